This is an optimization exercise on Yosys and OpenROAD, whose aim is small area and a short achievable clock period, not a production implementation.
At most, simulation tests tie the RTL to the original design; equivalence was not proved.
The runs stand in the order in which they began. Some may have run side by side, so a run need not build on the results above it, and the first need not be the original design.
Not every run is shown, and edits may drop behaviour that the tests do not exercise.
For runs 1 to 3, 5, 6, 8 to 10, 16 to 19, 22 to 26, 28, 30, 31 and 34, only the layout was checked, not whether the RTL still works.
The clock port is modelled as an ideal driver; clocking choices that lean on that would not hold on a real chip.
No activity file was given, so power comes from the tool's default toggle rates.

[flow/design.v]
module montgomery_reduce (
    input               clk ,
    input       [23:0]  p   ,
    output reg  [11:0]  r
);
localparam [11:0] Q = 12'd3329;
wire [26:0] prod = p[23:11] * 14'd10079;
reg [12:0] qh;
reg [13:0] pl;
always @(posedge clk) begin
    qh <= prod[26:14];
    pl <= p[13:0];
end
wire [13:0] rr  = pl - qh * Q;
wire [13:0] rs  = rr - {2'b0, Q};
always @(posedge clk)
    r <= rs[13] ? rr[11:0] : rs[11:0];
endmodule
module montgomery_multiply (
    input               clk ,
    input       [11:0]  a   ,
    input       [11:0]  b   ,
    output reg  [23:0]  p
);
always @(posedge clk)
    p <= a * b;
endmodule
module montgomery_top (
    input           clk     ,
    input           rst_n   ,
    input           en      ,
    input   [11:0]  a       ,
    input   [11:0]  b       ,
    output          busy    ,
    output          done    ,
    output  [11:0]  r
);
reg [3:0] vld;
always @(posedge clk) begin
    if (!rst_n) vld <= 4'd0;
    else        vld <= {vld[2:0], en};
end
reg [11:0] a0, b0;
always @(posedge clk) begin
    a0 <= a;
    b0 <= b;
end
wire [23:0] p;
montgomery_multiply u_mul (.clk(clk), .a(a0), .b(b0), .p(p));
montgomery_reduce u_red (.clk(clk), .p(p), .r(r));
assign done = vld[3];
assign busy = en | done;
endmodule
[flow/run.sh]
#!/bin/bash
# synth_recipe.tcl (not shown) runs the flow's synth.tcl, then flattens the netlist and writes it again
# the make line also repeats each setting of config.mk as NAME=value (left out here)
make -C /OpenROAD-flow-scripts/flow DESIGN_CONFIG=/design/flow/config.mk WORK_HOME=/design/flow/orfs CLKGATE_MAP_FILE= SYNTH_SCRIPT=/design/flow/synth_recipe.tcl finish
[flow/config.mk]
export PLATFORM = sky130hd
export DESIGN_NAME = montgomery_top
export DESIGN_NICKNAME = montgomery_top
export VERILOG_FILES = /design/flow/design.v
export SDC_FILE = /design/flow/constraint.sdc
export NUM_CORES = 4
export LEC_CHECK = 0
export CAP_MARGIN = 20
export CORE_MARGIN = 2
export CORE_UTILIZATION = 40
export SLEW_MARGIN = 20
[flow/constraint.sdc]
create_clock -name core_clock -period 8.0 [get_ports {clk}]
set_input_delay 1.6000 -clock core_clock [delete_from_list [all_inputs] [get_ports {clk}]]
set_output_delay 1.6000 -clock core_clock [all_outputs]
set_load 0.01 [all_outputs]
==> reports/qor.csv, run 1 <==
stage,metric,value,unit
status,status,"complete, no violations",
timing,Worst Skew,0.0113,ns
clock_tree,setup repair bufs after CTS,0,
grt,vias in the first global route,8274,
drt,final WL,22800,um
timing,total negative slack,0,ns
cells_and_area,max reg flops,24,
grt,All-Layer GR Usage,0.161,
cells_and_area,area delta synth->final,8.85,%
drt,DRC Markers,0,
cells_and_area,fill count,2892,
placed_design,DP Cell Count,1657,
cells_and_area,Register Area,1820,um^2
setup_path,"CP delay by family, top",adder cells,
timing,Final Critical Period,5.60,ns
timing,Max Freq,0.179,GHz
yosys,post-synthesis register bit count,91,
timing,Final period util,0.700,
floorplan,die width,177,um
setup_path,Critical Path AT,5.90,ns
drt,WL/cell,13.6,um
yosys,Synth Area in Compound Gates,0.0627,
yosys,post-synthesis simple-gate area fraction,0.122,
setup_path,R2R cell count,17,
placed_design,detailed placement HPWL,19600,um
setup_path,Critical Path RT,8.30,ns
job,max-cap viol count,0,
clock_tree,hold_buf cts,0,
setup_path,Setup crit start,a0[2]$_DFF_P_,
grt,largest net degree at the start of global routing,20,
yosys,"Cell Area, Synth",12000,um^2
clock_tree,Clock Sinks,91,
timing,Pins Over Slew Limit,0,
grt,first-pass GRT wire length,40000,um
cells_and_area,Multi-input gate area,8980,um^2
yosys,Syn Inst Count,1258,
drt,Detail Route Antenna Nets,0,
setup_path,critical path class,reg -> reg,
setup_path,Reg-to-Reg Start,a0[2]$_DFF_P_,
cells_and_area,# diodes,0,
grt,gr ovfl total,0,
setup_path,"Cell Chain, Critical Path",nand2_1 > fa_1 > fa_1 > inv_1 > fa_1 > fa_1 > inv_1 > fa_1 > inv_1 > ha_1 > a21o_1 > a21oi_1 > o22ai_1 > o41ai_1 > a31oi_1 > or4_1 > nand3_1,
cells_and_area,biggest regs,"u_mul.p x24, u_red.pl x14, u_red.qh x13",
yosys,Adder-Cell Fraction of Synth Area,0.507,
clock_tree,CTS H-tree lvls,3,
setup_path,Most common cell on crit path,fa_1,
setup_path,Crit. path cell count,17,
yosys,Synth cell types,59,
clock_tree,clk slew on worst S/H paths,0.08,ns
timing,Max transition margin,0.439,
setup_path,CP Buf/Inv Count,3,
hold_path,Hold WC Path Type,reg -> reg,
timing,Hold Fails Final Rpt,0,
yosys,number of synthesized flops with an enable pin,0,
timing,RSZ-0062 raised after global routing,false,
drt,Via density,4.68,
setup_path,Crit Path Max Fanout,12,
floorplan,Initial Util,0.406,
floorplan,Die H,177,um
setup_path,CP endpoint kind,flop,
timing,Worst Tran Pin Value,0.839,ns
yosys,post-synthesis mux area share,0.0117,
cells_and_area,layout cell share with drive strength beyond 1,0.0265,
yosys,main combinational cell family by area after synthesis,adder cells,
yosys,ys async rst share,0,
hold_path,hold path startpoint,u_mul.p[6]$_DFF_P_,
setup_path,critical path's largest stage delay,0.58,ns
clock_tree,clk buf depth,2,
floorplan,Ports,41,
hold_path,hold path cells,0,
clock_tree,Skew-Pair Late Insertion Delay,0.36,ns
timing,Final setup viols,0,
floorplan,row cnt,63,
floorplan,Core ar.,29600,um^2
drt,number of iterations in the first detailed-routing pass,4,
clock_tree,post-CTS resize count,0,
drt,total number of vias,7828,
grt,initial antenna violation count,0,
cells_and_area,fin nets,1685,
drt,initial DRC count,343,
setup_path,slowest cell on the critical path,dfxtp_1,
clock_tree,CTS tree,built,
placed_design,Placer Congestion,0.872,
cells_and_area,Largest Register,u_mul.p,
cells_and_area,final non-filler cell total,1673,
yosys,synthesis warning total,3,
setup_path,crit path launch type,flop,
yosys,xor-xnor portion of the synthesized cell area,0.0446,
yosys,"Top FF cell, synth",dfxtp_1,
floorplan,die area,31400,um^2
yosys,"Avg Cell Area, Syn",9.53,um^2
placed_design,Port Buffer Count,40,
yosys,"Seq/Total Area, Yosys",0.152,
clock_tree,Root Buffer,clkbuf_16,
clock_tree,total CTS buffers,9,
final timing paths:
kind / end / slack, ns
max: u_mul.p[23]$_DFF_P_ / 2.40
min: u_red.pl[6]$_DFF_P_ / 0.32
max reg2reg: u_mul.p[23]$_DFF_P_ / 2.40
min reg2reg: u_red.pl[6]$_DFF_P_ / 0.32
logic make-up (layout without fill, tap and decap cells):
| group | Yosys count | in the layout |
|---|---|---|
| adder cells (fa/ha/maj) | 380 | 380 |
| XOR/XNOR | 59 | 59 |
| AO/OA/AOI/OAI | 107 | 107 |
| multiplexers | 14 | 14 |
| flip-flops | 91 | 91 |
| AND/OR/NAND/NOR | 293 | 293 |
| buffers and inverters | 314 | 339 |
cells in the final DEF (no fill, tap or decap), drive strengths merged, types with 12 or more instances in the layout:
master	instances
inv	288
ha	203
fa	177
nand2	110
dfxtp	91
and2	69
xnor2	41
nor2	40
clkdlybuf4s50	40
a21oi	27
xor2	18
o21ai	16
mux2i	14
nor3	13
o21a	12
synth_stat cells, types with 3 or more instances:
cell type  instances  area share
clkbuf_1          24      0.0075
nor3b_1            3      0.0019
buf_2              4      0.0017
mux2i_1           14       0.012
inv_1            283       0.089
and2_1            69       0.036
nand2b_1           4      0.0021
dfxtp_1           91        0.15
o21bai_1           7      0.0044
a31oi_1            6      0.0031
nand4_1            7      0.0037
a211o_1            3      0.0022
nor2b_1            6      0.0031
o21a_1            12      0.0075
nor4_1             3      0.0016
a21oi_2            3      0.0022
nand3b_1           3      0.0019
fa_1             177        0.30
nor3_1            13      0.0054
or4_1              3      0.0019
and3_1             5      0.0026
or2_2              6      0.0031
a211oi_1           5      0.0031
ha_1             203        0.21
nand3_1           11      0.0046
xnor2_1           40       0.029
o21ai_0           15      0.0063
a21o_1             9      0.0056
a21oi_1           24       0.010
nor2_1            40       0.013
nand2_1          110       0.034
xor2_1            18       0.013
o31ai_1            3      0.0019
metrics by stage:
step,instance area [um^2],setup slack (ns),utilization,hold slack (ns)
after floorplan,12000,2.78,-,0.310
after global placement,12700,2.53,0.431,0.313
after detailed placement,12700,2.42,0.431,0.313
after CTS,13000,2.40,0.441,0.327
after global routing,13100,1.95,0.442,0.338
final,13100,2.40,0.442,0.325
area by class of cell:
class	count	area share
multi-input combinational	853	0.688
sequential	91	0.140
inverter	283	0.0814
tap	390	0.0374
timing repair buffer	40	0.0307
clock buffer	9	0.0173
clock inverter	7	0.00585
routing by layer:
layer | global-route usage | up-vias | wire length [um]
li1 | - | 3959 | -
met1 | 0.216 | 3769 | 11000
met2 | 0.274 | 85 | 11100
met3 | 0.0217 | 15 | 496
met4 | 0.0379 | 0 | 258
met5 | 0 | - | 0
worst reg2reg max path: cells and delay by family, from the launching register on:
family | cells | cell delay (ns)
compound gates | 5 | 1.13
fa+ha+maj | 6 | 2.99
buf+inv | 3 | 0.15
flops | 1 | 0.58
simple gates | 3 | 0.66
Power of run 1 is not shown: default switching activity piles up to over one toggle a cycle in this logic, so the estimate is an artifact.
==> inputs of run 2 (changes only) <==
--- a/flow/config.mk
+++ b/flow/config.mk
@@ -6,6 +6,8 @@
 export NUM_CORES = 4
 export LEC_CHECK = 0
+export ABC_CLOCK_PERIOD_IN_PS = 3000
 export CAP_MARGIN = 20
 export CORE_MARGIN = 2
 export CORE_UTILIZATION = 40
+export SETUP_SLACK_MARGIN = 4.6
 export SLEW_MARGIN = 20
==> reports/qor.csv, run 2 <==
stage,metric,value,unit
yosys,number of synthesized flops with an enable pin,0,
timing,Max transition margin,0.640,
setup_path,critical path class,reg -> reg,
clock_tree,Skew-Pair Late Insertion Delay,0.36,ns
yosys,"Avg Cell Area, Syn",9.53,um^2
floorplan,die width,177,um
yosys,Synth top cells by count,"inv_1 (283), ha_1 (203), fa_1 (177)",
timing,Final Critical Period,4.89,ns
grt,All-Layer GR Usage,0.161,
setup_path,"CP delay by family, top",adder cells,
yosys,ys async rst share,0,
setup_path,Most common cell on crit path,fa_1,
cells_and_area,most frequent cells in the layout,"inv_1 (265), ha_1 (180), fa_1 (166), nand2_1 (97), and2_1 (65)",
setup_path,Critical Path RT,8.30,ns
yosys,"count leader, synth",inv_1,
clock_tree,CTS tree,built,
grt,gr ovfl total,0,
drt,total number of vias,8221,
clock_tree,Clock Sinks,91,
timing,Final period util,0.611,
drt,Via density,4.70,
yosys,Synth area leaders,"fa_1 (30%), ha_1 (21%), dfxtp_1 (15%)",
cells_and_area,area delta synth->final,22.2,%
yosys,post-synth top area cell,fa_1,
timing,Worst Tran Pin Value,0.527,ns
drt,Detail Route Antenna Nets,0,
floorplan,die area,31400,um^2
clock_tree,clk slew on worst S/H paths,0.08,ns
timing,Final setup viols,0,
yosys,synthesis warning total,3,
setup_path,critical path's largest stage delay,0.53,ns
timing,Pins Over Slew Limit,0,
timing,Worst Skew,0.0121,ns
cells_and_area,"most common cell after layout, fill and taps aside",inv_1,
floorplan,Ports,41,
job,max-cap viol count,0,
setup_path,"Cell Chain, Critical Path",and2_4 > fa_1 > inv_1 > fa_1 > inv_2 > fa_1 > fa_1 > inv_1 > fa_1 > inv_2 > ha_4 > a21o_1 > a21oi_2 > o22ai_2 > o41ai_2 > a31oi_1 > or4_1 > nand3_1,
drt,initial DRC count,283,
setup_path,CP Buf/Inv Count,4,
timing,Hold Fails Final Rpt,0,
yosys,Synth top area share,0.295,
cells_and_area,biggest regs,"u_mul.p x24, u_red.pl x14, u_red.qh x13",
cells_and_area,Largest Register,u_mul.p,
floorplan,Core ar.,29600,um^2
drt,WL/cell,13.8,um
hold_path,Hold WC Path Type,reg -> reg,
yosys,Synth cell types,59,
placed_design,Placer Congestion,0.845,
grt,largest net degree at the start of global routing,20,
yosys,"Cell Area, Synth",12000,um^2
cells_and_area,fin nets,1763,
floorplan,Initial Util,0.406,
drt,DRC Markers,0,
yosys,post-synthesis register bit count,91,
setup_path,slowest cell on the critical path,fa_1,
floorplan,Die H,177,um
clock_tree,clk buf depth,2,
placed_design,detailed placement HPWL,19400,um
clock_tree,Root Buffer,clkbuf_16,
timing,total negative slack,0,ns
setup_path,CP endpoint kind,flop,
cells_and_area,max reg flops,24,
cells_and_area,# diodes,0,
clock_tree,total CTS buffers,9,
drt,number of iterations in the first detailed-routing pass,4,
cells_and_area,layout cell share with drive strength beyond 1,0.209,
setup_path,Critical Path AT,5.18,ns
timing,RSZ-0062 raised after global routing,true,
placed_design,Port Buffer Count,40,
grt,first-pass GRT wire length,40700,um
yosys,"Seq/Total Area, Yosys",0.152,
setup_path,crit path launch type,flop,
drt,final WL,24100,um
yosys,"Top FF cell, synth",dfxtp_1,
grt,vias in the first global route,8580,
clock_tree,CTS H-tree lvls,3,
grt,initial antenna violation count,0,
status,status,"complete, no violations",
floorplan,row cnt,63,
yosys,Syn Inst Count,1258,
clock_tree,hold_buf cts,0,
timing,Max Freq,0.205,GHz
setup_path,Crit Path Max Fanout,5,
run 2: cell type report:
type | instances | area (um^2)
clock inverter | 7 | 81.3
tap | 390 | 488
clock buffer | 9 | 225
sequential | 91 | 1950
fill | 2746 | 14900
timing repair buffer | 118 | 1100
inverter | 283 | 1070
multi-input combinational | 853 | 9740
run 2: final timing paths:
kind | cells after the start | from | end | slack, ns
setup / recovery | 18 | a0[3]$_DFF_P_ | u_mul.p[23]$_DFF_P_ | 3.11
hold / removal | 0 | u_mul.p[5]$_DFF_P_ | u_red.pl[5]$_DFF_P_ | 0.33
setup reg to reg | 18 | a0[3]$_DFF_P_ | u_mul.p[23]$_DFF_P_ | 3.11
hold reg to reg | 0 | u_mul.p[5]$_DFF_P_ | u_red.pl[5]$_DFF_P_ | 0.33
run 2: repair_timing:
action | in CTS | in global routing
endpoints found under the hold margin | 0 | 0
pin swaps | 71 | 45
buffers inserted | 58 | 19
setup endpoints to repair | 45 | 45
gates cloned | 1 | 0
gates resized for setup | 120 | 54
run 2: cell families (layout without fill, tap and decap cells):
family	count (synthesis)	in the layout	synth area share
AND/OR/NAND/NOR	293	293	0.122
AO/OA/AOI/OAI	107	107	0.0627
multiplexers	14	14	0.0117
XOR/XNOR	59	59	0.0446
flip-flops	91	91	0.152
adder cells (fa/ha/maj)	380	380	0.507
buffers and inverters	314	417	0.0999
run 2: routing by layer:
| metal | wire [um] | vias to the layer above | global-route usage |
|---|---|---|---|
| li1 | - | 4104 | - |
| met1 | 11700 | 3982 | 0.221 |
| met2 | 11500 | 107 | 0.274 |
| met3 | 620 | 28 | 0.0191 |
| met4 | 310 | 0 | 0.0348 |
| met5 | 0 | - | 0 |
run 2: metrics by stage:
stage / util / std cells / setup WS, ns / area (um^2) / hold WS, ns
5_1_grt: 0.496 / 1751 / 2.91 / 14700 / 0.335
3_3_place_gp: 0.444 / 1657 / 2.77 / 13100 / 0.312
2_1_floorplan: - / 1258 / 3.11 / 12600 / 0.310
3_5_place_dp: 0.444 / 1657 / 2.67 / 13100 / 0.312
6_report: 0.496 / 1751 / 3.11 / 14700 / 0.329
4_1_cts: 0.482 / 1732 / 3.16 / 14300 / 0.330
run 2: worst register-to-register path: cells and delay by family, from the launching register on:
family                   cells  cell delay [ns]
flip-flops                   1             0.37
adder cells (fa/ha/maj)      6             2.68
AND/OR/NAND/NOR              3             0.68
buffers and inverters        4             0.19
AO/OA/AOI/OAI                5             0.92
Power of run 2 is left out for the same reason.
==> inputs of run 3 (changes only) <==
==> flow/design.v (replaced) <==
module montgomery_reduce #(
    parameter [11:0]    N = 3329        ,
    parameter [12:0]    R = 12          ,
    parameter [12:0]    N_prime = 3327  
)
(
    input                   clk     ,
    input                   rst_n   ,
    input                   en      ,
    input    [25:0]         X       , 
    output   [14:0]         y       ,
    output                  valid
);
reg     [25:0]      X_delay_1       ;
reg     [25:0]      X_delay_2       ;
always@(posedge clk)begin
    if(!rst_n)begin
        X_delay_1 <= 26'b0;
        X_delay_2 <= 26'b0;
    end
    else begin
        X_delay_1 <= X;
        X_delay_2 <= X_delay_1;
    end
end
reg  [3:0]   valid_delay_reg;  
always @(posedge clk)begin	
    if(!rst_n)
        valid_delay_reg <= 4'd0;
    else if(en == 1'b1)
        valid_delay_reg <= {valid_delay_reg[2:0],en};
    else
        valid_delay_reg <= {valid_delay_reg[2:0],1'b0};
end
assign valid = valid_delay_reg[3];  
reg     [11:0]      m               ;
reg     [23:0]      m_mul_N         ;
reg     [26:0]      X_plus_mul      ;
reg     [14:0]      result_reduce   ;
always@(posedge clk)begin
    if(!rst_n)begin
        m <= 12'b0;
        m_mul_N <= 24'b0;
        X_plus_mul <= 27'b0;
        result_reduce <= 15'b0;
    end
    else begin
        m <= X * N_prime;
        m_mul_N <= m * N;
        X_plus_mul <= X_delay_2 + m_mul_N;
        result_reduce <= X_plus_mul >> R;
    end
end
assign y = (result_reduce < N) ? result_reduce : result_reduce - N;
endmodule
module montgomery_multiply #(
    parameter [11:0]    N = 3329        ,
    parameter [12:0]    R = 12          ,
    parameter [12:0]    N_prime = 3327  ,
    parameter [12:0]    R_sq_modN = 2385
)
(
    input                   clk     ,
    input                   rst_n   ,
    input                   en      ,
    input    [11:0]         a       ,
    input    [11:0]         b       ,
    output   [11:0]         result  ,
    output                  valid
);
reg     [23:0]              A1;
reg     [23:0]              B1;
wire    [14:0]              a_mont;
wire    [14:0]              b_mont;
wire                        a_mont_valid;
wire                        b_mont_valid;
reg  [3:0]   en_delay_reg ;
wire         en_delay_1;
always @(posedge clk)begin	
    if(!rst_n)
        en_delay_reg <= 4'd0;
    else if(en == 1'b1)
        en_delay_reg <= {en_delay_reg[2:0],en};
    else
        en_delay_reg <= {en_delay_reg[2:0],1'b0};
end
assign en_delay_1 = en_delay_reg[0] ;
always@(posedge clk)begin
    if(!rst_n)begin
        A1 <= 24'b0;
        B1 <= 24'b0;
    end
    else if(en)begin
        A1 <= a * R_sq_modN;
        B1 <= b * R_sq_modN;
    end
end
montgomery_reduce #(
    .N          (N),
    .R          (R),
    .N_prime    (N_prime)
)
montgomery_reduce_A1
(
    .clk     (clk           ),
    .rst_n   (rst_n         ),
    .en      (en_delay_1    ),
    .X       ({2'b0, A1}    ), 
    .y       (a_mont        ),
    .valid   (a_mont_valid  )
);
montgomery_reduce #(
    .N          (N),
    .R          (R),
    .N_prime    (N_prime)
)
montgomery_reduce_B1
(
    .clk     (clk           ),
    .rst_n   (rst_n         ),
    .en      (en_delay_1    ),
    .X       ({2'b0, B1}    ), 
    .y       (b_mont        ),
    .valid   (b_mont_valid  )
);
reg         [25:0]      X_mul_ab;
reg                     X_mul_ab_valid;
always@(posedge clk)begin
    if(!rst_n)begin 
        X_mul_ab <= 26'b0;
        X_mul_ab_valid <= 1'b0;
    end
    else if(a_mont_valid & b_mont_valid)begin
        X_mul_ab <= a_mont * b_mont;
        X_mul_ab_valid <= a_mont_valid && b_mont_valid;
    end
    else begin 
        X_mul_ab_valid <= a_mont_valid && b_mont_valid;
    end
end
wire     [14:0]     X_out;
wire                X_out_valid;
montgomery_reduce #(
    .N          (N),
    .R          (R),
    .N_prime    (N_prime)
)
montgomery_reduce_X
(
    .clk     (clk           ),
    .rst_n   (rst_n         ),
    .en      (X_mul_ab_valid),
    .X       (X_mul_ab      ), 
    .y       (X_out         ),
    .valid   (X_out_valid   )
);
wire     [14:0]     X1_out;
wire                X1_out_valid;
montgomery_reduce #(
    .N          (N),
    .R          (R),
    .N_prime    (N_prime)
)
montgomery_reduce_X1
(
    .clk     (clk           ),
    .rst_n   (rst_n         ),
    .en      (X_out_valid   ),
    .X       ({11'b0, X_out}), 
    .y       (X1_out        ),
    .valid   (X1_out_valid  )
);
assign result = X1_out;
assign valid = X1_out_valid;
endmodule
module montgomery_top#(
    parameter [11:0]    N = 3329        ,
    parameter [12:0]    R = 12          ,
    parameter [12:0]    N_prime = 3327  ,
    parameter [12:0]    R_sq_modN = 2385
)
(
    input           clk     ,
    input           rst_n   ,
    input           en      ,
    input   [11:0]  a       ,
    input   [11:0]  b       ,
    output          busy    ,
    output          done    ,
    output  [11:0]  r       
);
montgomery_multiply #(
    .N          (N          ),
    .R          (R          ),
    .N_prime    (N_prime    ),
    .R_sq_modN  (R_sq_modN  )
)
u_montgomery_multiply
(
    .clk     (clk       ),
    .rst_n   (rst_n     ),
    .en      (en        ),
    .a       (a         ),
    .b       (b         ),
    .result  (r         ),
    .valid   (done      )
);
assign busy = en || done;
endmodule
--- a/flow/config.mk
+++ b/flow/config.mk
@@ -6,8 +6,6 @@
 export NUM_CORES = 4
 export LEC_CHECK = 0
-export ABC_CLOCK_PERIOD_IN_PS = 3000
 export CAP_MARGIN = 20
 export CORE_MARGIN = 2
 export CORE_UTILIZATION = 40
-export SETUP_SLACK_MARGIN = 4.6
 export SLEW_MARGIN = 20
==> reports/qor.csv, run 3 <==
stage,metric,value,unit
timing,Worst Tran Pin Value,1.18,ns
power,Pwr Density,223,nW/um^2
yosys,"count leader, synth",ha_1,
drt,WL/cell,13.4,um
power,Psw,3480,uW
drt,initial DRC count,967,
power,VDD IR-drop max,0.169,mV
setup_path,Crit Path Max Fanout,9,
cells_and_area,area delta synth->final,10.4,%
timing,total negative slack,0,ns
cells_and_area,# diodes,0,
power,logic gate share of total power,0.416,
timing,Pins Over Slew Limit,0,
power,Seq pwr share,0.311,
yosys,Synth cell types,80,
clock_tree,Clock Sinks,510,
yosys,Syn Inst Count,4059,
power,Net Sw Frac,0.359,
setup_path,reg2reg setup slack,0.42,ns
yosys,"Seq/Total Area, Yosys",0.258,
setup_path,CP endpoint kind,flop,
setup_path,critical path class,reg -> reg,
timing,Final setup viols,0,
setup_path,slowest cell on the critical path,fa_1,
grt,vias in the first global route,26200,
clock_tree,hold_buf cts,0,
yosys,Synth top area share,0.258,
setup_path,critical path's largest stage delay,0.54,ns
setup_path,Most common cell on crit path,fa_1,
clock_tree,Root Buffer,clkbuf_16,
yosys,post-synthesis register bit count,510,
timing,Max Freq,0.132,GHz
setup_path,R2R cell count,29,
drt,number of iterations in the first detailed-routing pass,5,
clock_tree,clk buf depth,3,
hold_path,Hold WC Path Type,reg -> reg,
power,internal power,6230,uW
power,total power,9720,uW
grt,gr ovfl total,0,
yosys,"Avg Cell Area, Syn",9.73,um^2
cells_and_area,fin nets,5209,
floorplan,Core ar.,98100,um^2
floorplan,row cnt,115,
drt,total number of vias,25700,
setup_path,"CP delay by family, top",adder cells,
yosys,Synth top cells by count,"ha_1 (689), inv_1 (644), dfxtp_1 (510)",
grt,largest net degree at the start of global routing,129,
yosys,"Top FF cell, synth",dfxtp_1,
status,status,"complete, no violations",
grt,first-pass GRT wire length,127000,um
clock_tree,CTS tree,built,
clock_tree,clk slew on worst S/H paths,0.06,ns
setup_path,CP Buf/Inv Count,6,
drt,Via density,4.69,
cells_and_area,most frequent cells in the layout,"ha_1 (689), inv_1 (644), dfxtp_1 (510), nor2_1 (369), fa_1 (354)",
clock_tree,total CTS buffers,56,
drt,Detail Route Antenna Nets,0,
power,Clock power frac,0.273,
grt,initial antenna violation count,1,
setup_path,Critical Path AT,8.07,ns
placed_design,detailed placement HPWL,59100,um
floorplan,Ports,41,
yosys,post-synth top area cell,dfxtp_1,
grt,All-Layer GR Usage,0.149,
yosys,ys async rst share,0,
drt,final WL,73500,um
yosys,Synth area leaders,"dfxtp_1 (26%), ha_1 (22%), fa_1 (18%)",
cells_and_area,"most common cell after layout, fill and taps aside",ha_1,
clock_tree,CTS H-tree lvls,2,
floorplan,Die H,318,um
cells_and_area,layout cell share with drive strength beyond 1,0.0444,
timing,Final period util,0.948,
yosys,synthesis warning total,2,
clock_tree,Skew-Pair Late Insertion Delay,0.64,ns
floorplan,Initial Util,0.402,
timing,Final Critical Period,7.58,ns
clock_tree,setup repair bufs after CTS,0,
floorplan,die width,318,um
clock_tree,post-CTS resize count,0,
timing,Max transition margin,0.188,
yosys,number of synthesized flops with an enable pin,0,
floorplan,die area,101000,um^2
drt,DRC Markers,0,
setup_path,Critical Path RT,8.49,ns
timing,Hold Fails Final Rpt,0,
setup_path,CP Capture Point,u_montgomery_multiply.X_mul_ab[24]$_SDFFE_PN0P_,
job,max-cap viol count,0,
placed_design,Port Buffer Count,40,
yosys,"Cell Area, Synth",39500,um^2
setup_path,Crit. path cell count,29,
power,leak pwr,0.0223,uW
cells_and_area,fin util,0.445,
cells_and_area,biggest regs,"u_montgomery_multiply.X_mul_ab x26, u_montgomery_multiply.montgomery_reduce_X.X_delay_1 x26, u_montgomery_multiply.montgomery_reduce_X.X_delay_2 x26",
setup_path,crit path launch type,flop,
placed_design,Placer Congestion,0.898,
setup_path,Critical R2R Capture,u_montgomery_multiply.X_mul_ab[24]$_SDFFE_PN0P_,
timing,Worst Skew,0.0370,ns
[run 3: cell count changes after synthesis, moves of 48 or more]
| cell | previous run | this run |
|---|---|---|
| xnor2_1 | 40 | 168 |
| ha_1 | 203 | 689 |
| xor2_1 | 18 | 92 |
| nor2_1 | 40 | 369 |
| clkbuf_1 | 24 | 72 |
| o21ai_0 | 15 | 74 |
| dfxtp_1 | 91 | 510 |
| inv_1 | 283 | 644 |
| fa_1 | 177 | 354 |
| a21o_1 | 9 | 67 |
| nor3_1 | 13 | 65 |
| a21oi_1 | 24 | 121 |
| and2_1 | 69 | 290 |
[run 3: kinds of logic after synthesis]
kind of cell    count (synthesis)  synth area share
buf+inv                       729            0.0695
simple gates                 1037             0.131
flops                         510             0.258
compound gates                419            0.0699
fa+ha+maj                    1043             0.398
other cells                     2          0.000190
xor+xnor                      262            0.0586
mux                            57            0.0145
[run 3: power by group through the flow]
stage | registers, uW | clock network, uW | logic [uW]
2_1_floorplan | 2990 | 0 | 3290
3_3_place_gp | 3080 | 0 | 4030
3_5_place_dp | 3080 | 0 | 4080
4_1_cts | 3030 | 2740 | 4120
5_1_grt | 3050 | 2850 | 4750
6_report | 3020 | 2660 | 4040
[run 3: cell type report]
cell class	instances	area, um^2
Tap cell	1287	1610
Multi-Input combinational cell	2842	26700
Inverter	645	2430
Fill cell	9563	54500
Clock buffer	72	1570
Timing Repair Buffer	84	731
Sequential cell	510	10200
Clock inverter	34	385
[run 3: how the worst min path moves through the flow]
stage,endpoint,slack [ns],cells after the start
after global routing,flop,0.43,1
final,flop,0.41,1
after detailed placement,flop,0.42,1
after global placement,flop,0.41,1
after CTS,flop,0.42,1
after floorplan,flop,0.41,1
[run 3: routing by layer]
metal / track usage / vias to the layer above / share of wire
li1: - / 13200 / -
met5: 0 / - / 0
met1: 0.200 / 12100 / 0.48
met4: 0.0312 / 0 / 0.016
met3: 0.0204 / 84 / 0.033
met2: 0.256 / 327 / 0.47
[run 3: metrics by stage]
stage                     cells  worst slack (ns)  hold WS, ns  instance area, um^2
after floorplan            4081             0.523        0.412                39600
after global placement     5368             0.232        0.414                41600
after detailed placement   5368            0.0896        0.417                41600
after CTS                  5474            0.0547        0.419                43600
after global routing       5474          -0.00256        0.427                43600
final                      5474             0.416        0.410                43600
==> inputs of run 4 (changes only) <==
==> flow/design.v (replaced) <==
module montgomery_reduce (
    input   [23:0]  p1,
    output  [12:0]  qh,
    input   [12:0]  qh2,
    input   [12:0]  pl2,
    output  [12:0]  rp
);
wire q_1;
wire q_2;
wire q_3;
wire q_4;
wire q_5;
wire q_6;
wire q_7;
wire q_8;
wire q_9;
wire q_10;
wire q_11;
wire q_12;
wire q_13;
wire q_14;
wire q_15;
wire q_16;
wire q_17;
wire q_18;
wire q_19;
wire q_20;
wire q_21;
wire q_22;
wire q_23;
wire q_24;
wire q_25;
wire q_26;
wire q_27;
wire q_28;
wire q_29;
wire q_30;
wire q_31;
wire q_32;
wire q_33;
wire q_34;
wire q_35;
wire q_36;
wire q_37;
wire q_38;
wire q_39;
wire q_40;
wire q_41;
wire q_42;
wire q_43;
wire q_44;
wire q_45;
wire q_46;
wire q_47;
wire q_48;
wire q_49;
wire q_50;
wire q_51;
wire q_52;
wire q_53;
wire q_54;
wire q_55;
wire q_56;
wire q_57;
wire q_58;
wire q_59;
wire q_60;
wire q_61;
wire q_62;
wire q_63;
wire q_64;
wire q_65;
wire q_66;
wire q_67;
wire q_68;
wire q_69;
wire q_70;
wire q_71;
wire q_72;
wire q_73;
wire q_74;
wire q_75;
wire q_76;
wire q_77;
wire q_78;
wire q_79;
wire q_80;
wire q_81;
wire q_82;
wire r_1;
wire r_2;
wire r_3;
wire r_4;
wire r_5;
wire r_6;
wire r_7;
wire r_8;
wire r_9;
wire r_10;
wire r_11;
wire r_12;
wire r_13;
wire r_14;
wire r_15;
wire r_16;
wire r_17;
wire r_18;
wire r_19;
wire r_20;
wire r_21;
wire r_22;
wire r_23;
wire r_24;
wire r_25;
wire r_26;
wire r_27;
wire r_28;
wire r_29;
wire r_30;
wire r_31;
wire r_32;
wire r_33;
wire r_34;
wire r_35;
wire r_36;
wire r_37;
wire r_38;
wire r_39;
wire r_40;
wire r_41;
wire r_42;
wire r_43;
wire r_44;
wire r_45;
wire r_46;
assign q_1 = p1[10] ^ p1[12];
assign q_2 = p1[10] & p1[12];
assign q_3 = p1[11] ^ p1[13];
assign q_4 = p1[11] & p1[13];
assign q_5 = p1[12] ^ p1[14];
assign q_6 = p1[12] & p1[14];
assign q_7 = p1[13] ^ p1[15];
assign q_8 = p1[13] & p1[15];
assign q_9 = p1[14] ^ p1[16];
assign q_10 = p1[14] & p1[16];
assign q_11 = p1[15] ^ p1[17];
assign q_12 = p1[15] & p1[17];
assign q_13 = p1[16] ^ p1[18];
assign q_14 = p1[16] & p1[18];
assign q_15 = p1[17] ^ p1[19];
assign q_16 = p1[17] & p1[19];
assign q_17 = p1[11] ^ ~p1[15];
assign q_18 = p1[11] & ~p1[15];
assign q_19 = ~p1[16] ^ ~p1[18] ^ 1'b1;
assign q_20 = (~p1[16] & ~p1[18]) | (1'b1 & (~p1[16] ^ ~p1[18]));
assign q_21 = ~p1[17] ^ ~p1[19] ^ q_2;
assign q_22 = (~p1[17] & ~p1[19]) | (q_2 & (~p1[17] ^ ~p1[19]));
assign q_23 = ~p1[18] ^ ~p1[20] ^ q_4;
assign q_24 = (~p1[18] & ~p1[20]) | (q_4 & (~p1[18] ^ ~p1[20]));
assign q_25 = ~p1[19] ^ ~p1[21] ^ q_6;
assign q_26 = (~p1[19] & ~p1[21]) | (q_6 & (~p1[19] ^ ~p1[21]));
assign q_27 = ~p1[20] ^ ~p1[22] ^ q_8;
assign q_28 = (~p1[20] & ~p1[22]) | (q_8 & (~p1[20] ^ ~p1[22]));
assign q_29 = ~p1[21] ^ ~p1[23] ^ q_10;
assign q_30 = (~p1[21] & ~p1[23]) | (q_10 & (~p1[21] ^ ~p1[23]));
assign q_31 = ~p1[22] ^ 1'b1 ^ q_12;
assign q_32 = (~p1[22] & 1'b1) | (q_12 & (~p1[22] ^ 1'b1));
assign q_33 = ~p1[23] ^ 1'b1 ^ q_14;
assign q_34 = (~p1[23] & 1'b1) | (q_14 & (~p1[23] ^ 1'b1));
assign q_35 = p1[18] ^ p1[20];
assign q_36 = p1[18] & p1[20];
assign q_37 = p1[19] ^ p1[21];
assign q_38 = p1[19] & p1[21];
assign q_39 = p1[20] ^ p1[22];
assign q_40 = p1[20] & p1[22];
assign q_41 = p1[21] ^ p1[23];
assign q_42 = p1[21] & p1[23];
assign q_43 = ~p1[10] ^ ~p1[12];
assign q_44 = ~p1[10] & ~p1[12];
assign q_45 = ~p1[11] ^ ~p1[13];
assign q_46 = ~p1[11] & ~p1[13];
assign q_47 = ~p1[12] ^ ~p1[14];
assign q_48 = ~p1[12] & ~p1[14];
assign q_49 = ~p1[13] ^ ~p1[15];
assign q_50 = ~p1[13] & ~p1[15];
assign q_51 = p1[10] ^ ~p1[14] ^ ~p1[16];
assign q_52 = (p1[10] & ~p1[14]) | (~p1[16] & (p1[10] ^ ~p1[14]));
assign q_53 = ~p1[17] ^ 1'b1 ^ q_17;
assign q_54 = (~p1[17] & 1'b1) | (q_17 & (~p1[17] ^ 1'b1));
assign q_55 = q_1 ^ q_18 ^ q_19;
assign q_56 = (q_1 & q_18) | (q_19 & (q_1 ^ q_18));
assign q_57 = q_3 ^ q_20 ^ q_21;
assign q_58 = (q_3 & q_20) | (q_21 & (q_3 ^ q_20));
assign q_59 = q_5 ^ q_22 ^ q_23;
assign q_60 = (q_5 & q_22) | (q_23 & (q_5 ^ q_22));
assign q_61 = q_7 ^ q_24 ^ q_25;
assign q_62 = (q_7 & q_24) | (q_25 & (q_7 ^ q_24));
assign q_63 = q_9 ^ q_26 ^ q_27;
assign q_64 = (q_9 & q_26) | (q_27 & (q_9 ^ q_26));
assign q_65 = q_11 ^ q_28 ^ q_29;
assign q_66 = (q_11 & q_28) | (q_29 & (q_11 ^ q_28));
assign q_67 = q_13 ^ q_30 ^ q_31;
assign q_68 = (q_13 & q_30) | (q_31 & (q_13 ^ q_30));
assign q_69 = q_15 ^ q_32 ^ q_33;
assign q_70 = (q_15 & q_32) | (q_33 & (q_15 ^ q_32));
assign q_71 = q_16 ^ q_34 ^ q_35;
assign q_72 = (q_16 & q_34) | (q_35 & (q_16 ^ q_34));
assign q_73 = 1'b1 ^ q_36 ^ q_37;
assign q_74 = (1'b1 & q_36) | (q_37 & (1'b1 ^ q_36));
assign q_75 = 1'b1 ^ q_38 ^ q_39;
assign q_76 = (1'b1 & q_38) | (q_39 & (1'b1 ^ q_38));
assign q_77 = 1'b1 ^ q_40 ^ q_41;
assign q_78 = (1'b1 & q_40) | (q_41 & (1'b1 ^ q_40));
assign q_79 = p1[22] ^ 1'b1 ^ q_42;
assign q_80 = (p1[22] & 1'b1) | (q_42 & (p1[22] ^ 1'b1));
assign q_81 = p1[23] ^ 1'b1;
assign q_82 = p1[23] & 1'b1;
wire [23:0] qsum = {1'b1, 1'b1, q_80, q_78, q_76, q_74, q_72, q_70, q_68, q_66, q_64, q_62, q_60, q_58, q_56, q_54, q_52, q_50, q_48, q_46, q_44, 1'b1, ~p1[11], ~p1[10]} + {1'b0, q_82, q_81, q_79, q_77, q_75, q_73, q_71, q_69, q_67, q_65, q_63, q_61, q_59, q_57, q_55, q_53, q_51, q_49, q_47, q_45, q_43, 1'b0, 1'b1};
assign qh = qsum[22:10];
assign r_1 = pl2[10] ^ ~qh2[10];
assign r_2 = pl2[10] & ~qh2[10];
assign r_3 = pl2[11] ^ ~qh2[11] ^ ~qh2[3];
assign r_4 = (pl2[11] & ~qh2[11]) | (~qh2[3] & (pl2[11] ^ ~qh2[11]));
assign r_5 = ~qh2[1] ^ ~qh2[0];
assign r_6 = ~qh2[1] & ~qh2[0];
assign r_7 = pl2[12] ^ ~qh2[12] ^ ~qh2[4];
assign r_8 = (pl2[12] & ~qh2[12]) | (~qh2[4] & (pl2[12] ^ ~qh2[12]));
assign r_9 = ~qh2[2] ^ ~qh2[1];
assign r_10 = ~qh2[2] & ~qh2[1];
assign r_11 = pl2[8] ^ ~qh2[8];
assign r_12 = pl2[8] & ~qh2[8];
assign r_13 = pl2[9] ^ ~qh2[9];
assign r_14 = pl2[9] & ~qh2[9];
assign r_15 = ~qh2[2] ^ ~qh2[0] ^ 1'b1;
assign r_16 = (~qh2[2] & ~qh2[0]) | (1'b1 & (~qh2[2] ^ ~qh2[0]));
assign r_17 = 1'b1 ^ r_2 ^ r_3;
assign r_18 = (1'b1 & r_2) | (r_3 & (1'b1 ^ r_2));
assign r_19 = r_4 ^ r_6 ^ r_7;
assign r_20 = (r_4 & r_6) | (r_7 & (r_4 ^ r_6));
assign r_21 = pl2[0] ^ ~qh2[0];
assign r_22 = pl2[0] & ~qh2[0];
assign r_23 = pl2[1] ^ ~qh2[1];
assign r_24 = pl2[1] & ~qh2[1];
assign r_25 = pl2[2] ^ ~qh2[2];
assign r_26 = pl2[2] & ~qh2[2];
assign r_27 = pl2[3] ^ ~qh2[3];
assign r_28 = pl2[3] & ~qh2[3];
assign r_29 = pl2[4] ^ ~qh2[4];
assign r_30 = pl2[4] & ~qh2[4];
assign r_31 = pl2[5] ^ ~qh2[5];
assign r_32 = pl2[5] & ~qh2[5];
assign r_33 = pl2[6] ^ ~qh2[6];
assign r_34 = pl2[6] & ~qh2[6];
assign r_35 = pl2[7] ^ ~qh2[7];
assign r_36 = pl2[7] & ~qh2[7];
assign r_37 = ~qh2[0] ^ 1'b1 ^ r_11;
assign r_38 = (~qh2[0] & 1'b1) | (r_11 & (~qh2[0] ^ 1'b1));
assign r_39 = ~qh2[1] ^ r_12 ^ r_13;
assign r_40 = (~qh2[1] & r_12) | (r_13 & (~qh2[1] ^ r_12));
assign r_41 = r_1 ^ r_14 ^ r_15;
assign r_42 = (r_1 & r_14) | (r_15 & (r_1 ^ r_14));
assign r_43 = r_5 ^ r_16 ^ r_17;
assign r_44 = (r_5 & r_16) | (r_17 & (r_5 ^ r_16));
assign r_45 = r_9 ^ r_18 ^ r_19;
assign r_46 = (r_9 & r_18) | (r_19 & (r_9 ^ r_18));
assign rp = {r_44, r_42, r_40, r_38, r_36, r_34, r_32, r_30, r_28, r_26, r_24, r_22, 1'b1} + {r_45, r_43, r_41, r_39, r_37, r_35, r_33, r_31, r_29, r_27, r_25, r_23, r_21};
endmodule
module montgomery_multiply (
    input   [11:0]  a0,
    input   [11:0]  b0,
    output  [23:0]  p
);
wire m_1;
wire m_2;
wire m_3;
wire m_4;
wire m_5;
wire m_6;
wire m_7;
wire m_8;
wire m_9;
wire m_10;
wire m_11;
wire m_12;
wire m_13;
wire m_14;
wire m_15;
wire m_16;
wire m_17;
wire m_18;
wire m_19;
wire m_20;
wire m_21;
wire m_22;
wire m_23;
wire m_24;
wire m_25;
wire m_26;
wire m_27;
wire m_28;
wire m_29;
wire m_30;
wire m_31;
wire m_32;
wire m_33;
wire m_34;
wire m_35;
wire m_36;
wire m_37;
wire m_38;
wire m_39;
wire m_40;
wire m_41;
wire m_42;
wire m_43;
wire m_44;
wire m_45;
wire m_46;
wire m_47;
wire m_48;
wire m_49;
wire m_50;
wire m_51;
wire m_52;
wire m_53;
wire m_54;
wire m_55;
wire m_56;
wire m_57;
wire m_58;
wire m_59;
wire m_60;
wire m_61;
wire m_62;
wire m_63;
wire m_64;
wire m_65;
wire m_66;
wire m_67;
wire m_68;
wire m_69;
wire m_70;
wire m_71;
wire m_72;
wire m_73;
wire m_74;
wire m_75;
wire m_76;
wire m_77;
wire m_78;
wire m_79;
wire m_80;
wire m_81;
wire m_82;
wire m_83;
wire m_84;
wire m_85;
wire m_86;
wire m_87;
wire m_88;
wire m_89;
wire m_90;
wire m_91;
wire m_92;
wire m_93;
wire m_94;
wire m_95;
wire m_96;
wire m_97;
wire m_98;
wire m_99;
wire m_100;
wire m_101;
wire m_102;
wire m_103;
wire m_104;
wire m_105;
wire m_106;
wire m_107;
wire m_108;
wire m_109;
wire m_110;
wire m_111;
wire m_112;
wire m_113;
wire m_114;
wire m_115;
wire m_116;
wire m_117;
wire m_118;
wire m_119;
wire m_120;
wire m_121;
wire m_122;
wire m_123;
wire m_124;
wire m_125;
wire m_126;
wire m_127;
wire m_128;
wire m_129;
wire m_130;
wire m_131;
wire m_132;
wire m_133;
wire m_134;
wire m_135;
wire m_136;
wire m_137;
wire m_138;
wire m_139;
wire m_140;
wire m_141;
wire m_142;
wire m_143;
wire m_144;
wire m_145;
wire m_146;
wire m_147;
wire m_148;
wire m_149;
wire m_150;
wire m_151;
wire m_152;
wire m_153;
wire m_154;
wire m_155;
wire m_156;
wire m_157;
wire m_158;
wire m_159;
wire m_160;
wire m_161;
wire m_162;
wire m_163;
wire m_164;
wire m_165;
wire m_166;
wire m_167;
wire m_168;
wire m_169;
wire m_170;
wire m_171;
wire m_172;
wire m_173;
wire m_174;
wire m_175;
wire m_176;
wire m_177;
wire m_178;
wire m_179;
wire m_180;
wire m_181;
wire m_182;
wire m_183;
wire m_184;
wire m_185;
wire m_186;
wire m_187;
wire m_188;
wire m_189;
wire m_190;
wire m_191;
wire m_192;
wire m_193;
wire m_194;
wire m_195;
wire m_196;
wire m_197;
wire m_198;
wire m_199;
wire m_200;
wire m_201;
wire m_202;
wire m_203;
wire m_204;
wire m_205;
wire m_206;
wire m_207;
wire m_208;
wire m_209;
wire m_210;
wire m_211;
wire m_212;
wire m_213;
wire m_214;
wire m_215;
wire m_216;
wire m_217;
wire m_218;
wire m_219;
wire m_220;
wire m_221;
wire m_222;
wire m_223;
wire m_224;
wire m_225;
wire m_226;
wire m_227;
wire m_228;
wire m_229;
wire m_230;
wire m_231;
wire m_232;
wire m_233;
wire m_234;
wire m_235;
wire m_236;
wire m_237;
wire m_238;
wire m_239;
wire m_240;
wire m_241;
wire m_242;
wire m_243;
wire m_244;
wire m_245;
wire m_246;
wire m_247;
wire m_248;
wire m_249;
wire m_250;
wire m_251;
wire m_252;
wire m_253;
wire m_254;
wire m_255;
wire m_256;
wire m_257;
wire m_258;
wire m_259;
wire m_260;
wire m_261;
wire m_262;
wire m_263;
wire m_264;
wire m_265;
wire m_266;
wire m_267;
wire m_268;
wire m_269;
wire m_270;
wire m_271;
wire m_272;
wire m_273;
wire m_274;
wire m_275;
wire m_276;
wire m_277;
wire m_278;
wire m_279;
wire m_280;
wire m_281;
wire m_282;
wire m_283;
wire m_284;
wire m_285;
wire m_286;
wire m_287;
wire m_288;
wire m_289;
wire m_290;
wire m_291;
wire m_292;
wire m_293;
wire m_294;
wire m_295;
wire m_296;
wire m_297;
wire m_298;
wire m_299;
wire m_300;
wire m_301;
wire m_302;
wire m_303;
wire m_304;
wire m_305;
wire m_306;
wire m_307;
wire m_308;
wire m_309;
wire m_310;
wire m_311;
wire m_312;
wire m_313;
wire m_314;
wire m_315;
wire m_316;
wire m_317;
wire m_318;
wire m_319;
wire m_320;
wire m_321;
wire m_322;
wire m_323;
wire m_324;
wire m_325;
wire m_326;
wire m_327;
wire m_328;
wire m_329;
wire m_330;
wire m_331;
wire m_332;
wire m_333;
wire m_334;
wire m_335;
wire m_336;
wire m_337;
wire m_338;
wire m_339;
wire m_340;
wire m_341;
wire m_342;
wire m_343;
wire m_344;
wire m_345;
wire m_346;
wire m_347;
wire m_348;
wire m_349;
wire m_350;
wire m_351;
wire m_352;
wire m_353;
wire m_354;
wire m_355;
wire m_356;
wire m_357;
wire m_358;
wire m_359;
wire m_360;
wire m_361;
wire m_362;
wire m_363;
wire m_364;
assign m_1 = a0[0] & b0[0];
assign m_2 = a0[0] & b0[1];
assign m_3 = a0[0] & b0[2];
assign m_4 = a0[0] & b0[3];
assign m_5 = a0[0] & b0[4];
assign m_6 = a0[0] & b0[5];
assign m_7 = a0[0] & b0[6];
assign m_8 = a0[0] & b0[7];
assign m_9 = a0[0] & b0[8];
assign m_10 = a0[0] & b0[9];
assign m_11 = a0[0] & b0[10];
assign m_12 = a0[0] & b0[11];
assign m_13 = a0[1] & b0[0];
assign m_14 = a0[1] & b0[1];
assign m_15 = a0[1] & b0[2];
assign m_16 = a0[1] & b0[3];
assign m_17 = a0[1] & b0[4];
assign m_18 = a0[1] & b0[5];
assign m_19 = a0[1] & b0[6];
assign m_20 = a0[1] & b0[7];
assign m_21 = a0[1] & b0[8];
assign m_22 = a0[1] & b0[9];
assign m_23 = a0[1] & b0[10];
assign m_24 = a0[1] & b0[11];
assign m_25 = a0[2] & b0[0];
assign m_26 = a0[2] & b0[1];
assign m_27 = a0[2] & b0[2];
assign m_28 = a0[2] & b0[3];
assign m_29 = a0[2] & b0[4];
assign m_30 = a0[2] & b0[5];
assign m_31 = a0[2] & b0[6];
assign m_32 = a0[2] & b0[7];
assign m_33 = a0[2] & b0[8];
assign m_34 = a0[2] & b0[9];
assign m_35 = a0[2] & b0[10];
assign m_36 = a0[2] & b0[11];
assign m_37 = a0[3] & b0[0];
assign m_38 = a0[3] & b0[1];
assign m_39 = a0[3] & b0[2];
assign m_40 = a0[3] & b0[3];
assign m_41 = a0[3] & b0[4];
assign m_42 = a0[3] & b0[5];
assign m_43 = a0[3] & b0[6];
assign m_44 = a0[3] & b0[7];
assign m_45 = a0[3] & b0[8];
assign m_46 = a0[3] & b0[9];
assign m_47 = a0[3] & b0[10];
assign m_48 = a0[3] & b0[11];
assign m_49 = a0[4] & b0[0];
assign m_50 = a0[4] & b0[1];
assign m_51 = a0[4] & b0[2];
assign m_52 = a0[4] & b0[3];
assign m_53 = a0[4] & b0[4];
assign m_54 = a0[4] & b0[5];
assign m_55 = a0[4] & b0[6];
assign m_56 = a0[4] & b0[7];
assign m_57 = a0[4] & b0[8];
assign m_58 = a0[4] & b0[9];
assign m_59 = a0[4] & b0[10];
assign m_60 = a0[4] & b0[11];
assign m_61 = a0[5] & b0[0];
assign m_62 = a0[5] & b0[1];
assign m_63 = a0[5] & b0[2];
assign m_64 = a0[5] & b0[3];
assign m_65 = a0[5] & b0[4];
assign m_66 = a0[5] & b0[5];
assign m_67 = a0[5] & b0[6];
assign m_68 = a0[5] & b0[7];
assign m_69 = a0[5] & b0[8];
assign m_70 = a0[5] & b0[9];
assign m_71 = a0[5] & b0[10];
assign m_72 = a0[5] & b0[11];
assign m_73 = a0[6] & b0[0];
assign m_74 = a0[6] & b0[1];
assign m_75 = a0[6] & b0[2];
assign m_76 = a0[6] & b0[3];
assign m_77 = a0[6] & b0[4];
assign m_78 = a0[6] & b0[5];
assign m_79 = a0[6] & b0[6];
assign m_80 = a0[6] & b0[7];
assign m_81 = a0[6] & b0[8];
assign m_82 = a0[6] & b0[9];
assign m_83 = a0[6] & b0[10];
assign m_84 = a0[6] & b0[11];
assign m_85 = a0[7] & b0[0];
assign m_86 = a0[7] & b0[1];
assign m_87 = a0[7] & b0[2];
assign m_88 = a0[7] & b0[3];
assign m_89 = a0[7] & b0[4];
assign m_90 = a0[7] & b0[5];
assign m_91 = a0[7] & b0[6];
assign m_92 = a0[7] & b0[7];
assign m_93 = a0[7] & b0[8];
assign m_94 = a0[7] & b0[9];
assign m_95 = a0[7] & b0[10];
assign m_96 = a0[7] & b0[11];
assign m_97 = a0[8] & b0[0];
assign m_98 = a0[8] & b0[1];
assign m_99 = a0[8] & b0[2];
assign m_100 = a0[8] & b0[3];
assign m_101 = a0[8] & b0[4];
assign m_102 = a0[8] & b0[5];
assign m_103 = a0[8] & b0[6];
assign m_104 = a0[8] & b0[7];
assign m_105 = a0[8] & b0[8];
assign m_106 = a0[8] & b0[9];
assign m_107 = a0[8] & b0[10];
assign m_108 = a0[8] & b0[11];
assign m_109 = a0[9] & b0[0];
assign m_110 = a0[9] & b0[1];
assign m_111 = a0[9] & b0[2];
assign m_112 = a0[9] & b0[3];
assign m_113 = a0[9] & b0[4];
assign m_114 = a0[9] & b0[5];
assign m_115 = a0[9] & b0[6];
assign m_116 = a0[9] & b0[7];
assign m_117 = a0[9] & b0[8];
assign m_118 = a0[9] & b0[9];
assign m_119 = a0[9] & b0[10];
assign m_120 = a0[9] & b0[11];
assign m_121 = a0[10] & b0[0];
assign m_122 = a0[10] & b0[1];
assign m_123 = a0[10] & b0[2];
assign m_124 = a0[10] & b0[3];
assign m_125 = a0[10] & b0[4];
assign m_126 = a0[10] & b0[5];
assign m_127 = a0[10] & b0[6];
assign m_128 = a0[10] & b0[7];
assign m_129 = a0[10] & b0[8];
assign m_130 = a0[10] & b0[9];
assign m_131 = a0[10] & b0[10];
assign m_132 = a0[10] & b0[11];
assign m_133 = a0[11] & b0[0];
assign m_134 = a0[11] & b0[1];
assign m_135 = a0[11] & b0[2];
assign m_136 = a0[11] & b0[3];
assign m_137 = a0[11] & b0[4];
assign m_138 = a0[11] & b0[5];
assign m_139 = a0[11] & b0[6];
assign m_140 = a0[11] & b0[7];
assign m_141 = a0[11] & b0[8];
assign m_142 = a0[11] & b0[9];
assign m_143 = a0[11] & b0[10];
assign m_144 = a0[11] & b0[11];
assign m_145 = m_10 ^ m_21;
assign m_146 = m_10 & m_21;
assign m_147 = m_11 ^ m_22 ^ m_33;
assign m_148 = (m_11 & m_22) | (m_33 & (m_11 ^ m_22));
assign m_149 = m_44 ^ m_55;
assign m_150 = m_44 & m_55;
assign m_151 = m_12 ^ m_23 ^ m_34;
assign m_152 = (m_12 & m_23) | (m_34 & (m_12 ^ m_23));
assign m_153 = m_45 ^ m_56 ^ m_67;
assign m_154 = (m_45 & m_56) | (m_67 & (m_45 ^ m_56));
assign m_155 = m_78 ^ m_89;
assign m_156 = m_78 & m_89;
assign m_157 = m_24 ^ m_35 ^ m_46;
assign m_158 = (m_24 & m_35) | (m_46 & (m_24 ^ m_35));
assign m_159 = m_57 ^ m_68 ^ m_79;
assign m_160 = (m_57 & m_68) | (m_79 & (m_57 ^ m_68));
assign m_161 = m_90 ^ m_101;
assign m_162 = m_90 & m_101;
assign m_163 = m_36 ^ m_47 ^ m_58;
assign m_164 = (m_36 & m_47) | (m_58 & (m_36 ^ m_47));
assign m_165 = m_69 ^ m_80 ^ m_91;
assign m_166 = (m_69 & m_80) | (m_91 & (m_69 ^ m_80));
assign m_167 = m_48 ^ m_59 ^ m_70;
assign m_168 = (m_48 & m_59) | (m_70 & (m_48 ^ m_59));
assign m_169 = m_7 ^ m_18;
assign m_170 = m_7 & m_18;
assign m_171 = m_8 ^ m_19 ^ m_30;
assign m_172 = (m_8 & m_19) | (m_30 & (m_8 ^ m_19));
assign m_173 = m_41 ^ m_52;
assign m_174 = m_41 & m_52;
assign m_175 = m_9 ^ m_20 ^ m_31;
assign m_176 = (m_9 & m_20) | (m_31 & (m_9 ^ m_20));
assign m_177 = m_42 ^ m_53 ^ m_64;
assign m_178 = (m_42 & m_53) | (m_64 & (m_42 ^ m_53));
assign m_179 = m_75 ^ m_86;
assign m_180 = m_75 & m_86;
assign m_181 = m_32 ^ m_43 ^ m_54;
assign m_182 = (m_32 & m_43) | (m_54 & (m_32 ^ m_43));
assign m_183 = m_65 ^ m_76 ^ m_87;
assign m_184 = (m_65 & m_76) | (m_87 & (m_65 ^ m_76));
assign m_185 = m_98 ^ m_109 ^ m_145;
assign m_186 = (m_98 & m_109) | (m_145 & (m_98 ^ m_109));
assign m_187 = m_66 ^ m_77 ^ m_88;
assign m_188 = (m_66 & m_77) | (m_88 & (m_66 ^ m_77));
assign m_189 = m_99 ^ m_110 ^ m_121;
assign m_190 = (m_99 & m_110) | (m_121 & (m_99 ^ m_110));
assign m_191 = m_146 ^ m_147 ^ m_149;
assign m_192 = (m_146 & m_147) | (m_149 & (m_146 ^ m_147));
assign m_193 = m_100 ^ m_111 ^ m_122;
assign m_194 = (m_100 & m_111) | (m_122 & (m_100 ^ m_111));
assign m_195 = m_133 ^ m_148 ^ m_150;
assign m_196 = (m_133 & m_148) | (m_150 & (m_133 ^ m_148));
assign m_197 = m_151 ^ m_153 ^ m_155;
assign m_198 = (m_151 & m_153) | (m_155 & (m_151 ^ m_153));
assign m_199 = m_112 ^ m_123 ^ m_134;
assign m_200 = (m_112 & m_123) | (m_134 & (m_112 ^ m_123));
assign m_201 = m_152 ^ m_154 ^ m_156;
assign m_202 = (m_152 & m_154) | (m_156 & (m_152 ^ m_154));
assign m_203 = m_157 ^ m_159 ^ m_161;
assign m_204 = (m_157 & m_159) | (m_161 & (m_157 ^ m_159));
assign m_205 = m_102 ^ m_113 ^ m_124;
assign m_206 = (m_102 & m_113) | (m_124 & (m_102 ^ m_113));
assign m_207 = m_135 ^ m_158 ^ m_160;
assign m_208 = (m_135 & m_158) | (m_160 & (m_135 ^ m_158));
assign m_209 = m_162 ^ m_163 ^ m_165;
assign m_210 = (m_162 & m_163) | (m_165 & (m_162 ^ m_163));
assign m_211 = m_81 ^ m_92 ^ m_103;
assign m_212 = (m_81 & m_92) | (m_103 & (m_81 ^ m_92));
assign m_213 = m_114 ^ m_125 ^ m_136;
assign m_214 = (m_114 & m_125) | (m_136 & (m_114 ^ m_125));
assign m_215 = m_164 ^ m_166 ^ m_167;
assign m_216 = (m_164 & m_166) | (m_167 & (m_164 ^ m_166));
assign m_217 = m_60 ^ m_71 ^ m_82;
assign m_218 = (m_60 & m_71) | (m_82 & (m_60 ^ m_71));
assign m_219 = m_93 ^ m_104 ^ m_115;
assign m_220 = (m_93 & m_104) | (m_115 & (m_93 ^ m_104));
assign m_221 = m_126 ^ m_137 ^ m_168;
assign m_222 = (m_126 & m_137) | (m_168 & (m_126 ^ m_137));
assign m_223 = m_72 ^ m_83 ^ m_94;
assign m_224 = (m_72 & m_83) | (m_94 & (m_72 ^ m_83));
assign m_225 = m_105 ^ m_116 ^ m_127;
assign m_226 = (m_105 & m_116) | (m_127 & (m_105 ^ m_116));
assign m_227 = m_84 ^ m_95 ^ m_106;
assign m_228 = (m_84 & m_95) | (m_106 & (m_84 ^ m_95));
assign m_229 = m_5 ^ m_16;
assign m_230 = m_5 & m_16;
assign m_231 = m_6 ^ m_17 ^ m_28;
assign m_232 = (m_6 & m_17) | (m_28 & (m_6 ^ m_17));
assign m_233 = m_39 ^ m_50;
assign m_234 = m_39 & m_50;
assign m_235 = m_29 ^ m_40 ^ m_51;
assign m_236 = (m_29 & m_40) | (m_51 & (m_29 ^ m_40));
assign m_237 = m_62 ^ m_73 ^ m_169;
assign m_238 = (m_62 & m_73) | (m_169 & (m_62 ^ m_73));
assign m_239 = m_63 ^ m_74 ^ m_85;
assign m_240 = (m_63 & m_74) | (m_85 & (m_63 ^ m_74));
assign m_241 = m_170 ^ m_171 ^ m_173;
assign m_242 = (m_170 & m_171) | (m_173 & (m_170 ^ m_171));
assign m_243 = m_97 ^ m_172 ^ m_174;
assign m_244 = (m_97 & m_172) | (m_174 & (m_97 ^ m_172));
assign m_245 = m_175 ^ m_177 ^ m_179;
assign m_246 = (m_175 & m_177) | (m_179 & (m_175 ^ m_177));
assign m_247 = m_176 ^ m_178 ^ m_180;
assign m_248 = (m_176 & m_178) | (m_180 & (m_176 ^ m_178));
assign m_249 = m_181 ^ m_183 ^ m_185;
assign m_250 = (m_181 & m_183) | (m_185 & (m_181 ^ m_183));
assign m_251 = m_182 ^ m_184 ^ m_186;
assign m_252 = (m_182 & m_184) | (m_186 & (m_182 ^ m_184));
assign m_253 = m_187 ^ m_189 ^ m_191;
assign m_254 = (m_187 & m_189) | (m_191 & (m_187 ^ m_189));
assign m_255 = m_188 ^ m_190 ^ m_192;
assign m_256 = (m_188 & m_190) | (m_192 & (m_188 ^ m_190));
assign m_257 = m_193 ^ m_195 ^ m_197;
assign m_258 = (m_193 & m_195) | (m_197 & (m_193 ^ m_195));
assign m_259 = m_194 ^ m_196 ^ m_198;
assign m_260 = (m_194 & m_196) | (m_198 & (m_194 ^ m_196));
assign m_261 = m_199 ^ m_201 ^ m_203;
assign m_262 = (m_199 & m_201) | (m_203 & (m_199 ^ m_201));
assign m_263 = m_200 ^ m_202 ^ m_204;
assign m_264 = (m_200 & m_202) | (m_204 & (m_200 ^ m_202));
assign m_265 = m_205 ^ m_207 ^ m_209;
assign m_266 = (m_205 & m_207) | (m_209 & (m_205 ^ m_207));
assign m_267 = m_206 ^ m_208 ^ m_210;
assign m_268 = (m_206 & m_208) | (m_210 & (m_206 ^ m_208));
assign m_269 = m_211 ^ m_213 ^ m_215;
assign m_270 = (m_211 & m_213) | (m_215 & (m_211 ^ m_213));
assign m_271 = m_212 ^ m_214 ^ m_216;
assign m_272 = (m_212 & m_214) | (m_216 & (m_212 ^ m_214));
assign m_273 = m_217 ^ m_219 ^ m_221;
assign m_274 = (m_217 & m_219) | (m_221 & (m_217 ^ m_219));
assign m_275 = m_138 ^ m_218 ^ m_220;
assign m_276 = (m_138 & m_218) | (m_220 & (m_138 ^ m_218));
assign m_277 = m_222 ^ m_223 ^ m_225;
assign m_278 = (m_222 & m_223) | (m_225 & (m_222 ^ m_223));
assign m_279 = m_117 ^ m_128 ^ m_139;
assign m_280 = (m_117 & m_128) | (m_139 & (m_117 ^ m_128));
assign m_281 = m_224 ^ m_226 ^ m_227;
assign m_282 = (m_224 & m_226) | (m_227 & (m_224 ^ m_226));
assign m_283 = m_96 ^ m_107 ^ m_118;
assign m_284 = (m_96 & m_107) | (m_118 & (m_96 ^ m_107));
assign m_285 = m_129 ^ m_140 ^ m_228;
assign m_286 = (m_129 & m_140) | (m_228 & (m_129 ^ m_140));
assign m_287 = m_108 ^ m_119 ^ m_130;
assign m_288 = (m_108 & m_119) | (m_130 & (m_108 ^ m_119));
assign m_289 = m_4 ^ m_15;
assign m_290 = m_4 & m_15;
assign m_291 = m_27 ^ m_38 ^ m_49;
assign m_292 = (m_27 & m_38) | (m_49 & (m_27 ^ m_38));
assign m_293 = m_61 ^ m_230 ^ m_231;
assign m_294 = (m_61 & m_230) | (m_231 & (m_61 ^ m_230));
assign m_295 = m_232 ^ m_234 ^ m_235;
assign m_296 = (m_232 & m_234) | (m_235 & (m_232 ^ m_234));
assign m_297 = m_236 ^ m_238 ^ m_239;
assign m_298 = (m_236 & m_238) | (m_239 & (m_236 ^ m_238));
assign m_299 = m_240 ^ m_242 ^ m_243;
assign m_300 = (m_240 & m_242) | (m_243 & (m_240 ^ m_242));
assign m_301 = m_244 ^ m_246 ^ m_247;
assign m_302 = (m_244 & m_246) | (m_247 & (m_244 ^ m_246));
assign m_303 = m_248 ^ m_250 ^ m_251;
assign m_304 = (m_248 & m_250) | (m_251 & (m_248 ^ m_250));
assign m_305 = m_252 ^ m_254 ^ m_255;
assign m_306 = (m_252 & m_254) | (m_255 & (m_252 ^ m_254));
assign m_307 = m_256 ^ m_258 ^ m_259;
assign m_308 = (m_256 & m_258) | (m_259 & (m_256 ^ m_258));
assign m_309 = m_260 ^ m_262 ^ m_263;
assign m_310 = (m_260 & m_262) | (m_263 & (m_260 ^ m_262));
assign m_311 = m_264 ^ m_266 ^ m_267;
assign m_312 = (m_264 & m_266) | (m_267 & (m_264 ^ m_266));
assign m_313 = m_268 ^ m_270 ^ m_271;
assign m_314 = (m_268 & m_270) | (m_271 & (m_268 ^ m_270));
assign m_315 = m_272 ^ m_274 ^ m_275;
assign m_316 = (m_272 & m_274) | (m_275 & (m_272 ^ m_274));
assign m_317 = m_276 ^ m_278 ^ m_279;
assign m_318 = (m_276 & m_278) | (m_279 & (m_276 ^ m_278));
assign m_319 = m_280 ^ m_282 ^ m_283;
assign m_320 = (m_280 & m_282) | (m_283 & (m_280 ^ m_282));
assign m_321 = m_141 ^ m_284 ^ m_286;
assign m_322 = (m_141 & m_284) | (m_286 & (m_141 ^ m_284));
assign m_323 = m_120 ^ m_131 ^ m_142;
assign m_324 = (m_120 & m_131) | (m_142 & (m_120 ^ m_131));
assign m_325 = m_3 ^ m_14;
assign m_326 = m_3 & m_14;
assign m_327 = m_26 ^ m_37 ^ m_289;
assign m_328 = (m_26 & m_37) | (m_289 & (m_26 ^ m_37));
assign m_329 = m_229 ^ m_290 ^ m_291;
assign m_330 = (m_229 & m_290) | (m_291 & (m_229 ^ m_290));
assign m_331 = m_233 ^ m_292 ^ m_293;
assign m_332 = (m_233 & m_292) | (m_293 & (m_233 ^ m_292));
assign m_333 = m_237 ^ m_294 ^ m_295;
assign m_334 = (m_237 & m_294) | (m_295 & (m_237 ^ m_294));
assign m_335 = m_241 ^ m_296 ^ m_297;
assign m_336 = (m_241 & m_296) | (m_297 & (m_241 ^ m_296));
assign m_337 = m_245 ^ m_298 ^ m_299;
assign m_338 = (m_245 & m_298) | (m_299 & (m_245 ^ m_298));
assign m_339 = m_249 ^ m_300 ^ m_301;
assign m_340 = (m_249 & m_300) | (m_301 & (m_249 ^ m_300));
assign m_341 = m_253 ^ m_302 ^ m_303;
assign m_342 = (m_253 & m_302) | (m_303 & (m_253 ^ m_302));
assign m_343 = m_257 ^ m_304 ^ m_305;
assign m_344 = (m_257 & m_304) | (m_305 & (m_257 ^ m_304));
assign m_345 = m_261 ^ m_306 ^ m_307;
assign m_346 = (m_261 & m_306) | (m_307 & (m_261 ^ m_306));
assign m_347 = m_265 ^ m_308 ^ m_309;
assign m_348 = (m_265 & m_308) | (m_309 & (m_265 ^ m_308));
assign m_349 = m_269 ^ m_310 ^ m_311;
assign m_350 = (m_269 & m_310) | (m_311 & (m_269 ^ m_310));
assign m_351 = m_273 ^ m_312 ^ m_313;
assign m_352 = (m_273 & m_312) | (m_313 & (m_273 ^ m_312));
assign m_353 = m_277 ^ m_314 ^ m_315;
assign m_354 = (m_277 & m_314) | (m_315 & (m_277 ^ m_314));
assign m_355 = m_281 ^ m_316 ^ m_317;
assign m_356 = (m_281 & m_316) | (m_317 & (m_281 ^ m_316));
assign m_357 = m_285 ^ m_318 ^ m_319;
assign m_358 = (m_285 & m_318) | (m_319 & (m_285 ^ m_318));
assign m_359 = m_287 ^ m_320 ^ m_321;
assign m_360 = (m_287 & m_320) | (m_321 & (m_287 ^ m_320));
assign m_361 = m_288 ^ m_322 ^ m_323;
assign m_362 = (m_288 & m_322) | (m_323 & (m_288 ^ m_322));
assign m_363 = m_132 ^ m_143 ^ m_324;
assign m_364 = (m_132 & m_143) | (m_324 & (m_132 ^ m_143));
assign p = {1'b0, m_144, m_362, m_360, m_358, m_356, m_354, m_352, m_350, m_348, m_346, m_344, m_342, m_340, m_338, m_336, m_334, m_332, m_330, m_328, m_326, m_25, m_2, m_1} + {1'b0, m_364, m_363, m_361, m_359, m_357, m_355, m_353, m_351, m_349, m_347, m_345, m_343, m_341, m_339, m_337, m_335, m_333, m_331, m_329, m_327, m_325, m_13, 1'b0};
endmodule
module montgomery_top (
    input           clk     ,
    input           rst_n   ,
    input           en      ,
    input   [11:0]  a       ,
    input   [11:0]  b       ,
    output          busy    ,
    output          done    ,
    output  [11:0]  r
);
reg [3:0] vld;
always @(posedge clk) begin
    if (!rst_n) vld <= 4'd0;
    else        vld <= {vld[2:0], en};
end
assign done = vld[3];
assign busy = en | done;
reg [11:0] a0, b0;
always @(posedge clk) begin
    a0 <= a;
    b0 <= b;
end
wire [23:0] p;
montgomery_multiply u_mul (.a0(a0), .b0(b0), .p(p));
reg [23:0] p1;
always @(posedge clk) p1 <= p;
wire [12:0] qh;
wire [12:0] rp;
reg  [12:0] qh2, pl2, rp3;
montgomery_reduce u_red (.p1(p1), .qh(qh), .qh2(qh2), .pl2(pl2), .rp(rp));
always @(posedge clk) begin
    qh2 <= qh;
    pl2 <= p1[12:0];
    rp3 <= rp;
end
assign r = rp3[12] ? rp3[11:0] + 12'd3329 : rp3[11:0];
endmodule
==> reports/qor.csv, run 4 <==
stage,metric,value,unit
timing,Final Critical Period,4.97,ns
clock_tree,Root Buffer,clkbuf_16,
cells_and_area,fill count,2157,
yosys,synthesis warning total,1,
drt,initial DRC count,276,
setup_path,critical path class,reg -> reg,
cells_and_area,Final Instance Area,9850,um^2
clock_tree,total CTS buffers,9,
placed_design,"worst slack, placed",3.05,ns
grt,first-pass GRT wire length,31200,um
drt,number of iterations in the first detailed-routing pass,4,
setup_path,Critical R2R Capture,p1[21]$_DFF_P_,
yosys,Synth area leaders,"fa_1 (27%), dfxtp_1 (20%), ha_1 (15%)",
yosys,post-synthesis simple-gate area fraction,0.137,
timing,Pins Over Slew Limit,0,
floorplan,Initial Util,0.408,
grt,gr ovfl total,0,
floorplan,die width,153,um
yosys,Synth top area share,0.270,
cells_and_area,most frequent cells in the layout,"inv_1 (184), fa_1 (120), ha_1 (107), nand2_1 (94), dfxtp_1 (91)",
yosys,main combinational cell family by area after synthesis,adder cells,
setup_path,Reg-to-Reg Start,b0[8]$_DFF_P_,
setup_path,reg2reg setup slack,3.03,ns
placed_design,DP Area,9560,um^2
cells_and_area,layout cell share with drive strength beyond 1,0.0347,
setup_path,Critical Path AT,5.21,ns
grt,initial antenna violation count,0,
floorplan,Die H,153,um
setup_path,Setup crit start,b0[8]$_DFF_P_,
clock_tree,Clock Sinks,91,
floorplan,Core ar.,21800,um^2
cells_and_area,fin util,0.451,
setup_path,R2R cell count,14,
clock_tree,post-CTS resize count,0,
timing,Final setup viols,0,
timing,Hold Fails Final Rpt,0,
yosys,post-synth top area cell,fa_1,
cells_and_area,area delta synth->final,10.6,%
grt,All-Layer GR Usage,0.163,
floorplan,die area,23500,um^2
setup_path,Most common cell on crit path,fa_1,
setup_path,Crit Path Max Fanout,12,
cells_and_area,Multi-input gate area,6300,um^2
yosys,ys async rst share,0,
clock_tree,clk buf depth,2,
drt,Via density,4.78,
yosys,Synth cell types,53,
clock_tree,Skew-Pair Late Insertion Delay,0.35,ns
setup_path,Critical Path RT,8.24,ns
clock_tree,CTS tree,built,
placed_design,Placer Congestion,0.845,
yosys,Synth top cells by count,"inv_1 (184), fa_1 (120), ha_1 (107)",
yosys,"Top FF cell, synth",dfxtp_1,
setup_path,"Cell Chain, Critical Path",nand2_1 > fa_1 > fa_1 > fa_1 > inv_1 > fa_1 > fa_1 > ha_1 > a211oi_1 > o21ai_0 > a21oi_1 > o221ai_2 > o41a_1 > xor2_1,
yosys,post-synthesis register bit count,91,
floorplan,Ports,41,
cells_and_area,Register Area,1820,um^2
hold_path,Hold WC Path Type,reg -> reg,
clock_tree,clk slew on worst S/H paths,0.07,ns
setup_path,CP Capture Point,p1[21]$_DFF_P_,
grt,vias in the first global route,6374,
drt,final WL,17700,um
yosys,number of synthesized flops with an enable pin,0,
setup_path,critical path's largest stage delay,0.60,ns
job,max-cap viol count,0,
timing,worst setup margin,3.03,ns
cells_and_area,max reg flops,24,
yosys,xor-xnor portion of the synthesized cell area,0.0521,
cells_and_area,"most common cell after layout, fill and taps aside",inv_1,
drt,Detail Route Antenna Nets,0,
cells_and_area,Largest Register,p1,
yosys,"Seq/Total Area, Yosys",0.205,
drt,total number of vias,6030,
clock_tree,setup repair bufs after CTS,0,
setup_path,slowest cell on the critical path,dfxtp_1,
setup_path,crit path launch type,flop,
grt,largest net degree at the start of global routing,18,
timing,Max Freq,0.201,GHz
clock_tree,CTS H-tree lvls,3,
timing,total negative slack,0,ns
yosys,"count leader, synth",inv_1,
timing,Max transition margin,0.613,
timing,Worst Skew,0.00984,ns
setup_path,CP endpoint kind,flop,
clock_tree,hold_buf cts,0,
drt,WL/cell,14.1,um
drt,DRC Markers,0,
yosys,"Avg Cell Area, Syn",9.36,um^2
placed_design,detailed placement HPWL,14500,um
cells_and_area,fin nets,1230,
timing,Final period util,0.621,
yosys,"Cell Area, Synth",8910,um^2
yosys,post-synthesis mux area share,0.00126,
cells_and_area,# diodes,0,
placed_design,Port Buffer Count,40,
floorplan,row cnt,54,
yosys,Synth Area in Compound Gates,0.0962,
yosys,Adder-Cell Fraction of Synth Area,0.420,
timing,Worst Tran Pin Value,0.580,ns
timing,RSZ-0062 raised after global routing,false,
yosys,Syn Inst Count,951,
status,status,"complete, no violations",
-- run 4: cell count changes in the layout (fill, tap and decap cells not counted), sizes merged, moves of 59 or more --
cell	delta
fa	-234
ha	-582
and2	-215
clkbuf	-62
xnor2	-133
nor3	-59
nor2	-336
a21oi	-89
dfxtp	-419
inv	-463
xor2	-75
-- run 4: logic make-up (layout without fill, tap and decap cells) --
kind of cell	Yosys count	count (layout)
adders and majority gates	227	227
DFF	91	91
xor gates and xnor gates	53	53
AOI/OAI and AO/OA	121	121
and+or+nand+nor	248	248
muxes	1	1
buffers and inverters	210	240
-- run 4: area by class of cell --
type	instances	area share
clock buffers	10	0.0243
clock inverters	6	0.00546
inverters	184	0.0701
multi-input cells	650	0.639
flip-flops and latches	91	0.185
well taps	280	0.0356
repair buffers	40	0.0406
-- run 4: metal layers --
| metal | GRT usage | vias up | routed length (um) |
|---|---|---|---|
| met5 | 0 | - | 0 |
| met4 | 0.0432 | 0 | 233 |
| met3 | 0.0250 | 17 | 641 |
| met2 | 0.265 | 100 | 8140 |
| met1 | 0.227 | 2903 | 8720 |
| li1 | - | 3010 | - |
-- run 4: critical path: cells and delay by family (launching register included) --
family,cells,cell delay [ns]
compound gates,5,1.18
xor+xnor,1,0.14
fa+ha+maj,6,2.74
buf+inv,1,0.05
flops,1,0.60
simple gates,1,0.14
-- run 4: worst min-delay path by stage --
stage	start	endpoint	cells after the start
after CTS	p1[1]$_DFF_P_	pl2[1]$_DFF_P_	0
after global routing	p1[1]$_DFF_P_	pl2[1]$_DFF_P_	0
after detailed placement	p1[1]$_DFF_P_	pl2[1]$_DFF_P_	0
after global placement	p1[7]$_DFF_P_	pl2[7]$_DFF_P_	0
final	p1[1]$_DFF_P_	pl2[1]$_DFF_P_	0
after floorplan	p1[0]$_DFF_P_	pl2[0]$_DFF_P_	0
-- run 4: metrics by stage --
step                cells  hold WS [ns]
global placement     1245         0.312
finish               1261         0.328
floorplan             951         0.310
global route         1261         0.331
CTS                  1261         0.329
detailed placement   1245         0.312
Power of run 4 is left out: the tool's default activity adds up to more than one toggle a clock period on the data nets, which glitch-free logic cannot reach.
## Run 5: large edit since run 4, in outline
flow/design.v: 1039 -> 1159 lines; modules unchanged: 0
  montgomery_reduce: edited, 267 -> 2 lines
  montgomery_multiply: edited, 735 -> 1133 lines, shown in part
  montgomery_top: edited, 37 -> 24 lines
==> module montgomery_reduce as of run 5 <==
module montgomery_reduce;
endmodule
==> module montgomery_multiply as of run 5, first 151 of 1133 lines <==
module montgomery_multiply (
    input           clk,
    input   [11:0]  a0,
    input   [11:0]  b0,
    output  [11:0]  r
);
reg [22:0] px1;
reg [21:0] py1;
reg [20:0] qx2;
reg [20:0] qy2;
reg [12:0] pl2;
reg [11:0] rx3;
reg [12:0] ry3;
reg [11:0] r4;
wire w1;
wire w2;
wire w3;
wire w4;
wire w5;
wire w6;
wire w7;
wire w8;
wire w9;
wire w10;
wire w11;
wire w12;
wire w13;
wire w14;
wire w15;
wire w16;
wire w17;
wire w18;
wire w19;
wire w20;
wire w21;
wire w22;
wire w23;
wire w24;
wire w25;
wire w26;
wire w27;
wire w28;
wire w29;
wire w30;
wire w31;
wire w32;
wire w33;
wire w34;
wire w35;
wire w36;
wire w37;
wire w38;
wire w39;
wire w40;
wire w41;
wire w42;
wire w43;
wire w44;
wire w45;
wire w46;
wire w47;
wire w48;
wire w49;
wire w50;
wire w51;
wire w52;
wire w53;
wire w54;
wire w55;
wire w56;
wire w57;
wire w58;
wire w59;
wire w60;
wire w61;
wire w62;
wire w63;
wire w64;
wire w65;
wire w66;
wire w67;
wire w68;
wire w69;
wire w70;
wire w71;
wire w72;
wire w73;
wire w74;
wire w75;
wire w76;
wire w77;
wire w78;
wire w79;
wire w80;
wire w81;
wire w82;
wire w83;
wire w84;
wire w85;
wire w86;
wire w87;
wire w88;
wire w89;
wire w90;
wire w91;
wire w92;
wire w93;
wire w94;
wire w95;
wire w96;
wire w97;
wire w98;
wire w99;
wire w100;
wire w101;
wire w102;
wire w103;
wire w104;
wire w105;
wire w106;
wire w107;
wire w108;
wire w109;
wire w110;
wire w111;
wire w112;
wire w113;
wire w114;
wire w115;
wire w116;
wire w117;
wire w118;
wire w119;
wire w120;
wire w121;
wire w122;
wire w123;
wire w124;
wire w125;
wire w126;
wire w127;
wire w128;
wire w129;
wire w130;
wire w131;
wire w132;
wire w133;
wire w134;
wire w135;
wire w136;
wire w137;
==> module montgomery_top as of run 5 <==
module montgomery_top (
    input           clk     ,
    input           rst_n   ,
    input           en      ,
    input   [11:0]  a       ,
    input   [11:0]  b       ,
    output          busy    ,
    output          done    ,
    output  [11:0]  r
);
reg [4:0] vld;
always @(posedge clk) begin
    if (!rst_n) vld <= 5'd0;
    else        vld <= {vld[3:0], en};
end
assign done = vld[4];
assign busy = en | done;
reg [11:0] a0, b0;
always @(posedge clk) begin
    a0 <= a;
    b0 <= b;
end
montgomery_multiply u_mm (.clk(clk), .a0(a0), .b0(b0), .r(r));
endmodule
==> reports/qor.csv, run 5 <==
stage,metric,value,unit
floorplan,row cnt,59,
setup_path,Crit Path Max Fanout,2,
clock_tree,hold_buf cts,0,
timing,Hold Fails Final Rpt,0,
clock_tree,CTS H-tree lvls,4,
timing,Pins Over Slew Limit,0,
setup_path,Critical Path RT,6.40,ns
yosys,post-synth top area cell,dfxtp_1,
yosys,"Top FF cell, synth",dfxtp_1,
clock_tree,total CTS buffers,17,
setup_path,Most common cell on crit path,clkdlybuf4s50_1,
clock_tree,Clock Sinks,166,
setup_path,CP endpoint kind,output pin,
clock_tree,clk slew on worst S/H paths,0.07,ns
cells_and_area,biggest regs,"u_mm.px1 x23, u_mm.py1 x22",
yosys,ys async rst share,0,
yosys,number of synthesized flops with an enable pin,0,
floorplan,Initial Util,0.410,
yosys,Synth top cells by count,"inv_1 (170), dfxtp_1 (166), fa_1 (124)",
cells_and_area,fin nets,1334,
timing,Max transition margin,0.455,
cells_and_area,Register Area,3320,um^2
cells_and_area,area delta synth->final,12.2,%
drt,initial DRC count,200,
clock_tree,Skew-Pair Late Insertion Delay,0.42,ns
grt,gr ovfl total,0,
cells_and_area,"most common cell after layout, fill and taps aside",inv_1,
cells_and_area,Largest Register,u_mm.px1,
yosys,Synth cell types,52,
drt,total number of vias,6528,
timing,Final period util,0.545,
setup_path,critical path's largest stage delay,0.48,ns
grt,largest net degree at the start of global routing,20,
timing,Final setup viols,0,
cells_and_area,max reg flops,23,
floorplan,die area,28200,um^2
timing,total negative slack,0,ns
floorplan,Die H,168,um
yosys,synthesis warning total,2,
timing,Final Critical Period,4.36,ns
job,max-cap viol count,0,
setup_path,slowest cell on the critical path,clkdlybuf4s50_1,
setup_path,critical path class,in -> out,
hold_path,Hold WC Path Type,reg -> reg,
yosys,"Avg Cell Area, Syn",10.4,um^2
cells_and_area,fill count,2433,
status,status,"complete, no violations",
drt,Via density,4.61,
grt,vias in the first global route,6702,
drt,final WL,19500,um
floorplan,Ports,41,
drt,WL/cell,13.8,um
cells_and_area,most frequent cells in the layout,"inv_1 (170), dfxtp_1 (166), fa_1 (124), and2_1 (116), ha_1 (116)",
timing,Worst Skew,0.0139,ns
drt,number of iterations in the first detailed-routing pass,4,
floorplan,die width,168,um
yosys,Synth top area share,0.310,
yosys,Syn Inst Count,1034,
timing,Worst Tran Pin Value,0.809,ns
yosys,post-synthesis register bit count,166,
grt,initial antenna violation count,0,
setup_path,"Cell Chain, Critical Path",clkdlybuf4s50_1 > or2_2 > clkdlybuf4s50_1,
cells_and_area,# diodes,0,
setup_path,"CP delay by family, top",buffers and inverters,
cells_and_area,layout cell share with drive strength beyond 1,0.0426,
placed_design,"worst slack, placed",3.63,ns
grt,first-pass GRT wire length,33200,um
yosys,Synth area leaders,"dfxtp_1 (31%), fa_1 (23%), ha_1 (14%)",
placed_design,detailed placement HPWL,15500,um
yosys,"Seq/Total Area, Yosys",0.310,
yosys,"count leader, synth",inv_1,
placed_design,Placer Congestion,0.815,
setup_path,Critical Path AT,2.76,ns
placed_design,Port Buffer Count,40,
clock_tree,setup repair bufs after CTS,0,
grt,All-Layer GR Usage,0.148,
clock_tree,Root Buffer,clkbuf_16,
clock_tree,CTS tree,built,
timing,Max Freq,0.229,GHz
clock_tree,clk buf depth,2,
timing,RSZ-0062 raised after global routing,false,
setup_path,crit path launch type,input pin,
timing,worst setup margin,3.64,ns
cells_and_area,Multi-input gate area,6670,um^2
setup_path,CP Buf/Inv Count,2,
floorplan,Core ar.,26200,um^2
drt,Detail Route Antenna Nets,0,
drt,DRC Markers,0,
clock_tree,post-CTS resize count,0,
yosys,"Cell Area, Synth",10700,um^2
-- run 5: through the flow --
step / hold WS, ns / cells / instance area [um^2] / util
after floorplan: 0.310 / 1034 / 10700 / -
after global placement: 0.318 / 1383 / 11500 / 0.437
after detailed placement: 0.321 / 1383 / 11500 / 0.437
after CTS: 0.338 / 1415 / 12000 / 0.459
after global routing: 0.346 / 1415 / 12000 / 0.459
final: 0.335 / 1415 / 12000 / 0.459
-- run 5: kinds of logic after synthesis --
logic type / synth area share
flops: 0.310
simple gates: 0.120
buf+inv: 0.0691
fa+ha+maj: 0.367
xor+xnor: 0.0511
mux: 0.00385
compound gates: 0.0797
-- run 5: cell type report --
cell class                 instances  area share
clock buffer                      17      0.0353
clock inverter                    15      0.0128
inverter                         170      0.0530
multi-input combinational        671       0.554
sequential                       166       0.276
tap                              335      0.0348
timing repair buffer              41      0.0339
-- run 5: metal layers --
layer | vias to the layer above | global-route usage | routed length, um | share of wire
met5 | - | 0 | 0 | 0
met4 | 0 | 0.0529 | 372 | 0.019
met3 | 23 | 0.0219 | 534 | 0.027
met2 | 97 | 0.252 | 9370 | 0.48
met1 | 3103 | 0.193 | 9220 | 0.47
li1 | 3305 | - | - | -
-- run 5: final timing paths --
kind                  startpoint                    to  slack [ns]  cells past startpoint
min          u_mm.px1[0]$_DFF_P_   u_mm.pl2[0]$_DFF_P_        0.33                      0
max                           en                  busy        3.64                      3
min reg2reg  u_mm.px1[0]$_DFF_P_   u_mm.pl2[0]$_DFF_P_        0.33                      0
max reg2reg  u_mm.py1[0]$_DFF_P_  u_mm.qy2[10]$_DFF_P_        3.91                     14
Power of run 5 is left out for the same reason.
==> inputs of run 6 (changes only) <==
--- a/flow/config.mk
+++ b/flow/config.mk
@@ -6,6 +6,8 @@
 export NUM_CORES = 4
 export LEC_CHECK = 0
+export ABC_CLOCK_PERIOD_IN_PS = 3500
 export CAP_MARGIN = 20
 export CORE_MARGIN = 2
 export CORE_UTILIZATION = 40
+export SETUP_SLACK_MARGIN = 4.4
 export SLEW_MARGIN = 20
==> reports/qor.csv, run 6 <==
stage,metric,value,unit
clock_tree,clk slew on worst S/H paths,0.08,ns
grt,met3 global-route usage,0.0237,
grt,met1 usage,0.190,
yosys,ys async rst share,0,
yosys,Synth cell types,52,
setup_path,CP endpoint kind,flop,
drt,Detail Route Antenna Nets,0,
timing,Final period util,0.468,
cells_and_area,area delta synth->final,16.9,%
yosys,"Avg Cell Area, Syn",10.4,um^2
timing,worst setup margin,4.26,ns
drt,WL/cell,14.1,um
cells_and_area,"most common cell after layout, fill and taps aside",inv_1,
setup_path,R2R cell count,17,
yosys,"Top FF cell, synth",dfxtp_1,
placed_design,detailed placement HPWL,15500,um
floorplan,row cnt,59,
clock_tree,CTS tree,built,
cells_and_area,max reg flops,23,
clock_tree,hold_buf cts,0,
setup_path,critical path class,reg -> reg,
cells_and_area,# diodes,0,
grt,GRT Max-Usage Layer,met2,
grt,vias in the first global route,6929,
cells_and_area,fill count,2381,
drt,final WL,20100,um
floorplan,Initial Util,0.410,
floorplan,Core ar.,26200,um^2
setup_path,Critical Path RT,8.32,ns
floorplan,die area,28200,um^2
floorplan,die width,168,um
drt,number of iterations in the first detailed-routing pass,4,
timing,Final setup viols,0,
yosys,post-synthesis register bit count,166,
timing,Pins Over Slew Limit,0,
yosys,Synth top cells by count,"inv_1 (170), dfxtp_1 (166), fa_1 (124)",
setup_path,crit path launch type,flop,
yosys,"Cell Area, Synth",10700,um^2
setup_path,Crit Path Max Fanout,3,
cells_and_area,Largest Register,u_mm.px1,
setup_path,Critical R2R Capture,u_mm.ry3[12]$_DFF_P_,
floorplan,Ports,41,
timing,Max transition margin,0.400,
clock_tree,Clock Sinks,166,
drt,initial DRC count,243,
yosys,post-synth top area cell,dfxtp_1,
cells_and_area,biggest regs,"u_mm.px1 x23, u_mm.py1 x22",
grt,initial antenna violation count,0,
job,max-cap viol count,0,
cells_and_area,fin nets,1350,
timing,Max Freq,0.267,GHz
hold_path,hold path startpoint,u_mm.px1[0]$_DFF_P_,
timing,total negative slack,0,ns
hold_path,hold path cells,0,
clock_tree,total CTS buffers,17,
timing,RSZ-0062 raised after global routing,true,
hold_path,WHS Endpoint,u_mm.pl2[0]$_DFF_P_,
floorplan,Die H,168,um
timing,Final Critical Period,3.74,ns
grt,first-pass GRT wire length,33900,um
clock_tree,Root Buffer,clkbuf_16,
clock_tree,CTS H-tree lvls,4,
setup_path,Critical Path AT,4.06,ns
clock_tree,Skew-Pair Late Insertion Delay,0.43,ns
status,status,"complete, no violations",
grt,largest net degree at the start of global routing,21,
yosys,synthesis warning total,2,
yosys,number of synthesized flops with an enable pin,0,
grt,All-Layer GR Usage,0.152,
drt,Via density,4.68,
grt,met2 usage,0.266,
drt,DRC Markers,0,
yosys,"Seq/Total Area, Yosys",0.310,
hold_path,Hold WC Path Type,reg -> reg,
setup_path,reg2reg setup slack,4.26,ns
timing,Worst Skew,0.0118,ns
timing,Worst Tran Pin Value,0.890,ns
setup_path,Reg-to-Reg Start,u_mm.qx2[11]$_DFF_P_,
clock_tree,clk buf depth,2,
yosys,Synth area leaders,"dfxtp_1 (31%), fa_1 (23%), ha_1 (14%)",
cells_and_area,layout cell share with drive strength beyond 1,0.106,
yosys,Synth top area share,0.310,
timing,Hold Fails Final Rpt,0,
placed_design,"worst slack, placed",3.64,ns
placed_design,Port Buffer Count,40,
cells_and_area,most frequent cells in the layout,"inv_1 (168), dfxtp_1 (160), fa_1 (119), and2_1 (116), ha_1 (103)",
yosys,"count leader, synth",inv_1,
placed_design,Placer Congestion,0.812,
drt,total number of vias,6701,
grt,gr ovfl total,0,
yosys,Syn Inst Count,1034,
run 6: cells by family (layout without fill, tap and decap cells):
logic type | after synthesis | after routing | share of synthesized area
compound gates | 126 | 126 | 0.0797
xor+xnor | 61 | 61 | 0.0511
simple gates | 240 | 240 | 0.120
mux | 4 | 4 | 0.00385
fa+ha+maj | 240 | 240 | 0.367
buf+inv | 197 | 259 | 0.0691
flops | 166 | 166 | 0.310
run 6: repair_timing:
action                                 in CTS  in global routing
setup endpoints to repair                  14                 16
endpoints found under the hold margin       0                  0
gates resized for setup                    37                 36
setup buffers                              10                  6
pin swaps                                  32                 27
run 6: layer usage:
metal	vias up	part of all wire
li1	3337	-
met1	3200	0.46
met2	111	0.49
met3	53	0.028
met4	0	0.031
met5	-	0
run 6: area by class of cell:
class | count | area [um^2] | share of cell area
Sequential cell | 166 | 3330 | 0.265
Tap cell | 335 | 419 | 0.0334
Timing Repair Buffer | 57 | 534 | 0.0426
Clock buffer | 17 | 425 | 0.0339
Clock inverter | 15 | 195 | 0.0156
Multi-Input combinational cell | 671 | 7010 | 0.558
Inverter | 170 | 638 | 0.0508
run 6: how the worst max path moves through the flow:
| stage | start | to | slack, ns | cells past startpoint |
|---|---|---|---|---|
| detailed placement | en | busy | 3.64 | 3 |
| CTS | u_mm.qy2[1]$_DFF_P_ | u_mm.ry3[12]$_DFF_P_ | 4.25 | 17 |
| global placement | en | busy | 3.64 | 3 |
| global route | u_mm.qy2[9]$_DFF_P_ | u_mm.ry3[12]$_DFF_P_ | 4.05 | 17 |
| floorplan | u_mm.py1[0]$_DFF_P_ | u_mm.qy2[10]$_DFF_P_ | 4.41 | 14 |
| finish | u_mm.qx2[11]$_DFF_P_ | u_mm.ry3[12]$_DFF_P_ | 4.26 | 17 |
run 6: critical path: stages, from the launching register on:
cell      delay [ns]
dfxtp_2         0.33
ha_4            0.18
nor3_4          0.18
o211ai_1        0.14
a211oi_2        0.31
nor3_2          0.08
o211ai_1        0.27
a21boi_1        0.14
o21ai_2         0.18
a21oi_2         0.10
fa_1            0.53
ha_2            0.20
xor2_2          0.16
xnor2_1         0.15
xnor2_1         0.16
xnor2_1         0.16
xnor2_1         0.15
xnor3_1         0.23
run 6: through the flow:
step	instances	util	hold WS, ns	instance area (um^2)
2_1_floorplan	1034	-	0.310	10800
3_3_place_gp	1383	0.438	0.315	11500
3_5_place_dp	1383	0.438	0.320	11500
4_1_cts	1425	0.471	0.338	12300
5_1_grt	1431	0.479	0.350	12600
6_report	1431	0.479	0.333	12600
Power of run 6 is left out for the same reason.
==> inputs of run 7 (changes only) <==
==> flow/design.v: back to that of run 4 <==
==> reports/qor.csv, run 7 <==
stage,metric,value,unit
status,status,"complete, no violations",
setup_path,critical path class,reg -> reg,
hold_path,WHS Endpoint,pl2[2]$_DFF_P_,
yosys,Syn Inst Count,951,
setup_path,Critical Path AT,4.71,ns
cells_and_area,Register Area,1890,um^2
drt,number of iterations in the first detailed-routing pass,4,
drt,final WL,18500,um
hold_path,hold path cells,0,
cells_and_area,area delta synth->final,19.3,%
setup_path,R2R cell count,15,
timing,Final Critical Period,4.48,ns
placed_design,Port Buffer Count,40,
drt,WL/cell,14.2,um
timing,Hold Slack,0.327,ns
floorplan,Die H,153,um
grt,first-pass GRT wire length,31000,um
yosys,main combinational cell family by area after synthesis,adder cells,
floorplan,die area,23500,um^2
yosys,number of synthesized flops with an enable pin,0,
yosys,"Seq/Total Area, Yosys",0.205,
clock_tree,Root Buffer,clkbuf_16,
hold_path,Hold WC Path Type,reg -> reg,
placed_design,DP Cell Count,1245,
yosys,xor-xnor portion of the synthesized cell area,0.0521,
cells_and_area,layout cell share with drive strength beyond 1,0.166,
yosys,post-synthesis register bit count,91,
yosys,Synth Area in Compound Gates,0.0962,
setup_path,"Cell Chain, Critical Path",and2_4 > fa_1 > inv_1 > fa_2 > fa_1 > inv_1 > fa_1 > fa_1 > ha_4 > a211oi_4 > o21ai_2 > a21oi_2 > o221ai_2 > o41a_1 > xor2_1,
grt,vias in the first global route,6353,
floorplan,Ports,41,
cells_and_area,"most common cell after layout, fill and taps aside",inv_1,
clock_tree,CTS H-tree lvls,3,
setup_path,crit path launch type,flop,
cells_and_area,Multi-input gate area,6680,um^2
timing,RSZ-0062 raised after global routing,true,
setup_path,Critical R2R Capture,p1[21]$_DFF_P_,
grt,All-Layer GR Usage,0.162,
setup_path,Most common cell on crit path,fa_1,
yosys,"Cell Area, Synth",8910,um^2
timing,total negative slack,0,ns
setup_path,Critical Path RT,8.23,ns
job,max-cap viol count,0,
cells_and_area,fill count,2083,
yosys,ys async rst share,0,
timing,Worst Tran Pin Value,0.530,ns
grt,initial antenna violation count,0,
clock_tree,Skew-Pair Late Insertion Delay,0.35,ns
timing,Max transition margin,0.646,
clock_tree,Clock Sinks,91,
cells_and_area,final non-filler cell total,1301,
placed_design,Placer Congestion,0.802,
yosys,post-synthesis mux area share,0.00126,
clock_tree,clk slew on worst S/H paths,0.07,ns
yosys,"count leader, synth",inv_1,
yosys,Synth area leaders,"fa_1 (27%), dfxtp_1 (20%), ha_1 (15%)",
yosys,"Top FF cell, synth",dfxtp_1,
cells_and_area,Largest Register,p1,
yosys,synthesis warning total,1,
grt,largest net degree at the start of global routing,17,
clock_tree,CTS tree,built,
yosys,post-synthesis simple-gate area fraction,0.137,
placed_design,detailed placement HPWL,14500,um
cells_and_area,most frequent cells in the layout,"inv_1 (181), fa_1 (105), ha_1 (94), nand2_1 (89)",
timing,Pins Over Slew Limit,0,
setup_path,reg2reg setup slack,3.52,ns
setup_path,CP endpoint kind,flop,
yosys,post-synth top area cell,fa_1,
floorplan,row cnt,54,
cells_and_area,max reg flops,24,
setup_path,Crit Path Max Fanout,4,
timing,Final setup viols,0,
hold_path,hold path startpoint,p1[2]$_DFF_P_,
cells_and_area,fin nets,1271,
drt,total number of vias,6169,
timing,Hold Fails Final Rpt,0,
clock_tree,hold_buf cts,0,
cells_and_area,# diodes,0,
clock_tree,total CTS buffers,9,
timing,Final period util,0.560,
grt,gr ovfl total,0,
timing,Worst Skew,0.0161,ns
drt,Via density,4.74,
yosys,Synth top area share,0.270,
drt,initial DRC count,233,
floorplan,die width,153,um
floorplan,Initial Util,0.408,
yosys,"Avg Cell Area, Syn",9.36,um^2
yosys,Adder-Cell Fraction of Synth Area,0.420,
yosys,Synth top cells by count,"inv_1 (184), fa_1 (120), ha_1 (107)",
setup_path,Reg-to-Reg Start,a0[2]$_DFF_P_,
drt,Detail Route Antenna Nets,0,
setup_path,critical path's largest stage delay,0.56,ns
floorplan,Core ar.,21800,um^2
yosys,Synth cell types,53,
setup_path,slowest cell on the critical path,fa_1,
clock_tree,clk buf depth,2,
drt,DRC Markers,0,
timing,Max Freq,0.223,GHz
run 7: cell types whose count changed after synthesis, sizes merged, moves of 6 or more:
cell    delta
xor2       -6
nor2b      +8
dfxtp     -75
a21o       -7
and2      -41
o21bai    -14
nor2      +11
nand2     +32
a211oi     +6
ha         -9
inv       +14
run 7: logic make-up after synthesis:
| kind of cell | count (synthesis) |
|---|---|
| simple gates | 248 |
| xor+xnor | 53 |
| flops | 91 |
| mux | 1 |
| buf+inv | 210 |
| compound gates | 121 |
| fa+ha+maj | 227 |
run 7: critical path: cells and delay by family, from the launching register on:
family,cells,cell delay [ns]
simple gates,1,0.16
flops,1,0.37
buf+inv,2,0.10
fa+ha+maj,6,2.60
compound gates,5,0.99
xor+xnor,1,0.14
run 7: cell type report:
type	count	area share
Clock buffer	9	0.0212
Clock inverter	6	0.00683
Inverter	184	0.0650
Multi-Input combinational cell	650	0.629
Sequential cell	91	0.177
Tap cell	280	0.0330
Timing Repair Buffer	81	0.0677
run 7: timing repair:
| item | 4_1_cts | 5_1_grt |
|---|---|---|
| setup buffers | 21 | 20 |
| endpoints found under the setup margin | 24 | 25 |
| gates resized for setup | 54 | 66 |
| pin swaps | 15 | 49 |
run 7: routing by layer:
metal  part of all wire  GRT usage
met5                  0          0
met3              0.020     0.0255
met4              0.015     0.0366
met1               0.47      0.218
met2               0.49      0.277
run 7: through the flow:
step | utilization | cell area [um^2] | worst slack, ns
floorplan | - | 9140 | 3.54
global placement | 0.445 | 9710 | 3.28
detailed placement | 0.445 | 9710 | 3.20
CTS | 0.470 | 10300 | 3.53
global route | 0.487 | 10600 | 3.39
finish | 0.487 | 10600 | 3.52
run 7: how the worst max path moves through the flow:
| stage | start | to | slack (ns) | depth (start not counted) |
|---|---|---|---|---|
| floorplan | a0[1]$_DFF_P_ | p1[21]$_DFF_P_ | 3.54 | 16 |
| detailed placement | a0[3]$_DFF_P_ | p1[21]$_DFF_P_ | 3.20 | 14 |
| global placement | a0[1]$_DFF_P_ | p1[21]$_DFF_P_ | 3.28 | 16 |
| finish | a0[2]$_DFF_P_ | p1[21]$_DFF_P_ | 3.52 | 15 |
| CTS | a0[2]$_DFF_P_ | p1[21]$_DFF_P_ | 3.53 | 15 |
| global route | a0[2]$_DFF_P_ | p1[21]$_DFF_P_ | 3.39 | 15 |
Power of run 7 is left out for the same reason.
--- run 8: outline of the changes from run 7 ---
flow/design.v: 1039 -> 962 lines; modules unchanged: 0
  mm_fa: new, 4 lines
  mm_ha: new, 4 lines
  montgomery_multiply: edited, 735 -> 930 lines, shown in part
  montgomery_top: edited, 37 -> 24 lines
  removed: montgomery_reduce
==> module mm_fa as of run 8 <==
module mm_fa (input a, input b, input c, output s, output co);
assign s  = a ^ b ^ c;
assign co = (a & b) | (c & (a ^ b));
endmodule
==> module mm_ha as of run 8 <==
module mm_ha (input a, input b, output s, output co);
assign s  = a ^ b;
assign co = a & b;
endmodule
==> module montgomery_multiply as of run 8, first 119 of 930 lines <==
module montgomery_multiply (
    input           clk,
    input   [11:0]  a0,
    input   [11:0]  b0,
    output  [11:0]  r
);
reg [22:0] px1;
reg [21:0] py1;
reg [22:0] qx2;
reg [21:0] qy2;
reg [12:0] pl2;
reg [12:0] rx3;
reg [12:0] ry3;
reg [11:0] r4;
wire w1;
wire w2;
wire w3;
wire w4;
wire w5;
wire w6;
wire w7;
wire w8;
wire w9;
wire w10;
wire w11;
wire w12;
wire w13;
wire w14;
wire w15;
wire w16;
wire w17;
wire w18;
wire w19;
wire w20;
wire w21;
wire w22;
wire w23;
wire w24;
wire w25;
wire w26;
wire w27;
wire w28;
wire w29;
wire w30;
wire w31;
wire w32;
wire w33;
wire w34;
wire w35;
wire w36;
wire w37;
wire w38;
wire w39;
wire w40;
wire w41;
wire w42;
wire w43;
wire w44;
wire w45;
wire w46;
wire w47;
wire w48;
wire w49;
wire w50;
wire w51;
wire w52;
wire w53;
wire w54;
wire w55;
wire w56;
wire w57;
wire w58;
wire w59;
wire w60;
wire w61;
wire w62;
wire w63;
wire w64;
wire w65;
wire w66;
wire w67;
wire w68;
wire w69;
wire w70;
wire w71;
wire w72;
wire w73;
wire w74;
wire w75;
wire w76;
wire w77;
wire w78;
wire w79;
wire w80;
wire w81;
wire w82;
wire w83;
wire w84;
wire w85;
wire w86;
wire w87;
wire w88;
wire w89;
wire w90;
wire w91;
wire w92;
wire w93;
wire w94;
wire w95;
wire w96;
wire w97;
wire w98;
wire w99;
wire w100;
wire w101;
wire w102;
wire w103;
wire w104;
wire w105;
==> module montgomery_top as of run 8 <==
module montgomery_top (
    input           clk     ,
    input           rst_n   ,
    input           en      ,
    input   [11:0]  a       ,
    input   [11:0]  b       ,
    output          busy    ,
    output          done    ,
    output  [11:0]  r
);
reg [4:0] vld;
always @(posedge clk) begin
    if (!rst_n) vld <= 5'd0;
    else        vld <= {vld[3:0], en};
end
assign done = vld[4];
assign busy = en | done;
reg [11:0] a0, b0;
always @(posedge clk) begin
    a0 <= a;
    b0 <= b;
end
montgomery_multiply u_mm (.clk(clk), .a0(a0), .b0(b0), .r(r));
endmodule
--- a/flow/config.mk
+++ b/flow/config.mk
@@ -12,2 +12,3 @@
 export SETUP_SLACK_MARGIN = 4.4
 export SLEW_MARGIN = 20
+export SYNTH_HIERARCHICAL = 1
==> reports/qor.csv, run 8 <==
stage,metric,value,unit
status,status,"complete, no violations",
yosys,Syn Inst Count,939,
drt,Via density,4.87,
timing,total negative slack,0,ns
grt,first-pass GRT wire length,34400,um
cells_and_area,# diodes,0,
yosys,"Cell Area, Synth",10700,um^2
setup_path,CP endpoint kind,output pin,
grt,gr ovfl total,0,
drt,initial DRC count,216,
timing,Final Critical Period,3.63,ns
setup_path,Critical Path RT,6.40,ns
cells_and_area,Multi-input gate area,7220,um^2
cells_and_area,layout cell share with drive strength beyond 1,0.101,
placed_design,Port Buffer Count,40,
clock_tree,CTS tree,built,
placed_design,DP Cell Count,1281,
timing,Worst Tran Pin Value,0.677,ns
grt,largest net degree at the start of global routing,20,
cells_and_area,biggest regs,"u_mm.px1 x23, u_mm.py1 x22",
drt,WL/cell,15.3,um
yosys,"Seq/Total Area, Yosys",0.313,
setup_path,critical path class,in -> out,
cells_and_area,max reg flops,23,
floorplan,die area,28000,um^2
yosys,"count leader, synth",dfxtp_1,
drt,total number of vias,6456,
yosys,"Top FF cell, synth",dfxtp_1,
yosys,number of synthesized flops with an enable pin,0,
cells_and_area,area delta synth->final,14.8,%
clock_tree,CTS H-tree lvls,4,
floorplan,Die H,167,um
setup_path,Crit. path cell count,3,
floorplan,die width,167,um
timing,RSZ-0062 raised after global routing,true,
yosys,post-synth top area cell,dfxtp_1,
timing,Max transition margin,0.547,
timing,Max Freq,0.276,GHz
setup_path,R2R cell count,14,
timing,Final period util,0.454,
job,max-cap viol count,0,
clock_tree,Skew-Pair Late Insertion Delay,0.43,ns
clock_tree,Root Buffer,clkbuf_16,
cells_and_area,"most common cell after layout, fill and taps aside",dfxtp_1,
setup_path,slowest cell on the critical path,or2_1,
cells_and_area,fin nets,1242,
cells_and_area,Register Area,3350,um^2
timing,Hold Slack,0.334,ns
timing,Final setup viols,0,
cells_and_area,Largest Register,u_mm.px1,
setup_path,"CP delay by family, top",buffers and inverters,
setup_path,critical path's largest stage delay,0.20,ns
yosys,Synth area leaders,"dfxtp_1 (31%), fa_1 (26%), ha_1 (12%)",
floorplan,Core ar.,26100,um^2
yosys,ys async rst share,0,
setup_path,Critical Path AT,2.03,ns
setup_path,"Cell Chain, Critical Path",buf_6 > or2_1 > buf_2,
placed_design,Placer Congestion,0.808,
clock_tree,Clock Sinks,167,
cells_and_area,fill count,2406,
setup_path,crit path launch type,input pin,
drt,Detail Route Antenna Nets,0,
yosys,Synth top cells by count,"dfxtp_1 (167), and2_1 (152), fa_1 (138)",
setup_path,CP Buf/Inv Count,2,
yosys,"Avg Cell Area, Syn",11.4,um^2
timing,Worst Skew,0.0131,ns
yosys,Synth cell types,62,
clock_tree,total CTS buffers,17,
timing,Hold Fails Final Rpt,0,
floorplan,Ports,41,
drt,DRC Markers,0,
grt,initial antenna violation count,0,
floorplan,row cnt,59,
setup_path,Crit Path Max Fanout,2,
drt,final WL,20300,um
clock_tree,clk buf depth,2,
placed_design,detailed placement HPWL,15700,um
drt,number of iterations in the first detailed-routing pass,4,
timing,Pins Over Slew Limit,0,
floorplan,Initial Util,0.409,
cells_and_area,most frequent cells in the layout,"dfxtp_1 (163), and2_1 (152), fa_1 (134), ha_1 (95), inv_1 (45)",
yosys,post-synthesis register bit count,167,
cells_and_area,final non-filler cell total,1325,
hold_path,hold path cells,0,
grt,All-Layer GR Usage,0.154,
clock_tree,clk slew on worst S/H paths,0.07,ns
yosys,synthesis warning total,8,
yosys,Synth top area share,0.313,
hold_path,Hold WC Path Type,reg -> reg,
grt,vias in the first global route,6922,
[run 8: area by class of cell]
| class | instances | share of cell area |
|---|---|---|
| Multi-Input combinational cell | 693 | 0.589 |
| Sequential cell | 167 | 0.273 |
| Timing Repair Buffer | 52 | 0.0397 |
| Clock buffer | 17 | 0.0347 |
| Tap cell | 335 | 0.0342 |
| Clock inverter | 15 | 0.0148 |
| Inverter | 46 | 0.0141 |
[run 8: final timing paths]
kind / start / slack (ns) / endpoint
setup / recovery: en / 4.37 / busy
hold / removal: u_mm.px1[0]$_DFF_P_ / 0.33 / u_mm.pl2[0]$_DFF_P_
setup reg to reg: u_mm.px1[1]$_DFF_P_ / 4.43 / u_mm.qy2[9]$_DFF_P_
hold reg to reg: u_mm.px1[0]$_DFF_P_ / 0.33 / u_mm.pl2[0]$_DFF_P_
[run 8: layer usage]
metal	vias up	part of all wire	GRT usage
met5	-	0	0
met4	0	0.016	0.0503
met3	20	0.021	0.0251
met2	88	0.50	0.268
met1	3183	0.46	0.196
li1	3165	-	-
[run 8: kinds of logic (layout without fill, tap and decap cells)]
kind of cell / after synthesis / after routing / share of synthesized area
flops: 167 / 167 / 0.313
fa+ha+maj: 238 / 238 / 0.376
compound gates: 143 / 143 / 0.0935
xor+xnor: 57 / 57 / 0.0485
simple gates: 247 / 247 / 0.132
buf+inv: 79 / 130 / 0.0289
mux: 8 / 8 / 0.00750
[run 8: per-module statistics from Yosys, one instance, submodules excluded]
module,copies in the design,flip-flops and latches,cell area (um^2)
mm_fa,131,0,20.0
mm_ha,32,0,12.5
montgomery_multiply,1,138,7040
montgomery_top,1,29,618
[run 8: metrics by stage]
stage | cell area, um^2 | worst slack [ns] | utilization
floorplan | 10700 | 4.43 | -
global placement | 11400 | 3.71 | 0.435
detailed placement | 11400 | 3.70 | 0.435
CTS | 12000 | 4.23 | 0.461
global route | 12300 | 4.25 | 0.469
finish | 12300 | 4.37 | 0.469
[run 8: timing repair]
action                     4_1_cts  5_1_grt
resized for setup               15       33
pin swaps                        6       17
setup buffers                    4        8
hold buffers                     0        0
setup endpoints to repair       17       18
Power of run 8 is left out for the same reason.
==> inputs of run 9 (changes only) <==
--- a/flow/config.mk
+++ b/flow/config.mk
@@ -9,5 +9,6 @@
 export CAP_MARGIN = 20
 export CORE_MARGIN = 2
-export CORE_UTILIZATION = 40
+export CORE_UTILIZATION = 65
+export CTS_CLUSTER_SIZE = 40
 export SETUP_SLACK_MARGIN = 4.4
 export SLEW_MARGIN = 20
==> reports/qor.csv, run 9 <==
stage,metric,value,unit
yosys,Synth cell types,62,
placed_design,DP Area,11200,um^2
timing,Hold Fails Final Rpt,0,
setup_path,Most common cell on crit path,buf_2,
setup_path,Critical R2R Capture,u_mm.qy2[9]$_DFF_P_,
clock_tree,CTS tree,built,
cells_and_area,max reg flops,23,
clock_tree,total CTS buffers,17,
yosys,ys async rst share,0,
floorplan,Initial Util,0.670,
yosys,synthesis warning total,8,
setup_path,critical path's largest stage delay,0.19,ns
setup_path,"CP delay by family, top",buffers and inverters,
setup_path,crit path launch type,input pin,
yosys,"count leader, synth",dfxtp_1,
drt,metal3 WL,590,um
yosys,"Avg Cell Area, Syn",11.4,um^2
drt,total number of vias,6717,
yosys,Synth top area share,0.313,
setup_path,R2R cell count,14,
cells_and_area,Multi-input gate area,7210,um^2
yosys,Synth Area in Compound Gates,0.0935,
timing,Worst Skew,0.0116,ns
timing,Worst Tran Pin Value,0.673,ns
yosys,"Seq/Total Area, Yosys",0.313,
drt,WL/cell,17.1,um
setup_path,Critical Path RT,6.40,ns
yosys,Synth top cells by count,"dfxtp_1 (167), and2_1 (152), fa_1 (138)",
cells_and_area,Register Area,3350,um^2
timing,total negative slack,0,ns
drt,final WL,20500,um
timing,Final Critical Period,3.63,ns
cells_and_area,Largest Register,u_mm.px1,
placed_design,detailed placement HPWL,16100,um
cells_and_area,most frequent cells in the layout,"dfxtp_1 (166), and2_1 (152), fa_1 (135), ha_1 (97), inv_1 (45)",
setup_path,Reg-to-Reg Start,u_mm.px1[1]$_DFF_P_,
setup_path,critical path class,in -> out,
yosys,post-synthesis simple-gate area fraction,0.132,
timing,RSZ-0062 raised after global routing,true,
yosys,Synth area leaders,"dfxtp_1 (31%), fa_1 (26%), ha_1 (12%)",
hold_path,Hold WC Path Type,reg -> reg,
setup_path,slowest cell on the critical path,or2_1,
cells_and_area,# diodes,0,
yosys,"Top FF cell, synth",dfxtp_1,
setup_path,CP endpoint kind,output pin,
setup_path,CP Capture Point,busy,
yosys,post-synthesis mux area share,0.00750,
clock_tree,Root Buffer,clkbuf_16,
grt,first-pass GRT wire length,34100,um
placed_design,Port Buffer Count,40,
drt,Max Used Layer,met4,
floorplan,die area,17500,um^2
drt,Via density,5.57,
drt,WL met2,11100,um
yosys,Syn Inst Count,939,
grt,All-Layer GR Usage,0.248,
clock_tree,Skew-Pair Late Insertion Delay,0.42,ns
drt,Detail Route Antenna Nets,0,
drt,DRC Markers,0,
grt,largest net degree at the start of global routing,20,
yosys,post-synth top area cell,dfxtp_1,
drt,initial DRC count,232,
grt,initial antenna violation count,0,
yosys,"Cell Area, Synth",10700,um^2
cells_and_area,layout cell share with drive strength beyond 1,0.0961,
cells_and_area,Final Instance Area,12100,um^2
drt,Metal-1 WL,8450,um
grt,vias in the first global route,7306,
cells_and_area,fill count,1061,
floorplan,Core ar.,15900,um^2
drt,number of iterations in the first detailed-routing pass,4,
yosys,main combinational cell family by area after synthesis,adder cells,
clock_tree,clk slew on worst S/H paths,0.06,ns
clock_tree,Clock Sinks,167,
floorplan,die width,132,um
cells_and_area,fin nets,1242,
yosys,xor-xnor portion of the synthesized cell area,0.0485,
yosys,post-synthesis register bit count,167,
grt,gr ovfl total,0,
timing,Hold Slack,0.326,ns
clock_tree,clk buf depth,2,
clock_tree,hold_buf cts,0,
floorplan,row cnt,46,
yosys,Adder-Cell Fraction of Synth Area,0.376,
timing,Max Freq,0.276,GHz
cells_and_area,biggest regs,"u_mm.px1 x23, u_mm.py1 x22",
setup_path,Crit. path cell count,3,
setup_path,Critical Path AT,2.03,ns
setup_path,CP Buf/Inv Count,2,
setup_path,Setup crit start,en,
timing,Max transition margin,0.550,
setup_path,reg2reg setup slack,4.49,ns
cells_and_area,"most common cell after layout, fill and taps aside",dfxtp_1,
setup_path,"Cell Chain, Critical Path",buf_2 > or2_1 > buf_2,
setup_path,Crit Path Max Fanout,2,
placed_design,Placer Congestion,0.915,
cells_and_area,area delta synth->final,12.9,%
timing,Final period util,0.453,
floorplan,Ports,41,
timing,Pins Over Slew Limit,0,
floorplan,Die H,132,um
job,max-cap viol count,0,
status,status,"complete, no violations",
timing,Final setup viols,0,
clock_tree,CTS H-tree lvls,4,
yosys,number of synthesized flops with an enable pin,0,
[run 9: logic make-up after synthesis]
kind of cell | after synthesis
DFF | 167
and+or+nand+nor | 247
adders and majority gates | 238
buffers and inverters | 79
muxes | 8
AOI/OAI and AO/OA | 143
xor gates and xnor gates | 57
[run 9: how the worst min path moves through the flow]
stage                   startpoint                  end  slack (ns)  cells after the start
5_1_grt        u_mm.px1[0]$_DFF_P_  u_mm.pl2[0]$_DFF_P_        0.34                      0
3_3_place_gp   u_mm.px1[0]$_DFF_P_  u_mm.pl2[0]$_DFF_P_        0.31                      0
6_report       u_mm.px1[0]$_DFF_P_  u_mm.pl2[0]$_DFF_P_        0.33                      0
2_1_floorplan  u_mm.px1[0]$_DFF_P_  u_mm.pl2[0]$_DFF_P_        0.31                      0
4_1_cts        u_mm.px1[0]$_DFF_P_  u_mm.pl2[0]$_DFF_P_        0.33                      0
3_5_place_dp   u_mm.px1[0]$_DFF_P_  u_mm.pl2[0]$_DFF_P_        0.31                      0
[run 9: cell type report]
cell class / instances / area share
Multi-Input combinational cell: 693 / 0.598
Clock inverter: 11 / 0.00934
Clock buffer: 20 / 0.0387
Tap cell: 216 / 0.0224
Sequential cell: 167 / 0.278
Inverter: 46 / 0.0143
Timing Repair Buffer: 52 / 0.0399
[run 9: per-layer routing]
layer,track usage,vias to the layer above
li1,-,3168
met1,0.279,3383
met2,0.468,131
met3,0.0381,35
met4,0.0960,0
met5,0,-
[run 9: per-module statistics from Yosys, one instance, submodules excluded]
module / times used / flip-flops and latches / cells inside / cell area [um^2]
montgomery_top: 1 / 29 / 35 / 618
montgomery_multiply: 1 / 138 / 741 / 7040
mm_fa: 131 / 0 / 1 / 20.0
mm_ha: 32 / 0 / 1 / 12.5
[run 9: repair_timing]
action,CTS,global route
endpoints found under the setup margin,16,18
buffers inserted,5,7
pin swaps,6,6
resized for setup,18,24
[run 9: through the flow]
step / util / std cells / setup WS (ns)
after floorplan: - / 939 / 4.43
after global placement: 0.703 / 1162 / 3.71
after detailed placement: 0.703 / 1162 / 3.71
after CTS: 0.746 / 1198 / 4.37
after global routing: 0.756 / 1205 / 4.34
final: 0.756 / 1205 / 4.37
Power of run 9 is left out for the same reason.
==> inputs of run 10 (changes only) <==
--- a/flow/config.mk
+++ b/flow/config.mk
@@ -9,5 +9,6 @@
 export CAP_MARGIN = 20
 export CORE_MARGIN = 2
-export CORE_UTILIZATION = 65
+export CORE_UTILIZATION = 40
+export CTS_CLUSTER_DIAMETER = 100
 export CTS_CLUSTER_SIZE = 40
 export SETUP_SLACK_MARGIN = 4.4
==> reports/qor.csv, run 10 <==
stage,metric,value,unit
timing,Final period util,0.454,
cells_and_area,# diodes,0,
cells_and_area,"most common cell after layout, fill and taps aside",dfxtp_1,
timing,Final Critical Period,3.63,ns
floorplan,Core ar.,26100,um^2
placed_design,"worst slack, placed",3.70,ns
drt,WL/cell,15.3,um
placed_design,DP Cell Count,1281,
cells_and_area,layout cell share with drive strength beyond 1,0.101,
cells_and_area,area delta synth->final,14.8,%
grt,largest net degree at the start of global routing,20,
yosys,Adder-Cell Fraction of Synth Area,0.376,
yosys,ys async rst share,0,
yosys,post-synthesis register bit count,167,
setup_path,Critical Path RT,6.40,ns
cells_and_area,most frequent cells in the layout,"dfxtp_1 (163), and2_1 (152), fa_1 (134), ha_1 (95), inv_1 (45)",
timing,Hold Fails Final Rpt,0,
drt,final WL,20300,um
setup_path,CP endpoint kind,output pin,
drt,Metal-1 WL,9350,um
yosys,post-synth top area cell,dfxtp_1,
grt,All-Layer GR Usage,0.154,
clock_tree,total CTS buffers,17,
timing,total negative slack,0,ns
floorplan,die area,28000,um^2
setup_path,critical path class,in -> out,
timing,Max transition margin,0.547,
clock_tree,CTS tree,built,
drt,metal3 WL,436,um
cells_and_area,biggest regs,"u_mm.px1 x23, u_mm.py1 x22",
setup_path,crit path launch type,input pin,
placed_design,Placer Congestion,0.808,
yosys,Syn Inst Count,939,
clock_tree,CTS H-tree lvls,4,
drt,DRC Markers,0,
yosys,Synth top area share,0.313,
yosys,"Top FF cell, synth",dfxtp_1,
setup_path,R2R cell count,14,
cells_and_area,final non-filler cell total,1325,
yosys,Synth cell types,62,
floorplan,row cnt,59,
floorplan,Die H,167,um
timing,Pins Over Slew Limit,0,
grt,first-pass GRT wire length,34400,um
yosys,"Cell Area, Synth",10700,um^2
drt,Detail Route Antenna Nets,0,
timing,RSZ-0062 raised after global routing,true,
yosys,Synth Area in Compound Gates,0.0935,
clock_tree,Clock Sinks,167,
placed_design,Port Buffer Count,40,
drt,total number of vias,6456,
timing,worst setup margin,4.37,ns
cells_and_area,fin nets,1242,
drt,Via density,4.87,
setup_path,CP Capture Point,busy,
setup_path,reg2reg setup slack,4.43,ns
yosys,"Seq/Total Area, Yosys",0.313,
yosys,post-synthesis simple-gate area fraction,0.132,
yosys,xor-xnor portion of the synthesized cell area,0.0485,
placed_design,detailed placement HPWL,15700,um
yosys,"Avg Cell Area, Syn",11.4,um^2
status,status,"complete, no violations",
clock_tree,clk buf depth,2,
clock_tree,clk slew on worst S/H paths,0.07,ns
floorplan,Ports,41,
timing,Final setup viols,0,
grt,vias in the first global route,6922,
yosys,Synth top cells by count,"dfxtp_1 (167), and2_1 (152), fa_1 (138)",
timing,Worst Skew,0.0131,ns
clock_tree,Root Buffer,clkbuf_16,
clock_tree,Skew-Pair Late Insertion Delay,0.43,ns
grt,initial antenna violation count,0,
hold_path,Hold WC Path Type,reg -> reg,
drt,WL met2,10200,um
timing,Worst Tran Pin Value,0.677,ns
yosys,Synth area leaders,"dfxtp_1 (31%), fa_1 (26%), ha_1 (12%)",
setup_path,Setup crit start,en,
setup_path,Critical Path AT,2.03,ns
cells_and_area,Largest Register,u_mm.px1,
yosys,synthesis warning total,8,
setup_path,Crit Path Max Fanout,2,
yosys,main combinational cell family by area after synthesis,adder cells,
clock_tree,hold_buf cts,0,
job,max-cap viol count,0,
grt,gr ovfl total,0,
yosys,"count leader, synth",dfxtp_1,
floorplan,die width,167,um
cells_and_area,max reg flops,23,
floorplan,Initial Util,0.409,
drt,number of iterations in the first detailed-routing pass,4,
drt,Max Used Layer,met4,
setup_path,Critical R2R Capture,u_mm.qy2[9]$_DFF_P_,
yosys,number of synthesized flops with an enable pin,0,
timing,Max Freq,0.276,GHz
yosys,post-synthesis mux area share,0.00750,
drt,initial DRC count,216,
setup_path,Reg-to-Reg Start,u_mm.px1[1]$_DFF_P_,
==> run 10: cell counts after synthesis <==
Identical to the previous run, type by type.
==> run 10: per-stage QoR <==
stage          instance area [um^2]  utilization  hold WS (ns)
2_1_floorplan                 10700            -         0.310
3_3_place_gp                  11400        0.435         0.314
3_5_place_dp                  11400        0.435         0.325
4_1_cts                       12000        0.461         0.339
5_1_grt                       12300        0.469         0.346
6_report                      12300        0.469         0.334
==> run 10: how the worst min path moves through the flow <==
stage / slack (ns) / start / endpoint / cells after the start
after floorplan: 0.31 / u_mm.px1[0]$_DFF_P_ / u_mm.pl2[0]$_DFF_P_ / 0
after global placement: 0.31 / u_mm.px1[0]$_DFF_P_ / u_mm.pl2[0]$_DFF_P_ / 0
after detailed placement: 0.33 / u_mm.px1[0]$_DFF_P_ / u_mm.pl2[0]$_DFF_P_ / 0
after CTS: 0.34 / u_mm.px1[0]$_DFF_P_ / u_mm.pl2[0]$_DFF_P_ / 0
after global routing: 0.35 / u_mm.px1[0]$_DFF_P_ / u_mm.pl2[0]$_DFF_P_ / 0
final: 0.33 / u_mm.px1[0]$_DFF_P_ / u_mm.pl2[0]$_DFF_P_ / 0
==> run 10: logic make-up (layout without fill, tap and decap cells) <==
family	Yosys count	in the layout
xor+xnor	57	57
flops	167	167
compound gates	143	143
mux	8	8
fa+ha+maj	238	238
buf+inv	79	130
simple gates	247	247
==> run 10: critical path, stage by stage <==
cell	delay, ns
buf_6	0.09
or2_1	0.20
buf_2	0.14
==> run 10: per-module statistics from Yosys, one instance, submodules excluded <==
| module | cells | flip-flops and latches | cell area, um^2 |
|---|---|---|---|
| mm_ha | 1 | 0 | 12.5 |
| mm_fa | 1 | 0 | 20.0 |
| montgomery_top | 35 | 29 | 618 |
| montgomery_multiply | 741 | 138 | 7040 |
==> run 10: cell type report <==
type / instances / area (um^2)
clock buffers: 17 / 425
flip-flops and latches: 167 / 3350
repair buffers: 52 / 487
well taps: 335 / 419
inverters: 46 / 173
fillers: 2406 / 13900
clock inverters: 15 / 181
multi-input cells: 693 / 7220
==> run 10: routing by layer <==
| layer | vias up | track usage |
|---|---|---|
| li1 | 3165 | - |
| met1 | 3183 | 0.196 |
| met2 | 88 | 0.268 |
| met3 | 20 | 0.0251 |
| met4 | 0 | 0.0503 |
| met5 | - | 0 |
==> run 10: timing repair <==
item,CTS,global route
endpoints found under the setup margin,17,18
resized for setup,15,33
pin swaps,6,17
buffers inserted,4,8
Power of run 10 is left out for the same reason.
==> inputs of run 11 (changes only) <==
--- a/flow/design.v
+++ b/flow/design.v
@@ -15,10 +15,8 @@
 reg [22:0] px1;
 reg [21:0] py1;
-reg [22:0] qx2;
-reg [21:0] qy2;
-reg [12:0] pl2;
-reg [12:0] rx3;
-reg [12:0] ry3;
-reg [11:0] r4;
+reg [23:0] p2r;
+reg [12:0] qhn3;
+reg [12:0] pl3;
+reg [12:0] r4;
 wire w1;
 wire w2;
@@ -745,25 +743,25 @@
 mm_fa u_w361 (.a(w288), .b(w322), .c(w323), .s(w361), .co(w362));
 mm_fa u_w363 (.a(w132), .b(w143), .c(w324), .s(w363), .co(w364));
-mm_ha u_w365 (.a(p2[12]), .b(~p2[16]), .s(w365), .co(w366));
-mm_fa u_w367 (.a(p2[11]), .b(p2[13]), .c(~p2[17]), .s(w367), .co(w368));
-mm_ha u_w369 (.a(p2[12]), .b(p2[14]), .s(w369), .co(w370));
-mm_ha u_w371 (.a(p2[13]), .b(p2[15]), .s(w371), .co(w372));
-mm_ha u_w373 (.a(p2[14]), .b(p2[16]), .s(w373), .co(w374));
-mm_ha u_w375 (.a(p2[15]), .b(p2[17]), .s(w375), .co(w376));
-mm_ha u_w377 (.a(~p2[18]), .b(p2[11]), .s(w377), .co(w378));
-mm_fa u_w379 (.a(~p2[19]), .b(p2[10]), .c(w366), .s(w379), .co(w380));
-mm_fa u_w381 (.a(~p2[18]), .b(~p2[20]), .c(w368), .s(w381), .co(w382));
-mm_fa u_w383 (.a(~p2[19]), .b(~p2[21]), .c(w370), .s(w383), .co(w384));
-mm_fa u_w385 (.a(~p2[20]), .b(~p2[22]), .c(w372), .s(w385), .co(w386));
-mm_fa u_w387 (.a(~p2[21]), .b(~p2[23]), .c(w374), .s(w387), .co(w388));
-mm_fa u_w389 (.a(p2[18]), .b(~p2[22]), .c(~p2[16]), .s(w389), .co(w390));
-mm_fa u_w391 (.a(p2[19]), .b(~p2[23]), .c(p2[16]), .s(w391), .co(w392));
-mm_ha u_w393 (.a(p2[18]), .b(p2[20]), .s(w393), .co(w394));
-mm_ha u_w395 (.a(~p2[11]), .b(~p2[13]), .s(w395), .co(w396));
-mm_ha u_w397 (.a(~p2[12]), .b(~p2[14]), .s(w397), .co(w398));
-mm_ha u_w399 (.a(~p2[13]), .b(~p2[15]), .s(w399), .co(w400));
-mm_fa u_w401 (.a(p2[10]), .b(~p2[14]), .c(~p2[16]), .s(w401), .co(w402));
-mm_fa u_w403 (.a(~p2[15]), .b(~p2[17]), .c(~p2[11]), .s(w403), .co(w404));
-mm_fa u_w405 (.a(~p2[10]), .b(w365), .c(w377), .s(w405), .co(w406));
+mm_ha u_w365 (.a(p2r[12]), .b(~p2r[16]), .s(w365), .co(w366));
+mm_fa u_w367 (.a(p2r[11]), .b(p2r[13]), .c(~p2r[17]), .s(w367), .co(w368));
+mm_ha u_w369 (.a(p2r[12]), .b(p2r[14]), .s(w369), .co(w370));
+mm_ha u_w371 (.a(p2r[13]), .b(p2r[15]), .s(w371), .co(w372));
+mm_ha u_w373 (.a(p2r[14]), .b(p2r[16]), .s(w373), .co(w374));
+mm_ha u_w375 (.a(p2r[15]), .b(p2r[17]), .s(w375), .co(w376));
+mm_ha u_w377 (.a(~p2r[18]), .b(p2r[11]), .s(w377), .co(w378));
+mm_fa u_w379 (.a(~p2r[19]), .b(p2r[10]), .c(w366), .s(w379), .co(w380));
+mm_fa u_w381 (.a(~p2r[18]), .b(~p2r[20]), .c(w368), .s(w381), .co(w382));
+mm_fa u_w383 (.a(~p2r[19]), .b(~p2r[21]), .c(w370), .s(w383), .co(w384));
+mm_fa u_w385 (.a(~p2r[20]), .b(~p2r[22]), .c(w372), .s(w385), .co(w386));
+mm_fa u_w387 (.a(~p2r[21]), .b(~p2r[23]), .c(w374), .s(w387), .co(w388));
+mm_fa u_w389 (.a(p2r[18]), .b(~p2r[22]), .c(~p2r[16]), .s(w389), .co(w390));
+mm_fa u_w391 (.a(p2r[19]), .b(~p2r[23]), .c(p2r[16]), .s(w391), .co(w392));
+mm_ha u_w393 (.a(p2r[18]), .b(p2r[20]), .s(w393), .co(w394));
+mm_ha u_w395 (.a(~p2r[11]), .b(~p2r[13]), .s(w395), .co(w396));
+mm_ha u_w397 (.a(~p2r[12]), .b(~p2r[14]), .s(w397), .co(w398));
+mm_ha u_w399 (.a(~p2r[13]), .b(~p2r[15]), .s(w399), .co(w400));
+mm_fa u_w401 (.a(p2r[10]), .b(~p2r[14]), .c(~p2r[16]), .s(w401), .co(w402));
+mm_fa u_w403 (.a(~p2r[15]), .b(~p2r[17]), .c(~p2r[11]), .s(w403), .co(w404));
+mm_fa u_w405 (.a(~p2r[10]), .b(w365), .c(w377), .s(w405), .co(w406));
 mm_fa u_w407 (.a(w367), .b(w378), .c(w379), .s(w407), .co(w408));
 mm_fa u_w409 (.a(w369), .b(w380), .c(w381), .s(w409), .co(w410));
@@ -772,35 +770,33 @@
 mm_fa u_w415 (.a(w375), .b(w386), .c(w387), .s(w415), .co(w416));
 mm_fa u_w417 (.a(w376), .b(w388), .c(w389), .s(w417), .co(w418));
-mm_fa u_w419 (.a(~p2[17]), .b(w390), .c(w391), .s(w419), .co(w420));
-mm_fa u_w421 (.a(p2[17]), .b(w392), .c(w393), .s(w421), .co(w422));
-mm_fa u_w423 (.a(p2[21]), .b(~p2[19]), .c(w394), .s(w423), .co(w424));
-mm_fa u_w425 (.a(p2[22]), .b(p2[19]), .c(~p2[20]), .s(w425), .co(w426));
-mm_fa u_w427 (.a(p2[23]), .b(p2[20]), .c(~p2[21]), .s(w427), .co(w428));
-mm_ha u_w429 (.a(p2[21]), .b(~p2[22]), .s(w429), .co(w430));
-mm_ha u_w431 (.a(p2[22]), .b(~p2[23]), .s(w431), .co(w432));
-mm_fa u_w433 (.a(~qh3[11]), .b(~qh3[3]), .c(~qh3[1]), .s(w433), .co(w434));
-mm_fa u_w435 (.a(pl2[12]), .b(~qh3[12]), .c(~qh3[4]), .s(w435), .co(w436));
-mm_ha u_w437 (.a(~qh3[2]), .b(~qh3[1]), .s(w437), .co(w438));
-mm_ha u_w439 (.a(pl2[9]), .b(~qh3[9]), .s(w439), .co(w440));
-mm_fa u_w441 (.a(~qh3[10]), .b(~qh3[2]), .c(~qh3[0]), .s(w441), .co(w442));
-mm_fa u_w443 (.a(~qh3[0]), .b(pl2[10]), .c(~pl2[11]), .s(w443), .co(w444));
-mm_fa u_w445 (.a(pl2[11]), .b(w434), .c(w435), .s(w445), .co(w446));
-mm_ha u_w447 (.a(pl2[1]), .b(~qh3[1]), .s(w447), .co(w448));
-mm_ha u_w449 (.a(pl2[2]), .b(~qh3[2]), .s(w449), .co(w450));
-mm_ha u_w451 (.a(pl2[3]), .b(~qh3[3]), .s(w451), .co(w452));
-mm_ha u_w453 (.a(pl2[4]), .b(~qh3[4]), .s(w453), .co(w454));
-mm_ha u_w455 (.a(pl2[5]), .b(~qh3[5]), .s(w455), .co(w456));
-mm_ha u_w457 (.a(pl2[6]), .b(~qh3[6]), .s(w457), .co(w458));
-mm_ha u_w459 (.a(pl2[7]), .b(~qh3[7]), .s(w459), .co(w460));
-mm_fa u_w461 (.a(~qh3[8]), .b(~qh3[0]), .c(~pl2[8]), .s(w461), .co(w462));
-mm_fa u_w463 (.a(~qh3[1]), .b(pl2[8]), .c(w439), .s(w463), .co(w464));
-mm_fa u_w465 (.a(~pl2[10]), .b(w440), .c(w441), .s(w465), .co(w466));
+mm_fa u_w419 (.a(~p2r[17]), .b(w390), .c(w391), .s(w419), .co(w420));
+mm_fa u_w421 (.a(p2r[17]), .b(w392), .c(w393), .s(w421), .co(w422));
+mm_fa u_w423 (.a(p2r[21]), .b(~p2r[19]), .c(w394), .s(w423), .co(w424));
+mm_fa u_w425 (.a(p2r[22]), .b(p2r[19]), .c(~p2r[20]), .s(w425), .co(w426));
+mm_fa u_w427 (.a(p2r[23]), .b(p2r[20]), .c(~p2r[21]), .s(w427), .co(w428));
+mm_ha u_w429 (.a(p2r[21]), .b(~p2r[22]), .s(w429), .co(w430));
+mm_ha u_w431 (.a(p2r[22]), .b(~p2r[23]), .s(w431), .co(w432));
+mm_fa u_w433 (.a(qhn3[11]), .b(qhn3[3]), .c(qhn3[1]), .s(w433), .co(w434));
+mm_fa u_w435 (.a(pl3[12]), .b(qhn3[12]), .c(qhn3[4]), .s(w435), .co(w436));
+mm_ha u_w437 (.a(qhn3[2]), .b(qhn3[1]), .s(w437), .co(w438));
+mm_ha u_w439 (.a(pl3[9]), .b(qhn3[9]), .s(w439), .co(w440));
+mm_fa u_w441 (.a(qhn3[10]), .b(qhn3[2]), .c(qhn3[0]), .s(w441), .co(w442));
+mm_fa u_w443 (.a(qhn3[0]), .b(pl3[10]), .c(~pl3[11]), .s(w443), .co(w444));
+mm_fa u_w445 (.a(pl3[11]), .b(w434), .c(w435), .s(w445), .co(w446));
+mm_ha u_w447 (.a(pl3[1]), .b(qhn3[1]), .s(w447), .co(w448));
+mm_ha u_w449 (.a(pl3[2]), .b(qhn3[2]), .s(w449), .co(w450));
+mm_ha u_w451 (.a(pl3[3]), .b(qhn3[3]), .s(w451), .co(w452));
+mm_ha u_w453 (.a(pl3[4]), .b(qhn3[4]), .s(w453), .co(w454));
+mm_ha u_w455 (.a(pl3[5]), .b(qhn3[5]), .s(w455), .co(w456));
+mm_ha u_w457 (.a(pl3[6]), .b(qhn3[6]), .s(w457), .co(w458));
+mm_ha u_w459 (.a(pl3[7]), .b(qhn3[7]), .s(w459), .co(w460));
+mm_fa u_w461 (.a(qhn3[8]), .b(qhn3[0]), .c(~pl3[8]), .s(w461), .co(w462));
+mm_fa u_w463 (.a(qhn3[1]), .b(pl3[8]), .c(w439), .s(w463), .co(w464));
+mm_fa u_w465 (.a(~pl3[10]), .b(w440), .c(w441), .s(w465), .co(w466));
 mm_fa u_w467 (.a(w433), .b(w442), .c(w443), .s(w467), .co(w468));
 mm_fa u_w469 (.a(w437), .b(w444), .c(w445), .s(w469), .co(w470));
 wire [23:0] p2 = {1'b0, px1[22], px1[21], px1[20], px1[19], px1[18], px1[17], px1[16], px1[15], px1[14], px1[13], px1[12], px1[11], px1[10], px1[9], px1[8], px1[7], px1[6], px1[5], px1[4], px1[3], px1[2], px1[1], px1[0]} + {1'b0, py1[21], py1[20], py1[19], py1[18], py1[17], py1[16], py1[15], py1[14], py1[13], py1[12], py1[11], py1[10], py1[9], py1[8], py1[7], py1[6], py1[5], py1[4], py1[3], py1[2], py1[1], py1[0], 1'b0};
-wire [22:0] qs3 = {qx2[22], qx2[21], qx2[20], qx2[19], qx2[18], qx2[17], qx2[16], qx2[15], qx2[14], qx2[13], qx2[12], qx2[11], qx2[10], qx2[9], qx2[8], qx2[7], qx2[6], qx2[5], qx2[4], qx2[3], qx2[2], qx2[1], qx2[0]} + {qy2[21], qy2[20], qy2[19], qy2[18], qy2[17], qy2[16], qy2[15], qy2[14], qy2[13], qy2[12], qy2[11], qy2[10], qy2[9], qy2[8], qy2[7], qy2[6], qy2[5], qy2[4], qy2[3], qy2[2], qy2[1], qy2[0], 1'b0};
-wire [12:0] qh3 = qs3[22:10];
-wire [12:0] ra4 = {rx3[12], rx3[11], rx3[10], rx3[9], rx3[8], rx3[7], rx3[6], rx3[5], rx3[4], rx3[3], rx3[2], rx3[1], rx3[0]} + {ry3[12], ry3[11], ry3[10], ry3[9], ry3[8], ry3[7], ry3[6], ry3[5], ry3[4], ry3[3], ry3[2], ry3[1], ry3[0]};
-wire [11:0] rb4 = {rx3[11], rx3[10], rx3[9], rx3[8], rx3[7], rx3[6], rx3[5], rx3[4], rx3[3], rx3[2], rx3[1], rx3[0]} + {ry3[11], ry3[10], ry3[9], ry3[8], ry3[7], ry3[6], ry3[5], ry3[4], ry3[3], ry3[2], ry3[1], ry3[0]} + 12'd3329;
+wire [22:0] qs3 = {~p2r[23], w430, w428, w426, w424, w422, w420, w418, w416, w414, w412, w410, w408, w406, w404, w402, w400, w398, w396, ~p2r[10], ~p2r[12], ~p2r[11], p2r[10]} + {w432, w431, w429, w427, w425, w423, w421, w419, w417, w415, w413, w411, w409, w407, w405, w403, w401, w399, w397, w395, p2r[10], ~p2r[10], 1'b0};
+wire [12:0] ra4 = {w468, w466, w464, w462, w460, w458, w456, w454, w452, w450, w448, pl3[0], qhn3[0]} + {w469, w467, w465, w463, w461, w459, w457, w455, w453, w451, w449, w447, ~pl3[0]};
 always @(posedge clk) begin
     px1[0] <= w1;
@@ -849,91 +845,57 @@
     py1[20] <= w363;
     py1[21] <= w364;
-    qx2[0] <= p2[10];
-    qx2[1] <= ~p2[11];
-    qx2[2] <= ~p2[12];
-    qx2[3] <= ~p2[10];
-    qx2[4] <= w396;
-    qx2[5] <= w398;
-    qx2[6] <= w400;
-    qx2[7] <= w402;
-    qx2[8] <= w404;
-    qx2[9] <= w406;
-    qx2[10] <= w408;
-    qx2[11] <= w410;
-    qx2[12] <= w412;
-    qx2[13] <= w414;
-    qx2[14] <= w416;
-    qx2[15] <= w418;
-    qx2[16] <= w420;
-    qx2[17] <= w422;
-    qx2[18] <= w424;
-    qx2[19] <= w426;
-    qx2[20] <= w428;
-    qx2[21] <= w430;
-    qx2[22] <= ~p2[23];
-    qy2[0] <= ~p2[10];
-    qy2[1] <= p2[10];
-    qy2[2] <= w395;
-    qy2[3] <= w397;
-    qy2[4] <= w399;
-    qy2[5] <= w401;
-    qy2[6] <= w403;
-    qy2[7] <= w405;
-    qy2[8] <= w407;
-    qy2[9] <= w409;
-    qy2[10] <= w411;
-    qy2[11] <= w413;
-    qy2[12] <= w415;
-    qy2[13] <= w417;
-    qy2[14] <= w419;
-    qy2[15] <= w421;
-    qy2[16] <= w423;
-    qy2[17] <= w425;
-    qy2[18] <= w427;
-    qy2[19] <= w429;
-    qy2[20] <= w431;
-    qy2[21] <= w432;
-    pl2[0] <= p2[0];
-    pl2[1] <= p2[1];
-    pl2[2] <= p2[2];
-    pl2[3] <= p2[3];
-    pl2[4] <= p2[4];
-    pl2[5] <= p2[5];
-    pl2[6] <= p2[6];
-    pl2[7] <= p2[7];
-    pl2[8] <= p2[8];
-    pl2[9] <= p2[9];
-    pl2[10] <= p2[10];
-    pl2[11] <= p2[11];
-    pl2[12] <= p2[12];
-    rx3[0] <= ~qh3[0];
-    rx3[1] <= pl2[0];
-    rx3[2] <= w448;
-    rx3[3] <= w450;
-    rx3[4] <= w452;
-    rx3[5] <= w454;
-    rx3[6] <= w456;
-    rx3[7] <= w458;
-    rx3[8] <= w460;
-    rx3[9] <= w462;
-    rx3[10] <= w464;
-    rx3[11] <= w466;
-    rx3[12] <= w468;
-    ry3[0] <= ~pl2[0];
-    ry3[1] <= w447;
-    ry3[2] <= w449;
-    ry3[3] <= w451;
-    ry3[4] <= w453;
-    ry3[5] <= w455;
-    ry3[6] <= w457;
-    ry3[7] <= w459;
-    ry3[8] <= w461;
-    ry3[9] <= w463;
-    ry3[10] <= w465;
-    ry3[11] <= w467;
-    ry3[12] <= w469;
-    r4 <= ra4[12] ? rb4 : ra4[11:0];
+    p2r[0] <= p2[0];
+    p2r[1] <= p2[1];
+    p2r[2] <= p2[2];
+    p2r[3] <= p2[3];
+    p2r[4] <= p2[4];
+    p2r[5] <= p2[5];
+    p2r[6] <= p2[6];
+    p2r[7] <= p2[7];
+    p2r[8] <= p2[8];
+    p2r[9] <= p2[9];
+    p2r[10] <= p2[10];
+    p2r[11] <= p2[11];
+    p2r[12] <= p2[12];
+    p2r[13] <= p2[13];
+    p2r[14] <= p2[14];
+    p2r[15] <= p2[15];
+    p2r[16] <= p2[16];
+    p2r[17] <= p2[17];
+    p2r[18] <= p2[18];
+    p2r[19] <= p2[19];
+    p2r[20] <= p2[20];
+    p2r[21] <= p2[21];
+    p2r[22] <= p2[22];
+    p2r[23] <= p2[23];
+    qhn3[0] <= ~qs3[10];
+    qhn3[1] <= ~qs3[11];
+    qhn3[2] <= ~qs3[12];
+    qhn3[3] <= ~qs3[13];
+    qhn3[4] <= ~qs3[14];
+    qhn3[5] <= ~qs3[15];
+    qhn3[6] <= ~qs3[16];
+    qhn3[7] <= ~qs3[17];
+    qhn3[8] <= ~qs3[18];
+    qhn3[9] <= ~qs3[19];
+    qhn3[10] <= ~qs3[20];
+    qhn3[11] <= ~qs3[21];
+    qhn3[12] <= ~qs3[22];
+    pl3[0] <= p2r[0];
+    pl3[1] <= p2r[1];
+    pl3[2] <= p2r[2];
+    pl3[3] <= p2r[3];
+    pl3[4] <= p2r[4];
+    pl3[5] <= p2r[5];
+    pl3[6] <= p2r[6];
+    pl3[7] <= p2r[7];
+    pl3[8] <= p2r[8];
+    pl3[9] <= p2r[9];
+    pl3[10] <= p2r[10];
+    pl3[11] <= p2r[11];
+    pl3[12] <= p2r[12];
+    r4 <= ra4;
 end
-assign r = r4;
+assign r = r4[12] ? r4[11:0] + 12'd3329 : r4[11:0];
 endmodule
 module montgomery_top (
--- a/flow/config.mk
+++ b/flow/config.mk
@@ -10,6 +10,4 @@
 export CORE_MARGIN = 2
 export CORE_UTILIZATION = 40
-export CTS_CLUSTER_DIAMETER = 100
-export CTS_CLUSTER_SIZE = 40
 export SETUP_SLACK_MARGIN = 4.4
 export SLEW_MARGIN = 20
==> reports/qor.csv, run 11 <==
stage,metric,value,unit
drt,final WL,18100,um
floorplan,die area,24900,um^2
floorplan,Initial Util,0.405,
clock_tree,Clock Sinks,137,
grt,All-Layer GR Usage,0.160,
setup_path,CP Buf/Inv Count,2,
timing,RSZ-0062 raised after global routing,true,
yosys,post-synth top area cell,dfxtp_1,
drt,initial DRC count,182,
timing,Final setup viols,0,
yosys,"Avg Cell Area, Syn",11.2,um^2
cells_and_area,"most common cell after layout, fill and taps aside",and2_1,
yosys,"count leader, synth",and2_1,
timing,Worst Tran Pin Value,0.529,ns
timing,Max Freq,0.277,GHz
yosys,Synth top area share,0.290,
clock_tree,CTS H-tree lvls,4,
grt,initial antenna violation count,0,
floorplan,row cnt,56,
clock_tree,clk slew on worst S/H paths,0.06,ns
yosys,main combinational cell family by area after synthesis,adder cells,
yosys,post-synthesis simple-gate area fraction,0.153,
yosys,Synth Area in Compound Gates,0.0839,
drt,DRC Markers,0,
cells_and_area,layout cell share with drive strength beyond 1,0.0721,
yosys,xor-xnor portion of the synthesized cell area,0.0510,
status,status,"complete, no violations",
grt,gr ovfl total,0,
timing,Final Critical Period,3.61,ns
drt,Detail Route Antenna Nets,0,
cells_and_area,most frequent cells in the layout,"and2_1 (151), fa_1 (132), dfxtp_1 (130), ha_1 (85), xnor2_1 (43)",
grt,first-pass GRT wire length,31000,um
timing,Max transition margin,0.639,
yosys,ys async rst share,0,
yosys,post-synthesis mux area share,0.00119,
cells_and_area,area delta synth->final,14.6,%
timing,Final period util,0.452,
grt,largest net degree at the start of global routing,17,
job,max-cap viol count,0,
yosys,"Top FF cell, synth",dfxtp_1,
setup_path,Critical Path AT,2.01,ns
setup_path,"Cell Chain, Critical Path",clkbuf_2 > or2_1 > buf_2,
timing,Pins Over Slew Limit,0,
setup_path,critical path's largest stage delay,0.19,ns
setup_path,Crit Path Max Fanout,2,
timing,Hold Fails Final Rpt,0,
yosys,number of synthesized flops with an enable pin,0,
yosys,Synth top cells by count,"and2_1 (151), dfxtp_1 (137), fa_1 (133)",
placed_design,Placer Congestion,0.886,
yosys,Synth area leaders,"dfxtp_1 (29%), fa_1 (28%), ha_1 (12%)",
floorplan,die width,158,um
cells_and_area,max reg flops,24,
floorplan,Die H,158,um
cells_and_area,# diodes,0,
yosys,Adder-Cell Fraction of Synth Area,0.397,
timing,total negative slack,0,ns
drt,Via density,4.84,
hold_path,Hold WC Path Type,reg -> reg,
clock_tree,Root Buffer,clkbuf_16,
setup_path,slowest cell on the critical path,or2_1,
placed_design,detailed placement HPWL,14000,um
clock_tree,clk buf depth,2,
timing,Hold Slack,0.320,ns
yosys,Synth cell types,50,
setup_path,CP endpoint kind,output pin,
cells_and_area,fin nets,1122,
yosys,synthesis warning total,8,
drt,number of iterations in the first detailed-routing pass,4,
floorplan,Ports,41,
yosys,post-synthesis register bit count,137,
setup_path,"CP delay by family, top",buffers and inverters,
floorplan,Core ar.,23300,um^2
drt,total number of vias,5842,
clock_tree,total CTS buffers,17,
setup_path,crit path launch type,input pin,
cells_and_area,Largest Register,u_mm.p2r,
timing,Worst Skew,0.0115,ns
cells_and_area,fin util,0.464,
setup_path,Critical Path RT,6.40,ns
yosys,"Cell Area, Synth",9450,um^2
placed_design,Port Buffer Count,40,
clock_tree,Skew-Pair Late Insertion Delay,0.42,ns
clock_tree,hold_buf cts,0,
drt,WL/cell,15.0,um
yosys,Syn Inst Count,843,
grt,vias in the first global route,6267,
setup_path,critical path class,in -> out,
clock_tree,CTS tree,built,
yosys,"Seq/Total Area, Yosys",0.290,
cells_and_area,biggest regs,"u_mm.p2r x24, u_mm.px1 x23, u_mm.py1 x22",
-- run 11: changes by cell type after synthesis, sizes merged, moves of 8 or more --
cell and delta:
nor2 +8, o21ai -10, ha -13, xnor2 +9, inv -13, mux2i -8
dfxtp -30, xor2 -11
-- run 11: final timing paths --
| kind | cells past startpoint | end | start | slack, ns |
|---|---|---|---|---|
| worst min-delay path | 0 | u_mm.pl3[7]$_DFF_P_ | u_mm.p2r[7]$_DFF_P_ | 0.32 |
| worst max-delay path | 3 | busy | en | 4.39 |
| worst max register to register | 12 | u_mm.qhn3[10]$_DFF_P_ | u_mm.p2r[17]$_DFF_P_ | 4.57 |
| worst min register to register | 0 | u_mm.pl3[7]$_DFF_P_ | u_mm.p2r[7]$_DFF_P_ | 0.32 |
-- run 11: timing repair --
action,CTS,global route
resized for setup,14,19
setup buffers,0,1
endpoints found under the setup margin,7,14
pin swaps,0,2
-- run 11: cell type report --
| class | instances | area, um^2 |
|---|---|---|
| clock inverters | 15 | 221 |
| inverters | 33 | 124 |
| fillers | 2203 | 12500 |
| multi-input cells | 645 | 6520 |
| repair buffers | 41 | 393 |
| flip-flops and latches | 137 | 2750 |
| clock buffers | 17 | 425 |
| well taps | 319 | 399 |
-- run 11: per-layer routing --
layer / global-route usage / share of wire
met1: 0.212 / 0.48
met2: 0.266 / 0.48
met3: 0.0257 / 0.024
met4: 0.0545 / 0.017
met5: 0 / 0
-- run 11: worst reg2reg max path, stage by stage (launching register included) --
cell	delay, ns
dfxtp_2	0.36
inv_2	0.08
fa_1	0.38
fa_2	0.36
fa_1	0.53
ha_2	0.31
a21o_1	0.20
a21oi_1	0.14
nor2b_1	0.08
o41ai_2	0.35
a31oi_2	0.19
nor4b_2	0.25
a311oi_1	0.07
-- run 11: kinds of logic after synthesis --
logic type / after synthesis
flip-flops: 137
AO/OA/AOI/OAI: 114
XOR/XNOR: 55
adder cells (fa/ha/maj): 220
AND/OR/NAND/NOR: 255
buffers and inverters: 61
multiplexers: 1
-- run 11: Yosys stat by module (local to each module, per instance) --
module	cells	flops+latches	area, um^2
montgomery_multiply	645	108	5810
montgomery_top	35	29	618
mm_fa	1	0	20.0
mm_ha	1	0	12.5
-- run 11: metrics by stage --
stage                     std cells  instance area, um^2  setup slack, ns
final                          1207                10800             4.39
after CTS                      1206                10800             4.28
after detailed placement       1174                10100             3.69
after global placement         1174                10100             3.70
after global routing           1207                10800             4.36
after floorplan                 843                 9450             4.57
Power of run 11 is left out for the same reason.
==> inputs of run 12 (changes only) <==
--- a/flow/config.mk
+++ b/flow/config.mk
@@ -9,5 +9,6 @@
 export CAP_MARGIN = 20
 export CORE_MARGIN = 2
-export CORE_UTILIZATION = 40
+export CORE_UTILIZATION = 65
+export CTS_CLUSTER_SIZE = 40
 export SETUP_SLACK_MARGIN = 4.4
 export SLEW_MARGIN = 20
==> reports/qor.csv, run 12 <==
stage,metric,value,unit
status,status,"complete, no violations",
cells_and_area,most frequent cells in the layout,"and2_1 (151), dfxtp_1 (132), fa_1 (131), ha_1 (84), xnor2_1 (43)",
timing,Final period util,0.451,
timing,Max Freq,0.277,GHz
cells_and_area,"most common cell after layout, fill and taps aside",and2_1,
clock_tree,clk slew on worst S/H paths,0.05,ns
timing,Worst Skew,0.0131,ns
setup_path,Critical Path RT,6.40,ns
timing,Worst Tran Pin Value,0.489,ns
hold_path,Hold WC Path Type,reg -> reg,
clock_tree,clk buf depth,2,
clock_tree,CTS tree,built,
grt,first-pass GRT wire length,31100,um
yosys,number of synthesized flops with an enable pin,0,
floorplan,Die H,125,um
drt,Via density,5.67,
yosys,ys async rst share,0,
clock_tree,Root Buffer,clkbuf_16,
timing,Hold Slack,0.323,ns
yosys,"Cell Area, Synth",9450,um^2
timing,Hold Fails Final Rpt,0,
timing,worst setup margin,4.40,ns
yosys,Synth top cells by count,"and2_1 (151), dfxtp_1 (137), fa_1 (133)",
timing,Pins Over Slew Limit,0,
grt,largest net degree at the start of global routing,17,
placed_design,detailed placement HPWL,14200,um
cells_and_area,layout cell share with drive strength beyond 1,0.0643,
clock_tree,total CTS buffers,17,
setup_path,reg2reg setup slack,4.52,ns
setup_path,Critical Path AT,2.00,ns
grt,All-Layer GR Usage,0.252,
placed_design,"worst slack, placed",3.72,ns
yosys,post-synth top area cell,dfxtp_1,
floorplan,row cnt,44,
yosys,synthesis warning total,8,
clock_tree,CTS H-tree lvls,4,
placed_design,Placer Congestion,0.942,
yosys,Synth area leaders,"dfxtp_1 (29%), fa_1 (28%), ha_1 (12%)",
yosys,Syn Inst Count,843,
timing,Max transition margin,0.673,
clock_tree,Skew-Pair Late Insertion Delay,0.42,ns
drt,initial DRC count,357,
drt,total number of vias,6072,
grt,initial antenna violation count,0,
floorplan,Ports,41,
grt,vias in the first global route,6671,
cells_and_area,Largest Register,u_mm.p2r,
job,max-cap viol count,0,
floorplan,Initial Util,0.658,
yosys,"count leader, synth",and2_1,
cells_and_area,fin nets,1122,
cells_and_area,Final Instance Area,10600,um^2
cells_and_area,max reg flops,24,
floorplan,die area,15500,um^2
yosys,"Avg Cell Area, Syn",11.2,um^2
cells_and_area,biggest regs,"u_mm.p2r x24, u_mm.px1 x23, u_mm.py1 x22",
yosys,Synth cell types,50,
floorplan,die width,125,um
floorplan,Core ar.,14400,um^2
cells_and_area,# diodes,0,
setup_path,crit path launch type,input pin,
setup_path,Crit Path Max Fanout,2,
yosys,post-synthesis register bit count,137,
timing,total negative slack,0,ns
clock_tree,hold_buf cts,0,
drt,WL/cell,17.0,um
timing,RSZ-0062 raised after global routing,true,
grt,gr ovfl total,0,
setup_path,CP endpoint kind,output pin,
yosys,Synth top area share,0.290,
placed_design,Port Buffer Count,40,
timing,Final Critical Period,3.60,ns
placed_design,DP Area,9980,um^2
setup_path,critical path class,in -> out,
clock_tree,Clock Sinks,137,
cells_and_area,area delta synth->final,12.0,%
yosys,"Top FF cell, synth",dfxtp_1,
drt,Detail Route Antenna Nets,0,
yosys,"Seq/Total Area, Yosys",0.290,
drt,number of iterations in the first detailed-routing pass,5,
drt,final WL,18200,um
timing,Final setup viols,0,
drt,DRC Markers,0,
-- run 12: cell types whose count changed in the layout (fill, tap and decap cells not counted), moves of 2 or more --
cell / previous run / this run
inv_8: 5 / 0
clkinv_8: 2 / 0
clkinv_2: 0 / 4
inv_6: 4 / 0
clkinv_4: 0 / 2
dfxtp_1: 130 / 132
clkbuf_1: 0 / 5
dfxtp_2: 6 / 3
-- run 12: final timing paths --
path | from | cells past startpoint | end
worst min-delay path | u_mm.p2r[7]$_DFF_P_ | 0 | u_mm.pl3[7]$_DFF_P_
worst max-delay path | en | 3 | busy
worst max register to register | u_mm.p2r[17]$_DFF_P_ | 12 | u_mm.qhn3[12]$_DFF_P_
worst min register to register | u_mm.p2r[7]$_DFF_P_ | 0 | u_mm.pl3[7]$_DFF_P_
-- run 12: metrics by stage --
| step | utilization | instances |
|---|---|---|
| detailed placement | 0.694 | 1039 |
| finish | 0.736 | 1071 |
| global route | 0.736 | 1071 |
| global placement | 0.694 | 1039 |
| CTS | 0.734 | 1071 |
| floorplan | - | 843 |
-- run 12: cell families after synthesis --
logic type               Yosys count  synth area share
AO/OA/AOI/OAI                    114            0.0839
XOR/XNOR                          55            0.0510
adder cells (fa/ha/maj)          220             0.397
buffers and inverters             61            0.0242
flip-flops                       137             0.290
multiplexers                       1           0.00119
AND/OR/NAND/NOR                  255             0.153
-- run 12: final cells by class --
| cell class | count | area [um^2] |
|---|---|---|
| repair buffers | 41 | 392 |
| fillers | 1027 | 3790 |
| clock buffers | 23 | 458 |
| multi-input cells | 645 | 6530 |
| clock inverters | 8 | 97.6 |
| flip-flops and latches | 137 | 2750 |
| well taps | 184 | 230 |
| inverters | 33 | 124 |
-- run 12: layer usage --
layer | track usage | vias to the layer above | share of wire
met3 | 0.0477 | 49 | 0.043
met2 | 0.447 | 183 | 0.51
met1 | 0.302 | 2982 | 0.42
li1 | - | 2858 | -
met5 | 0 | - | 0
met4 | 0.101 | 0 | 0.030
-- run 12: what timing repair did --
item,CTS,global route
setup endpoints to repair,8,13
pin swaps,2,5
setup buffers,1,0
resized for setup,14,19
-- run 12: worst max-delay path, stage by stage --
cell and delay, ns:
clkbuf_2 0.08, or2_1 0.19, buf_2 0.13
-- run 12: modules after synthesis, one instance, submodules excluded --
module,copies in the design,cell area [um^2],cells inside,flops+latches
montgomery_multiply,1,5810,645,108
montgomery_top,1,618,35,29
mm_fa,131,20.0,1,0
mm_ha,32,12.5,1,0
Power of run 12 is left out for the same reason.
==> inputs of run 13 (changes only) <==
--- a/flow/config.mk
+++ b/flow/config.mk
@@ -10,4 +10,5 @@
 export CORE_MARGIN = 2
 export CORE_UTILIZATION = 65
+export CTS_BUF_LIST = sky130_fd_sc_hd__clkbuf_4
 export CTS_CLUSTER_SIZE = 40
 export SETUP_SLACK_MARGIN = 4.4
==> reports/qor.csv, run 13 <==
stage,metric,value,unit
floorplan,Initial Util,0.658,
hold_path,WHS Endpoint,u_mm.pl3[7]$_DFF_P_,
yosys,post-synth top area cell,dfxtp_1,
timing,Max Freq,0.277,GHz
yosys,"Top FF cell, synth",dfxtp_1,
setup_path,"Cell Chain, Critical Path",buf_6 > or2_1 > buf_2,
setup_path,CP endpoint kind,output pin,
yosys,Synth top cells by count,"and2_1 (151), dfxtp_1 (137), fa_1 (133)",
grt,All-Layer GR Usage,0.249,
floorplan,Die H,125,um
drt,WL/cell,16.8,um
grt,first-pass GRT wire length,30900,um
cells_and_area,biggest regs,"u_mm.p2r x24, u_mm.px1 x23, u_mm.py1 x22",
timing,Worst Skew,0.0210,ns
timing,Final Critical Period,3.61,ns
grt,largest net degree at the start of global routing,17,
cells_and_area,# diodes,0,
drt,Via density,5.65,
yosys,"Seq/Total Area, Yosys",0.290,
timing,Pins Over Slew Limit,0,
setup_path,critical path class,in -> out,
placed_design,detailed placement HPWL,14200,um
grt,initial antenna violation count,0,
setup_path,R2R cell count,12,
setup_path,Critical Path RT,6.40,ns
setup_path,critical path's largest stage delay,0.19,ns
floorplan,die width,125,um
yosys,synthesis warning total,8,
job,max-cap viol count,0,
clock_tree,CTS H-tree lvls,4,
floorplan,Ports,41,
floorplan,Core ar.,14400,um^2
cells_and_area,area delta synth->final,9.59,%
setup_path,crit path launch type,input pin,
cells_and_area,"most common cell after layout, fill and taps aside",and2_1,
setup_path,Crit Path Max Fanout,2,
timing,Final period util,0.451,
yosys,number of synthesized flops with an enable pin,0,
yosys,post-synthesis register bit count,137,
drt,initial DRC count,291,
yosys,Synth cell types,50,
clock_tree,Skew-Pair Late Insertion Delay,0.56,ns
grt,vias in the first global route,6640,
timing,RSZ-0062 raised after global routing,true,
clock_tree,total CTS buffers,17,
drt,number of iterations in the first detailed-routing pass,4,
yosys,Syn Inst Count,843,
timing,total negative slack,0,ns
timing,Worst Tran Pin Value,0.442,ns
drt,total number of vias,6083,
timing,Final setup viols,0,
timing,Max transition margin,0.698,
drt,final WL,18100,um
yosys,Synth top area share,0.290,
floorplan,row cnt,44,
clock_tree,clk buf depth,2,
status,status,"complete, no violations",
hold_path,Hold WC Path Type,reg -> reg,
setup_path,Reg-to-Reg Start,u_mm.p2r[17]$_DFF_P_,
clock_tree,CTS tree,built,
yosys,"Cell Area, Synth",9450,um^2
setup_path,reg2reg setup slack,4.50,ns
cells_and_area,fin nets,1128,
yosys,"Avg Cell Area, Syn",11.2,um^2
drt,DRC Markers,0,
placed_design,"worst slack, placed",3.72,ns
clock_tree,Clock Sinks,137,
setup_path,slowest cell on the critical path,or2_1,
timing,worst setup margin,4.39,ns
clock_tree,Root Buffer,clkbuf_4,
grt,gr ovfl total,0,
hold_path,hold path cells,0,
clock_tree,hold_buf cts,0,
setup_path,CP Buf/Inv Count,2,
clock_tree,clk slew on worst S/H paths,0.10,ns
placed_design,Placer Congestion,0.942,
setup_path,"CP delay by family, top",buffers and inverters,
drt,Detail Route Antenna Nets,0,
yosys,Synth area leaders,"dfxtp_1 (29%), fa_1 (28%), ha_1 (12%)",
yosys,"count leader, synth",and2_1,
timing,Hold Fails Final Rpt,0,
setup_path,Critical R2R Capture,u_mm.qhn3[10]$_DFF_P_,
setup_path,Critical Path AT,2.01,ns
placed_design,Port Buffer Count,40,
cells_and_area,most frequent cells in the layout,"and2_1 (151), fa_1 (131), dfxtp_1 (128), ha_1 (84), xnor2_1 (43)",
cells_and_area,Largest Register,u_mm.p2r,
cells_and_area,max reg flops,24,
hold_path,hold path startpoint,u_mm.p2r[7]$_DFF_P_,
yosys,ys async rst share,0,
floorplan,die area,15500,um^2
cells_and_area,layout cell share with drive strength beyond 1,0.0851,
[run 13: per-layer routing]
layer	vias up	GRT usage	part of all wire	routed length, um
met2	184	0.441	0.51	9160
met3	48	0.0503	0.047	858
met1	2982	0.299	0.41	7450
met4	0	0.0998	0.034	622
met5	-	0	0	0
li1	2869	-	-	-
[run 13: area by class of cell]
cell class                      instances  area, um^2
Multi-Input combinational cell        645        6540
Inverter                               33         124
Clock buffer                           22         165
Tap cell                              184         230
Sequential cell                       137        2760
Fill cell                            1070        4010
Clock inverter                          9         101
Timing Repair Buffer                   47         437
[run 13: kinds of logic (layout without fill, tap and decap cells)]
logic type	Yosys count	count (layout)	synth area share
simple gates	255	255	0.153
mux	1	1	0.00119
compound gates	114	114	0.0839
xor+xnor	55	55	0.0510
fa+ha+maj	220	220	0.397
flops	137	137	0.290
buf+inv	61	111	0.0242
[run 13: how the worst max path moves through the flow]
| stage | start | endpoint | slack (ns) | depth (start not counted) |
|---|---|---|---|---|
| after floorplan | en | busy | 4.57 | 1 |
| after global placement | en | busy | 3.72 | 3 |
| after detailed placement | en | busy | 3.72 | 3 |
| after CTS | en | busy | 4.22 | 3 |
| after global routing | u_mm.p2r[17]$_DFF_P_ | u_mm.qhn3[10]$_DFF_P_ | 4.35 | 12 |
| final | en | busy | 4.39 | 3 |
[run 13: modules after synthesis (local to each module, per instance)]
module | copies in the design | cells inside | flops+latches | cell area (um^2)
mm_ha | 32 | 1 | 0 | 12.5
montgomery_multiply | 1 | 645 | 108 | 5810
mm_fa | 131 | 1 | 0 | 20.0
montgomery_top | 1 | 35 | 29 | 618
[run 13: metrics by stage]
| step | hold slack, ns | instance area (um^2) | cells | util |
|---|---|---|---|---|
| after floorplan | 0.310 | 9450 | 843 | - |
| after global placement | 0.311 | 9980 | 1039 | 0.694 |
| after detailed placement | 0.312 | 9980 | 1039 | 0.694 |
| after CTS | 0.339 | 10300 | 1073 | 0.715 |
| after global routing | 0.337 | 10400 | 1077 | 0.721 |
| final | 0.335 | 10400 | 1077 | 0.721 |
[run 13: worst register-to-register path, cell delays in order, from the launching register on]
cell	delay [ns]
dfxtp_4	0.37
inv_2	0.07
fa_2	0.36
fa_2	0.57
fa_1	0.45
ha_4	0.19
a21o_1	0.16
a21oi_1	0.14
nor2b_1	0.09
o41ai_2	0.36
a31oi_2	0.20
buf_4	0.18
a311oi_1	0.28
[run 13: timing repair]
| action | 4_1_cts | 5_1_grt |
|---|---|---|
| endpoints found under the hold margin | 0 | 0 |
| gates cloned | 0 | 0 |
| setup buffers | 3 | 4 |
| resized for setup | 28 | 23 |
| pin swaps | 3 | 9 |
| endpoints found under the setup margin | 13 | 12 |
Power of run 13 is left out for the same reason.
==> inputs of run 14 (changes only) <==
--- a/flow/config.mk
+++ b/flow/config.mk
@@ -6,11 +6,10 @@
 export NUM_CORES = 4
 export LEC_CHECK = 0
-export ABC_CLOCK_PERIOD_IN_PS = 3500
+export ABC_CLOCK_PERIOD_IN_PS = 3300
 export CAP_MARGIN = 20
 export CORE_MARGIN = 2
 export CORE_UTILIZATION = 65
-export CTS_BUF_LIST = sky130_fd_sc_hd__clkbuf_4
 export CTS_CLUSTER_SIZE = 40
-export SETUP_SLACK_MARGIN = 4.4
+export SETUP_SLACK_MARGIN = 4.6
 export SLEW_MARGIN = 20
 export SYNTH_HIERARCHICAL = 1
==> reports/qor.csv, run 14 <==
stage,metric,value,unit
drt,Detail Route Antenna Nets,0,
yosys,"Cell Area, Synth",9450,um^2
floorplan,Die H,125,um
floorplan,Ports,41,
floorplan,Core ar.,14400,um^2
timing,total negative slack,0,ns
cells_and_area,"most common cell after layout, fill and taps aside",and2_1,
yosys,synthesis warning total,8,
placed_design,detailed placement HPWL,14200,um
clock_tree,clk buf depth,2,
drt,DRC Markers,0,
grt,met1 usage,0.302,
setup_path,crit path launch type,input pin,
clock_tree,Skew-Pair Late Insertion Delay,0.42,ns
grt,largest net degree at the start of global routing,17,
grt,met2 usage,0.451,
floorplan,die area,15500,um^2
cells_and_area,max reg flops,24,
setup_path,"Cell Chain, Critical Path",buf_6 > or2_4 > buf_6,
timing,Final Critical Period,3.62,ns
drt,number of iterations in the first detailed-routing pass,5,
yosys,"Avg Cell Area, Syn",11.2,um^2
grt,met3 global-route usage,0.0550,
placed_design,Port Buffer Count,40,
timing,Final setup viols,0,
setup_path,CP endpoint kind,output pin,
cells_and_area,area delta synth->final,14.3,%
setup_path,"CP delay by family, top",simple AND/OR/NAND/NOR gates,
timing,Max transition margin,0.693,
cells_and_area,layout cell share with drive strength beyond 1,0.0969,
setup_path,slowest cell on the critical path,or2_4,
cells_and_area,# diodes,0,
setup_path,Critical Path RT,6.40,ns
clock_tree,total CTS buffers,17,
clock_tree,CTS tree,built,
cells_and_area,Largest Register,u_mm.p2r,
hold_path,Hold WC Path Type,reg -> reg,
floorplan,die width,125,um
grt,first-pass GRT wire length,31700,um
clock_tree,CTS H-tree lvls,4,
grt,initial antenna violation count,0,
yosys,"Seq/Total Area, Yosys",0.290,
setup_path,CP Buf/Inv Count,2,
yosys,Syn Inst Count,843,
job,max-cap viol count,0,
timing,Pins Over Slew Limit,0,
yosys,"count leader, synth",and2_1,
setup_path,critical path class,in -> out,
yosys,ys async rst share,0,
drt,Via density,5.67,
grt,gr ovfl total,0,
status,status,"complete, no violations",
setup_path,critical path's largest stage delay,0.22,ns
timing,Worst Skew,0.0126,ns
timing,Worst Tran Pin Value,0.449,ns
yosys,Synth cell types,50,
yosys,number of synthesized flops with an enable pin,0,
clock_tree,clk slew on worst S/H paths,0.05,ns
floorplan,Initial Util,0.658,
yosys,post-synth top area cell,dfxtp_1,
drt,WL/cell,17.4,um
cells_and_area,most frequent cells in the layout,"and2_1 (151), fa_1 (130), dfxtp_1 (127), ha_1 (84), xnor2_1 (43)",
yosys,Synth top cells by count,"and2_1 (151), dfxtp_1 (137), fa_1 (133)",
clock_tree,Clock Sinks,137,
grt,vias in the first global route,6824,
timing,Max Freq,0.276,GHz
setup_path,Most common cell on crit path,buf_6,
timing,RSZ-0062 raised after global routing,true,
drt,initial DRC count,341,
placed_design,Placer Congestion,0.940,
yosys,post-synthesis register bit count,137,
grt,GRT Max-Usage Layer,met2,
yosys,Synth area leaders,"dfxtp_1 (29%), fa_1 (28%), ha_1 (12%)",
cells_and_area,fill count,947,
timing,Hold Fails Final Rpt,0,
setup_path,Crit Path Max Fanout,2,
floorplan,row cnt,44,
clock_tree,Root Buffer,clkbuf_16,
timing,Final period util,0.453,
grt,All-Layer GR Usage,0.255,
cells_and_area,biggest regs,"u_mm.p2r x24, u_mm.px1 x23, u_mm.py1 x22",
drt,total number of vias,6139,
drt,final WL,18900,um
setup_path,Critical Path AT,2.02,ns
yosys,Synth top area share,0.290,
yosys,"Top FF cell, synth",dfxtp_1,
cells_and_area,fin nets,1132,
[run 14: cell counts after synthesis]
No cell type changed its count.
[run 14: repair_timing]
action	4_1_cts	5_1_grt
pin swaps	9	10
setup endpoints to repair	17	14
gates resized for setup	49	19
buffers inserted	4	7
hold buffers	0	0
[run 14: per-stage QoR]
step	hold slack (ns)	std cells	cell area, um^2	worst slack, ns	utilization
after detailed placement	0.314	1039	9980	3.68	0.694
after global routing	0.330	1082	10800	4.37	0.752
after global placement	0.311	1039	9980	3.69	0.694
after CTS	0.328	1075	10700	4.35	0.743
final	0.324	1082	10800	4.38	0.752
after floorplan	0.310	843	9450	4.58	-
[run 14: kinds of logic (layout without fill, tap and decap cells)]
group | Yosys count | after routing | synth area share
AND/OR/NAND/NOR | 255 | 255 | 0.153
adder cells (fa/ha/maj) | 220 | 220 | 0.397
flip-flops | 137 | 137 | 0.290
AO/OA/AOI/OAI | 114 | 114 | 0.0839
buffers and inverters | 61 | 116 | 0.0242
XOR/XNOR | 55 | 55 | 0.0510
multiplexers | 1 | 1 | 0.00119
[run 14: layout make-up]
type                       instances  area, um^2  share of cell area
inverter                          33         124              0.0115
timing repair buffer              51         477              0.0441
tap                              184         230              0.0213
sequential                       137        2760               0.256
multi-input combinational        645        6610               0.612
clock buffer                      21         460              0.0426
clock inverter                    11         145              0.0134
[run 14: per-layer routing]
metal | vias to the layer above | share of wire | routed length [um]
met4 | 0 | 0.032 | 609
li1 | 2872 | - | -
met2 | 185 | 0.51 | 9580
met1 | 3032 | 0.42 | 7870
met3 | 50 | 0.043 | 804
met5 | - | 0 | 0
[run 14: path summary, 6_finish.rpt]
check	end	depth (start not counted)	slack, ns	start
worst max register to register	u_mm.qhn3[12]$_DFF_P_	11	4.73	u_mm.p2r[11]$_DFF_P_
worst min-delay path	u_mm.pl3[7]$_DFF_P_	0	0.32	u_mm.p2r[7]$_DFF_P_
worst max-delay path	busy	3	4.38	en
worst min register to register	u_mm.pl3[7]$_DFF_P_	0	0.32	u_mm.p2r[7]$_DFF_P_
[run 14: worst reg2reg max path: stages (launching register included)]
cell	delay [ns]
dfxtp_4	0.37
fa_2	0.40
fa_2	0.54
fa_2	0.45
ha_4	0.31
inv_1	0.05
nor3_1	0.17
o21ai_1	0.09
o211a_1	0.16
o211a_4	0.28
o31ai_2	0.23
xnor2_1	0.14
[run 14: Yosys stat by module (local to each module, per instance)]
module	cells	cell area [um^2]
mm_ha	1	12.5
montgomery_top	35	618
mm_fa	1	20.0
montgomery_multiply	645	5810
Power of run 14 is left out for the same reason.
==> run 15: too many edits to list; what changed since run 14 <==
flow/design.v: 924 -> 1637 lines; modules unchanged: 3
  montgomery_multiply: edited, 892 -> 1605 lines, shown in part
==> module montgomery_multiply, changes in run 15, first 144 of 921 lines <==
@@ -481,4 +481,353 @@
 wire w469;
 wire w470;
+wire w471;
+wire w472;
+wire w473;
+wire w474;
+wire w475;
+wire w476;
+wire w477;
+wire w478;
+wire w479;
+wire w480;
+wire w481;
+wire w482;
+wire w483;
+wire w484;
+wire w485;
+wire w486;
+wire w487;
+wire w488;
+wire w489;
+wire w490;
+wire w491;
+wire w492;
+wire w493;
+wire w494;
+wire w495;
+wire w496;
+wire w497;
+wire w498;
+wire w499;
+wire w500;
+wire w501;
+wire w502;
+wire w503;
+wire w504;
+wire w505;
+wire w506;
+wire w507;
+wire w508;
+wire w509;
+wire w510;
+wire w511;
+wire w512;
+wire w513;
+wire w514;
+wire w515;
+wire w516;
+wire w517;
+wire w518;
+wire w519;
+wire w520;
+wire w521;
+wire w522;
+wire w523;
+wire w524;
+wire w525;
+wire w526;
+wire w527;
+wire w528;
+wire w529;
+wire w530;
+wire w531;
+wire w532;
+wire w533;
+wire w534;
+wire w535;
+wire w536;
+wire w537;
+wire w538;
+wire w539;
+wire w540;
+wire w541;
+wire w542;
+wire w543;
+wire w544;
+wire w545;
+wire w546;
+wire w547;
+wire w548;
+wire w549;
+wire w550;
+wire w551;
+wire w552;
+wire w553;
+wire w554;
+wire w555;
+wire w556;
+wire w557;
+wire w558;
+wire w559;
+wire w560;
+wire w561;
+wire w562;
+wire w563;
+wire w564;
+wire w565;
+wire w566;
+wire w567;
+wire w568;
+wire w569;
+wire w570;
+wire w571;
+wire w572;
+wire w573;
+wire w574;
+wire w575;
+wire w576;
+wire w577;
+wire w578;
+wire w579;
+wire w580;
+wire w581;
+wire w582;
+wire w583;
+wire w584;
+wire w585;
+wire w586;
+wire w587;
+wire w588;
+wire w589;
+wire w590;
+wire w591;
+wire w592;
+wire w593;
+wire w594;
+wire w595;
+wire w596;
+wire w597;
+wire w598;
+wire w599;
+wire w600;
+wire w601;
+wire w602;
+wire w603;
+wire w604;
+wire w605;
+wire w606;
+wire w607;
+wire w608;
+wire w609;
+wire w610;
+wire w611;
--- a/flow/config.mk
+++ b/flow/config.mk
@@ -6,10 +6,11 @@
 export NUM_CORES = 4
 export LEC_CHECK = 0
-export ABC_CLOCK_PERIOD_IN_PS = 3300
+export ABC_CLOCK_PERIOD_IN_PS = 3500
 export CAP_MARGIN = 20
 export CORE_MARGIN = 2
 export CORE_UTILIZATION = 65
+export CTS_BUF_LIST = sky130_fd_sc_hd__clkbuf_8
 export CTS_CLUSTER_SIZE = 40
-export SETUP_SLACK_MARGIN = 4.6
+export SETUP_SLACK_MARGIN = 4.4
 export SLEW_MARGIN = 20
 export SYNTH_HIERARCHICAL = 1
==> reports/qor.csv, run 15 <==
stage,metric,value,unit
cells_and_area,fin nets,1011,
cells_and_area,fill count,958,
yosys,Synth top area share,0.314,
cells_and_area,fin util,0.734,
yosys,Synth cell types,43,
setup_path,R2R cell count,6,
drt,Detail Route Antenna Nets,0,
clock_tree,CTS H-tree lvls,4,
job,max-cap viol count,0,
yosys,"Top FF cell, synth",dfxtp_1,
setup_path,CP endpoint kind,output pin,
yosys,Synth area leaders,"fa_1 (31%), dfxtp_1 (31%), ha_1 (11%)",
setup_path,Crit. path cell count,3,
drt,WL/cell,17.4,um
timing,Final Critical Period,3.64,ns
drt,number of iterations in the first detailed-routing pass,4,
drt,final WL,16700,um
setup_path,"Cell Chain, Critical Path",buf_6 > or2_1 > buf_2,
grt,vias in the first global route,5861,
yosys,"Avg Cell Area, Syn",12.0,um^2
cells_and_area,most frequent cells in the layout,"and2_1 (150), fa_1 (138), dfxtp_1 (132), ha_1 (76), inv_1 (38)",
placed_design,Placer Congestion,0.850,
grt,largest net degree at the start of global routing,17,
drt,Via density,5.49,
setup_path,critical path's largest stage delay,0.21,ns
clock_tree,clk buf depth,2,
setup_path,critical path class,in -> out,
yosys,synthesis warning total,8,
cells_and_area,# diodes,0,
yosys,"count leader, synth",and2_1,
cells_and_area,layout cell share with drive strength beyond 1,0.0729,
floorplan,Core ar.,13200,um^2
timing,Max Freq,0.275,GHz
cells_and_area,Final Instance Area,9730,um^2
clock_tree,total CTS buffers,17,
cells_and_area,Largest Register,u_mm.p2r,
clock_tree,Clock Sinks,137,
clock_tree,Skew-Pair Late Insertion Delay,0.44,ns
yosys,ys async rst share,0,
cells_and_area,"most common cell after layout, fill and taps aside",and2_1,
timing,Pins Over Slew Limit,0,
hold_path,Hold WC Path Type,reg -> reg,
floorplan,Ports,41,
timing,RSZ-0062 raised after global routing,true,
floorplan,die width,120,um
clock_tree,Root Buffer,clkbuf_8,
timing,Worst Tran Pin Value,0.517,ns
clock_tree,clk slew on worst S/H paths,0.07,ns
hold_path,hold path cells,0,
clock_tree,CTS tree,built,
yosys,Synth top cells by count,"and2_1 (150), fa_1 (138), dfxtp_1 (137)",
placed_design,Port Buffer Count,40,
timing,worst setup margin,4.36,ns
setup_path,"CP delay by family, top",buffers and inverters,
grt,initial antenna violation count,0,
setup_path,Critical Path AT,2.04,ns
floorplan,Initial Util,0.664,
setup_path,slowest cell on the critical path,or2_1,
timing,Max transition margin,0.655,
placed_design,"worst slack, placed",3.69,ns
drt,initial DRC count,228,
drt,DRC Markers,0,
setup_path,Critical Path RT,6.40,ns
grt,All-Layer GR Usage,0.257,
yosys,number of synthesized flops with an enable pin,0,
cells_and_area,biggest regs,"u_mm.p2r x24, u_mm.px1 x23, u_mm.py1 x22",
grt,first-pass GRT wire length,28300,um
floorplan,Die H,120,um
cells_and_area,area delta synth->final,10.7,%
setup_path,CP Buf/Inv Count,2,
timing,Hold Fails Final Rpt,0,
status,status,"complete, no violations",
yosys,"Seq/Total Area, Yosys",0.312,
placed_design,detailed placement HPWL,12600,um
timing,Final period util,0.455,
timing,Final setup viols,0,
floorplan,row cnt,42,
floorplan,die area,14500,um^2
grt,gr ovfl total,0,
cells_and_area,max reg flops,24,
drt,total number of vias,5256,
setup_path,crit path launch type,input pin,
timing,total negative slack,0,ns
yosys,"Cell Area, Synth",8790,um^2
placed_design,DP Area,9320,um^2
yosys,post-synthesis register bit count,137,
timing,Worst Skew,0.0144,ns
yosys,post-synth top area cell,fa_1,
yosys,Syn Inst Count,734,
setup_path,Crit Path Max Fanout,2,
-- run 15: changes by cell type after synthesis, sizes merged, moves of 4 or more --
| cell | previous run | this run |
|---|---|---|
| a21oi | 40 | 20 |
| nor2 | 33 | 17 |
| xnor2 | 43 | 31 |
| ha | 87 | 77 |
| nand2 | 25 | 16 |
| o21ai | 17 | 9 |
| a21o | 13 | 7 |
| fa | 133 | 138 |
| nor2b | 6 | 2 |
| nor3 | 8 | 4 |
-- run 15: logic make-up (layout without fill, tap and decap cells) --
group	Yosys count	count (layout)	synth area share
adders and majority gates	215	215	0.424
buffers and inverters	61	109	0.0261
xor gates and xnor gates	46	46	0.0458
and+or+nand+nor	214	214	0.142
muxes	1	1	0.00128
DFF	137	137	0.312
AOI/OAI and AO/OA	60	60	0.0484
-- run 15: routing by layer --
layer,share of wire,GRT usage,vias up
li1,-,-,2423
met1,0.41,0.305,2624
met2,0.51,0.459,166
met3,0.044,0.0538,43
met4,0.026,0.0996,0
met5,0,0,-
-- run 15: per-module statistics from Yosys (local to each module, per instance) --
| module | cell area (um^2) | copies in the design |
|---|---|---|
| mm_ha | 12.5 | 29 |
| montgomery_top | 618 | 1 |
| mm_fa | 20.0 | 128 |
| montgomery_multiply | 5250 | 1 |
-- run 15: stage by stage --
step | std cells | hold WS [ns]
2_1_floorplan | 734 | 0.310
3_3_place_gp | 925 | 0.310
3_5_place_dp | 925 | 0.312
4_1_cts | 957 | 0.331
5_1_grt | 958 | 0.337
6_report | 958 | 0.329
-- run 15: final timing paths --
| path | slack (ns) | from | endpoint |
|---|---|---|---|
| worst max-delay path | 4.36 | en | busy |
| worst min-delay path | 0.33 | u_mm.p2r[9]$_DFF_P_ | u_mm.pl3[9]$_DFF_P_ |
| worst max register to register | 4.67 | a0[0]$_DFF_P_ | u_mm.py1[11]$_DFF_P_ |
| worst min register to register | 0.33 | u_mm.p2r[9]$_DFF_P_ | u_mm.pl3[9]$_DFF_P_ |
-- run 15: layout make-up --
class / instances / area, um^2 / area share
clock buffer: 20 / 275 / 0.0283
clock inverter: 12 / 125 / 0.0129
inverter: 36 / 135 / 0.0139
multi-input combinational: 536 / 5830 / 0.599
sequential: 137 / 2750 / 0.283
tap: 176 / 220 / 0.0226
timing repair buffer: 41 / 393 / 0.0404
-- run 15: repair_timing --
item,4_1_cts,5_1_grt
setup buffers,0,1
resized for setup,15,17
setup endpoints to repair,8,11
pin swaps,0,4
hold buffers,0,0
Power of run 15 is not shown: the default activity estimate is doubtful for this run.
--- run 16: outline of the changes from run 15 ---
flow/design.v: 1637 -> 1655 lines; modules unchanged: 3
  montgomery_multiply: edited, 1605 -> 1623 lines, shown in part
==> module montgomery_multiply as of run 16, first 165 of 1623 lines <==
module montgomery_multiply (
    input           clk,
    input   [11:0]  a0,
    input   [11:0]  b0,
    output  [11:0]  r
);
reg [22:0] px1;
reg [21:0] py1;
reg [23:0] p2r;
reg [12:0] qhn3;
reg [12:0] pl3;
reg [12:0] r4;
wire w1;
wire w2;
wire w3;
wire w4;
wire w5;
wire w6;
wire w7;
wire w8;
wire w9;
wire w10;
wire w11;
wire w12;
wire w13;
wire w14;
wire w15;
wire w16;
wire w17;
wire w18;
wire w19;
wire w20;
wire w21;
wire w22;
wire w23;
wire w24;
wire w25;
wire w26;
wire w27;
wire w28;
wire w29;
wire w30;
wire w31;
wire w32;
wire w33;
wire w34;
wire w35;
wire w36;
wire w37;
wire w38;
wire w39;
wire w40;
wire w41;
wire w42;
wire w43;
wire w44;
wire w45;
wire w46;
wire w47;
wire w48;
wire w49;
wire w50;
wire w51;
wire w52;
wire w53;
wire w54;
wire w55;
wire w56;
wire w57;
wire w58;
wire w59;
wire w60;
wire w61;
wire w62;
wire w63;
wire w64;
wire w65;
wire w66;
wire w67;
wire w68;
wire w69;
wire w70;
wire w71;
wire w72;
wire w73;
wire w74;
wire w75;
wire w76;
wire w77;
wire w78;
wire w79;
wire w80;
wire w81;
wire w82;
wire w83;
wire w84;
wire w85;
wire w86;
wire w87;
wire w88;
wire w89;
wire w90;
wire w91;
wire w92;
wire w93;
wire w94;
wire w95;
wire w96;
wire w97;
wire w98;
wire w99;
wire w100;
wire w101;
wire w102;
wire w103;
wire w104;
wire w105;
wire w106;
wire w107;
wire w108;
wire w109;
wire w110;
wire w111;
wire w112;
wire w113;
wire w114;
wire w115;
wire w116;
wire w117;
wire w118;
wire w119;
wire w120;
wire w121;
wire w122;
wire w123;
wire w124;
wire w125;
wire w126;
wire w127;
wire w128;
wire w129;
wire w130;
wire w131;
wire w132;
wire w133;
wire w134;
wire w135;
wire w136;
wire w137;
wire w138;
wire w139;
wire w140;
wire w141;
wire w142;
wire w143;
wire w144;
wire w145;
wire w146;
wire w147;
wire w148;
wire w149;
wire w150;
wire w151;
wire w152;
wire w153;
==> reports/qor.csv, run 16 <==
stage,metric,value,unit
drt,initial DRC count,266,
grt,largest net degree at the start of global routing,17,
placed_design,DP Area,9170,um^2
grt,initial antenna violation count,0,
yosys,xor-xnor portion of the synthesized cell area,0.0448,
timing,Worst Skew,0.00986,ns
grt,first-pass GRT wire length,27900,um
yosys,Synth Area in Compound Gates,0.0531,
timing,Pins Over Slew Limit,0,
timing,Final period util,0.451,
yosys,"count leader, synth",nand2_1,
timing,worst setup margin,4.39,ns
setup_path,CP endpoint kind,output pin,
placed_design,"worst slack, placed",3.72,ns
timing,RSZ-0062 raised after global routing,true,
cells_and_area,biggest regs,"u_mm.p2r x24, u_mm.px1 x23, u_mm.py1 x22",
placed_design,Port Buffer Count,40,
clock_tree,CTS tree,built,
grt,All-Layer GR Usage,0.255,
cells_and_area,fill count,868,
yosys,Syn Inst Count,752,
cells_and_area,fin nets,1039,
floorplan,row cnt,42,
hold_path,Hold WC Path Type,reg -> reg,
setup_path,Critical Path AT,2.01,ns
placed_design,detailed placement HPWL,12500,um
clock_tree,Root Buffer,clkbuf_8,
cells_and_area,# diodes,0,
setup_path,Crit Path Max Fanout,2,
cells_and_area,"most common cell after layout, fill and taps aside",nand2_1,
yosys,ys async rst share,0,
job,max-cap viol count,0,
cells_and_area,Final Instance Area,9600,um^2
yosys,Synth area leaders,"fa_1 (35%), dfxtp_1 (32%), ha_1 (9.6%)",
floorplan,Core ar.,13100,um^2
setup_path,critical path class,in -> out,
yosys,"Seq/Total Area, Yosys",0.319,
grt,vias in the first global route,6022,
cells_and_area,area delta synth->final,11.5,%
clock_tree,total CTS buffers,17,
clock_tree,Skew-Pair Late Insertion Delay,0.45,ns
timing,Max Freq,0.277,GHz
placed_design,Placer Congestion,0.902,
cells_and_area,max reg flops,24,
timing,Hold Fails Final Rpt,0,
floorplan,die area,14200,um^2
drt,Detail Route Antenna Nets,0,
yosys,synthesis warning total,8,
timing,Final Critical Period,3.61,ns
cells_and_area,layout cell share with drive strength beyond 1,0.0716,
clock_tree,Clock Sinks,137,
yosys,post-synthesis mux area share,0.00131,
cells_and_area,Largest Register,u_mm.p2r,
cells_and_area,Multi-input gate area,5670,um^2
cells_and_area,Register Area,2750,um^2
floorplan,Initial Util,0.658,
clock_tree,CTS H-tree lvls,4,
timing,total negative slack,0,ns
yosys,Synth top cells by count,"nand2_1 (162), fa_1 (149), dfxtp_1 (137)",
drt,total number of vias,5346,
timing,Final setup viols,0,
yosys,main combinational cell family by area after synthesis,adder cells,
yosys,post-synth top area cell,fa_1,
yosys,Adder-Cell Fraction of Synth Area,0.443,
timing,Worst Tran Pin Value,0.590,ns
status,status,"complete, no violations",
drt,final WL,16200,um
setup_path,crit path launch type,input pin,
drt,number of iterations in the first detailed-routing pass,4,
clock_tree,clk buf depth,2,
yosys,"Cell Area, Synth",8610,um^2
yosys,post-synthesis simple-gate area fraction,0.110,
yosys,post-synthesis register bit count,137,
clock_tree,clk slew on worst S/H paths,0.08,ns
yosys,Synth cell types,45,
floorplan,Die H,119,um
floorplan,die width,119,um
setup_path,Critical Path RT,6.40,ns
cells_and_area,most frequent cells in the layout,"nand2_1 (162), fa_1 (149), dfxtp_1 (132), ha_1 (65), inv_1 (41)",
yosys,"Top FF cell, synth",dfxtp_1,
yosys,number of synthesized flops with an enable pin,0,
grt,gr ovfl total,0,
yosys,Synth top area share,0.347,
floorplan,Ports,41,
timing,Max transition margin,0.606,
drt,Via density,5.42,
drt,WL/cell,16.5,um
yosys,"Avg Cell Area, Syn",11.4,um^2
drt,DRC Markers,0,
==> run 16: worst max-delay path, stage by stage <==
cell and delay [ns]:
clkbuf_2 0.08, or2_1 0.19, buf_2 0.13
==> run 16: final timing paths <==
kind | cells after the start | slack [ns] | from | endpoint
hold / removal | 0 | 0.33 | u_mm.p2r[6]$_DFF_P_ | u_mm.pl3[6]$_DFF_P_
hold reg to reg | 0 | 0.33 | u_mm.p2r[6]$_DFF_P_ | u_mm.pl3[6]$_DFF_P_
setup / recovery | 3 | 4.39 | en | busy
setup reg to reg | 11 | 4.54 | u_mm.p2r[19]$_DFF_P_ | u_mm.qhn3[12]$_DFF_P_
==> run 16: cell families after synthesis <==
logic type | Yosys count
xor gates and xnor gates | 44
buffers and inverters | 66
AOI/OAI and AO/OA | 64
other | 1
DFF | 137
and+or+nand+nor | 224
muxes | 1
adders and majority gates | 215
==> run 16: repair_timing <==
action / CTS / global route
buffers inserted: 0 / 1
pin swaps: 0 / 1
setup endpoints to repair: 9 / 8
hold buffers: 0 / 0
gates resized for setup: 17 / 12
==> run 16: final cells by class <==
type | count | area share
Clock buffer | 18 | 0.0258
Sequential cell | 137 | 0.287
Timing Repair Buffer | 41 | 0.0406
Inverter | 41 | 0.0160
Clock inverter | 14 | 0.0167
Multi-Input combinational cell | 559 | 0.591
Tap cell | 176 | 0.0229
==> run 16: routing by layer <==
| layer | global-route usage | share of wire |
|---|---|---|
| met2 | 0.437 | 0.51 |
| met4 | 0.101 | 0.015 |
| met1 | 0.310 | 0.40 |
| met5 | 0 | 0 |
| met3 | 0.0661 | 0.067 |
==> run 16: Yosys stat by module (local to each module, per instance) <==
| module | cells | cell area, um^2 |
|---|---|---|
| mm_fa | 1 | 20.0 |
| montgomery_multiply | 560 | 4980 |
| mm_ha | 1 | 12.5 |
| montgomery_top | 35 | 618 |
==> run 16: stage by stage <==
stage	hold slack, ns	instances	utilization
3_5_place_dp	0.312	953	0.701
4_1_cts	0.330	985	0.732
6_report	0.326	986	0.733
3_3_place_gp	0.310	953	0.701
5_1_grt	0.340	986	0.733
2_1_floorplan	0.310	762	-
Power of run 16 is not shown: the default activity estimate is doubtful for this run.
==> inputs of run 17 (changes only) <==
--- a/flow/config.mk
+++ b/flow/config.mk
@@ -6,4 +6,5 @@
 export NUM_CORES = 4
 export LEC_CHECK = 0
+export ABC_AREA = 1
 export ABC_CLOCK_PERIOD_IN_PS = 3500
 export CAP_MARGIN = 20
==> reports/qor.csv, run 17 <==
stage,metric,value,unit
drt,total number of vias,5982,
setup_path,CP Buf/Inv Count,3,
cells_and_area,fill count,998,
yosys,"Avg Cell Area, Syn",10.1,um^2
setup_path,Critical Path RT,6.40,ns
placed_design,Port Buffer Count,40,
cells_and_area,# diodes,0,
setup_path,slowest cell on the critical path,clkdlybuf4s15_1,
cells_and_area,Multi-input gate area,5820,um^2
timing,Hold Fails Final Rpt,0,
yosys,"count leader, synth",nand2_1,
timing,Worst Tran Pin Value,0.586,ns
yosys,Synth top cells by count,"nand2_1 (265), fa_1 (149), dfxtp_1 (137)",
grt,vias in the first global route,6461,
setup_path,Crit Path Max Fanout,2,
grt,first-pass GRT wire length,29200,um
drt,DRC Markers,0,
cells_and_area,"most common cell after layout, fill and taps aside",nand2_1,
cells_and_area,layout cell share with drive strength beyond 1,0.0681,
setup_path,reg2reg setup slack,4.56,ns
setup_path,crit path launch type,input pin,
floorplan,Ports,41,
setup_path,"CP delay by family, top",buffers and inverters,
timing,Pins Over Slew Limit,0,
job,max-cap viol count,0,
timing,Max Freq,0.276,GHz
setup_path,CP Capture Point,busy,
cells_and_area,most frequent cells in the layout,"nand2_1 (265), fa_1 (149), dfxtp_1 (131), inv_1 (87), ha_1 (66)",
setup_path,critical path class,in -> out,
timing,total negative slack,0,ns
yosys,Syn Inst Count,883,
clock_tree,clk buf depth,2,
clock_tree,Skew-Pair Late Insertion Delay,0.44,ns
clock_tree,Clock Sinks,137,
placed_design,detailed placement HPWL,13200,um
setup_path,critical path's largest stage delay,0.18,ns
grt,largest net degree at the start of global routing,17,
setup_path,Crit. path cell count,4,
timing,Final setup viols,0,
cells_and_area,area delta synth->final,11.1,%
clock_tree,Root Buffer,clkbuf_8,
yosys,synthesis warning total,8,
floorplan,Initial Util,0.670,
yosys,"Seq/Total Area, Yosys",0.307,
yosys,Synth area leaders,"fa_1 (33%), dfxtp_1 (31%), nand2_1 (11%)",
drt,Detail Route Antenna Nets,0,
yosys,post-synth top area cell,fa_1,
cells_and_area,Register Area,2750,um^2
floorplan,die area,14700,um^2
drt,Via density,5.36,
timing,RSZ-0062 raised after global routing,true,
grt,All-Layer GR Usage,0.259,
clock_tree,clk slew on worst S/H paths,0.07,ns
yosys,post-synthesis register bit count,137,
yosys,Synth top area share,0.334,
clock_tree,CTS H-tree lvls,4,
timing,Worst Skew,0.0117,ns
yosys,number of synthesized flops with an enable pin,0,
cells_and_area,Largest Register,u_mm.p2r,
setup_path,Critical R2R Capture,u_mm.py1[11]$_DFF_P_,
drt,initial DRC count,253,
grt,gr ovfl total,0,
status,status,"complete, no violations",
yosys,"Top FF cell, synth",dfxtp_1,
drt,WL/cell,15.2,um
timing,Max transition margin,0.609,
floorplan,row cnt,42,
clock_tree,hold_buf cts,0,
clock_tree,total CTS buffers,17,
setup_path,"Cell Chain, Critical Path",clkdlybuf4s15_1 > inv_1 > nand2_1 > buf_2,
floorplan,Die H,121,um
setup_path,R2R cell count,6,
grt,initial antenna violation count,0,
yosys,ys async rst share,0,
floorplan,Core ar.,13300,um^2
setup_path,Critical Path AT,2.02,ns
yosys,"Cell Area, Synth",8940,um^2
setup_path,Reg-to-Reg Start,b0[5]$_DFF_P_,
cells_and_area,max reg flops,24,
cells_and_area,biggest regs,"u_mm.p2r x24, u_mm.px1 x23, u_mm.py1 x22",
setup_path,Setup crit start,en,
drt,final WL,17000,um
clock_tree,CTS tree,built,
floorplan,die width,121,um
hold_path,Hold WC Path Type,reg -> reg,
drt,number of iterations in the first detailed-routing pass,5,
timing,Final Critical Period,3.62,ns
timing,Final period util,0.453,
placed_design,Placer Congestion,0.924,
cells_and_area,fin nets,1169,
yosys,Synth cell types,36,
setup_path,CP endpoint kind,output pin,
-- run 17: cell count changes after synthesis, sizes merged, moves of 7 or more --
cell / change
a21oi: +12
and2: -7
nand3: +21
xnor2: -9
inv: +47
a21o: -7
nand2: +116
nor2: +10
nor2b: -7
-- run 17: what timing repair did --
item | 4_1_cts | 5_1_grt
setup buffers | 0 | 0
pin swaps | 1 | 2
resized for setup | 19 | 6
endpoints found under the setup margin | 11 | 5
-- run 17: cell families (layout without fill, tap and decap cells) --
| kind of cell | count (synthesis) | in the layout | share of synthesized area |
|---|---|---|---|
| fa+ha+maj | 215 | 215 | 0.426 |
| flops | 137 | 137 | 0.307 |
| other cells | 1 | 11 | 0.000420 |
| buf+inv | 113 | 160 | 0.0476 |
| compound gates | 43 | 43 | 0.0294 |
| xor+xnor | 29 | 29 | 0.0284 |
| simple gates | 345 | 345 | 0.161 |
-- run 17: worst min-delay path by stage --
stage	startpoint	end	slack, ns	cells after the start
floorplan	u_mm.p2r[0]$_DFF_P_	u_mm.pl3[0]$_DFF_P_	0.31	0
global placement	u_mm.p2r[4]$_DFF_P_	u_mm.pl3[4]$_DFF_P_	0.31	0
detailed placement	u_mm.p2r[6]$_DFF_P_	u_mm.pl3[6]$_DFF_P_	0.31	0
CTS	u_mm.p2r[2]$_DFF_P_	u_mm.pl3[2]$_DFF_P_	0.33	0
global route	u_mm.p2r[2]$_DFF_P_	u_mm.pl3[2]$_DFF_P_	0.33	0
finish	u_mm.p2r[2]$_DFF_P_	u_mm.pl3[2]$_DFF_P_	0.33	0
-- run 17: cell type report --
type / instances / share of cell area
tap: 176 / 0.0222
clock inverter: 15 / 0.0178
clock buffer: 17 / 0.0236
multi-input combinational: 643 / 0.586
sequential: 137 / 0.277
inverter: 88 / 0.0333
timing repair buffer: 40 / 0.0401
-- run 17: Yosys stat by module (local to each module, per instance) --
module	copies in the design	cells inside	flip-flops and latches
mm_ha	18	1	0
montgomery_multiply	1	684	108
montgomery_top	1	42	29
mm_fa	139	1	0
-- run 17: routing by layer --
metal / routed length, um / GRT usage
met4: 417 / 0.111
met3: 1170 / 0.0620
met2: 8890 / 0.469
met5: 0 / 0
met1: 6530 / 0.290
-- run 17: per-stage QoR --
step           worst slack (ns)  hold WS (ns)  cell area (um^2)  utilization  instances
2_1_floorplan              4.69         0.310              8970            -        893
6_report                   4.38         0.330              9930        0.744       1116
3_5_place_dp               3.67         0.313              9500        0.712       1084
5_1_grt                    4.34         0.332              9930        0.744       1116
4_1_cts                    4.31         0.331              9910        0.743       1116
3_3_place_gp               3.71         0.310              9500        0.712       1084
Power of run 17 is not shown: default switching activity piles up to over one toggle a cycle in this logic, so the estimate is an artifact.
==> inputs of run 18 (changes only) <==
--- a/flow/config.mk
+++ b/flow/config.mk
@@ -6,9 +6,8 @@
 export NUM_CORES = 4
 export LEC_CHECK = 0
-export ABC_AREA = 1
 export ABC_CLOCK_PERIOD_IN_PS = 3500
 export CAP_MARGIN = 20
 export CORE_MARGIN = 2
-export CORE_UTILIZATION = 65
+export CORE_UTILIZATION = 80
 export CTS_BUF_LIST = sky130_fd_sc_hd__clkbuf_8
 export CTS_CLUSTER_SIZE = 40
==> reports/qor.csv, run 18 <==
stage,metric,value,unit
drt,initial DRC count,539,
timing,total negative slack,0,ns
cells_and_area,area delta synth->final,10.9,%
yosys,post-synth top area cell,fa_1,
job,max-cap viol count,0,
floorplan,die width,108,um
timing,Max transition margin,0.572,
timing,Worst Skew,0.0125,ns
cells_and_area,biggest regs,"u_mm.p2r x24, u_mm.px1 x23, u_mm.py1 x22",
clock_tree,CTS H-tree lvls,4,
clock_tree,Skew-Pair Late Insertion Delay,0.46,ns
floorplan,die area,11600,um^2
floorplan,Initial Util,0.830,
yosys,"Seq/Total Area, Yosys",0.319,
clock_tree,CTS tree,built,
clock_tree,total CTS buffers,17,
setup_path,slowest cell on the critical path,or2_1,
yosys,Syn Inst Count,752,
timing,Final setup viols,0,
floorplan,Die H,108,um
yosys,Synth top area share,0.347,
cells_and_area,# diodes,0,
timing,Final period util,0.454,
drt,number of iterations in the first detailed-routing pass,6,
yosys,Synth area leaders,"fa_1 (35%), dfxtp_1 (32%), ha_1 (9.6%)",
floorplan,row cnt,37,
timing,RSZ-0062 raised after global routing,true,
grt,gr ovfl total,0,
drt,final WL,22500,um
setup_path,Critical R2R Capture,u_mm.py1[14]$_DFF_P_,
cells_and_area,Largest Register,u_mm.p2r,
drt,Via density,6.55,
clock_tree,clk buf depth,2,
hold_path,WHS Endpoint,u_mm.pl3[2]$_DFF_P_,
setup_path,reg2reg setup slack,4.46,ns
cells_and_area,"most common cell after layout, fill and taps aside",nand2_1,
yosys,number of synthesized flops with an enable pin,0,
setup_path,crit path launch type,input pin,
hold_path,hold path cells,0,
setup_path,Critical Path AT,2.03,ns
drt,DRC Markers,0,
grt,first-pass GRT wire length,35400,um
yosys,Synth top cells by count,"nand2_1 (162), fa_1 (149), dfxtp_1 (137)",
drt,WL/cell,23.8,um
drt,total number of vias,6195,
cells_and_area,layout cell share with drive strength beyond 1,0.0765,
yosys,"Top FF cell, synth",dfxtp_1,
placed_design,Placer Congestion,0.870,
yosys,"Avg Cell Area, Syn",11.4,um^2
clock_tree,Clock Sinks,137,
floorplan,Core ar.,10400,um^2
timing,Final Critical Period,3.63,ns
cells_and_area,max reg flops,24,
placed_design,DP Area,9120,um^2
timing,Pins Over Slew Limit,0,
yosys,synthesis warning total,8,
yosys,"Cell Area, Synth",8610,um^2
status,status,"complete, no violations",
grt,largest net degree at the start of global routing,17,
cells_and_area,fin nets,1039,
yosys,ys async rst share,0,
yosys,"count leader, synth",nand2_1,
yosys,post-synthesis register bit count,137,
timing,Hold Fails Final Rpt,0,
timing,Max Freq,0.276,GHz
yosys,Synth cell types,45,
placed_design,Port Buffer Count,40,
grt,initial antenna violation count,0,
timing,Hold Slack,0.329,ns
setup_path,R2R cell count,6,
setup_path,critical path's largest stage delay,0.21,ns
cells_and_area,Final Instance Area,9550,um^2
timing,Worst Tran Pin Value,0.640,ns
setup_path,Reg-to-Reg Start,a0[4]$_DFF_P_,
grt,vias in the first global route,7001,
grt,All-Layer GR Usage,0.418,
setup_path,Critical Path RT,6.40,ns
clock_tree,clk slew on worst S/H paths,0.07,ns
setup_path,CP endpoint kind,output pin,
hold_path,hold path startpoint,u_mm.p2r[2]$_DFF_P_,
setup_path,"Cell Chain, Critical Path",clkbuf_2 > or2_1 > buf_2,
hold_path,Hold WC Path Type,reg -> reg,
setup_path,Crit Path Max Fanout,2,
placed_design,detailed placement HPWL,14600,um
setup_path,critical path class,in -> out,
cells_and_area,most frequent cells in the layout,"nand2_1 (161), fa_1 (149), dfxtp_1 (131), ha_1 (65), inv_1 (41)",
drt,Detail Route Antenna Nets,0,
cells_and_area,fill count,351,
floorplan,Ports,41,
clock_tree,Root Buffer,clkbuf_8,
-- run 18: logic make-up after synthesis --
logic type | count (synthesis) | synth area share
simple gates | 224 | 0.110
fa+ha+maj | 215 | 0.443
flops | 137 | 0.319
buf+inv | 66 | 0.0288
compound gates | 64 | 0.0531
xor+xnor | 44 | 0.0448
other cells | 1 | 0.000436
mux | 1 | 0.00131
-- run 18: per-module statistics from Yosys (local to each module, per instance) --
module               flops+latches  times used
montgomery_multiply            108           1
mm_fa                            0         139
montgomery_top                  29           1
mm_ha                            0          18
-- run 18: worst max-delay path by stage --
stage,from,to,slack [ns]
after floorplan,en,busy,4.57
after global placement,en,busy,3.71
after detailed placement,en,busy,3.71
after CTS,en,busy,4.23
after global routing,en,busy,4.35
final,en,busy,4.37
-- run 18: layout make-up --
class	instances	area [um^2]	area share
clock inverters	14	169	0.0177
clock buffers	18	248	0.0259
well taps	136	170	0.0178
multi-input cells	559	5670	0.594
repair buffers	41	387	0.0405
flip-flops and latches	137	2750	0.288
inverters	41	154	0.0161
-- run 18: what timing repair did --
action | CTS | global route
setup buffers | 0 | 1
hold endpoints to repair | 0 | 0
hold buffers | 0 | 0
setup endpoints to repair | 9 | 10
pin swaps | 0 | 4
gates resized for setup | 19 | 15
-- run 18: routing by layer --
metal | GRT usage | wire length (um) | vias up
li1 | - | - | 2472
met1 | 0.440 | 7160 | 2973
met2 | 0.735 | 11300 | 548
met3 | 0.116 | 2220 | 202
met4 | 0.266 | 1850 | 0
met5 | 0 | 0 | -
-- run 18: worst max-delay path: cells and delay by family --
kind / cells / cell delay (ns)
buffers and inverters: 2 / 0.22
and+or+nand+nor: 1 / 0.21
-- run 18: metrics by stage --
stage                util  worst slack, ns  instances
floorplan               -             4.57        762
global placement    0.880             3.71        913
detailed placement  0.880             3.71        913
CTS                 0.920             4.23        945
global route        0.921             4.35        946
finish              0.921             4.37        946
Power of run 18 is left out for the same reason.
==> inputs of run 19 (changes only) <==
==> flow/flow/run.sh (new file) <==
#!/bin/bash
# Standard layout, with the port buffers made from the smallest plain buffer.
set -euo pipefail
bash standard.sh "BUFFER_PORTS_ARGS=-buffer_cell sky130_fd_sc_hd__buf_1" finish > standard_flow.log 2>&1
==> flow/standard.sh (new file) <==
#!/bin/bash
# synth_recipe.tcl (not shown) runs the flow's synth.tcl, then flattens the netlist and writes it again
# the make line also repeats each setting of config.mk as NAME=value (left out here)
make -C /OpenROAD-flow-scripts/flow DESIGN_CONFIG=/design/flow/config.mk WORK_HOME=/design/flow/orfs CLKGATE_MAP_FILE= SYNTH_SCRIPT=/design/flow/synth_recipe.tcl "${@:-finish}"
--- a/flow/config.mk
+++ b/flow/config.mk
@@ -9,5 +9,5 @@
 export CAP_MARGIN = 20
 export CORE_MARGIN = 2
-export CORE_UTILIZATION = 80
+export CORE_UTILIZATION = 65
 export CTS_BUF_LIST = sky130_fd_sc_hd__clkbuf_8
 export CTS_CLUSTER_SIZE = 40
removed: flow/run.sh
==> reports/qor.csv, run 19 <==
stage,metric,value,unit
clock_tree,Skew-Pair Late Insertion Delay,0.45,ns
clock_tree,Clock Sinks,137,
grt,met3 global-route usage,0.0589,
yosys,Synth top cells by count,"nand2_1 (162), fa_1 (149), dfxtp_1 (137)",
clock_tree,clk slew on worst S/H paths,0.07,ns
grt,GRT Max-Usage Layer,met2,
drt,WL/cell,16.4,um
grt,first-pass GRT wire length,27400,um
yosys,"Top FF cell, synth",dfxtp_1,
cells_and_area,layout cell share with drive strength beyond 1,0.0605,
yosys,Synth cell types,45,
setup_path,critical path class,in -> out,
setup_path,crit path launch type,input pin,
timing,Hold Fails Final Rpt,0,
yosys,"count leader, synth",nand2_1,
cells_and_area,Final Instance Area,9310,um^2
drt,total number of vias,5298,
yosys,Synth top area share,0.347,
clock_tree,hold_buf cts,0,
grt,All-Layer GR Usage,0.251,
cells_and_area,fin util,0.712,
yosys,"Seq/Total Area, Yosys",0.319,
placed_design,DP Area,8920,um^2
status,status,"complete, no violations",
timing,Final setup viols,0,
clock_tree,clk buf depth,2,
drt,DRC Markers,0,
yosys,number of synthesized flops with an enable pin,0,
yosys,"Cell Area, Synth",8610,um^2
cells_and_area,# diodes,0,
drt,number of iterations in the first detailed-routing pass,4,
timing,Pins Over Slew Limit,0,
floorplan,Ports,41,
setup_path,CP endpoint kind,output pin,
timing,Max transition margin,0.619,
cells_and_area,fin nets,1039,
cells_and_area,Largest Register,u_mm.p2r,
timing,RSZ-0062 raised after global routing,true,
yosys,ys async rst share,0,
grt,vias in the first global route,5891,
yosys,Synth area leaders,"fa_1 (35%), dfxtp_1 (32%), ha_1 (9.6%)",
placed_design,detailed placement HPWL,12700,um
floorplan,Initial Util,0.658,
job,max-cap viol count,0,
cells_and_area,area delta synth->final,8.17,%
drt,Via density,5.37,
clock_tree,total CTS buffers,17,
yosys,synthesis warning total,8,
setup_path,Critical Path AT,2.01,ns
timing,Worst Tran Pin Value,0.571,ns
grt,initial antenna violation count,0,
floorplan,die area,14200,um^2
timing,total negative slack,0,ns
timing,Final period util,0.452,
yosys,post-synthesis register bit count,137,
grt,largest net degree at the start of global routing,17,
timing,Max Freq,0.277,GHz
cells_and_area,"most common cell after layout, fill and taps aside",nand2_1,
placed_design,Placer Congestion,0.893,
grt,met1 usage,0.294,
hold_path,Hold WC Path Type,reg -> reg,
clock_tree,CTS tree,built,
cells_and_area,biggest regs,"u_mm.p2r x24, u_mm.px1 x23, u_mm.py1 x22",
grt,met2 usage,0.443,
yosys,"Avg Cell Area, Syn",11.4,um^2
drt,final WL,16200,um
placed_design,Port Buffer Count,40,
setup_path,Critical Path RT,6.40,ns
timing,Final Critical Period,3.61,ns
floorplan,Die H,119,um
floorplan,Core ar.,13100,um^2
yosys,Syn Inst Count,752,
cells_and_area,fill count,962,
cells_and_area,most frequent cells in the layout,"nand2_1 (162), fa_1 (149), dfxtp_1 (137), ha_1 (66), inv_1 (43)",
setup_path,Crit Path Max Fanout,2,
cells_and_area,max reg flops,24,
floorplan,row cnt,42,
floorplan,die width,119,um
grt,gr ovfl total,0,
yosys,post-synth top area cell,fa_1,
timing,Worst Skew,0.0125,ns
clock_tree,CTS H-tree lvls,4,
clock_tree,Root Buffer,clkbuf_8,
drt,Detail Route Antenna Nets,0,
drt,initial DRC count,204,
## run 19: critical path: stages
cell and delay, ns:
buf_6 0.09, or2_1 0.19, buf_2 0.13
## run 19: Yosys stat by module, one instance, submodules excluded
module	area (um^2)	cells inside	flip-flops and latches	times used
mm_fa	20.0	1	0	139
mm_ha	12.5	1	0	18
montgomery_multiply	4980	560	108	1
montgomery_top	618	35	29	1
## run 19: logic make-up (layout without fill, tap and decap cells)
| kind of cell | after synthesis | in the layout | share of synthesized area |
|---|---|---|---|
| buf+inv | 66 | 114 | 0.0288 |
| mux | 1 | 1 | 0.00131 |
| simple gates | 224 | 224 | 0.110 |
| compound gates | 64 | 64 | 0.0531 |
| flops | 137 | 137 | 0.319 |
| xor+xnor | 44 | 44 | 0.0448 |
| other cells | 1 | 11 | 0.000436 |
| fa+ha+maj | 215 | 215 | 0.443 |
## run 19: layout make-up
| type | count | area (um^2) | area share |
|---|---|---|---|
| tap | 176 | 220 | 0.0237 |
| inverter | 41 | 154 | 0.0165 |
| multi-input combinational | 559 | 5660 | 0.608 |
| clock buffer | 17 | 234 | 0.0251 |
| clock inverter | 15 | 131 | 0.0141 |
| timing repair buffer | 41 | 168 | 0.0180 |
| sequential | 137 | 2740 | 0.295 |
## run 19: metal layers
metal,share of wire,up-vias
met5,0,-
met4,0.014,0
met3,0.066,25
met2,0.52,185
met1,0.40,2624
li1,-,2464
## run 19: path summary, 6_finish.rpt
check	slack [ns]	end	cells past startpoint	start
worst max register to register	4.63	u_mm.py1[11]$_DFF_P_	6	b0[5]$_DFF_P_
worst min-delay path	0.33	u_mm.pl3[3]$_DFF_P_	0	u_mm.p2r[3]$_DFF_P_
worst min register to register	0.33	u_mm.pl3[3]$_DFF_P_	0	u_mm.p2r[3]$_DFF_P_
worst max-delay path	4.39	busy	3	en
## run 19: repair_timing
item,4_1_cts,5_1_grt
setup endpoints to repair,0,4
resized for setup,0,8
setup buffers,0,1
## run 19: per-stage QoR
| stage | hold slack [ns] | setup WS [ns] | cells |
|---|---|---|---|
| floorplan | 0.310 | 4.57 | 762 |
| global placement | 0.310 | 4.41 | 953 |
| detailed placement | 0.312 | 4.40 | 953 |
| CTS | 0.331 | 4.40 | 985 |
| global route | 0.340 | 4.37 | 986 |
| finish | 0.329 | 4.39 | 986 |
Power of run 19 is not shown: the default activity estimate is doubtful for this run.
==> inputs of run 20 (changes only) <==
--- a/flow/design.v
+++ b/flow/design.v
@@ -14,5 +14,5 @@
 );
 reg [22:0] px1;
-reg [21:0] py1;
+reg [20:0] py1;
 reg [23:0] p2r;
 reg [12:0] qhn3;
@@ -991,34 +991,34 @@
 assign w143 = ~(a0[11] & b0[10]);
 assign w144 = ~(a0[11] & b0[11]);
-mm_fa u_w145 (.a(w10), .b(w21), .c(1'b1), .s(w145), .co(w146));
+mm_fa u_w145 (.a(w10), .b(w21), .c(w32), .s(w145), .co(w146));
 mm_fa u_w147 (.a(w11), .b(w22), .c(w33), .s(w147), .co(w148));
-mm_fa u_w149 (.a(w44), .b(w55), .c(1'b1), .s(w149), .co(w150));
+mm_fa u_w149 (.a(w44), .b(w55), .c(w66), .s(w149), .co(w150));
 mm_fa u_w151 (.a(w12), .b(w23), .c(w34), .s(w151), .co(w152));
 mm_fa u_w153 (.a(w45), .b(w56), .c(w67), .s(w153), .co(w154));
-mm_fa u_w155 (.a(w78), .b(w89), .c(1'b1), .s(w155), .co(w156));
+mm_fa u_w155 (.a(w78), .b(w89), .c(w100), .s(w155), .co(w156));
 mm_fa u_w157 (.a(w24), .b(w35), .c(w46), .s(w157), .co(w158));
 mm_fa u_w159 (.a(w57), .b(w68), .c(w79), .s(w159), .co(w160));
-mm_fa u_w161 (.a(w90), .b(w101), .c(1'b1), .s(w161), .co(w162));
+mm_fa u_w161 (.a(w90), .b(w101), .c(w112), .s(w161), .co(w162));
 mm_fa u_w163 (.a(w36), .b(w47), .c(w58), .s(w163), .co(w164));
 mm_fa u_w165 (.a(w69), .b(w80), .c(w91), .s(w165), .co(w166));
 mm_fa u_w167 (.a(w48), .b(w59), .c(w70), .s(w167), .co(w168));
-mm_fa u_w169 (.a(w7), .b(w18), .c(1'b1), .s(w169), .co(w170));
+mm_fa u_w169 (.a(w7), .b(w18), .c(w29), .s(w169), .co(w170));
 mm_fa u_w171 (.a(w8), .b(w19), .c(w30), .s(w171), .co(w172));
-mm_fa u_w173 (.a(w41), .b(w52), .c(1'b1), .s(w173), .co(w174));
+mm_fa u_w173 (.a(w41), .b(w52), .c(w63), .s(w173), .co(w174));
 mm_fa u_w175 (.a(w9), .b(w20), .c(w31), .s(w175), .co(w176));
 mm_fa u_w177 (.a(w42), .b(w53), .c(w64), .s(w177), .co(w178));
-mm_fa u_w179 (.a(w75), .b(w86), .c(1'b1), .s(w179), .co(w180));
-mm_fa u_w181 (.a(w32), .b(w43), .c(w54), .s(w181), .co(w182));
-mm_fa u_w183 (.a(w65), .b(w76), .c(w87), .s(w183), .co(w184));
-mm_fa u_w185 (.a(w98), .b(w109), .c(w145), .s(w185), .co(w186));
-mm_fa u_w187 (.a(w66), .b(w77), .c(w88), .s(w187), .co(w188));
-mm_fa u_w189 (.a(w99), .b(w110), .c(w121), .s(w189), .co(w190));
-mm_fa u_w191 (.a(w146), .b(w147), .c(w149), .s(w191), .co(w192));
-mm_fa u_w193 (.a(w100), .b(w111), .c(w122), .s(w193), .co(w194));
-mm_fa u_w195 (.a(w133), .b(w148), .c(w150), .s(w195), .co(w196));
-mm_fa u_w197 (.a(w151), .b(w153), .c(w155), .s(w197), .co(w198));
-mm_fa u_w199 (.a(w112), .b(w123), .c(w134), .s(w199), .co(w200));
-mm_fa u_w201 (.a(w152), .b(w154), .c(w156), .s(w201), .co(w202));
-mm_fa u_w203 (.a(w157), .b(w159), .c(w161), .s(w203), .co(w204));
+mm_fa u_w179 (.a(w75), .b(w86), .c(w97), .s(w179), .co(w180));
+mm_fa u_w181 (.a(w43), .b(w54), .c(w65), .s(w181), .co(w182));
+mm_fa u_w183 (.a(w76), .b(w87), .c(w98), .s(w183), .co(w184));
+mm_fa u_w185 (.a(w109), .b(w145), .c(1'b1), .s(w185), .co(w186));
+mm_fa u_w187 (.a(w77), .b(w88), .c(w99), .s(w187), .co(w188));
+mm_fa u_w189 (.a(w110), .b(w121), .c(w146), .s(w189), .co(w190));
+mm_fa u_w191 (.a(w147), .b(w149), .c(1'b1), .s(w191), .co(w192));
+mm_fa u_w193 (.a(w111), .b(w122), .c(w133), .s(w193), .co(w194));
+mm_fa u_w195 (.a(w148), .b(w150), .c(w151), .s(w195), .co(w196));
+mm_fa u_w197 (.a(w153), .b(w155), .c(1'b1), .s(w197), .co(w198));
+mm_fa u_w199 (.a(w123), .b(w134), .c(w152), .s(w199), .co(w200));
+mm_fa u_w201 (.a(w154), .b(w156), .c(w157), .s(w201), .co(w202));
+mm_fa u_w203 (.a(w159), .b(w161), .c(1'b1), .s(w203), .co(w204));
 mm_fa u_w205 (.a(w102), .b(w113), .c(w124), .s(w205), .co(w206));
 mm_fa u_w207 (.a(w135), .b(w158), .c(w160), .s(w207), .co(w208));
@@ -1033,13 +1033,13 @@
 mm_fa u_w225 (.a(w105), .b(w116), .c(w127), .s(w225), .co(w226));
 mm_fa u_w227 (.a(w84), .b(w95), .c(w106), .s(w227), .co(w228));
-mm_fa u_w229 (.a(w5), .b(w16), .c(1'b1), .s(w229), .co(w230));
+mm_fa u_w229 (.a(w5), .b(w16), .c(w27), .s(w229), .co(w230));
 mm_fa u_w231 (.a(w6), .b(w17), .c(w28), .s(w231), .co(w232));
-mm_fa u_w233 (.a(w39), .b(w50), .c(1'b1), .s(w233), .co(w234));
-mm_fa u_w235 (.a(w29), .b(w40), .c(w51), .s(w235), .co(w236));
-mm_fa u_w237 (.a(w62), .b(w73), .c(w169), .s(w237), .co(w238));
-mm_fa u_w239 (.a(w63), .b(w74), .c(w85), .s(w239), .co(w240));
-mm_fa u_w241 (.a(w170), .b(w171), .c(w173), .s(w241), .co(w242));
-mm_fa u_w243 (.a(w97), .b(w172), .c(w174), .s(w243), .co(w244));
-mm_fa u_w245 (.a(w175), .b(w177), .c(w179), .s(w245), .co(w246));
+mm_fa u_w233 (.a(w39), .b(w50), .c(w61), .s(w233), .co(w234));
+mm_fa u_w235 (.a(w40), .b(w51), .c(w62), .s(w235), .co(w236));
+mm_fa u_w237 (.a(w73), .b(w169), .c(1'b1), .s(w237), .co(w238));
+mm_fa u_w239 (.a(w74), .b(w85), .c(w170), .s(w239), .co(w240));
+mm_fa u_w241 (.a(w171), .b(w173), .c(1'b1), .s(w241), .co(w242));
+mm_fa u_w243 (.a(w172), .b(w174), .c(w175), .s(w243), .co(w244));
+mm_fa u_w245 (.a(w177), .b(w179), .c(1'b1), .s(w245), .co(w246));
 mm_fa u_w247 (.a(w176), .b(w178), .c(w180), .s(w247), .co(w248));
 mm_fa u_w249 (.a(w181), .b(w183), .c(w185), .s(w249), .co(w250));
@@ -1063,7 +1063,7 @@
 mm_fa u_w285 (.a(w129), .b(w140), .c(w228), .s(w285), .co(w286));
 mm_fa u_w287 (.a(w108), .b(w119), .c(w130), .s(w287), .co(w288));
-mm_fa u_w289 (.a(w4), .b(w15), .c(1'b1), .s(w289), .co(w290));
-mm_fa u_w291 (.a(w27), .b(w38), .c(w49), .s(w291), .co(w292));
-mm_fa u_w293 (.a(w61), .b(w230), .c(w231), .s(w293), .co(w294));
+mm_fa u_w289 (.a(w4), .b(w15), .c(w26), .s(w289), .co(w290));
+mm_fa u_w291 (.a(w38), .b(w49), .c(w229), .s(w291), .co(w292));
+mm_fa u_w293 (.a(w230), .b(w231), .c(w233), .s(w293), .co(w294));
 mm_fa u_w295 (.a(w232), .b(w234), .c(w235), .s(w295), .co(w296));
 mm_fa u_w297 (.a(w236), .b(w238), .c(w239), .s(w297), .co(w298));
@@ -1081,8 +1081,8 @@
 mm_fa u_w321 (.a(w141), .b(w284), .c(w286), .s(w321), .co(w322));
 mm_fa u_w323 (.a(w120), .b(w131), .c(w142), .s(w323), .co(w324));
-mm_fa u_w325 (.a(w3), .b(w14), .c(1'b1), .s(w325), .co(w326));
-mm_fa u_w327 (.a(w26), .b(w37), .c(w289), .s(w327), .co(w328));
-mm_fa u_w329 (.a(w229), .b(w290), .c(w291), .s(w329), .co(w330));
-mm_fa u_w331 (.a(w233), .b(w292), .c(w293), .s(w331), .co(w332));
+mm_fa u_w325 (.a(w3), .b(w14), .c(w25), .s(w325), .co(w326));
+mm_fa u_w327 (.a(w37), .b(w289), .c(1'b1), .s(w327), .co(w328));
+mm_fa u_w329 (.a(w290), .b(w291), .c(1'b1), .s(w329), .co(w330));
+mm_fa u_w331 (.a(w292), .b(w293), .c(1'b1), .s(w331), .co(w332));
 mm_fa u_w333 (.a(w237), .b(w294), .c(w295), .s(w333), .co(w334));
 mm_fa u_w335 (.a(w241), .b(w296), .c(w297), .s(w335), .co(w336));
@@ -1105,46 +1105,46 @@
 assign w367 = px1[1] & py1[0];
 assign w368 = px1[1] ^ py1[0];
-assign w369 = px1[2] & py1[1];
-assign w370 = px1[2] ^ py1[1];
-assign w371 = px1[3] & py1[2];
-assign w372 = px1[3] ^ py1[2];
-assign w373 = px1[4] & py1[3];
-assign w374 = px1[4] ^ py1[3];
-assign w375 = px1[5] & py1[4];
-assign w376 = px1[5] ^ py1[4];
-assign w377 = px1[6] & py1[5];
-assign w378 = px1[6] ^ py1[5];
-assign w379 = px1[7] & py1[6];
-assign w380 = px1[7] ^ py1[6];
-assign w381 = px1[8] & py1[7];
-assign w382 = px1[8] ^ py1[7];
-assign w383 = px1[9] & py1[8];
-assign w384 = px1[9] ^ py1[8];
-assign w385 = px1[10] & py1[9];
-assign w386 = px1[10] ^ py1[9];
-assign w387 = px1[11] & py1[10];
-assign w388 = px1[11] ^ py1[10];
-assign w389 = px1[12] & py1[11];
-assign w390 = px1[12] ^ py1[11];
-assign w391 = px1[13] & py1[12];
-assign w392 = px1[13] ^ py1[12];
-assign w393 = px1[14] & py1[13];
-assign w394 = px1[14] ^ py1[13];
-assign w395 = px1[15] & py1[14];
-assign w396 = px1[15] ^ py1[14];
-assign w397 = px1[16] & py1[15];
-assign w398 = px1[16] ^ py1[15];
-assign w399 = px1[17] & py1[16];
-assign w400 = px1[17] ^ py1[16];
-assign w401 = px1[18] & py1[17];
-assign w402 = px1[18] ^ py1[17];
-assign w403 = px1[19] & py1[18];
-assign w404 = px1[19] ^ py1[18];
-assign w405 = px1[20] & py1[19];
-assign w406 = px1[20] ^ py1[19];
-assign w407 = px1[21] & py1[20];
-assign w408 = px1[21] ^ py1[20];
-assign w409 = px1[22] & py1[21];
-assign w410 = px1[22] ^ py1[21];
+assign w369 = px1[2] & 1'b1;
+assign w370 = px1[2] ^ 1'b1;
+assign w371 = px1[3] & py1[1];
+assign w372 = px1[3] ^ py1[1];
+assign w373 = px1[4] & py1[2];
+assign w374 = px1[4] ^ py1[2];
+assign w375 = px1[5] & py1[3];
+assign w376 = px1[5] ^ py1[3];
+assign w377 = px1[6] & py1[4];
+assign w378 = px1[6] ^ py1[4];
+assign w379 = px1[7] & py1[5];
+assign w380 = px1[7] ^ py1[5];
+assign w381 = px1[8] & py1[6];
+assign w382 = px1[8] ^ py1[6];
+assign w383 = px1[9] & py1[7];
+assign w384 = px1[9] ^ py1[7];
+assign w385 = px1[10] & py1[8];
+assign w386 = px1[10] ^ py1[8];
+assign w387 = px1[11] & py1[9];
+assign w388 = px1[11] ^ py1[9];
+assign w389 = px1[12] & py1[10];
+assign w390 = px1[12] ^ py1[10];
+assign w391 = px1[13] & py1[11];
+assign w392 = px1[13] ^ py1[11];
+assign w393 = px1[14] & py1[12];
+assign w394 = px1[14] ^ py1[12];
+assign w395 = px1[15] & py1[13];
+assign w396 = px1[15] ^ py1[13];
+assign w397 = px1[16] & py1[14];
+assign w398 = px1[16] ^ py1[14];
+assign w399 = px1[17] & py1[15];
+assign w400 = px1[17] ^ py1[15];
+assign w401 = px1[18] & py1[16];
+assign w402 = px1[18] ^ py1[16];
+assign w403 = px1[19] & py1[17];
+assign w404 = px1[19] ^ py1[17];
+assign w405 = px1[20] & py1[18];
+assign w406 = px1[20] ^ py1[18];
+assign w407 = px1[21] & py1[19];
+assign w408 = px1[21] ^ py1[19];
+assign w409 = px1[22] & py1[20];
+assign w410 = px1[22] ^ py1[20];
 assign w411 = 1'b1 & 1'b1;
 assign w412 = 1'b1 ^ 1'b1;
@@ -1521,5 +1521,5 @@
     px1[0] <= w1;
     px1[1] <= w2;
-    px1[2] <= w25;
+    px1[2] <= w325;
     px1[3] <= w326;
     px1[4] <= w328;
@@ -1543,25 +1543,24 @@
     px1[22] <= w144;
     py1[0] <= w13;
-    py1[1] <= w325;
-    py1[2] <= w327;
-    py1[3] <= w329;
-    py1[4] <= w331;
-    py1[5] <= w333;
-    py1[6] <= w335;
-    py1[7] <= w337;
-    py1[8] <= w339;
-    py1[9] <= w341;
-    py1[10] <= w343;
-    py1[11] <= w345;
-    py1[12] <= w347;
-    py1[13] <= w349;
-    py1[14] <= w351;
-    py1[15] <= w353;
-    py1[16] <= w355;
-    py1[17] <= w357;
-    py1[18] <= w359;
-    py1[19] <= w361;
-    py1[20] <= w363;
-    py1[21] <= w364;
+    py1[1] <= w327;
+    py1[2] <= w329;
+    py1[3] <= w331;
+    py1[4] <= w333;
+    py1[5] <= w335;
+    py1[6] <= w337;
+    py1[7] <= w339;
+    py1[8] <= w341;
+    py1[9] <= w343;
+    py1[10] <= w345;
+    py1[11] <= w347;
+    py1[12] <= w349;
+    py1[13] <= w351;
+    py1[14] <= w353;
+    py1[15] <= w355;
+    py1[16] <= w357;
+    py1[17] <= w359;
+    py1[18] <= w361;
+    py1[19] <= w363;
+    py1[20] <= w364;
     p2r[0] <= ~w518;
     p2r[1] <= ~w519;
==> reports/qor.csv, run 20 <==
stage,metric,value,unit
timing,Hold Fails Final Rpt,0,
cells_and_area,final non-filler cell total,964,
job,max-cap viol count,0,
yosys,"count leader, synth",nand2_1,
cells_and_area,fill count,915,
cells_and_area,"most common cell after layout, fill and taps aside",nand2_1,
drt,Via density,5.40,
clock_tree,Skew-Pair Late Insertion Delay,0.45,ns
clock_tree,hold_buf cts,0,
grt,All-Layer GR Usage,0.250,
floorplan,Die H,119,um
yosys,post-synthesis register bit count,136,
yosys,"Seq/Total Area, Yosys",0.319,
timing,Final setup viols,0,
yosys,"Cell Area, Synth",8530,um^2
placed_design,detailed placement HPWL,12500,um
yosys,post-synth top area cell,fa_1,
cells_and_area,area delta synth->final,9.49,%
grt,first-pass GRT wire length,27100,um
cells_and_area,Largest Register,u_mm.p2r,
timing,Max transition margin,0.618,
setup_path,critical path class,in -> out,
drt,WL/cell,16.3,um
drt,final WL,15800,um
yosys,Synth area leaders,"fa_1 (35%), dfxtp_1 (32%), ha_1 (9.7%)",
status,status,"complete, no violations",
floorplan,Core ar.,12700,um^2
drt,total number of vias,5209,
hold_path,Hold WC Path Type,reg -> reg,
cells_and_area,# diodes,0,
setup_path,Critical Path RT,6.40,ns
clock_tree,total CTS buffers,17,
grt,largest net degree at the start of global routing,17,
drt,DRC Markers,0,
setup_path,CP endpoint kind,output pin,
yosys,Synth top area share,0.347,
drt,Detail Route Antenna Nets,0,
yosys,Synth top cells by count,"nand2_1 (160), fa_1 (148), dfxtp_1 (136)",
clock_tree,Clock Sinks,136,
cells_and_area,max reg flops,24,
floorplan,die width,119,um
cells_and_area,Multi-input gate area,5630,um^2
setup_path,Crit Path Max Fanout,2,
cells_and_area,layout cell share with drive strength beyond 1,0.0720,
placed_design,Port Buffer Count,40,
timing,Final Critical Period,3.60,ns
yosys,Syn Inst Count,735,
floorplan,die area,14100,um^2
floorplan,Initial Util,0.670,
cells_and_area,biggest regs,"u_mm.p2r x24, u_mm.px1 x23, u_mm.py1 x21",
grt,initial antenna violation count,0,
yosys,Synth cell types,49,
timing,Max Freq,0.278,GHz
clock_tree,CTS H-tree lvls,4,
timing,Worst Tran Pin Value,0.573,ns
yosys,number of synthesized flops with an enable pin,0,
cells_and_area,Register Area,2730,um^2
cells_and_area,fin nets,1020,
timing,total negative slack,0,ns
timing,RSZ-0062 raised after global routing,true,
clock_tree,clk slew on worst S/H paths,0.07,ns
timing,Pins Over Slew Limit,0,
placed_design,DP Cell Count,931,
yosys,synthesis warning total,8,
yosys,"Top FF cell, synth",dfxtp_1,
clock_tree,CTS tree,built,
drt,number of iterations in the first detailed-routing pass,4,
clock_tree,clk buf depth,2,
drt,initial DRC count,192,
placed_design,Placer Congestion,0.914,
floorplan,Ports,41,
clock_tree,Root Buffer,clkbuf_8,
timing,Final period util,0.450,
yosys,"Avg Cell Area, Syn",11.6,um^2
yosys,ys async rst share,0,
setup_path,crit path launch type,input pin,
timing,Worst Skew,0.0124,ns
grt,gr ovfl total,0,
floorplan,row cnt,41,
cells_and_area,most frequent cells in the layout,"nand2_1 (160), fa_1 (148), dfxtp_1 (132), ha_1 (65), inv_1 (40)",
setup_path,Critical Path AT,2.00,ns
grt,vias in the first global route,5881,
==> run 20: area by class of cell <==
cell class / instances / share of cell area
Clock inverter: 13 / 0.0217
Inverter: 38 / 0.0153
Multi-Input combinational cell: 545 / 0.603
Clock buffer: 19 / 0.0280
Sequential cell: 136 / 0.292
Timing Repair Buffer: 41 / 0.0170
Tap cell: 172 / 0.0231
==> run 20: what timing repair did <==
action / in CTS / in global routing
setup endpoints to repair: 1 / 8
resized for setup: 0 / 10
pin swaps: 0 / 3
gates cloned: 0 / 0
setup buffers: 0 / 1
==> run 20: cells by family after synthesis <==
group / after synthesis / synth area share
buffers and inverters: 63 / 0.0277
multiplexers: 1 / 0.00132
AND/OR/NAND/NOR: 212 / 0.105
other: 1 / 0.000440
flip-flops: 136 / 0.319
XOR/XNOR: 46 / 0.0472
AO/OA/AOI/OAI: 62 / 0.0549
adder cells (fa/ha/maj): 214 / 0.444
==> run 20: stage by stage <==
stage	setup slack, ns	hold slack [ns]	util	cell area [um^2]
after global routing	4.38	0.333	0.734	9340
after detailed placement	4.40	0.313	0.694	8830
after CTS	4.40	0.331	0.731	9300
after global placement	4.41	0.311	0.694	8830
after floorplan	4.57	0.310	-	8560
final	4.40	0.329	0.734	9340
==> run 20: modules after synthesis (local to each module, per instance) <==
| module | flip-flops and latches | area, um^2 | copies in the design | cells |
|---|---|---|---|---|
| mm_ha | 0 | 12.5 | 18 | 1 |
| montgomery_multiply | 107 | 4900 | 1 | 543 |
| montgomery_top | 29 | 618 | 1 | 35 |
| mm_fa | 0 | 20.0 | 139 | 1 |
==> run 20: final timing paths <==
path,to,start,slack (ns),cells after the start
max,busy,en,4.40,3
min,u_mm.pl3[4]$_DFF_P_,u_mm.p2r[4]$_DFF_P_,0.33,0
max reg2reg,u_mm.qhn3[12]$_DFF_P_,u_mm.p2r[19]$_DFF_P_,4.52,12
min reg2reg,u_mm.pl3[4]$_DFF_P_,u_mm.p2r[4]$_DFF_P_,0.33,0
==> run 20: critical path: stages <==
cell,delay [ns]
buf_1,0.08
or2_1,0.20
buf_1,0.12
==> run 20: per-layer routing <==
| layer | share of wire | vias up | global-route usage | routed length, um |
|---|---|---|---|---|
| met4 | 0.026 | 0 | 0.114 | 412 |
| li1 | - | 2412 | - | - |
| met1 | 0.40 | 2579 | 0.287 | 6250 |
| met3 | 0.061 | 39 | 0.0647 | 959 |
| met2 | 0.52 | 179 | 0.439 | 8130 |
| met5 | 0 | - | 0 | 0 |
Power of run 20 is not shown: the default activity estimate is doubtful for this run.
==> inputs of run 21 (changes only) <==
==> flow/flow/run.sh (replaced) <==
#!/bin/bash
# Standard layout, with the port buffers made from the smallest plain buffer and
# no dummy loads in the clock tree.
set -euo pipefail
bash standard.sh "BUFFER_PORTS_ARGS=-buffer_cell sky130_fd_sc_hd__buf_1" \
  "CTS_ARGS=-sink_clustering_enable -repair_clock_nets -dont_use_dummy_load -sink_clustering_size 40 -buf_list sky130_fd_sc_hd__clkbuf_8" \
  finish > standard_flow.log 2>&1
==> reports/qor.csv, run 21 <==
stage,metric,value,unit
cells_and_area,fin nets,1020,
grt,vias in the first global route,5841,
cells_and_area,fill count,954,
setup_path,crit path launch type,input pin,
setup_path,R2R cell count,11,
drt,number of iterations in the first detailed-routing pass,4,
clock_tree,total CTS buffers,17,
grt,All-Layer GR Usage,0.246,
drt,Via density,5.44,
setup_path,Most common cell on crit path,buf_1,
setup_path,"Cell Chain, Critical Path",buf_1 > or2_1 > buf_1,
cells_and_area,Register Area,2730,um^2
yosys,synthesis warning total,8,
placed_design,DP Area,8830,um^2
placed_design,detailed placement HPWL,12500,um
setup_path,reg2reg setup slack,4.52,ns
grt,gr ovfl total,0,
timing,Max transition margin,0.627,
timing,Final setup viols,0,
floorplan,row cnt,41,
drt,initial DRC count,218,
floorplan,Die H,119,um
status,status,"complete, no violations",
timing,Hold Slack,0.329,ns
timing,total negative slack,0,ns
cells_and_area,fin util,0.716,
placed_design,Placer Congestion,0.914,
yosys,Synth cell types,49,
yosys,Synth area leaders,"fa_1 (35%), dfxtp_1 (32%), ha_1 (9.7%)",
cells_and_area,biggest regs,"u_mm.p2r x24, u_mm.px1 x23, u_mm.py1 x21",
cells_and_area,"most common cell after layout, fill and taps aside",nand2_1,
setup_path,critical path class,in -> out,
setup_path,Critical Path RT,6.40,ns
floorplan,Initial Util,0.670,
floorplan,Ports,41,
yosys,"Cell Area, Synth",8530,um^2
yosys,"Seq/Total Area, Yosys",0.319,
drt,DRC Markers,0,
clock_tree,Root Buffer,clkbuf_8,
yosys,Synth top cells by count,"nand2_1 (160), fa_1 (148), dfxtp_1 (136)",
setup_path,slowest cell on the critical path,or2_1,
cells_and_area,area delta synth->final,6.76,%
timing,Max Freq,0.278,GHz
timing,Pins Over Slew Limit,0,
timing,Hold Fails Final Rpt,0,
job,max-cap viol count,0,
timing,Final Critical Period,3.60,ns
clock_tree,CTS tree,built,
drt,Detail Route Antenna Nets,0,
hold_path,Hold WC Path Type,reg -> reg,
timing,Worst Tran Pin Value,0.558,ns
placed_design,Port Buffer Count,40,
cells_and_area,most frequent cells in the layout,"nand2_1 (160), fa_1 (148), dfxtp_1 (133), ha_1 (65), buf_1 (40)",
setup_path,CP Capture Point,busy,
clock_tree,clk buf depth,2,
timing,RSZ-0062 raised after global routing,true,
setup_path,Crit Path Max Fanout,2,
cells_and_area,# diodes,0,
grt,initial antenna violation count,0,
cells_and_area,max reg flops,24,
cells_and_area,Largest Register,u_mm.p2r,
floorplan,die area,14100,um^2
yosys,post-synth top area cell,fa_1,
clock_tree,clk slew on worst S/H paths,0.07,ns
grt,first-pass GRT wire length,26800,um
yosys,Synth top area share,0.347,
drt,WL/cell,16.4,um
yosys,ys async rst share,0,
setup_path,Critical Path AT,2.00,ns
yosys,number of synthesized flops with an enable pin,0,
yosys,"count leader, synth",nand2_1,
setup_path,CP endpoint kind,output pin,
setup_path,Reg-to-Reg Start,u_mm.p2r[20]$_DFF_P_,
clock_tree,CTS H-tree lvls,4,
drt,total number of vias,5164,
yosys,post-synthesis register bit count,136,
yosys,"Top FF cell, synth",dfxtp_1,
drt,final WL,15600,um
setup_path,critical path's largest stage delay,0.20,ns
setup_path,Setup crit start,en,
floorplan,Core ar.,12700,um^2
cells_and_area,Final Instance Area,9100,um^2
yosys,Syn Inst Count,735,
cells_and_area,layout cell share with drive strength beyond 1,0.0553,
floorplan,die width,119,um
clock_tree,Skew-Pair Late Insertion Delay,0.44,ns
timing,Worst Skew,0.0188,ns
yosys,"Avg Cell Area, Syn",11.6,um^2
cells_and_area,Multi-input gate area,5630,um^2
setup_path,Critical R2R Capture,u_mm.qhn3[12]$_DFF_P_,
grt,largest net degree at the start of global routing,17,
timing,Final period util,0.450,
clock_tree,Clock Sinks,136,
run 21: cell counts after synthesis:
No cell type changed its count.
run 21: routing by layer:
layer | share of wire | global-route usage | up-vias
met5 | 0 | 0 | -
met4 | 0.011 | 0.0945 | 0
met3 | 0.059 | 0.0647 | 12
met2 | 0.53 | 0.439 | 156
met1 | 0.40 | 0.281 | 2596
li1 | - | - | 2400
run 21: how the worst min path moves through the flow:
stage / start / to / slack, ns / depth (start not counted)
floorplan: u_mm.p2r[0]$_DFF_P_ / u_mm.pl3[0]$_DFF_P_ / 0.31 / 0
global placement: u_mm.p2r[0]$_DFF_P_ / u_mm.pl3[0]$_DFF_P_ / 0.31 / 0
detailed placement: u_mm.p2r[3]$_DFF_P_ / u_mm.pl3[3]$_DFF_P_ / 0.31 / 0
CTS: u_mm.p2r[3]$_DFF_P_ / u_mm.pl3[3]$_DFF_P_ / 0.33 / 0
global route: u_mm.p2r[0]$_DFF_P_ / u_mm.pl3[0]$_DFF_P_ / 0.33 / 0
finish: u_mm.p2r[4]$_DFF_P_ / u_mm.pl3[4]$_DFF_P_ / 0.33 / 0
run 21: area by class of cell:
class	count	share of cell area
Inverter	38	0.0157
Timing Repair Buffer	41	0.0173
Multi-Input combinational cell	545	0.618
Tap cell	172	0.0236
Clock buffer	17	0.0257
Sequential cell	136	0.300
run 21: logic make-up (layout without fill, tap and decap cells):
group,Yosys count,after routing,share of synthesized area
flip-flops,136,136,0.319
multiplexers,1,1,0.00132
XOR/XNOR,46,46,0.0472
other,1,10,0.000440
adder cells (fa/ha/maj),214,214,0.444
AND/OR/NAND/NOR,212,212,0.105
buffers and inverters,63,96,0.0277
AO/OA/AOI/OAI,62,62,0.0549
run 21: metrics by stage:
stage                     setup slack, ns  cells
after CTS                            4.40    948
after floorplan                      4.57    744
after detailed placement             4.40    931
after global placement               4.41    931
final                                4.40    949
after global routing                 4.39    949
run 21: critical path: cells and delay by family:
family	cells	cell delay, ns
buffers and inverters	2	0.20
AND/OR/NAND/NOR	1	0.20
run 21: what timing repair did:
item / CTS / global route
setup endpoints to repair: 1 / 8
hold buffers: 0 / 0
pin swaps: 0 / 3
resized for setup: 0 / 9
buffers inserted: 0 / 1
run 21: per-module statistics from Yosys, one instance, submodules excluded:
module,area [um^2],flops+latches,cells
montgomery_multiply,4900,107,543
montgomery_top,618,29,35
mm_fa,20.0,0,1
mm_ha,12.5,0,1
Power of run 21 is not shown: the default activity estimate is doubtful for this run.
==> inputs of run 22 (changes only) <==
--- a/flow/design.v
+++ b/flow/design.v
@@ -1627,5 +1627,5 @@
     r4[12] <= w828;
 end
-assign r = r4[12] ? r4[11:0] + 12'd3329 : r4[11:0];
+assign r = r4[11:0] + ({12{r4[12]}} & 12'd3329);
 endmodule
 module montgomery_top (
==> reports/qor.csv, run 22 <==
stage,metric,value,unit
grt,initial antenna violation count,0,
setup_path,Critical R2R Capture,u_mm.qhn3[12]$_DFF_P_,
setup_path,reg2reg setup slack,4.55,ns
timing,RSZ-0062 raised after global routing,true,
yosys,Syn Inst Count,731,
drt,Detail Route Antenna Nets,0,
floorplan,Die H,118,um
timing,Worst Skew,0.0276,ns
cells_and_area,max reg flops,24,
setup_path,CP Buf/Inv Count,2,
yosys,number of synthesized flops with an enable pin,0,
yosys,"Seq/Total Area, Yosys",0.321,
status,status,"complete, no violations",
timing,Final Critical Period,3.60,ns
setup_path,Critical Path RT,6.40,ns
drt,WL/cell,16.7,um
setup_path,slowest cell on the critical path,or2_1,
timing,total negative slack,0,ns
yosys,Synth top area share,0.349,
yosys,post-synth top area cell,fa_1,
timing,Final setup viols,0,
drt,final WL,15800,um
grt,largest net degree at the start of global routing,17,
floorplan,die area,14000,um^2
setup_path,Critical Path AT,2.00,ns
clock_tree,clk slew on worst S/H paths,0.07,ns
grt,first-pass GRT wire length,26800,um
yosys,"Avg Cell Area, Syn",11.6,um^2
yosys,"Top FF cell, synth",dfxtp_1,
grt,All-Layer GR Usage,0.249,
grt,vias in the first global route,5758,
yosys,ys async rst share,0,
drt,total number of vias,5205,
floorplan,Core ar.,12700,um^2
timing,Hold Fails Final Rpt,0,
clock_tree,Root Buffer,clkbuf_8,
clock_tree,CTS tree,built,
floorplan,Ports,41,
setup_path,Reg-to-Reg Start,u_mm.p2r[19]$_DFF_P_,
drt,number of iterations in the first detailed-routing pass,5,
floorplan,Initial Util,0.669,
clock_tree,total CTS buffers,17,
yosys,"Cell Area, Synth",8480,um^2
floorplan,row cnt,41,
hold_path,hold path startpoint,u_mm.p2r[2]$_DFF_P_,
cells_and_area,# diodes,0,
cells_and_area,biggest regs,"u_mm.p2r x24, u_mm.px1 x23, u_mm.py1 x21",
timing,Max transition margin,0.615,
hold_path,hold path cells,0,
drt,DRC Markers,0,
placed_design,detailed placement HPWL,12400,um
setup_path,crit path launch type,input pin,
setup_path,Crit Path Max Fanout,2,
job,max-cap viol count,0,
setup_path,Setup crit start,en,
timing,Worst Tran Pin Value,0.576,ns
clock_tree,CTS H-tree lvls,4,
cells_and_area,fin nets,1021,
timing,Max Freq,0.278,GHz
cells_and_area,layout cell share with drive strength beyond 1,0.0697,
setup_path,critical path's largest stage delay,0.19,ns
drt,Via density,5.50,
cells_and_area,most frequent cells in the layout,"nand2_1 (160), fa_1 (148), dfxtp_1 (130), ha_1 (65), buf_1 (37)",
setup_path,R2R cell count,11,
clock_tree,clk buf depth,2,
floorplan,die width,118,um
clock_tree,Clock Sinks,136,
clock_tree,hold_buf cts,0,
yosys,Synth top cells by count,"nand2_1 (160), fa_1 (148), dfxtp_1 (136)",
timing,Final period util,0.450,
setup_path,"CP delay by family, top",buffers and inverters,
placed_design,Placer Congestion,0.879,
setup_path,critical path class,in -> out,
cells_and_area,"most common cell after layout, fill and taps aside",nand2_1,
cells_and_area,area delta synth->final,8.14,%
yosys,Synth area leaders,"fa_1 (35%), dfxtp_1 (32%), ha_1 (10%)",
setup_path,CP endpoint kind,output pin,
placed_design,Port Buffer Count,40,
yosys,"count leader, synth",nand2_1,
timing,Pins Over Slew Limit,0,
hold_path,Hold WC Path Type,reg -> reg,
clock_tree,Skew-Pair Late Insertion Delay,0.44,ns
cells_and_area,Largest Register,u_mm.p2r,
hold_path,WHS Endpoint,u_mm.pl3[2]$_DFF_P_,
yosys,synthesis warning total,8,
drt,initial DRC count,244,
setup_path,"Cell Chain, Critical Path",buf_1 > or2_1 > clkbuf_2,
grt,gr ovfl total,0,
yosys,Synth cell types,45,
yosys,post-synthesis register bit count,136,
-- run 22: layer usage --
| layer | part of all wire | up-vias | GRT usage |
|---|---|---|---|
| li1 | - | 2389 | - |
| met1 | 0.39 | 2595 | 0.289 |
| met2 | 0.53 | 182 | 0.440 |
| met3 | 0.054 | 39 | 0.0569 |
| met4 | 0.024 | 0 | 0.107 |
| met5 | 0 | - | 0 |
-- run 22: how the worst max path moves through the flow --
| stage | slack, ns | to | cells after the start |
|---|---|---|---|
| 3_5_place_dp | 4.40 | busy | 3 |
| 2_1_floorplan | 4.57 | busy | 1 |
| 6_report | 4.40 | busy | 3 |
| 5_1_grt | 4.36 | r[11] | 7 |
| 3_3_place_gp | 4.41 | busy | 3 |
| 4_1_cts | 4.39 | r[10] | 8 |
-- run 22: final cells by class --
class                      instances  area (um^2)
multi-input combinational        542         5680
inverter                          38          143
fill                             953         3500
tap                              172          215
sequential                       136         2730
timing repair buffer              42          169
clock buffer                      17          234
-- run 22: kinds of logic (layout without fill, tap and decap cells) --
kind of cell / after synthesis / after routing / synth area share
adders and majority gates: 217 / 217 / 0.451
and+or+nand+nor: 214 / 214 / 0.105
DFF: 136 / 136 / 0.321
buffers and inverters: 62 / 97 / 0.0274
AOI/OAI and AO/OA: 55 / 55 / 0.0469
xor gates and xnor gates: 46 / 46 / 0.0475
other: 1 / 10 / 0.000442
-- run 22: Yosys stat by module (local to each module, per instance) --
| module | copies in the design | flops+latches |
|---|---|---|
| mm_fa | 139 | 0 |
| mm_ha | 18 | 0 |
| montgomery_top | 1 | 29 |
| montgomery_multiply | 1 | 107 |
-- run 22: per-stage QoR --
stage	cells	hold WS [ns]	utilization	setup slack (ns)	cell area, um^2
finish	947	0.315	0.724	4.40	9170
global route	947	0.324	0.724	4.36	9170
CTS	945	0.316	0.717	4.39	9080
detailed placement	928	0.313	0.694	4.40	8790
global placement	928	0.311	0.694	4.41	8790
floorplan	740	0.310	-	4.57	8510
-- run 22: what timing repair did --
item,4_1_cts,5_1_grt
gates resized for setup,12,21
pin swaps,1,6
setup buffers,0,2
setup endpoints to repair,5,6
Power of run 22 is left out: the tool's default activity adds up to more than one toggle a clock period on the data nets, which glitch-free logic cannot reach.
==> inputs of run 23 (changes only) <==
==> flow/flow/run.sh (replaced) <==
#!/bin/bash
# Standard layout, with the port buffers made from the smallest plain buffer and
# a clock tree of larger sink clusters without dummy loads.
set -euo pipefail
bash standard.sh "BUFFER_PORTS_ARGS=-buffer_cell sky130_fd_sc_hd__buf_1" \
  "CTS_ARGS=-sink_clustering_enable -repair_clock_nets -dont_use_dummy_load -sink_clustering_size 40 -sink_clustering_max_diameter 200 -buf_list sky130_fd_sc_hd__clkbuf_8" \
  finish > standard_flow.log 2>&1
==> reports/qor.csv, run 23 <==
stage,metric,value,unit
yosys,"Cell Area, Synth",8480,um^2
job,max-cap viol count,0,
setup_path,"Cell Chain, Critical Path",buf_1 > or2_1 > clkbuf_2,
yosys,Synth Area in Compound Gates,0.0469,
timing,total negative slack,0,ns
timing,Hold Fails Final Rpt,0,
yosys,Synth area leaders,"fa_1 (35%), dfxtp_1 (32%), ha_1 (10%)",
cells_and_area,# diodes,0,
cells_and_area,fin nets,1021,
floorplan,die area,14000,um^2
yosys,"Avg Cell Area, Syn",11.6,um^2
clock_tree,Root Buffer,clkbuf_8,
floorplan,Core ar.,12700,um^2
timing,Max Freq,0.278,GHz
setup_path,reg2reg setup slack,4.55,ns
yosys,number of synthesized flops with an enable pin,0,
yosys,"Top FF cell, synth",dfxtp_1,
cells_and_area,area delta synth->final,8.14,%
hold_path,hold path startpoint,u_mm.p2r[2]$_DFF_P_,
setup_path,Critical Path AT,2.00,ns
floorplan,Die H,118,um
drt,DRC Markers,0,
yosys,post-synth top area cell,fa_1,
hold_path,Hold WC Path Type,reg -> reg,
yosys,post-synthesis register bit count,136,
setup_path,critical path's largest stage delay,0.19,ns
setup_path,"CP delay by family, top",buffers and inverters,
floorplan,Initial Util,0.669,
setup_path,Critical R2R Capture,u_mm.qhn3[12]$_DFF_P_,
setup_path,R2R cell count,11,
timing,Final setup viols,0,
yosys,synthesis warning total,8,
clock_tree,CTS tree,built,
yosys,xor-xnor portion of the synthesized cell area,0.0475,
timing,RSZ-0062 raised after global routing,true,
timing,Worst Tran Pin Value,0.576,ns
yosys,Synth top cells by count,"nand2_1 (160), fa_1 (148), dfxtp_1 (136)",
clock_tree,CTS H-tree lvls,4,
timing,Worst Skew,0.0276,ns
setup_path,critical path class,in -> out,
yosys,"Seq/Total Area, Yosys",0.321,
grt,first-pass GRT wire length,26800,um
cells_and_area,layout cell share with drive strength beyond 1,0.0697,
grt,initial antenna violation count,0,
yosys,ys async rst share,0,
cells_and_area,"most common cell after layout, fill and taps aside",nand2_1,
setup_path,CP Buf/Inv Count,2,
clock_tree,clk slew on worst S/H paths,0.07,ns
drt,initial DRC count,244,
yosys,Syn Inst Count,731,
grt,All-Layer GR Usage,0.249,
timing,worst setup margin,4.40,ns
cells_and_area,Largest Register,u_mm.p2r,
timing,Final Critical Period,3.60,ns
clock_tree,Skew-Pair Late Insertion Delay,0.44,ns
timing,Pins Over Slew Limit,0,
clock_tree,Clock Sinks,136,
clock_tree,clk buf depth,2,
timing,Hold Slack,0.315,ns
timing,Max transition margin,0.615,
yosys,post-synthesis simple-gate area fraction,0.105,
yosys,main combinational cell family by area after synthesis,adder cells,
yosys,post-synthesis mux area share,0,
drt,total number of vias,5205,
yosys,Adder-Cell Fraction of Synth Area,0.451,
floorplan,die width,118,um
clock_tree,total CTS buffers,17,
grt,vias in the first global route,5758,
cells_and_area,most frequent cells in the layout,"nand2_1 (160), fa_1 (148), dfxtp_1 (130), ha_1 (65), buf_1 (37)",
hold_path,WHS Endpoint,u_mm.pl3[2]$_DFF_P_,
hold_path,hold path cells,0,
cells_and_area,biggest regs,"u_mm.p2r x24, u_mm.px1 x23, u_mm.py1 x21",
setup_path,Reg-to-Reg Start,u_mm.p2r[19]$_DFF_P_,
setup_path,slowest cell on the critical path,or2_1,
setup_path,crit path launch type,input pin,
floorplan,Ports,41,
placed_design,Placer Congestion,0.879,
setup_path,Critical Path RT,6.40,ns
drt,WL/cell,16.7,um
placed_design,detailed placement HPWL,12400,um
drt,Via density,5.50,
setup_path,Crit Path Max Fanout,2,
grt,largest net degree at the start of global routing,17,
drt,number of iterations in the first detailed-routing pass,5,
floorplan,row cnt,41,
status,status,"complete, no violations",
grt,gr ovfl total,0,
cells_and_area,fin util,0.724,
drt,final WL,15800,um
yosys,Synth top area share,0.349,
yosys,Synth cell types,45,
setup_path,CP endpoint kind,output pin,
placed_design,"worst slack, placed",4.40,ns
drt,Detail Route Antenna Nets,0,
cells_and_area,max reg flops,24,
timing,Final period util,0.450,
yosys,"count leader, synth",nand2_1,
placed_design,Port Buffer Count,40,
-- run 23: cell counts after synthesis --
No cell type changed its count.
-- run 23: cell type report --
cell class | count | area (um^2)
inverters | 38 | 143
fillers | 953 | 3500
clock buffers | 17 | 234
well taps | 172 | 215
repair buffers | 42 | 169
flip-flops and latches | 136 | 2730
multi-input cells | 542 | 5680
-- run 23: repair_timing --
| action | in CTS | in global routing |
|---|---|---|
| hold buffers | 0 | 0 |
| pin swaps | 1 | 6 |
| setup endpoints to repair | 5 | 6 |
| setup buffers | 0 | 2 |
| resized for setup | 12 | 21 |
-- run 23: per-layer routing --
metal / track usage / part of all wire
met5: 0 / 0
met4: 0.107 / 0.024
met3: 0.0569 / 0.054
met2: 0.440 / 0.53
met1: 0.289 / 0.39
-- run 23: worst max-delay path by stage --
stage / to / start / depth (start not counted) / slack (ns)
floorplan: busy / en / 1 / 4.57
global placement: busy / en / 3 / 4.41
detailed placement: busy / en / 3 / 4.40
CTS: r[10] / u_mm.r4[0]$_DFF_P_ / 8 / 4.39
global route: r[11] / u_mm.r4[12]$_DFF_P_ / 7 / 4.36
finish: busy / en / 3 / 4.40
-- run 23: per-stage QoR --
stage	cell area, um^2	cells
after floorplan	8510	740
after global placement	8790	928
after detailed placement	8790	928
after CTS	9080	945
after global routing	9170	947
final	9170	947
-- run 23: logic make-up (layout without fill, tap and decap cells) --
group	after synthesis	after routing
fa+ha+maj	217	217
simple gates	214	214
flops	136	136
buf+inv	62	97
compound gates	55	55
xor+xnor	46	46
other cells	1	10
-- run 23: per-module statistics from Yosys (local to each module, per instance) --
module | cell area, um^2 | cells inside
montgomery_multiply | 4850 | 539
mm_fa | 20.0 | 1
montgomery_top | 618 | 35
mm_ha | 12.5 | 1
Power of run 23 is left out for the same reason.
==> inputs of run 24 (changes only) <==
==> flow/flow/run.sh (replaced) <==
#!/bin/bash
# Standard layout, with the port buffers made from the smallest plain buffer and
# a clock tree of larger sink clusters without dummy loads.
set -euo pipefail
bash standard.sh "BUFFER_PORTS_ARGS=-buffer_cell sky130_fd_sc_hd__buf_1" \
  "CTS_ARGS=-sink_clustering_enable -repair_clock_nets -dont_use_dummy_load -sink_clustering_size 80 -sink_clustering_max_diameter 300 -sink_clustering_levels 1 -buf_list sky130_fd_sc_hd__clkbuf_8" \
  finish > standard_flow.log 2>&1
==> reports/qor.csv, run 24 <==
stage,metric,value,unit
placed_design,detailed placement HPWL,12400,um
setup_path,R2R cell count,11,
drt,total number of vias,5205,
setup_path,crit path launch type,input pin,
yosys,Synth area leaders,"fa_1 (35%), dfxtp_1 (32%), ha_1 (10%)",
drt,DRC Markers,0,
drt,WL/cell,16.7,um
drt,Detail Route Antenna Nets,0,
clock_tree,clk buf depth,2,
yosys,ys async rst share,0,
yosys,Synth top area share,0.349,
setup_path,reg2reg setup slack,4.55,ns
setup_path,slowest cell on the critical path,or2_1,
cells_and_area,layout cell share with drive strength beyond 1,0.0697,
yosys,"Avg Cell Area, Syn",11.6,um^2
timing,Max transition margin,0.615,
timing,Final setup viols,0,
floorplan,die width,118,um
placed_design,Port Buffer Count,40,
setup_path,Critical Path RT,6.40,ns
setup_path,Critical Path AT,2.00,ns
setup_path,Reg-to-Reg Start,u_mm.p2r[19]$_DFF_P_,
placed_design,Placer Congestion,0.879,
yosys,Syn Inst Count,731,
timing,Pins Over Slew Limit,0,
yosys,synthesis warning total,8,
grt,initial antenna violation count,0,
yosys,number of synthesized flops with an enable pin,0,
floorplan,Initial Util,0.669,
status,status,"complete, no violations",
drt,Via density,5.50,
timing,Max Freq,0.278,GHz
timing,Hold Fails Final Rpt,0,
cells_and_area,# diodes,0,
grt,vias in the first global route,5758,
clock_tree,CTS H-tree lvls,4,
cells_and_area,fill count,953,
hold_path,hold path startpoint,u_mm.p2r[2]$_DFF_P_,
floorplan,row cnt,41,
drt,initial DRC count,244,
yosys,Synth cell types,45,
cells_and_area,most frequent cells in the layout,"nand2_1 (160), fa_1 (148), dfxtp_1 (130), ha_1 (65), buf_1 (37)",
grt,gr ovfl total,0,
timing,total negative slack,0,ns
cells_and_area,fin nets,1021,
timing,Final Critical Period,3.60,ns
yosys,"count leader, synth",nand2_1,
drt,number of iterations in the first detailed-routing pass,5,
grt,largest net degree at the start of global routing,17,
yosys,Synth top cells by count,"nand2_1 (160), fa_1 (148), dfxtp_1 (136)",
floorplan,Die H,118,um
timing,Worst Tran Pin Value,0.576,ns
setup_path,Critical R2R Capture,u_mm.qhn3[12]$_DFF_P_,
clock_tree,Skew-Pair Late Insertion Delay,0.44,ns
yosys,"Cell Area, Synth",8480,um^2
floorplan,Core ar.,12700,um^2
timing,Worst Skew,0.0276,ns
cells_and_area,max reg flops,24,
clock_tree,Root Buffer,clkbuf_8,
hold_path,Hold WC Path Type,reg -> reg,
yosys,post-synth top area cell,fa_1,
clock_tree,CTS tree,built,
setup_path,critical path's largest stage delay,0.19,ns
hold_path,hold path cells,0,
clock_tree,total CTS buffers,17,
cells_and_area,Largest Register,u_mm.p2r,
drt,final WL,15800,um
hold_path,WHS Endpoint,u_mm.pl3[2]$_DFF_P_,
job,max-cap viol count,0,
cells_and_area,area delta synth->final,8.14,%
cells_and_area,biggest regs,"u_mm.p2r x24, u_mm.px1 x23, u_mm.py1 x21",
cells_and_area,"most common cell after layout, fill and taps aside",nand2_1,
clock_tree,Clock Sinks,136,
grt,first-pass GRT wire length,26800,um
setup_path,CP Buf/Inv Count,2,
yosys,"Seq/Total Area, Yosys",0.321,
yosys,post-synthesis register bit count,136,
timing,Final period util,0.450,
clock_tree,clk slew on worst S/H paths,0.07,ns
setup_path,CP endpoint kind,output pin,
setup_path,"Cell Chain, Critical Path",buf_1 > or2_1 > clkbuf_2,
timing,RSZ-0062 raised after global routing,true,
setup_path,critical path class,in -> out,
setup_path,Setup crit start,en,
yosys,"Top FF cell, synth",dfxtp_1,
grt,All-Layer GR Usage,0.249,
setup_path,Crit Path Max Fanout,2,
floorplan,die area,14000,um^2
floorplan,Ports,41,
setup_path,"CP delay by family, top",buffers and inverters,
run 24: cell counts after synthesis:
No cell type changed its count.
run 24: cells by family after synthesis:
family | count (synthesis) | share of synthesized area
adder cells (fa/ha/maj) | 217 | 0.451
other | 1 | 0.000442
XOR/XNOR | 46 | 0.0475
flip-flops | 136 | 0.321
buffers and inverters | 62 | 0.0274
AO/OA/AOI/OAI | 55 | 0.0469
AND/OR/NAND/NOR | 214 | 0.105
run 24: how the worst max path moves through the flow:
stage,end,slack [ns],depth (start not counted)
after floorplan,busy,4.57,1
after global placement,busy,4.41,3
after detailed placement,busy,4.40,3
after CTS,r[10],4.39,8
after global routing,r[11],4.36,7
final,busy,4.40,3
run 24: what timing repair did:
action                     CTS  global route
pin swaps                    1             6
gates resized for setup     12            21
setup endpoints to repair    5             6
hold buffers                 0             0
setup buffers                0             2
cloned                       0             0
run 24: per-layer routing:
layer  vias to the layer above  wire, um  global-route usage
met5                         -         0                   0
met2                       182      8330               0.440
met3                        39       859              0.0569
met4                         0       384               0.107
li1                       2389         -                   -
met1                      2595      6240               0.289
run 24: through the flow:
step | hold slack [ns] | cell area [um^2] | utilization | std cells | worst slack, ns
after floorplan | 0.310 | 8510 | - | 740 | 4.57
after global placement | 0.311 | 8790 | 0.694 | 928 | 4.41
after global routing | 0.324 | 9170 | 0.724 | 947 | 4.36
after CTS | 0.316 | 9080 | 0.717 | 945 | 4.39
final | 0.315 | 9170 | 0.724 | 947 | 4.40
after detailed placement | 0.313 | 8790 | 0.694 | 928 | 4.40
run 24: final cells by class:
class | count | area, um^2 | share of cell area
tap | 172 | 215 | 0.0235
sequential | 136 | 2730 | 0.298
clock buffer | 17 | 234 | 0.0255
multi-input combinational | 542 | 5680 | 0.619
inverter | 38 | 143 | 0.0156
timing repair buffer | 42 | 169 | 0.0184
run 24: Yosys stat by module (local to each module, per instance):
module	flops+latches	copies in the design	cells inside	cell area [um^2]
montgomery_multiply	107	1	539	4850
mm_ha	0	18	1	12.5
mm_fa	0	139	1	20.0
montgomery_top	29	1	35	618
Power of run 24 is left out for the same reason.
==> run 25: too many edits to list; what changed since run 24 <==
flow/design.v: 1654 -> 1611 lines; modules unchanged: 3
  montgomery_multiply: edited, 1622 -> 1579 lines, shown in part
==> module montgomery_multiply, changes in run 25, first 72 of 1042 lines <==
@@ -5,6 +5,8 @@
     output  [11:0]  r
 );
-reg [22:0] px1;
-reg [20:0] py1;
+reg [9:0] plo1;
+reg [0:0] cy1;
+reg [12:0] px1;
+reg [12:0] py1;
 reg [23:0] p2r;
 reg [12:0] qhn3;
@@ -820,23 +822,4 @@
 wire w808;
 wire w809;
-wire w810;
-wire w811;
-wire w812;
-wire w813;
-wire w814;
-wire w815;
-wire w816;
-wire w817;
-wire w818;
-wire w819;
-wire w820;
-wire w821;
-wire w822;
-wire w823;
-wire w824;
-wire w825;
-wire w826;
-wire w827;
-wire w828;
 assign w1 = ~(a0[0] & b0[0]);
 assign w2 = ~(a0[0] & b0[1]);
@@ -1093,503 +1076,477 @@
 mm_fa u_w361 (.a(w288), .b(w322), .c(w323), .s(w361), .co(w362));
 mm_fa u_w363 (.a(w132), .b(w143), .c(w324), .s(w363), .co(w364));
-assign w365 = px1[0] & 1'b1;
-assign w366 = px1[0] ^ 1'b1;
-assign w367 = px1[1] & py1[0];
-assign w368 = px1[1] ^ py1[0];
-assign w369 = px1[2] & 1'b1;
-assign w370 = px1[2] ^ 1'b1;
-assign w371 = px1[3] & py1[1];
-assign w372 = px1[3] ^ py1[1];
-assign w373 = px1[4] & py1[2];
-assign w374 = px1[4] ^ py1[2];
-assign w375 = px1[5] & py1[3];
-assign w376 = px1[5] ^ py1[3];
-assign w377 = px1[6] & py1[4];
-assign w378 = px1[6] ^ py1[4];
-assign w379 = px1[7] & py1[5];
-assign w380 = px1[7] ^ py1[5];
-assign w381 = px1[8] & py1[6];
-assign w382 = px1[8] ^ py1[6];
-assign w383 = px1[9] & py1[7];
-assign w384 = px1[9] ^ py1[7];
-assign w385 = px1[10] & py1[8];
-assign w386 = px1[10] ^ py1[8];
-assign w387 = px1[11] & py1[9];
-assign w388 = px1[11] ^ py1[9];
-assign w389 = px1[12] & py1[10];
-assign w390 = px1[12] ^ py1[10];
-assign w391 = px1[13] & py1[11];
-assign w392 = px1[13] ^ py1[11];
-assign w393 = px1[14] & py1[12];
-assign w394 = px1[14] ^ py1[12];
-assign w395 = px1[15] & py1[13];
-assign w396 = px1[15] ^ py1[13];
-assign w397 = px1[16] & py1[14];
-assign w398 = px1[16] ^ py1[14];
==> flow/flow/run.sh (replaced) <==
#!/bin/bash
# Standard layout, with the port buffers made from the smallest plain buffer and
# no dummy loads in the clock tree.
set -euo pipefail
bash standard.sh "BUFFER_PORTS_ARGS=-buffer_cell sky130_fd_sc_hd__buf_1" \
  "CTS_ARGS=-sink_clustering_enable -repair_clock_nets -dont_use_dummy_load -sink_clustering_size 40 -buf_list sky130_fd_sc_hd__clkbuf_8" \
  finish > standard_flow.log 2>&1
==> reports/qor.csv, run 25 <==
stage,metric,value,unit
setup_path,CP endpoint kind,output pin,
placed_design,detailed placement HPWL,12100,um
clock_tree,Clock Sinks,129,
timing,Hold Fails Final Rpt,0,
cells_and_area,most frequent cells in the layout,"nand2_1 (154), fa_1 (150), dfxtp_1 (113), ha_1 (63), inv_1 (43)",
floorplan,Core ar.,12600,um^2
yosys,Synth top cells by count,"nand2_1 (156), fa_1 (152), dfxtp_1 (129)",
yosys,Synth cell types,42,
floorplan,Initial Util,0.664,
yosys,ys async rst share,0,
timing,Pins Over Slew Limit,0,
drt,WL/cell,16.3,um
yosys,post-synthesis register bit count,129,
setup_path,"CP delay by family, top",buffers and inverters,
setup_path,Critical Path AT,1.99,ns
clock_tree,Root Buffer,clkbuf_8,
clock_tree,clk slew on worst S/H paths,0.07,ns
timing,total negative slack,0,ns
yosys,Syn Inst Count,727,
grt,gr ovfl total,0,
timing,Final setup viols,0,
yosys,number of synthesized flops with an enable pin,0,
setup_path,CP Buf/Inv Count,2,
setup_path,Most common cell on crit path,buf_1,
yosys,"Top FF cell, synth",dfxtp_1,
timing,Worst Skew,0.0253,ns
drt,DRC Markers,0,
yosys,"count leader, synth",nand2_1,
placed_design,DP Cell Count,924,
setup_path,"Cell Chain, Critical Path",buf_1 > or2_1 > buf_1,
cells_and_area,fill count,912,
yosys,Synth area leaders,"fa_1 (36%), dfxtp_1 (31%), ha_1 (10%)",
setup_path,Critical Path RT,6.40,ns
yosys,"Cell Area, Synth",8380,um^2
cells_and_area,"most common cell after layout, fill and taps aside",nand2_1,
drt,Via density,5.42,
clock_tree,total CTS buffers,17,
floorplan,die area,13800,um^2
drt,number of iterations in the first detailed-routing pass,4,
drt,final WL,15500,um
setup_path,slowest cell on the critical path,or2_1,
placed_design,Placer Congestion,0.852,
timing,Worst Tran Pin Value,0.525,ns
grt,first-pass GRT wire length,26300,um
cells_and_area,area delta synth->final,8.99,%
yosys,post-synth top area cell,fa_1,
cells_and_area,fin nets,1027,
clock_tree,clk buf depth,2,
drt,initial DRC count,234,
floorplan,Ports,41,
yosys,"Avg Cell Area, Syn",11.5,um^2
grt,largest net degree at the start of global routing,17,
timing,Final period util,0.449,
floorplan,Die H,118,um
setup_path,critical path's largest stage delay,0.19,ns
setup_path,crit path launch type,input pin,
cells_and_area,max reg flops,24,
timing,Max Freq,0.278,GHz
floorplan,die width,118,um
timing,Final Critical Period,3.59,ns
cells_and_area,layout cell share with drive strength beyond 1,0.0873,
floorplan,row cnt,41,
timing,RSZ-0062 raised after global routing,true,
drt,Detail Route Antenna Nets,0,
drt,total number of vias,5153,
grt,vias in the first global route,5667,
cells_and_area,# diodes,0,
clock_tree,CTS H-tree lvls,4,
yosys,"Seq/Total Area, Yosys",0.308,
timing,Max transition margin,0.650,
yosys,Synth top area share,0.363,
hold_path,Hold WC Path Type,reg -> reg,
setup_path,critical path class,in -> out,
grt,initial antenna violation count,0,
cells_and_area,final non-filler cell total,951,
status,status,"complete, no violations",
placed_design,Port Buffer Count,40,
clock_tree,CTS tree,built,
grt,All-Layer GR Usage,0.246,
clock_tree,hold_buf cts,0,
job,max-cap viol count,0,
yosys,synthesis warning total,8,
setup_path,Crit Path Max Fanout,2,
clock_tree,Skew-Pair Late Insertion Delay,0.45,ns
cells_and_area,Largest Register,u_mm.p2r,
[run 25: cell type report]
class                      count  area (um^2)  area share
sequential                   129         2620       0.287
multi-input combinational    540         5670       0.621
clock buffer                  17          234      0.0256
inverter                      43          161      0.0177
tap                          172          215      0.0236
timing repair buffer          50          233      0.0255
[run 25: worst reg2reg max path, stage by stage (launching register included)]
cell and delay (ns):
dfxtp_4 0.37, nand2_4 0.05, fa_2 0.38, fa_1 0.53, fa_1 0.43, fa_1 0.54, ha_4 0.23, nand3_2 0.06
nand2_1 0.06, a41oi_2 0.20, nand2b_1 0.10, fa_1 0.39, xnor2_1 0.13
[run 25: final timing paths]
check / startpoint / slack (ns) / to / cells past startpoint
hold / removal: u_mm.plo1[7]$_DFF_P_ / 0.30 / u_mm.p2r[7]$_DFF_P_ / 0
setup / recovery: en / 4.41 / busy / 3
setup reg to reg: a0[0]$_DFF_P_ / 4.41 / u_mm.plo1[9]$_DFF_P_ / 12
hold reg to reg: u_mm.plo1[7]$_DFF_P_ / 0.30 / u_mm.p2r[7]$_DFF_P_ / 0
[run 25: cells by family (layout without fill, tap and decap cells)]
group                    count (synthesis)  after routing  share of synthesized area
buffers and inverters                   67            110                     0.0300
XOR/XNOR                                43             43                     0.0449
adder cells (fa/ha/maj)                219            219                      0.463
AND/OR/NAND/NOR                        207            207                      0.103
AO/OA/AOI/OAI                           61             61                     0.0503
other                                    1             10                   0.000447
flip-flops                             129            129                      0.308
[run 25: per-module statistics from Yosys (local to each module, per instance)]
module / copies in the design / flops+latches / cells
montgomery_multiply: 1 / 100 / 535
montgomery_top: 1 / 29 / 35
mm_fa: 139 / 0 / 1
mm_ha: 18 / 0 / 1
[run 25: metrics by stage]
| step | cell area, um^2 | util | setup slack (ns) | hold slack [ns] |
|---|---|---|---|---|
| after CTS | 9080 | 0.719 | 4.41 | 0.300 |
| after floorplan | 8490 | - | 4.39 | 0.310 |
| after global routing | 9140 | 0.724 | 4.30 | 0.301 |
| final | 9140 | 0.724 | 4.41 | 0.297 |
| after global placement | 8730 | 0.692 | 4.13 | 0.312 |
| after detailed placement | 8730 | 0.692 | 4.02 | 0.312 |
[run 25: repair_timing]
item | 4_1_cts | 5_1_grt
buffers inserted | 9 | 1
pin swaps | 3 | 2
resized for setup | 25 | 13
endpoints found under the setup margin | 7 | 6
[run 25: per-layer routing]
layer	vias up	routed length, um	GRT usage
met5	-	0	0
met4	0	308	0.0919
met3	27	795	0.0552
met2	144	7930	0.424
met1	2606	6440	0.304
li1	2376	-	-
Power of run 25 is left out for the same reason.
==> inputs of run 26 (changes only) <==
--- a/flow/design.v
+++ b/flow/design.v
@@ -806,28 +806,4 @@
 wire w784;
 wire w785;
-wire w786;
-wire w787;
-wire w788;
-wire w789;
-wire w790;
-wire w791;
-wire w792;
-wire w793;
-wire w794;
-wire w795;
-wire w796;
-wire w797;
-wire w798;
-wire w799;
-wire w800;
-wire w801;
-wire w802;
-wire w803;
-wire w804;
-wire w805;
-wire w806;
-wire w807;
-wire w808;
-wire w809;
 assign w1 = ~(a0[0] & b0[0]);
 assign w2 = ~(a0[0] & b0[1]);
@@ -1180,306 +1156,282 @@
 assign w459 = w432 | (w433 & w458);
 assign w460 = w433 & w431;
-assign w461 = w436 | (w437 & w434);
-assign w462 = w437 & w435;
-assign w463 = w440 | (w441 & w438);
-assign w464 = w441 & w439;
-assign w465 = w444 | (w445 & w442);
-assign w466 = w445 & w443;
-assign w467 = w448 | (w449 & w446);
-assign w468 = w449 & w447;
-assign w469 = w452 | (w453 & w450);
-assign w470 = w453 & w451;
-assign w471 = w456 | (w457 & w454);
-assign w472 = w457 & w455;
-assign w473 = w434 | (w435 & w459);
-assign w474 = w435 & w460;
-assign w475 = w461 | (w462 & w459);
-assign w476 = w462 & w460;
-assign w477 = w442 | (w443 & w463);
-assign w478 = w443 & w464;
-assign w479 = w465 | (w466 & w463);
-assign w480 = w466 & w464;
-assign w481 = w450 | (w451 & w467);
-assign w482 = w451 & w468;
-assign w483 = w469 | (w470 & w467);
-assign w484 = w470 & w468;
-assign w485 = w438 | (w439 & w475);
-assign w486 = w439 & w476;
-assign w487 = w463 | (w464 & w475);
-assign w488 = w464 & w476;
-assign w489 = w477 | (w478 & w475);
-assign w490 = w478 & w476;
-assign w491 = w479 | (w480 & w475);
-assign w492 = w480 & w476;
-assign w493 = w454 | (w455 & w483);
-assign w494 = w455 & w484;
-assign w495 = w471 | (w472 & w483);
-assign w496 = w472 & w484;
-assign w497 = w446 | (w447 & w491);
-assign w498 = w447 & w492;
-assign w499 = w467 | (w468 & w491);
-assign w500 = w468 & w492;
-assign w501 = w481 | (w482 & w491);
-assign w502 = w482 & w492;
-assign w503 = w483 | (w484 & w491);
-assign w504 = w484 & w492;
-assign w505 = w493 | (w494 & w491);
-assign w506 = w494 & w492;
-assign w507 = w495 | (w496 & w491);
-assign w508 = w496 & w492;
-assign w509 = w431 ^ cy1[0];
-assign w510 = w433 ^ w458;
-assign w511 = w435 ^ w459;
-assign w512 = w437 ^ w473;
-assign w513 = w439 ^ w475;
-assign w514 = w441 ^ w485;
-assign w515 = w443 ^ w487;
-assign w516 = w445 ^ w489;
-assign w517 = w447 ^ w491;
-assign w518 = w449 ^ w497;
-assign w519 = w451 ^ w499;
-assign w520 = w453 ^ w501;
-assign w521 = w455 ^ w503;
-assign w522 = w457 ^ w505;
-mm_ha u_w523 (.a(p2r[12]), .b(p2r[14]), .s(w523), .co(w524));
-mm_ha u_w525 (.a(p2r[13]), .b(p2r[15]), .s(w525), .co(w526));
-mm_ha u_w527 (.a(p2r[14]), .b(p2r[16]), .s(w527), .co(w528));
-mm_ha u_w529 (.a(p2r[15]), .b(p2r[17]), .s(w529), .co(w530));
-mm_ha u_w531 (.a(p2r[10]), .b(p2r[12]), .s(w531), .co(w532));
-mm_fa u_w533 (.a(p2r[13]), .b(~p2r[17]), .c(~p2r[19]), .s(w533), .co(w534));
-mm_fa u_w535 (.a(~p2r[18]), .b(~p2r[20]), .c(p2r[11]), .s(w535), .co(w536));
-mm_fa u_w537 (.a(~p2r[19]), .b(~p2r[21]), .c(w524), .s(w537), .co(w538));
-mm_fa u_w539 (.a(~p2r[20]), .b(~p2r[22]), .c(w526), .s(w539), .co(w540));
-mm_fa u_w541 (.a(~p2r[21]), .b(~p2r[23]), .c(w528), .s(w541), .co(w542));
-mm_fa u_w543 (.a(p2r[18]), .b(~p2r[22]), .c(~p2r[16]), .s(w543), .co(w544));
-mm_fa u_w545 (.a(p2r[19]), .b(~p2r[23]), .c(p2r[16]), .s(w545), .co(w546));
-mm_ha u_w547 (.a(p2r[18]), .b(p2r[20]), .s(w547), .co(w548));
-mm_ha u_w549 (.a(p2r[11]), .b(~p2r[15]), .s(w549), .co(w550));
-mm_fa u_w551 (.a(~p2r[16]), .b(~p2r[18]), .c(w531), .s(w551), .co(w552));
-mm_fa u_w553 (.a(~p2r[11]), .b(w532), .c(w533), .s(w553), .co(w554));
-mm_fa u_w555 (.a(w523), .b(w534), .c(w535), .s(w555), .co(w556));
-mm_fa u_w557 (.a(w525), .b(w536), .c(w537), .s(w557), .co(w558));
-mm_fa u_w559 (.a(w527), .b(w538), .c(w539), .s(w559), .co(w560));
-mm_fa u_w561 (.a(w529), .b(w540), .c(w541), .s(w561), .co(w562));
-mm_fa u_w563 (.a(w530), .b(w542), .c(w543), .s(w563), .co(w564));
-mm_fa u_w565 (.a(~p2r[17]), .b(w544), .c(w545), .s(w565), .co(w566));
-mm_fa u_w567 (.a(p2r[17]), .b(w546), .c(w547), .s(w567), .co(w568));
-mm_fa u_w569 (.a(p2r[21]), .b(~p2r[19]), .c(w548), .s(w569), .co(w570));
-mm_fa u_w571 (.a(p2r[22]), .b(p2r[19]), .c(~p2r[20]), .s(w571), .co(w572));
-mm_fa u_w573 (.a(p2r[23]), .b(p2r[20]), .c(~p2r[21]), .s(w573), .co(w574));
-mm_ha u_w575 (.a(p2r[21]), .b(~p2r[22]), .s(w575), .co(w576));
-mm_ha u_w577 (.a(p2r[22]), .b(~p2r[23]), .s(w577), .co(w578));
-assign w579 = ~p2r[17] & w549;
-assign w580 = ~p2r[17] ^ w549;
+assign w461 = w434 | (w435 & w459);
+assign w462 = w435 & w460;
+assign w463 = w436 | (w437 & w461);
+assign w464 = w437 & w462;
+assign w465 = w438 | (w439 & w463);
+assign w466 = w439 & w464;
+assign w467 = w440 | (w441 & w465);
+assign w468 = w441 & w466;
+assign w469 = w442 | (w443 & w467);
+assign w470 = w443 & w468;
+assign w471 = w444 | (w445 & w469);
+assign w472 = w445 & w470;
+assign w473 = w446 | (w447 & w471);
+assign w474 = w447 & w472;
+assign w475 = w448 | (w449 & w473);
+assign w476 = w449 & w474;
+assign w477 = w450 | (w451 & w475);
+assign w478 = w451 & w476;
+assign w479 = w452 | (w453 & w477);
+assign w480 = w453 & w478;
+assign w481 = w454 | (w455 & w479);
+assign w482 = w455 & w480;
+assign w483 = w456 | (w457 & w481);
+assign w484 = w457 & w482;
+assign w485 = w431 ^ cy1[0];
+assign w486 = w433 ^ w458;
+assign w487 = w435 ^ w459;
+assign w488 = w437 ^ w461;
+assign w489 = w439 ^ w463;
+assign w490 = w441 ^ w465;
+assign w491 = w443 ^ w467;
+assign w492 = w445 ^ w469;
+assign w493 = w447 ^ w471;
+assign w494 = w449 ^ w473;
+assign w495 = w451 ^ w475;
+assign w496 = w453 ^ w477;
+assign w497 = w455 ^ w479;
+assign w498 = w457 ^ w481;
+mm_ha u_w499 (.a(p2r[12]), .b(p2r[14]), .s(w499), .co(w500));
+mm_ha u_w501 (.a(p2r[13]), .b(p2r[15]), .s(w501), .co(w502));
+mm_ha u_w503 (.a(p2r[14]), .b(p2r[16]), .s(w503), .co(w504));
+mm_ha u_w505 (.a(p2r[15]), .b(p2r[17]), .s(w505), .co(w506));
+mm_ha u_w507 (.a(p2r[10]), .b(p2r[12]), .s(w507), .co(w508));
+mm_fa u_w509 (.a(p2r[13]), .b(~p2r[17]), .c(~p2r[19]), .s(w509), .co(w510));
+mm_fa u_w511 (.a(~p2r[18]), .b(~p2r[20]), .c(p2r[11]), .s(w511), .co(w512));
+mm_fa u_w513 (.a(~p2r[19]), .b(~p2r[21]), .c(w500), .s(w513), .co(w514));
+mm_fa u_w515 (.a(~p2r[20]), .b(~p2r[22]), .c(w502), .s(w515), .co(w516));
+mm_fa u_w517 (.a(~p2r[21]), .b(~p2r[23]), .c(w504), .s(w517), .co(w518));
+mm_fa u_w519 (.a(p2r[18]), .b(~p2r[22]), .c(~p2r[16]), .s(w519), .co(w520));
+mm_fa u_w521 (.a(p2r[19]), .b(~p2r[23]), .c(p2r[16]), .s(w521), .co(w522));
+mm_ha u_w523 (.a(p2r[18]), .b(p2r[20]), .s(w523), .co(w524));
+mm_ha u_w525 (.a(p2r[11]), .b(~p2r[15]), .s(w525), .co(w526));
+mm_fa u_w527 (.a(~p2r[16]), .b(~p2r[18]), .c(w507), .s(w527), .co(w528));
+mm_fa u_w529 (.a(~p2r[11]), .b(w508), .c(w509), .s(w529), .co(w530));
+mm_fa u_w531 (.a(w499), .b(w510), .c(w511), .s(w531), .co(w532));
+mm_fa u_w533 (.a(w501), .b(w512), .c(w513), .s(w533), .co(w534));
+mm_fa u_w535 (.a(w503), .b(w514), .c(w515), .s(w535), .co(w536));
+mm_fa u_w537 (.a(w505), .b(w516), .c(w517), .s(w537), .co(w538));
+mm_fa u_w539 (.a(w506), .b(w518), .c(w519), .s(w539), .co(w540));
+mm_fa u_w541 (.a(~p2r[17]), .b(w520), .c(w521), .s(w541), .co(w542));
+mm_fa u_w543 (.a(p2r[17]), .b(w522), .c(w523), .s(w543), .co(w544));
+mm_fa u_w545 (.a(p2r[21]), .b(~p2r[19]), .c(w524), .s(w545), .co(w546));
+mm_fa u_w547 (.a(p2r[22]), .b(p2r[19]), .c(~p2r[20]), .s(w547), .co(w548));
+mm_fa u_w549 (.a(p2r[23]), .b(p2r[20]), .c(~p2r[21]), .s(w549), .co(w550));
+mm_ha u_w551 (.a(p2r[21]), .b(~p2r[22]), .s(w551), .co(w552));
+mm_ha u_w553 (.a(p2r[22]), .b(~p2r[23]), .s(w553), .co(w554));
+assign w555 = ~p2r[17] & w525;
+assign w556 = ~p2r[17] ^ w525;
+assign w557 = w526 & w527;
+assign w558 = w526 ^ w527;
+assign w559 = w528 & w529;
+assign w560 = w528 ^ w529;
+assign w561 = w530 & w531;
+assign w562 = w530 ^ w531;
+assign w563 = w532 & w533;
+assign w564 = w532 ^ w533;
+assign w565 = w534 & w535;
+assign w566 = w534 ^ w535;
+assign w567 = w536 & w537;
+assign w568 = w536 ^ w537;
+assign w569 = w538 & w539;
+assign w570 = w538 ^ w539;
+assign w571 = w540 & w541;
+assign w572 = w540 ^ w541;
+assign w573 = w542 & w543;
+assign w574 = w542 ^ w543;
+assign w575 = w544 & w545;
+assign w576 = w544 ^ w545;
+assign w577 = w546 & w547;
+assign w578 = w546 ^ w547;
+assign w579 = w548 & w549;
+assign w580 = w548 ^ w549;
 assign w581 = w550 & w551;
 assign w582 = w550 ^ w551;
 assign w583 = w552 & w553;
 assign w584 = w552 ^ w553;
-assign w585 = w554 & w555;
-assign w586 = w554 ^ w555;
-assign w587 = w556 & w557;
-assign w588 = w556 ^ w557;
-assign w589 = w558 & w559;
-assign w590 = w558 ^ w559;
-assign w591 = w560 & w561;
-assign w592 = w560 ^ w561;
-assign w593 = w562 & w563;
-assign w594 = w562 ^ w563;
-assign w595 = w564 & w565;
-assign w596 = w564 ^ w565;
-assign w597 = w566 & w567;
-assign w598 = w566 ^ w567;
-assign w599 = w568 & w569;
-assign w600 = w568 ^ w569;
-assign w601 = w570 & w571;
-assign w602 = w570 ^ w571;
-assign w603 = w572 & w573;
-assign w604 = w572 ^ w573;
-assign w605 = w574 & w575;
-assign w606 = w574 ^ w575;
-assign w607 = w576 & w577;
-assign w608 = w576 ^ w577;
-assign w609 = ~p2r[23] & w578;
-assign w610 = ~p2r[23] ^ w578;
-assign w611 = w581 | (w582 & w579);
-assign w612 = w582 & w580;
-assign w613 = w585 | (w586 & w583);
-assign w614 = w586 & w584;
-assign w615 = w589 | (w590 & w587);
-assign w616 = w590 & w588;
-assign w617 = w593 | (w594 & w591);
-assign w618 = w594 & w592;
-assign w619 = w597 | (w598 & w595);
-assign w620 = w598 & w596;
-assign w621 = w601 | (w602 & w599);
-assign w622 = w602 & w600;
-assign w623 = w605 | (w606 & w603);
-assign w624 = w606 & w604;
-assign w625 = w609 | (w610 & w607);
-assign w626 = w610 & w608;
-assign w627 = w583 | (w584 & w611);
-assign w628 = w584 & w612;
-assign w629 = w613 | (w614 & w611);
-assign w630 = w614 & w612;
-assign w631 = w591 | (w592 & w615);
-assign w632 = w592 & w616;
-assign w633 = w617 | (w618 & w615);
-assign w634 = w618 & w616;
-assign w635 = w599 | (w600 & w619);
-assign w636 = w600 & w620;
-assign w637 = w621 | (w622 & w619);
-assign w638 = w622 & w620;
-assign w639 = w607 | (w608 & w623);
-assign w640 = w608 & w624;
-assign w641 = w625 | (w626 & w623);
-assign w642 = w626 & w624;
-assign w643 = w587 | (w588 & w629);
-assign w644 = w588 & w630;
-assign w645 = w615 | (w616 & w629);
-assign w646 = w616 & w630;
-assign w647 = w631 | (w632 & w629);
-assign w648 = w632 & w630;
-assign w649 = w633 | (w634 & w629);
-assign w650 = w634 & w630;
-assign w651 = w603 | (w604 & w637);
-assign w652 = w604 & w638;
-assign w653 = w623 | (w624 & w637);
-assign w654 = w624 & w638;
-assign w655 = w639 | (w640 & w637);
-assign w656 = w640 & w638;
-assign w657 = w641 | (w642 & w637);
-assign w658 = w642 & w638;
-assign w659 = w595 | (w596 & w649);
-assign w660 = w596 & w650;
-assign w661 = w619 | (w620 & w649);
-assign w662 = w620 & w650;
-assign w663 = w635 | (w636 & w649);
-assign w664 = w636 & w650;
-assign w665 = w637 | (w638 & w649);
-assign w666 = w638 & w650;
-assign w667 = w651 | (w652 & w649);
-assign w668 = w652 & w650;
-assign w669 = w653 | (w654 & w649);
-assign w670 = w654 & w650;
-assign w671 = w655 | (w656 & w649);
-assign w672 = w656 & w650;
-assign w673 = w657 | (w658 & w649);
-assign w674 = w658 & w650;
-assign w675 = w582 ^ w579;
-assign w676 = w584 ^ w611;
-assign w677 = w586 ^ w627;
-assign w678 = w588 ^ w629;
-assign w679 = w590 ^ w643;
-assign w680 = w592 ^ w645;
-assign w681 = w594 ^ w647;
-assign w682 = w596 ^ w649;
-assign w683 = w598 ^ w659;
-assign w684 = w600 ^ w661;
-assign w685 = w602 ^ w663;
-assign w686 = w604 ^ w665;
-assign w687 = w606 ^ w667;
-assign w688 = w608 ^ w669;
-assign w689 = w610 ^ w671;
-mm_fa u_w690 (.a(qhn3[11]), .b(qhn3[3]), .c(qhn3[1]), .s(w690), .co(w691));
-mm_fa u_w692 (.a(pl3[12]), .b(qhn3[12]), .c(qhn3[4]), .s(w692), .co(w693));
-mm_ha u_w694 (.a(qhn3[2]), .b(qhn3[1]), .s(w694), .co(w695));
-mm_ha u_w696 (.a(pl3[9]), .b(qhn3[9]), .s(w696), .co(w697));
-mm_fa u_w698 (.a(qhn3[10]), .b(qhn3[2]), .c(qhn3[0]), .s(w698), .co(w699));
-mm_fa u_w700 (.a(qhn3[0]), .b(pl3[10]), .c(~pl3[11]), .s(w700), .co(w701));
-mm_fa u_w702 (.a(pl3[11]), .b(w691), .c(w692), .s(w702), .co(w703));
-mm_ha u_w704 (.a(pl3[1]), .b(qhn3[1]), .s(w704), .co(w705));
-mm_ha u_w706 (.a(pl3[2]), .b(qhn3[2]), .s(w706), .co(w707));
-mm_ha u_w708 (.a(pl3[3]), .b(qhn3[3]), .s(w708), .co(w709));
-mm_ha u_w710 (.a(pl3[4]), .b(qhn3[4]), .s(w710), .co(w711));
-mm_ha u_w712 (.a(pl3[5]), .b(qhn3[5]), .s(w712), .co(w713));
-mm_ha u_w714 (.a(pl3[6]), .b(qhn3[6]), .s(w714), .co(w715));
-mm_ha u_w716 (.a(pl3[7]), .b(qhn3[7]), .s(w716), .co(w717));
-mm_fa u_w718 (.a(qhn3[8]), .b(qhn3[0]), .c(~pl3[8]), .s(w718), .co(w719));
-mm_fa u_w720 (.a(qhn3[1]), .b(pl3[8]), .c(w696), .s(w720), .co(w721));
-mm_fa u_w722 (.a(~pl3[10]), .b(w697), .c(w698), .s(w722), .co(w723));
-mm_fa u_w724 (.a(w690), .b(w699), .c(w700), .s(w724), .co(w725));
-mm_fa u_w726 (.a(w694), .b(w701), .c(w702), .s(w726), .co(w727));
-assign w728 = qhn3[0] & ~pl3[0];
-assign w729 = qhn3[0] ^ ~pl3[0];
-assign w730 = pl3[0] & w704;
-assign w731 = pl3[0] ^ w704;
-assign w732 = w705 & w706;
-assign w733 = w705 ^ w706;
-assign w734 = w707 & w708;
-assign w735 = w707 ^ w708;
-assign w736 = w709 & w710;
-assign w737 = w709 ^ w710;
-assign w738 = w711 & w712;
-assign w739 = w711 ^ w712;
-assign w740 = w713 & w714;
-assign w741 = w713 ^ w714;
-assign w742 = w715 & w716;
-assign w743 = w715 ^ w716;
-assign w744 = w717 & w718;
-assign w745 = w717 ^ w718;
-assign w746 = w719 & w720;
-assign w747 = w719 ^ w720;
-assign w748 = w721 & w722;
-assign w749 = w721 ^ w722;
-assign w750 = w723 & w724;
-assign w751 = w723 ^ w724;
-assign w752 = w725 & w726;
-assign w753 = w725 ^ w726;
-assign w754 = w730 | (w731 & w728);
-assign w755 = w731 & w729;
-assign w756 = w734 | (w735 & w732);
-assign w757 = w735 & w733;
-assign w758 = w738 | (w739 & w736);
-assign w759 = w739 & w737;
-assign w760 = w742 | (w743 & w740);
-assign w761 = w743 & w741;
-assign w762 = w746 | (w747 & w744);
-assign w763 = w747 & w745;
-assign w764 = w750 | (w751 & w748);
-assign w765 = w751 & w749;
-assign w766 = w732 | (w733 & w754);
-assign w767 = w733 & w755;
-assign w768 = w756 | (w757 & w754);
-assign w769 = w757 & w755;
-assign w770 = w740 | (w741 & w758);
-assign w771 = w741 & w759;
-assign w772 = w760 | (w761 & w758);
-assign w773 = w761 & w759;
-assign w774 = w748 | (w749 & w762);
-assign w775 = w749 & w763;
-assign w776 = w764 | (w765 & w762);
-assign w777 = w765 & w763;
-assign w778 = w736 | (w737 & w768);
-assign w779 = w737 & w769;
-assign w780 = w758 | (w759 & w768);
-assign w781 = w759 & w769;
-assign w782 = w770 | (w771 & w768);
-assign w783 = w771 & w769;
-assign w784 = w772 | (w773 & w768);
-assign w785 = w773 & w769;
-assign w786 = w752 | (w753 & w776);
-assign w787 = w753 & w777;
-assign w788 = w744 | (w745 & w784);
-assign w789 = w745 & w785;
-assign w790 = w762 | (w763 & w784);
-assign w791 = w763 & w785;
-assign w792 = w774 | (w775 & w784);
-assign w793 = w775 & w785;
-assign w794 = w776 | (w777 & w784);
-assign w795 = w777 & w785;
-assign w796 = w786 | (w787 & w784);
-assign w797 = w787 & w785;
-assign w798 = w731 ^ w728;
-assign w799 = w733 ^ w754;
-assign w800 = w735 ^ w766;
-assign w801 = w737 ^ w768;
-assign w802 = w739 ^ w778;
-assign w803 = w741 ^ w780;
-assign w804 = w743 ^ w782;
-assign w805 = w745 ^ w784;
-assign w806 = w747 ^ w788;
-assign w807 = w749 ^ w790;
-assign w808 = w751 ^ w792;
-assign w809 = w753 ^ w794;
+assign w585 = ~p2r[23] & w554;
+assign w586 = ~p2r[23] ^ w554;
+assign w587 = w557 | (w558 & w555);
+assign w588 = w558 & w556;
+assign w589 = w561 | (w562 & w559);
+assign w590 = w562 & w560;
+assign w591 = w565 | (w566 & w563);
+assign w592 = w566 & w564;
+assign w593 = w569 | (w570 & w567);
+assign w594 = w570 & w568;
+assign w595 = w573 | (w574 & w571);
+assign w596 = w574 & w572;
+assign w597 = w577 | (w578 & w575);
+assign w598 = w578 & w576;
+assign w599 = w581 | (w582 & w579);
+assign w600 = w582 & w580;
+assign w601 = w585 | (w586 & w583);
+assign w602 = w586 & w584;
+assign w603 = w559 | (w560 & w587);
+assign w604 = w560 & w588;
+assign w605 = w589 | (w590 & w587);
+assign w606 = w590 & w588;
+assign w607 = w567 | (w568 & w591);
+assign w608 = w568 & w592;
+assign w609 = w593 | (w594 & w591);
+assign w610 = w594 & w592;
+assign w611 = w575 | (w576 & w595);
+assign w612 = w576 & w596;
+assign w613 = w597 | (w598 & w595);
+assign w614 = w598 & w596;
+assign w615 = w583 | (w584 & w599);
+assign w616 = w584 & w600;
+assign w617 = w601 | (w602 & w599);
+assign w618 = w602 & w600;
+assign w619 = w563 | (w564 & w605);
+assign w620 = w564 & w606;
+assign w621 = w591 | (w592 & w605);
+assign w622 = w592 & w606;
+assign w623 = w607 | (w608 & w605);
+assign w624 = w608 & w606;
+assign w625 = w609 | (w610 & w605);
+assign w626 = w610 & w606;
+assign w627 = w579 | (w580 & w613);
+assign w628 = w580 & w614;
+assign w629 = w599 | (w600 & w613);
+assign w630 = w600 & w614;
+assign w631 = w615 | (w616 & w613);
+assign w632 = w616 & w614;
+assign w633 = w617 | (w618 & w613);
+assign w634 = w618 & w614;
+assign w635 = w571 | (w572 & w625);
+assign w636 = w572 & w626;
+assign w637 = w595 | (w596 & w625);
+assign w638 = w596 & w626;
+assign w639 = w611 | (w612 & w625);
+assign w640 = w612 & w626;
+assign w641 = w613 | (w614 & w625);
+assign w642 = w614 & w626;
+assign w643 = w627 | (w628 & w625);
+assign w644 = w628 & w626;
+assign w645 = w629 | (w630 & w625);
+assign w646 = w630 & w626;
+assign w647 = w631 | (w632 & w625);
+assign w648 = w632 & w626;
+assign w649 = w633 | (w634 & w625);
+assign w650 = w634 & w626;
+assign w651 = w558 ^ w555;
+assign w652 = w560 ^ w587;
+assign w653 = w562 ^ w603;
+assign w654 = w564 ^ w605;
+assign w655 = w566 ^ w619;
+assign w656 = w568 ^ w621;
+assign w657 = w570 ^ w623;
+assign w658 = w572 ^ w625;
+assign w659 = w574 ^ w635;
+assign w660 = w576 ^ w637;
+assign w661 = w578 ^ w639;
+assign w662 = w580 ^ w641;
+assign w663 = w582 ^ w643;
+assign w664 = w584 ^ w645;
+assign w665 = w586 ^ w647;
+mm_fa u_w666 (.a(qhn3[11]), .b(qhn3[3]), .c(qhn3[1]), .s(w666), .co(w667));
+mm_fa u_w668 (.a(pl3[12]), .b(qhn3[12]), .c(qhn3[4]), .s(w668), .co(w669));
+mm_ha u_w670 (.a(qhn3[2]), .b(qhn3[1]), .s(w670), .co(w671));
+mm_ha u_w672 (.a(pl3[9]), .b(qhn3[9]), .s(w672), .co(w673));
+mm_fa u_w674 (.a(qhn3[10]), .b(qhn3[2]), .c(qhn3[0]), .s(w674), .co(w675));
+mm_fa u_w676 (.a(qhn3[0]), .b(pl3[10]), .c(~pl3[11]), .s(w676), .co(w677));
+mm_fa u_w678 (.a(pl3[11]), .b(w667), .c(w668), .s(w678), .co(w679));
+mm_ha u_w680 (.a(pl3[1]), .b(qhn3[1]), .s(w680), .co(w681));
+mm_ha u_w682 (.a(pl3[2]), .b(qhn3[2]), .s(w682), .co(w683));
+mm_ha u_w684 (.a(pl3[3]), .b(qhn3[3]), .s(w684), .co(w685));
+mm_ha u_w686 (.a(pl3[4]), .b(qhn3[4]), .s(w686), .co(w687));
+mm_ha u_w688 (.a(pl3[5]), .b(qhn3[5]), .s(w688), .co(w689));
+mm_ha u_w690 (.a(pl3[6]), .b(qhn3[6]), .s(w690), .co(w691));
+mm_ha u_w692 (.a(pl3[7]), .b(qhn3[7]), .s(w692), .co(w693));
+mm_fa u_w694 (.a(qhn3[8]), .b(qhn3[0]), .c(~pl3[8]), .s(w694), .co(w695));
+mm_fa u_w696 (.a(qhn3[1]), .b(pl3[8]), .c(w672), .s(w696), .co(w697));
+mm_fa u_w698 (.a(~pl3[10]), .b(w673), .c(w674), .s(w698), .co(w699));
+mm_fa u_w700 (.a(w666), .b(w675), .c(w676), .s(w700), .co(w701));
+mm_fa u_w702 (.a(w670), .b(w677), .c(w678), .s(w702), .co(w703));
+assign w704 = qhn3[0] & ~pl3[0];
+assign w705 = qhn3[0] ^ ~pl3[0];
+assign w706 = pl3[0] & w680;
+assign w707 = pl3[0] ^ w680;
+assign w708 = w681 & w682;
+assign w709 = w681 ^ w682;
+assign w710 = w683 & w684;
+assign w711 = w683 ^ w684;
+assign w712 = w685 & w686;
+assign w713 = w685 ^ w686;
+assign w714 = w687 & w688;
+assign w715 = w687 ^ w688;
+assign w716 = w689 & w690;
+assign w717 = w689 ^ w690;
+assign w718 = w691 & w692;
+assign w719 = w691 ^ w692;
+assign w720 = w693 & w694;
+assign w721 = w693 ^ w694;
+assign w722 = w695 & w696;
+assign w723 = w695 ^ w696;
+assign w724 = w697 & w698;
+assign w725 = w697 ^ w698;
+assign w726 = w699 & w700;
+assign w727 = w699 ^ w700;
+assign w728 = w701 & w702;
+assign w729 = w701 ^ w702;
+assign w730 = w706 | (w707 & w704);
+assign w731 = w707 & w705;
+assign w732 = w710 | (w711 & w708);
+assign w733 = w711 & w709;
+assign w734 = w714 | (w715 & w712);
+assign w735 = w715 & w713;
+assign w736 = w718 | (w719 & w716);
+assign w737 = w719 & w717;
+assign w738 = w722 | (w723 & w720);
+assign w739 = w723 & w721;
+assign w740 = w726 | (w727 & w724);
+assign w741 = w727 & w725;
+assign w742 = w708 | (w709 & w730);
+assign w743 = w709 & w731;
+assign w744 = w732 | (w733 & w730);
+assign w745 = w733 & w731;
+assign w746 = w716 | (w717 & w734);
+assign w747 = w717 & w735;
+assign w748 = w736 | (w737 & w734);
+assign w749 = w737 & w735;
+assign w750 = w724 | (w725 & w738);
+assign w751 = w725 & w739;
+assign w752 = w740 | (w741 & w738);
+assign w753 = w741 & w739;
+assign w754 = w712 | (w713 & w744);
+assign w755 = w713 & w745;
+assign w756 = w734 | (w735 & w744);
+assign w757 = w735 & w745;
+assign w758 = w746 | (w747 & w744);
+assign w759 = w747 & w745;
+assign w760 = w748 | (w749 & w744);
+assign w761 = w749 & w745;
+assign w762 = w728 | (w729 & w752);
+assign w763 = w729 & w753;
+assign w764 = w720 | (w721 & w760);
+assign w765 = w721 & w761;
+assign w766 = w738 | (w739 & w760);
+assign w767 = w739 & w761;
+assign w768 = w750 | (w751 & w760);
+assign w769 = w751 & w761;
+assign w770 = w752 | (w753 & w760);
+assign w771 = w753 & w761;
+assign w772 = w762 | (w763 & w760);
+assign w773 = w763 & w761;
+assign w774 = w707 ^ w704;
+assign w775 = w709 ^ w730;
+assign w776 = w711 ^ w742;
+assign w777 = w713 ^ w744;
+assign w778 = w715 ^ w754;
+assign w779 = w717 ^ w756;
+assign w780 = w719 ^ w758;
+assign w781 = w721 ^ w760;
+assign w782 = w723 ^ w764;
+assign w783 = w725 ^ w766;
+assign w784 = w727 ^ w768;
+assign w785 = w729 ^ w770;
 always @(posedge clk) begin
     plo1[0] <= ~w419;
@@ -1530,31 +1482,31 @@
     p2r[8] <= plo1[8];
     p2r[9] <= plo1[9];
-    p2r[10] <= ~w509;
-    p2r[11] <= ~w510;
-    p2r[12] <= ~w511;
-    p2r[13] <= ~w512;
-    p2r[14] <= ~w513;
-    p2r[15] <= ~w514;
-    p2r[16] <= ~w515;
-    p2r[17] <= ~w516;
-    p2r[18] <= ~w517;
-    p2r[19] <= ~w518;
-    p2r[20] <= ~w519;
-    p2r[21] <= ~w520;
-    p2r[22] <= ~w521;
-    p2r[23] <= ~w522;
-    qhn3[0] <= ~w677;
-    qhn3[1] <= ~w678;
-    qhn3[2] <= ~w679;
-    qhn3[3] <= ~w680;
-    qhn3[4] <= ~w681;
-    qhn3[5] <= ~w682;
-    qhn3[6] <= ~w683;
-    qhn3[7] <= ~w684;
-    qhn3[8] <= ~w685;
-    qhn3[9] <= ~w686;
-    qhn3[10] <= ~w687;
-    qhn3[11] <= ~w688;
-    qhn3[12] <= ~w689;
+    p2r[10] <= ~w485;
+    p2r[11] <= ~w486;
+    p2r[12] <= ~w487;
+    p2r[13] <= ~w488;
+    p2r[14] <= ~w489;
+    p2r[15] <= ~w490;
+    p2r[16] <= ~w491;
+    p2r[17] <= ~w492;
+    p2r[18] <= ~w493;
+    p2r[19] <= ~w494;
+    p2r[20] <= ~w495;
+    p2r[21] <= ~w496;
+    p2r[22] <= ~w497;
+    p2r[23] <= ~w498;
+    qhn3[0] <= ~w653;
+    qhn3[1] <= ~w654;
+    qhn3[2] <= ~w655;
+    qhn3[3] <= ~w656;
+    qhn3[4] <= ~w657;
+    qhn3[5] <= ~w658;
+    qhn3[6] <= ~w659;
+    qhn3[7] <= ~w660;
+    qhn3[8] <= ~w661;
+    qhn3[9] <= ~w662;
+    qhn3[10] <= ~w663;
+    qhn3[11] <= ~w664;
+    qhn3[12] <= ~w665;
     pl3[0] <= p2r[0];
     pl3[1] <= p2r[1];
@@ -1570,17 +1522,17 @@
     pl3[11] <= p2r[11];
     pl3[12] <= p2r[12];
-    r4[0] <= w729;
-    r4[1] <= w798;
-    r4[2] <= w799;
-    r4[3] <= w800;
-    r4[4] <= w801;
-    r4[5] <= w802;
-    r4[6] <= w803;
-    r4[7] <= w804;
-    r4[8] <= w805;
-    r4[9] <= w806;
-    r4[10] <= w807;
-    r4[11] <= w808;
-    r4[12] <= w809;
+    r4[0] <= w705;
+    r4[1] <= w774;
+    r4[2] <= w775;
+    r4[3] <= w776;
+    r4[4] <= w777;
+    r4[5] <= w778;
+    r4[6] <= w779;
+    r4[7] <= w780;
+    r4[8] <= w781;
+    r4[9] <= w782;
+    r4[10] <= w783;
+    r4[11] <= w784;
+    r4[12] <= w785;
 end
 assign r = r4[11:0] + ({12{r4[12]}} & 12'd3329);
==> reports/qor.csv, run 26 <==
stage,metric,value,unit
grt,GRT Max-Usage Layer,met2,
setup_path,"Cell Chain, Critical Path",fa_1 > inv_1 > fa_2 > fa_2 > fa_2 > fa_2 > fa_2 > fa_2 > fa_2 > fa_2 > fa_2 > fa_2 > fa_2 > fa_1,
yosys,"Seq/Total Area, Yosys",0.316,
cells_and_area,fin util,0.741,
yosys,Synth top cells by count,"fa_1 (160), nand2_1 (146), dfxtp_1 (129)",
yosys,Synth cell types,40,
cells_and_area,"most common cell after layout, fill and taps aside",fa_1,
hold_path,Hold WC Path Type,reg -> reg,
yosys,Synth top area share,0.392,
clock_tree,CTS H-tree lvls,4,
timing,Max transition margin,0.653,
timing,Worst Tran Pin Value,0.520,ns
setup_path,Crit Path Max Fanout,1,
grt,vias in the first global route,5377,
timing,Max Freq,0.203,GHz
grt,gr ovfl total,0,
timing,Hold Slack,0.329,ns
cells_and_area,area delta synth->final,10.2,%
clock_tree,Skew-Pair Late Insertion Delay,0.44,ns
yosys,"count leader, synth",fa_1,
clock_tree,Clock Sinks,129,
drt,total number of vias,4960,
clock_tree,Root Buffer,clkbuf_8,
yosys,number of synthesized flops with an enable pin,0,
cells_and_area,fill count,835,
yosys,"Top FF cell, synth",dfxtp_1,
yosys,Synth area leaders,"fa_1 (39%), dfxtp_1 (32%), ha_1 (8.6%)",
cells_and_area,Register Area,2630,um^2
drt,final WL,14800,um
setup_path,slowest cell on the critical path,fa_1,
yosys,post-synthesis register bit count,129,
timing,Hold Fails Final Rpt,0,
cells_and_area,# diodes,0,
timing,total negative slack,0,ns
placed_design,detailed placement HPWL,11700,um
cells_and_area,fin nets,995,
timing,Final Critical Period,4.91,ns
grt,largest net degree at the start of global routing,17,
setup_path,CP endpoint kind,flop,
yosys,Syn Inst Count,693,
drt,Detail Route Antenna Nets,0,
clock_tree,CTS tree,built,
yosys,"Cell Area, Synth",8180,um^2
drt,WL/cell,16.1,um
placed_design,Port Buffer Count,40,
placed_design,Placer Congestion,0.902,
grt,All-Layer GR Usage,0.247,
setup_path,"CP delay by family, top",adder cells,
grt,first-pass GRT wire length,24600,um
yosys,"Avg Cell Area, Syn",11.8,um^2
timing,Final setup viols,0,
setup_path,CP Buf/Inv Count,1,
yosys,post-synth top area cell,fa_1,
yosys,synthesis warning total,8,
setup_path,critical path's largest stage delay,0.43,ns
floorplan,Initial Util,0.673,
grt,met1 usage,0.300,
status,status,"complete, no violations",
timing,Pins Over Slew Limit,0,
timing,Final period util,0.614,
floorplan,die area,13500,um^2
floorplan,row cnt,40,
drt,DRC Markers,0,
timing,Worst Skew,0.0223,ns
setup_path,crit path launch type,flop,
cells_and_area,most frequent cells in the layout,"fa_1 (148), nand2_1 (146), dfxtp_1 (109), inv_1 (58), ha_1 (52)",
floorplan,Die H,116,um
floorplan,die width,116,um
floorplan,Core ar.,12200,um^2
cells_and_area,max reg flops,24,
job,max-cap viol count,0,
drt,number of iterations in the first detailed-routing pass,4,
grt,met3 global-route usage,0.0509,
drt,Via density,5.40,
cells_and_area,layout cell share with drive strength beyond 1,0.115,
cells_and_area,Multi-input gate area,5450,um^2
drt,initial DRC count,234,
grt,met2 usage,0.428,
clock_tree,total CTS buffers,17,
clock_tree,clk slew on worst S/H paths,0.07,ns
grt,initial antenna violation count,0,
timing,RSZ-0062 raised after global routing,true,
setup_path,Critical Path RT,8.30,ns
floorplan,Ports,41,
setup_path,reg2reg setup slack,3.09,ns
yosys,ys async rst share,0,
setup_path,Critical Path AT,5.22,ns
setup_path,Most common cell on crit path,fa_2,
cells_and_area,Largest Register,u_mm.p2r,
setup_path,critical path class,reg -> reg,
clock_tree,clk buf depth,2,
-- run 26: cell count changes after synthesis, moves of 7 or more --
cell and change:
ha_1 -11, xnor2_1 -10, a21oi_1 -14, fa_1 +8, o21ai_0 -7, nand2_1 -10
inv_1 +15
-- run 26: modules after synthesis (local to each module, per instance) --
| module | cells | times used | area, um^2 |
|---|---|---|---|
| montgomery_multiply | 501 | 1 | 4550 |
| montgomery_top | 35 | 1 | 618 |
| mm_ha | 1 | 18 | 12.5 |
| mm_fa | 1 | 139 | 20.0 |
-- run 26: path summary, 6_finish.rpt --
path / cells past startpoint / to / startpoint
setup / recovery: 14 / u_mm.p2r[22]$_DFF_P_ / u_mm.cy1$_DFF_P_
hold / removal: 0 / u_mm.p2r[5]$_DFF_P_ / u_mm.plo1[5]$_DFF_P_
setup reg to reg: 14 / u_mm.p2r[22]$_DFF_P_ / u_mm.cy1$_DFF_P_
hold reg to reg: 0 / u_mm.p2r[5]$_DFF_P_ / u_mm.plo1[5]$_DFF_P_
-- run 26: worst reg2reg max path, stage by stage (launching register included) --
cell and delay, ns:
dfxtp_2 0.33, fa_1 0.17, inv_1 0.05, fa_2 0.34, fa_2 0.35, fa_2 0.35, fa_2 0.35, fa_2 0.34
fa_2 0.34, fa_2 0.34, fa_2 0.35, fa_2 0.35, fa_2 0.35, fa_2 0.34, fa_1 0.43
-- run 26: per-layer routing --
metal  vias up  part of all wire
li1       2232                 -
met1      2495              0.40
met2       204              0.51
met3        29             0.062
met4         0             0.022
met5         -                 0
-- run 26: area by class of cell --
class,count,share of cell area
multi-input cells,491,0.605
flip-flops and latches,129,0.292
repair buffers,55,0.0296
clock buffers,17,0.0260
inverters,58,0.0242
well taps,168,0.0233
-- run 26: cells by family (layout without fill, tap and decap cells) --
group | count (synthesis) | after routing | share of synthesized area
AO/OA/AOI/OAI | 36 | 36 | 0.0337
XOR/XNOR | 34 | 34 | 0.0364
adder cells (fa/ha/maj) | 216 | 216 | 0.477
buffers and inverters | 82 | 130 | 0.0376
flip-flops | 129 | 129 | 0.316
other | 1 | 10 | 0.000458
AND/OR/NAND/NOR | 195 | 195 | 0.0988
-- run 26: metrics by stage --
| step | cell area [um^2] | setup slack, ns | cells |
|---|---|---|---|
| detailed placement | 8510 | 3.05 | 886 |
| floorplan | 8250 | 3.20 | 702 |
| global route | 9010 | 2.97 | 918 |
| finish | 9010 | 3.09 | 918 |
| global placement | 8510 | 3.12 | 886 |
| CTS | 8870 | 3.06 | 912 |
-- run 26: timing repair --
action / in CTS / in global routing
resized for setup: 24 / 25
hold buffers: 0 / 0
endpoints found under the hold margin: 0 / 0
setup buffers: 9 / 6
pin swaps: 2 / 10
setup endpoints to repair: 12 / 14
Power of run 26 is not shown: the default activity estimate is doubtful for this run.
## Run 27: large edit since run 26, in outline
flow/design.v: 1563 -> 1585 lines; modules unchanged: 3
  montgomery_multiply: edited, 1531 -> 1553 lines, shown in part
==> module montgomery_multiply, changes in run 27, first 64 of 720 lines <==
@@ -798,4 +798,15 @@
 wire w784;
 wire w785;
+wire w786;
+wire w787;
+wire w788;
+wire w789;
+wire w790;
+wire w791;
+wire w792;
+wire w793;
+wire w794;
+wire w795;
+wire w796;
 assign w1 = ~(a0[0] & b0[0]);
 assign w2 = ~(a0[0] & b0[1]);
@@ -1127,303 +1138,314 @@
 assign w438 = px1[4] & py1[4];
 assign w439 = px1[4] ^ py1[4];
-assign w440 = px1[5] & py1[5];
-assign w441 = px1[5] ^ py1[5];
-assign w442 = px1[6] & py1[6];
-assign w443 = px1[6] ^ py1[6];
-assign w444 = px1[7] & py1[7];
-assign w445 = px1[7] ^ py1[7];
-assign w446 = px1[8] & py1[8];
-assign w447 = px1[8] ^ py1[8];
-assign w448 = px1[9] & py1[9];
-assign w449 = px1[9] ^ py1[9];
-assign w450 = px1[10] & py1[10];
-assign w451 = px1[10] ^ py1[10];
-assign w452 = px1[11] & py1[11];
-assign w453 = px1[11] ^ py1[11];
-assign w454 = px1[12] & py1[12];
-assign w455 = px1[12] ^ py1[12];
-assign w456 = 1'b1 & 1'b1;
-assign w457 = 1'b1 ^ 1'b1;
-assign w458 = w430 | (w431 & cy1[0]);
-assign w459 = w432 | (w433 & w458);
-assign w460 = w433 & w431;
-assign w461 = w434 | (w435 & w459);
-assign w462 = w435 & w460;
-assign w463 = w436 | (w437 & w461);
-assign w464 = w437 & w462;
-assign w465 = w438 | (w439 & w463);
-assign w466 = w439 & w464;
-assign w467 = w440 | (w441 & w465);
-assign w468 = w441 & w466;
-assign w469 = w442 | (w443 & w467);
-assign w470 = w443 & w468;
-assign w471 = w444 | (w445 & w469);
-assign w472 = w445 & w470;
-assign w473 = w446 | (w447 & w471);
-assign w474 = w447 & w472;
-assign w475 = w448 | (w449 & w473);
-assign w476 = w449 & w474;
-assign w477 = w450 | (w451 & w475);
-assign w478 = w451 & w476;
-assign w479 = w452 | (w453 & w477);
-assign w480 = w453 & w478;
-assign w481 = w454 | (w455 & w479);
-assign w482 = w455 & w480;
-assign w483 = w456 | (w457 & w481);
-assign w484 = w457 & w482;
==> reports/qor.csv, run 27 <==
stage,metric,value,unit
status,status,"complete, no violations",
drt,DRC Markers,0,
floorplan,Ports,41,
timing,Final Critical Period,3.59,ns
drt,total number of vias,4886,
cells_and_area,# diodes,0,
yosys,"Seq/Total Area, Yosys",0.314,
clock_tree,total CTS buffers,17,
grt,first-pass GRT wire length,24200,um
clock_tree,Root Buffer,clkbuf_8,
timing,Max Freq,0.279,GHz
timing,Hold Fails Final Rpt,0,
drt,final WL,14600,um
yosys,Synth cell types,38,
yosys,"Cell Area, Synth",8210,um^2
timing,RSZ-0062 raised after global routing,true,
clock_tree,CTS tree,built,
grt,initial antenna violation count,0,
setup_path,Critical Path AT,1.99,ns
yosys,"count leader, synth",fa_1,
grt,largest net degree at the start of global routing,17,
cells_and_area,Largest Register,u_mm.p2r,
floorplan,die width,116,um
grt,All-Layer GR Usage,0.240,
drt,initial DRC count,198,
timing,Worst Tran Pin Value,0.516,ns
job,max-cap viol count,0,
yosys,"Top FF cell, synth",dfxtp_1,
floorplan,Core ar.,12500,um^2
drt,Detail Route Antenna Nets,0,
placed_design,Placer Congestion,0.886,
setup_path,critical path class,in -> out,
clock_tree,Clock Sinks,129,
setup_path,crit path launch type,input pin,
floorplan,Initial Util,0.659,
drt,WL/cell,15.8,um
yosys,"Avg Cell Area, Syn",11.8,um^2
yosys,Synth top area share,0.380,
timing,Final period util,0.449,
cells_and_area,area delta synth->final,10.1,%
setup_path,"Cell Chain, Critical Path",buf_1 > or2_1 > clkbuf_2,
placed_design,detailed placement HPWL,11900,um
setup_path,CP endpoint kind,output pin,
hold_path,Hold WC Path Type,reg -> reg,
grt,gr ovfl total,0,
clock_tree,clk buf depth,2,
timing,Worst Skew,0.0205,ns
clock_tree,Skew-Pair Late Insertion Delay,0.44,ns
yosys,Synth area leaders,"fa_1 (38%), dfxtp_1 (31%), ha_1 (9.4%)",
drt,number of iterations in the first detailed-routing pass,4,
drt,Via density,5.28,
yosys,ys async rst share,0,
cells_and_area,max reg flops,24,
yosys,Syn Inst Count,697,
cells_and_area,layout cell share with drive strength beyond 1,0.123,
setup_path,Critical Path RT,6.40,ns
placed_design,Port Buffer Count,40,
setup_path,slowest cell on the critical path,or2_1,
floorplan,die area,13600,um^2
clock_tree,clk slew on worst S/H paths,0.07,ns
yosys,number of synthesized flops with an enable pin,0,
yosys,Synth top cells by count,"fa_1 (156), nand2_1 (149), dfxtp_1 (129)",
yosys,synthesis warning total,8,
timing,Max transition margin,0.655,
setup_path,critical path's largest stage delay,0.19,ns
cells_and_area,fin nets,1001,
yosys,post-synth top area cell,fa_1,
timing,Hold Slack,0.328,ns
yosys,post-synthesis register bit count,129,
floorplan,Die H,116,um
clock_tree,CTS H-tree lvls,4,
floorplan,row cnt,41,
setup_path,Crit Path Max Fanout,2,
cells_and_area,most frequent cells in the layout,"nand2_1 (149), fa_1 (147), dfxtp_1 (106), ha_1 (58), inv_1 (45)",
timing,Pins Over Slew Limit,0,
grt,vias in the first global route,5329,
timing,total negative slack,0,ns
clock_tree,hold_buf cts,0,
timing,Final setup viols,0,
cells_and_area,"most common cell after layout, fill and taps aside",nand2_1,
## run 27: kinds of logic after synthesis
logic type	count (synthesis)	synth area share
other	1	0.000457
AND/OR/NAND/NOR	196	0.0984
AO/OA/AOI/OAI	42	0.0381
XOR/XNOR	38	0.0405
adder cells (fa/ha/maj)	218	0.475
flip-flops	129	0.314
buffers and inverters	73	0.0334
## run 27: cell type report
cell class / count / area [um^2]
clock buffers: 17 / 234
fillers: 899 / 3430
inverters: 49 / 184
multi-input cells: 504 / 5500
flip-flops and latches: 129 / 2630
well taps: 172 / 215
repair buffers: 55 / 268
## run 27: worst paths after layout
path         depth (start not counted)  slack [ns]                 start                   end
min                                  0        0.33  u_mm.plo1[5]$_DFF_P_   u_mm.p2r[5]$_DFF_P_
max                                  3        4.41                    en                  busy
min reg2reg                          0        0.33  u_mm.plo1[5]$_DFF_P_   u_mm.p2r[5]$_DFF_P_
max reg2reg                         10        4.44         a0[0]$_DFF_P_  u_mm.plo1[8]$_DFF_P_
## run 27: Yosys stat by module (local to each module, per instance)
module	flip-flops and latches	area, um^2	cells
montgomery_multiply	100	4590	505
mm_fa	0	20.0	1
montgomery_top	29	618	35
mm_ha	0	12.5	1
## run 27: metrics by stage
step,cell area [um^2],util,std cells,setup slack [ns]
floorplan,8260,-,706,4.42
global placement,8530,0.684,894,4.22
detailed placement,8530,0.684,894,4.10
CTS,8890,0.713,916,4.35
global route,9040,0.725,926,4.30
finish,9040,0.725,926,4.41
## run 27: repair_timing
action / CTS / global route
buffers inserted: 5 / 10
endpoints found under the setup margin: 11 / 11
pin swaps: 5 / 13
cloned: 0 / 0
resized for setup: 31 / 34
## run 27: worst max-delay path: cells and delay by family
| kind | cells | cell delay (ns) |
|---|---|---|
| AND/OR/NAND/NOR | 1 | 0.19 |
| buffers and inverters | 2 | 0.19 |
## run 27: layer usage
metal  track usage  vias up  wire [um]
met5             0        -          0
met4         0.124        0        504
met3        0.0509       36        685
met2         0.410      152       7410
met1         0.290     2441       6030
li1              -     2257          -
Power of run 27 is not shown: the default activity estimate is doubtful for this run.
==> inputs of run 28 (changes only) <==
--- a/flow/design.v
+++ b/flow/design.v
@@ -813,8 +813,4 @@
 wire w791;
 wire w792;
-wire w793;
-wire w794;
-wire w795;
-wire w796;
 assign w1 = ~(a0[0] & b0[0]);
 assign w2 = ~(a0[0] & b0[1]);
@@ -1146,104 +1142,104 @@
 assign w438 = px1[4] & py1[4];
 assign w439 = px1[4] ^ py1[4];
-assign w440 = w430 | (w431 & cy1[0]);
-assign w441 = w432 | (w433 & w440);
-assign w442 = w433 & w431;
-assign w443 = w434 | (w435 & w441);
-assign w444 = w435 & w442;
-assign w445 = w436 | (w437 & w443);
-assign w446 = w437 & w444;
-assign w447 = w438 | (w439 & w445);
-assign w448 = w439 & w446;
-assign w449 = 1'b0 & w448;
-assign w450 = w431 ^ cy1[0];
-assign w451 = w433 ^ w440;
-assign w452 = w435 ^ w441;
-assign w453 = w437 ^ w443;
-assign w454 = w439 ^ w445;
-assign w455 = 1'b0 ^ w447;
-assign w456 = px1[5] & py1[5];
-assign w457 = px1[5] ^ py1[5];
-assign w458 = px1[6] & py1[6];
-assign w459 = px1[6] ^ py1[6];
-assign w460 = px1[7] & py1[7];
-assign w461 = px1[7] ^ py1[7];
-assign w462 = px1[8] & py1[8];
-assign w463 = px1[8] ^ py1[8];
-assign w464 = px1[9] & py1[9];
-assign w465 = px1[9] ^ py1[9];
-assign w466 = px1[10] & py1[10];
-assign w467 = px1[10] ^ py1[10];
-assign w468 = px1[11] & py1[11];
-assign w469 = px1[11] ^ py1[11];
-assign w470 = px1[12] & py1[12];
-assign w471 = px1[12] ^ py1[12];
-assign w472 = 1'b1 & 1'b1;
-assign w473 = 1'b1 ^ 1'b1;
-assign w474 = w456 | (w457 & w455);
-assign w475 = w458 | (w459 & w474);
-assign w476 = w459 & w457;
-assign w477 = w462 | (w463 & w460);
-assign w478 = w463 & w461;
-assign w479 = w466 | (w467 & w464);
-assign w480 = w467 & w465;
-assign w481 = w470 | (w471 & w468);
-assign w482 = w471 & w469;
-assign w483 = w460 | (w461 & w475);
-assign w484 = w461 & w476;
-assign w485 = w477 | (w478 & w475);
-assign w486 = w478 & w476;
-assign w487 = w468 | (w469 & w479);
-assign w488 = w469 & w480;
-assign w489 = w481 | (w482 & w479);
-assign w490 = w482 & w480;
-assign w491 = w464 | (w465 & w485);
-assign w492 = w465 & w486;
-assign w493 = w479 | (w480 & w485);
-assign w494 = w480 & w486;
-assign w495 = w487 | (w488 & w485);
-assign w496 = w488 & w486;
-assign w497 = w489 | (w490 & w485);
-assign w498 = w490 & w486;
-assign w499 = w472 | (w473 & w497);
-assign w500 = w473 & w498;
-assign w501 = w457 ^ w455;
-assign w502 = w459 ^ w474;
-assign w503 = w461 ^ w475;
-assign w504 = w463 ^ w483;
-assign w505 = w465 ^ w485;
-assign w506 = w467 ^ w491;
-assign w507 = w469 ^ w493;
-assign w508 = w471 ^ w495;
-assign w509 = w473 ^ w497;
-mm_ha u_w510 (.a(p2r[12]), .b(p2r[14]), .s(w510), .co(w511));
-mm_ha u_w512 (.a(p2r[13]), .b(p2r[15]), .s(w512), .co(w513));
-mm_ha u_w514 (.a(p2r[14]), .b(p2r[16]), .s(w514), .co(w515));
-mm_ha u_w516 (.a(p2r[15]), .b(p2r[17]), .s(w516), .co(w517));
-mm_ha u_w518 (.a(p2r[10]), .b(p2r[12]), .s(w518), .co(w519));
-mm_fa u_w520 (.a(p2r[13]), .b(~p2r[17]), .c(~p2r[19]), .s(w520), .co(w521));
-mm_fa u_w522 (.a(~p2r[18]), .b(~p2r[20]), .c(p2r[11]), .s(w522), .co(w523));
-mm_fa u_w524 (.a(~p2r[19]), .b(~p2r[21]), .c(w511), .s(w524), .co(w525));
-mm_fa u_w526 (.a(~p2r[20]), .b(~p2r[22]), .c(w513), .s(w526), .co(w527));
-mm_fa u_w528 (.a(~p2r[21]), .b(~p2r[23]), .c(w515), .s(w528), .co(w529));
-mm_fa u_w530 (.a(p2r[18]), .b(~p2r[22]), .c(~p2r[16]), .s(w530), .co(w531));
-mm_fa u_w532 (.a(p2r[19]), .b(~p2r[23]), .c(p2r[16]), .s(w532), .co(w533));
-mm_ha u_w534 (.a(p2r[18]), .b(p2r[20]), .s(w534), .co(w535));
-mm_ha u_w536 (.a(p2r[11]), .b(~p2r[15]), .s(w536), .co(w537));
-mm_fa u_w538 (.a(~p2r[16]), .b(~p2r[18]), .c(w518), .s(w538), .co(w539));
-mm_fa u_w540 (.a(~p2r[11]), .b(w519), .c(w520), .s(w540), .co(w541));
+assign w440 = px1[5] & py1[5];
+assign w441 = px1[5] ^ py1[5];
+assign w442 = px1[6] & py1[6];
+assign w443 = px1[6] ^ py1[6];
+assign w444 = w430 | (w431 & cy1[0]);
+assign w445 = w432 | (w433 & w444);
+assign w446 = w433 & w431;
+assign w447 = w434 | (w435 & w445);
+assign w448 = w435 & w446;
+assign w449 = w436 | (w437 & w447);
+assign w450 = w437 & w448;
+assign w451 = w438 | (w439 & w449);
+assign w452 = w439 & w450;
+assign w453 = w440 | (w441 & w451);
+assign w454 = w441 & w452;
+assign w455 = w442 | (w443 & w453);
+assign w456 = w443 & w454;
+assign w457 = 1'b0 & w456;
+assign w458 = w431 ^ cy1[0];
+assign w459 = w433 ^ w444;
+assign w460 = w435 ^ w445;
+assign w461 = w437 ^ w447;
+assign w462 = w439 ^ w449;
+assign w463 = w441 ^ w451;
+assign w464 = w443 ^ w453;
+assign w465 = 1'b0 ^ w455;
+assign w466 = px1[7] & py1[7];
+assign w467 = px1[7] ^ py1[7];
+assign w468 = px1[8] & py1[8];
+assign w469 = px1[8] ^ py1[8];
+assign w470 = px1[9] & py1[9];
+assign w471 = px1[9] ^ py1[9];
+assign w472 = px1[10] & py1[10];
+assign w473 = px1[10] ^ py1[10];
+assign w474 = px1[11] & py1[11];
+assign w475 = px1[11] ^ py1[11];
+assign w476 = px1[12] & py1[12];
+assign w477 = px1[12] ^ py1[12];
+assign w478 = 1'b1 & 1'b1;
+assign w479 = 1'b1 ^ 1'b1;
+assign w480 = w466 | (w467 & w465);
+assign w481 = w468 | (w469 & w480);
+assign w482 = w469 & w467;
+assign w483 = w472 | (w473 & w470);
+assign w484 = w473 & w471;
+assign w485 = w476 | (w477 & w474);
+assign w486 = w477 & w475;
+assign w487 = w470 | (w471 & w481);
+assign w488 = w471 & w482;
+assign w489 = w483 | (w484 & w481);
+assign w490 = w484 & w482;
+assign w491 = w478 | (w479 & w485);
+assign w492 = w479 & w486;
+assign w493 = w474 | (w475 & w489);
+assign w494 = w475 & w490;
+assign w495 = w485 | (w486 & w489);
+assign w496 = w486 & w490;
+assign w497 = w491 | (w492 & w489);
+assign w498 = w492 & w490;
+assign w499 = w467 ^ w465;
+assign w500 = w469 ^ w480;
+assign w501 = w471 ^ w481;
+assign w502 = w473 ^ w487;
+assign w503 = w475 ^ w489;
+assign w504 = w477 ^ w493;
+assign w505 = w479 ^ w495;
+mm_ha u_w506 (.a(p2r[12]), .b(p2r[14]), .s(w506), .co(w507));
+mm_ha u_w508 (.a(p2r[13]), .b(p2r[15]), .s(w508), .co(w509));
+mm_ha u_w510 (.a(p2r[14]), .b(p2r[16]), .s(w510), .co(w511));
+mm_ha u_w512 (.a(p2r[15]), .b(p2r[17]), .s(w512), .co(w513));
+mm_ha u_w514 (.a(p2r[10]), .b(p2r[12]), .s(w514), .co(w515));
+mm_fa u_w516 (.a(p2r[13]), .b(~p2r[17]), .c(~p2r[19]), .s(w516), .co(w517));
+mm_fa u_w518 (.a(~p2r[18]), .b(~p2r[20]), .c(p2r[11]), .s(w518), .co(w519));
+mm_fa u_w520 (.a(~p2r[19]), .b(~p2r[21]), .c(w507), .s(w520), .co(w521));
+mm_fa u_w522 (.a(~p2r[20]), .b(~p2r[22]), .c(w509), .s(w522), .co(w523));
+mm_fa u_w524 (.a(~p2r[21]), .b(~p2r[23]), .c(w511), .s(w524), .co(w525));
+mm_fa u_w526 (.a(p2r[18]), .b(~p2r[22]), .c(~p2r[16]), .s(w526), .co(w527));
+mm_fa u_w528 (.a(p2r[19]), .b(~p2r[23]), .c(p2r[16]), .s(w528), .co(w529));
+mm_ha u_w530 (.a(p2r[18]), .b(p2r[20]), .s(w530), .co(w531));
+mm_ha u_w532 (.a(p2r[11]), .b(~p2r[15]), .s(w532), .co(w533));
+mm_fa u_w534 (.a(~p2r[16]), .b(~p2r[18]), .c(w514), .s(w534), .co(w535));
+mm_fa u_w536 (.a(~p2r[11]), .b(w515), .c(w516), .s(w536), .co(w537));
+mm_fa u_w538 (.a(w506), .b(w517), .c(w518), .s(w538), .co(w539));
+mm_fa u_w540 (.a(w508), .b(w519), .c(w520), .s(w540), .co(w541));
 mm_fa u_w542 (.a(w510), .b(w521), .c(w522), .s(w542), .co(w543));
 mm_fa u_w544 (.a(w512), .b(w523), .c(w524), .s(w544), .co(w545));
-mm_fa u_w546 (.a(w514), .b(w525), .c(w526), .s(w546), .co(w547));
-mm_fa u_w548 (.a(w516), .b(w527), .c(w528), .s(w548), .co(w549));
-mm_fa u_w550 (.a(w517), .b(w529), .c(w530), .s(w550), .co(w551));
-mm_fa u_w552 (.a(~p2r[17]), .b(w531), .c(w532), .s(w552), .co(w553));
-mm_fa u_w554 (.a(p2r[17]), .b(w533), .c(w534), .s(w554), .co(w555));
-mm_fa u_w556 (.a(p2r[21]), .b(~p2r[19]), .c(w535), .s(w556), .co(w557));
-mm_fa u_w558 (.a(p2r[22]), .b(p2r[19]), .c(~p2r[20]), .s(w558), .co(w559));
-mm_fa u_w560 (.a(p2r[23]), .b(p2r[20]), .c(~p2r[21]), .s(w560), .co(w561));
-mm_ha u_w562 (.a(p2r[21]), .b(~p2r[22]), .s(w562), .co(w563));
-mm_ha u_w564 (.a(p2r[22]), .b(~p2r[23]), .s(w564), .co(w565));
-assign w566 = ~p2r[17] & w536;
-assign w567 = ~p2r[17] ^ w536;
+mm_fa u_w546 (.a(w513), .b(w525), .c(w526), .s(w546), .co(w547));
+mm_fa u_w548 (.a(~p2r[17]), .b(w527), .c(w528), .s(w548), .co(w549));
+mm_fa u_w550 (.a(p2r[17]), .b(w529), .c(w530), .s(w550), .co(w551));
+mm_fa u_w552 (.a(p2r[21]), .b(~p2r[19]), .c(w531), .s(w552), .co(w553));
+mm_fa u_w554 (.a(p2r[22]), .b(p2r[19]), .c(~p2r[20]), .s(w554), .co(w555));
+mm_fa u_w556 (.a(p2r[23]), .b(p2r[20]), .c(~p2r[21]), .s(w556), .co(w557));
+mm_ha u_w558 (.a(p2r[21]), .b(~p2r[22]), .s(w558), .co(w559));
+mm_ha u_w560 (.a(p2r[22]), .b(~p2r[23]), .s(w560), .co(w561));
+assign w562 = ~p2r[17] & w532;
+assign w563 = ~p2r[17] ^ w532;
+assign w564 = w533 & w534;
+assign w565 = w533 ^ w534;
+assign w566 = w535 & w536;
+assign w567 = w535 ^ w536;
 assign w568 = w537 & w538;
 assign w569 = w537 ^ w538;
@@ -1270,112 +1266,112 @@
 assign w590 = w559 & w560;
 assign w591 = w559 ^ w560;
-assign w592 = w561 & w562;
-assign w593 = w561 ^ w562;
-assign w594 = w563 & w564;
-assign w595 = w563 ^ w564;
-assign w596 = ~p2r[23] & w565;
-assign w597 = ~p2r[23] ^ w565;
-assign w598 = w568 | (w569 & w566);
-assign w599 = w569 & w567;
-assign w600 = w572 | (w573 & w570);
-assign w601 = w573 & w571;
-assign w602 = w576 | (w577 & w574);
-assign w603 = w577 & w575;
-assign w604 = w580 | (w581 & w578);
-assign w605 = w581 & w579;
-assign w606 = w584 | (w585 & w582);
-assign w607 = w585 & w583;
-assign w608 = w588 | (w589 & w586);
-assign w609 = w589 & w587;
-assign w610 = w592 | (w593 & w590);
-assign w611 = w593 & w591;
+assign w592 = ~p2r[23] & w561;
+assign w593 = ~p2r[23] ^ w561;
+assign w594 = w564 | (w565 & w562);
+assign w595 = w565 & w563;
+assign w596 = w568 | (w569 & w566);
+assign w597 = w569 & w567;
+assign w598 = w572 | (w573 & w570);
+assign w599 = w573 & w571;
+assign w600 = w576 | (w577 & w574);
+assign w601 = w577 & w575;
+assign w602 = w580 | (w581 & w578);
+assign w603 = w581 & w579;
+assign w604 = w584 | (w585 & w582);
+assign w605 = w585 & w583;
+assign w606 = w588 | (w589 & w586);
+assign w607 = w589 & w587;
+assign w608 = w592 | (w593 & w590);
+assign w609 = w593 & w591;
+assign w610 = w566 | (w567 & w594);
+assign w611 = w567 & w595;
 assign w612 = w596 | (w597 & w594);
 assign w613 = w597 & w595;
-assign w614 = w570 | (w571 & w598);
-assign w615 = w571 & w599;
+assign w614 = w574 | (w575 & w598);
+assign w615 = w575 & w599;
 assign w616 = w600 | (w601 & w598);
 assign w617 = w601 & w599;
-assign w618 = w578 | (w579 & w602);
-assign w619 = w579 & w603;
+assign w618 = w582 | (w583 & w602);
+assign w619 = w583 & w603;
 assign w620 = w604 | (w605 & w602);
 assign w621 = w605 & w603;
-assign w622 = w586 | (w587 & w606);
-assign w623 = w587 & w607;
+assign w622 = w590 | (w591 & w606);
+assign w623 = w591 & w607;
 assign w624 = w608 | (w609 & w606);
 assign w625 = w609 & w607;
-assign w626 = w594 | (w595 & w610);
-assign w627 = w595 & w611;
-assign w628 = w612 | (w613 & w610);
-assign w629 = w613 & w611;
-assign w630 = w574 | (w575 & w616);
-assign w631 = w575 & w617;
-assign w632 = w602 | (w603 & w616);
-assign w633 = w603 & w617;
-assign w634 = w618 | (w619 & w616);
-assign w635 = w619 & w617;
-assign w636 = w620 | (w621 & w616);
-assign w637 = w621 & w617;
-assign w638 = w590 | (w591 & w624);
-assign w639 = w591 & w625;
-assign w640 = w610 | (w611 & w624);
-assign w641 = w611 & w625;
-assign w642 = w626 | (w627 & w624);
-assign w643 = w627 & w625;
-assign w644 = w628 | (w629 & w624);
-assign w645 = w629 & w625;
-assign w646 = w582 | (w583 & w636);
-assign w647 = w583 & w637;
-assign w648 = w606 | (w607 & w636);
-assign w649 = w607 & w637;
-assign w650 = w622 | (w623 & w636);
-assign w651 = w623 & w637;
-assign w652 = w624 | (w625 & w636);
-assign w653 = w625 & w637;
-assign w654 = w638 | (w639 & w636);
-assign w655 = w639 & w637;
-assign w656 = w640 | (w641 & w636);
-assign w657 = w641 & w637;
-assign w658 = w642 | (w643 & w636);
-assign w659 = w643 & w637;
-assign w660 = w644 | (w645 & w636);
-assign w661 = w645 & w637;
-assign w662 = w569 ^ w566;
-assign w663 = w571 ^ w598;
-assign w664 = w573 ^ w614;
-assign w665 = w575 ^ w616;
-assign w666 = w577 ^ w630;
-assign w667 = w579 ^ w632;
-assign w668 = w581 ^ w634;
-assign w669 = w583 ^ w636;
-assign w670 = w585 ^ w646;
-assign w671 = w587 ^ w648;
-assign w672 = w589 ^ w650;
-assign w673 = w591 ^ w652;
-assign w674 = w593 ^ w654;
-assign w675 = w595 ^ w656;
-assign w676 = w597 ^ w658;
-mm_fa u_w677 (.a(qhn3[11]), .b(qhn3[3]), .c(qhn3[1]), .s(w677), .co(w678));
-mm_fa u_w679 (.a(pl3[12]), .b(qhn3[12]), .c(qhn3[4]), .s(w679), .co(w680));
-mm_ha u_w681 (.a(qhn3[2]), .b(qhn3[1]), .s(w681), .co(w682));
-mm_ha u_w683 (.a(pl3[9]), .b(qhn3[9]), .s(w683), .co(w684));
-mm_fa u_w685 (.a(qhn3[10]), .b(qhn3[2]), .c(qhn3[0]), .s(w685), .co(w686));
-mm_fa u_w687 (.a(qhn3[0]), .b(pl3[10]), .c(~pl3[11]), .s(w687), .co(w688));
-mm_fa u_w689 (.a(pl3[11]), .b(w678), .c(w679), .s(w689), .co(w690));
-mm_ha u_w691 (.a(pl3[1]), .b(qhn3[1]), .s(w691), .co(w692));
-mm_ha u_w693 (.a(pl3[2]), .b(qhn3[2]), .s(w693), .co(w694));
-mm_ha u_w695 (.a(pl3[3]), .b(qhn3[3]), .s(w695), .co(w696));
-mm_ha u_w697 (.a(pl3[4]), .b(qhn3[4]), .s(w697), .co(w698));
-mm_ha u_w699 (.a(pl3[5]), .b(qhn3[5]), .s(w699), .co(w700));
-mm_ha u_w701 (.a(pl3[6]), .b(qhn3[6]), .s(w701), .co(w702));
-mm_ha u_w703 (.a(pl3[7]), .b(qhn3[7]), .s(w703), .co(w704));
-mm_fa u_w705 (.a(qhn3[8]), .b(qhn3[0]), .c(~pl3[8]), .s(w705), .co(w706));
-mm_fa u_w707 (.a(qhn3[1]), .b(pl3[8]), .c(w683), .s(w707), .co(w708));
-mm_fa u_w709 (.a(~pl3[10]), .b(w684), .c(w685), .s(w709), .co(w710));
-mm_fa u_w711 (.a(w677), .b(w686), .c(w687), .s(w711), .co(w712));
-mm_fa u_w713 (.a(w681), .b(w688), .c(w689), .s(w713), .co(w714));
-assign w715 = qhn3[0] & ~pl3[0];
-assign w716 = qhn3[0] ^ ~pl3[0];
-assign w717 = pl3[0] & w691;
-assign w718 = pl3[0] ^ w691;
+assign w626 = w570 | (w571 & w612);
+assign w627 = w571 & w613;
+assign w628 = w598 | (w599 & w612);
+assign w629 = w599 & w613;
+assign w630 = w614 | (w615 & w612);
+assign w631 = w615 & w613;
+assign w632 = w616 | (w617 & w612);
+assign w633 = w617 & w613;
+assign w634 = w586 | (w587 & w620);
+assign w635 = w587 & w621;
+assign w636 = w606 | (w607 & w620);
+assign w637 = w607 & w621;
+assign w638 = w622 | (w623 & w620);
+assign w639 = w623 & w621;
+assign w640 = w624 | (w625 & w620);
+assign w641 = w625 & w621;
+assign w642 = w578 | (w579 & w632);
+assign w643 = w579 & w633;
+assign w644 = w602 | (w603 & w632);
+assign w645 = w603 & w633;
+assign w646 = w618 | (w619 & w632);
+assign w647 = w619 & w633;
+assign w648 = w620 | (w621 & w632);
+assign w649 = w621 & w633;
+assign w650 = w634 | (w635 & w632);
+assign w651 = w635 & w633;
+assign w652 = w636 | (w637 & w632);
+assign w653 = w637 & w633;
+assign w654 = w638 | (w639 & w632);
+assign w655 = w639 & w633;
+assign w656 = w640 | (w641 & w632);
+assign w657 = w641 & w633;
+assign w658 = w565 ^ w562;
+assign w659 = w567 ^ w594;
+assign w660 = w569 ^ w610;
+assign w661 = w571 ^ w612;
+assign w662 = w573 ^ w626;
+assign w663 = w575 ^ w628;
+assign w664 = w577 ^ w630;
+assign w665 = w579 ^ w632;
+assign w666 = w581 ^ w642;
+assign w667 = w583 ^ w644;
+assign w668 = w585 ^ w646;
+assign w669 = w587 ^ w648;
+assign w670 = w589 ^ w650;
+assign w671 = w591 ^ w652;
+assign w672 = w593 ^ w654;
+mm_fa u_w673 (.a(qhn3[11]), .b(qhn3[3]), .c(qhn3[1]), .s(w673), .co(w674));
+mm_fa u_w675 (.a(pl3[12]), .b(qhn3[12]), .c(qhn3[4]), .s(w675), .co(w676));
+mm_ha u_w677 (.a(qhn3[2]), .b(qhn3[1]), .s(w677), .co(w678));
+mm_ha u_w679 (.a(pl3[9]), .b(qhn3[9]), .s(w679), .co(w680));
+mm_fa u_w681 (.a(qhn3[10]), .b(qhn3[2]), .c(qhn3[0]), .s(w681), .co(w682));
+mm_fa u_w683 (.a(qhn3[0]), .b(pl3[10]), .c(~pl3[11]), .s(w683), .co(w684));
+mm_fa u_w685 (.a(pl3[11]), .b(w674), .c(w675), .s(w685), .co(w686));
+mm_ha u_w687 (.a(pl3[1]), .b(qhn3[1]), .s(w687), .co(w688));
+mm_ha u_w689 (.a(pl3[2]), .b(qhn3[2]), .s(w689), .co(w690));
+mm_ha u_w691 (.a(pl3[3]), .b(qhn3[3]), .s(w691), .co(w692));
+mm_ha u_w693 (.a(pl3[4]), .b(qhn3[4]), .s(w693), .co(w694));
+mm_ha u_w695 (.a(pl3[5]), .b(qhn3[5]), .s(w695), .co(w696));
+mm_ha u_w697 (.a(pl3[6]), .b(qhn3[6]), .s(w697), .co(w698));
+mm_ha u_w699 (.a(pl3[7]), .b(qhn3[7]), .s(w699), .co(w700));
+mm_fa u_w701 (.a(qhn3[8]), .b(qhn3[0]), .c(~pl3[8]), .s(w701), .co(w702));
+mm_fa u_w703 (.a(qhn3[1]), .b(pl3[8]), .c(w679), .s(w703), .co(w704));
+mm_fa u_w705 (.a(~pl3[10]), .b(w680), .c(w681), .s(w705), .co(w706));
+mm_fa u_w707 (.a(w673), .b(w682), .c(w683), .s(w707), .co(w708));
+mm_fa u_w709 (.a(w677), .b(w684), .c(w685), .s(w709), .co(w710));
+assign w711 = qhn3[0] & ~pl3[0];
+assign w712 = qhn3[0] ^ ~pl3[0];
+assign w713 = pl3[0] & w687;
+assign w714 = pl3[0] ^ w687;
+assign w715 = w688 & w689;
+assign w716 = w688 ^ w689;
+assign w717 = w690 & w691;
+assign w718 = w690 ^ w691;
 assign w719 = w692 & w693;
 assign w720 = w692 ^ w693;
@@ -1396,64 +1392,60 @@
 assign w735 = w708 & w709;
 assign w736 = w708 ^ w709;
-assign w737 = w710 & w711;
-assign w738 = w710 ^ w711;
-assign w739 = w712 & w713;
-assign w740 = w712 ^ w713;
-assign w741 = w717 | (w718 & w715);
-assign w742 = w718 & w716;
-assign w743 = w721 | (w722 & w719);
-assign w744 = w722 & w720;
-assign w745 = w725 | (w726 & w723);
-assign w746 = w726 & w724;
-assign w747 = w729 | (w730 & w727);
-assign w748 = w730 & w728;
-assign w749 = w733 | (w734 & w731);
-assign w750 = w734 & w732;
-assign w751 = w737 | (w738 & w735);
-assign w752 = w738 & w736;
-assign w753 = w719 | (w720 & w741);
-assign w754 = w720 & w742;
+assign w737 = w713 | (w714 & w711);
+assign w738 = w714 & w712;
+assign w739 = w717 | (w718 & w715);
+assign w740 = w718 & w716;
+assign w741 = w721 | (w722 & w719);
+assign w742 = w722 & w720;
+assign w743 = w725 | (w726 & w723);
+assign w744 = w726 & w724;
+assign w745 = w729 | (w730 & w727);
+assign w746 = w730 & w728;
+assign w747 = w733 | (w734 & w731);
+assign w748 = w734 & w732;
+assign w749 = w715 | (w716 & w737);
+assign w750 = w716 & w738;
+assign w751 = w739 | (w740 & w737);
+assign w752 = w740 & w738;
+assign w753 = w723 | (w724 & w741);
+assign w754 = w724 & w742;
 assign w755 = w743 | (w744 & w741);
 assign w756 = w744 & w742;
-assign w757 = w727 | (w728 & w745);
-assign w758 = w728 & w746;
+assign w757 = w731 | (w732 & w745);
+assign w758 = w732 & w746;
 assign w759 = w747 | (w748 & w745);
 assign w760 = w748 & w746;
-assign w761 = w735 | (w736 & w749);
-assign w762 = w736 & w750;
-assign w763 = w751 | (w752 & w749);
-assign w764 = w752 & w750;
-assign w765 = w723 | (w724 & w755);
-assign w766 = w724 & w756;
-assign w767 = w745 | (w746 & w755);
-assign w768 = w746 & w756;
-assign w769 = w757 | (w758 & w755);
-assign w770 = w758 & w756;
-assign w771 = w759 | (w760 & w755);
-assign w772 = w760 & w756;
-assign w773 = w739 | (w740 & w763);
-assign w774 = w740 & w764;
-assign w775 = w731 | (w732 & w771);
-assign w776 = w732 & w772;
-assign w777 = w749 | (w750 & w771);
-assign w778 = w750 & w772;
-assign w779 = w761 | (w762 & w771);
-assign w780 = w762 & w772;
-assign w781 = w763 | (w764 & w771);
-assign w782 = w764 & w772;
-assign w783 = w773 | (w774 & w771);
-assign w784 = w774 & w772;
-assign w785 = w718 ^ w715;
-assign w786 = w720 ^ w741;
-assign w787 = w722 ^ w753;
-assign w788 = w724 ^ w755;
-assign w789 = w726 ^ w765;
-assign w790 = w728 ^ w767;
-assign w791 = w730 ^ w769;
-assign w792 = w732 ^ w771;
-assign w793 = w734 ^ w775;
-assign w794 = w736 ^ w777;
-assign w795 = w738 ^ w779;
-assign w796 = w740 ^ w781;
+assign w761 = w719 | (w720 & w751);
+assign w762 = w720 & w752;
+assign w763 = w741 | (w742 & w751);
+assign w764 = w742 & w752;
+assign w765 = w753 | (w754 & w751);
+assign w766 = w754 & w752;
+assign w767 = w755 | (w756 & w751);
+assign w768 = w756 & w752;
+assign w769 = w735 | (w736 & w759);
+assign w770 = w736 & w760;
+assign w771 = w727 | (w728 & w767);
+assign w772 = w728 & w768;
+assign w773 = w745 | (w746 & w767);
+assign w774 = w746 & w768;
+assign w775 = w757 | (w758 & w767);
+assign w776 = w758 & w768;
+assign w777 = w759 | (w760 & w767);
+assign w778 = w760 & w768;
+assign w779 = w769 | (w770 & w767);
+assign w780 = w770 & w768;
+assign w781 = w714 ^ w711;
+assign w782 = w716 ^ w737;
+assign w783 = w718 ^ w749;
+assign w784 = w720 ^ w751;
+assign w785 = w722 ^ w761;
+assign w786 = w724 ^ w763;
+assign w787 = w726 ^ w765;
+assign w788 = w728 ^ w767;
+assign w789 = w730 ^ w771;
+assign w790 = w732 ^ w773;
+assign w791 = w734 ^ w775;
+assign w792 = w736 ^ w777;
 always @(posedge clk) begin
     plo1[0] <= ~w419;
@@ -1504,31 +1496,31 @@
     p2r[8] <= plo1[8];
     p2r[9] <= plo1[9];
-    p2r[10] <= ~w450;
-    p2r[11] <= ~w451;
-    p2r[12] <= ~w452;
-    p2r[13] <= ~w453;
-    p2r[14] <= ~w454;
-    p2r[15] <= ~w501;
-    p2r[16] <= ~w502;
-    p2r[17] <= ~w503;
-    p2r[18] <= ~w504;
-    p2r[19] <= ~w505;
-    p2r[20] <= ~w506;
-    p2r[21] <= ~w507;
-    p2r[22] <= ~w508;
-    p2r[23] <= ~w509;
-    qhn3[0] <= ~w664;
-    qhn3[1] <= ~w665;
-    qhn3[2] <= ~w666;
-    qhn3[3] <= ~w667;
-    qhn3[4] <= ~w668;
-    qhn3[5] <= ~w669;
-    qhn3[6] <= ~w670;
-    qhn3[7] <= ~w671;
-    qhn3[8] <= ~w672;
-    qhn3[9] <= ~w673;
-    qhn3[10] <= ~w674;
-    qhn3[11] <= ~w675;
-    qhn3[12] <= ~w676;
+    p2r[10] <= ~w458;
+    p2r[11] <= ~w459;
+    p2r[12] <= ~w460;
+    p2r[13] <= ~w461;
+    p2r[14] <= ~w462;
+    p2r[15] <= ~w463;
+    p2r[16] <= ~w464;
+    p2r[17] <= ~w499;
+    p2r[18] <= ~w500;
+    p2r[19] <= ~w501;
+    p2r[20] <= ~w502;
+    p2r[21] <= ~w503;
+    p2r[22] <= ~w504;
+    p2r[23] <= ~w505;
+    qhn3[0] <= ~w660;
+    qhn3[1] <= ~w661;
+    qhn3[2] <= ~w662;
+    qhn3[3] <= ~w663;
+    qhn3[4] <= ~w664;
+    qhn3[5] <= ~w665;
+    qhn3[6] <= ~w666;
+    qhn3[7] <= ~w667;
+    qhn3[8] <= ~w668;
+    qhn3[9] <= ~w669;
+    qhn3[10] <= ~w670;
+    qhn3[11] <= ~w671;
+    qhn3[12] <= ~w672;
     pl3[0] <= p2r[0];
     pl3[1] <= p2r[1];
@@ -1544,17 +1536,17 @@
     pl3[11] <= p2r[11];
     pl3[12] <= p2r[12];
-    r4[0] <= w716;
-    r4[1] <= w785;
-    r4[2] <= w786;
-    r4[3] <= w787;
-    r4[4] <= w788;
-    r4[5] <= w789;
-    r4[6] <= w790;
-    r4[7] <= w791;
-    r4[8] <= w792;
-    r4[9] <= w793;
-    r4[10] <= w794;
-    r4[11] <= w795;
-    r4[12] <= w796;
+    r4[0] <= w712;
+    r4[1] <= w781;
+    r4[2] <= w782;
+    r4[3] <= w783;
+    r4[4] <= w784;
+    r4[5] <= w785;
+    r4[6] <= w786;
+    r4[7] <= w787;
+    r4[8] <= w788;
+    r4[9] <= w789;
+    r4[10] <= w790;
+    r4[11] <= w791;
+    r4[12] <= w792;
 end
 assign r = r4[11:0] + ({12{r4[12]}} & 12'd3329);
==> reports/qor.csv, run 28 <==
stage,metric,value,unit
placed_design,DP Cell Count,889,
drt,initial DRC count,194,
floorplan,Ports,41,
cells_and_area,"most common cell after layout, fill and taps aside",nand2_1,
yosys,"count leader, synth",fa_1,
grt,All-Layer GR Usage,0.236,
cells_and_area,# diodes,0,
timing,Final setup viols,0,
yosys,Synth cell types,37,
yosys,Syn Inst Count,692,
drt,final WL,14400,um
yosys,number of synthesized flops with an enable pin,0,
setup_path,Critical Path AT,4.55,ns
cells_and_area,fin util,0.724,
timing,RSZ-0062 raised after global routing,true,
setup_path,Crit Path Max Fanout,2,
placed_design,Port Buffer Count,40,
clock_tree,clk buf depth,2,
grt,initial antenna violation count,0,
drt,DRC Markers,0,
yosys,"Avg Cell Area, Syn",11.8,um^2
drt,Detail Route Antenna Nets,0,
yosys,post-synth top area cell,fa_1,
job,max-cap viol count,0,
drt,total number of vias,4841,
yosys,ys async rst share,0,
timing,Max Freq,0.239,GHz
floorplan,Die H,116,um
floorplan,die area,13500,um^2
clock_tree,Skew-Pair Late Insertion Delay,0.42,ns
drt,WL/cell,15.6,um
timing,Final Critical Period,4.19,ns
grt,vias in the first global route,5370,
timing,Worst Tran Pin Value,0.520,ns
cells_and_area,final non-filler cell total,921,
cells_and_area,layout cell share with drive strength beyond 1,0.116,
clock_tree,Clock Sinks,129,
cells_and_area,max reg flops,24,
floorplan,die width,116,um
setup_path,reg2reg setup slack,3.81,ns
timing,Max transition margin,0.653,
setup_path,CP endpoint kind,flop,
status,status,"complete, no violations",
timing,Pins Over Slew Limit,0,
grt,first-pass GRT wire length,23900,um
yosys,Synth top area share,0.386,
setup_path,crit path launch type,flop,
yosys,post-synthesis register bit count,129,
placed_design,Placer Congestion,0.862,
setup_path,critical path class,reg -> reg,
drt,number of iterations in the first detailed-routing pass,4,
grt,largest net degree at the start of global routing,17,
clock_tree,clk slew on worst S/H paths,0.07,ns
cells_and_area,fin nets,996,
clock_tree,total CTS buffers,17,
floorplan,row cnt,41,
clock_tree,CTS tree,built,
yosys,"Cell Area, Synth",8200,um^2
timing,Hold Fails Final Rpt,0,
cells_and_area,Largest Register,u_mm.p2r,
cells_and_area,area delta synth->final,10.1,%
yosys,"Top FF cell, synth",dfxtp_1,
timing,Worst Skew,0.0203,ns
grt,gr ovfl total,0,
cells_and_area,most frequent cells in the layout,"nand2_1 (147), fa_1 (146), dfxtp_1 (108), ha_1 (57), inv_1 (49)",
setup_path,Critical Path RT,8.36,ns
floorplan,Initial Util,0.658,
floorplan,Core ar.,12500,um^2
placed_design,detailed placement HPWL,11400,um
hold_path,Hold WC Path Type,reg -> reg,
timing,Final period util,0.524,
yosys,"Seq/Total Area, Yosys",0.315,
yosys,Synth area leaders,"fa_1 (39%), dfxtp_1 (32%), ha_1 (9.2%)",
yosys,Synth top cells by count,"fa_1 (158), nand2_1 (147), dfxtp_1 (129)",
yosys,synthesis warning total,8,
timing,total negative slack,0,ns
clock_tree,CTS H-tree lvls,4,
drt,Via density,5.26,
clock_tree,Root Buffer,clkbuf_8,
-- run 28: cell count changes after synthesis, sizes merged, moves of 2 or more --
cell and change:
nor2 -4, ha -2, fa +2, nand2 -2, and3 +2, inv +4
-- run 28: final cells by class --
type	instances	area, um^2
Multi-Input combinational cell	495	5470
Fill cell	887	3440
Sequential cell	129	2630
Timing Repair Buffer	55	270
Clock buffer	17	234
Tap cell	172	215
Inverter	53	199
-- run 28: cell families (layout without fill, tap and decap cells) --
family,Yosys count,after routing,synth area share
AND/OR/NAND/NOR,190,190,0.0959
XOR/XNOR,36,36,0.0385
flip-flops,129,129,0.315
adder cells (fa/ha/maj),218,218,0.477
other,1,10,0.000458
buffers and inverters,77,125,0.0353
AO/OA/AOI/OAI,41,41,0.0374
-- run 28: per-layer routing --
metal	up-vias	wire [um]	track usage
met3	18	948	0.0711
met4	0	229	0.0992
met1	2410	5860	0.281
li1	2241	-	-
met2	172	7330	0.403
met5	-	0	0
-- run 28: per-module statistics from Yosys (local to each module, per instance) --
module,cells inside,times used
mm_ha,1,18
mm_fa,1,139
montgomery_multiply,500,1
montgomery_top,35,1
-- run 28: timing repair --
action,4_1_cts,5_1_grt
pin swaps,4,12
hold buffers,0,0
resized for setup,24,27
setup endpoints to repair,10,16
buffers inserted,9,6
-- run 28: through the flow --
| stage | worst slack (ns) | cell area [um^2] | hold WS (ns) |
|---|---|---|---|
| final | 3.81 | 9020 | 0.328 |
| after global routing | 3.68 | 9020 | 0.333 |
| after CTS | 3.80 | 8880 | 0.331 |
| after detailed placement | 3.82 | 8530 | 0.313 |
| after global placement | 3.84 | 8530 | 0.313 |
| after floorplan | 3.92 | 8260 | 0.310 |
-- run 28: path summary, 6_finish.rpt --
check,cells past startpoint,end,start
hold / removal,0,u_mm.p2r[8]$_DFF_P_,u_mm.plo1[8]$_DFF_P_
setup reg to reg,15,u_mm.p2r[21]$_DFF_P_,u_mm.cy1$_DFF_P_
setup / recovery,15,u_mm.p2r[21]$_DFF_P_,u_mm.cy1$_DFF_P_
hold reg to reg,0,u_mm.p2r[8]$_DFF_P_,u_mm.plo1[8]$_DFF_P_
-- run 28: critical path, cell delays in order (launching register included) --
cell and delay (ns):
dfxtp_2 0.34, fa_2 0.20, inv_2 0.04, fa_2 0.33
fa_2 0.36, fa_2 0.35, fa_2 0.34, fa_2 0.35
fa_2 0.34, fa_2 0.34, fa_2 0.34, inv_2 0.07
a21o_1 0.10, a21o_1 0.14, fa_2 0.43, inv_1 0.06
Power of run 28 is not shown: the default activity estimate is doubtful for this run.
==> inputs of run 29 (changes only) <==
==> flow/design.v: back to that of run 27 <==
==> flow/flow/run.sh (replaced) <==
#!/bin/bash
# Standard layout, with the port buffers made from the smallest plain buffer, no
# dummy loads in the clock tree, and busy's OR rebuilt as nor2 + inv (busy.tcl).
set -euo pipefail
here=$(pwd)
bash standard.sh "BUFFER_PORTS_ARGS=-buffer_cell sky130_fd_sc_hd__buf_1" \
  "CTS_ARGS=-sink_clustering_enable -repair_clock_nets -dont_use_dummy_load -sink_clustering_size 40 -buf_list sky130_fd_sc_hd__clkbuf_8" \
  "PRE_GLOBAL_PLACE_TCL=$here/flow/busy.tcl" \
  finish > standard_flow.log 2>&1
==> flow/flow/busy.tcl (new file) <==
# Before global placement: rebuild busy = en | done as nor2 + inv, which is
# faster than an or2 on the input-to-output path. Same function.
set drv ""
foreach pin [get_pins -of_objects [get_nets busy]] {
  if {[get_property $pin direction] == "output"} { set drv $pin }
}
if {$drv != ""} {
  set inst [get_cells -of_objects $drv]
  set cell [get_property $inst ref_name]
  if {[string match "sky130_fd_sc_hd__or2_*" $cell]} {
    set name [get_property $inst name]
    set na [get_nets -of_objects [get_pins $name/A]]
    set nb [get_nets -of_objects [get_pins $name/B]]
    set ny [get_nets -of_objects [get_pins $name/X]]
    delete_instance $name
    set mid [make_net busy_nor_n]
    make_instance busy_nor sky130_fd_sc_hd__nor2_2
    make_instance busy_inv sky130_fd_sc_hd__inv_2
    connect_pin $na busy_nor/A
    connect_pin $nb busy_nor/B
    connect_pin $mid busy_nor/Y
    connect_pin $mid busy_inv/A
    connect_pin $ny busy_inv/Y
    foreach p {busy_nor/A busy_nor/B busy_nor/Y busy_inv/A busy_inv/Y} {
      if {[get_nets -quiet -of_objects [get_pins $p]] == ""} { error "busy.tcl: $p not connected" }
    }
    puts "busy.tcl: replaced $name ($cell) by nor2 + inv"
  }
}
==> reports/qor.csv, run 29 <==
stage,metric,value,unit
clock_tree,Skew-Pair Late Insertion Delay,0.43,ns
grt,vias in the first global route,5314,
cells_and_area,max reg flops,24,
yosys,Syn Inst Count,697,
clock_tree,Root Buffer,clkbuf_8,
clock_tree,CTS H-tree lvls,4,
floorplan,row cnt,41,
yosys,ys async rst share,0,
floorplan,die area,13600,um^2
setup_path,Critical Path RT,8.37,ns
clock_tree,total CTS buffers,17,
cells_and_area,final non-filler cell total,925,
yosys,Synth cell types,38,
drt,initial DRC count,183,
cells_and_area,Largest Register,u_mm.p2r,
yosys,"Cell Area, Synth",8210,um^2
cells_and_area,area delta synth->final,9.60,%
cells_and_area,Register Area,2630,um^2
hold_path,Hold WC Path Type,reg -> reg,
grt,first-pass GRT wire length,24600,um
yosys,"Avg Cell Area, Syn",11.8,um^2
floorplan,die width,116,um
yosys,"Seq/Total Area, Yosys",0.314,
cells_and_area,# diodes,0,
cells_and_area,most frequent cells in the layout,"fa_1 (150), nand2_1 (149), dfxtp_1 (111), ha_1 (58), inv_1 (47)",
setup_path,"CP delay by family, top",adder cells,
setup_path,CP Buf/Inv Count,4,
grt,All-Layer GR Usage,0.247,
clock_tree,clk buf depth,2,
setup_path,Crit Path Max Fanout,2,
cells_and_area,Multi-input gate area,5490,um^2
yosys,Synth top cells by count,"fa_1 (156), nand2_1 (149), dfxtp_1 (129)",
timing,total negative slack,0,ns
yosys,post-synthesis register bit count,129,
placed_design,detailed placement HPWL,12000,um
clock_tree,Clock Sinks,129,
placed_design,DP Area,8530,um^2
timing,Max transition margin,0.652,
setup_path,critical path's largest stage delay,0.39,ns
placed_design,Placer Congestion,0.924,
cells_and_area,fill count,923,
setup_path,CP endpoint kind,flop,
setup_path,"Cell Chain, Critical Path",fa_1 > inv_1 > fa_2 > fa_2 > fa_2 > fa_2 > fa_2 > fa_2 > inv_2 > a21o_1 > a21o_1 > buf_4 > fa_1 > inv_1,
yosys,post-synth top area cell,fa_1,
drt,DRC Markers,0,
timing,Hold Fails Final Rpt,0,
clock_tree,clk slew on worst S/H paths,0.07,ns
timing,Worst Skew,0.0269,ns
floorplan,Die H,116,um
timing,Final setup viols,0,
drt,WL/cell,16.3,um
yosys,"count leader, synth",fa_1,
timing,Pins Over Slew Limit,0,
drt,total number of vias,4924,
status,status,"complete, no violations",
timing,Final period util,0.445,
placed_design,"worst slack, placed",4.07,ns
timing,Final Critical Period,3.56,ns
cells_and_area,"most common cell after layout, fill and taps aside",fa_1,
floorplan,Ports,41,
floorplan,Core ar.,12500,um^2
timing,Max Freq,0.281,GHz
drt,Via density,5.32,
floorplan,Initial Util,0.659,
grt,initial antenna violation count,0,
setup_path,Critical Path AT,3.93,ns
placed_design,Port Buffer Count,40,
yosys,"Top FF cell, synth",dfxtp_1,
cells_and_area,fin nets,1000,
timing,Worst Tran Pin Value,0.521,ns
grt,gr ovfl total,0,
drt,final WL,15100,um
yosys,synthesis warning total,8,
cells_and_area,layout cell share with drive strength beyond 1,0.105,
yosys,Synth top area share,0.380,
yosys,number of synthesized flops with an enable pin,0,
job,max-cap viol count,0,
drt,number of iterations in the first detailed-routing pass,7,
clock_tree,CTS tree,built,
timing,worst setup margin,4.44,ns
setup_path,critical path class,reg -> reg,
clock_tree,hold_buf cts,0,
setup_path,slowest cell on the critical path,fa_1,
timing,RSZ-0062 raised after global routing,true,
grt,largest net degree at the start of global routing,17,
drt,Detail Route Antenna Nets,0,
setup_path,Most common cell on crit path,fa_2,
placed_design,DP Cell Count,895,
setup_path,crit path launch type,flop,
cells_and_area,Final Instance Area,9000,um^2
yosys,Synth area leaders,"fa_1 (38%), dfxtp_1 (31%), ha_1 (9.4%)",
[run 29: cell types whose count changed in the layout (fill, tap and decap cells not counted), sizes merged, moves of 2 or more]
cell and change:
nor2 +5, inv -3, and3 -2, fa -2, ha +2, nand2 +2
[run 29: path summary, 6_finish.rpt]
check	start	slack, ns	endpoint	cells past startpoint
max reg2reg	u_mm.cy1$_DFF_P_	4.44	u_mm.p2r[19]$_DFF_P_	14
min	u_mm.plo1[4]$_DFF_P_	0.33	u_mm.p2r[4]$_DFF_P_	0
min reg2reg	u_mm.plo1[4]$_DFF_P_	0.33	u_mm.p2r[4]$_DFF_P_	0
max	u_mm.cy1$_DFF_P_	4.44	u_mm.p2r[19]$_DFF_P_	14
[run 29: kinds of logic (layout without fill, tap and decap cells)]
kind of cell             after synthesis  count (layout)  synth area share
flip-flops                           129             129             0.314
adder cells (fa/ha/maj)              218             218             0.475
other                                  1              10          0.000457
XOR/XNOR                              38              38            0.0405
AO/OA/AOI/OAI                         42              42            0.0381
buffers and inverters                 73             120            0.0334
AND/OR/NAND/NOR                      196             196            0.0984
[run 29: metal layers]
| metal | global-route usage | share of wire | vias to the layer above |
|---|---|---|---|
| met4 | 0.105 | 0.029 | 0 |
| met1 | 0.300 | 0.40 | 2449 |
| met2 | 0.426 | 0.51 | 183 |
| met3 | 0.0592 | 0.057 | 34 |
| met5 | 0 | 0 | - |
| li1 | - | - | 2258 |
[run 29: modules after synthesis (local to each module, per instance)]
| module | times used | area [um^2] | cells | flip-flops and latches |
|---|---|---|---|---|
| mm_fa | 139 | 20.0 | 1 | 0 |
| mm_ha | 18 | 12.5 | 1 | 0 |
| montgomery_multiply | 1 | 4590 | 505 | 100 |
| montgomery_top | 1 | 618 | 35 | 29 |
[run 29: area by class of cell]
| class | instances | area share |
|---|---|---|
| multi-input cells | 504 | 0.610 |
| flip-flops and latches | 129 | 0.292 |
| repair buffers | 53 | 0.0278 |
| clock buffers | 17 | 0.0260 |
| well taps | 172 | 0.0239 |
| inverters | 50 | 0.0209 |
[run 29: what timing repair did]
| item | CTS | global route |
|---|---|---|
| endpoints found under the setup margin | 11 | 11 |
| setup buffers | 8 | 5 |
| gates resized for setup | 38 | 12 |
| pin swaps | 9 | 12 |
[run 29: through the flow]
stage	hold slack, ns	util
detailed placement	0.312	0.684
CTS	0.327	0.715
finish	0.328	0.722
floorplan	0.310	-
global placement	0.312	0.684
global route	0.333	0.722
[run 29: worst register-to-register path, cell delays in order, from the launching register on]
cell,delay (ns)
dfxtp_2,0.33
fa_1,0.16
inv_1,0.05
fa_2,0.33
fa_2,0.36
fa_2,0.36
fa_2,0.35
fa_2,0.34
fa_2,0.34
inv_2,0.06
a21o_1,0.10
a21o_1,0.13
buf_4,0.11
fa_1,0.39
inv_1,0.06
Power of run 29 is not shown: the default activity estimate is doubtful for this run.
==> run 30: too many edits to list; what changed since run 29 <==
flow/design.v: 1585 -> 1626 lines; modules unchanged: 3
  montgomery_multiply: edited, 1553 -> 1594 lines, shown in part
==> module montgomery_multiply, changes in run 30, first 76 of 976 lines <==
@@ -5,8 +5,8 @@
     output  [11:0]  r
 );
-reg [9:0] plo1;
+reg [6:0] plo1;
 reg [0:0] cy1;
-reg [12:0] px1;
-reg [12:0] py1;
+reg [15:0] px1;
+reg [15:0] py1;
 reg [23:0] p2r;
 reg [12:0] qhn3;
@@ -809,4 +809,23 @@
 wire w795;
 wire w796;
+wire w797;
+wire w798;
+wire w799;
+wire w800;
+wire w801;
+wire w802;
+wire w803;
+wire w804;
+wire w805;
+wire w806;
+wire w807;
+wire w808;
+wire w809;
+wire w810;
+wire w811;
+wire w812;
+wire w813;
+wire w814;
+wire w815;
 assign w1 = ~(a0[0] & b0[0]);
 assign w2 = ~(a0[0] & b0[1]);
@@ -1077,413 +1096,435 @@
 assign w377 = w332 & w333;
 assign w378 = w332 ^ w333;
-assign w379 = w334 & w335;
-assign w380 = w334 ^ w335;
-assign w381 = w336 & w337;
-assign w382 = w336 ^ w337;
-assign w383 = w338 & w339;
-assign w384 = w338 ^ w339;
-assign w385 = w365 | (w366 & 1'b1);
-assign w386 = w367 | (w368 & w385);
-assign w387 = w368 & w366;
-assign w388 = w371 | (w372 & w369);
-assign w389 = w372 & w370;
-assign w390 = w375 | (w376 & w373);
-assign w391 = w376 & w374;
-assign w392 = w379 | (w380 & w377);
-assign w393 = w380 & w378;
-assign w394 = w383 | (w384 & w381);
-assign w395 = w384 & w382;
-assign w396 = w369 | (w370 & w386);
-assign w397 = w370 & w387;
-assign w398 = w388 | (w389 & w386);
-assign w399 = w389 & w387;
-assign w400 = w377 | (w378 & w390);
-assign w401 = w378 & w391;
-assign w402 = w392 | (w393 & w390);
-assign w403 = w393 & w391;
-assign w404 = 1'b0 & w395;
-assign w405 = w373 | (w374 & w398);
-assign w406 = w374 & w399;
-assign w407 = w390 | (w391 & w398);
-assign w408 = w391 & w399;
-assign w409 = w400 | (w401 & w398);
-assign w410 = w401 & w399;
-assign w411 = w402 | (w403 & w398);
-assign w412 = w403 & w399;
-assign w413 = w381 | (w382 & w411);
-assign w414 = w382 & w412;
-assign w415 = w394 | (w395 & w411);
--- a/flow/config.mk
+++ b/flow/config.mk
@@ -12,5 +12,5 @@
 export CTS_BUF_LIST = sky130_fd_sc_hd__clkbuf_8
 export CTS_CLUSTER_SIZE = 40
-export SETUP_SLACK_MARGIN = 4.4
+export SETUP_SLACK_MARGIN = 4.6
 export SLEW_MARGIN = 20
 export SYNTH_HIERARCHICAL = 1
==> reports/qor.csv, run 30 <==
stage,metric,value,unit
yosys,xor-xnor portion of the synthesized cell area,0.0444,
hold_path,Hold WC Path Type,reg -> reg,
drt,final WL,15600,um
clock_tree,Clock Sinks,132,
drt,metal3 WL,955,um
yosys,"Seq/Total Area, Yosys",0.311,
grt,vias in the first global route,5861,
timing,total negative slack,0,ns
setup_path,slowest cell on the critical path,clkbuf_2,
yosys,post-synthesis mux area share,0,
timing,Hold Fails Final Rpt,0,
yosys,"Avg Cell Area, Syn",11.6,um^2
drt,DRC Markers,0,
cells_and_area,"most common cell after layout, fill and taps aside",nand2_1,
status,status,"complete, no violations",
yosys,Synth top area share,0.356,
yosys,Syn Inst Count,729,
setup_path,critical path's largest stage delay,0.11,ns
timing,RSZ-0062 raised after global routing,true,
timing,Worst Skew,0.0273,ns
grt,largest net degree at the start of global routing,17,
yosys,"count leader, synth",nand2_1,
cells_and_area,layout cell share with drive strength beyond 1,0.0825,
drt,number of iterations in the first detailed-routing pass,5,
timing,Final Critical Period,3.52,ns
cells_and_area,# diodes,0,
clock_tree,total CTS buffers,17,
yosys,synthesis warning total,8,
placed_design,Port Buffer Count,40,
setup_path,Crit Path Max Fanout,2,
timing,Final period util,0.440,
floorplan,Die H,118,um
cells_and_area,Largest Register,u_mm.p2r,
yosys,post-synthesis register bit count,132,
floorplan,row cnt,41,
yosys,post-synth top area cell,fa_1,
drt,WL/cell,16.5,um
setup_path,Critical Path AT,1.92,ns
cells_and_area,max reg flops,24,
placed_design,"worst slack, placed",4.49,ns
setup_path,CP Buf/Inv Count,3,
timing,Max transition margin,0.657,
yosys,"Cell Area, Synth",8490,um^2
yosys,Synth top cells by count,"nand2_1 (153), fa_1 (151), dfxtp_1 (132)",
drt,Via density,5.54,
cells_and_area,biggest regs,"u_mm.p2r x24, u_mm.px1 x16, u_mm.py1 x16",
yosys,post-synthesis simple-gate area fraction,0.106,
grt,initial antenna violation count,0,
setup_path,"Cell Chain, Critical Path",buf_1 > nor2_2 > inv_2 > clkbuf_2,
setup_path,Critical Path RT,6.40,ns
floorplan,die area,14000,um^2
cells_and_area,area delta synth->final,8.18,%
floorplan,Core ar.,12700,um^2
setup_path,crit path launch type,input pin,
yosys,Adder-Cell Fraction of Synth Area,0.455,
drt,Max Used Layer,met4,
clock_tree,Root Buffer,clkbuf_8,
grt,gr ovfl total,0,
setup_path,critical path class,in -> out,
timing,Worst Tran Pin Value,0.513,ns
drt,total number of vias,5252,
drt,WL met2,7890,um
placed_design,detailed placement HPWL,12100,um
clock_tree,clk buf depth,2,
yosys,"Top FF cell, synth",dfxtp_1,
placed_design,Placer Congestion,0.862,
timing,Max Freq,0.284,GHz
clock_tree,clk slew on worst S/H paths,0.07,ns
drt,Detail Route Antenna Nets,0,
drt,Metal-1 WL,6430,um
grt,first-pass GRT wire length,26700,um
cells_and_area,fin nets,1023,
setup_path,"CP delay by family, top",buffers and inverters,
yosys,Synth Area in Compound Gates,0.0545,
yosys,ys async rst share,0,
timing,Final setup viols,0,
grt,All-Layer GR Usage,0.246,
clock_tree,CTS tree,built,
yosys,Synth area leaders,"fa_1 (36%), dfxtp_1 (31%), ha_1 (9.9%)",
setup_path,CP endpoint kind,output pin,
clock_tree,Skew-Pair Late Insertion Delay,0.44,ns
drt,initial DRC count,168,
floorplan,Initial Util,0.670,
job,max-cap viol count,0,
timing,worst setup margin,4.48,ns
cells_and_area,most frequent cells in the layout,"nand2_1 (153), fa_1 (151), dfxtp_1 (115), ha_1 (64), inv_1 (40)",
yosys,main combinational cell family by area after synthesis,adder cells,
floorplan,die width,118,um
yosys,number of synthesized flops with an enable pin,0,
yosys,Synth cell types,48,
timing,Pins Over Slew Limit,0,
floorplan,Ports,41,
clock_tree,CTS H-tree lvls,4,
==> run 30: changes by cell type after synthesis, sizes merged, moves of 5 or more <==
cell / delta
ha: +5
nor2: -6
nand2b: +5
a21o: -5
o21a: +6
inv: -9
fa: -5
a21oi: +5
==> run 30: through the flow <==
stage | cell area [um^2] | instances | hold slack, ns | util
floorplan | 8530 | 738 | 0.310 | -
global placement | 8800 | 926 | 0.312 | 0.694
detailed placement | 8800 | 926 | 0.312 | 0.694
CTS | 9120 | 946 | 0.331 | 0.720
global route | 9180 | 948 | 0.339 | 0.725
finish | 9180 | 948 | 0.330 | 0.725
==> run 30: timing repair <==
action | CTS | global route
pin swaps | 5 | 9
buffers inserted | 3 | 2
setup endpoints to repair | 6 | 13
gates resized for setup | 16 | 25
hold buffers | 0 | 0
==> run 30: path summary, 6_finish.rpt <==
kind / to / depth (start not counted) / slack [ns] / start
worst max-delay path: busy / 4 / 4.48 / en
worst min-delay path: u_mm.pl3[4]$_DFF_P_ / 0 / 0.33 / u_mm.p2r[4]$_DFF_P_
worst max register to register: u_mm.py1[6]$_DFF_P_ / 6 / 4.70 / a0[2]$_DFF_P_
worst min register to register: u_mm.pl3[4]$_DFF_P_ / 0 / 0.33 / u_mm.p2r[4]$_DFF_P_
==> run 30: per-layer routing <==
layer  up-vias  track usage
met5         -            0
met4         0        0.106
met3        34       0.0637
met2       205        0.425
met1      2607        0.290
li1       2406            -
==> run 30: logic make-up after synthesis <==
kind of cell / after synthesis
adder cells (fa/ha/maj): 218
AND/OR/NAND/NOR: 208
flip-flops: 132
buffers and inverters: 65
AO/OA/AOI/OAI: 62
XOR/XNOR: 43
other: 1
==> run 30: cell type report <==
class	instances	area, um^2
sequential	132	2670
multi-input combinational	541	5720
fill	942	3490
timing repair buffer	45	194
clock buffer	17	234
tap	172	215
inverter	41	154
==> run 30: Yosys stat by module, one instance, submodules excluded <==
module	cells	flops+latches	times used	area (um^2)
montgomery_top	35	29	1	618
mm_ha	1	0	18	12.5
montgomery_multiply	537	103	1	4860
mm_fa	1	0	139	20.0
Power of run 30 is not shown: default switching activity piles up to over one toggle a cycle in this logic, so the estimate is an artifact.
==> inputs of run 31 (changes only) <==
==> flow/design.v: back to that of run 25 <==
==> reports/qor.csv, run 31 <==
stage,metric,value,unit
yosys,"Seq/Total Area, Yosys",0.308,
setup_path,critical path class,reg -> reg,
setup_path,"CP delay by family, top",adder cells,
placed_design,Port Buffer Count,40,
grt,All-Layer GR Usage,0.248,
yosys,"Cell Area, Synth",8380,um^2
yosys,main combinational cell family by area after synthesis,adder cells,
clock_tree,hold_buf cts,0,
yosys,xor-xnor portion of the synthesized cell area,0.0449,
yosys,"count leader, synth",nand2_1,
cells_and_area,"most common cell after layout, fill and taps aside",nand2_1,
grt,gr ovfl total,0,
floorplan,Core ar.,12600,um^2
cells_and_area,most frequent cells in the layout,"nand2_1 (153), fa_1 (149), dfxtp_1 (108), ha_1 (63), inv_1 (43)",
clock_tree,CTS H-tree lvls,4,
yosys,ys async rst share,0,
placed_design,detailed placement HPWL,12100,um
timing,Final setup viols,0,
yosys,post-synth top area cell,fa_1,
yosys,Syn Inst Count,727,
timing,total negative slack,0,ns
floorplan,row cnt,41,
cells_and_area,# diodes,0,
drt,number of iterations in the first detailed-routing pass,5,
drt,total number of vias,5150,
cells_and_area,area delta synth->final,11.0,%
setup_path,Critical Path RT,8.35,ns
setup_path,CP endpoint kind,flop,
yosys,"Avg Cell Area, Syn",11.5,um^2
clock_tree,clk buf depth,2,
floorplan,die width,118,um
setup_path,"Cell Chain, Critical Path",nand2_4 > fa_2 > fa_1 > fa_1 > fa_1 > ha_4 > nand3_2 > nand2_1 > a41oi_2 > nand2b_1 > fa_2 > inv_1,
clock_tree,Clock Sinks,129,
drt,DRC Markers,0,
yosys,Synth top area share,0.363,
floorplan,Die H,118,um
yosys,Synth Area in Compound Gates,0.0503,
clock_tree,clk slew on worst S/H paths,0.07,ns
grt,initial antenna violation count,0,
yosys,post-synthesis register bit count,129,
floorplan,Initial Util,0.664,
drt,final WL,15700,um
setup_path,crit path launch type,flop,
placed_design,Placer Congestion,0.847,
clock_tree,Root Buffer,clkbuf_8,
drt,Detail Route Antenna Nets,0,
yosys,synthesis warning total,8,
timing,Worst Skew,0.0182,ns
yosys,Synth area leaders,"fa_1 (36%), dfxtp_1 (31%), ha_1 (10%)",
setup_path,Critical Path AT,3.97,ns
cells_and_area,fin nets,1038,
timing,Final period util,0.453,
drt,initial DRC count,299,
setup_path,Crit Path Max Fanout,4,
job,max-cap viol count,0,
drt,Via density,5.35,
yosys,number of synthesized flops with an enable pin,0,
setup_path,CP Buf/Inv Count,1,
floorplan,die area,13800,um^2
timing,Pins Over Slew Limit,0,
cells_and_area,layout cell share with drive strength beyond 1,0.119,
status,status,"complete, no violations",
hold_path,Hold WC Path Type,reg -> reg,
timing,RSZ-0062 raised after global routing,true,
floorplan,Ports,41,
grt,vias in the first global route,5564,
timing,Max transition margin,0.646,
drt,WL/cell,16.3,um
yosys,post-synthesis simple-gate area fraction,0.103,
grt,largest net degree at the start of global routing,17,
setup_path,slowest cell on the critical path,fa_1,
setup_path,critical path's largest stage delay,0.56,ns
timing,Max Freq,0.276,GHz
timing,Final Critical Period,3.62,ns
timing,Worst Tran Pin Value,0.530,ns
yosys,Synth top cells by count,"nand2_1 (156), fa_1 (152), dfxtp_1 (129)",
timing,Hold Fails Final Rpt,0,
clock_tree,CTS tree,built,
yosys,"Top FF cell, synth",dfxtp_1,
setup_path,Most common cell on crit path,fa_1,
yosys,Synth cell types,42,
yosys,post-synthesis mux area share,0,
clock_tree,Skew-Pair Late Insertion Delay,0.44,ns
cells_and_area,Largest Register,u_mm.p2r,
cells_and_area,max reg flops,24,
yosys,Adder-Cell Fraction of Synth Area,0.463,
clock_tree,total CTS buffers,17,
grt,first-pass GRT wire length,26500,um
-- run 31: cell count changes in the layout (fill, tap and decap cells not counted), sizes merged, moves of 4 or more --
cell	change
buf	+17
a21oi	+7
and3	-4
nor2	+5
-- run 31: path summary, 6_finish.rpt --
check,startpoint,end,slack [ns],cells after the start
worst max-delay path,a0[1]$_DFF_P_,u_mm.plo1[8]$_DFF_P_,4.38,12
worst min-delay path,u_mm.p2r[5]$_DFF_P_,u_mm.pl3[5]$_DFF_P_,0.32,0
worst max register to register,a0[1]$_DFF_P_,u_mm.plo1[8]$_DFF_P_,4.38,12
worst min register to register,u_mm.p2r[5]$_DFF_P_,u_mm.pl3[5]$_DFF_P_,0.32,0
-- run 31: Yosys stat by module, one instance, submodules excluded --
module               cells inside  area (um^2)  copies in the design  flip-flops and latches
montgomery_multiply           535         4760                     1                     100
montgomery_top                 35          618                     1                      29
mm_fa                           1         20.0                   139                       0
mm_ha                           1         12.5                    18                       0
-- run 31: metrics by stage --
| step | setup slack [ns] | cells | hold WS (ns) | util | cell area, um^2 |
|---|---|---|---|---|---|
| 2_1_floorplan | 4.39 | 736 | 0.310 | - | 8500 |
| 3_3_place_gp | 4.12 | 925 | 0.312 | 0.692 | 8730 |
| 3_5_place_dp | 4.00 | 925 | 0.312 | 0.692 | 8730 |
| 4_1_cts | 4.37 | 961 | 0.328 | 0.732 | 9240 |
| 5_1_grt | 4.29 | 962 | 0.336 | 0.737 | 9310 |
| 6_report | 4.38 | 962 | 0.325 | 0.737 | 9310 |
-- run 31: layout make-up --
class	count	area [um^2]
repair buffers	60	325
multi-input cells	540	5740
clock buffers	17	234
well taps	172	215
flip-flops and latches	129	2630
inverters	44	165
fillers	890	3310
-- run 31: repair_timing --
action,4_1_cts,5_1_grt
setup endpoints to repair,10,16
resized for setup,45,18
pin swaps,19,10
setup buffers,19,1
hold endpoints to repair,0,0
-- run 31: cell families after synthesis --
logic type / Yosys count
AOI/OAI and AO/OA: 61
xor gates and xnor gates: 43
adders and majority gates: 219
buffers and inverters: 67
DFF: 129
other: 1
and+or+nand+nor: 207
-- run 31: per-layer routing --
metal,GRT usage,vias up,wire [um]
met5,0,-,0
met4,0.0821,0,311
met3,0.0552,34,849
met2,0.433,180,8020
met1,0.307,2530,6540
li1,-,2406,-
Power of run 31 is left out for the same reason.
==> inputs of run 32 (changes only) <==
==> flow/design.v: back to that of run 27 <==
==> reports/qor.csv, run 32 <==
stage,metric,value,unit
hold_path,hold path startpoint,u_mm.p2r[5]$_DFF_P_,
setup_path,reg2reg setup slack,4.49,ns
drt,DRC Markers,0,
yosys,"Seq/Total Area, Yosys",0.314,
placed_design,Placer Congestion,0.862,
timing,Final period util,0.439,
yosys,"Avg Cell Area, Syn",11.8,um^2
setup_path,critical path's largest stage delay,0.11,ns
placed_design,Port Buffer Count,40,
grt,initial antenna violation count,0,
setup_path,Critical Path RT,6.40,ns
yosys,Synth cell types,38,
drt,final WL,15200,um
yosys,Synth top area share,0.380,
timing,Final setup viols,0,
floorplan,die area,13600,um^2
yosys,Syn Inst Count,697,
yosys,"count leader, synth",fa_1,
status,status,"complete, no violations",
setup_path,critical path class,in -> out,
timing,Pins Over Slew Limit,0,
yosys,synthesis warning total,8,
floorplan,Initial Util,0.659,
cells_and_area,fin nets,1005,
timing,Max transition margin,0.640,
cells_and_area,Largest Register,u_mm.p2r,
setup_path,Crit Path Max Fanout,2,
yosys,Synth area leaders,"fa_1 (38%), dfxtp_1 (31%), ha_1 (9.4%)",
clock_tree,clk buf depth,2,
cells_and_area,# diodes,0,
timing,total negative slack,0,ns
cells_and_area,fin util,0.733,
cells_and_area,Multi-input gate area,5550,um^2
floorplan,row cnt,41,
yosys,"Top FF cell, synth",dfxtp_1,
floorplan,Core ar.,12500,um^2
timing,Hold Fails Final Rpt,0,
grt,All-Layer GR Usage,0.252,
clock_tree,CTS H-tree lvls,4,
clock_tree,Root Buffer,clkbuf_8,
placed_design,detailed placement HPWL,12000,um
cells_and_area,fill count,871,
drt,number of iterations in the first detailed-routing pass,4,
clock_tree,clk slew on worst S/H paths,0.06,ns
clock_tree,Skew-Pair Late Insertion Delay,0.44,ns
drt,initial DRC count,193,
setup_path,Critical R2R Capture,u_mm.plo1[8]$_DFF_P_,
cells_and_area,Final Instance Area,9140,um^2
setup_path,"Cell Chain, Critical Path",buf_8 > nor2_4 > inv_2 > buf_6,
clock_tree,Clock Sinks,129,
yosys,"Cell Area, Synth",8210,um^2
timing,RSZ-0062 raised after global routing,true,
timing,Worst Skew,0.0304,ns
floorplan,die width,116,um
floorplan,Die H,116,um
grt,largest net degree at the start of global routing,17,
drt,Via density,5.35,
timing,Worst Tran Pin Value,0.539,ns
yosys,post-synth top area cell,fa_1,
hold_path,Hold WC Path Type,reg -> reg,
floorplan,Ports,41,
drt,WL/cell,16.4,um
clock_tree,total CTS buffers,17,
grt,vias in the first global route,5462,
timing,Max Freq,0.284,GHz
drt,total number of vias,4977,
setup_path,slowest cell on the critical path,buf_6,
timing,Hold Slack,0.326,ns
timing,Final Critical Period,3.52,ns
setup_path,Critical Path AT,1.92,ns
job,max-cap viol count,0,
yosys,number of synthesized flops with an enable pin,0,
drt,Detail Route Antenna Nets,0,
yosys,Synth top cells by count,"fa_1 (156), nand2_1 (149), dfxtp_1 (129)",
setup_path,Reg-to-Reg Start,b0[4]$_DFF_P_,
grt,gr ovfl total,0,
hold_path,hold path cells,0,
cells_and_area,max reg flops,24,
yosys,ys async rst share,0,
grt,first-pass GRT wire length,25200,um
cells_and_area,Register Area,2640,um^2
placed_design,DP Area,8580,um^2
setup_path,R2R cell count,10,
cells_and_area,layout cell share with drive strength beyond 1,0.149,
hold_path,WHS Endpoint,u_mm.pl3[5]$_DFF_P_,
yosys,post-synthesis register bit count,129,
setup_path,crit path launch type,input pin,
setup_path,CP endpoint kind,output pin,
cells_and_area,area delta synth->final,11.2,%
cells_and_area,most frequent cells in the layout,"nand2_1 (145), fa_1 (145), dfxtp_1 (102), ha_1 (57), inv_1 (45)",
clock_tree,CTS tree,built,
run 32: modules after synthesis (local to each module, per instance):
module | copies in the design | area, um^2 | cells inside | flops+latches
montgomery_multiply | 1 | 4590 | 505 | 100
montgomery_top | 1 | 618 | 35 | 29
mm_fa | 139 | 20.0 | 1 | 0
mm_ha | 18 | 12.5 | 1 | 0
run 32: how the worst max path moves through the flow:
stage | from | end | slack [ns] | cells past startpoint
final | en | busy | 4.48 | 4
after global routing | b0[4]$_DFF_P_ | u_mm.plo1[8]$_DFF_P_ | 4.37 | 10
after CTS | en | busy | 4.47 | 4
after detailed placement | b0[5]$_DFF_P_ | u_mm.plo1[8]$_DFF_P_ | 4.16 | 10
after global placement | b0[5]$_DFF_P_ | u_mm.plo1[8]$_DFF_P_ | 4.26 | 10
after floorplan | b0[4]$_DFF_P_ | u_mm.plo1[8]$_DFF_P_ | 4.49 | 11
run 32: cell type report:
type / count / share of cell area
Sequential cell: 129 / 0.289
Clock buffer: 17 / 0.0256
Timing Repair Buffer: 58 / 0.0340
Tap cell: 172 / 0.0236
Multi-Input combinational cell: 504 / 0.607
Inverter: 50 / 0.0205
run 32: cell families (layout without fill, tap and decap cells):
kind of cell	count (synthesis)	count (layout)	synth area share
flip-flops	129	129	0.314
buffers and inverters	73	125	0.0334
AO/OA/AOI/OAI	42	42	0.0381
XOR/XNOR	38	38	0.0405
AND/OR/NAND/NOR	196	196	0.0984
adder cells (fa/ha/maj)	218	218	0.475
other	1	10	0.000457
run 32: worst max-delay path, delay by kind of cell:
family        cells  cell delay, ns
buf+inv           3            0.25
simple gates      1            0.07
run 32: metrics by stage:
step / worst slack (ns) / cells
finish: 4.48 / 930
global route: 4.37 / 930
detailed placement: 4.16 / 895
global placement: 4.26 / 895
floorplan: 4.49 / 706
CTS: 4.47 / 930
run 32: what timing repair did:
item,CTS,global route
hold buffers,0,0
gates cloned,0,0
buffers inserted,18,0
gates resized for setup,47,21
pin swaps,18,7
endpoints found under the setup margin,16,27
run 32: layer usage:
metal,wire length (um),GRT usage
met3,753,0.0581
met5,0,0
met4,351,0.0952
met2,7950,0.445
met1,6180,0.303
Power of run 32 is not shown: the default activity estimate is doubtful for this run.
==> inputs of run 33 (changes only) <==
==> flow/flow/run.sh (replaced) <==
#!/bin/bash
# Standard layout, with the port buffers made from the smallest plain buffer, no
# dummy loads in the clock tree, and busy's OR rebuilt as nor2 + inv (busy.tcl).
set -euo pipefail
here=$(pwd)
bash standard.sh "BUFFER_PORTS_ARGS=-buffer_cell sky130_fd_sc_hd__buf_1" \
  "CTS_ARGS=-sink_clustering_enable -repair_clock_nets -dont_use_dummy_load -sink_clustering_size 40 -buf_list sky130_fd_sc_hd__clkbuf_4" \
  "PRE_GLOBAL_PLACE_TCL=$here/flow/busy.tcl" \
  finish > standard_flow.log 2>&1
==> reports/qor.csv, run 33 <==
stage,metric,value,unit
status,status,"complete, no violations",
timing,total negative slack,0,ns
timing,Worst Skew,0.0522,ns
drt,Detail Route Antenna Nets,0,
cells_and_area,Final Instance Area,9150,um^2
cells_and_area,area delta synth->final,11.4,%
floorplan,die width,116,um
job,max-cap viol count,0,
setup_path,"Cell Chain, Critical Path",ha_4 > ha_4 > nand2_2 > or2_4 > nor2_1 > o21ai_1 > xnor2_1 > buf_2,
yosys,"Cell Area, Synth",8210,um^2
grt,vias in the first global route,5491,
cells_and_area,layout cell share with drive strength beyond 1,0.172,
floorplan,die area,13600,um^2
yosys,post-synth top area cell,fa_1,
cells_and_area,max reg flops,24,
placed_design,DP Cell Count,895,
floorplan,Core ar.,12500,um^2
setup_path,slowest cell on the critical path,dfxtp_4,
setup_path,Critical Path AT,1.96,ns
floorplan,row cnt,41,
clock_tree,clk slew on worst S/H paths,0.10,ns
setup_path,CP Buf/Inv Count,1,
floorplan,Die H,116,um
clock_tree,total CTS buffers,17,
yosys,number of synthesized flops with an enable pin,0,
clock_tree,CTS H-tree lvls,4,
setup_path,Crit Path Max Fanout,4,
yosys,synthesis warning total,8,
floorplan,Ports,41,
setup_path,crit path launch type,flop,
yosys,Synth cell types,38,
drt,total number of vias,5010,
setup_path,Critical Path RT,6.40,ns
timing,Worst Tran Pin Value,0.552,ns
grt,first-pass GRT wire length,25200,um
hold_path,Hold WC Path Type,reg -> reg,
clock_tree,Skew-Pair Late Insertion Delay,0.54,ns
yosys,Synth top area share,0.380,
timing,Final setup viols,0,
clock_tree,Clock Sinks,129,
timing,Max Freq,0.281,GHz
grt,gr ovfl total,0,
yosys,Synth top cells by count,"fa_1 (156), nand2_1 (149), dfxtp_1 (129)",
yosys,post-synthesis register bit count,129,
cells_and_area,most frequent cells in the layout,"fa_1 (145), nand2_1 (143), dfxtp_1 (98), ha_1 (56), inv_1 (45)",
drt,WL/cell,16.4,um
placed_design,DP Area,8580,um^2
timing,Hold Fails Final Rpt,0,
placed_design,detailed placement HPWL,12000,um
drt,DRC Markers,0,
clock_tree,clk buf depth,2,
yosys,ys async rst share,0,
drt,Via density,5.34,
yosys,Syn Inst Count,697,
cells_and_area,"most common cell after layout, fill and taps aside",fa_1,
timing,Final period util,0.445,
cells_and_area,final non-filler cell total,939,
yosys,"count leader, synth",fa_1,
clock_tree,Root Buffer,clkbuf_4,
grt,All-Layer GR Usage,0.252,
placed_design,Placer Congestion,0.862,
setup_path,CP endpoint kind,output pin,
timing,Max transition margin,0.632,
cells_and_area,fill count,883,
grt,largest net degree at the start of global routing,17,
drt,initial DRC count,226,
setup_path,Most common cell on crit path,ha_4,
drt,number of iterations in the first detailed-routing pass,6,
grt,initial antenna violation count,0,
setup_path,critical path's largest stage delay,0.40,ns
placed_design,Port Buffer Count,40,
setup_path,"CP delay by family, top",flip-flops,
yosys,"Seq/Total Area, Yosys",0.314,
clock_tree,CTS tree,built,
timing,RSZ-0062 raised after global routing,true,
yosys,"Avg Cell Area, Syn",11.8,um^2
cells_and_area,fin nets,1014,
drt,final WL,15400,um
timing,Final Critical Period,3.56,ns
cells_and_area,Largest Register,u_mm.p2r,
yosys,"Top FF cell, synth",dfxtp_1,
cells_and_area,# diodes,0,
setup_path,critical path class,reg -> out,
yosys,Synth area leaders,"fa_1 (38%), dfxtp_1 (31%), ha_1 (9.4%)",
floorplan,Initial Util,0.659,
timing,Pins Over Slew Limit,0,
-- run 33: logic make-up after synthesis --
family | count (synthesis) | share of synthesized area
AOI/OAI and AO/OA | 42 | 0.0381
and+or+nand+nor | 196 | 0.0984
xor gates and xnor gates | 38 | 0.0405
adders and majority gates | 218 | 0.475
DFF | 129 | 0.314
other | 1 | 0.000457
buffers and inverters | 73 | 0.0334
-- run 33: worst paths after layout --
path,to,depth (start not counted),slack (ns),start
max,r[10],8,4.44,u_mm.r4[12]$_DFF_P_
min,u_mm.p2r[8]$_DFF_P_,0,0.33,u_mm.plo1[8]$_DFF_P_
max reg2reg,u_mm.p2r[21]$_DFF_P_,15,4.49,u_mm.py1[0]$_DFF_P_
min reg2reg,u_mm.p2r[8]$_DFF_P_,0,0.33,u_mm.plo1[8]$_DFF_P_
-- run 33: metrics by stage --
stage | worst slack (ns) | hold WS [ns] | utilization
after floorplan | 4.49 | 0.310 | -
final | 4.44 | 0.335 | 0.734
after global routing | 4.28 | 0.345 | 0.734
after global placement | 4.26 | 0.312 | 0.688
after detailed placement | 4.16 | 0.312 | 0.688
after CTS | 4.41 | 0.331 | 0.724
-- run 33: what timing repair did --
action,in CTS,in global routing
setup endpoints to repair,19,29
buffers inserted,24,3
gates cloned,0,0
hold buffers,0,0
pin swaps,21,21
resized for setup,53,31
hold endpoints to repair,0,0
-- run 33: layout make-up --
cell class	instances	area (um^2)	area share
multi-input cells	504	5580	0.610
well taps	172	215	0.0235
clock buffers	17	128	0.0139
repair buffers	67	394	0.0431
flip-flops and latches	129	2650	0.289
inverters	50	188	0.0205
-- run 33: Yosys stat by module (local to each module, per instance) --
| module | cells | flops+latches | cell area [um^2] |
|---|---|---|---|
| montgomery_top | 35 | 29 | 618 |
| mm_fa | 1 | 0 | 20.0 |
| montgomery_multiply | 505 | 100 | 4590 |
| mm_ha | 1 | 0 | 12.5 |
-- run 33: routing by layer --
layer,part of all wire,GRT usage,vias up,routed length [um]
met5,0,0,-,0
met2,0.52,0.441,145,7940
met1,0.40,0.303,2542,6150
li1,-,-,2288,-
met4,0.030,0.120,0,458
met3,0.052,0.0472,35,804
Power of run 33 is not shown: the default activity estimate is doubtful for this run.
==> inputs of run 34 (changes only) <==
--- a/flow/design.v
+++ b/flow/design.v
@@ -1570,16 +1570,11 @@
     output  [11:0]  r
 );
-reg [4:0] vld;
+reg [3:0] vld;
 always @(posedge clk) begin
-    if (!rst_n) vld <= 5'd0;
-    else        vld <= {vld[3:0], en};
+    if (!rst_n) vld <= 4'd0;
+    else        vld <= {vld[2:0], en};
 end
-assign done = vld[4];
+assign done = vld[3];
 assign busy = en | done;
-reg [11:0] a0, b0;
-always @(posedge clk) begin
-    a0 <= a;
-    b0 <= b;
-end
-montgomery_multiply u_mm (.clk(clk), .a0(a0), .b0(b0), .r(r));
+montgomery_multiply u_mm (.clk(clk), .a0(a), .b0(b), .r(r));
 endmodule
==> flow/flow/run.sh (replaced) <==
#!/bin/bash
# Standard layout, with the port buffers made from the smallest plain buffer, no
# dummy loads in the clock tree, and busy's OR rebuilt as nor2 + inv (busy.tcl).
set -euo pipefail
here=$(pwd)
bash standard.sh "BUFFER_PORTS_ARGS=-buffer_cell sky130_fd_sc_hd__buf_1" \
  "CTS_ARGS=-sink_clustering_enable -repair_clock_nets -dont_use_dummy_load -sink_clustering_size 40 -buf_list sky130_fd_sc_hd__clkbuf_8" \
  "PRE_GLOBAL_PLACE_TCL=$here/flow/busy.tcl" \
  finish > standard_flow.log 2>&1
==> reports/qor.csv, run 34 <==
stage,metric,value,unit
grt,largest net degree at the start of global routing,20,
yosys,synthesis warning total,8,
floorplan,Ports,41,
drt,Detail Route Antenna Nets,0,
drt,WL/cell,17.6,um
placed_design,Placer Congestion,0.877,
clock_tree,clk slew on worst S/H paths,0.09,ns
yosys,post-synthesis register bit count,104,
clock_tree,CTS tree,built,
placed_design,detailed placement HPWL,11900,um
yosys,"count leader, synth",fa_1,
timing,RSZ-0062 raised after global routing,true,
setup_path,Critical Path RT,8.30,ns
grt,vias in the first global route,5392,
cells_and_area,max reg flops,24,
cells_and_area,fin nets,983,
yosys,post-synth top area cell,fa_1,
clock_tree,Root Buffer,clkbuf_8,
setup_path,reg2reg setup slack,4.41,ns
cells_and_area,"most common cell after layout, fill and taps aside",nand2_1,
placed_design,Port Buffer Count,40,
setup_path,Reg-to-Reg Start,u_mm.cy1$_DFF_P_,
floorplan,Initial Util,0.669,
yosys,"Top FF cell, synth",dfxtp_1,
yosys,Synth area leaders,"fa_1 (41%), dfxtp_1 (27%), ha_1 (10%)",
cells_and_area,area delta synth->final,19.9,%
timing,Final setup viols,0,
yosys,number of synthesized flops with an enable pin,0,
clock_tree,total CTS buffers,9,
setup_path,Setup crit start,a[1],
setup_path,Critical R2R Capture,u_mm.p2r[23]$_DFF_P_,
floorplan,Core ar.,11500,um^2
yosys,"Seq/Total Area, Yosys",0.270,
timing,Final Critical Period,4.48,ns
floorplan,Die H,113,um
timing,Worst Skew,0.0274,ns
setup_path,critical path class,in -> reg,
floorplan,row cnt,39,
cells_and_area,# diodes,0,
setup_path,crit path launch type,input pin,
setup_path,R2R cell count,15,
setup_path,CP Capture Point,u_mm.plo1[8]$_DFF_P_,
yosys,Synth top cells by count,"fa_1 (156), nand2_1 (149), dfxtp_1 (104)",
timing,Hold Slack,0.323,ns
timing,Hold Fails Final Rpt,0,
yosys,Syn Inst Count,671,
timing,Final period util,0.560,
drt,Via density,5.59,
yosys,Synth top area share,0.405,
yosys,"Cell Area, Synth",7710,um^2
setup_path,Critical Path AT,4.78,ns
status,status,"complete, no violations",
cells_and_area,most frequent cells in the layout,"nand2_1 (117), dfxtp_1 (96), fa_1 (80), fa_2 (76), ha_1 (53)",
setup_path,Crit Path Max Fanout,4,
clock_tree,CTS H-tree lvls,3,
grt,initial antenna violation count,0,
setup_path,CP endpoint kind,flop,
clock_tree,Clock Sinks,104,
grt,All-Layer GR Usage,0.262,
grt,first-pass GRT wire length,25600,um
yosys,Synth cell types,38,
timing,total negative slack,0,ns
yosys,"Avg Cell Area, Syn",11.5,um^2
drt,number of iterations in the first detailed-routing pass,16,
grt,gr ovfl total,0,
yosys,ys async rst share,0,
drt,DRC Markers,0,
job,max-cap viol count,0,
floorplan,die width,113,um
timing,Pins Over Slew Limit,0,
clock_tree,clk buf depth,2,
clock_tree,Skew-Pair Late Insertion Delay,0.36,ns
cells_and_area,Largest Register,u_mm.p2r,
hold_path,Hold WC Path Type,reg -> reg,
drt,final WL,15500,um
drt,total number of vias,4916,
drt,initial DRC count,243,
timing,Max Freq,0.223,GHz
floorplan,die area,12700,um^2
cells_and_area,layout cell share with drive strength beyond 1,0.298,
run 34: cell count changes after synthesis, sizes merged:
| cell | change |
|---|---|
| and2 | -1 |
| dfxtp | -25 |
run 34: final cells by class:
class	count	area, um^2
Clock buffer	9	124
Fill cell	701	2280
Inverter	50	188
Multi-Input combinational cell	503	5910
Sequential cell	104	2100
Tap cell	143	179
Timing Repair Buffer	70	741
run 34: critical path, stage by stage:
cell	delay, ns
buf_12	0.11
nand2_4	0.07
fa_2	0.45
fa_2	0.38
fa_1	0.53
fa_1	0.45
ha_4	0.30
nand2_2	0.04
o211ai_1	0.29
fa_2	0.50
inv_1	0.05
run 34: worst min path at each step:
stage / start / endpoint / slack, ns / depth (start not counted)
after detailed placement: u_mm.plo1[7]$_DFF_P_ / u_mm.p2r[7]$_DFF_P_ / 0.31 / 0
after floorplan: u_mm.plo1[0]$_DFF_P_ / u_mm.p2r[0]$_DFF_P_ / 0.31 / 0
after global routing: u_mm.plo1[5]$_DFF_P_ / u_mm.p2r[5]$_DFF_P_ / 0.33 / 0
final: u_mm.plo1[5]$_DFF_P_ / u_mm.p2r[5]$_DFF_P_ / 0.32 / 0
after global placement: u_mm.p2r[3]$_DFF_P_ / u_mm.pl3[3]$_DFF_P_ / 0.31 / 0
after CTS: u_mm.plo1[5]$_DFF_P_ / u_mm.p2r[5]$_DFF_P_ / 0.32 / 0
run 34: routing by layer:
metal	track usage	part of all wire
met1	0.332	0.40
met2	0.465	0.52
met3	0.0343	0.052
met4	0.0943	0.022
met5	0	0
run 34: logic make-up after synthesis:
group	after synthesis	share of synthesized area
AO/OA/AOI/OAI	42	0.0406
buffers and inverters	73	0.0356
AND/OR/NAND/NOR	195	0.104
flip-flops	104	0.270
XOR/XNOR	38	0.0432
other	1	0.000487
adder cells (fa/ha/maj)	218	0.506
run 34: modules after synthesis, one instance, submodules excluded:
module,flip-flops and latches,area (um^2),times used,cells
mm_fa,0,20.0,139,1
montgomery_multiply,100,4590,1,505
mm_ha,0,12.5,18,1
montgomery_top,4,111,1,9
run 34: timing repair:
action,in CTS,in global routing
pin swaps,37,44
buffers inserted,12,18
hold buffers,0,0
setup endpoints to repair,44,38
gates resized for setup,138,51
run 34: metrics by stage:
stage | instances | worst slack, ns | cell area [um^2] | utilization
floorplan | 680 | 3.24 | 8410 | -
global route | 879 | 3.45 | 9240 | 0.802
finish | 879 | 3.52 | 9240 | 0.802
CTS | 861 | 3.60 | 8910 | 0.774
global placement | 840 | 2.68 | 8290 | 0.719
detailed placement | 840 | 2.54 | 8290 | 0.719
Power of run 34 is not shown: the default activity estimate is doubtful for this run.
==> inputs of run 35 (changes only) <==
--- a/flow/design.v
+++ b/flow/design.v
@@ -1570,11 +1570,16 @@
     output  [11:0]  r
 );
-reg [3:0] vld;
+reg [4:0] vld;
 always @(posedge clk) begin
-    if (!rst_n) vld <= 4'd0;
-    else        vld <= {vld[2:0], en};
+    if (!rst_n) vld <= 5'd0;
+    else        vld <= {vld[3:0], en};
 end
-assign done = vld[3];
+assign done = vld[4];
 assign busy = en | done;
-montgomery_multiply u_mm (.clk(clk), .a0(a), .b0(b), .r(r));
+reg [11:0] a0, b0;
+always @(posedge clk) begin
+    a0 <= a;
+    b0 <= b;
+end
+montgomery_multiply u_mm (.clk(clk), .a0(a0), .b0(b0), .r(r));
 endmodule
--- a/flow/config.mk
+++ b/flow/config.mk
@@ -12,4 +12,5 @@
 export CTS_BUF_LIST = sky130_fd_sc_hd__clkbuf_8
 export CTS_CLUSTER_SIZE = 40
+export PLACE_DENSITY = 0.75
 export SETUP_SLACK_MARGIN = 4.6
 export SLEW_MARGIN = 20
==> reports/qor.csv, run 35 <==
stage,metric,value,unit
status,status,"complete, no violations",
drt,final WL,15800,um
grt,largest net degree at the start of global routing,17,
yosys,"Seq/Total Area, Yosys",0.314,
grt,vias in the first global route,5499,
setup_path,"Cell Chain, Critical Path",buf_6 > nor2_4 > inv_2 > buf_6,
yosys,number of synthesized flops with an enable pin,0,
yosys,Syn Inst Count,697,
placed_design,DP Area,8580,um^2
job,max-cap viol count,0,
floorplan,Ports,41,
clock_tree,total CTS buffers,17,
yosys,"count leader, synth",fa_1,
timing,total negative slack,0,ns
setup_path,reg2reg setup slack,4.46,ns
cells_and_area,fill count,880,
grt,initial antenna violation count,0,
placed_design,Port Buffer Count,40,
yosys,Synth area leaders,"fa_1 (38%), dfxtp_1 (31%), ha_1 (9.4%)",
cells_and_area,"most common cell after layout, fill and taps aside",nand2_1,
timing,Final period util,0.443,
yosys,Synth top cells by count,"fa_1 (156), nand2_1 (149), dfxtp_1 (129)",
drt,Detail Route Antenna Nets,0,
cells_and_area,Final Instance Area,9240,um^2
timing,Max transition margin,0.654,
drt,Via density,5.34,
cells_and_area,layout cell share with drive strength beyond 1,0.168,
timing,RSZ-0062 raised after global routing,true,
yosys,post-synthesis register bit count,129,
floorplan,Die H,116,um
floorplan,Initial Util,0.659,
grt,first-pass GRT wire length,25700,um
setup_path,"CP delay by family, top",buffers and inverters,
hold_path,Hold WC Path Type,reg -> reg,
cells_and_area,fin nets,1014,
clock_tree,Clock Sinks,129,
setup_path,critical path's largest stage delay,0.11,ns
drt,total number of vias,5017,
setup_path,Critical Path AT,1.94,ns
clock_tree,CTS H-tree lvls,4,
drt,WL/cell,16.8,um
clock_tree,Root Buffer,clkbuf_8,
grt,All-Layer GR Usage,0.258,
setup_path,Most common cell on crit path,buf_6,
placed_design,detailed placement HPWL,12200,um
hold_path,hold path startpoint,u_mm.plo1[7]$_DFF_P_,
yosys,Synth cell types,38,
setup_path,CP Buf/Inv Count,3,
placed_design,Placer Congestion,0.858,
setup_path,crit path launch type,input pin,
clock_tree,Skew-Pair Late Insertion Delay,0.45,ns
drt,initial DRC count,235,
grt,gr ovfl total,0,
clock_tree,CTS tree,built,
cells_and_area,Register Area,2650,um^2
timing,Pins Over Slew Limit,0,
yosys,post-synth top area cell,fa_1,
timing,Hold Fails Final Rpt,0,
cells_and_area,# diodes,0,
floorplan,die width,116,um
setup_path,Crit Path Max Fanout,2,
timing,Final Critical Period,3.54,ns
cells_and_area,Multi-input gate area,5580,um^2
cells_and_area,area delta synth->final,12.5,%
floorplan,row cnt,41,
floorplan,Core ar.,12500,um^2
drt,number of iterations in the first detailed-routing pass,6,
setup_path,critical path class,in -> out,
timing,Final setup viols,0,
timing,Worst Skew,0.0298,ns
clock_tree,clk buf depth,2,
yosys,Synth top area share,0.380,
setup_path,Setup crit start,en,
yosys,"Avg Cell Area, Syn",11.8,um^2
yosys,ys async rst share,0,
setup_path,CP endpoint kind,output pin,
drt,DRC Markers,0,
floorplan,die area,13600,um^2
timing,Worst Tran Pin Value,0.518,ns
clock_tree,clk slew on worst S/H paths,0.08,ns
setup_path,Reg-to-Reg Start,a0[0]$_DFF_P_,
cells_and_area,Largest Register,u_mm.p2r,
yosys,"Top FF cell, synth",dfxtp_1,
setup_path,Critical Path RT,6.40,ns
cells_and_area,most frequent cells in the layout,"nand2_1 (145), fa_1 (142), dfxtp_1 (101), ha_1 (56), inv_1 (45)",
yosys,synthesis warning total,8,
setup_path,slowest cell on the critical path,buf_6,
timing,Max Freq,0.282,GHz
cells_and_area,max reg flops,24,
clock_tree,hold_buf cts,0,
yosys,"Cell Area, Synth",8210,um^2
run 35: worst register-to-register path, delay by kind of cell, from the launching register on:
family | cells | cell delay [ns]
fa+ha+maj | 6 | 2.66
compound gates | 1 | 0.26
simple gates | 2 | 0.11
buf+inv | 1 | 0.07
flops | 1 | 0.38
run 35: path summary, 6_finish.rpt:
path,to,cells after the start
setup / recovery,busy,4
hold reg to reg,u_mm.p2r[7]$_DFF_P_,0
setup reg to reg,u_mm.plo1[8]$_DFF_P_,10
hold / removal,u_mm.p2r[7]$_DFF_P_,0
run 35: metal layers:
| metal | track usage | part of all wire | vias to the layer above |
|---|---|---|---|
| li1 | - | - | 2278 |
| met1 | 0.317 | 0.41 | 2569 |
| met2 | 0.451 | 0.52 | 142 |
| met3 | 0.0576 | 0.048 | 28 |
| met4 | 0.0905 | 0.018 | 0 |
| met5 | 0 | 0 | - |
run 35: stage by stage:
stage	hold WS, ns	setup slack, ns	instances	util
after floorplan	0.310	4.49	706	-
after global placement	0.313	4.26	895	0.688
after detailed placement	0.312	4.17	895	0.688
after CTS	0.297	4.44	936	0.732
after global routing	0.295	4.34	939	0.741
final	0.298	4.46	939	0.741
run 35: area by class of cell:
type,instances,area share
multi-input cells,504,0.604
repair buffers,67,0.0409
well taps,172,0.0233
clock buffers,17,0.0253
flip-flops and latches,129,0.286
inverters,50,0.0203
run 35: per-module statistics from Yosys (local to each module, per instance):
| module | cell area [um^2] | cells inside | copies in the design |
|---|---|---|---|
| montgomery_multiply | 4590 | 505 | 1 |
| montgomery_top | 618 | 35 | 1 |
| mm_fa | 20.0 | 1 | 139 |
| mm_ha | 12.5 | 1 | 18 |
run 35: what timing repair did:
action | 4_1_cts | 5_1_grt
setup endpoints to repair | 18 | 24
setup buffers | 24 | 3
gates resized for setup | 46 | 33
pin swaps | 22 | 16
run 35: logic make-up (layout without fill, tap and decap cells):
logic type / after synthesis / after routing / share of synthesized area
fa+ha+maj: 218 / 218 / 0.475
simple gates: 196 / 196 / 0.0984
flops: 129 / 129 / 0.314
buf+inv: 73 / 134 / 0.0334
compound gates: 42 / 42 / 0.0381
xor+xnor: 38 / 38 / 0.0405
other cells: 1 / 10 / 0.000457
Power of run 35 is not shown: the default activity estimate is doubtful for this run.
==> inputs of run 36 (changes only) <==
--- a/flow/config.mk
+++ b/flow/config.mk
@@ -12,5 +12,6 @@
 export CTS_BUF_LIST = sky130_fd_sc_hd__clkbuf_8
 export CTS_CLUSTER_SIZE = 40
-export PLACE_DENSITY = 0.75
+export GPL_ROUTABILITY_DRIVEN = 0
+export GPL_TIMING_DRIVEN = 0
 export SETUP_SLACK_MARGIN = 4.6
 export SLEW_MARGIN = 20
==> reports/qor.csv, run 36 <==
stage,metric,value,unit
cells_and_area,max reg flops,24,
yosys,post-synthesis register bit count,129,
timing,Max Freq,0.282,GHz
yosys,"Avg Cell Area, Syn",11.8,um^2
setup_path,Crit Path Max Fanout,10,
floorplan,Initial Util,0.659,
clock_tree,clk buf depth,2,
timing,Worst Skew,0.0287,ns
yosys,Synth top cells by count,"fa_1 (156), nand2_1 (149), dfxtp_1 (129)",
grt,All-Layer GR Usage,0.242,
setup_path,Critical Path RT,8.39,ns
cells_and_area,"most common cell after layout, fill and taps aside",nand2_1,
drt,Via density,5.20,
floorplan,Ports,41,
timing,Hold Slack,0.326,ns
cells_and_area,layout cell share with drive strength beyond 1,0.157,
timing,Pins Over Slew Limit,0,
clock_tree,total CTS buffers,17,
yosys,number of synthesized flops with an enable pin,0,
job,max-cap viol count,0,
drt,initial DRC count,179,
timing,worst setup margin,4.46,ns
drt,final WL,14400,um
drt,Detail Route Antenna Nets,0,
clock_tree,hold_buf cts,0,
grt,first-pass GRT wire length,24500,um
timing,Final Critical Period,3.54,ns
yosys,post-synth top area cell,fa_1,
grt,largest net degree at the start of global routing,17,
clock_tree,Skew-Pair Late Insertion Delay,0.44,ns
timing,Final setup viols,0,
floorplan,die width,116,um
yosys,Synth area leaders,"fa_1 (38%), dfxtp_1 (31%), ha_1 (9.4%)",
floorplan,die area,13600,um^2
placed_design,detailed placement HPWL,11500,um
floorplan,Die H,116,um
clock_tree,CTS H-tree lvls,4,
clock_tree,CTS tree,built,
yosys,"Top FF cell, synth",dfxtp_1,
drt,total number of vias,4969,
clock_tree,Root Buffer,clkbuf_8,
cells_and_area,Largest Register,u_mm.p2r,
placed_design,Port Buffer Count,40,
yosys,Synth top area share,0.380,
grt,initial antenna violation count,0,
status,status,"complete, no violations",
clock_tree,clk slew on worst S/H paths,0.08,ns
setup_path,reg2reg setup slack,4.46,ns
yosys,ys async rst share,0,
yosys,Synth cell types,38,
grt,met1 usage,0.294,
timing,RSZ-0062 raised after global routing,true,
hold_path,Hold WC Path Type,reg -> reg,
timing,Hold Fails Final Rpt,0,
clock_tree,Clock Sinks,129,
drt,WL/cell,15.0,um
cells_and_area,most frequent cells in the layout,"nand2_1 (147), fa_1 (144), dfxtp_1 (116), ha_1 (57), inv_1 (45)",
grt,GRT Max-Usage Layer,met2,
grt,gr ovfl total,0,
placed_design,"worst slack, placed",4.23,ns
cells_and_area,area delta synth->final,13.3,%
yosys,Syn Inst Count,697,
setup_path,CP endpoint kind,flop,
floorplan,row cnt,41,
setup_path,crit path launch type,flop,
cells_and_area,fin util,0.747,
timing,Worst Tran Pin Value,0.551,ns
yosys,synthesis warning total,8,
cells_and_area,# diodes,0,
grt,vias in the first global route,5452,
floorplan,Core ar.,12500,um^2
yosys,"Cell Area, Synth",8210,um^2
grt,met2 usage,0.423,
yosys,"count leader, synth",fa_1,
drt,DRC Markers,0,
timing,Max transition margin,0.633,
yosys,"Seq/Total Area, Yosys",0.314,
setup_path,critical path class,reg -> reg,
cells_and_area,fin nets,1031,
drt,number of iterations in the first detailed-routing pass,4,
setup_path,Critical Path AT,3.94,ns
timing,Final period util,0.443,
grt,met3 global-route usage,0.0514,
timing,total negative slack,0,ns
## run 36: final timing paths
kind / endpoint / depth (start not counted) / start
worst max-delay path: u_mm.plo1[8]$_DFF_P_ / 11 / a0[0]$_DFF_P_
worst min-delay path: u_mm.pl3[4]$_DFF_P_ / 0 / u_mm.p2r[4]$_DFF_P_
worst max register to register: u_mm.plo1[8]$_DFF_P_ / 11 / a0[0]$_DFF_P_
worst min register to register: u_mm.pl3[4]$_DFF_P_ / 0 / u_mm.p2r[4]$_DFF_P_
## run 36: per-layer routing
| layer | routed length [um] | part of all wire | vias to the layer above |
|---|---|---|---|
| li1 | - | - | 2320 |
| met1 | 5940 | 0.41 | 2471 |
| met2 | 7410 | 0.51 | 150 |
| met3 | 713 | 0.050 | 28 |
| met4 | 324 | 0.023 | 0 |
| met5 | 0 | 0 | - |
## run 36: cells by family (layout without fill, tap and decap cells)
| family | after synthesis | in the layout | share of synthesized area |
|---|---|---|---|
| buffers and inverters | 73 | 151 | 0.0334 |
| other | 1 | 10 | 0.000457 |
| flip-flops | 129 | 129 | 0.314 |
| adder cells (fa/ha/maj) | 218 | 218 | 0.475 |
| AO/OA/AOI/OAI | 42 | 42 | 0.0381 |
| AND/OR/NAND/NOR | 196 | 196 | 0.0984 |
| XOR/XNOR | 38 | 38 | 0.0405 |
## run 36: cell type report
| class | instances | area [um^2] |
|---|---|---|
| multi-input combinational | 504 | 5550 |
| sequential | 129 | 2600 |
| clock buffer | 17 | 234 |
| inverter | 50 | 188 |
| tap | 172 | 215 |
| fill | 865 | 3160 |
| buffer | 24 | 193 |
| timing repair buffer | 60 | 325 |
## run 36: per-module statistics from Yosys, one instance, submodules excluded
module,cells inside,copies in the design
mm_fa,1,139
mm_ha,1,18
montgomery_multiply,505,1
montgomery_top,35,1
## run 36: metrics by stage
step / cell area, um^2 / cells
finish: 9310 / 956
detailed placement: 8710 / 919
global route: 9310 / 956
CTS: 9210 / 954
floorplan: 8340 / 706
global placement: 8710 / 919
## run 36: worst max-delay path, cell delays in order, from the launching register on
cell and delay [ns]:
dfxtp_2 0.33, clkbuf_8 0.16, nand2_1 0.08, fa_2 0.45
fa_2 0.35, fa_1 0.53, fa_1 0.46, ha_4 0.30
nand2_1 0.04, o211ai_1 0.26, fa_2 0.49, inv_1 0.06
## run 36: timing repair
item	4_1_cts	5_1_grt
resized for setup	42	45
endpoints found under the setup margin	22	33
pin swaps	19	11
setup buffers	18	2
gates cloned	0	0
Power of run 36 is not shown: the default activity estimate is doubtful for this run.
==> inputs of run 37 (changes only) <==
--- a/flow/flow/run.sh
+++ b/flow/flow/run.sh
@@ -6,4 +6,4 @@
 bash standard.sh "BUFFER_PORTS_ARGS=-buffer_cell sky130_fd_sc_hd__buf_1" \
   "CTS_ARGS=-sink_clustering_enable -repair_clock_nets -dont_use_dummy_load -sink_clustering_size 40 -buf_list sky130_fd_sc_hd__clkbuf_8" \
-  "PRE_GLOBAL_PLACE_TCL=$here/flow/busy.tcl" \
+  "PRE_GLOBAL_PLACE_TCL=$here/flow/busy.tcl" "PRE_CTS_TCL=$here/flow/cts_pre.tcl" \
   finish > standard_flow.log 2>&1
==> flow/flow/cts_pre.tcl (new file) <==
set_max_fanout 40 [current_design]
--- a/flow/config.mk
+++ b/flow/config.mk
@@ -12,6 +12,4 @@
 export CTS_BUF_LIST = sky130_fd_sc_hd__clkbuf_8
 export CTS_CLUSTER_SIZE = 40
-export GPL_ROUTABILITY_DRIVEN = 0
-export GPL_TIMING_DRIVEN = 0
 export SETUP_SLACK_MARGIN = 4.6
 export SLEW_MARGIN = 20
==> reports/qor.csv, run 37 <==
stage,metric,value,unit
floorplan,row cnt,41,
clock_tree,total CTS buffers,17,
timing,Pins Over Slew Limit,0,
clock_tree,CTS tree,built,
drt,Via density,5.35,
status,status,"complete, no violations",
yosys,Synth top area share,0.380,
clock_tree,clk slew on worst S/H paths,0.06,ns
placed_design,detailed placement HPWL,12000,um
drt,initial DRC count,193,
timing,Worst Skew,0.0304,ns
setup_path,Crit Path Max Fanout,2,
cells_and_area,area delta synth->final,11.2,%
clock_tree,Skew-Pair Late Insertion Delay,0.44,ns
cells_and_area,layout cell share with drive strength beyond 1,0.149,
timing,RSZ-0062 raised after global routing,true,
job,max-cap viol count,0,
floorplan,die width,116,um
cells_and_area,max reg flops,24,
placed_design,DP Cell Count,895,
yosys,"Avg Cell Area, Syn",11.8,um^2
yosys,"count leader, synth",fa_1,
floorplan,Initial Util,0.659,
cells_and_area,fin nets,1005,
grt,first-pass GRT wire length,25200,um
drt,metal3 WL,753,um
yosys,Synth top cells by count,"fa_1 (156), nand2_1 (149), dfxtp_1 (129)",
floorplan,Die H,116,um
yosys,"Seq/Total Area, Yosys",0.314,
cells_and_area,# diodes,0,
timing,Max Freq,0.284,GHz
drt,WL/cell,16.4,um
drt,DRC Markers,0,
clock_tree,Clock Sinks,129,
cells_and_area,Largest Register,u_mm.p2r,
timing,Final Critical Period,3.52,ns
setup_path,critical path class,in -> out,
timing,Max transition margin,0.640,
yosys,Synth cell types,38,
drt,Detail Route Antenna Nets,0,
timing,Worst Tran Pin Value,0.539,ns
drt,WL met2,7950,um
grt,All-Layer GR Usage,0.252,
drt,Metal-1 WL,6180,um
placed_design,Placer Congestion,0.862,
yosys,ys async rst share,0,
drt,number of iterations in the first detailed-routing pass,4,
drt,Max Used Layer,met4,
yosys,post-synthesis register bit count,129,
timing,Hold Fails Final Rpt,0,
yosys,Synth area leaders,"fa_1 (38%), dfxtp_1 (31%), ha_1 (9.4%)",
yosys,"Cell Area, Synth",8210,um^2
placed_design,Port Buffer Count,40,
timing,Final period util,0.439,
cells_and_area,final non-filler cell total,930,
drt,total number of vias,4977,
yosys,post-synth top area cell,fa_1,
timing,Hold Slack,0.326,ns
yosys,Syn Inst Count,697,
grt,vias in the first global route,5462,
cells_and_area,most frequent cells in the layout,"nand2_1 (145), fa_1 (145), dfxtp_1 (102), ha_1 (57), inv_1 (45)",
setup_path,CP endpoint kind,output pin,
floorplan,Core ar.,12500,um^2
floorplan,Ports,41,
yosys,synthesis warning total,8,
timing,Final setup viols,0,
grt,largest net degree at the start of global routing,17,
setup_path,Critical Path RT,6.40,ns
setup_path,crit path launch type,input pin,
yosys,number of synthesized flops with an enable pin,0,
hold_path,Hold WC Path Type,reg -> reg,
floorplan,die area,13600,um^2
grt,initial antenna violation count,0,
timing,total negative slack,0,ns
yosys,"Top FF cell, synth",dfxtp_1,
grt,gr ovfl total,0,
setup_path,Critical Path AT,1.92,ns
drt,final WL,15200,um
## run 37: cell counts after synthesis
Identical to the previous run, type by type.
## run 37: area by class of cell, without the clock buffers
cell class / count / area, um^2
Multi-Input combinational cell: 504 / 5550
Fill cell: 871 / 3330
Timing Repair Buffer: 58 / 310
Sequential cell: 129 / 2640
Tap cell: 172 / 215
Inverter: 50 / 188
## run 37: Yosys stat by module, one instance, submodules excluded
module / times used / flops+latches / cells / area, um^2
montgomery_multiply: 1 / 100 / 505 / 4590
montgomery_top: 1 / 29 / 35 / 618
mm_fa: 139 / 0 / 1 / 20.0
mm_ha: 18 / 0 / 1 / 12.5
## run 37: worst max-delay path, cell delays in order
cell and delay [ns]:
buf_8 0.10, nor2_4 0.07, inv_2 0.04, buf_6 0.11
## run 37: kinds of logic after synthesis
group	synth area share
adder cells (fa/ha/maj)	0.475
AND/OR/NAND/NOR	0.0984
flip-flops	0.314
buffers and inverters	0.0334
AO/OA/AOI/OAI	0.0381
XOR/XNOR	0.0405
other	0.000457
## run 37: metrics by stage
step                area (um^2)  setup WS (ns)  utilization
finish                     9140           4.48        0.733
global route               9140           4.37        0.733
CTS                        9070           4.47        0.728
detailed placement         8580           4.16        0.688
global placement           8580           4.26        0.688
floorplan                  8340           4.49            -
## run 37: worst paths after layout
check	to	cells past startpoint	slack (ns)	start
max	busy	4	4.48	en
min	u_mm.pl3[5]$_DFF_P_	0	0.33	u_mm.p2r[5]$_DFF_P_
max reg2reg	u_mm.plo1[8]$_DFF_P_	10	4.49	b0[4]$_DFF_P_
min reg2reg	u_mm.pl3[5]$_DFF_P_	0	0.33	u_mm.p2r[5]$_DFF_P_
## run 37: metal layers
metal	vias to the layer above	GRT usage
met5	-	0
met4	0	0.0952
met3	29	0.0581
met2	154	0.445
met1	2529	0.303
li1	2265	-
## run 37: repair_timing
item / in CTS / in global routing
hold buffers: 0 / 0
cloned: 0 / 0
pin swaps: 18 / 7
setup buffers: 18 / 0
setup endpoints to repair: 16 / 27
resized for setup: 47 / 21
Power of run 37 is not shown: the default activity estimate is doubtful for this run.
==> inputs of run 38 (changes only) <==
--- a/flow/flow/run.sh
+++ b/flow/flow/run.sh
@@ -6,4 +6,4 @@
 bash standard.sh "BUFFER_PORTS_ARGS=-buffer_cell sky130_fd_sc_hd__buf_1" \
   "CTS_ARGS=-sink_clustering_enable -repair_clock_nets -dont_use_dummy_load -sink_clustering_size 40 -buf_list sky130_fd_sc_hd__clkbuf_8" \
-  "PRE_GLOBAL_PLACE_TCL=$here/flow/busy.tcl" "PRE_CTS_TCL=$here/flow/cts_pre.tcl" \
+  "PRE_GLOBAL_PLACE_TCL=$here/flow/busy.tcl" \
   finish > standard_flow.log 2>&1
--- a/flow/config.mk
+++ b/flow/config.mk
@@ -12,5 +12,5 @@
 export CTS_BUF_LIST = sky130_fd_sc_hd__clkbuf_8
 export CTS_CLUSTER_SIZE = 40
-export SETUP_SLACK_MARGIN = 4.6
+export SETUP_SLACK_MARGIN = 4.5
 export SLEW_MARGIN = 20
 export SYNTH_HIERARCHICAL = 1
removed: flow/flow/cts_pre.tcl
==> reports/qor.csv, run 38 <==
stage,metric,value,unit
clock_tree,Root Buffer,clkbuf_8,
job,max-cap viol count,0,
clock_tree,CTS H-tree lvls,4,
yosys,post-synth top area cell,fa_1,
yosys,"Avg Cell Area, Syn",11.8,um^2
setup_path,critical path class,in -> out,
setup_path,slowest cell on the critical path,buf_6,
timing,Final Critical Period,3.53,ns
yosys,Synth area leaders,"fa_1 (38%), dfxtp_1 (31%), ha_1 (9.4%)",
setup_path,CP endpoint kind,output pin,
floorplan,die width,116,um
timing,Final period util,0.441,
cells_and_area,layout cell share with drive strength beyond 1,0.138,
yosys,"Seq/Total Area, Yosys",0.314,
timing,Worst Skew,0.0226,ns
setup_path,reg2reg setup slack,4.48,ns
yosys,main combinational cell family by area after synthesis,adder cells,
placed_design,detailed placement HPWL,11500,um
timing,Final setup viols,0,
setup_path,Crit Path Max Fanout,2,
grt,first-pass GRT wire length,24000,um
drt,Detail Route Antenna Nets,0,
drt,Via density,5.24,
clock_tree,Skew-Pair Late Insertion Delay,0.43,ns
floorplan,Core ar.,12500,um^2
drt,final WL,14600,um
yosys,ys async rst share,0,
setup_path,crit path launch type,input pin,
clock_tree,hold_buf cts,0,
cells_and_area,Largest Register,u_mm.p2r,
timing,Worst Tran Pin Value,0.517,ns
grt,largest net degree at the start of global routing,17,
drt,DRC Markers,0,
drt,initial DRC count,178,
drt,WL/cell,15.6,um
yosys,number of synthesized flops with an enable pin,0,
yosys,Synth Area in Compound Gates,0.0381,
cells_and_area,fin nets,1008,
drt,total number of vias,4887,
clock_tree,clk slew on worst S/H paths,0.07,ns
yosys,"Top FF cell, synth",dfxtp_1,
setup_path,Reg-to-Reg Start,u_mm.cy1$_DFF_P_,
floorplan,Initial Util,0.659,
setup_path,critical path's largest stage delay,0.11,ns
grt,gr ovfl total,0,
yosys,Synth cell types,38,
setup_path,R2R cell count,14,
setup_path,Critical R2R Capture,u_mm.p2r[19]$_DFF_P_,
yosys,post-synthesis register bit count,129,
yosys,post-synthesis simple-gate area fraction,0.0984,
hold_path,hold path startpoint,u_mm.plo1[3]$_DFF_P_,
timing,RSZ-0062 raised after global routing,true,
clock_tree,Clock Sinks,129,
floorplan,row cnt,41,
placed_design,Port Buffer Count,40,
yosys,Synth top area share,0.380,
cells_and_area,max reg flops,24,
status,status,"complete, no violations",
grt,All-Layer GR Usage,0.240,
setup_path,Setup crit start,en,
cells_and_area,# diodes,0,
setup_path,Critical Path RT,6.40,ns
clock_tree,CTS tree,built,
yosys,"Cell Area, Synth",8210,um^2
hold_path,hold path cells,0,
yosys,xor-xnor portion of the synthesized cell area,0.0405,
setup_path,Critical Path AT,1.93,ns
hold_path,WHS Endpoint,u_mm.p2r[3]$_DFF_P_,
hold_path,Hold WC Path Type,reg -> reg,
yosys,Syn Inst Count,697,
timing,total negative slack,0,ns
clock_tree,total CTS buffers,17,
yosys,Adder-Cell Fraction of Synth Area,0.475,
timing,Pins Over Slew Limit,0,
floorplan,Ports,41,
timing,Max transition margin,0.655,
drt,number of iterations in the first detailed-routing pass,4,
cells_and_area,most frequent cells in the layout,"nand2_1 (146), fa_1 (146), dfxtp_1 (105), ha_1 (56), inv_1 (47)",
timing,Max Freq,0.283,GHz
clock_tree,clk buf depth,2,
setup_path,Most common cell on crit path,buf_6,
placed_design,Placer Congestion,0.847,
grt,initial antenna violation count,0,
cells_and_area,area delta synth->final,11.4,%
yosys,post-synthesis mux area share,0,
floorplan,Die H,116,um
grt,vias in the first global route,5273,
timing,Hold Fails Final Rpt,0,
yosys,synthesis warning total,8,
floorplan,die area,13600,um^2
setup_path,"Cell Chain, Critical Path",buf_6 > nor2_4 > inv_2 > buf_6,
yosys,Synth top cells by count,"fa_1 (156), nand2_1 (149), dfxtp_1 (129)",
yosys,"count leader, synth",fa_1,
-- run 38: cell counts after synthesis --
Identical to the previous run, type by type.
-- run 38: timing repair --
| item | 4_1_cts | 5_1_grt |
|---|---|---|
| buffers inserted | 14 | 7 |
| pin swaps | 12 | 24 |
| setup endpoints to repair | 12 | 14 |
| endpoints found under the hold margin | 0 | 0 |
| resized for setup | 37 | 28 |
-- run 38: per-module statistics from Yosys (local to each module, per instance) --
module	flip-flops and latches	copies in the design	cells
montgomery_multiply	100	1	505
mm_ha	0	18	1
mm_fa	0	139	1
montgomery_top	29	1	35
-- run 38: through the flow --
stage	cells	instance area (um^2)	hold slack [ns]	util	setup WS, ns
after floorplan	706	8330	0.310	-	4.49
after global placement	895	8570	0.312	0.688	4.28
after detailed placement	895	8570	0.312	0.688	4.20
after CTS	926	9000	0.331	0.722	4.46
after global routing	933	9150	0.334	0.734	4.34
final	933	9150	0.330	0.734	4.47
-- run 38: cells by family (layout without fill, tap and decap cells) --
family | after synthesis | in the layout
AND/OR/NAND/NOR | 196 | 196
other | 1 | 10
adder cells (fa/ha/maj) | 218 | 218
flip-flops | 129 | 129
XOR/XNOR | 38 | 38
buffers and inverters | 73 | 128
AO/OA/AOI/OAI | 42 | 42
-- run 38: layer usage --
| layer | global-route usage | wire [um] | vias to the layer above |
|---|---|---|---|
| met5 | 0 | 0 | - |
| met1 | 0.290 | 6100 | 2414 |
| met2 | 0.425 | 7430 | 165 |
| met3 | 0.0550 | 686 | 37 |
| met4 | 0.0825 | 353 | 0 |
| li1 | - | - | 2271 |
-- run 38: how the worst max path moves through the flow --
stage	slack, ns	endpoint
detailed placement	4.20	u_mm.plo1[8]$_DFF_P_
floorplan	4.49	u_mm.plo1[8]$_DFF_P_
CTS	4.46	r[10]
global placement	4.28	u_mm.plo1[8]$_DFF_P_
global route	4.34	u_mm.p2r[22]$_DFF_P_
finish	4.47	busy
-- run 38: final cells by class --
| cell class | count | area [um^2] |
|---|---|---|
| fillers | 863 | 3310 |
| inverters | 50 | 188 |
| well taps | 172 | 215 |
| clock buffers | 17 | 234 |
| multi-input cells | 504 | 5540 |
| flip-flops and latches | 129 | 2640 |
| repair buffers | 61 | 334 |
-- run 38: critical path: cells and delay by family --
kind / cells / cell delay [ns]
buffers and inverters: 3 / 0.25
AND/OR/NAND/NOR: 1 / 0.09
Power of run 38 is not shown: the default activity estimate is doubtful for this run.
==> inputs of run 39 (changes only) <==
--- a/flow/config.mk
+++ b/flow/config.mk
@@ -12,5 +12,5 @@
 export CTS_BUF_LIST = sky130_fd_sc_hd__clkbuf_8
 export CTS_CLUSTER_SIZE = 40
-export SETUP_SLACK_MARGIN = 4.5
+export SETUP_SLACK_MARGIN = 4.7
 export SLEW_MARGIN = 20
 export SYNTH_HIERARCHICAL = 1
==> reports/qor.csv, run 39 <==
stage,metric,value,unit
cells_and_area,Largest Register,u_mm.p2r,
yosys,Syn Inst Count,697,
grt,vias in the first global route,5538,
cells_and_area,most frequent cells in the layout,"nand2_1 (139), fa_1 (135), dfxtp_1 (97), ha_1 (55), inv_1 (43)",
clock_tree,Skew-Pair Late Insertion Delay,0.44,ns
cells_and_area,# diodes,0,
yosys,"count leader, synth",fa_1,
yosys,"Seq/Total Area, Yosys",0.314,
placed_design,detailed placement HPWL,12000,um
drt,final WL,15600,um
placed_design,DP Cell Count,895,
setup_path,Crit Path Max Fanout,2,
timing,Final setup viols,0,
clock_tree,Root Buffer,clkbuf_8,
drt,number of iterations in the first detailed-routing pass,5,
cells_and_area,fin nets,1023,
setup_path,CP endpoint kind,output pin,
grt,gr ovfl total,0,
timing,Worst Skew,0.0314,ns
grt,All-Layer GR Usage,0.256,
floorplan,row cnt,41,
timing,Final period util,0.440,
setup_path,reg2reg setup slack,4.49,ns
timing,total negative slack,0,ns
cells_and_area,Multi-input gate area,5670,um^2
yosys,Synth top area share,0.380,
yosys,post-synthesis register bit count,129,
placed_design,Placer Congestion,0.862,
cells_and_area,max reg flops,24,
timing,Hold Fails Final Rpt,0,
setup_path,Critical Path AT,1.92,ns
grt,largest net degree at the start of global routing,17,
grt,first-pass GRT wire length,25600,um
timing,Pins Over Slew Limit,0,
floorplan,Die H,116,um
floorplan,die area,13600,um^2
clock_tree,CTS H-tree lvls,4,
drt,WL/cell,16.5,um
yosys,synthesis warning total,8,
floorplan,Core ar.,12500,um^2
timing,Worst Tran Pin Value,0.508,ns
cells_and_area,layout cell share with drive strength beyond 1,0.206,
yosys,Synth cell types,38,
cells_and_area,Register Area,2660,um^2
yosys,Synth area leaders,"fa_1 (38%), dfxtp_1 (31%), ha_1 (9.4%)",
clock_tree,hold_buf cts,0,
drt,Detail Route Antenna Nets,0,
drt,DRC Markers,0,
yosys,"Top FF cell, synth",dfxtp_1,
cells_and_area,fill count,836,
setup_path,crit path launch type,input pin,
yosys,ys async rst share,0,
yosys,"Avg Cell Area, Syn",11.8,um^2
cells_and_area,final non-filler cell total,948,
grt,initial antenna violation count,0,
drt,Via density,5.32,
placed_design,Port Buffer Count,40,
clock_tree,clk slew on worst S/H paths,0.06,ns
floorplan,die width,116,um
drt,total number of vias,5047,
cells_and_area,area delta synth->final,14.9,%
clock_tree,clk buf depth,2,
timing,Final Critical Period,3.52,ns
yosys,Synth top cells by count,"fa_1 (156), nand2_1 (149), dfxtp_1 (129)",
yosys,number of synthesized flops with an enable pin,0,
timing,Hold Slack,0.325,ns
yosys,post-synth top area cell,fa_1,
status,status,"complete, no violations",
drt,initial DRC count,258,
floorplan,Ports,41,
timing,RSZ-0062 raised after global routing,true,
hold_path,Hold WC Path Type,reg -> reg,
floorplan,Initial Util,0.659,
job,max-cap viol count,0,
cells_and_area,"most common cell after layout, fill and taps aside",nand2_1,
clock_tree,CTS tree,built,
clock_tree,Clock Sinks,129,
setup_path,critical path class,in -> out,
yosys,"Cell Area, Synth",8210,um^2
setup_path,Critical Path RT,6.40,ns
timing,Max transition margin,0.661,
clock_tree,total CTS buffers,17,
timing,Max Freq,0.284,GHz
[run 39: modules after synthesis (local to each module, per instance)]
| module | flops+latches | area, um^2 | times used |
|---|---|---|---|
| montgomery_top | 29 | 618 | 1 |
| mm_ha | 0 | 12.5 | 18 |
| mm_fa | 0 | 20.0 | 139 |
| montgomery_multiply | 100 | 4590 | 1 |
[run 39: worst max-delay path, cell delays in order]
cell    delay [ns]
buf_8         0.10
nor2_4        0.07
inv_2         0.04
buf_6         0.11
[run 39: metrics by stage]
| stage | util | worst slack (ns) | area, um^2 |
|---|---|---|---|
| after global routing | 0.757 | 4.37 | 9430 |
| after global placement | 0.688 | 4.26 | 8580 |
| after detailed placement | 0.688 | 4.16 | 8580 |
| after floorplan | - | 4.49 | 8340 |
| after CTS | 0.742 | 4.47 | 9250 |
| final | 0.757 | 4.48 | 9430 |
[run 39: final timing paths]
check        cells past startpoint                start                   end
max reg2reg                     15  u_mm.px1[0]$_DFF_P_  u_mm.p2r[21]$_DFF_P_
min reg2reg                      0  u_mm.p2r[5]$_DFF_P_   u_mm.pl3[5]$_DFF_P_
min                              0  u_mm.p2r[5]$_DFF_P_   u_mm.pl3[5]$_DFF_P_
max                              4                   en                  busy
[run 39: logic make-up after synthesis]
family	count (synthesis)	share of synthesized area
buffers and inverters	73	0.0334
adder cells (fa/ha/maj)	218	0.475
AND/OR/NAND/NOR	196	0.0984
AO/OA/AOI/OAI	42	0.0381
flip-flops	129	0.314
other	1	0.000457
XOR/XNOR	38	0.0405
[run 39: per-layer routing]
metal  up-vias  part of all wire  wire length [um]  track usage
li1       2303                 -                 -            -
met1      2548              0.40              6240        0.309
met2       171              0.53              8200        0.448
met3        25             0.054               846       0.0571
met4         0             0.020               314        0.105
met5         -                 0                 0            0
[run 39: timing repair]
item,CTS,global route
setup buffers,28,8
setup endpoints to repair,30,30
pin swaps,38,23
gates resized for setup,76,39
[run 39: area by class of cell]
| cell class | instances | share of cell area |
|---|---|---|
| multi-input combinational | 504 | 0.601 |
| sequential | 129 | 0.281 |
| timing repair buffer | 76 | 0.0505 |
| clock buffer | 17 | 0.0248 |
| tap | 172 | 0.0228 |
| inverter | 50 | 0.0199 |
Power of run 39 is not shown: the default activity estimate is doubtful for this run.

-- what the ideal ports hide --
The flow's constraints put no driver on any port. The routed layouts listed below were extracted and timed again, unchanged, in two steps. Step 1 sets driving cells, clkbuf_16 on the clock port and buf_2 on the other inputs (assumed; they add their load-dependent delay and slew). Step 2 times the ports against the registers' clock, not the clock port: input delays grow and output delays shrink by t, the midpoint of the rising clock arrivals with the driver on. Three values: no drivers, after step 1, after step 2; two values: the first two.
run | t (ns) | slack for setup (ns) | worst setup path at the end | slew at the worst register clock pin (ns) | pins driven straight from the clock port
run 1 | 0.404 | 2.401 / 2.401 / 2.401 | register to register | 0.08 / 0.08 | 1
run 2 | 0.403 | 3.113 / 3.113 / 3.113 | register to register | 0.08 / 0.08 | 1
run 3 | 0.680 | 0.416 / 0.416 / 0.416 | register to register | 0.07 / 0.07 | 1
run 4 | 0.392 | 3.030 / 3.030 / 3.030 | register to register | 0.08 / 0.08 | 1
run 5 | 0.460 | 3.639 / 3.615 / 3.615 | input to output | 0.07 / 0.07 | 1
run 6 | 0.474 | 4.257 / 4.257 / 4.257 | register to register | 0.08 / 0.08 | 1
run 7 | 0.391 | 3.516 / 3.516 / 3.516 | register to register | 0.08 / 0.08 | 1
run 8 | 0.472 | 4.370 / 4.336 / 4.336 | input to output | 0.08 / 0.08 | 1
run 9 | 0.459 | 4.374 / 4.353 / 4.353 | input to output | 0.07 / 0.07 | 1
run 10 | 0.472 | 4.370 / 4.336 / 4.336 | input to output | 0.08 / 0.08 | 1
run 11 | 0.463 | 4.385 / 4.364 / 4.364 | input to output | 0.07 / 0.07 | 1
run 12 | 0.455 | 4.395 / 4.375 / 4.375 | input to output | 0.06 / 0.06 | 1
run 13 | 0.580 | 4.389 / 4.358 / 4.358 | input to output | 0.12 / 0.12 | 1
run 14 | 0.457 | 4.375 / 4.344 / 4.344 | input to output | 0.06 / 0.06 | 1
run 15 | 0.470 | 4.361 / 4.324 / 4.324 | input to output | 0.08 / 0.08 | 1
run 16 | 0.483 | 4.394 / 4.369 / 4.369 | input to output | 0.08 / 0.08 | 1
run 17 | 0.475 | 4.377 / 4.353 / 4.353 | input to output | 0.08 / 0.08 | 1
run 18 | 0.485 | 4.371 / 4.342 / 4.342 | input to output | 0.08 / 0.08 | 1
run 19 | 0.477 | 4.387 / 4.356 / 4.356 | input to output | 0.08 / 0.08 | 1
run 20 | 0.476 | 4.401 / 4.381 / 4.381 | input to output | 0.08 / 0.08 | 1
run 21 | 0.472 | 4.403 / 4.383 / 4.383 | input to output | 0.07 / 0.07 | 1
run 22 | 0.464 | 4.403 / 4.382 / 4.382 | input to output | 0.07 / 0.07 | 1
run 23 | 0.464 | 4.403 / 4.382 / 4.382 | input to output | 0.07 / 0.07 | 1
run 24 | 0.464 | 4.403 / 4.382 / 4.382 | input to output | 0.07 / 0.07 | 1
run 25 | 0.474 | 4.409 / 4.388 / 4.388 | input to output | 0.07 / 0.07 | 1
run 26 | 0.463 | 3.085 / 3.085 / 3.085 | register to register | 0.07 / 0.07 | 1
run 27 | 0.463 | 4.409 / 4.385 / 4.385 | input to output | 0.07 / 0.07 | 1
run 28 | 0.447 | 3.812 / 3.812 / 3.812 | register to register | 0.07 / 0.07 | 1
run 29 | 0.457 | 4.437 / 4.437 / 4.437 | register to register | 0.07 / 0.07 | 1
run 30 | 0.453 | 4.481 / 4.460 / 4.460 | input to output | 0.07 / 0.07 | 1
run 31 | 0.470 | 4.376 / 4.376 / 4.376 | register to register | 0.07 / 0.07 | 1
run 32 | 0.463 | 4.485 / 4.440 / 4.440 | input to output | 0.08 / 0.08 | 1
run 33 | 0.550 | 4.439 / 4.404 / 4.441 | input to output | 0.12 / 0.12 | 1
run 34 | 0.379 | 3.523 / 3.501 / 3.122 | input to register | 0.10 / 0.10 | 1
run 35 | 0.475 | 4.458 / 4.422 / 4.422 | input to output | 0.08 / 0.08 | 1
run 36 | 0.463 | 4.455 / 4.436 / 4.436 | input to output | 0.08 / 0.08 | 1
run 37 | 0.463 | 4.485 / 4.440 / 4.440 | input to output | 0.08 / 0.08 | 1
run 38 | 0.456 | 4.471 / 4.436 / 4.436 | input to output | 0.07 / 0.07 | 1
run 39 | 0.460 | 4.483 / 4.440 / 4.440 | input to output | 0.08 / 0.08 | 1
After both steps every run listed still meets setup and hold. The setup slack of run 34, which loses most, moves by -0.022 ns with the drivers and by -0.401 ns with both steps.
